Source: an optimization exercise on an open RTL-to-GDS flow (aim: small area, a short achievable clock period and few clock cycles per item). Production flows keep margins and buffers that such runs may drop.
In this exercise RTL edits were held to simulation tests only and were not proved equivalent to the original.
The runs stand in the order in which they began. Some may have run side by side, so a run need not build on the results above it, and the first need not be the original design.
Not every run is shown, and edits may drop behaviour that the tests do not exercise.

<file path="design/flow/run.sh">
#!/bin/bash
# synth_recipe.tcl (not shown) runs the flow's synth.tcl, then flattens the netlist and writes it again
# the make line also repeats each setting of config.mk as NAME=value (left out here)
make -C /OpenROAD-flow-scripts/flow DESIGN_CONFIG=/design/flow/config.mk WORK_HOME=/design/flow/orfs CLKGATE_MAP_FILE= SYNTH_SCRIPT=/design/flow/synth_recipe.tcl finish
</file>
<file path="design/flow/config.mk">
export PLATFORM = sky130hd
export DESIGN_NAME = admm_check_node
export DESIGN_NICKNAME = admm_check_node
export VERILOG_FILES = /design/flow/design.v
export SDC_FILE = /design/flow/constraint.sdc
export NUM_CORES = 4
export LEC_CHECK = 0
export CAP_MARGIN = 20
export CORE_MARGIN = 2
export CORE_UTILIZATION = 40
export SLEW_MARGIN = 20
</file>
<file path="design/flow/constraint.sdc">
create_clock -name core_clock -period 10.0 [get_ports {clk}]
set_input_delay 2.0000 -clock core_clock [delete_from_list [all_inputs] [get_ports {clk}]]
set_output_delay 2.0000 -clock core_clock [all_outputs]
set_load 0.01 [all_outputs]
</file>
<file path="design/flow/design.v">
module PipelineTrain #  
(
	parameter TAG_WIDTH = 32,
	parameter NUM_REGISTERS	= 10  
) 
(
	input clk,
	input reset,
	input valid_in,
	input ready_in,
	input [TAG_WIDTH-1:0] tag_in,
	output valid_out,
	output ready_out,
	output busy,
	output enable,
	output [TAG_WIDTH-1:0] tag_out
);
reg [0:NUM_REGISTERS-1] validReg;
assign ready_out = ready_in | ~validReg[NUM_REGISTERS-1];
assign enable = ready_out & (busy | valid_in); 
assign valid_out = validReg[NUM_REGISTERS-1] & enable;
wire [0:NUM_REGISTERS-1] nextValidReg;
generate
	if(NUM_REGISTERS > 1) begin
		assign nextValidReg = {valid_in,validReg[0:NUM_REGISTERS-2]};
	end else begin
		assign nextValidReg = valid_in;  
	end
endgenerate
always @(posedge clk, posedge reset) begin
	if (1'b1 == reset) begin
		validReg <= 0;
	end else if (1'b1 == enable) begin
		validReg <= nextValidReg;
	end
end
assign busy = | validReg;  
reg [TAG_WIDTH-1:0] tagReg [0:NUM_REGISTERS-1];
integer i;
always @(posedge clk, posedge reset) begin
	if (1'b1 == reset) begin
		for(i = 0; i<NUM_REGISTERS; i=i+1 ) begin
			tagReg[i] <= 0;
		end
	end else if(1'b1 == enable) begin
		for(i = 1; i<NUM_REGISTERS; i=i+1 ) begin
			tagReg[i] <= tagReg[i-1];
		end
		tagReg[0] <= tag_in;
	end
end
assign tag_out = tagReg[NUM_REGISTERS-1];
endmodule
module PipelineSummer #
(
	parameter TAG_WIDTH = 32,
	parameter BLOCKLENGTH = 5, 
	parameter DATA_WIDTH = 8
) 
(
	input clk,
	input reset,
	input ready_in,
	input valid_in,
	input [TAG_WIDTH-1:0] tag_in,
	input [DATA_WIDTH*BLOCKLENGTH-1:0] data_in,
	output busy,
	output ready_out,
	output valid_out,
	output [TAG_WIDTH-1:0] tag_out,
	output signed [DATA_WIDTH-1:0] sum	
);
localparam NUM_REGISTERS = log2(BLOCKLENGTH) + 1;  
wire enable;
PipelineTrain #(.TAG_WIDTH(TAG_WIDTH),
				.NUM_REGISTERS(NUM_REGISTERS)) chooChoo(	clk, reset, valid_in, ready_in, tag_in,
															valid_out, ready_out, busy, enable, tag_out);
reg [DATA_WIDTH*BLOCKLENGTH-1:0] data_in_reg;
always @(posedge clk, posedge reset) begin
	if (1'b1 == reset) begin
		data_in_reg <= 0;
	end else if (1'b1 == enable) begin
		data_in_reg <= data_in;
	end
end	
Summer #(.BLOCKLENGTH(BLOCKLENGTH), 
		.DATA_WIDTH(DATA_WIDTH)) sumMod(clk, reset, enable, data_in_reg, sum);
function integer log2;
	input integer value;
	begin
		value = value-1;
		for (log2=0; value>0; log2=log2+1) begin
			value = value>>1;
		end
	end
endfunction
endmodule
module Summer # 
(
	parameter BLOCKLENGTH = 5, 
	parameter DATA_WIDTH = 8
) 
(
	input clk,
	input reset,
	input enable,
	input [DATA_WIDTH*BLOCKLENGTH-1:0] data_in,
	output signed [DATA_WIDTH-1:0] sum	
);
localparam LEVELS = log2(BLOCKLENGTH);
wire [DATA_WIDTH*BLOCKLENGTH-1:0] lvl [0:LEVELS];
assign lvl[0] = data_in;
genvar k;
genvar j;
generate
	for(k = 0; k < LEVELS; k = k+1) begin : levelLoop
		localparam integer N = levelCount(BLOCKLENGTH, k);  
		localparam integer M = (N+1)/2;  
		for(j = 0; j < M; j = j+1) begin : nodeLoop
			wire signed [DATA_WIDTH-1:0] a;
			wire signed [DATA_WIDTH-1:0] b;
			assign a = lvl[k][DATA_WIDTH*(2*j) +: DATA_WIDTH];
			if(2*j+1 < N) begin : pairAdd
				assign b = lvl[k][DATA_WIDTH*(2*j+1) +: DATA_WIDTH];
			end else begin : oddPass
				assign b = {(DATA_WIDTH){1'b0}};
			end
			reg signed [DATA_WIDTH-1:0] r;
			always @(posedge clk, posedge reset) begin
				if (1'b1 == reset) begin
					r <= 0;
				end else if (1'b1 == enable) begin
					r <= a + b;
				end
			end
			assign lvl[k+1][DATA_WIDTH*j +: DATA_WIDTH] = r;
		end
		if(M < BLOCKLENGTH) begin : padLoop
			assign lvl[k+1][DATA_WIDTH*BLOCKLENGTH-1:DATA_WIDTH*M] = 0;
		end
	end
endgenerate
assign sum = lvl[LEVELS][DATA_WIDTH-1:0];
function integer levelCount;
	input integer n;
	input integer lv;
	integer c;
	begin
		levelCount = n;
		for (c=0; c<lv; c=c+1) begin
			levelCount = (levelCount+1)/2;
		end
	end
endfunction
function integer log2;
	input integer value;
	begin
		value = value-1;
		for (log2=0; value>0; log2=log2+1) begin
			value = value>>1;
		end
	end
endfunction
endmodule
module VectorSummer #
(
	parameter TAG_WIDTH = 32,
	parameter BLOCKLENGTH = 5, 
	parameter DATA_WIDTH = 8
) 
(
	input clk,
	input reset,
	input ready_in,
	input valid_in,
	input [TAG_WIDTH-1:0] tag_in,
	input [DATA_WIDTH*BLOCKLENGTH-1:0] data_in1,
	input [DATA_WIDTH*BLOCKLENGTH-1:0] data_in2,
	output busy,
	output ready_out,
	output valid_out,
	output [TAG_WIDTH-1:0] tag_out,
	output [DATA_WIDTH*BLOCKLENGTH-1:0] data_out	
);
localparam NUM_REGISTERS = 2;
wire enable;
PipelineTrain #(.TAG_WIDTH(TAG_WIDTH),
				.NUM_REGISTERS(NUM_REGISTERS)) chooChoo(	clk, reset, valid_in, ready_in, tag_in,
															valid_out, ready_out, busy, enable, tag_out);
wire signed [DATA_WIDTH-1:0] in1 [0:BLOCKLENGTH-1];
genvar unpackIndex1; 
generate 
	for (unpackIndex1=0; unpackIndex1<(BLOCKLENGTH); unpackIndex1=unpackIndex1+1) begin : unpackLoop1 
		assign in1[unpackIndex1][((DATA_WIDTH)-1):0] = data_in1[((DATA_WIDTH)*unpackIndex1+(DATA_WIDTH-1)):((DATA_WIDTH)*unpackIndex1)]; 
	end 
endgenerate 
wire signed [DATA_WIDTH-1:0] in2 [0:BLOCKLENGTH-1];
genvar unpackIndex2; 
generate 
	for (unpackIndex2=0; unpackIndex2<(BLOCKLENGTH); unpackIndex2=unpackIndex2+1) begin : unpackLoop2 
		assign in2[unpackIndex2][((DATA_WIDTH)-1):0] = data_in2[((DATA_WIDTH)*unpackIndex2+(DATA_WIDTH-1)):((DATA_WIDTH)*unpackIndex2)]; 
	end 
endgenerate 
reg signed [DATA_WIDTH-1:0] reg1 [0:BLOCKLENGTH-1];
reg signed [DATA_WIDTH-1:0] reg2 [0:BLOCKLENGTH-1];
integer i;
always @(posedge clk, posedge reset) begin
	if (1'b1 == reset) begin
		for(i = 0; i<BLOCKLENGTH; i=i+1 ) begin
			reg1[i] <= 0;
			reg2[i] <= 0;
		end
	end else if (1'b1 == enable) begin
		for(i = 0; i<BLOCKLENGTH; i=i+1 ) begin
			reg1[i] <= in1[i];
			reg2[i] <= in2[i];
		end
	end
end
reg signed [DATA_WIDTH-1:0] outReg [0:BLOCKLENGTH-1];
always @(posedge clk, posedge reset) begin
	if (1'b1 == reset) begin
		for(i = 0; i<BLOCKLENGTH; i=i+1 ) begin
			outReg[i] <= 0;
		end
	end else if (1'b1 == enable) begin
		for(i = 0; i<BLOCKLENGTH; i=i+1 ) begin
			outReg[i] <= reg1[i] + reg2[i];
		end
	end
end
genvar pk_idx; 
generate 
	for (pk_idx=0; pk_idx<(BLOCKLENGTH); pk_idx=pk_idx+1) begin : packLoop 
		assign data_out[((DATA_WIDTH)*pk_idx+((DATA_WIDTH)-1)):((DATA_WIDTH)*pk_idx)] = outReg[pk_idx][((DATA_WIDTH)-1):0]; 
	end 
endgenerate 
endmodule
module VectorTrim # 
(
	parameter TAG_WIDTH = 32,
	parameter BLOCKLENGTH = 5, 
	parameter IN_DATA_WIDTH = 8,
	parameter IN_FRACTION_WIDTH = 6,
	parameter OUT_DATA_WIDTH = 8,
	parameter OUT_FRACTION_WIDTH = 6
) 
(
	input clk,
	input reset,
	input ready_in,
	input valid_in,
	input [TAG_WIDTH-1:0] tag_in,
	input [IN_DATA_WIDTH*BLOCKLENGTH-1:0] data_in,
	output busy,
	output ready_out,
	output valid_out,
	output [TAG_WIDTH-1:0] tag_out,
	output [OUT_DATA_WIDTH*BLOCKLENGTH-1:0] data_out
);
localparam IN_INTEGER_WIDTH = IN_DATA_WIDTH - IN_FRACTION_WIDTH - 1;
localparam OUT_INTEGER_WIDTH = OUT_DATA_WIDTH - OUT_FRACTION_WIDTH - 1;
localparam NUM_REGISTERS = 2;
wire enable;
PipelineTrain #(.TAG_WIDTH(TAG_WIDTH),
				.NUM_REGISTERS(NUM_REGISTERS)) chooChoo(	clk, reset, valid_in, ready_in, tag_in,
															valid_out, ready_out, busy, enable, tag_out);
wire signed [OUT_DATA_WIDTH-1:0] OUT_MAX;
wire signed [OUT_DATA_WIDTH-1:0] OUT_MIN;
assign OUT_MAX = {1'b0,{(OUT_DATA_WIDTH-1){1'b1}}};
assign OUT_MIN = -OUT_MAX; 
wire signed [IN_DATA_WIDTH-1:0] IN_MAX;
wire signed [IN_DATA_WIDTH-1:0] IN_MIN;
generate 
	if(OUT_FRACTION_WIDTH >= IN_FRACTION_WIDTH) begin
		assign IN_MAX = {{(IN_INTEGER_WIDTH-OUT_INTEGER_WIDTH){OUT_MAX[OUT_DATA_WIDTH-1]}}, OUT_MAX[OUT_DATA_WIDTH-1:OUT_FRACTION_WIDTH], OUT_MAX[OUT_FRACTION_WIDTH-1:OUT_FRACTION_WIDTH-IN_FRACTION_WIDTH]};
		assign IN_MIN = -IN_MAX; 
	end else begin
		assign IN_MAX = {{(IN_INTEGER_WIDTH-OUT_INTEGER_WIDTH){OUT_MAX[OUT_DATA_WIDTH-1]}}, OUT_MAX[OUT_DATA_WIDTH-1:0], {(IN_FRACTION_WIDTH-OUT_FRACTION_WIDTH){1'b0}}};
		assign IN_MIN = -IN_MAX; 
	end
endgenerate
wire signed [IN_DATA_WIDTH-1:0] in [0:BLOCKLENGTH-1];
genvar unpackIndex1; 
generate 
	for (unpackIndex1=0; unpackIndex1<(BLOCKLENGTH); unpackIndex1=unpackIndex1+1) begin : unpackLoop1 
		assign in[unpackIndex1][((IN_DATA_WIDTH)-1):0] = data_in[((IN_DATA_WIDTH)*unpackIndex1+(IN_DATA_WIDTH-1)):((IN_DATA_WIDTH)*unpackIndex1)]; 
	end 
endgenerate 
reg signed [IN_DATA_WIDTH-1:0] reg1 [0:BLOCKLENGTH-1];
integer i;
always @(posedge clk, posedge reset) begin
	if (1'b1 == reset) begin
		for(i = 0; i<BLOCKLENGTH; i=i+1 ) begin
			reg1[i] <= 0;
		end
	end else if (1'b1 == enable) begin
		for(i = 0; i<BLOCKLENGTH; i=i+1 ) begin
			reg1[i] <= in[i];
		end
	end
end
wire [0:BLOCKLENGTH-1] tooLow;
wire [0:BLOCKLENGTH-1] tooHigh;
wire signed [OUT_DATA_WIDTH-1:0] selection [0:BLOCKLENGTH-1];
genvar j;
generate
	for(j=0; j<BLOCKLENGTH; j=j+1) begin : satLoop
		assign tooLow[j] = (reg1[j] <= IN_MIN);
		assign tooHigh[j] = (reg1[j] >= IN_MAX);
		if(OUT_FRACTION_WIDTH > IN_FRACTION_WIDTH) begin
			assign selection[j] = {reg1[j][IN_FRACTION_WIDTH+OUT_INTEGER_WIDTH:0],{(OUT_FRACTION_WIDTH-IN_FRACTION_WIDTH){1'b0}}};
		end else if(OUT_FRACTION_WIDTH < IN_FRACTION_WIDTH) begin
			assign selection[j] = reg1[j][IN_FRACTION_WIDTH+OUT_INTEGER_WIDTH:IN_FRACTION_WIDTH-OUT_FRACTION_WIDTH] + {{(OUT_DATA_WIDTH-1){1'b0}}, reg1[j][IN_FRACTION_WIDTH-OUT_FRACTION_WIDTH-1]};
		end else begin
			assign selection[j] = reg1[j][IN_FRACTION_WIDTH+OUT_INTEGER_WIDTH:0];
		end
	end
endgenerate
reg signed [OUT_DATA_WIDTH-1:0] reg2 [0:BLOCKLENGTH-1];
always @(posedge clk, posedge reset) begin
	if (1'b1 == reset) begin
		for(i = 0; i<BLOCKLENGTH; i=i+1 ) begin
			reg2[i] <= 0;
		end
	end else if (1'b1 == enable) begin
		for(i = 0; i<BLOCKLENGTH; i=i+1 ) begin
			reg2[i] <= tooLow[i] ? OUT_MIN :
						tooHigh[i] ? OUT_MAX :
						selection[i];
		end
	end
end
genvar pk_idx; 
generate 
	for (pk_idx=0; pk_idx<(BLOCKLENGTH); pk_idx=pk_idx+1) begin : packLoop 
		assign data_out[((OUT_DATA_WIDTH)*pk_idx+((OUT_DATA_WIDTH)-1)):((OUT_DATA_WIDTH)*pk_idx)] = reg2[pk_idx][((OUT_DATA_WIDTH)-1):0]; 
	end 
endgenerate 
endmodule
module CenteredProjectBox # 
(
	parameter TAG_WIDTH = 32,
	parameter BLOCKLENGTH = 5, 
	parameter DATA_WIDTH = 8,
	parameter IN_FRACTION_WIDTH = 6
) 
(
	input clk,
	input reset,
	input ready_in,
	input valid_in,
	input [TAG_WIDTH-1:0] tag_in,
	input [DATA_WIDTH*BLOCKLENGTH-1:0] data_in,
	output busy,
	output ready_out,
	output valid_out,
	output [TAG_WIDTH-1:0] tag_out,
	output [DATA_WIDTH*BLOCKLENGTH-1:0] data_out	
);
localparam OUT_FRACTION_WIDTH = DATA_WIDTH-1;
localparam NUM_REGISTERS = 2;
wire enable;
PipelineTrain #(	.TAG_WIDTH(TAG_WIDTH),
						.NUM_REGISTERS(NUM_REGISTERS)) chooChoo(	clk, reset, valid_in, ready_in, tag_in,
																				valid_out, ready_out, busy, enable, tag_out);
localparam IN_INTEGER_WIDTH = DATA_WIDTH - IN_FRACTION_WIDTH -1;
localparam OUT_INTEGER_WIDTH = DATA_WIDTH - OUT_FRACTION_WIDTH -1;  
wire signed [DATA_WIDTH-1:0] IN_HALF;
wire signed [DATA_WIDTH-1:0] OUT_HALF;
assign OUT_HALF = {1'b0,1'b1,{(OUT_FRACTION_WIDTH-1){1'b0}}};
assign IN_HALF = {{(IN_INTEGER_WIDTH+1){1'b0}},1'b1,{(IN_FRACTION_WIDTH-1){1'b0}}};
wire signed [DATA_WIDTH-1:0] in [0:BLOCKLENGTH-1];
genvar unpk_idx; 
generate 
	for (unpk_idx=0; unpk_idx<(BLOCKLENGTH); unpk_idx=unpk_idx+1) begin : unpackLoop 
		assign in[unpk_idx][((DATA_WIDTH)-1):0] = data_in[((DATA_WIDTH)*unpk_idx+(DATA_WIDTH-1)):((DATA_WIDTH)*unpk_idx)]; 
	end 
endgenerate 
reg signed [DATA_WIDTH-1:0] reg0 [0:BLOCKLENGTH-1];
integer i;
always @(posedge clk, posedge reset) begin
	if (1'b1 == reset) begin
		for(i = 0; i<BLOCKLENGTH; i=i+1 ) begin
			reg0[i] <= 0;
		end
	end else if (1'b1 == enable) begin
		for(i = 0; i<BLOCKLENGTH; i=i+1 ) begin
			reg0[i] <= in[i];
		end
	end
end
wire signed [DATA_WIDTH-1:0] outFractions [0:BLOCKLENGTH-1];
wire [0:BLOCKLENGTH-1] belowNegHalf;
wire [0:BLOCKLENGTH-1] aboveHalf;
genvar j;
generate
	for(j = 0; j < BLOCKLENGTH; j=j+1) begin : CAP_LOOP
		assign belowNegHalf[j] = reg0[j] <= -IN_HALF; 
		assign aboveHalf[j] = reg0[j] >= IN_HALF;  
		if(OUT_FRACTION_WIDTH > IN_FRACTION_WIDTH) begin
			assign outFractions[j] = {reg0[j][DATA_WIDTH-1], reg0[j][IN_FRACTION_WIDTH-1:0],{(OUT_FRACTION_WIDTH-IN_FRACTION_WIDTH){1'b0}}};
		end else begin
			assign outFractions[j] = {reg0[j][DATA_WIDTH-1], reg0[j][IN_FRACTION_WIDTH-1:0]};
		end		
	end
endgenerate
reg signed [DATA_WIDTH-1:0] reg1 [0:BLOCKLENGTH-1];
always @(posedge clk, posedge reset) begin
	if (1'b1 == reset) begin
		for(i = 0; i<BLOCKLENGTH; i=i+1 ) begin
			reg1[i] <= 0;
		end
	end else if (1'b1 == enable) begin
		for(i = 0; i<BLOCKLENGTH; i=i+1 ) begin
			reg1[i] <= 	belowNegHalf[i] ? -OUT_HALF :
						aboveHalf[i] ?  OUT_HALF :
						outFractions[i];
		end
	end
end
genvar pk_idx; 
generate 
	for (pk_idx=0; pk_idx<(BLOCKLENGTH); pk_idx=pk_idx+1) begin : packLoop 
		assign data_out[((DATA_WIDTH)*pk_idx+((DATA_WIDTH)-1)):((DATA_WIDTH)*pk_idx)] = reg1[pk_idx][((DATA_WIDTH)-1):0]; 
	end 
endgenerate 
endmodule
module ArgMin # 
(
	parameter BLOCKLENGTH = 5, 
	parameter DATA_WIDTH = 8
) 
(
	input clk,
	input reset,
	input enable,
	input [DATA_WIDTH*BLOCKLENGTH-1:0] data_in,
	output [0:BLOCKLENGTH-1] arg	
);
generate
	if( 1 == BLOCKLENGTH ) begin
		assign arg[0] = 1'b1;
	end else if( 2 == BLOCKLENGTH) begin
		am2 #(	.BLOCKLENGTH(BLOCKLENGTH),
					.DATA_WIDTH(DATA_WIDTH)) amin(clk, reset, enable, data_in, arg);
	end else if( 3 == BLOCKLENGTH) begin
		am3 #(	.BLOCKLENGTH(BLOCKLENGTH),
					.DATA_WIDTH(DATA_WIDTH)) amin(clk, reset, enable, data_in, arg);
	end else if( 4 == BLOCKLENGTH) begin
		am4 #(	.BLOCKLENGTH(BLOCKLENGTH),
					.DATA_WIDTH(DATA_WIDTH)) amin(clk, reset, enable, data_in, arg);
	end else if( 5 == BLOCKLENGTH) begin
		am5 #(	.BLOCKLENGTH(BLOCKLENGTH),
					.DATA_WIDTH(DATA_WIDTH)) amin(clk, reset, enable, data_in, arg);
	end else if( 6 == BLOCKLENGTH) begin
		am6 #(	.BLOCKLENGTH(BLOCKLENGTH),
					.DATA_WIDTH(DATA_WIDTH)) amin(clk, reset, enable, data_in, arg);
	end else if( 7 == BLOCKLENGTH) begin
		am7 #(	.BLOCKLENGTH(BLOCKLENGTH),
					.DATA_WIDTH(DATA_WIDTH)) amin(clk, reset, enable, data_in, arg);
	end else if( 8 == BLOCKLENGTH) begin
		am8 #(	.BLOCKLENGTH(BLOCKLENGTH),
					.DATA_WIDTH(DATA_WIDTH)) amin(clk, reset, enable, data_in, arg);
	end else if( 14 == BLOCKLENGTH) begin
		am14 #(	.BLOCKLENGTH(BLOCKLENGTH),
					.DATA_WIDTH(DATA_WIDTH)) amin(clk, reset, enable, data_in, arg);
	end else if( 15 == BLOCKLENGTH) begin
		am15 #(	.BLOCKLENGTH(BLOCKLENGTH),
					.DATA_WIDTH(DATA_WIDTH)) amin(clk, reset, enable, data_in, arg);
	end else if( 16 == BLOCKLENGTH) begin
		am16 #(	.BLOCKLENGTH(BLOCKLENGTH),
					.DATA_WIDTH(DATA_WIDTH)) amin(clk, reset, enable, data_in, arg);
	end
endgenerate
endmodule
module am2 # 
(
	parameter BLOCKLENGTH = 2, 
	parameter DATA_WIDTH = 8
) 
(
	input clk,
	input reset,
	input enable,
	input [DATA_WIDTH*BLOCKLENGTH-1:0] data_in,
	output [0:BLOCKLENGTH-1] arg	
);
wire [DATA_WIDTH-1:0] in [0:BLOCKLENGTH-1];
genvar unpk_idx; 
generate 
	for (unpk_idx=0; unpk_idx<(BLOCKLENGTH); unpk_idx=unpk_idx+1) begin : unpackLoop 
		assign in[unpk_idx][((DATA_WIDTH)-1):0] = data_in[((DATA_WIDTH)*unpk_idx+(DATA_WIDTH-1)):((DATA_WIDTH)*unpk_idx)]; 
	end 
endgenerate 
reg [0:BLOCKLENGTH-1] out;
wire leq;
assign leq = in[0] <= in[1];
always @(posedge clk, posedge reset) begin
	if (1'b1 == reset) begin
		out <= 0;
	end else if (1'b1 == enable) begin
		out[0] <= leq;
		out[1] <= ~leq;
	end
end
assign arg = out;
endmodule
module am3 # 
(
	parameter BLOCKLENGTH = 3, 
	parameter DATA_WIDTH = 8
) 
(
	input clk,
	input reset,
	input enable,
	input [DATA_WIDTH*BLOCKLENGTH-1:0] data_in,
	output [0:BLOCKLENGTH-1] arg	
);
wire [DATA_WIDTH-1:0] in [0:BLOCKLENGTH-1];
genvar unpk_idx; 
generate 
	for (unpk_idx=0; unpk_idx<(BLOCKLENGTH); unpk_idx=unpk_idx+1) begin : unpackLoop 
		assign in[unpk_idx][((DATA_WIDTH)-1):0] = data_in[((DATA_WIDTH)*unpk_idx+(DATA_WIDTH-1)):((DATA_WIDTH)*unpk_idx)]; 
	end 
endgenerate 
reg [0:BLOCKLENGTH-1] arg1;
reg [DATA_WIDTH-1:0] min1 [0:1];
wire leq1;
assign leq1 = in[0] <= in[1];
always @(posedge clk, posedge reset) begin
	if (1'b1 == reset) begin
		min1[0] <= 0;
		min1[1] <= 0;
		arg1 <= 0;
	end else if (1'b1 == enable) begin
		arg1[0] <= leq1;
		arg1[1] <= ~leq1;
		arg1[2] <= 1'b1;
		min1[0] <= leq1 ? in[0] : in[1];
		min1[1] <= in[2];
	end
end
reg [0:BLOCKLENGTH-1] arg2;
wire leq2;
assign leq2 = min1[0] <= min1[1];
always @(posedge clk, posedge reset) begin
	if (1'b1 == reset) begin
		arg2 <= 0;
	end else if (1'b1 == enable) begin
		arg2[0] <= arg1[0] & leq2;
		arg2[1] <= arg1[1] & leq2;
		arg2[2] <= arg1[2] & ~leq2;
	end
end
assign arg = arg2;
endmodule
module am4 # 
(
	parameter BLOCKLENGTH = 4, 
	parameter DATA_WIDTH = 8
) 
(
	input clk,
	input reset,
	input enable,
	input [DATA_WIDTH*BLOCKLENGTH-1:0] data_in,
	output [0:BLOCKLENGTH-1] arg	
);
wire [DATA_WIDTH-1:0] in [0:BLOCKLENGTH-1];
genvar unpk_idx; 
generate 
	for (unpk_idx=0; unpk_idx<(BLOCKLENGTH); unpk_idx=unpk_idx+1) begin : unpackLoop 
		assign in[unpk_idx][((DATA_WIDTH)-1):0] = data_in[((DATA_WIDTH)*unpk_idx+(DATA_WIDTH-1)):((DATA_WIDTH)*unpk_idx)]; 
	end 
endgenerate 
reg [0:BLOCKLENGTH-1] arg1;
reg [DATA_WIDTH-1:0] min1 [0:1];
wire [0:1] leq1;
assign leq1[0] = in[0] <= in[1];
assign leq1[1] = in[2] <= in[3];
always @(posedge clk, posedge reset) begin
	if (1'b1 == reset) begin
		min1[0] <= 0;
		min1[1] <= 0;
		arg1 <= 0;
	end else if (1'b1 == enable) begin
		arg1[0] <= leq1[0];
		arg1[1] <= ~leq1[0];
		arg1[2] <= leq1[1];
		arg1[3] <= ~leq1[1];
		min1[0] <= leq1[0] ? in[0] : in[1];
		min1[1] <= leq1[1] ? in[2] : in[3];
	end
end
reg [0:BLOCKLENGTH-1] arg2;
wire leq2;
assign leq2 = min1[0] <= min1[1];
always @(posedge clk, posedge reset) begin
	if (1'b1 == reset) begin
		arg2 <= 0;
	end else if (1'b1 == enable) begin
		arg2[0] <= arg1[0] & leq2;
		arg2[1] <= arg1[1] & leq2;
		arg2[2] <= arg1[2] & ~leq2;
		arg2[3] <= arg1[3] & ~leq2;
	end
end
assign arg = arg2;
endmodule
module am5 # 
(
	parameter BLOCKLENGTH = 5, 
	parameter DATA_WIDTH = 8
) 
(
	input clk,
	input reset,
	input enable,
	input [DATA_WIDTH*BLOCKLENGTH-1:0] data_in,
	output [0:BLOCKLENGTH-1] arg	
);
wire [DATA_WIDTH-1:0] in [0:BLOCKLENGTH-1];
genvar unpk_idx; 
generate 
	for (unpk_idx=0; unpk_idx<(BLOCKLENGTH); unpk_idx=unpk_idx+1) begin : unpackLoop 
		assign in[unpk_idx][((DATA_WIDTH)-1):0] = data_in[((DATA_WIDTH)*unpk_idx+(DATA_WIDTH-1)):((DATA_WIDTH)*unpk_idx)]; 
	end 
endgenerate 
reg [0:BLOCKLENGTH-1] arg1;
reg [DATA_WIDTH-1:0] min1 [0:2];
wire [0:1] leq1;
assign leq1[0] = in[0] <= in[1];
assign leq1[1] = in[2] <= in[3];
always @(posedge clk, posedge reset) begin
	if (1'b1 == reset) begin
		min1[0] <= 0;
		min1[1] <= 0;
		min1[2] <= 0;
		arg1 <= 0;
	end else if (1'b1 == enable) begin
		arg1[0] <= leq1[0];
		arg1[1] <= ~leq1[0];
		arg1[2] <= leq1[1];
		arg1[3] <= ~leq1[1];
		arg1[4] <= 1'b1;
		min1[0] <= leq1[0] ? in[0] : in[1];
		min1[1] <= leq1[1] ? in[2] : in[3];
		min1[2] <= in[4];
	end
end
reg [DATA_WIDTH-1:0] min2 [0:1];
reg [0:BLOCKLENGTH-1] arg2;
wire leq2;
assign leq2 = min1[0] <= min1[1];
always @(posedge clk, posedge reset) begin
	if (1'b1 == reset) begin
		min2[0] <= 0;
		min2[1] <= 0;
		arg2 <= 0;
	end else if (1'b1 == enable) begin
		arg2[0] <= arg1[0] & leq2;
		arg2[1] <= arg1[1] & leq2;
		arg2[2] <= arg1[2] & ~leq2;
		arg2[3] <= arg1[3] & ~leq2;
		arg2[4] <= arg1[4];
		min2[0] <= leq2 ? min1[0] : min1[1];
		min2[1] <= min1[2]; 
	end
end
reg [0:BLOCKLENGTH-1] arg3;
wire leq3;
assign leq3 = min2[0] <= min2[1];
always @(posedge clk, posedge reset) begin
	if (1'b1 == reset) begin
		arg3 <= 0;
	end else if (1'b1 == enable) begin
		arg3[0] <= arg2[0] & leq3;
		arg3[1] <= arg2[1] & leq3;
		arg3[2] <= arg2[2] & leq3;
		arg3[3] <= arg2[3] & leq3;
		arg3[4] <= arg2[4] & ~leq3;
	end
end
assign arg = arg3;
endmodule
module am6 # 
(
	parameter BLOCKLENGTH = 6, 
	parameter DATA_WIDTH = 8
) 
(
	input clk,
	input reset,
	input enable,
	input [DATA_WIDTH*BLOCKLENGTH-1:0] data_in,
	output [0:BLOCKLENGTH-1] arg	
);
wire [DATA_WIDTH-1:0] in [0:BLOCKLENGTH-1];
genvar unpk_idx; 
generate 
	for (unpk_idx=0; unpk_idx<(BLOCKLENGTH); unpk_idx=unpk_idx+1) begin : unpackLoop 
		assign in[unpk_idx][((DATA_WIDTH)-1):0] = data_in[((DATA_WIDTH)*unpk_idx+(DATA_WIDTH-1)):((DATA_WIDTH)*unpk_idx)]; 
	end 
endgenerate 
reg [0:BLOCKLENGTH-1] arg1;
reg [DATA_WIDTH-1:0] min1 [0:2];
wire [0:2] leq1;
assign leq1[0] = in[0] <= in[1];
assign leq1[1] = in[2] <= in[3];
assign leq1[2] = in[4] <= in[5];
always @(posedge clk, posedge reset) begin
	if (1'b1 == reset) begin
		min1[0] <= 0;
		min1[1] <= 0;
		min1[2] <= 0;
		arg1 <= 0;
	end else if (1'b1 == enable) begin
		arg1[0] <= leq1[0];
		arg1[1] <= ~leq1[0];
		arg1[2] <= leq1[1];
		arg1[3] <= ~leq1[1];
		arg1[4] <= leq1[2];
		arg1[5] <= ~leq1[2];
		min1[0] <= leq1[0] ? in[0] : in[1];
		min1[1] <= leq1[1] ? in[2] : in[3];
		min1[2] <= leq1[2] ? in[4] : in[5];	
	end
end
reg [DATA_WIDTH-1:0] min2 [0:1];
reg [0:BLOCKLENGTH-1] arg2;
wire leq2;
assign leq2 = min1[0] <= min1[1];
always @(posedge clk, posedge reset) begin
	if (1'b1 == reset) begin
		min2[0] <= 0;
		min2[1] <= 0;
		arg2 <= 0;
	end else if (1'b1 == enable) begin
		arg2[0] <= arg1[0] & leq2;
		arg2[1] <= arg1[1] & leq2;
		arg2[2] <= arg1[2] & ~leq2;
		arg2[3] <= arg1[3] & ~leq2;
		arg2[4] <= arg1[4];
		arg2[5] <= arg1[5];
		min2[0] <= leq2 ? min1[0] : min1[1];
		min2[1] <= min1[2]; 
	end
end
reg [0:BLOCKLENGTH-1] arg3;
wire leq3;
assign leq3 = min2[0] <= min2[1];
always @(posedge clk, posedge reset) begin
	if (1'b1 == reset) begin
		arg3 <= 0;
	end else if (1'b1 == enable) begin
		arg3[0] <= arg2[0] & leq3;
		arg3[1] <= arg2[1] & leq3;
		arg3[2] <= arg2[2] & leq3;
		arg3[3] <= arg2[3] & leq3;
		arg3[4] <= arg2[4] & ~leq3;
		arg3[5] <= arg2[5] & ~leq3;
	end
end
assign arg = arg3;
endmodule
module am7 # 
(
	parameter BLOCKLENGTH = 7, 
	parameter DATA_WIDTH = 8
) 
(
	input clk,
	input reset,
	input enable,
	input [DATA_WIDTH*BLOCKLENGTH-1:0] data_in,
	output [0:BLOCKLENGTH-1] arg	
);
wire [DATA_WIDTH-1:0] in [0:BLOCKLENGTH-1];
genvar unpk_idx; 
generate 
	for (unpk_idx=0; unpk_idx<(BLOCKLENGTH); unpk_idx=unpk_idx+1) begin : unpackLoop 
		assign in[unpk_idx][((DATA_WIDTH)-1):0] = data_in[((DATA_WIDTH)*unpk_idx+(DATA_WIDTH-1)):((DATA_WIDTH)*unpk_idx)]; 
	end 
endgenerate 
reg [0:BLOCKLENGTH-1] arg1;
reg [DATA_WIDTH-1:0] min1 [0:3];
wire [0:2] leq1;
assign leq1[0] = in[0] <= in[1];
assign leq1[1] = in[2] <= in[3];
assign leq1[2] = in[4] <= in[5];
always @(posedge clk, posedge reset) begin
	if (1'b1 == reset) begin
		min1[0] <= 0;
		min1[1] <= 0;
		min1[2] <= 0;
		min1[3] <= 0;
		arg1 <= 0;
	end else if (1'b1 == enable) begin
		arg1[0] <= leq1[0];
		arg1[1] <= ~leq1[0];
		arg1[2] <= leq1[1];
		arg1[3] <= ~leq1[1];
		arg1[4] <= leq1[2];
		arg1[5] <= ~leq1[2];
		arg1[6] <= 1'b1;
		min1[0] <= leq1[0] ? in[0] : in[1];
		min1[1] <= leq1[1] ? in[2] : in[3];
		min1[2] <= leq1[2] ? in[4] : in[5];	
		min1[3] <= in[6];
	end
end
reg [DATA_WIDTH-1:0] min2 [0:1];
reg [0:BLOCKLENGTH-1] arg2;
wire [0:1] leq2;
assign leq2[0] = min1[0] <= min1[1];
assign leq2[1] = min1[2] <= min1[3];
always @(posedge clk, posedge reset) begin
	if (1'b1 == reset) begin
		min2[0] <= 0;
		min2[1] <= 0;
		arg2 <= 0;
	end else if (1'b1 == enable) begin
		arg2[0] <= arg1[0] & leq2[0];
		arg2[1] <= arg1[1] & leq2[0];
		arg2[2] <= arg1[2] & ~leq2[0];
		arg2[3] <= arg1[3] & ~leq2[0];
		arg2[4] <= arg1[4] & leq2[1];
		arg2[5] <= arg1[5] & leq2[1];
		arg2[6] <= arg1[6] & ~leq2[1];
		min2[0] <= leq2[0] ? min1[0] : min1[1];
		min2[1] <= leq2[1] ? min1[2] : min1[3]; 
	end
end
reg [0:BLOCKLENGTH-1] arg3;
wire leq3;
assign leq3 = min2[0] <= min2[1];
always @(posedge clk, posedge reset) begin
	if (1'b1 == reset) begin
		arg3 <= 0;
	end else if (1'b1 == enable) begin
		arg3[0] <= arg2[0] & leq3;
		arg3[1] <= arg2[1] & leq3;
		arg3[2] <= arg2[2] & leq3;
		arg3[3] <= arg2[3] & leq3;
		arg3[4] <= arg2[4] & ~leq3;
		arg3[5] <= arg2[5] & ~leq3;
		arg3[6] <= arg2[6] & ~leq3;
	end
end
assign arg = arg3;
endmodule
module am8 # 
(
	parameter BLOCKLENGTH = 8, 
	parameter DATA_WIDTH = 8
) 
(
	input clk,
	input reset,
	input enable,
	input [DATA_WIDTH*BLOCKLENGTH-1:0] data_in,
	output [0:BLOCKLENGTH-1] arg	
);
wire [DATA_WIDTH-1:0] in [0:BLOCKLENGTH-1];
genvar unpk_idx; 
generate 
	for (unpk_idx=0; unpk_idx<(BLOCKLENGTH); unpk_idx=unpk_idx+1) begin : unpackLoop 
		assign in[unpk_idx][((DATA_WIDTH)-1):0] = data_in[((DATA_WIDTH)*unpk_idx+(DATA_WIDTH-1)):((DATA_WIDTH)*unpk_idx)]; 
	end 
endgenerate 
reg [0:BLOCKLENGTH-1] arg1;
reg [DATA_WIDTH-1:0] min1 [0:3];
wire [0:3] leq1;
assign leq1[0] = in[0] <= in[1];
assign leq1[1] = in[2] <= in[3];
assign leq1[2] = in[4] <= in[5];
assign leq1[3] = in[6] <= in[7];
always @(posedge clk, posedge reset) begin
	if (1'b1 == reset) begin
		min1[0] <= 0;
		min1[1] <= 0;
		min1[2] <= 0;
		min1[3] <= 0;
		arg1 <= 0;
	end else if (1'b1 == enable) begin
		arg1[0] <= leq1[0];
		arg1[1] <= ~leq1[0];
		arg1[2] <= leq1[1];
		arg1[3] <= ~leq1[1];
		arg1[4] <= leq1[2];
		arg1[5] <= ~leq1[2];
		arg1[6] <= leq1[3];
		arg1[7] <= ~leq1[3];
		min1[0] <= leq1[0] ? in[0] : in[1];
		min1[1] <= leq1[1] ? in[2] : in[3];
		min1[2] <= leq1[2] ? in[4] : in[5];	
		min1[3] <= leq1[3] ? in[6] : in[7];	
	end
end
reg [DATA_WIDTH-1:0] min2 [0:1];
reg [0:BLOCKLENGTH-1] arg2;
wire [0:1] leq2;
assign leq2[0] = min1[0] <= min1[1];
assign leq2[1] = min1[2] <= min1[3];
always @(posedge clk, posedge reset) begin
	if (1'b1 == reset) begin
		min2[0] <= 0;
		min2[1] <= 0;
		arg2 <= 0;
	end else if (1'b1 == enable) begin
		arg2[0] <= arg1[0] & leq2[0];
		arg2[1] <= arg1[1] & leq2[0];
		arg2[2] <= arg1[2] & ~leq2[0];
		arg2[3] <= arg1[3] & ~leq2[0];
		arg2[4] <= arg1[4] & leq2[1];
		arg2[5] <= arg1[5] & leq2[1];
		arg2[6] <= arg1[6] & ~leq2[1];
		arg2[7] <= arg1[7] & ~leq2[1];
		min2[0] <= leq2[0] ? min1[0] : min1[1];
		min2[1] <= leq2[1] ? min1[2] : min1[3]; 
	end
end
reg [0:BLOCKLENGTH-1] arg3;
wire leq3;
assign leq3 = min2[0] <= min2[1];
always @(posedge clk, posedge reset) begin
	if (1'b1 == reset) begin
		arg3 <= 0;
	end else if (1'b1 == enable) begin
		arg3[0] <= arg2[0] & leq3;
		arg3[1] <= arg2[1] & leq3;
		arg3[2] <= arg2[2] & leq3;
		arg3[3] <= arg2[3] & leq3;
		arg3[4] <= arg2[4] & ~leq3;
		arg3[5] <= arg2[5] & ~leq3;
		arg3[6] <= arg2[6] & ~leq3;
		arg3[7] <= arg2[7] & ~leq3;
	end
end
assign arg = arg3;
endmodule
module am14 # 
(
	parameter BLOCKLENGTH = 14, 
	parameter DATA_WIDTH = 8
) 
(
	input clk,
	input reset,
	input enable,
	input [DATA_WIDTH*BLOCKLENGTH-1:0] data_in,
	output [0:BLOCKLENGTH-1] arg	
);
wire [DATA_WIDTH-1:0] in [0:BLOCKLENGTH-1];
genvar unpk_idx; 
generate 
	for (unpk_idx=0; unpk_idx<(BLOCKLENGTH); unpk_idx=unpk_idx+1) begin : unpackLoop 
		assign in[unpk_idx][((DATA_WIDTH)-1):0] = data_in[((DATA_WIDTH)*unpk_idx+(DATA_WIDTH-1)):((DATA_WIDTH)*unpk_idx)]; 
	end 
endgenerate 
reg [0:BLOCKLENGTH-1] arg1;
reg [DATA_WIDTH-1:0] min1 [0:6];
wire [0:6] leq1;
assign leq1[0] = in[0] <= in[1];
assign leq1[1] = in[2] <= in[3];
assign leq1[2] = in[4] <= in[5];
assign leq1[3] = in[6] <= in[7];
assign leq1[4] = in[8] <= in[9];
assign leq1[5] = in[10] <= in[11];
assign leq1[6] = in[12] <= in[13];
always @(posedge clk, posedge reset) begin
	if (1'b1 == reset) begin
		min1[0] <= 0;
		min1[1] <= 0;
		min1[2] <= 0;
		min1[3] <= 0;
		min1[4] <= 0;
		min1[5] <= 0;
		min1[6] <= 0;
		arg1 <= 0;
	end else if (1'b1 == enable) begin
		arg1[0] <= leq1[0];
		arg1[1] <= ~leq1[0];
		arg1[2] <= leq1[1];
		arg1[3] <= ~leq1[1];
		arg1[4] <= leq1[2];
		arg1[5] <= ~leq1[2];
		arg1[6] <= leq1[3];
		arg1[7] <= ~leq1[3];
		arg1[8] <= leq1[4];
		arg1[9] <= ~leq1[4];
		arg1[10] <= leq1[5];
		arg1[11] <= ~leq1[5];
		arg1[12] <= leq1[6];
		arg1[13] <= ~leq1[6];
		min1[0] <= leq1[0] ? in[0] : in[1];
		min1[1] <= leq1[1] ? in[2] : in[3];
		min1[2] <= leq1[2] ? in[4] : in[5];	
		min1[3] <= leq1[3] ? in[6] : in[7];
		min1[4] <= leq1[4] ? in[8] : in[9];
		min1[5] <= leq1[5] ? in[10] : in[11];
		min1[6] <= leq1[6] ? in[12] : in[13];		
	end
end
reg [DATA_WIDTH-1:0] min2 [0:3];
reg [0:BLOCKLENGTH-1] arg2;
wire [0:2] leq2;
assign leq2[0] = min1[0] <= min1[1];
assign leq2[1] = min1[2] <= min1[3];
assign leq2[2] = min1[4] <= min1[5];
always @(posedge clk, posedge reset) begin
	if (1'b1 == reset) begin
		min2[0] <= 0;
		min2[1] <= 0;
		min2[2] <= 0;
		min2[3] <= 0;
		arg2 <= 0;
	end else if (1'b1 == enable) begin
		arg2[0] <= arg1[0] & leq2[0];
		arg2[1] <= arg1[1] & leq2[0];
		arg2[2] <= arg1[2] & ~leq2[0];
		arg2[3] <= arg1[3] & ~leq2[0];
		arg2[4] <= arg1[4] & leq2[1];
		arg2[5] <= arg1[5] & leq2[1];
		arg2[6] <= arg1[6] & ~leq2[1];
		arg2[7] <= arg1[7] & ~leq2[1];
		arg2[8] <= arg1[8] & leq2[2];
		arg2[9] <= arg1[9] & leq2[2];
		arg2[10] <= arg1[10] & ~leq2[2];
		arg2[11] <= arg1[11] & ~leq2[2];
		arg2[12] <= arg1[12] & 1'b1;
		arg2[13] <= arg1[13] & 1'b1;
		min2[0] <= leq2[0] ? min1[0] : min1[1];
		min2[1] <= leq2[1] ? min1[2] : min1[3];
		min2[2] <= leq2[2] ? min1[4] : min1[5];
		min2[3] <= min1[6]; 		
	end
end
reg [DATA_WIDTH-1:0] min3 [0:1];
reg [0:BLOCKLENGTH-1] arg3;
wire [0:1] leq3;
assign leq3[0] = min2[0] <= min2[1];
assign leq3[1] = min2[2] <= min2[3];
always @(posedge clk, posedge reset) begin
	if (1'b1 == reset) begin
		arg3 <= 0;
		min3[0] <= 0;
		min3[1] <= 0;
	end else if (1'b1 == enable) begin
		arg3[0] <= arg2[0] & leq3[0];
		arg3[1] <= arg2[1] & leq3[0];
		arg3[2] <= arg2[2] & leq3[0];
		arg3[3] <= arg2[3] & leq3[0];
		arg3[4] <= arg2[4] & ~leq3[0];
		arg3[5] <= arg2[5] & ~leq3[0];
		arg3[6] <= arg2[6] & ~leq3[0];
		arg3[7] <= arg2[7] & ~leq3[0];
		arg3[8] <= arg2[8] & leq3[1];
		arg3[9] <= arg2[9] & leq3[1];
		arg3[10] <= arg2[10] & leq3[1];
		arg3[11] <= arg2[11] & leq3[1];
		arg3[12] <= arg2[12] & ~leq3[1];
		arg3[13] <= arg2[13] & ~leq3[1];	
		min3[0] <= leq3[0] ? min2[0] : min2[1];
		min3[1] <= leq3[1] ? min2[2] : min2[3];
	end
end
reg [0:BLOCKLENGTH-1] arg4;
wire leq4;
assign leq4 = min3[0] <= min3[1];
always @(posedge clk, posedge reset) begin
	if (1'b1 == reset) begin
		arg4 <= 0;
	end else if (1'b1 == enable) begin
		arg4[0] <= arg3[0] & leq4;
		arg4[1] <= arg3[1] & leq4;
		arg4[2] <= arg3[2] & leq4;
		arg4[3] <= arg3[3] & leq4;
		arg4[4] <= arg3[4] & leq4;
		arg4[5] <= arg3[5] & leq4;
		arg4[6] <= arg3[6] & leq4;
		arg4[7] <= arg3[7] & leq4;
		arg4[8] <= arg3[8] & ~leq4;
		arg4[9] <= arg3[9] & ~leq4;
		arg4[10] <= arg3[10] & ~leq4;
		arg4[11] <= arg3[11] & ~leq4;
		arg4[12] <= arg3[12] & ~leq4;
		arg4[13] <= arg3[13] & ~leq4;
	end
end
assign arg = arg4;
endmodule
module am15 # 
(
	parameter BLOCKLENGTH = 15, 
	parameter DATA_WIDTH = 8
) 
(
	input clk,
	input reset,
	input enable,
	input [DATA_WIDTH*BLOCKLENGTH-1:0] data_in,
	output [0:BLOCKLENGTH-1] arg	
);
wire [DATA_WIDTH-1:0] in [0:BLOCKLENGTH-1];
genvar unpk_idx; 
generate 
	for (unpk_idx=0; unpk_idx<(BLOCKLENGTH); unpk_idx=unpk_idx+1) begin : unpackLoop 
		assign in[unpk_idx][((DATA_WIDTH)-1):0] = data_in[((DATA_WIDTH)*unpk_idx+(DATA_WIDTH-1)):((DATA_WIDTH)*unpk_idx)]; 
	end 
endgenerate 
reg [0:BLOCKLENGTH-1] arg1;
reg [DATA_WIDTH-1:0] min1 [0:7];
wire [0:6] leq1;
assign leq1[0] = in[0] <= in[1];
assign leq1[1] = in[2] <= in[3];
assign leq1[2] = in[4] <= in[5];
assign leq1[3] = in[6] <= in[7];
assign leq1[4] = in[8] <= in[9];
assign leq1[5] = in[10] <= in[11];
assign leq1[6] = in[12] <= in[13];
always @(posedge clk, posedge reset) begin
	if (1'b1 == reset) begin
		min1[0] <= 0;
		min1[1] <= 0;
		min1[2] <= 0;
		min1[3] <= 0;
		min1[4] <= 0;
		min1[5] <= 0;
		min1[6] <= 0;
		min1[7] <= 0;
		arg1 <= 0;
	end else if (1'b1 == enable) begin
		arg1[0] <= leq1[0];
		arg1[1] <= ~leq1[0];
		arg1[2] <= leq1[1];
		arg1[3] <= ~leq1[1];
		arg1[4] <= leq1[2];
		arg1[5] <= ~leq1[2];
		arg1[6] <= leq1[3];
		arg1[7] <= ~leq1[3];
		arg1[8] <= leq1[4];
		arg1[9] <= ~leq1[4];
		arg1[10] <= leq1[5];
		arg1[11] <= ~leq1[5];
		arg1[12] <= leq1[6];
		arg1[13] <= ~leq1[6];
		arg1[14] <= 1'b1;
		min1[0] <= leq1[0] ? in[0] : in[1];
		min1[1] <= leq1[1] ? in[2] : in[3];
		min1[2] <= leq1[2] ? in[4] : in[5];	
		min1[3] <= leq1[3] ? in[6] : in[7];
		min1[4] <= leq1[4] ? in[8] : in[9];
		min1[5] <= leq1[5] ? in[10] : in[11];
		min1[6] <= leq1[6] ? in[12] : in[13];	
		min1[7] <= in[14];	
	end
end
reg [DATA_WIDTH-1:0] min2 [0:3];
reg [0:BLOCKLENGTH-1] arg2;
wire [0:3] leq2;
assign leq2[0] = min1[0] <= min1[1];
assign leq2[1] = min1[2] <= min1[3];
assign leq2[2] = min1[4] <= min1[5];
assign leq2[3] = min1[6] <= min1[7];
always @(posedge clk, posedge reset) begin
	if (1'b1 == reset) begin
		min2[0] <= 0;
		min2[1] <= 0;
		min2[2] <= 0;
		min2[3] <= 0;
		arg2 <= 0;
	end else if (1'b1 == enable) begin
		arg2[0] <= arg1[0] & leq2[0];
		arg2[1] <= arg1[1] & leq2[0];
		arg2[2] <= arg1[2] & ~leq2[0];
		arg2[3] <= arg1[3] & ~leq2[0];
		arg2[4] <= arg1[4] & leq2[1];
		arg2[5] <= arg1[5] & leq2[1];
		arg2[6] <= arg1[6] & ~leq2[1];
		arg2[7] <= arg1[7] & ~leq2[1];
		arg2[8] <= arg1[8] & leq2[2];
		arg2[9] <= arg1[9] & leq2[2];
		arg2[10] <= arg1[10] & ~leq2[2];
		arg2[11] <= arg1[11] & ~leq2[2];
		arg2[12] <= arg1[12] & leq2[3];
		arg2[13] <= arg1[13] & leq2[3];
		arg2[14] <= arg1[14] & ~leq2[3];
		min2[0] <= leq2[0] ? min1[0] : min1[1];
		min2[1] <= leq2[1] ? min1[2] : min1[3];
		min2[2] <= leq2[2] ? min1[4] : min1[5];
		min2[3] <= leq2[3] ? min1[6] : min1[7]; 		
	end
end
reg [DATA_WIDTH-1:0] min3 [0:1];
reg [0:BLOCKLENGTH-1] arg3;
wire [0:1] leq3;
assign leq3[0] = min2[0] <= min2[1];
assign leq3[1] = min2[2] <= min2[3];
always @(posedge clk, posedge reset) begin
	if (1'b1 == reset) begin
		arg3 <= 0;
		min3[0] <= 0;
		min3[1] <= 0;
	end else if (1'b1 == enable) begin
		arg3[0] <= arg2[0] & leq3[0];
		arg3[1] <= arg2[1] & leq3[0];
		arg3[2] <= arg2[2] & leq3[0];
		arg3[3] <= arg2[3] & leq3[0];
		arg3[4] <= arg2[4] & ~leq3[0];
		arg3[5] <= arg2[5] & ~leq3[0];
		arg3[6] <= arg2[6] & ~leq3[0];
		arg3[7] <= arg2[7] & ~leq3[0];
		arg3[8] <= arg2[8] & leq3[1];
		arg3[9] <= arg2[9] & leq3[1];
		arg3[10] <= arg2[10] & leq3[1];
		arg3[11] <= arg2[11] & leq3[1];
		arg3[12] <= arg2[12] & ~leq3[1];
		arg3[13] <= arg2[13] & ~leq3[1];
		arg3[14] <= arg2[14] & ~leq3[1];		
		min3[0] <= leq3[0] ? min2[0] : min2[1];
		min3[1] <= leq3[1] ? min2[2] : min2[3];
	end
end
reg [0:BLOCKLENGTH-1] arg4;
wire leq4;
assign leq4 = min3[0] <= min3[1];
always @(posedge clk, posedge reset) begin
	if (1'b1 == reset) begin
		arg4 <= 0;
	end else if (1'b1 == enable) begin
		arg4[0] <= arg3[0] & leq4;
		arg4[1] <= arg3[1] & leq4;
		arg4[2] <= arg3[2] & leq4;
		arg4[3] <= arg3[3] & leq4;
		arg4[4] <= arg3[4] & leq4;
		arg4[5] <= arg3[5] & leq4;
		arg4[6] <= arg3[6] & leq4;
		arg4[7] <= arg3[7] & leq4;
		arg4[8] <= arg3[8] & ~leq4;
		arg4[9] <= arg3[9] & ~leq4;
		arg4[10] <= arg3[10] & ~leq4;
		arg4[11] <= arg3[11] & ~leq4;
		arg4[12] <= arg3[12] & ~leq4;
		arg4[13] <= arg3[13] & ~leq4;
		arg4[14] <= arg3[14] & ~leq4;	
	end
end
assign arg = arg4;
endmodule
module am16 # 
(
	parameter BLOCKLENGTH = 16, 
	parameter DATA_WIDTH = 8
) 
(
	input clk,
	input reset,
	input enable,
	input [DATA_WIDTH*BLOCKLENGTH-1:0] data_in,
	output [0:BLOCKLENGTH-1] arg	
);
wire [DATA_WIDTH-1:0] in [0:BLOCKLENGTH-1];
genvar unpk_idx; 
generate 
	for (unpk_idx=0; unpk_idx<(BLOCKLENGTH); unpk_idx=unpk_idx+1) begin : unpackLoop 
		assign in[unpk_idx][((DATA_WIDTH)-1):0] = data_in[((DATA_WIDTH)*unpk_idx+(DATA_WIDTH-1)):((DATA_WIDTH)*unpk_idx)]; 
	end 
endgenerate 
reg [0:BLOCKLENGTH-1] arg1;
reg [DATA_WIDTH-1:0] min1 [0:7];
wire [0:7] leq1;
assign leq1[0] = in[0] <= in[1];
assign leq1[1] = in[2] <= in[3];
assign leq1[2] = in[4] <= in[5];
assign leq1[3] = in[6] <= in[7];
assign leq1[4] = in[8] <= in[9];
assign leq1[5] = in[10] <= in[11];
assign leq1[6] = in[12] <= in[13];
assign leq1[7] = in[14] <= in[15];
always @(posedge clk, posedge reset) begin
	if (1'b1 == reset) begin
		min1[0] <= 0;
		min1[1] <= 0;
		min1[2] <= 0;
		min1[3] <= 0;
		min1[4] <= 0;
		min1[5] <= 0;
		min1[6] <= 0;
		min1[7] <= 0;
		arg1 <= 0;
	end else if (1'b1 == enable) begin
		arg1[0] <= leq1[0];
		arg1[1] <= ~leq1[0];
		arg1[2] <= leq1[1];
		arg1[3] <= ~leq1[1];
		arg1[4] <= leq1[2];
		arg1[5] <= ~leq1[2];
		arg1[6] <= leq1[3];
		arg1[7] <= ~leq1[3];
		arg1[8] <= leq1[4];
		arg1[9] <= ~leq1[4];
		arg1[10] <= leq1[5];
		arg1[11] <= ~leq1[5];
		arg1[12] <= leq1[6];
		arg1[13] <= ~leq1[6];
		arg1[14] <= leq1[7];
		arg1[15] <= ~leq1[7];
		min1[0] <= leq1[0] ? in[0] : in[1];
		min1[1] <= leq1[1] ? in[2] : in[3];
		min1[2] <= leq1[2] ? in[4] : in[5];	
		min1[3] <= leq1[3] ? in[6] : in[7];
		min1[4] <= leq1[4] ? in[8] : in[9];
		min1[5] <= leq1[5] ? in[10] : in[11];
		min1[6] <= leq1[6] ? in[12] : in[13];	
		min1[7] <= leq1[7] ? in[14] : in[15];	
	end
end
reg [DATA_WIDTH-1:0] min2 [0:3];
reg [0:BLOCKLENGTH-1] arg2;
wire [0:3] leq2;
assign leq2[0] = min1[0] <= min1[1];
assign leq2[1] = min1[2] <= min1[3];
assign leq2[2] = min1[4] <= min1[5];
assign leq2[3] = min1[6] <= min1[7];
always @(posedge clk, posedge reset) begin
	if (1'b1 == reset) begin
		min2[0] <= 0;
		min2[1] <= 0;
		min2[2] <= 0;
		min2[3] <= 0;
		arg2 <= 0;
	end else if (1'b1 == enable) begin
		arg2[0] <= arg1[0] & leq2[0];
		arg2[1] <= arg1[1] & leq2[0];
		arg2[2] <= arg1[2] & ~leq2[0];
		arg2[3] <= arg1[3] & ~leq2[0];
		arg2[4] <= arg1[4] & leq2[1];
		arg2[5] <= arg1[5] & leq2[1];
		arg2[6] <= arg1[6] & ~leq2[1];
		arg2[7] <= arg1[7] & ~leq2[1];
		arg2[8] <= arg1[8] & leq2[2];
		arg2[9] <= arg1[9] & leq2[2];
		arg2[10] <= arg1[10] & ~leq2[2];
		arg2[11] <= arg1[11] & ~leq2[2];
		arg2[12] <= arg1[12] & leq2[3];
		arg2[13] <= arg1[13] & leq2[3];
		arg2[14] <= arg1[14] & ~leq2[3];
		arg2[15] <= arg1[15] & ~leq2[3];
		min2[0] <= leq2[0] ? min1[0] : min1[1];
		min2[1] <= leq2[1] ? min1[2] : min1[3];
		min2[2] <= leq2[2] ? min1[4] : min1[5];
		min2[3] <= leq2[3] ? min1[6] : min1[7]; 		
	end
end
reg [DATA_WIDTH-1:0] min3 [0:1];
reg [0:BLOCKLENGTH-1] arg3;
wire [0:1] leq3;
assign leq3[0] = min2[0] <= min2[1];
assign leq3[1] = min2[2] <= min2[3];
always @(posedge clk, posedge reset) begin
	if (1'b1 == reset) begin
		arg3 <= 0;
		min3[0] <= 0;
		min3[1] <= 0;
	end else if (1'b1 == enable) begin
		arg3[0] <= arg2[0] & leq3[0];
		arg3[1] <= arg2[1] & leq3[0];
		arg3[2] <= arg2[2] & leq3[0];
		arg3[3] <= arg2[3] & leq3[0];
		arg3[4] <= arg2[4] & ~leq3[0];
		arg3[5] <= arg2[5] & ~leq3[0];
		arg3[6] <= arg2[6] & ~leq3[0];
		arg3[7] <= arg2[7] & ~leq3[0];
		arg3[8] <= arg2[8] & leq3[1];
		arg3[9] <= arg2[9] & leq3[1];
		arg3[10] <= arg2[10] & leq3[1];
		arg3[11] <= arg2[11] & leq3[1];
		arg3[12] <= arg2[12] & ~leq3[1];
		arg3[13] <= arg2[13] & ~leq3[1];
		arg3[14] <= arg2[14] & ~leq3[1];
		arg3[15] <= arg2[15] & ~leq3[1];		
		min3[0] <= leq3[0] ? min2[0] : min2[1];
		min3[1] <= leq3[1] ? min2[2] : min2[3];
	end
end
reg [0:BLOCKLENGTH-1] arg4;
wire leq4;
assign leq4 = min3[0] <= min3[1];
always @(posedge clk, posedge reset) begin
	if (1'b1 == reset) begin
		arg4 <= 0;
	end else if (1'b1 == enable) begin
		arg4[0] <= arg3[0] & leq4;
		arg4[1] <= arg3[1] & leq4;
		arg4[2] <= arg3[2] & leq4;
		arg4[3] <= arg3[3] & leq4;
		arg4[4] <= arg3[4] & leq4;
		arg4[5] <= arg3[5] & leq4;
		arg4[6] <= arg3[6] & leq4;
		arg4[7] <= arg3[7] & leq4;
		arg4[8] <= arg3[8] & ~leq4;
		arg4[9] <= arg3[9] & ~leq4;
		arg4[10] <= arg3[10] & ~leq4;
		arg4[11] <= arg3[11] & ~leq4;
		arg4[12] <= arg3[12] & ~leq4;
		arg4[13] <= arg3[13] & ~leq4;
		arg4[14] <= arg3[14] & ~leq4;
		arg4[15] <= arg3[15] & ~leq4;		
	end
end
assign arg = arg4;
endmodule
module CenteredCutSearch # 
(
	parameter TAG_WIDTH = 32,
	parameter BLOCKLENGTH = 5, 
	parameter DATA_WIDTH = 8,
	parameter IN_FRACTION_WIDTH = 6
) 
(
	input clk,
	input reset,
	input ready_in,
	input valid_in,
	input [TAG_WIDTH-1:0] tag_in,
	input [DATA_WIDTH*BLOCKLENGTH-1:0] data_in,
	output busy,
	output ready_out,
	output valid_out,
	output [TAG_WIDTH-1:0] tag_out,
	output [0:BLOCKLENGTH-1] data_out	
);
localparam NUM_MIN_REGISTERS = log2(BLOCKLENGTH);
localparam NUM_REGISTERS = 3 + NUM_MIN_REGISTERS;
wire enable;
PipelineTrain #(	.TAG_WIDTH(TAG_WIDTH),
						.NUM_REGISTERS(NUM_REGISTERS)) chooChoo(	clk, reset, valid_in, ready_in, tag_in,
																				valid_out, ready_out, busy, enable, tag_out);
wire signed [DATA_WIDTH-1:0] in [0:BLOCKLENGTH-1];
genvar unpk_idx; 
generate 
	for (unpk_idx=0; unpk_idx<(BLOCKLENGTH); unpk_idx=unpk_idx+1) begin : unpackLoop 
		assign in[unpk_idx][((DATA_WIDTH)-1):0] = data_in[((DATA_WIDTH)*unpk_idx+(DATA_WIDTH-1)):((DATA_WIDTH)*unpk_idx)]; 
	end 
endgenerate 
reg signed [DATA_WIDTH-1:0] reg0 [0:BLOCKLENGTH-1];
integer i;
always @(posedge clk, posedge reset) begin
	if (1'b1 == reset) begin
		for(i = 0; i<BLOCKLENGTH; i=i+1 ) begin
			reg0[i] <= 0;
		end
	end else if (1'b1 == enable) begin
		for(i = 0; i<BLOCKLENGTH; i=i+1 ) begin
			reg0[i] <= in[i];
		end
	end
end
localparam IN_INTEGER_WIDTH = DATA_WIDTH - IN_FRACTION_WIDTH - 1;
localparam SUB_FRACTION_WIDTH = IN_FRACTION_WIDTH;
localparam SUB_INTEGER_WIDTH = IN_INTEGER_WIDTH+1;  
localparam SUB_DATA_WIDTH = SUB_INTEGER_WIDTH + SUB_FRACTION_WIDTH + 1;
wire signed [SUB_DATA_WIDTH-1:0] in_ext [0:BLOCKLENGTH-1];
genvar j;
generate
	for(j=0;j<BLOCKLENGTH;j=j+1) begin : extend_loop
		assign in_ext[j] = { reg0[j][DATA_WIDTH-1], reg0[j] };
	end
endgenerate
wire signed [SUB_DATA_WIDTH-1:0] neg [0:BLOCKLENGTH-1];
generate
	for(j=0;j<BLOCKLENGTH;j=j+1) begin : neg_loop
		assign neg[j] = in_ext[j][SUB_DATA_WIDTH-1] ? -in_ext[j] : in_ext[j];  
	end
endgenerate
reg [SUB_DATA_WIDTH-2:0] reg2 [0:BLOCKLENGTH-1];
reg [0:BLOCKLENGTH-1] f0;
always @(posedge clk, posedge reset) begin
	if (1'b1 == reset) begin
		for(i = 0; i<BLOCKLENGTH; i=i+1 ) begin
			f0[i] <= 0;
			reg2[i] <= 0;
		end
	end else if (1'b1 == enable) begin
		for(i = 0; i<BLOCKLENGTH; i=i+1 ) begin
			f0[i] <= in_ext[i]>0;  
			reg2[i] <=  neg[i][SUB_DATA_WIDTH-2:0];  
		end
	end
end
reg [0:NUM_MIN_REGISTERS-1] fbits;
always @(posedge clk, posedge reset) begin
	if (1'b1 == reset) begin
		fbits <= 0;
	end else if (1'b1 == enable) begin
		fbits <= {~(^f0),fbits[0:NUM_MIN_REGISTERS-2]};
	end
end
reg [0:BLOCKLENGTH-1] effs [0:NUM_MIN_REGISTERS-1];
always @(posedge clk, posedge reset) begin
	if (1'b1 == reset) begin
		for(i=1;i<NUM_MIN_REGISTERS;i=i+1) begin
			effs[i] <= 0;
		end
		effs[0] <= 0;
	end else if (1'b1 == enable) begin
		for(i=1;i<NUM_MIN_REGISTERS;i=i+1) begin
			effs[i] <= effs[i-1];
		end
		effs[0] <= f0;
	end
end
wire [(SUB_DATA_WIDTH-1)*BLOCKLENGTH-1:0] minIn;
genvar pk_idx; 
generate 
	for (pk_idx=0; pk_idx<(BLOCKLENGTH); pk_idx=pk_idx+1) begin : packLoop 
		assign minIn[((SUB_DATA_WIDTH-1)*pk_idx+((SUB_DATA_WIDTH-1)-1)):((SUB_DATA_WIDTH-1)*pk_idx)] = reg2[pk_idx][((SUB_DATA_WIDTH-1)-1):0]; 
	end 
endgenerate 
wire [0:BLOCKLENGTH-1] flipper;
ArgMin #(.BLOCKLENGTH(BLOCKLENGTH),
			.DATA_WIDTH(SUB_DATA_WIDTH-1)) amin(clk, reset, enable, minIn, flipper);
reg [0:BLOCKLENGTH-1] fOut;
always @(posedge clk, posedge reset) begin
	if (1'b1 == reset) begin
		fOut <= 0;
	end else if (1'b1 == enable) begin
		fOut <= effs[NUM_MIN_REGISTERS-1] ^ ({(BLOCKLENGTH){fbits[NUM_MIN_REGISTERS-1]}} & flipper);  
	end
end
assign data_out = fOut;
function integer log2;
	input integer value;
	begin
		value = value-1;
		for (log2=0; value>0; log2=log2+1) begin
			value = value>>1;
		end
	end
endfunction
endmodule
module CenteredSimilarityTransform # 
(
	parameter TAG_WIDTH = 32,
	parameter BLOCKLENGTH = 5, 
	parameter DATA_WIDTH = 8
) 
(
	input clk,
	input reset,
	input ready_in,
	input valid_in,
	input [TAG_WIDTH-1:0] tag_in,
	input [DATA_WIDTH*BLOCKLENGTH-1:0] data_in,
	input [0:BLOCKLENGTH-1] f,
	output busy,
	output ready_out,
	output valid_out,
	output [TAG_WIDTH-1:0] tag_out,
	output [DATA_WIDTH*BLOCKLENGTH-1:0] data_out	
);
localparam NUM_REGISTERS = 2;
wire enable;
PipelineTrain #(	.TAG_WIDTH(TAG_WIDTH),
						.NUM_REGISTERS(NUM_REGISTERS)) chooChoo(	clk, reset, valid_in, ready_in, tag_in,
																				valid_out, ready_out, busy, enable, tag_out);
wire signed [DATA_WIDTH-1:0] in [0:BLOCKLENGTH-1];
genvar unpk_idx; 
generate 
	for (unpk_idx=0; unpk_idx<(BLOCKLENGTH); unpk_idx=unpk_idx+1) begin : unpackLoop 
		assign in[unpk_idx][((DATA_WIDTH)-1):0] = data_in[((DATA_WIDTH)*unpk_idx+(DATA_WIDTH-1)):((DATA_WIDTH)*unpk_idx)]; 
	end 
endgenerate 
reg signed [DATA_WIDTH-1:0] reg0 [0:BLOCKLENGTH-1];
reg [0:BLOCKLENGTH-1] fReg0;
integer i;
always @(posedge clk, posedge reset) begin
	if (1'b1 == reset) begin
		for(i = 0; i<BLOCKLENGTH; i=i+1 ) begin
			reg0[i] <= 0;
		end
	end else if (1'b1 == enable) begin
		for(i = 0; i<BLOCKLENGTH; i=i+1 ) begin
			reg0[i] <= in[i];
		end
	end
end
always @(posedge clk, posedge reset) begin
	if (1'b1 == reset) begin
		fReg0 <= 0;
	end else if (1'b1 == enable) begin
		fReg0 <= f;
	end
end
reg signed [DATA_WIDTH-1:0] transform [0:BLOCKLENGTH-1];
always @(posedge clk, posedge reset) begin
	if (1'b1 == reset) begin
		for(i = 0; i<BLOCKLENGTH; i=i+1 ) begin
			transform[i] <= 0;
		end
	end else if (1'b1 == enable) begin
		for(i = 0; i<BLOCKLENGTH; i=i+1 ) begin
			transform[i] <= fReg0[i] ? -reg0[i] : reg0[i];
		end
	end
end
genvar pk_idx; 
generate 
	for (pk_idx=0; pk_idx<(BLOCKLENGTH); pk_idx=pk_idx+1) begin : packLoop 
		assign data_out[((DATA_WIDTH)*pk_idx+((DATA_WIDTH)-1)):((DATA_WIDTH)*pk_idx)] = transform[pk_idx][((DATA_WIDTH)-1):0]; 
	end 
endgenerate 
endmodule
module SortNetwork #  
(
	parameter TAG_WIDTH = 32,
	parameter BLOCKLENGTH	= 16, 
	parameter DATA_WIDTH = 8
) 
(
	input clk,
	input reset,
	input ready_in,
	input valid_in,
	input [TAG_WIDTH-1:0] tag_in,
	input [DATA_WIDTH*BLOCKLENGTH-1:0] unsortedData,
	output busy,
	output ready_out,
	output valid_out,
	output [TAG_WIDTH-1:0] tag_out,
	output [DATA_WIDTH*BLOCKLENGTH-1:0] sortedData 	
);
generate
	if (1 == BLOCKLENGTH) begin
		s1 #(	.TAG_WIDTH(TAG_WIDTH),
				.BLOCKLENGTH(BLOCKLENGTH),
				.DATA_WIDTH(DATA_WIDTH)) sorter(	clk, reset, ready_in, valid_in, tag_in, unsortedData,
															busy, ready_out, valid_out, tag_out, sortedData);
	end else if(2 == BLOCKLENGTH) begin
		s2 #( .TAG_WIDTH(TAG_WIDTH),
				.BLOCKLENGTH(BLOCKLENGTH),
				.DATA_WIDTH(DATA_WIDTH)) sorter(	clk, reset, ready_in, valid_in, tag_in, unsortedData,
															busy, ready_out, valid_out, tag_out, sortedData);
	end else if(3 == BLOCKLENGTH) begin
		s3 #( .TAG_WIDTH(TAG_WIDTH),
				.BLOCKLENGTH(BLOCKLENGTH),
				.DATA_WIDTH(DATA_WIDTH)) sorter(	clk, reset, ready_in, valid_in, tag_in, unsortedData,
															busy, ready_out, valid_out, tag_out, sortedData);
	end else if(4 == BLOCKLENGTH) begin
		s4 #( .TAG_WIDTH(TAG_WIDTH),
				.BLOCKLENGTH(BLOCKLENGTH),
				.DATA_WIDTH(DATA_WIDTH)) sorter(	clk, reset, ready_in, valid_in, tag_in, unsortedData,
															busy, ready_out, valid_out, tag_out, sortedData);
	end else if(5 == BLOCKLENGTH) begin
		s5 #( .TAG_WIDTH(TAG_WIDTH),
				.BLOCKLENGTH(BLOCKLENGTH),
				.DATA_WIDTH(DATA_WIDTH)) sorter(	clk, reset, ready_in, valid_in, tag_in, unsortedData,
															busy, ready_out, valid_out, tag_out, sortedData);
	end else if(6 == BLOCKLENGTH) begin
		s6 #( .TAG_WIDTH(TAG_WIDTH),
				.BLOCKLENGTH(BLOCKLENGTH),
				.DATA_WIDTH(DATA_WIDTH)) sorter(	clk, reset, ready_in, valid_in, tag_in, unsortedData,
															busy, ready_out, valid_out, tag_out, sortedData);
	end else if(7 == BLOCKLENGTH) begin
		s7 #( .TAG_WIDTH(TAG_WIDTH),
				.BLOCKLENGTH(BLOCKLENGTH),
				.DATA_WIDTH(DATA_WIDTH)) sorter(	clk, reset, ready_in, valid_in, tag_in, unsortedData,
															busy, ready_out, valid_out, tag_out, sortedData);
	end else if(8 == BLOCKLENGTH) begin
		s8 #( .TAG_WIDTH(TAG_WIDTH),
				.BLOCKLENGTH(BLOCKLENGTH),
				.DATA_WIDTH(DATA_WIDTH)) sorter(	clk, reset, ready_in, valid_in, tag_in, unsortedData,
															busy, ready_out, valid_out, tag_out, sortedData);
	end else if(14 == BLOCKLENGTH) begin
		s14 #( .TAG_WIDTH(TAG_WIDTH),
				.BLOCKLENGTH(BLOCKLENGTH),
				.DATA_WIDTH(DATA_WIDTH)) sorter(	clk, reset, ready_in, valid_in, tag_in, unsortedData,
															busy, ready_out, valid_out, tag_out, sortedData);
	end else if(15 == BLOCKLENGTH) begin
		s15 #( .TAG_WIDTH(TAG_WIDTH),
				.BLOCKLENGTH(BLOCKLENGTH),
				.DATA_WIDTH(DATA_WIDTH)) sorter(	clk, reset, ready_in, valid_in, tag_in, unsortedData,
															busy, ready_out, valid_out, tag_out, sortedData);
	end else if(16 == BLOCKLENGTH) begin
		s16 #( .TAG_WIDTH(TAG_WIDTH),
				.BLOCKLENGTH(BLOCKLENGTH),
				.DATA_WIDTH(DATA_WIDTH)) sorter(	clk, reset, ready_in, valid_in, tag_in, unsortedData,
															busy, ready_out, valid_out, tag_out, sortedData);
	end
endgenerate
endmodule
module s1 #
(
	parameter TAG_WIDTH = 32,
	parameter BLOCKLENGTH = 1,
	parameter DATA_WIDTH = 8
) 
(
	input clk,
	input reset,
	input ready_in,
	input valid_in,
	input [TAG_WIDTH-1:0] tag_in,
	input [DATA_WIDTH*BLOCKLENGTH-1:0] unsortedData,
	output busy,
	output ready_out,
	output valid_out,
	output [TAG_WIDTH-1:0] tag_out,
	output [DATA_WIDTH*BLOCKLENGTH-1:0] sortedData 
);
assign sortedData = unsortedData;
assign valid_out = valid_in;
assign ready_out = ready_in;
assign busy = 1'b0;
assign tag_out = tag_in;
endmodule
module s2 #
(
	parameter TAG_WIDTH = 32,
	parameter BLOCKLENGTH = 2,
	parameter DATA_WIDTH = 8
) 
(
	input clk,
	input reset,
	input ready_in,
	input valid_in,
	input [TAG_WIDTH-1:0] tag_in,
	input [DATA_WIDTH*BLOCKLENGTH-1:0] unsortedData_flat,
	output busy,
	output ready_out,
	output valid_out,
	output [TAG_WIDTH-1:0] tag_out,
	output [DATA_WIDTH*BLOCKLENGTH-1:0] sortedData_flat 
);
localparam NUM_REGISTERS = 2;
wire enable;
PipelineTrain #(	.TAG_WIDTH(TAG_WIDTH),
						.NUM_REGISTERS(NUM_REGISTERS)) chooChoo(	clk, reset, valid_in, ready_in, tag_in,
																				valid_out, ready_out, busy, enable, tag_out);
wire signed [DATA_WIDTH-1:0] unsorted [0:BLOCKLENGTH-1];
genvar unpk_idx; 
generate 
	for (unpk_idx=0; unpk_idx<(BLOCKLENGTH); unpk_idx=unpk_idx+1) begin : unpackLoop 
		assign unsorted[unpk_idx][((DATA_WIDTH)-1):0] = unsortedData_flat[((DATA_WIDTH)*unpk_idx+(DATA_WIDTH-1)):((DATA_WIDTH)*unpk_idx)]; 
	end 
endgenerate 
reg signed [DATA_WIDTH-1:0] reg0 [0:BLOCKLENGTH-1];
reg signed [DATA_WIDTH-1:0] reg1 [0:BLOCKLENGTH-1];
integer i;
always @(posedge clk, posedge reset) begin
	if (1'b1 == reset) begin
		for(i = 0; i<BLOCKLENGTH; i=i+1 ) begin
			reg0[i] <= 0;
		end
	end else if (1'b1 == enable) begin
		for(i = 0; i<BLOCKLENGTH; i=i+1 ) begin
			reg0[i] <= unsorted[i];
		end
	end
end
wire swapIndicator;
assign swapIndicator = reg0[0] < reg0[1];
always @(posedge clk, posedge reset) begin
	if (1'b1 == reset) begin
		reg1[0] <= 0;
		reg1[1] <= 0;
	end else if (1'b1 == enable) begin
		reg1[0] <= swapIndicator ? reg0[1] : reg0[0];
		reg1[1] <= swapIndicator ? reg0[0] : reg0[1];
	end
end
genvar pk_idx; 
generate 
	for (pk_idx=0; pk_idx<(BLOCKLENGTH); pk_idx=pk_idx+1) begin : packLoop 
		assign sortedData_flat[((DATA_WIDTH)*pk_idx+((DATA_WIDTH)-1)):((DATA_WIDTH)*pk_idx)] = reg1[pk_idx][((DATA_WIDTH)-1):0]; 
	end 
endgenerate 
endmodule
module s3 #
(
	parameter TAG_WIDTH = 32,
	parameter BLOCKLENGTH = 3,
	parameter DATA_WIDTH = 8
) 
(
	input clk,
	input reset,
	input ready_in,
	input valid_in,
	input [TAG_WIDTH-1:0] tag_in,
	input [DATA_WIDTH*BLOCKLENGTH-1:0] unsortedData_flat,
	output busy,
	output ready_out,
	output valid_out,
	output [TAG_WIDTH-1:0] tag_out,
	output [DATA_WIDTH*BLOCKLENGTH-1:0] sortedData_flat 
);
localparam NUM_REGISTERS = 4;
wire enable;
PipelineTrain #(	.TAG_WIDTH(TAG_WIDTH),
						.NUM_REGISTERS(NUM_REGISTERS)) chooChoo(	clk, reset, valid_in, ready_in, tag_in,
																				valid_out, ready_out, busy, enable, tag_out);
wire signed [DATA_WIDTH-1:0] unsorted [0:BLOCKLENGTH-1];
genvar unpk_idx; 
generate 
	for (unpk_idx=0; unpk_idx<(BLOCKLENGTH); unpk_idx=unpk_idx+1) begin : unpackLoop 
		assign unsorted[unpk_idx][((DATA_WIDTH)-1):0] = unsortedData_flat[((DATA_WIDTH)*unpk_idx+(DATA_WIDTH-1)):((DATA_WIDTH)*unpk_idx)]; 
	end 
endgenerate 
reg signed [DATA_WIDTH-1:0] reg0 [0:BLOCKLENGTH-1];
reg signed [DATA_WIDTH-1:0] reg1 [0:BLOCKLENGTH-1];
reg signed [DATA_WIDTH-1:0] reg2 [0:BLOCKLENGTH-1];
reg signed [DATA_WIDTH-1:0] reg3 [0:BLOCKLENGTH-1];
integer i;
always @(posedge clk, posedge reset) begin
	if (1'b1 == reset) begin
		for(i = 0; i<BLOCKLENGTH; i=i+1 ) begin
			reg0[i] <= 0;
		end
	end else if (1'b1 == enable) begin
		for(i = 0; i<BLOCKLENGTH; i=i+1 ) begin
			reg0[i] <= unsorted[i];
		end
	end
end
wire swapIndicator1;
assign swapIndicator1 = reg0[0] < reg0[1];
wire swapIndicator2;
assign swapIndicator2 = reg1[0] < reg1[2];
wire swapIndicator3;
assign swapIndicator3 = reg2[1] < reg2[2];
always @(posedge clk, posedge reset) begin
	if (1'b1 == reset) begin
		for(i = 0; i<BLOCKLENGTH; i=i+1 ) begin
			reg1[i] <= 0;
			reg2[i] <= 0;
			reg3[i] <= 0;
		end
	end else if (1'b1 == enable) begin
		reg1[0] <= swapIndicator1 ? reg0[1] : reg0[0];
		reg1[1] <= swapIndicator1 ? reg0[0] : reg0[1];
		reg1[2] <= reg0[2];
		reg2[0] <= swapIndicator2 ? reg1[2] : reg1[0];
		reg2[2] <= swapIndicator2 ? reg1[0] : reg1[2];
		reg2[1] <= reg1[1];
		reg3[1] <= swapIndicator3 ? reg2[2] : reg2[1];
		reg3[2] <= swapIndicator3 ? reg2[1] : reg2[2];
		reg3[0] <= reg2[0];
	end
end
genvar pk_idx; 
generate 
	for (pk_idx=0; pk_idx<(BLOCKLENGTH); pk_idx=pk_idx+1) begin : packLoop 
		assign sortedData_flat[((DATA_WIDTH)*pk_idx+((DATA_WIDTH)-1)):((DATA_WIDTH)*pk_idx)] = reg3[pk_idx][((DATA_WIDTH)-1):0]; 
	end 
endgenerate 
endmodule
module s4 #
(
	parameter TAG_WIDTH = 32,
	parameter BLOCKLENGTH = 4,
	parameter DATA_WIDTH = 8
) 
(
	input clk,
	input reset,
	input ready_in,
	input valid_in,
	input [TAG_WIDTH-1:0] tag_in,
	input [DATA_WIDTH*BLOCKLENGTH-1:0] unsortedData_flat,
	output busy,
	output ready_out,
	output valid_out,
	output [TAG_WIDTH-1:0] tag_out,
	output [DATA_WIDTH*BLOCKLENGTH-1:0] sortedData_flat 
);
localparam NUM_REGISTERS = 4;
wire enable;
PipelineTrain #(	.TAG_WIDTH(TAG_WIDTH),
						.NUM_REGISTERS(NUM_REGISTERS)) chooChoo(	clk, reset, valid_in, ready_in, tag_in,
																				valid_out, ready_out, busy, enable, tag_out);
wire signed [DATA_WIDTH-1:0] unsorted [0:BLOCKLENGTH-1];
genvar unpk_idx; 
generate 
	for (unpk_idx=0; unpk_idx<(BLOCKLENGTH); unpk_idx=unpk_idx+1) begin : unpackLoop 
		assign unsorted[unpk_idx][((DATA_WIDTH)-1):0] = unsortedData_flat[((DATA_WIDTH)*unpk_idx+(DATA_WIDTH-1)):((DATA_WIDTH)*unpk_idx)]; 
	end 
endgenerate 
reg signed [DATA_WIDTH-1:0] reg0 [0:BLOCKLENGTH-1];
reg signed [DATA_WIDTH-1:0] reg1 [0:BLOCKLENGTH-1];
reg signed [DATA_WIDTH-1:0] reg2 [0:BLOCKLENGTH-1];
reg signed [DATA_WIDTH-1:0] reg3 [0:BLOCKLENGTH-1];
integer i;
always @(posedge clk, posedge reset) begin
	if (1'b1 == reset) begin
		for(i = 0; i<BLOCKLENGTH; i=i+1 ) begin
			reg0[i] <= 0;
		end
	end else if (1'b1 == enable) begin
		for(i = 0; i<BLOCKLENGTH; i=i+1 ) begin
			reg0[i] <= unsorted[i];
		end
	end
end
wire [0:1] swapIndicator1;
assign swapIndicator1[0] = reg0[0] < reg0[1];
assign swapIndicator1[1] = reg0[2] < reg0[3];
wire [0:1] swapIndicator2;
assign swapIndicator2[0] = reg1[0] < reg1[2];
assign swapIndicator2[1] = reg1[1] < reg1[3];
wire swapIndicator3;
assign swapIndicator3 = reg2[1] < reg2[2];
always @(posedge clk, posedge reset) begin
	if (1'b1 == reset) begin
		for(i = 0; i<BLOCKLENGTH; i=i+1 ) begin
			reg1[i] <= 0;
			reg2[i] <= 0;
			reg3[i] <= 0;
		end
	end else if (1'b1 == enable) begin
		reg1[0] <= swapIndicator1[0] ? reg0[1] : reg0[0];
		reg1[1] <= swapIndicator1[0] ? reg0[0] : reg0[1];
		reg1[2] <= swapIndicator1[1] ? reg0[3] : reg0[2];
		reg1[3] <= swapIndicator1[1] ? reg0[2] : reg0[3];
		reg2[0] <= swapIndicator2[0] ? reg1[2] : reg1[0];
		reg2[2] <= swapIndicator2[0] ? reg1[0] : reg1[2];
		reg2[1] <= swapIndicator2[1] ? reg1[3] : reg1[1];
		reg2[3] <= swapIndicator2[1] ? reg1[1] : reg1[3];
		reg3[1] <= swapIndicator3 ? reg2[2] : reg2[1];
		reg3[2] <= swapIndicator3 ? reg2[1] : reg2[2];
		reg3[0] <= reg2[0];
		reg3[3] <= reg2[3];
	end
end
genvar pk_idx; 
generate 
	for (pk_idx=0; pk_idx<(BLOCKLENGTH); pk_idx=pk_idx+1) begin : packLoop 
		assign sortedData_flat[((DATA_WIDTH)*pk_idx+((DATA_WIDTH)-1)):((DATA_WIDTH)*pk_idx)] = reg3[pk_idx][((DATA_WIDTH)-1):0]; 
	end 
endgenerate 
endmodule
module s5 #
(
	parameter TAG_WIDTH = 32,
	parameter BLOCKLENGTH = 5,
	parameter DATA_WIDTH = 8
) 
(
	input clk,
	input reset,
	input ready_in,
	input valid_in,
	input [TAG_WIDTH-1:0] tag_in,
	input [DATA_WIDTH*BLOCKLENGTH-1:0] unsortedData_flat,
	output busy,
	output ready_out,
	output valid_out,
	output [TAG_WIDTH-1:0] tag_out,
	output [DATA_WIDTH*BLOCKLENGTH-1:0] sortedData_flat 
);
localparam NUM_REGISTERS = 6;
wire enable;
PipelineTrain #(	.TAG_WIDTH(TAG_WIDTH),
						.NUM_REGISTERS(NUM_REGISTERS)) chooChoo(	clk, reset, valid_in, ready_in, tag_in,
																				valid_out, ready_out, busy, enable, tag_out);
wire signed [DATA_WIDTH-1:0] unsorted [0:BLOCKLENGTH-1];
genvar unpk_idx; 
generate 
	for (unpk_idx=0; unpk_idx<(BLOCKLENGTH); unpk_idx=unpk_idx+1) begin : unpackLoop 
		assign unsorted[unpk_idx][((DATA_WIDTH)-1):0] = unsortedData_flat[((DATA_WIDTH)*unpk_idx+(DATA_WIDTH-1)):((DATA_WIDTH)*unpk_idx)]; 
	end 
endgenerate 
reg signed [DATA_WIDTH-1:0] reg0 [0:BLOCKLENGTH-1];
reg signed [DATA_WIDTH-1:0] reg1 [0:BLOCKLENGTH-1];
reg signed [DATA_WIDTH-1:0] reg2 [0:BLOCKLENGTH-1];
reg signed [DATA_WIDTH-1:0] reg3 [0:BLOCKLENGTH-1];
reg signed [DATA_WIDTH-1:0] reg4 [0:BLOCKLENGTH-1];
reg signed [DATA_WIDTH-1:0] reg5 [0:BLOCKLENGTH-1];
integer i;
always @(posedge clk, posedge reset) begin
	if (1'b1 == reset) begin
		for(i = 0; i<BLOCKLENGTH; i=i+1 ) begin
			reg0[i] <= 0;
		end
	end else if (1'b1 == enable) begin
		for(i = 0; i<BLOCKLENGTH; i=i+1 ) begin
			reg0[i] <= unsorted[i];
		end
	end
end
wire swapIndicator1 [0:1];
assign swapIndicator1[0] = reg0[0] < reg0[1];
assign swapIndicator1[1] = reg0[2] < reg0[3];
wire swapIndicator2 [0:1];
assign swapIndicator2[0] = reg1[0] < reg1[2];
assign swapIndicator2[1] = reg1[1] < reg1[4];
wire swapIndicator3 [0:1];
assign swapIndicator3[0] = reg2[0] < reg2[1];
assign swapIndicator3[1] = reg2[2] < reg2[3];
wire swapIndicator4 [0:1];
assign swapIndicator4[0] = reg3[1] < reg3[2];
assign swapIndicator4[1] = reg3[3] < reg3[4];
wire swapIndicator5;
assign swapIndicator5 = reg4[2] < reg4[3];
always @(posedge clk, posedge reset) begin
	if (1'b1 == reset) begin
		for(i = 0; i<BLOCKLENGTH; i=i+1 ) begin
			reg1[i] <= 0;
			reg2[i] <= 0;
			reg3[i] <= 0;
			reg4[i] <= 0;
			reg5[i] <= 0;
		end
	end else if (1'b1 == enable) begin
		reg1[0] <= swapIndicator1[0] ? reg0[1] : reg0[0];
		reg1[1] <= swapIndicator1[0] ? reg0[0] : reg0[1];
		reg1[2] <= swapIndicator1[1] ? reg0[3] : reg0[2];
		reg1[3] <= swapIndicator1[1] ? reg0[2] : reg0[3];
		reg1[4] <= reg0[4];
		reg2[0] <= swapIndicator2[0] ? reg1[2] : reg1[0];
		reg2[2] <= swapIndicator2[0] ? reg1[0] : reg1[2];
		reg2[1] <= swapIndicator2[1] ? reg1[4] : reg1[1];
		reg2[4] <= swapIndicator2[1] ? reg1[1] : reg1[4];
		reg2[3] <= reg1[3];
		reg3[0] <= swapIndicator3[0] ? reg2[1] : reg2[0];
		reg3[1] <= swapIndicator3[0] ? reg2[0] : reg2[1];
		reg3[2] <= swapIndicator3[1] ? reg2[3] : reg2[2];
		reg3[3] <= swapIndicator3[1] ? reg2[2] : reg2[3];
		reg3[4] <= reg2[4];
		reg4[1] <= swapIndicator4[0] ? reg3[2] : reg3[1];
		reg4[2] <= swapIndicator4[0] ? reg3[1] : reg3[2];
		reg4[3] <= swapIndicator4[1] ? reg3[4] : reg3[3];
		reg4[4] <= swapIndicator4[1] ? reg3[3] : reg3[4];
		reg4[0] <= reg3[0];
		reg5[2] <= swapIndicator5 ? reg4[3] : reg4[2];
		reg5[3] <= swapIndicator5 ? reg4[2] : reg4[3];
		reg5[0] <= reg4[0];
		reg5[1] <= reg4[1];
		reg5[4] <= reg4[4];
	end
end
genvar pk_idx; 
generate 
	for (pk_idx=0; pk_idx<(BLOCKLENGTH); pk_idx=pk_idx+1) begin : packLoop 
		assign sortedData_flat[((DATA_WIDTH)*pk_idx+((DATA_WIDTH)-1)):((DATA_WIDTH)*pk_idx)] = reg5[pk_idx][((DATA_WIDTH)-1):0]; 
	end 
endgenerate 
endmodule
module s6 #
(
	parameter TAG_WIDTH = 32,
	parameter BLOCKLENGTH = 6,
	parameter DATA_WIDTH = 8
) 
(
	input clk,
	input reset,
	input ready_in,
	input valid_in,
	input [TAG_WIDTH-1:0] tag_in,
	input [DATA_WIDTH*BLOCKLENGTH-1:0] unsortedData_flat,
	output busy,
	output ready_out,
	output valid_out,
	output [TAG_WIDTH-1:0] tag_out,
	output [DATA_WIDTH*BLOCKLENGTH-1:0] sortedData_flat 
);
localparam NUM_REGISTERS = 6;
wire enable;
PipelineTrain #(	.TAG_WIDTH(TAG_WIDTH),
						.NUM_REGISTERS(NUM_REGISTERS)) chooChoo(	clk, reset, valid_in, ready_in, tag_in,
																				valid_out, ready_out, busy, enable, tag_out);
wire signed [DATA_WIDTH-1:0] unsorted [0:BLOCKLENGTH-1];
genvar unpk_idx; 
generate 
	for (unpk_idx=0; unpk_idx<(BLOCKLENGTH); unpk_idx=unpk_idx+1) begin : unpackLoop 
		assign unsorted[unpk_idx][((DATA_WIDTH)-1):0] = unsortedData_flat[((DATA_WIDTH)*unpk_idx+(DATA_WIDTH-1)):((DATA_WIDTH)*unpk_idx)]; 
	end 
endgenerate 
reg signed [DATA_WIDTH-1:0] reg0 [0:BLOCKLENGTH-1];
reg signed [DATA_WIDTH-1:0] reg1 [0:BLOCKLENGTH-1];
reg signed [DATA_WIDTH-1:0] reg2 [0:BLOCKLENGTH-1];
reg signed [DATA_WIDTH-1:0] reg3 [0:BLOCKLENGTH-1];
reg signed [DATA_WIDTH-1:0] reg4 [0:BLOCKLENGTH-1];
reg signed [DATA_WIDTH-1:0] reg5 [0:BLOCKLENGTH-1];
integer i;
always @(posedge clk, posedge reset) begin
	if (1'b1 == reset) begin
		for(i = 0; i<BLOCKLENGTH; i=i+1 ) begin
			reg0[i] <= 0;
		end
	end else if (1'b1 == enable) begin
		for(i = 0; i<BLOCKLENGTH; i=i+1 ) begin
			reg0[i] <= unsorted[i];
		end
	end
end
wire swapIndicator1 [0:2];
assign swapIndicator1[0] = reg0[0] < reg0[1];
assign swapIndicator1[1] = reg0[2] < reg0[3];
assign swapIndicator1[2] = reg0[4] < reg0[5];
wire swapIndicator2 [0:2];
assign swapIndicator2[0] = reg1[0] < reg1[2];
assign swapIndicator2[1] = reg1[3] < reg1[5];
assign swapIndicator2[2] = reg1[1] < reg1[4];
wire swapIndicator3 [0:2];
assign swapIndicator3[0] = reg2[0] < reg2[1];
assign swapIndicator3[1] = reg2[2] < reg2[3];
assign swapIndicator3[2] = reg2[4] < reg2[5];
wire swapIndicator4 [0:1];
assign swapIndicator4[0] = reg3[1] < reg3[2];
assign swapIndicator4[1] = reg3[3] < reg3[4];
wire swapIndicator5;
assign swapIndicator5 = reg4[2] < reg4[3];
always @(posedge clk, posedge reset) begin
	if (1'b1 == reset) begin
		for(i = 0; i<BLOCKLENGTH; i=i+1 ) begin
			reg1[i] <= 0;
			reg2[i] <= 0;
			reg3[i] <= 0;
			reg4[i] <= 0;
			reg5[i] <= 0;
		end
	end else if (1'b1 == enable) begin
		reg1[0] <= swapIndicator1[0] ? reg0[1] : reg0[0];
		reg1[1] <= swapIndicator1[0] ? reg0[0] : reg0[1];
		reg1[2] <= swapIndicator1[1] ? reg0[3] : reg0[2];
		reg1[3] <= swapIndicator1[1] ? reg0[2] : reg0[3];
		reg1[4] <= swapIndicator1[2] ? reg0[5] : reg0[4];
		reg1[5] <= swapIndicator1[2] ? reg0[4] : reg0[5];
		reg2[0] <= swapIndicator2[0] ? reg1[2] : reg1[0];
		reg2[2] <= swapIndicator2[0] ? reg1[0] : reg1[2];
		reg2[3] <= swapIndicator2[1] ? reg1[5] : reg1[3];
		reg2[5] <= swapIndicator2[1] ? reg1[3] : reg1[5];
		reg2[1] <= swapIndicator2[2] ? reg1[4] : reg1[1];
		reg2[4] <= swapIndicator2[2] ? reg1[1] : reg1[4];
		reg3[0] <= swapIndicator3[0] ? reg2[1] : reg2[0];
		reg3[1] <= swapIndicator3[0] ? reg2[0] : reg2[1];
		reg3[2] <= swapIndicator3[1] ? reg2[3] : reg2[2];
		reg3[3] <= swapIndicator3[1] ? reg2[2] : reg2[3];
		reg3[4] <= swapIndicator3[2] ? reg2[5] : reg2[4];
		reg3[5] <= swapIndicator3[2] ? reg2[4] : reg2[5];
		reg4[1] <= swapIndicator4[0] ? reg3[2] : reg3[1];
		reg4[2] <= swapIndicator4[0] ? reg3[1] : reg3[2];
		reg4[3] <= swapIndicator4[1] ? reg3[4] : reg3[3];
		reg4[4] <= swapIndicator4[1] ? reg3[3] : reg3[4];
		reg4[0] <= reg3[0];
		reg4[5] <= reg3[5];
		reg5[2] <= swapIndicator5 ? reg4[3] : reg4[2];
		reg5[3] <= swapIndicator5 ? reg4[2] : reg4[3];
		reg5[0] <= reg4[0];
		reg5[1] <= reg4[1];
		reg5[4] <= reg4[4];
		reg5[5] <= reg4[5];
	end
end
genvar pk_idx; 
generate 
	for (pk_idx=0; pk_idx<(BLOCKLENGTH); pk_idx=pk_idx+1) begin : packLoop 
		assign sortedData_flat[((DATA_WIDTH)*pk_idx+((DATA_WIDTH)-1)):((DATA_WIDTH)*pk_idx)] = reg5[pk_idx][((DATA_WIDTH)-1):0]; 
	end 
endgenerate 
endmodule
module s7 #
(
	parameter TAG_WIDTH = 32,
	parameter BLOCKLENGTH = 7,
	parameter DATA_WIDTH = 8
) 
(
	input clk,
	input reset,
	input ready_in,
	input valid_in,
	input [TAG_WIDTH-1:0] tag_in,
	input [DATA_WIDTH*BLOCKLENGTH-1:0] unsortedData_flat,
	output busy,
	output ready_out,
	output valid_out,
	output [TAG_WIDTH-1:0] tag_out,
	output [DATA_WIDTH*BLOCKLENGTH-1:0] sortedData_flat 
);
localparam NUM_REGISTERS = 7;
wire enable;
PipelineTrain #(	.TAG_WIDTH(TAG_WIDTH),
						.NUM_REGISTERS(NUM_REGISTERS)) chooChoo(	clk, reset, valid_in, ready_in, tag_in,
																				valid_out, ready_out, busy, enable, tag_out);
wire signed [DATA_WIDTH-1:0] unsorted [0:BLOCKLENGTH-1];
genvar unpk_idx; 
generate 
	for (unpk_idx=0; unpk_idx<(BLOCKLENGTH); unpk_idx=unpk_idx+1) begin : unpackLoop 
		assign unsorted[unpk_idx][((DATA_WIDTH)-1):0] = unsortedData_flat[((DATA_WIDTH)*unpk_idx+(DATA_WIDTH-1)):((DATA_WIDTH)*unpk_idx)]; 
	end 
endgenerate 
reg signed [DATA_WIDTH-1:0] reg0 [0:BLOCKLENGTH-1];
reg signed [DATA_WIDTH-1:0] reg1 [0:BLOCKLENGTH-1];
reg signed [DATA_WIDTH-1:0] reg2 [0:BLOCKLENGTH-1];
reg signed [DATA_WIDTH-1:0] reg3 [0:BLOCKLENGTH-1];
reg signed [DATA_WIDTH-1:0] reg4 [0:BLOCKLENGTH-1];
reg signed [DATA_WIDTH-1:0] reg5 [0:BLOCKLENGTH-1];
reg signed [DATA_WIDTH-1:0] reg6 [0:BLOCKLENGTH-1];
integer i;
always @(posedge clk, posedge reset) begin
	if (1'b1 == reset) begin
		for(i = 0; i<BLOCKLENGTH; i=i+1 ) begin
			reg0[i] <= 0;
		end
	end else if (1'b1 == enable) begin
		for(i = 0; i<BLOCKLENGTH; i=i+1 ) begin
			reg0[i] <= unsorted[i];
		end
	end
end
wire swapIndicator1 [0:2];
assign swapIndicator1[0] = reg0[0] < reg0[1];
assign swapIndicator1[1] = reg0[2] < reg0[3];
assign swapIndicator1[2] = reg0[4] < reg0[5];
wire swapIndicator2 [0:2];
assign swapIndicator2[0] = reg1[0] < reg1[2];
assign swapIndicator2[1] = reg1[4] < reg1[6];
assign swapIndicator2[2] = reg1[1] < reg1[3];
wire swapIndicator3 [0:2];
assign swapIndicator3[0] = reg2[0] < reg2[4];
assign swapIndicator3[1] = reg2[1] < reg2[5];
assign swapIndicator3[2] = reg2[2] < reg2[6];
wire swapIndicator4 [0:1];
assign swapIndicator4[0] = reg3[1] < reg3[2];
assign swapIndicator4[1] = reg3[5] < reg3[6];
wire swapIndicator5 [0:1];
assign swapIndicator5[0] = reg4[2] < reg4[4];
assign swapIndicator5[1] = reg4[3] < reg4[5];
wire swapIndicator6 [0:2];
assign swapIndicator6[0] = reg5[1] < reg5[2];
assign swapIndicator6[1] = reg5[3] < reg5[4];
assign swapIndicator6[2] = reg5[5] < reg5[6];
always @(posedge clk, posedge reset) begin
	if (1'b1 == reset) begin
		for(i = 0; i<BLOCKLENGTH; i=i+1 ) begin
			reg1[i] <= 0;
			reg2[i] <= 0;
			reg3[i] <= 0;
			reg4[i] <= 0;
			reg5[i] <= 0;
			reg6[i] <= 0;
		end
	end else if (1'b1 == enable) begin
		reg1[0] <= swapIndicator1[0] ? reg0[1] : reg0[0];
		reg1[1] <= swapIndicator1[0] ? reg0[0] : reg0[1];
		reg1[2] <= swapIndicator1[1] ? reg0[3] : reg0[2];
		reg1[3] <= swapIndicator1[1] ? reg0[2] : reg0[3];
		reg1[4] <= swapIndicator1[2] ? reg0[5] : reg0[4];
		reg1[5] <= swapIndicator1[2] ? reg0[4] : reg0[5];
		reg1[6] <= reg0[6];
		reg2[0] <= swapIndicator2[0] ? reg1[2] : reg1[0];
		reg2[2] <= swapIndicator2[0] ? reg1[0] : reg1[2];
		reg2[4] <= swapIndicator2[1] ? reg1[6] : reg1[4];
		reg2[6] <= swapIndicator2[1] ? reg1[4] : reg1[6];
		reg2[1] <= swapIndicator2[2] ? reg1[3] : reg1[1];
		reg2[3] <= swapIndicator2[2] ? reg1[1] : reg1[3];
		reg2[5] <= reg1[5];
		reg3[0] <= swapIndicator3[0] ? reg2[4] : reg2[0];
		reg3[4] <= swapIndicator3[0] ? reg2[0] : reg2[4];
		reg3[1] <= swapIndicator3[1] ? reg2[5] : reg2[1];
		reg3[5] <= swapIndicator3[1] ? reg2[1] : reg2[5];
		reg3[2] <= swapIndicator3[2] ? reg2[6] : reg2[2];
		reg3[6] <= swapIndicator3[2] ? reg2[2] : reg2[6];
		reg3[3] <= reg2[3];
		reg4[1] <= swapIndicator4[0] ? reg3[2] : reg3[1];
		reg4[2] <= swapIndicator4[0] ? reg3[1] : reg3[2];
		reg4[5] <= swapIndicator4[1] ? reg3[6] : reg3[5];
		reg4[6] <= swapIndicator4[1] ? reg3[5] : reg3[6];
		reg4[0] <= reg3[0];
		reg4[3] <= reg3[3];
		reg4[4] <= reg3[4];
		reg5[2] <= swapIndicator5[0] ? reg4[4] : reg4[2];
		reg5[4] <= swapIndicator5[0] ? reg4[2] : reg4[4];
		reg5[3] <= swapIndicator5[1] ? reg4[5] : reg4[3];
		reg5[5] <= swapIndicator5[1] ? reg4[3] : reg4[5];
		reg5[0] <= reg4[0];
		reg5[1] <= reg4[1];
		reg5[6] <= reg4[6];
		reg6[1] <= swapIndicator6[0] ? reg5[2] : reg5[1];
		reg6[2] <= swapIndicator6[0] ? reg5[1] : reg5[2];
		reg6[3] <= swapIndicator6[1] ? reg5[4] : reg5[3];
		reg6[4] <= swapIndicator6[1] ? reg5[3] : reg5[4];
		reg6[5] <= swapIndicator6[2] ? reg5[6] : reg5[5];
		reg6[6] <= swapIndicator6[2] ? reg5[5] : reg5[6];
		reg6[0] <= reg5[0];
	end
end
genvar pk_idx; 
generate 
	for (pk_idx=0; pk_idx<(BLOCKLENGTH); pk_idx=pk_idx+1) begin : packLoop 
		assign sortedData_flat[((DATA_WIDTH)*pk_idx+((DATA_WIDTH)-1)):((DATA_WIDTH)*pk_idx)] = reg6[pk_idx][((DATA_WIDTH)-1):0]; 
	end 
endgenerate 
endmodule
module s8 #
(
	parameter TAG_WIDTH = 32,
	parameter BLOCKLENGTH = 8,
	parameter DATA_WIDTH = 8
) 
(
	input clk,
	input reset,
	input ready_in,
	input valid_in,
	input [TAG_WIDTH-1:0] tag_in,
	input [DATA_WIDTH*BLOCKLENGTH-1:0] unsortedData_flat,
	output busy,
	output ready_out,
	output valid_out,
	output [TAG_WIDTH-1:0] tag_out,
	output [DATA_WIDTH*BLOCKLENGTH-1:0] sortedData_flat 
);
localparam NUM_REGISTERS = 7;
wire enable;
PipelineTrain #(	.TAG_WIDTH(TAG_WIDTH),
						.NUM_REGISTERS(NUM_REGISTERS)) chooChoo(	clk, reset, valid_in, ready_in, tag_in,
																				valid_out, ready_out, busy, enable, tag_out);
wire signed [DATA_WIDTH-1:0] unsorted [0:BLOCKLENGTH-1];
genvar unpk_idx; 
generate 
	for (unpk_idx=0; unpk_idx<(BLOCKLENGTH); unpk_idx=unpk_idx+1) begin : unpackLoop 
		assign unsorted[unpk_idx][((DATA_WIDTH)-1):0] = unsortedData_flat[((DATA_WIDTH)*unpk_idx+(DATA_WIDTH-1)):((DATA_WIDTH)*unpk_idx)]; 
	end 
endgenerate 
reg signed [DATA_WIDTH-1:0] reg0 [0:BLOCKLENGTH-1];
reg signed [DATA_WIDTH-1:0] reg1 [0:BLOCKLENGTH-1];
reg signed [DATA_WIDTH-1:0] reg2 [0:BLOCKLENGTH-1];
reg signed [DATA_WIDTH-1:0] reg3 [0:BLOCKLENGTH-1];
reg signed [DATA_WIDTH-1:0] reg4 [0:BLOCKLENGTH-1];
reg signed [DATA_WIDTH-1:0] reg5 [0:BLOCKLENGTH-1];
reg signed [DATA_WIDTH-1:0] reg6 [0:BLOCKLENGTH-1];
integer i;
always @(posedge clk, posedge reset) begin
	if (1'b1 == reset) begin
		for(i = 0; i<BLOCKLENGTH; i=i+1 ) begin
			reg0[i] <= 0;
		end
	end else if (1'b1 == enable) begin
		for(i = 0; i<BLOCKLENGTH; i=i+1 ) begin
			reg0[i] <= unsorted[i];
		end
	end
end
wire swapIndicator1 [0:3];
assign swapIndicator1[0] = reg0[0] < reg0[1];
assign swapIndicator1[1] = reg0[2] < reg0[3];
assign swapIndicator1[2] = reg0[4] < reg0[5];
assign swapIndicator1[3] = reg0[6] < reg0[7];
wire swapIndicator2 [0:3];
assign swapIndicator2[0] = reg1[0] < reg1[2];
assign swapIndicator2[1] = reg1[4] < reg1[6];
assign swapIndicator2[2] = reg1[1] < reg1[3];
assign swapIndicator2[3] = reg1[5] < reg1[7];
wire swapIndicator3 [0:3];
assign swapIndicator3[0] = reg2[0] < reg2[4];
assign swapIndicator3[1] = reg2[1] < reg2[5];
assign swapIndicator3[2] = reg2[2] < reg2[6];
assign swapIndicator3[3] = reg2[3] < reg2[7];
wire swapIndicator4 [0:1];
assign swapIndicator4[0] = reg3[1] < reg3[2];
assign swapIndicator4[1] = reg3[5] < reg3[6];
wire swapIndicator5 [0:1];
assign swapIndicator5[0] = reg4[2] < reg4[4];
assign swapIndicator5[1] = reg4[3] < reg4[5];
wire swapIndicator6 [0:2];
assign swapIndicator6[0] = reg5[1] < reg5[2];
assign swapIndicator6[1] = reg5[3] < reg5[4];
assign swapIndicator6[2] = reg5[5] < reg5[6];
always @(posedge clk, posedge reset) begin
	if (1'b1 == reset) begin
		for(i = 0; i<BLOCKLENGTH; i=i+1 ) begin
			reg1[i] <= 0;
			reg2[i] <= 0;
			reg3[i] <= 0;
			reg4[i] <= 0;
			reg5[i] <= 0;
			reg6[i] <= 0;
		end
	end else if (1'b1 == enable) begin
		reg1[0] <= swapIndicator1[0] ? reg0[1] : reg0[0];
		reg1[1] <= swapIndicator1[0] ? reg0[0] : reg0[1];
		reg1[2] <= swapIndicator1[1] ? reg0[3] : reg0[2];
		reg1[3] <= swapIndicator1[1] ? reg0[2] : reg0[3];
		reg1[4] <= swapIndicator1[2] ? reg0[5] : reg0[4];
		reg1[5] <= swapIndicator1[2] ? reg0[4] : reg0[5];
		reg1[6] <= swapIndicator1[3] ? reg0[7] : reg0[6];
		reg1[7] <= swapIndicator1[3] ? reg0[6] : reg0[7];
		reg2[0] <= swapIndicator2[0] ? reg1[2] : reg1[0];
		reg2[2] <= swapIndicator2[0] ? reg1[0] : reg1[2];
		reg2[4] <= swapIndicator2[1] ? reg1[6] : reg1[4];
		reg2[6] <= swapIndicator2[1] ? reg1[4] : reg1[6];
		reg2[1] <= swapIndicator2[2] ? reg1[3] : reg1[1];
		reg2[3] <= swapIndicator2[2] ? reg1[1] : reg1[3];
		reg2[5] <= swapIndicator2[3] ? reg1[7] : reg1[5];
		reg2[7] <= swapIndicator2[3] ? reg1[5] : reg1[7];
		reg3[0] <= swapIndicator3[0] ? reg2[4] : reg2[0];
		reg3[4] <= swapIndicator3[0] ? reg2[0] : reg2[4];
		reg3[1] <= swapIndicator3[1] ? reg2[5] : reg2[1];
		reg3[5] <= swapIndicator3[1] ? reg2[1] : reg2[5];
		reg3[2] <= swapIndicator3[2] ? reg2[6] : reg2[2];
		reg3[6] <= swapIndicator3[2] ? reg2[2] : reg2[6];
		reg3[3] <= swapIndicator3[3] ? reg2[7] : reg2[3];
		reg3[7] <= swapIndicator3[3] ? reg2[3] : reg2[7];		
		reg4[1] <= swapIndicator4[0] ? reg3[2] : reg3[1];
		reg4[2] <= swapIndicator4[0] ? reg3[1] : reg3[2];
		reg4[5] <= swapIndicator4[1] ? reg3[6] : reg3[5];
		reg4[6] <= swapIndicator4[1] ? reg3[5] : reg3[6];
		reg4[0] <= reg3[0];
		reg4[3] <= reg3[3];
		reg4[4] <= reg3[4];
		reg4[7] <= reg3[7];
		reg5[2] <= swapIndicator5[0] ? reg4[4] : reg4[2];
		reg5[4] <= swapIndicator5[0] ? reg4[2] : reg4[4];
		reg5[3] <= swapIndicator5[1] ? reg4[5] : reg4[3];
		reg5[5] <= swapIndicator5[1] ? reg4[3] : reg4[5];
		reg5[0] <= reg4[0];
		reg5[1] <= reg4[1];
		reg5[6] <= reg4[6];
		reg5[7] <= reg4[7];
		reg6[1] <= swapIndicator6[0] ? reg5[2] : reg5[1];
		reg6[2] <= swapIndicator6[0] ? reg5[1] : reg5[2];
		reg6[3] <= swapIndicator6[1] ? reg5[4] : reg5[3];
		reg6[4] <= swapIndicator6[1] ? reg5[3] : reg5[4];
		reg6[5] <= swapIndicator6[2] ? reg5[6] : reg5[5];
		reg6[6] <= swapIndicator6[2] ? reg5[5] : reg5[6];
		reg6[0] <= reg5[0];
		reg6[7] <= reg5[7];
	end
end
genvar pk_idx; 
generate 
	for (pk_idx=0; pk_idx<(BLOCKLENGTH); pk_idx=pk_idx+1) begin : packLoop 
		assign sortedData_flat[((DATA_WIDTH)*pk_idx+((DATA_WIDTH)-1)):((DATA_WIDTH)*pk_idx)] = reg6[pk_idx][((DATA_WIDTH)-1):0]; 
	end 
endgenerate 
endmodule
module s14 #
(
	parameter TAG_WIDTH = 32,
	parameter BLOCKLENGTH = 14,
	parameter DATA_WIDTH = 8
) 
(
	input clk,
	input reset,
	input ready_in,
	input valid_in,
	input [TAG_WIDTH-1:0] tag_in,
	input [DATA_WIDTH*BLOCKLENGTH-1:0] unsortedData_flat,
	output busy,
	output ready_out,
	output valid_out,
	output [TAG_WIDTH-1:0] tag_out,
	output [DATA_WIDTH*BLOCKLENGTH-1:0] sortedData_flat 
);
localparam NUM_REGISTERS = 10;
wire enable;
PipelineTrain #(	.TAG_WIDTH(TAG_WIDTH),
						.NUM_REGISTERS(NUM_REGISTERS)) chooChoo(	clk, reset, valid_in, ready_in, tag_in,
																				valid_out, ready_out, busy, enable, tag_out);
wire signed [DATA_WIDTH-1:0] unsorted [0:BLOCKLENGTH-1];
genvar unpk_idx; 
generate 
	for (unpk_idx=0; unpk_idx<(BLOCKLENGTH); unpk_idx=unpk_idx+1) begin : unpackLoop 
		assign unsorted[unpk_idx][((DATA_WIDTH)-1):0] = unsortedData_flat[((DATA_WIDTH)*unpk_idx+(DATA_WIDTH-1)):((DATA_WIDTH)*unpk_idx)]; 
	end 
endgenerate 
reg signed [DATA_WIDTH-1:0] reg0 [0:BLOCKLENGTH-1];
integer i;
always @(posedge clk, posedge reset) begin
	if (1'b1 == reset) begin
		for(i = 0; i<BLOCKLENGTH; i=i+1 ) begin
			reg0[i] <= 0;
		end
	end else if (1'b1 == enable) begin
		for(i = 0; i<BLOCKLENGTH; i=i+1 ) begin
			reg0[i] <= unsorted[i];
		end
	end
end
wire swapIndicator1 [0:7];
wire signed [DATA_WIDTH-1:0] postLayer1 [0:BLOCKLENGTH-1];
genvar i1;
generate
	for (i1=0; i1<7; i1=i1+1) begin : layer1  
		assign swapIndicator1[i1] = reg0[2*i1] < reg0[2*i1+1];
		assign postLayer1[2*i1] = swapIndicator1[i1] ? reg0[2*i1+1] : reg0[2*i1];
		assign postLayer1[2*i1+1] = swapIndicator1[i1] ? reg0[2*i1] : reg0[2*i1+1];	
	end
endgenerate
reg signed [DATA_WIDTH-1:0] reg1 [0:BLOCKLENGTH-1];
always @(posedge clk, posedge reset) begin
	if (1'b1 == reset) begin
		for(i = 0; i<BLOCKLENGTH; i=i+1 ) begin
			reg1[i] <= 0;
		end
	end else if (1'b1 == enable) begin
		for(i = 0; i<BLOCKLENGTH; i=i+1 ) begin
			reg1[i] <= postLayer1[i];
		end
	end
end
wire swapIndicator2 [0:5];
wire signed [DATA_WIDTH-1:0] postLayer2 [0:BLOCKLENGTH-1];
genvar i2;
generate
	for (i2=0; i2<3; i2=i2+1) begin : layer2  
		assign swapIndicator2[i2*2] = reg1[i2*4] < reg1[i2*4+2];
		assign postLayer2[i2*4] = swapIndicator2[i2*2] ? reg1[i2*4+2] : reg1[i2*4];
		assign postLayer2[i2*4+2] = swapIndicator2[i2*2] ? reg1[i2*4] : reg1[i2*4+2];
		assign swapIndicator2[i2*2+1] = reg1[i2*4+1] < reg1[i2*4+3];
		assign postLayer2[i2*4+1] = swapIndicator2[i2*2+1] ? reg1[i2*4+3] : reg1[i2*4+1];
		assign postLayer2[i2*4+3] = swapIndicator2[i2*2+1] ? reg1[i2*4+1] : reg1[i2*4+3];
	end
endgenerate
assign postLayer2[13] = reg1[13];
assign postLayer2[12] = reg1[12];
reg signed [DATA_WIDTH-1:0] reg2 [0:BLOCKLENGTH-1];
always @(posedge clk, posedge reset) begin
	if (1'b1 == reset) begin
		for(i = 0; i<BLOCKLENGTH; i=i+1 ) begin
			reg2[i] <= 0;
		end
	end else if (1'b1 == enable) begin
		for(i = 0; i<BLOCKLENGTH; i=i+1 ) begin
			reg2[i] <= postLayer2[i];
		end
	end
end
wire swapIndicator3 [0:5];
wire signed [DATA_WIDTH-1:0] postLayer3 [0:BLOCKLENGTH-1];
genvar i3;
generate
	for (i3=0; i3<4; i3=i3+1) begin : layer3  
		assign swapIndicator3[i3] = reg2[i3] < reg2[i3+4];
		assign postLayer3[i3] = swapIndicator3[i3] ? reg2[i3+4] : reg2[i3];
		assign postLayer3[i3+4] = swapIndicator3[i3] ? reg2[i3] : reg2[i3+4];
	end
endgenerate
assign postLayer3[10] = reg2[10];
assign postLayer3[11] = reg2[11];
assign swapIndicator3[4] = reg2[8] < reg2[12];
assign postLayer3[8] = swapIndicator3[4] ? reg2[12] : reg2[8];
assign postLayer3[12] = swapIndicator3[4] ? reg2[8] : reg2[12];
assign swapIndicator3[5] = reg2[9] < reg2[13];
assign postLayer3[9] = swapIndicator3[5] ? reg2[13] : reg2[9];
assign postLayer3[13] = swapIndicator3[5] ? reg2[9] : reg2[13];
reg signed [DATA_WIDTH-1:0] reg3 [0:BLOCKLENGTH-1];
always @(posedge clk, posedge reset) begin
	if (1'b1 == reset) begin
		for(i = 0; i<BLOCKLENGTH; i=i+1 ) begin
			reg3[i] <= 0;
		end
	end else if (1'b1 == enable) begin
		for(i = 0; i<BLOCKLENGTH; i=i+1 ) begin
			reg3[i] <= postLayer3[i];
		end
	end
end
wire swapIndicator4 [0:5];
wire signed [DATA_WIDTH-1:0] postLayer4 [0:BLOCKLENGTH-1];
assign postLayer4[7] = reg3[7];
assign postLayer4[6] = reg3[6];
genvar i4;
generate
	for (i4=0; i4<6; i4=i4+1) begin : layer4  
		assign swapIndicator4[i4] = reg3[i4] < reg3[i4+8];
		assign postLayer4[i4] = swapIndicator4[i4] ? reg3[i4+8] : reg3[i4];
		assign postLayer4[i4+8] = swapIndicator4[i4] ? reg3[i4] : reg3[i4+8];	
	end
endgenerate
reg signed [DATA_WIDTH-1:0] reg4 [0:BLOCKLENGTH-1];
always @(posedge clk, posedge reset) begin
	if (1'b1 == reset) begin
		for(i = 0; i<BLOCKLENGTH; i=i+1 ) begin
			reg4[i] <= 0;
		end
	end else if (1'b1 == enable) begin
		for(i = 0; i<BLOCKLENGTH; i=i+1 ) begin
			reg4[i] <= postLayer4[i];
		end
	end
end
wire swapIndicator5 [0:5];
wire signed [DATA_WIDTH-1:0] postLayer5 [0:BLOCKLENGTH-1];
assign postLayer5[0] = reg4[0];
assign postLayer5[13] = reg4[13];
assign swapIndicator5[0] = reg4[1] < reg4[2];
assign postLayer5[1] = swapIndicator5[0] ? reg4[2] : reg4[1];
assign postLayer5[2] = swapIndicator5[0] ? reg4[1] : reg4[2];
assign swapIndicator5[1] = reg4[3] < reg4[12];
assign postLayer5[3] = swapIndicator5[1] ? reg4[12] : reg4[3];
assign postLayer5[12] = swapIndicator5[1] ? reg4[3] : reg4[12];
assign swapIndicator5[2] = reg4[4] < reg4[8];
assign postLayer5[4] = swapIndicator5[2] ? reg4[8] : reg4[4];
assign postLayer5[8] = swapIndicator5[2] ? reg4[4] : reg4[8];
assign swapIndicator5[3] = reg4[5] < reg4[10];
assign postLayer5[5] = swapIndicator5[3] ? reg4[10] : reg4[5];
assign postLayer5[10] = swapIndicator5[3] ? reg4[5] : reg4[10];
assign swapIndicator5[4] = reg4[6] < reg4[9];
assign postLayer5[6] = swapIndicator5[4] ? reg4[9] : reg4[6];
assign postLayer5[9] = swapIndicator5[4] ? reg4[6] : reg4[9];
assign swapIndicator5[5] = reg4[7] < reg4[11];
assign postLayer5[7] = swapIndicator5[5] ? reg4[11] : reg4[7];
assign postLayer5[11] = swapIndicator5[5] ? reg4[7] : reg4[11];
reg signed [DATA_WIDTH-1:0] reg5 [0:BLOCKLENGTH-1];
always @(posedge clk, posedge reset) begin
	if (1'b1 == reset) begin
		for(i = 0; i<BLOCKLENGTH; i=i+1 ) begin
			reg5[i] <= 0;
		end
	end else if (1'b1 == enable) begin
		for(i = 0; i<BLOCKLENGTH; i=i+1 ) begin
			reg5[i] <= postLayer5[i];
		end
	end
end
wire swapIndicator6 [0:5];
wire signed [DATA_WIDTH-1:0] postLayer6 [0:BLOCKLENGTH-1];
assign postLayer6[0] = reg5[0];
assign postLayer6[11] = reg5[11];
assign swapIndicator6[0] = reg5[1] < reg5[4];
assign postLayer6[1] = swapIndicator6[0] ? reg5[4] : reg5[1];
assign postLayer6[4] = swapIndicator6[0] ? reg5[1] : reg5[4];
assign swapIndicator6[1] = reg5[2] < reg5[8];
assign postLayer6[2] = swapIndicator6[1] ? reg5[8] : reg5[2];
assign postLayer6[8] = swapIndicator6[1] ? reg5[2] : reg5[8];
assign swapIndicator6[2] = reg5[3] < reg5[10];
assign postLayer6[3] = swapIndicator6[2] ? reg5[10] : reg5[3];
assign postLayer6[10] = swapIndicator6[2] ? reg5[3] : reg5[10];
assign swapIndicator6[3] = reg5[5] < reg5[9];
assign postLayer6[5] = swapIndicator6[3] ? reg5[9] : reg5[5];
assign postLayer6[9] = swapIndicator6[3] ? reg5[5] : reg5[9];
assign swapIndicator6[4] = reg5[6] < reg5[12];
assign postLayer6[6] = swapIndicator6[4] ? reg5[12] : reg5[6];
assign postLayer6[12] = swapIndicator6[4] ? reg5[6] : reg5[12];
assign swapIndicator6[5] = reg5[7] < reg5[13];
assign postLayer6[7] = swapIndicator6[5] ? reg5[13] : reg5[7];
assign postLayer6[13] = swapIndicator6[5] ? reg5[7] : reg5[13];
reg signed [DATA_WIDTH-1:0] reg6 [0:BLOCKLENGTH-1];
always @(posedge clk, posedge reset) begin
	if (1'b1 == reset) begin
		for(i = 0; i<BLOCKLENGTH; i=i+1 ) begin
			reg6[i] <= 0;
		end
	end else if (1'b1 == enable) begin
		for(i = 0; i<BLOCKLENGTH; i=i+1 ) begin
			reg6[i] <= postLayer6[i];
		end
	end
end
wire swapIndicator7 [0:5];
wire signed [DATA_WIDTH-1:0] postLayer7 [0:BLOCKLENGTH-1];
assign postLayer7[0] = reg6[0];
assign postLayer7[1] = reg6[1];
genvar i7;
generate
	for (i7=0; i7<3; i7=i7+1) begin : layer7  
		assign swapIndicator7[i7] = reg6[4*i7+2] < reg6[4*i7+4];
		assign postLayer7[4*i7+2] = swapIndicator7[i7] ? reg6[4*i7+4] : reg6[4*i7+2];
		assign postLayer7[4*i7+4] = swapIndicator7[i7] ? reg6[4*i7+2] : reg6[4*i7+4];
		assign swapIndicator7[i7+3] = reg6[4*i7+3] < reg6[4*i7+5];
		assign postLayer7[4*i7+3] = swapIndicator7[i7+3] ? reg6[4*i7+5] : reg6[4*i7+3];
		assign postLayer7[4*i7+5] = swapIndicator7[i7+3] ? reg6[4*i7+3] : reg6[4*i7+5];
	end
endgenerate
reg signed [DATA_WIDTH-1:0] reg7 [0:BLOCKLENGTH-1];
always @(posedge clk, posedge reset) begin
	if (1'b1 == reset) begin
		for(i = 0; i<BLOCKLENGTH; i=i+1 ) begin
			reg7[i] <= 0;
		end
	end else if (1'b1 == enable) begin
		for(i = 0; i<BLOCKLENGTH; i=i+1 ) begin
			reg7[i] <= postLayer7[i];
		end
	end
end
wire swapIndicator8 [0:3];
wire signed [DATA_WIDTH-1:0] postLayer8 [0:BLOCKLENGTH-1];
assign postLayer8[0] = reg7[0];
assign postLayer8[1] = reg7[1];
assign postLayer8[2] = reg7[2];
assign postLayer8[4] = reg7[4];
assign postLayer8[11] = reg7[11];
assign postLayer8[13] = reg7[13];
genvar i8;
generate
	for (i8=0; i8<4; i8=i8+1) begin : layer8  
		assign swapIndicator8[i8] = reg7[2*i8+3] < reg7[2*i8+6];
		assign postLayer8[2*i8+3] = swapIndicator8[i8] ? reg7[2*i8+6] : reg7[2*i8+3];
		assign postLayer8[2*i8+6] = swapIndicator8[i8] ? reg7[2*i8+3] : reg7[2*i8+6];
	end
endgenerate
reg signed [DATA_WIDTH-1:0] reg8 [0:BLOCKLENGTH-1];
always @(posedge clk, posedge reset) begin
	if (1'b1 == reset) begin
		for(i = 0; i<BLOCKLENGTH; i=i+1 ) begin
			reg8[i] <= 0;
		end
	end else if (1'b1 == enable) begin
		for(i = 0; i<BLOCKLENGTH; i=i+1 ) begin
			reg8[i] <= postLayer8[i];
		end
	end
end
wire swapIndicator9 [0:4];
wire signed [DATA_WIDTH-1:0] postLayer9 [0:BLOCKLENGTH-1];
assign postLayer9[0] = reg8[0];
assign postLayer9[1] = reg8[1];
assign postLayer9[2] = reg8[2];
assign postLayer9[13] = reg8[13];
genvar i9;
generate
	for (i9=0; i9<5; i9=i9+1) begin : layer9  
		assign swapIndicator9[i9] = reg8[2*i9+3] < reg8[2*i9+4];
		assign postLayer9[2*i9+3] = swapIndicator9[i9] ? reg8[2*i9+4] : reg8[2*i9+3];
		assign postLayer9[2*i9+4] = swapIndicator9[i9] ? reg8[2*i9+3] : reg8[2*i9+4];
	end
endgenerate
reg signed [DATA_WIDTH-1:0] reg9 [0:BLOCKLENGTH-1];
always @(posedge clk, posedge reset) begin
	if (1'b1 == reset) begin
		for(i = 0; i<BLOCKLENGTH; i=i+1 ) begin
			reg9[i] <= 0;
		end
	end else if (1'b1 == enable) begin
		for(i = 0; i<BLOCKLENGTH; i=i+1 ) begin
			reg9[i] <= postLayer9[i];
		end
	end
end
genvar pk_idx; 
generate 
	for (pk_idx=0; pk_idx<(BLOCKLENGTH); pk_idx=pk_idx+1) begin : packLoop 
		assign sortedData_flat[((DATA_WIDTH)*pk_idx+((DATA_WIDTH)-1)):((DATA_WIDTH)*pk_idx)] = reg9[pk_idx][((DATA_WIDTH)-1):0]; 
	end 
endgenerate 
endmodule
module s15 #
(
	parameter TAG_WIDTH = 32,
	parameter BLOCKLENGTH = 15,
	parameter DATA_WIDTH = 8
) 
(
	input clk,
	input reset,
	input ready_in,
	input valid_in,
	input [TAG_WIDTH-1:0] tag_in,
	input [DATA_WIDTH*BLOCKLENGTH-1:0] unsortedData_flat,
	output busy,
	output ready_out,
	output valid_out,
	output [TAG_WIDTH-1:0] tag_out,
	output [DATA_WIDTH*BLOCKLENGTH-1:0] sortedData_flat 
);
localparam NUM_REGISTERS = 10;
wire enable;
PipelineTrain #(	.TAG_WIDTH(TAG_WIDTH),
						.NUM_REGISTERS(NUM_REGISTERS)) chooChoo(	clk, reset, valid_in, ready_in, tag_in,
																				valid_out, ready_out, busy, enable, tag_out);
wire signed [DATA_WIDTH-1:0] unsorted [0:BLOCKLENGTH-1];
genvar unpk_idx; 
generate 
	for (unpk_idx=0; unpk_idx<(BLOCKLENGTH); unpk_idx=unpk_idx+1) begin : unpackLoop 
		assign unsorted[unpk_idx][((DATA_WIDTH)-1):0] = unsortedData_flat[((DATA_WIDTH)*unpk_idx+(DATA_WIDTH-1)):((DATA_WIDTH)*unpk_idx)]; 
	end 
endgenerate 
reg signed [DATA_WIDTH-1:0] reg0 [0:BLOCKLENGTH-1];
integer i;
always @(posedge clk, posedge reset) begin
	if (1'b1 == reset) begin
		for(i = 0; i<BLOCKLENGTH; i=i+1 ) begin
			reg0[i] <= 0;
		end
	end else if (1'b1 == enable) begin
		for(i = 0; i<BLOCKLENGTH; i=i+1 ) begin
			reg0[i] <= unsorted[i];
		end
	end
end
wire swapIndicator1 [0:7];
wire signed [DATA_WIDTH-1:0] postLayer1 [0:BLOCKLENGTH-1];
genvar i1;
generate
	for (i1=0; i1<7; i1=i1+1) begin : layer1  
		assign swapIndicator1[i1] = reg0[2*i1] < reg0[2*i1+1];
		assign postLayer1[2*i1] = swapIndicator1[i1] ? reg0[2*i1+1] : reg0[2*i1];
		assign postLayer1[2*i1+1] = swapIndicator1[i1] ? reg0[2*i1] : reg0[2*i1+1];	
	end
endgenerate
assign postLayer1[14] = reg0[14];
reg signed [DATA_WIDTH-1:0] reg1 [0:BLOCKLENGTH-1];
always @(posedge clk, posedge reset) begin
	if (1'b1 == reset) begin
		for(i = 0; i<BLOCKLENGTH; i=i+1 ) begin
			reg1[i] <= 0;
		end
	end else if (1'b1 == enable) begin
		for(i = 0; i<BLOCKLENGTH; i=i+1 ) begin
			reg1[i] <= postLayer1[i];
		end
	end
end
wire swapIndicator2 [0:6];
wire signed [DATA_WIDTH-1:0] postLayer2 [0:BLOCKLENGTH-1];
genvar i2;
generate
	for (i2=0; i2<3; i2=i2+1) begin : layer2  
		assign swapIndicator2[i2*2] = reg1[i2*4] < reg1[i2*4+2];
		assign postLayer2[i2*4] = swapIndicator2[i2*2] ? reg1[i2*4+2] : reg1[i2*4];
		assign postLayer2[i2*4+2] = swapIndicator2[i2*2] ? reg1[i2*4] : reg1[i2*4+2];
		assign swapIndicator2[i2*2+1] = reg1[i2*4+1] < reg1[i2*4+3];
		assign postLayer2[i2*4+1] = swapIndicator2[i2*2+1] ? reg1[i2*4+3] : reg1[i2*4+1];
		assign postLayer2[i2*4+3] = swapIndicator2[i2*2+1] ? reg1[i2*4+1] : reg1[i2*4+3];
	end
endgenerate
assign postLayer2[13] = reg1[13];
assign swapIndicator2[6] = reg1[12] < reg1[14];
assign postLayer2[12] = swapIndicator2[6] ? reg1[14] : reg1[12];
assign postLayer2[14] = swapIndicator2[6] ? reg1[12] : reg1[14];
reg signed [DATA_WIDTH-1:0] reg2 [0:BLOCKLENGTH-1];
always @(posedge clk, posedge reset) begin
	if (1'b1 == reset) begin
		for(i = 0; i<BLOCKLENGTH; i=i+1 ) begin
			reg2[i] <= 0;
		end
	end else if (1'b1 == enable) begin
		for(i = 0; i<BLOCKLENGTH; i=i+1 ) begin
			reg2[i] <= postLayer2[i];
		end
	end
end
wire swapIndicator3 [0:6];
wire signed [DATA_WIDTH-1:0] postLayer3 [0:BLOCKLENGTH-1];
genvar i3;
generate
	for (i3=0; i3<3; i3=i3+1) begin : layer3  
		assign swapIndicator3[i3] = reg2[i3] < reg2[i3+4];
		assign postLayer3[i3] = swapIndicator3[i3] ? reg2[i3+4] : reg2[i3];
		assign postLayer3[i3+4] = swapIndicator3[i3] ? reg2[i3] : reg2[i3+4];
		assign swapIndicator3[i3+4] = reg2[i3+8] < reg2[i3+12];
		assign postLayer3[i3+8] = swapIndicator3[i3+4] ? reg2[i3+12] : reg2[i3+8];
		assign postLayer3[i3+12] = swapIndicator3[i3+4] ? reg2[i3+8] : reg2[i3+12];
	end
endgenerate
assign postLayer3[11] = reg2[11];
assign swapIndicator3[3] = reg2[3] < reg2[7];
assign postLayer3[3] = swapIndicator3[3] ? reg2[7] : reg2[3];
assign postLayer3[7] = swapIndicator3[3] ? reg2[3] : reg2[7];
reg signed [DATA_WIDTH-1:0] reg3 [0:BLOCKLENGTH-1];
always @(posedge clk, posedge reset) begin
	if (1'b1 == reset) begin
		for(i = 0; i<BLOCKLENGTH; i=i+1 ) begin
			reg3[i] <= 0;
		end
	end else if (1'b1 == enable) begin
		for(i = 0; i<BLOCKLENGTH; i=i+1 ) begin
			reg3[i] <= postLayer3[i];
		end
	end
end
wire swapIndicator4 [0:6];
wire signed [DATA_WIDTH-1:0] postLayer4 [0:BLOCKLENGTH-1];
assign postLayer4[7] = reg3[7];
genvar i4;
generate
	for (i4=0; i4<7; i4=i4+1) begin : layer4  
		assign swapIndicator4[i4] = reg3[i4] < reg3[i4+8];
		assign postLayer4[i4] = swapIndicator4[i4] ? reg3[i4+8] : reg3[i4];
		assign postLayer4[i4+8] = swapIndicator4[i4] ? reg3[i4] : reg3[i4+8];	
	end
endgenerate
reg signed [DATA_WIDTH-1:0] reg4 [0:BLOCKLENGTH-1];
always @(posedge clk, posedge reset) begin
	if (1'b1 == reset) begin
		for(i = 0; i<BLOCKLENGTH; i=i+1 ) begin
			reg4[i] <= 0;
		end
	end else if (1'b1 == enable) begin
		for(i = 0; i<BLOCKLENGTH; i=i+1 ) begin
			reg4[i] <= postLayer4[i];
		end
	end
end
wire swapIndicator5 [0:6];
wire signed [DATA_WIDTH-1:0] postLayer5 [0:BLOCKLENGTH-1];
assign postLayer5[0] = reg4[0];
assign swapIndicator5[0] = reg4[1] < reg4[2];
assign postLayer5[1] = swapIndicator5[0] ? reg4[2] : reg4[1];
assign postLayer5[2] = swapIndicator5[0] ? reg4[1] : reg4[2];
assign swapIndicator5[1] = reg4[3] < reg4[12];
assign postLayer5[3] = swapIndicator5[1] ? reg4[12] : reg4[3];
assign postLayer5[12] = swapIndicator5[1] ? reg4[3] : reg4[12];
assign swapIndicator5[2] = reg4[4] < reg4[8];
assign postLayer5[4] = swapIndicator5[2] ? reg4[8] : reg4[4];
assign postLayer5[8] = swapIndicator5[2] ? reg4[4] : reg4[8];
assign swapIndicator5[3] = reg4[5] < reg4[10];
assign postLayer5[5] = swapIndicator5[3] ? reg4[10] : reg4[5];
assign postLayer5[10] = swapIndicator5[3] ? reg4[5] : reg4[10];
assign swapIndicator5[4] = reg4[6] < reg4[9];
assign postLayer5[6] = swapIndicator5[4] ? reg4[9] : reg4[6];
assign postLayer5[9] = swapIndicator5[4] ? reg4[6] : reg4[9];
assign swapIndicator5[5] = reg4[7] < reg4[11];
assign postLayer5[7] = swapIndicator5[5] ? reg4[11] : reg4[7];
assign postLayer5[11] = swapIndicator5[5] ? reg4[7] : reg4[11];
assign swapIndicator5[6] = reg4[13] < reg4[14];
assign postLayer5[13] = swapIndicator5[6] ? reg4[14] : reg4[13];
assign postLayer5[14] = swapIndicator5[6] ? reg4[13] : reg4[14];
reg signed [DATA_WIDTH-1:0] reg5 [0:BLOCKLENGTH-1];
always @(posedge clk, posedge reset) begin
	if (1'b1 == reset) begin
		for(i = 0; i<BLOCKLENGTH; i=i+1 ) begin
			reg5[i] <= 0;
		end
	end else if (1'b1 == enable) begin
		for(i = 0; i<BLOCKLENGTH; i=i+1 ) begin
			reg5[i] <= postLayer5[i];
		end
	end
end
wire swapIndicator6 [0:6];
wire signed [DATA_WIDTH-1:0] postLayer6 [0:BLOCKLENGTH-1];
assign postLayer6[0] = reg5[0];
assign swapIndicator6[0] = reg5[1] < reg5[4];
assign postLayer6[1] = swapIndicator6[0] ? reg5[4] : reg5[1];
assign postLayer6[4] = swapIndicator6[0] ? reg5[1] : reg5[4];
assign swapIndicator6[1] = reg5[2] < reg5[8];
assign postLayer6[2] = swapIndicator6[1] ? reg5[8] : reg5[2];
assign postLayer6[8] = swapIndicator6[1] ? reg5[2] : reg5[8];
assign swapIndicator6[2] = reg5[3] < reg5[10];
assign postLayer6[3] = swapIndicator6[2] ? reg5[10] : reg5[3];
assign postLayer6[10] = swapIndicator6[2] ? reg5[3] : reg5[10];
assign swapIndicator6[3] = reg5[5] < reg5[9];
assign postLayer6[5] = swapIndicator6[3] ? reg5[9] : reg5[5];
assign postLayer6[9] = swapIndicator6[3] ? reg5[5] : reg5[9];
assign swapIndicator6[4] = reg5[6] < reg5[12];
assign postLayer6[6] = swapIndicator6[4] ? reg5[12] : reg5[6];
assign postLayer6[12] = swapIndicator6[4] ? reg5[6] : reg5[12];
assign swapIndicator6[5] = reg5[7] < reg5[13];
assign postLayer6[7] = swapIndicator6[5] ? reg5[13] : reg5[7];
assign postLayer6[13] = swapIndicator6[5] ? reg5[7] : reg5[13];
assign swapIndicator6[6] = reg5[11] < reg5[14];
assign postLayer6[11] = swapIndicator6[6] ? reg5[14] : reg5[11];
assign postLayer6[14] = swapIndicator6[6] ? reg5[11] : reg5[14];
reg signed [DATA_WIDTH-1:0] reg6 [0:BLOCKLENGTH-1];
always @(posedge clk, posedge reset) begin
	if (1'b1 == reset) begin
		for(i = 0; i<BLOCKLENGTH; i=i+1 ) begin
			reg6[i] <= 0;
		end
	end else if (1'b1 == enable) begin
		for(i = 0; i<BLOCKLENGTH; i=i+1 ) begin
			reg6[i] <= postLayer6[i];
		end
	end
end
wire swapIndicator7 [0:5];
wire signed [DATA_WIDTH-1:0] postLayer7 [0:BLOCKLENGTH-1];
assign postLayer7[0] = reg6[0];
assign postLayer7[1] = reg6[1];
assign postLayer7[14] = reg6[14];
genvar i7;
generate
	for (i7=0; i7<3; i7=i7+1) begin : layer7  
		assign swapIndicator7[i7] = reg6[4*i7+2] < reg6[4*i7+4];
		assign postLayer7[4*i7+2] = swapIndicator7[i7] ? reg6[4*i7+4] : reg6[4*i7+2];
		assign postLayer7[4*i7+4] = swapIndicator7[i7] ? reg6[4*i7+2] : reg6[4*i7+4];
		assign swapIndicator7[i7+3] = reg6[4*i7+3] < reg6[4*i7+5];
		assign postLayer7[4*i7+3] = swapIndicator7[i7+3] ? reg6[4*i7+5] : reg6[4*i7+3];
		assign postLayer7[4*i7+5] = swapIndicator7[i7+3] ? reg6[4*i7+3] : reg6[4*i7+5];
	end
endgenerate
reg signed [DATA_WIDTH-1:0] reg7 [0:BLOCKLENGTH-1];
always @(posedge clk, posedge reset) begin
	if (1'b1 == reset) begin
		for(i = 0; i<BLOCKLENGTH; i=i+1 ) begin
			reg7[i] <= 0;
		end
	end else if (1'b1 == enable) begin
		for(i = 0; i<BLOCKLENGTH; i=i+1 ) begin
			reg7[i] <= postLayer7[i];
		end
	end
end
wire swapIndicator8 [0:3];
wire signed [DATA_WIDTH-1:0] postLayer8 [0:BLOCKLENGTH-1];
assign postLayer8[0] = reg7[0];
assign postLayer8[1] = reg7[1];
assign postLayer8[2] = reg7[2];
assign postLayer8[4] = reg7[4];
assign postLayer8[11] = reg7[11];
assign postLayer8[13] = reg7[13];
assign postLayer8[14] = reg7[14];
genvar i8;
generate
	for (i8=0; i8<4; i8=i8+1) begin : layer8  
		assign swapIndicator8[i8] = reg7[2*i8+3] < reg7[2*i8+6];
		assign postLayer8[2*i8+3] = swapIndicator8[i8] ? reg7[2*i8+6] : reg7[2*i8+3];
		assign postLayer8[2*i8+6] = swapIndicator8[i8] ? reg7[2*i8+3] : reg7[2*i8+6];
	end
endgenerate
reg signed [DATA_WIDTH-1:0] reg8 [0:BLOCKLENGTH-1];
always @(posedge clk, posedge reset) begin
	if (1'b1 == reset) begin
		for(i = 0; i<BLOCKLENGTH; i=i+1 ) begin
			reg8[i] <= 0;
		end
	end else if (1'b1 == enable) begin
		for(i = 0; i<BLOCKLENGTH; i=i+1 ) begin
			reg8[i] <= postLayer8[i];
		end
	end
end
wire swapIndicator9 [0:4];
wire signed [DATA_WIDTH-1:0] postLayer9 [0:BLOCKLENGTH-1];
assign postLayer9[0] = reg8[0];
assign postLayer9[1] = reg8[1];
assign postLayer9[2] = reg8[2];
assign postLayer9[13] = reg8[13];
assign postLayer9[14] = reg8[14];
genvar i9;
generate
	for (i9=0; i9<5; i9=i9+1) begin : layer9  
		assign swapIndicator9[i9] = reg8[2*i9+3] < reg8[2*i9+4];
		assign postLayer9[2*i9+3] = swapIndicator9[i9] ? reg8[2*i9+4] : reg8[2*i9+3];
		assign postLayer9[2*i9+4] = swapIndicator9[i9] ? reg8[2*i9+3] : reg8[2*i9+4];
	end
endgenerate
reg signed [DATA_WIDTH-1:0] reg9 [0:BLOCKLENGTH-1];
always @(posedge clk, posedge reset) begin
	if (1'b1 == reset) begin
		for(i = 0; i<BLOCKLENGTH; i=i+1 ) begin
			reg9[i] <= 0;
		end
	end else if (1'b1 == enable) begin
		for(i = 0; i<BLOCKLENGTH; i=i+1 ) begin
			reg9[i] <= postLayer9[i];
		end
	end
end
genvar pk_idx; 
generate 
	for (pk_idx=0; pk_idx<(BLOCKLENGTH); pk_idx=pk_idx+1) begin : packLoop 
		assign sortedData_flat[((DATA_WIDTH)*pk_idx+((DATA_WIDTH)-1)):((DATA_WIDTH)*pk_idx)] = reg9[pk_idx][((DATA_WIDTH)-1):0]; 
	end 
endgenerate 
endmodule
module s16 #
(
	parameter TAG_WIDTH = 32,
	parameter BLOCKLENGTH = 16,
	parameter DATA_WIDTH = 8
) 
(
	input clk,
	input reset,
	input ready_in,
	input valid_in,
	input [TAG_WIDTH-1:0] tag_in,
	input [DATA_WIDTH*BLOCKLENGTH-1:0] unsortedData_flat,
	output busy,
	output ready_out,
	output valid_out,
	output [TAG_WIDTH-1:0] tag_out,
	output [DATA_WIDTH*BLOCKLENGTH-1:0] sortedData_flat 
);
localparam NUM_REGISTERS = 10;
wire enable;
PipelineTrain #(	.TAG_WIDTH(TAG_WIDTH),
						.NUM_REGISTERS(NUM_REGISTERS)) chooChoo(	clk, reset, valid_in, ready_in, tag_in,
																				valid_out, ready_out, busy, enable, tag_out);
wire signed [DATA_WIDTH-1:0] unsorted [0:BLOCKLENGTH-1];
genvar unpk_idx; 
generate 
	for (unpk_idx=0; unpk_idx<(BLOCKLENGTH); unpk_idx=unpk_idx+1) begin : unpackLoop 
		assign unsorted[unpk_idx][((DATA_WIDTH)-1):0] = unsortedData_flat[((DATA_WIDTH)*unpk_idx+(DATA_WIDTH-1)):((DATA_WIDTH)*unpk_idx)]; 
	end 
endgenerate 
reg signed [DATA_WIDTH-1:0] reg0 [0:BLOCKLENGTH-1];
integer i;
always @(posedge clk, posedge reset) begin
	if (1'b1 == reset) begin
		for(i = 0; i<BLOCKLENGTH; i=i+1 ) begin
			reg0[i] <= 0;
		end
	end else if (1'b1 == enable) begin
		for(i = 0; i<BLOCKLENGTH; i=i+1 ) begin
			reg0[i] <= unsorted[i];
		end
	end
end
wire swapIndicator1 [0:7];
wire signed [DATA_WIDTH-1:0] postLayer1 [0:BLOCKLENGTH-1];
genvar i1;
generate
	for (i1=0; i1<8; i1=i1+1) begin : layer1  
		assign swapIndicator1[i1] = reg0[2*i1] < reg0[2*i1+1];
		assign postLayer1[2*i1] = swapIndicator1[i1] ? reg0[2*i1+1] : reg0[2*i1];
		assign postLayer1[2*i1+1] = swapIndicator1[i1] ? reg0[2*i1] : reg0[2*i1+1];	
	end
endgenerate
reg signed [DATA_WIDTH-1:0] reg1 [0:BLOCKLENGTH-1];
always @(posedge clk, posedge reset) begin
	if (1'b1 == reset) begin
		for(i = 0; i<BLOCKLENGTH; i=i+1 ) begin
			reg1[i] <= 0;
		end
	end else if (1'b1 == enable) begin
		for(i = 0; i<BLOCKLENGTH; i=i+1 ) begin
			reg1[i] <= postLayer1[i];
		end
	end
end
wire swapIndicator2 [0:7];
wire signed [DATA_WIDTH-1:0] postLayer2 [0:BLOCKLENGTH-1];
genvar i2;
generate
	for (i2=0; i2<4; i2=i2+1) begin : layer2  
		assign swapIndicator2[i2*2] = reg1[i2*4] < reg1[i2*4+2];
		assign postLayer2[i2*4] = swapIndicator2[i2*2] ? reg1[i2*4+2] : reg1[i2*4];
		assign postLayer2[i2*4+2] = swapIndicator2[i2*2] ? reg1[i2*4] : reg1[i2*4+2];
		assign swapIndicator2[i2*2+1] = reg1[i2*4+1] < reg1[i2*4+3];
		assign postLayer2[i2*4+1] = swapIndicator2[i2*2+1] ? reg1[i2*4+3] : reg1[i2*4+1];
		assign postLayer2[i2*4+3] = swapIndicator2[i2*2+1] ? reg1[i2*4+1] : reg1[i2*4+3];
	end
endgenerate
reg signed [DATA_WIDTH-1:0] reg2 [0:BLOCKLENGTH-1];
always @(posedge clk, posedge reset) begin
	if (1'b1 == reset) begin
		for(i = 0; i<BLOCKLENGTH; i=i+1 ) begin
			reg2[i] <= 0;
		end
	end else if (1'b1 == enable) begin
		for(i = 0; i<BLOCKLENGTH; i=i+1 ) begin
			reg2[i] <= postLayer2[i];
		end
	end
end
wire swapIndicator3 [0:7];
wire signed [DATA_WIDTH-1:0] postLayer3 [0:BLOCKLENGTH-1];
genvar i3;
generate
	for (i3=0; i3<4; i3=i3+1) begin : layer3  
		assign swapIndicator3[i3] = reg2[i3] < reg2[i3+4];
		assign postLayer3[i3] = swapIndicator3[i3] ? reg2[i3+4] : reg2[i3];
		assign postLayer3[i3+4] = swapIndicator3[i3] ? reg2[i3] : reg2[i3+4];
		assign swapIndicator3[i3+4] = reg2[i3+8] < reg2[i3+12];
		assign postLayer3[i3+8] = swapIndicator3[i3+4] ? reg2[i3+12] : reg2[i3+8];
		assign postLayer3[i3+12] = swapIndicator3[i3+4] ? reg2[i3+8] : reg2[i3+12];
	end
endgenerate
reg signed [DATA_WIDTH-1:0] reg3 [0:BLOCKLENGTH-1];
always @(posedge clk, posedge reset) begin
	if (1'b1 == reset) begin
		for(i = 0; i<BLOCKLENGTH; i=i+1 ) begin
			reg3[i] <= 0;
		end
	end else if (1'b1 == enable) begin
		for(i = 0; i<BLOCKLENGTH; i=i+1 ) begin
			reg3[i] <= postLayer3[i];
		end
	end
end
wire swapIndicator4 [0:7];
wire signed [DATA_WIDTH-1:0] postLayer4 [0:BLOCKLENGTH-1];
genvar i4;
generate
	for (i4=0; i4<8; i4=i4+1) begin : layer4  
		assign swapIndicator4[i4] = reg3[i4] < reg3[i4+8];
		assign postLayer4[i4] = swapIndicator4[i4] ? reg3[i4+8] : reg3[i4];
		assign postLayer4[i4+8] = swapIndicator4[i4] ? reg3[i4] : reg3[i4+8];	
	end
endgenerate
reg signed [DATA_WIDTH-1:0] reg4 [0:BLOCKLENGTH-1];
always @(posedge clk, posedge reset) begin
	if (1'b1 == reset) begin
		for(i = 0; i<BLOCKLENGTH; i=i+1 ) begin
			reg4[i] <= 0;
		end
	end else if (1'b1 == enable) begin
		for(i = 0; i<BLOCKLENGTH; i=i+1 ) begin
			reg4[i] <= postLayer4[i];
		end
	end
end
wire swapIndicator5 [0:6];
wire signed [DATA_WIDTH-1:0] postLayer5 [0:BLOCKLENGTH-1];
assign postLayer5[0] = reg4[0];
assign postLayer5[15] = reg4[15];
assign swapIndicator5[0] = reg4[1] < reg4[2];
assign postLayer5[1] = swapIndicator5[0] ? reg4[2] : reg4[1];
assign postLayer5[2] = swapIndicator5[0] ? reg4[1] : reg4[2];
assign swapIndicator5[1] = reg4[3] < reg4[12];
assign postLayer5[3] = swapIndicator5[1] ? reg4[12] : reg4[3];
assign postLayer5[12] = swapIndicator5[1] ? reg4[3] : reg4[12];
assign swapIndicator5[2] = reg4[4] < reg4[8];
assign postLayer5[4] = swapIndicator5[2] ? reg4[8] : reg4[4];
assign postLayer5[8] = swapIndicator5[2] ? reg4[4] : reg4[8];
assign swapIndicator5[3] = reg4[5] < reg4[10];
assign postLayer5[5] = swapIndicator5[3] ? reg4[10] : reg4[5];
assign postLayer5[10] = swapIndicator5[3] ? reg4[5] : reg4[10];
assign swapIndicator5[4] = reg4[6] < reg4[9];
assign postLayer5[6] = swapIndicator5[4] ? reg4[9] : reg4[6];
assign postLayer5[9] = swapIndicator5[4] ? reg4[6] : reg4[9];
assign swapIndicator5[5] = reg4[7] < reg4[11];
assign postLayer5[7] = swapIndicator5[5] ? reg4[11] : reg4[7];
assign postLayer5[11] = swapIndicator5[5] ? reg4[7] : reg4[11];
assign swapIndicator5[6] = reg4[13] < reg4[14];
assign postLayer5[13] = swapIndicator5[6] ? reg4[14] : reg4[13];
assign postLayer5[14] = swapIndicator5[6] ? reg4[13] : reg4[14];
reg signed [DATA_WIDTH-1:0] reg5 [0:BLOCKLENGTH-1];
always @(posedge clk, posedge reset) begin
	if (1'b1 == reset) begin
		for(i = 0; i<BLOCKLENGTH; i=i+1 ) begin
			reg5[i] <= 0;
		end
	end else if (1'b1 == enable) begin
		for(i = 0; i<BLOCKLENGTH; i=i+1 ) begin
			reg5[i] <= postLayer5[i];
		end
	end
end
wire swapIndicator6 [0:6];
wire signed [DATA_WIDTH-1:0] postLayer6 [0:BLOCKLENGTH-1];
assign postLayer6[0] = reg5[0];
assign postLayer6[15] = reg5[15];
assign swapIndicator6[0] = reg5[1] < reg5[4];
assign postLayer6[1] = swapIndicator6[0] ? reg5[4] : reg5[1];
assign postLayer6[4] = swapIndicator6[0] ? reg5[1] : reg5[4];
assign swapIndicator6[1] = reg5[2] < reg5[8];
assign postLayer6[2] = swapIndicator6[1] ? reg5[8] : reg5[2];
assign postLayer6[8] = swapIndicator6[1] ? reg5[2] : reg5[8];
assign swapIndicator6[2] = reg5[3] < reg5[10];
assign postLayer6[3] = swapIndicator6[2] ? reg5[10] : reg5[3];
assign postLayer6[10] = swapIndicator6[2] ? reg5[3] : reg5[10];
assign swapIndicator6[3] = reg5[5] < reg5[9];
assign postLayer6[5] = swapIndicator6[3] ? reg5[9] : reg5[5];
assign postLayer6[9] = swapIndicator6[3] ? reg5[5] : reg5[9];
assign swapIndicator6[4] = reg5[6] < reg5[12];
assign postLayer6[6] = swapIndicator6[4] ? reg5[12] : reg5[6];
assign postLayer6[12] = swapIndicator6[4] ? reg5[6] : reg5[12];
assign swapIndicator6[5] = reg5[7] < reg5[13];
assign postLayer6[7] = swapIndicator6[5] ? reg5[13] : reg5[7];
assign postLayer6[13] = swapIndicator6[5] ? reg5[7] : reg5[13];
assign swapIndicator6[6] = reg5[11] < reg5[14];
assign postLayer6[11] = swapIndicator6[6] ? reg5[14] : reg5[11];
assign postLayer6[14] = swapIndicator6[6] ? reg5[11] : reg5[14];
reg signed [DATA_WIDTH-1:0] reg6 [0:BLOCKLENGTH-1];
always @(posedge clk, posedge reset) begin
	if (1'b1 == reset) begin
		for(i = 0; i<BLOCKLENGTH; i=i+1 ) begin
			reg6[i] <= 0;
		end
	end else if (1'b1 == enable) begin
		for(i = 0; i<BLOCKLENGTH; i=i+1 ) begin
			reg6[i] <= postLayer6[i];
		end
	end
end
wire swapIndicator7 [0:5];
wire signed [DATA_WIDTH-1:0] postLayer7 [0:BLOCKLENGTH-1];
assign postLayer7[0] = reg6[0];
assign postLayer7[1] = reg6[1];
assign postLayer7[14] = reg6[14];
assign postLayer7[15] = reg6[15];
genvar i7;
generate
	for (i7=0; i7<3; i7=i7+1) begin : layer7  
		assign swapIndicator7[i7] = reg6[4*i7+2] < reg6[4*i7+4];
		assign postLayer7[4*i7+2] = swapIndicator7[i7] ? reg6[4*i7+4] : reg6[4*i7+2];
		assign postLayer7[4*i7+4] = swapIndicator7[i7] ? reg6[4*i7+2] : reg6[4*i7+4];
		assign swapIndicator7[i7+3] = reg6[4*i7+3] < reg6[4*i7+5];
		assign postLayer7[4*i7+3] = swapIndicator7[i7+3] ? reg6[4*i7+5] : reg6[4*i7+3];
		assign postLayer7[4*i7+5] = swapIndicator7[i7+3] ? reg6[4*i7+3] : reg6[4*i7+5];
	end
endgenerate
reg signed [DATA_WIDTH-1:0] reg7 [0:BLOCKLENGTH-1];
always @(posedge clk, posedge reset) begin
	if (1'b1 == reset) begin
		for(i = 0; i<BLOCKLENGTH; i=i+1 ) begin
			reg7[i] <= 0;
		end
	end else if (1'b1 == enable) begin
		for(i = 0; i<BLOCKLENGTH; i=i+1 ) begin
			reg7[i] <= postLayer7[i];
		end
	end
end
wire swapIndicator8 [0:3];
wire signed [DATA_WIDTH-1:0] postLayer8 [0:BLOCKLENGTH-1];
assign postLayer8[0] = reg7[0];
assign postLayer8[1] = reg7[1];
assign postLayer8[2] = reg7[2];
assign postLayer8[4] = reg7[4];
assign postLayer8[11] = reg7[11];
assign postLayer8[13] = reg7[13];
assign postLayer8[14] = reg7[14];
assign postLayer8[15] = reg7[15];
genvar i8;
generate
	for (i8=0; i8<4; i8=i8+1) begin : layer8  
		assign swapIndicator8[i8] = reg7[2*i8+3] < reg7[2*i8+6];
		assign postLayer8[2*i8+3] = swapIndicator8[i8] ? reg7[2*i8+6] : reg7[2*i8+3];
		assign postLayer8[2*i8+6] = swapIndicator8[i8] ? reg7[2*i8+3] : reg7[2*i8+6];
	end
endgenerate
reg signed [DATA_WIDTH-1:0] reg8 [0:BLOCKLENGTH-1];
always @(posedge clk, posedge reset) begin
	if (1'b1 == reset) begin
		for(i = 0; i<BLOCKLENGTH; i=i+1 ) begin
			reg8[i] <= 0;
		end
	end else if (1'b1 == enable) begin
		for(i = 0; i<BLOCKLENGTH; i=i+1 ) begin
			reg8[i] <= postLayer8[i];
		end
	end
end
wire swapIndicator9 [0:4];
wire signed [DATA_WIDTH-1:0] postLayer9 [0:BLOCKLENGTH-1];
assign postLayer9[0] = reg8[0];
assign postLayer9[1] = reg8[1];
assign postLayer9[2] = reg8[2];
assign postLayer9[13] = reg8[13];
assign postLayer9[14] = reg8[14];
assign postLayer9[15] = reg8[15];
genvar i9;
generate
	for (i9=0; i9<5; i9=i9+1) begin : layer9  
		assign swapIndicator9[i9] = reg8[2*i9+3] < reg8[2*i9+4];
		assign postLayer9[2*i9+3] = swapIndicator9[i9] ? reg8[2*i9+4] : reg8[2*i9+3];
		assign postLayer9[2*i9+4] = swapIndicator9[i9] ? reg8[2*i9+3] : reg8[2*i9+4];
	end
endgenerate
reg signed [DATA_WIDTH-1:0] reg9 [0:BLOCKLENGTH-1];
always @(posedge clk, posedge reset) begin
	if (1'b1 == reset) begin
		for(i = 0; i<BLOCKLENGTH; i=i+1 ) begin
			reg9[i] <= 0;
		end
	end else if (1'b1 == enable) begin
		for(i = 0; i<BLOCKLENGTH; i=i+1 ) begin
			reg9[i] <= postLayer9[i];
		end
	end
end
genvar pk_idx; 
generate 
	for (pk_idx=0; pk_idx<(BLOCKLENGTH); pk_idx=pk_idx+1) begin : packLoop 
		assign sortedData_flat[((DATA_WIDTH)*pk_idx+((DATA_WIDTH)-1)):((DATA_WIDTH)*pk_idx)] = reg9[pk_idx][((DATA_WIDTH)-1):0]; 
	end 
endgenerate 
endmodule
module PrefixAdder #  
(
	parameter TAG_WIDTH = 32,
	parameter BLOCKLENGTH	= 5, 
	parameter DATA_WIDTH = 8
) 
(
	input clk,
	input reset,
	input ready_in,
	input valid_in,
	input [TAG_WIDTH-1:0] tag_in,
	input [DATA_WIDTH*BLOCKLENGTH-1:0] data_in,
	output busy,
	output ready_out,
	output valid_out,
	output [TAG_WIDTH-1:0] tag_out,
	output [DATA_WIDTH*BLOCKLENGTH-1:0] data_out 	
);
generate
	if (1 == BLOCKLENGTH) begin
		a1 #(	.TAG_WIDTH(TAG_WIDTH),
				.BLOCKLENGTH(BLOCKLENGTH),
				.DATA_WIDTH(DATA_WIDTH)) adder(	clk, reset, ready_in, valid_in, tag_in, data_in,
															busy, ready_out, valid_out, tag_out, data_out);
	end else if(2 == BLOCKLENGTH) begin
		a2 #( .TAG_WIDTH(TAG_WIDTH),
				.BLOCKLENGTH(BLOCKLENGTH),
				.DATA_WIDTH(DATA_WIDTH)) adder(	clk, reset, ready_in, valid_in, tag_in, data_in,
															busy, ready_out, valid_out, tag_out, data_out);
	end else if(3 == BLOCKLENGTH) begin
		a3 #( .TAG_WIDTH(TAG_WIDTH),
				.BLOCKLENGTH(BLOCKLENGTH),
				.DATA_WIDTH(DATA_WIDTH)) adder(	clk, reset, ready_in, valid_in, tag_in, data_in,
															busy, ready_out, valid_out, tag_out, data_out);
	end else if(4 == BLOCKLENGTH) begin
		a4 #( .TAG_WIDTH(TAG_WIDTH),
				.BLOCKLENGTH(BLOCKLENGTH),
				.DATA_WIDTH(DATA_WIDTH)) adder(	clk, reset, ready_in, valid_in, tag_in, data_in,
															busy, ready_out, valid_out, tag_out, data_out);
	end else if(5 == BLOCKLENGTH) begin
		a5 #( .TAG_WIDTH(TAG_WIDTH),
				.BLOCKLENGTH(BLOCKLENGTH),
				.DATA_WIDTH(DATA_WIDTH)) adder(	clk, reset, ready_in, valid_in, tag_in, data_in,
															busy, ready_out, valid_out, tag_out, data_out);
	end else if(6 == BLOCKLENGTH) begin
		a6 #( .TAG_WIDTH(TAG_WIDTH),
				.BLOCKLENGTH(BLOCKLENGTH),
				.DATA_WIDTH(DATA_WIDTH)) adder(	clk, reset, ready_in, valid_in, tag_in, data_in,
															busy, ready_out, valid_out, tag_out, data_out);
	end else if(7 == BLOCKLENGTH) begin
		a7 #( .TAG_WIDTH(TAG_WIDTH),
				.BLOCKLENGTH(BLOCKLENGTH),
				.DATA_WIDTH(DATA_WIDTH)) adder(	clk, reset, ready_in, valid_in, tag_in, data_in,
															busy, ready_out, valid_out, tag_out, data_out);
	end else if(8 == BLOCKLENGTH) begin
		a8 #( .TAG_WIDTH(TAG_WIDTH),
				.BLOCKLENGTH(BLOCKLENGTH),
				.DATA_WIDTH(DATA_WIDTH)) adder(	clk, reset, ready_in, valid_in, tag_in, data_in,
															busy, ready_out, valid_out, tag_out, data_out);
	end else if(9 == BLOCKLENGTH) begin
		a9 #( .TAG_WIDTH(TAG_WIDTH),
				.BLOCKLENGTH(BLOCKLENGTH),
				.DATA_WIDTH(DATA_WIDTH)) adder(	clk, reset, ready_in, valid_in, tag_in, data_in,
															busy, ready_out, valid_out, tag_out, data_out);
	end else if(15 == BLOCKLENGTH) begin
		a15 #( .TAG_WIDTH(TAG_WIDTH),
				.BLOCKLENGTH(BLOCKLENGTH),
				.DATA_WIDTH(DATA_WIDTH)) adder(	clk, reset, ready_in, valid_in, tag_in, data_in,
															busy, ready_out, valid_out, tag_out, data_out);													
	end else if(16 == BLOCKLENGTH) begin
		a16 #( .TAG_WIDTH(TAG_WIDTH),
				.BLOCKLENGTH(BLOCKLENGTH),
				.DATA_WIDTH(DATA_WIDTH)) adder(	clk, reset, ready_in, valid_in, tag_in, data_in,
															busy, ready_out, valid_out, tag_out, data_out);
	end else if(17 == BLOCKLENGTH) begin
		a17 #( .TAG_WIDTH(TAG_WIDTH),
				.BLOCKLENGTH(BLOCKLENGTH),
				.DATA_WIDTH(DATA_WIDTH)) adder(	clk, reset, ready_in, valid_in, tag_in, data_in,
															busy, ready_out, valid_out, tag_out, data_out);
	end
endgenerate
endmodule
module a1 #
(
	parameter TAG_WIDTH = 32,
	parameter BLOCKLENGTH	= 1, 
	parameter DATA_WIDTH = 8
) 
(
	input clk,
	input reset,
	input ready_in,
	input valid_in,
	input [TAG_WIDTH-1:0] tag_in,
	input [DATA_WIDTH*BLOCKLENGTH-1:0] data_in,
	output busy,
	output ready_out,
	output valid_out,
	output [TAG_WIDTH-1:0] tag_out,
	output [DATA_WIDTH*BLOCKLENGTH-1:0] data_out	
);
assign data_out = data_in;
assign valid_out = valid_in;
assign ready_out = ready_in;
assign busy = 1'b0;
assign tag_out = tag_in;
endmodule
module a2 #
(
	parameter TAG_WIDTH = 32,
	parameter BLOCKLENGTH	= 2, 
	parameter DATA_WIDTH = 8
) 
(
	input clk,
	input reset,
	input ready_in,
	input valid_in,
	input [TAG_WIDTH-1:0] tag_in,
	input [DATA_WIDTH*BLOCKLENGTH-1:0] data_in,
	output busy,
	output ready_out,
	output valid_out,
	output [TAG_WIDTH-1:0] tag_out,
	output [DATA_WIDTH*BLOCKLENGTH-1:0] data_out
);
localparam NUM_REGISTERS = 2;
wire enable;
PipelineTrain #(	.TAG_WIDTH(TAG_WIDTH),
						.NUM_REGISTERS(NUM_REGISTERS)) chooChoo(	clk, reset, valid_in, ready_in, tag_in,
																				valid_out, ready_out, busy, enable, tag_out);
wire signed [DATA_WIDTH-1:0] in [0:BLOCKLENGTH-1];
genvar unpk_idx; 
generate 
	for (unpk_idx=0; unpk_idx<(BLOCKLENGTH); unpk_idx=unpk_idx+1) begin : unpackLoop 
		assign in[unpk_idx][((DATA_WIDTH)-1):0] = data_in[((DATA_WIDTH)*unpk_idx+(DATA_WIDTH-1)):((DATA_WIDTH)*unpk_idx)]; 
	end 
endgenerate 
reg signed [DATA_WIDTH-1:0] reg0 [0:BLOCKLENGTH-1];
reg signed [DATA_WIDTH-1:0] reg1 [0:BLOCKLENGTH-1];
integer i;
always @(posedge clk, posedge reset) begin
	if (1'b1 == reset) begin
		for(i = 0; i<BLOCKLENGTH; i=i+1 ) begin
			reg0[i] <= 0;
		end
	end else if (1'b1 == enable) begin
		for(i = 0; i<BLOCKLENGTH; i=i+1 ) begin
			reg0[i] <= in[i];
		end
	end
end
always @(posedge clk, posedge reset) begin
	if (1'b1 == reset) begin
		reg1[0] <= 0;
		reg1[1] <= 0;
	end else if (1'b1 == enable) begin
		reg1[0] <= reg0[0];
		reg1[1] <= reg0[0] + reg0[1];
	end
end
genvar pk_idx; 
generate 
	for (pk_idx=0; pk_idx<(BLOCKLENGTH); pk_idx=pk_idx+1) begin : packLoop 
		assign data_out[((DATA_WIDTH)*pk_idx+((DATA_WIDTH)-1)):((DATA_WIDTH)*pk_idx)] = reg1[pk_idx][((DATA_WIDTH)-1):0]; 
	end 
endgenerate 
endmodule
module a3 #
(
	parameter TAG_WIDTH = 32,
	parameter BLOCKLENGTH	= 3, 
	parameter DATA_WIDTH = 8
) 
(
	input clk,
	input reset,
	input ready_in,
	input valid_in,
	input [TAG_WIDTH-1:0] tag_in,
	input [DATA_WIDTH*BLOCKLENGTH-1:0] data_in,
	output busy,
	output ready_out,
	output valid_out,
	output [TAG_WIDTH-1:0] tag_out,
	output [DATA_WIDTH*BLOCKLENGTH-1:0] data_out
);
localparam NUM_REGISTERS = 3;
wire enable;
PipelineTrain #(	.TAG_WIDTH(TAG_WIDTH),
						.NUM_REGISTERS(NUM_REGISTERS)) chooChoo(	clk, reset, valid_in, ready_in, tag_in,
																				valid_out, ready_out, busy, enable, tag_out);
wire signed [DATA_WIDTH-1:0] in [0:BLOCKLENGTH-1];
genvar unpk_idx; 
generate 
	for (unpk_idx=0; unpk_idx<(BLOCKLENGTH); unpk_idx=unpk_idx+1) begin : unpackLoop 
		assign in[unpk_idx][((DATA_WIDTH)-1):0] = data_in[((DATA_WIDTH)*unpk_idx+(DATA_WIDTH-1)):((DATA_WIDTH)*unpk_idx)]; 
	end 
endgenerate 
reg signed [DATA_WIDTH-1:0] reg0 [0:BLOCKLENGTH-1];
reg signed [DATA_WIDTH-1:0] reg1 [0:BLOCKLENGTH-1];
reg signed [DATA_WIDTH-1:0] reg2 [0:BLOCKLENGTH-1];
integer i;
always @(posedge clk, posedge reset) begin
	if (1'b1 == reset) begin
		for(i = 0; i<BLOCKLENGTH; i=i+1 ) begin
			reg0[i] <= 0;
		end
	end else if (1'b1 == enable) begin
		for(i = 0; i<BLOCKLENGTH; i=i+1 ) begin
			reg0[i] <= in[i];
		end
	end
end
always @(posedge clk, posedge reset) begin
	if (1'b1 == reset) begin
		for(i = 0; i<BLOCKLENGTH; i=i+1 ) begin
			reg1[i] <= 0;
			reg2[i] <= 0;
		end
	end else if (1'b1 == enable) begin
		reg1[0] <= reg0[0];
		reg1[1] <= reg0[0] + reg0[1];
		reg1[2] <= reg0[2];
		reg2[0] <= reg1[0];
		reg2[1] <= reg1[1];
		reg2[2] <= reg1[1] + reg1[2];
	end
end
genvar pk_idx; 
generate 
	for (pk_idx=0; pk_idx<(BLOCKLENGTH); pk_idx=pk_idx+1) begin : packLoop 
		assign data_out[((DATA_WIDTH)*pk_idx+((DATA_WIDTH)-1)):((DATA_WIDTH)*pk_idx)] = reg2[pk_idx][((DATA_WIDTH)-1):0]; 
	end 
endgenerate 
endmodule
module a4 #
(
	parameter TAG_WIDTH = 32,
	parameter BLOCKLENGTH	= 4, 
	parameter DATA_WIDTH = 8
) 
(
	input clk,
	input reset,
	input ready_in,
	input valid_in,
	input [TAG_WIDTH-1:0] tag_in,
	input [DATA_WIDTH*BLOCKLENGTH-1:0] data_in,
	output busy,
	output ready_out,
	output valid_out,
	output [TAG_WIDTH-1:0] tag_out,
	output [DATA_WIDTH*BLOCKLENGTH-1:0] data_out
);
localparam NUM_REGISTERS = 3;
wire enable;
PipelineTrain #(	.TAG_WIDTH(TAG_WIDTH),
						.NUM_REGISTERS(NUM_REGISTERS)) chooChoo(	clk, reset, valid_in, ready_in, tag_in,
																				valid_out, ready_out, busy, enable, tag_out);
wire signed [DATA_WIDTH-1:0] in [0:BLOCKLENGTH-1];
genvar unpk_idx; 
generate 
	for (unpk_idx=0; unpk_idx<(BLOCKLENGTH); unpk_idx=unpk_idx+1) begin : unpackLoop 
		assign in[unpk_idx][((DATA_WIDTH)-1):0] = data_in[((DATA_WIDTH)*unpk_idx+(DATA_WIDTH-1)):((DATA_WIDTH)*unpk_idx)]; 
	end 
endgenerate 
reg signed [DATA_WIDTH-1:0] reg0 [0:BLOCKLENGTH-1];
reg signed [DATA_WIDTH-1:0] reg1 [0:BLOCKLENGTH-1];
reg signed [DATA_WIDTH-1:0] reg2 [0:BLOCKLENGTH-1];
integer i;
always @(posedge clk, posedge reset) begin
	if (1'b1 == reset) begin
		for(i = 0; i<BLOCKLENGTH; i=i+1 ) begin
			reg0[i] <= 0;
		end
	end else if (1'b1 == enable) begin
		for(i = 0; i<BLOCKLENGTH; i=i+1 ) begin
			reg0[i] <= in[i];
		end
	end
end
always @(posedge clk, posedge reset) begin
	if (1'b1 == reset) begin
		for(i = 0; i<BLOCKLENGTH; i=i+1 ) begin
			reg1[i] <= 0;
			reg2[i] <= 0;
		end
	end else if (1'b1 == enable) begin
		reg1[0] <= reg0[0];
		reg1[1] <= reg0[0] + reg0[1];
		reg1[2] <= reg0[2];
		reg1[3] <= reg0[2] + reg0[3];
		reg2[0] <= reg1[0];
		reg2[1] <= reg1[1];
		reg2[2] <= reg1[1] + reg1[2];
		reg2[3] <= reg1[1] + reg1[3];
	end
end
genvar pk_idx; 
generate 
	for (pk_idx=0; pk_idx<(BLOCKLENGTH); pk_idx=pk_idx+1) begin : packLoop 
		assign data_out[((DATA_WIDTH)*pk_idx+((DATA_WIDTH)-1)):((DATA_WIDTH)*pk_idx)] = reg2[pk_idx][((DATA_WIDTH)-1):0]; 
	end 
endgenerate 
endmodule
module a5 #
(
	parameter TAG_WIDTH = 32,
	parameter BLOCKLENGTH	= 5, 
	parameter DATA_WIDTH = 8
) 
(
	input clk,
	input reset,
	input ready_in,
	input valid_in,
	input [TAG_WIDTH-1:0] tag_in,
	input [DATA_WIDTH*BLOCKLENGTH-1:0] data_in,
	output busy,
	output ready_out,
	output valid_out,
	output [TAG_WIDTH-1:0] tag_out,
	output [DATA_WIDTH*BLOCKLENGTH-1:0] data_out
);
localparam NUM_REGISTERS = 4;
wire enable;
PipelineTrain #(	.TAG_WIDTH(TAG_WIDTH),
						.NUM_REGISTERS(NUM_REGISTERS)) chooChoo(	clk, reset, valid_in, ready_in, tag_in,
																				valid_out, ready_out, busy, enable, tag_out);
wire signed [DATA_WIDTH-1:0] in [0:BLOCKLENGTH-1];
genvar unpk_idx; 
generate 
	for (unpk_idx=0; unpk_idx<(BLOCKLENGTH); unpk_idx=unpk_idx+1) begin : unpackLoop 
		assign in[unpk_idx][((DATA_WIDTH)-1):0] = data_in[((DATA_WIDTH)*unpk_idx+(DATA_WIDTH-1)):((DATA_WIDTH)*unpk_idx)]; 
	end 
endgenerate 
reg signed [DATA_WIDTH-1:0] reg0 [0:BLOCKLENGTH-1];
reg signed [DATA_WIDTH-1:0] reg1 [0:BLOCKLENGTH-1];
reg signed [DATA_WIDTH-1:0] reg2 [0:BLOCKLENGTH-1];
reg signed [DATA_WIDTH-1:0] reg3 [0:BLOCKLENGTH-1];
integer i;
always @(posedge clk, posedge reset) begin
	if (1'b1 == reset) begin
		for(i = 0; i<BLOCKLENGTH; i=i+1 ) begin
			reg0[i] <= 0;
		end
	end else if (1'b1 == enable) begin
		for(i = 0; i<BLOCKLENGTH; i=i+1 ) begin
			reg0[i] <= in[i];
		end
	end
end
always @(posedge clk, posedge reset) begin
	if (1'b1 == reset) begin
		for(i = 0; i<BLOCKLENGTH; i=i+1 ) begin
			reg1[i] <= 0;
			reg2[i] <= 0;
			reg3[i] <= 0;
		end
	end else if (1'b1 == enable) begin
		reg1[0] <= reg0[0];
		reg1[1] <= reg0[0] + reg0[1];
		reg1[2] <= reg0[2];
		reg1[3] <= reg0[3];
		reg1[4] <= reg0[3] + reg0[4];
		reg2[0] <= reg1[0];
		reg2[1] <= reg1[1];
		reg2[2] <= reg1[1] + reg1[2];
		reg2[3] <= reg1[3];
		reg2[4] <= reg1[4];
		reg3[0] <= reg2[0];
		reg3[1] <= reg2[1];
		reg3[2] <= reg2[2];
		reg3[3] <= reg2[2] + reg2[3];
		reg3[4] <= reg2[2] + reg2[4];
	end
end
genvar pk_idx; 
generate 
	for (pk_idx=0; pk_idx<(BLOCKLENGTH); pk_idx=pk_idx+1) begin : packLoop 
		assign data_out[((DATA_WIDTH)*pk_idx+((DATA_WIDTH)-1)):((DATA_WIDTH)*pk_idx)] = reg3[pk_idx][((DATA_WIDTH)-1):0]; 
	end 
endgenerate 
endmodule
module a6 #
(
	parameter TAG_WIDTH = 32,
	parameter BLOCKLENGTH	= 6, 
	parameter DATA_WIDTH = 8
) 
(
	input clk,
	input reset,
	input ready_in,
	input valid_in,
	input [TAG_WIDTH-1:0] tag_in,
	input [DATA_WIDTH*BLOCKLENGTH-1:0] data_in,
	output busy,
	output ready_out,
	output valid_out,
	output [TAG_WIDTH-1:0] tag_out,
	output [DATA_WIDTH*BLOCKLENGTH-1:0] data_out
);
localparam NUM_REGISTERS = 4;
wire enable;
PipelineTrain #(	.TAG_WIDTH(TAG_WIDTH),
						.NUM_REGISTERS(NUM_REGISTERS)) chooChoo(	clk, reset, valid_in, ready_in, tag_in,
																				valid_out, ready_out, busy, enable, tag_out);
wire signed [DATA_WIDTH-1:0] in [0:BLOCKLENGTH-1];
genvar unpk_idx; 
generate 
	for (unpk_idx=0; unpk_idx<(BLOCKLENGTH); unpk_idx=unpk_idx+1) begin : unpackLoop 
		assign in[unpk_idx][((DATA_WIDTH)-1):0] = data_in[((DATA_WIDTH)*unpk_idx+(DATA_WIDTH-1)):((DATA_WIDTH)*unpk_idx)]; 
	end 
endgenerate 
reg signed [DATA_WIDTH-1:0] reg0 [0:BLOCKLENGTH-1];
reg signed [DATA_WIDTH-1:0] reg1 [0:BLOCKLENGTH-1];
reg signed [DATA_WIDTH-1:0] reg2 [0:BLOCKLENGTH-1];
reg signed [DATA_WIDTH-1:0] reg3 [0:BLOCKLENGTH-1];
integer i;
always @(posedge clk, posedge reset) begin
	if (1'b1 == reset) begin
		for(i = 0; i<BLOCKLENGTH; i=i+1 ) begin
			reg0[i] <= 0;
		end
	end else if (1'b1 == enable) begin
		for(i = 0; i<BLOCKLENGTH; i=i+1 ) begin
			reg0[i] <= in[i];
		end
	end
end
always @(posedge clk, posedge reset) begin
	if (1'b1 == reset) begin
		for(i = 0; i<BLOCKLENGTH; i=i+1 ) begin
			reg1[i] <= 0;
			reg2[i] <= 0;
			reg3[i] <= 0;
		end
	end else if (1'b1 == enable) begin
		reg1[0] <= reg0[0];
		reg1[1] <= reg0[0] + reg0[1];
		reg1[2] <= reg0[2];
		reg1[3] <= reg0[3];
		reg1[4] <= reg0[3] + reg0[4];
		reg1[5] <= reg0[5];
		reg2[0] <= reg1[0];
		reg2[1] <= reg1[1];
		reg2[2] <= reg1[1] + reg1[2];
		reg2[3] <= reg1[3];
		reg2[4] <= reg1[4];
		reg2[5] <= reg1[4] + reg1[5];
		reg3[0] <= reg2[0];
		reg3[1] <= reg2[1];
		reg3[2] <= reg2[2];
		reg3[3] <= reg2[2] + reg2[3];
		reg3[4] <= reg2[2] + reg2[4];
		reg3[5] <= reg2[2] + reg2[5];
	end
end
genvar pk_idx; 
generate 
	for (pk_idx=0; pk_idx<(BLOCKLENGTH); pk_idx=pk_idx+1) begin : packLoop 
		assign data_out[((DATA_WIDTH)*pk_idx+((DATA_WIDTH)-1)):((DATA_WIDTH)*pk_idx)] = reg3[pk_idx][((DATA_WIDTH)-1):0]; 
	end 
endgenerate 
endmodule
module a7 #
(
	parameter TAG_WIDTH = 32,
	parameter BLOCKLENGTH	= 7, 
	parameter DATA_WIDTH = 8
) 
(
	input clk,
	input reset,
	input ready_in,
	input valid_in,
	input [TAG_WIDTH-1:0] tag_in,
	input [DATA_WIDTH*BLOCKLENGTH-1:0] data_in,
	output busy,
	output ready_out,
	output valid_out,
	output [TAG_WIDTH-1:0] tag_out,
	output [DATA_WIDTH*BLOCKLENGTH-1:0] data_out
);
localparam NUM_REGISTERS = 4;
wire enable;
PipelineTrain #(	.TAG_WIDTH(TAG_WIDTH),
						.NUM_REGISTERS(NUM_REGISTERS)) chooChoo(	clk, reset, valid_in, ready_in, tag_in,
																				valid_out, ready_out, busy, enable, tag_out);
wire signed [DATA_WIDTH-1:0] in [0:BLOCKLENGTH-1];
genvar unpk_idx; 
generate 
	for (unpk_idx=0; unpk_idx<(BLOCKLENGTH); unpk_idx=unpk_idx+1) begin : unpackLoop 
		assign in[unpk_idx][((DATA_WIDTH)-1):0] = data_in[((DATA_WIDTH)*unpk_idx+(DATA_WIDTH-1)):((DATA_WIDTH)*unpk_idx)]; 
	end 
endgenerate 
reg signed [DATA_WIDTH-1:0] reg0 [0:BLOCKLENGTH-1];
reg signed [DATA_WIDTH-1:0] reg1 [0:BLOCKLENGTH-1];
reg signed [DATA_WIDTH-1:0] reg2 [0:BLOCKLENGTH-1];
reg signed [DATA_WIDTH-1:0] reg3 [0:BLOCKLENGTH-1];
integer i;
always @(posedge clk, posedge reset) begin
	if (1'b1 == reset) begin
		for(i = 0; i<BLOCKLENGTH; i=i+1 ) begin
			reg0[i] <= 0;
		end
	end else if (1'b1 == enable) begin
		for(i = 0; i<BLOCKLENGTH; i=i+1 ) begin
			reg0[i] <= in[i];
		end
	end
end
always @(posedge clk, posedge reset) begin
	if (1'b1 == reset) begin
		for(i = 0; i<BLOCKLENGTH; i=i+1 ) begin
			reg1[i] <= 0;
			reg2[i] <= 0;
			reg3[i] <= 0;
		end
	end else if (1'b1 == enable) begin
		reg1[0] <= reg0[0];
		reg1[1] <= reg0[0] + reg0[1];
		reg1[2] <= reg0[2];
		reg1[3] <= reg0[2] + reg0[3];
		reg1[4] <= reg0[4];
		reg1[5] <= reg0[4] + reg0[5];
		reg1[6] <= reg0[6];
		reg2[0] <= reg1[0];
		reg2[1] <= reg1[1];
		reg2[2] <= reg1[1] + reg1[2];
		reg2[3] <= reg1[1] + reg1[3];
		reg2[4] <= reg1[4];
		reg2[5] <= reg1[5];
		reg2[6] <= reg1[5] + reg1[6];
		reg3[0] <= reg2[0];
		reg3[1] <= reg2[1];
		reg3[2] <= reg2[2];
		reg3[3] <= reg2[3];
		reg3[4] <= reg2[3] + reg2[4];
		reg3[5] <= reg2[3] + reg2[5];
		reg3[6] <= reg2[3] + reg2[6];
	end
end
genvar pk_idx; 
generate 
	for (pk_idx=0; pk_idx<(BLOCKLENGTH); pk_idx=pk_idx+1) begin : packLoop 
		assign data_out[((DATA_WIDTH)*pk_idx+((DATA_WIDTH)-1)):((DATA_WIDTH)*pk_idx)] = reg3[pk_idx][((DATA_WIDTH)-1):0]; 
	end 
endgenerate 
endmodule
module a8 #
(
	parameter TAG_WIDTH = 32,
	parameter BLOCKLENGTH	= 8, 
	parameter DATA_WIDTH = 8
) 
(
	input clk,
	input reset,
	input ready_in,
	input valid_in,
	input [TAG_WIDTH-1:0] tag_in,
	input [DATA_WIDTH*BLOCKLENGTH-1:0] data_in,
	output busy,
	output ready_out,
	output valid_out,
	output [TAG_WIDTH-1:0] tag_out,
	output [DATA_WIDTH*BLOCKLENGTH-1:0] data_out
);
localparam NUM_REGISTERS = 4;
wire enable;
PipelineTrain #(	.TAG_WIDTH(TAG_WIDTH),
						.NUM_REGISTERS(NUM_REGISTERS)) chooChoo(	clk, reset, valid_in, ready_in, tag_in,
																				valid_out, ready_out, busy, enable, tag_out);
wire signed [DATA_WIDTH-1:0] in [0:BLOCKLENGTH-1];
genvar unpk_idx; 
generate 
	for (unpk_idx=0; unpk_idx<(BLOCKLENGTH); unpk_idx=unpk_idx+1) begin : unpackLoop 
		assign in[unpk_idx][((DATA_WIDTH)-1):0] = data_in[((DATA_WIDTH)*unpk_idx+(DATA_WIDTH-1)):((DATA_WIDTH)*unpk_idx)]; 
	end 
endgenerate 
reg signed [DATA_WIDTH-1:0] reg0 [0:BLOCKLENGTH-1];
reg signed [DATA_WIDTH-1:0] reg1 [0:BLOCKLENGTH-1];
reg signed [DATA_WIDTH-1:0] reg2 [0:BLOCKLENGTH-1];
reg signed [DATA_WIDTH-1:0] reg3 [0:BLOCKLENGTH-1];
integer i;
always @(posedge clk, posedge reset) begin
	if (1'b1 == reset) begin
		for(i = 0; i<BLOCKLENGTH; i=i+1 ) begin
			reg0[i] <= 0;
		end
	end else if (1'b1 == enable) begin
		for(i = 0; i<BLOCKLENGTH; i=i+1 ) begin
			reg0[i] <= in[i];
		end
	end
end
always @(posedge clk, posedge reset) begin
	if (1'b1 == reset) begin
		for(i = 0; i<BLOCKLENGTH; i=i+1 ) begin
			reg1[i] <= 0;
			reg2[i] <= 0;
			reg3[i] <= 0;
		end
	end else if (1'b1 == enable) begin
		reg1[0] <= reg0[0];
		reg1[1] <= reg0[0] + reg0[1];
		reg1[2] <= reg0[2];
		reg1[3] <= reg0[2] + reg0[3];
		reg1[4] <= reg0[4];
		reg1[5] <= reg0[4] + reg0[5];
		reg1[6] <= reg0[6];
		reg1[7] <= reg0[6] + reg0[7];
		reg2[0] <= reg1[0];
		reg2[1] <= reg1[1];
		reg2[2] <= reg1[1] + reg1[2];
		reg2[3] <= reg1[1] + reg1[3];
		reg2[4] <= reg1[4];
		reg2[5] <= reg1[5];
		reg2[6] <= reg1[5] + reg1[6];
		reg2[7] <= reg1[5] + reg1[7];
		reg3[0] <= reg2[0];
		reg3[1] <= reg2[1];
		reg3[2] <= reg2[2];
		reg3[3] <= reg2[3];
		reg3[4] <= reg2[3] + reg2[4];
		reg3[5] <= reg2[3] + reg2[5];
		reg3[6] <= reg2[3] + reg2[6];
		reg3[7] <= reg2[3] + reg2[7];
	end
end
genvar pk_idx; 
generate 
	for (pk_idx=0; pk_idx<(BLOCKLENGTH); pk_idx=pk_idx+1) begin : packLoop 
		assign data_out[((DATA_WIDTH)*pk_idx+((DATA_WIDTH)-1)):((DATA_WIDTH)*pk_idx)] = reg3[pk_idx][((DATA_WIDTH)-1):0]; 
	end 
endgenerate 
endmodule
module a9 #
(
	parameter TAG_WIDTH = 32,
	parameter BLOCKLENGTH	= 9, 
	parameter DATA_WIDTH = 8
) 
(
	input clk,
	input reset,
	input ready_in,
	input valid_in,
	input [TAG_WIDTH-1:0] tag_in,
	input [DATA_WIDTH*BLOCKLENGTH-1:0] data_in,
	output busy,
	output ready_out,
	output valid_out,
	output [TAG_WIDTH-1:0] tag_out,
	output [DATA_WIDTH*BLOCKLENGTH-1:0] data_out
);
localparam NUM_REGISTERS = 5;
wire enable;
PipelineTrain #(	.TAG_WIDTH(TAG_WIDTH),
						.NUM_REGISTERS(NUM_REGISTERS)) chooChoo(	clk, reset, valid_in, ready_in, tag_in,
																				valid_out, ready_out, busy, enable, tag_out);
wire signed [DATA_WIDTH-1:0] in [0:BLOCKLENGTH-1];
genvar unpk_idx; 
generate 
	for (unpk_idx=0; unpk_idx<(BLOCKLENGTH); unpk_idx=unpk_idx+1) begin : unpackLoop 
		assign in[unpk_idx][((DATA_WIDTH)-1):0] = data_in[((DATA_WIDTH)*unpk_idx+(DATA_WIDTH-1)):((DATA_WIDTH)*unpk_idx)]; 
	end 
endgenerate 
reg signed [DATA_WIDTH-1:0] reg0 [0:BLOCKLENGTH-1];
reg signed [DATA_WIDTH-1:0] reg1 [0:BLOCKLENGTH-1];
reg signed [DATA_WIDTH-1:0] reg2 [0:BLOCKLENGTH-1];
reg signed [DATA_WIDTH-1:0] reg3 [0:BLOCKLENGTH-1];
reg signed [DATA_WIDTH-1:0] reg4 [0:BLOCKLENGTH-1];
integer i;
always @(posedge clk, posedge reset) begin
	if (1'b1 == reset) begin
		for(i = 0; i<BLOCKLENGTH; i=i+1 ) begin
			reg0[i] <= 0;
		end
	end else if (1'b1 == enable) begin
		for(i = 0; i<BLOCKLENGTH; i=i+1 ) begin
			reg0[i] <= in[i];
		end
	end
end
always @(posedge clk, posedge reset) begin
	if (1'b1 == reset) begin
		for(i = 0; i<BLOCKLENGTH; i=i+1 ) begin
			reg1[i] <= 0;
			reg2[i] <= 0;
			reg3[i] <= 0;
			reg4[i] <= 0;
		end
	end else if (1'b1 == enable) begin
		reg1[0] <= reg0[0];
		reg1[1] <= reg0[0] + reg0[1];
		reg1[2] <= reg0[2];
		reg1[3] <= reg0[3];
		reg1[4] <= reg0[3] + reg0[4];
		reg1[5] <= reg0[5];
		reg1[6] <= reg0[5] + reg0[6];
		reg1[7] <= reg0[7];
		reg1[8] <= reg0[7] + reg0[8];
		reg2[0] <= reg1[0];
		reg2[1] <= reg1[1];
		reg2[2] <= reg1[1] + reg1[2];
		reg2[3] <= reg1[3];
		reg2[4] <= reg1[4];
		reg2[5] <= reg1[5];
		reg2[6] <= reg1[6];
		reg2[7] <= reg1[6] + reg1[7];
		reg2[8] <= reg1[6] + reg1[8];
		reg3[0] <= reg2[0];
		reg3[1] <= reg2[1];
		reg3[2] <= reg2[2];
		reg3[3] <= reg2[2] + reg2[3];
		reg3[4] <= reg2[2] + reg2[4];
		reg3[5] <= reg2[5];
		reg3[6] <= reg2[6];
		reg3[7] <= reg2[7];
		reg3[8] <= reg2[8];
		reg4[0] <= reg3[0];
		reg4[1] <= reg3[1];
		reg4[2] <= reg3[2];
		reg4[3] <= reg3[3];
		reg4[4] <= reg3[4];
		reg4[5] <= reg3[4] + reg3[5];
		reg4[6] <= reg3[4] + reg3[6];
		reg4[7] <= reg3[4] + reg3[7];
		reg4[8] <= reg3[4] + reg3[8];		
	end
end
genvar pk_idx; 
generate 
	for (pk_idx=0; pk_idx<(BLOCKLENGTH); pk_idx=pk_idx+1) begin : packLoop 
		assign data_out[((DATA_WIDTH)*pk_idx+((DATA_WIDTH)-1)):((DATA_WIDTH)*pk_idx)] = reg4[pk_idx][((DATA_WIDTH)-1):0]; 
	end 
endgenerate 
endmodule
module a15 #
(
	parameter TAG_WIDTH = 32,
	parameter BLOCKLENGTH = 15, 
	parameter DATA_WIDTH = 8
) 
(
	input clk,
	input reset,
	input ready_in,
	input valid_in,
	input [TAG_WIDTH-1:0] tag_in,
	input [DATA_WIDTH*BLOCKLENGTH-1:0] data_in,
	output busy,
	output ready_out,
	output valid_out,
	output [TAG_WIDTH-1:0] tag_out,
	output [DATA_WIDTH*BLOCKLENGTH-1:0] data_out
);
localparam NUM_REGISTERS = 5;
wire enable;
PipelineTrain #(	.TAG_WIDTH(TAG_WIDTH),
						.NUM_REGISTERS(NUM_REGISTERS)) chooChoo(	clk, reset, valid_in, ready_in, tag_in,
																				valid_out, ready_out, busy, enable, tag_out);
wire signed [DATA_WIDTH-1:0] in [0:BLOCKLENGTH-1];
genvar unpk_idx; 
generate 
	for (unpk_idx=0; unpk_idx<(BLOCKLENGTH); unpk_idx=unpk_idx+1) begin : unpackLoop 
		assign in[unpk_idx][((DATA_WIDTH)-1):0] = data_in[((DATA_WIDTH)*unpk_idx+(DATA_WIDTH-1)):((DATA_WIDTH)*unpk_idx)]; 
	end 
endgenerate 
reg signed [DATA_WIDTH-1:0] reg0 [0:BLOCKLENGTH-1];
reg signed [DATA_WIDTH-1:0] reg1 [0:BLOCKLENGTH-1];
reg signed [DATA_WIDTH-1:0] reg2 [0:BLOCKLENGTH-1];
reg signed [DATA_WIDTH-1:0] reg3 [0:BLOCKLENGTH-1];
reg signed [DATA_WIDTH-1:0] reg4 [0:BLOCKLENGTH-1];
integer i;
always @(posedge clk, posedge reset) begin
	if (1'b1 == reset) begin
		for(i = 0; i<BLOCKLENGTH; i=i+1 ) begin
			reg0[i] <= 0;
		end
	end else if (1'b1 == enable) begin
		for(i = 0; i<BLOCKLENGTH; i=i+1 ) begin
			reg0[i] <= in[i];
		end
	end
end
always @(posedge clk, posedge reset) begin
	if (1'b1 == reset) begin
		for(i = 0; i<BLOCKLENGTH; i=i+1 ) begin
			reg1[i] <= 0;
			reg2[i] <= 0;
			reg3[i] <= 0;
			reg4[i] <= 0;
		end
	end else if (1'b1 == enable) begin
		reg1[0] <= reg0[0];
		reg1[1] <= reg0[0] + reg0[1];
		reg1[2] <= reg0[2];
		reg1[3] <= reg0[2] + reg0[3];
		reg1[4] <= reg0[4];
		reg1[5] <= reg0[4] + reg0[5];
		reg1[6] <= reg0[6];
		reg1[7] <= reg0[6] + reg0[7];
		reg1[8] <= reg0[8];
		reg1[9] <= reg0[8] + reg0[9];
		reg1[10] <= reg0[10];
		reg1[11] <= reg0[10] + reg0[11];
		reg1[12] <= reg0[12];
		reg1[13] <= reg0[12] + reg0[13];
		reg1[14] <= reg0[14];
		reg2[0] <= reg1[0];
		reg2[1] <= reg1[1];
		reg2[2] <= reg1[1] + reg1[2];
		reg2[3] <= reg1[1] + reg1[3];
		reg2[4] <= reg1[4];
		reg2[5] <= reg1[5];
		reg2[6] <= reg1[6];
		reg2[7] <= reg1[5] + reg1[7];
		reg2[8] <= reg1[8];
		reg2[9] <= reg1[9];
		reg2[10] <= reg1[9] + reg1[10];
		reg2[11] <= reg1[9] + reg1[11];
		reg2[12] <= reg1[12];
		reg2[13] <= reg1[13];
		reg2[14] <= reg1[13] + reg1[14];
		reg3[0] <= reg2[0];
		reg3[1] <= reg2[1];
		reg3[2] <= reg2[2];
		reg3[3] <= reg2[3];
		reg3[4] <= reg2[3] + reg2[4];
		reg3[5] <= reg2[3] + reg2[5];
		reg3[6] <= reg2[6];
		reg3[7] <= reg2[3] + reg2[7];
		reg3[8] <= reg2[8];
		reg3[9] <= reg2[9];
		reg3[10] <= reg2[10];
		reg3[11] <= reg2[11];
		reg3[12] <= reg2[11] + reg2[12];
		reg3[13] <= reg2[11] + reg2[13];
		reg3[14] <= reg2[11] + reg2[14];
		reg4[0] <= reg3[0];
		reg4[1] <= reg3[1];
		reg4[2] <= reg3[2];
		reg4[3] <= reg3[3];
		reg4[4] <= reg3[4];
		reg4[5] <= reg3[5];
		reg4[6] <= reg3[5] + reg3[6];
		reg4[7] <= reg3[7];
		reg4[8] <= reg3[7] + reg3[8];
		reg4[9] <= reg3[7] + reg3[9];
		reg4[10] <= reg3[7] + reg3[10];
		reg4[11] <= reg3[7] + reg3[11];
		reg4[12] <= reg3[7] + reg3[12];
		reg4[13] <= reg3[7] + reg3[13];
		reg4[14] <= reg3[7] + reg3[14];
	end
end
genvar pk_idx; 
generate 
	for (pk_idx=0; pk_idx<(BLOCKLENGTH); pk_idx=pk_idx+1) begin : packLoop 
		assign data_out[((DATA_WIDTH)*pk_idx+((DATA_WIDTH)-1)):((DATA_WIDTH)*pk_idx)] = reg4[pk_idx][((DATA_WIDTH)-1):0]; 
	end 
endgenerate 
endmodule
module a16 #
(
	parameter TAG_WIDTH = 32,
	parameter BLOCKLENGTH = 16, 
	parameter DATA_WIDTH = 8
) 
(
	input clk,
	input reset,
	input ready_in,
	input valid_in,
	input [TAG_WIDTH-1:0] tag_in,
	input [DATA_WIDTH*BLOCKLENGTH-1:0] data_in,
	output busy,
	output ready_out,
	output valid_out,
	output [TAG_WIDTH-1:0] tag_out,
	output [DATA_WIDTH*BLOCKLENGTH-1:0] data_out
);
localparam NUM_REGISTERS = 5;
wire enable;
PipelineTrain #(	.TAG_WIDTH(TAG_WIDTH),
						.NUM_REGISTERS(NUM_REGISTERS)) chooChoo(	clk, reset, valid_in, ready_in, tag_in,
																				valid_out, ready_out, busy, enable, tag_out);
wire signed [DATA_WIDTH-1:0] in [0:BLOCKLENGTH-1];
genvar unpk_idx; 
generate 
	for (unpk_idx=0; unpk_idx<(BLOCKLENGTH); unpk_idx=unpk_idx+1) begin : unpackLoop 
		assign in[unpk_idx][((DATA_WIDTH)-1):0] = data_in[((DATA_WIDTH)*unpk_idx+(DATA_WIDTH-1)):((DATA_WIDTH)*unpk_idx)]; 
	end 
endgenerate 
reg signed [DATA_WIDTH-1:0] reg0 [0:BLOCKLENGTH-1];
reg signed [DATA_WIDTH-1:0] reg1 [0:BLOCKLENGTH-1];
reg signed [DATA_WIDTH-1:0] reg2 [0:BLOCKLENGTH-1];
reg signed [DATA_WIDTH-1:0] reg3 [0:BLOCKLENGTH-1];
reg signed [DATA_WIDTH-1:0] reg4 [0:BLOCKLENGTH-1];
integer i;
always @(posedge clk, posedge reset) begin
	if (1'b1 == reset) begin
		for(i = 0; i<BLOCKLENGTH; i=i+1 ) begin
			reg0[i] <= 0;
		end
	end else if (1'b1 == enable) begin
		for(i = 0; i<BLOCKLENGTH; i=i+1 ) begin
			reg0[i] <= in[i];
		end
	end
end
always @(posedge clk, posedge reset) begin
	if (1'b1 == reset) begin
		for(i = 0; i<BLOCKLENGTH; i=i+1 ) begin
			reg1[i] <= 0;
			reg2[i] <= 0;
			reg3[i] <= 0;
			reg4[i] <= 0;
		end
	end else if (1'b1 == enable) begin
		reg1[0] <= reg0[0];
		reg1[1] <= reg0[0] + reg0[1];
		reg1[2] <= reg0[2];
		reg1[3] <= reg0[2] + reg0[3];
		reg1[4] <= reg0[4];
		reg1[5] <= reg0[4] + reg0[5];
		reg1[6] <= reg0[6];
		reg1[7] <= reg0[6] + reg0[7];
		reg1[8] <= reg0[8];
		reg1[9] <= reg0[8] + reg0[9];
		reg1[10] <= reg0[10];
		reg1[11] <= reg0[10] + reg0[11];
		reg1[12] <= reg0[12];
		reg1[13] <= reg0[12] + reg0[13];
		reg1[14] <= reg0[14];
		reg1[15] <= reg0[14] + reg0[15];
		reg2[0] <= reg1[0];
		reg2[1] <= reg1[1];
		reg2[2] <= reg1[1] + reg1[2];
		reg2[3] <= reg1[1] + reg1[3];
		reg2[4] <= reg1[4];
		reg2[5] <= reg1[5];
		reg2[6] <= reg1[6];
		reg2[7] <= reg1[5] + reg1[7];
		reg2[8] <= reg1[8];
		reg2[9] <= reg1[9];
		reg2[10] <= reg1[9] + reg1[10];
		reg2[11] <= reg1[9] + reg1[11];
		reg2[12] <= reg1[12];
		reg2[13] <= reg1[13];
		reg2[14] <= reg1[13] + reg1[14];
		reg2[15] <= reg1[13] + reg1[15];
		reg3[0] <= reg2[0];
		reg3[1] <= reg2[1];
		reg3[2] <= reg2[2];
		reg3[3] <= reg2[3];
		reg3[4] <= reg2[3] + reg2[4];
		reg3[5] <= reg2[3] + reg2[5];
		reg3[6] <= reg2[6];
		reg3[7] <= reg2[3] + reg2[7];
		reg3[8] <= reg2[8];
		reg3[9] <= reg2[9];
		reg3[10] <= reg2[10];
		reg3[11] <= reg2[11];
		reg3[12] <= reg2[11] + reg2[12];
		reg3[13] <= reg2[11] + reg2[13];
		reg3[14] <= reg2[11] + reg2[14];
		reg3[15] <= reg2[11] + reg2[15];
		reg4[0] <= reg3[0];
		reg4[1] <= reg3[1];
		reg4[2] <= reg3[2];
		reg4[3] <= reg3[3];
		reg4[4] <= reg3[4];
		reg4[5] <= reg3[5];
		reg4[6] <= reg3[5] + reg3[6];
		reg4[7] <= reg3[7];
		reg4[8] <= reg3[7] + reg3[8];
		reg4[9] <= reg3[7] + reg3[9];
		reg4[10] <= reg3[7] + reg3[10];
		reg4[11] <= reg3[7] + reg3[11];
		reg4[12] <= reg3[7] + reg3[12];
		reg4[13] <= reg3[7] + reg3[13];
		reg4[14] <= reg3[7] + reg3[14];
		reg4[15] <= reg3[7] + reg3[15];
	end
end
genvar pk_idx; 
generate 
	for (pk_idx=0; pk_idx<(BLOCKLENGTH); pk_idx=pk_idx+1) begin : packLoop 
		assign data_out[((DATA_WIDTH)*pk_idx+((DATA_WIDTH)-1)):((DATA_WIDTH)*pk_idx)] = reg4[pk_idx][((DATA_WIDTH)-1):0]; 
	end 
endgenerate 
endmodule
module a17 #
(
	parameter TAG_WIDTH = 32,
	parameter BLOCKLENGTH = 17, 
	parameter DATA_WIDTH = 8
) 
(
	input clk,
	input reset,
	input ready_in,
	input valid_in,
	input [TAG_WIDTH-1:0] tag_in,
	input [DATA_WIDTH*BLOCKLENGTH-1:0] data_in,
	output busy,
	output ready_out,
	output valid_out,
	output [TAG_WIDTH-1:0] tag_out,
	output [DATA_WIDTH*BLOCKLENGTH-1:0] data_out
);
localparam NUM_REGISTERS = 6;
wire enable;
PipelineTrain #(	.TAG_WIDTH(TAG_WIDTH),
						.NUM_REGISTERS(NUM_REGISTERS)) chooChoo(	clk, reset, valid_in, ready_in, tag_in,
																				valid_out, ready_out, busy, enable, tag_out);
wire signed [DATA_WIDTH-1:0] in [0:BLOCKLENGTH-1];
genvar unpk_idx; 
generate 
	for (unpk_idx=0; unpk_idx<(BLOCKLENGTH); unpk_idx=unpk_idx+1) begin : unpackLoop 
		assign in[unpk_idx][((DATA_WIDTH)-1):0] = data_in[((DATA_WIDTH)*unpk_idx+(DATA_WIDTH-1)):((DATA_WIDTH)*unpk_idx)]; 
	end 
endgenerate 
reg signed [DATA_WIDTH-1:0] reg0 [0:BLOCKLENGTH-1];
reg signed [DATA_WIDTH-1:0] reg1 [0:BLOCKLENGTH-1];
reg signed [DATA_WIDTH-1:0] reg2 [0:BLOCKLENGTH-1];
reg signed [DATA_WIDTH-1:0] reg3 [0:BLOCKLENGTH-1];
reg signed [DATA_WIDTH-1:0] reg4 [0:BLOCKLENGTH-1];
reg signed [DATA_WIDTH-1:0] reg5 [0:BLOCKLENGTH-1];
integer i;
always @(posedge clk, posedge reset) begin
	if (1'b1 == reset) begin
		for(i = 0; i<BLOCKLENGTH; i=i+1 ) begin
			reg0[i] <= 0;
		end
	end else if (1'b1 == enable) begin
		for(i = 0; i<BLOCKLENGTH; i=i+1 ) begin
			reg0[i] <= in[i];
		end
	end
end
always @(posedge clk, posedge reset) begin
	if (1'b1 == reset) begin
		for(i = 0; i<BLOCKLENGTH; i=i+1 ) begin
			reg1[i] <= 0;
			reg2[i] <= 0;
			reg3[i] <= 0;
			reg4[i] <= 0;
			reg5[i] <= 0;
		end
	end else if (1'b1 == enable) begin
		reg1[0] <= reg0[0];
		reg1[1] <= reg0[0] + reg0[1];
		reg1[2] <= reg0[2];
		reg1[3] <= reg0[2] + reg0[3];
		reg1[4] <= reg0[4];
		reg1[5] <= reg0[4] + reg0[5];
		reg1[6] <= reg0[6];
		reg1[7] <= reg0[6] + reg0[7];
		reg1[8] <= reg0[8];
		reg1[9] <= reg0[9];
		reg1[10] <= reg0[9] + reg0[10];
		reg1[11] <= reg0[11];
		reg1[12] <= reg0[11] + reg0[12];
		reg1[13] <= reg0[13];
		reg1[14] <= reg0[13] + reg0[14];
		reg1[15] <= reg0[15];
		reg1[16] <= reg0[15] + reg0[16];
		reg2[0] <= reg1[0];
		reg2[1] <= reg1[1];
		reg2[2] <= reg1[1] + reg1[2];
		reg2[3] <= reg1[1] + reg1[3];
		reg2[4] <= reg1[4];
		reg2[5] <= reg1[5];
		reg2[6] <= reg1[6];
		reg2[7] <= reg1[7];
		reg2[8] <= reg1[7] + reg1[8];
		reg2[9] <= reg1[9];
		reg2[10] <= reg1[10];
		reg2[11] <= reg1[10] + reg1[11];
		reg2[12] <= reg1[10] + reg1[12];
		reg2[13] <= reg1[13];
		reg2[14] <= reg1[14];
		reg2[15] <= reg1[14] + reg1[15];
		reg2[16] <= reg1[14] + reg1[16];
		reg3[0] <= reg2[0];
		reg3[1] <= reg2[1];
		reg3[2] <= reg2[2];
		reg3[3] <= reg2[3];
		reg3[4] <= reg2[3] + reg2[4];
		reg3[5] <= reg2[3] + reg2[5];
		reg3[6] <= reg2[6];
		reg3[7] <= reg2[7];
		reg3[8] <= reg2[8];
		reg3[9] <= reg2[9];
		reg3[10] <= reg2[10];
		reg3[11] <= reg2[11];
		reg3[12] <= reg2[12];
		reg3[13] <= reg2[12] + reg2[13];
		reg3[14] <= reg2[12] + reg2[14];
		reg3[15] <= reg2[12] + reg2[15];
		reg3[16] <= reg2[12] + reg2[16];
		reg4[0] <= reg3[0];
		reg4[1] <= reg3[1];
		reg4[2] <= reg3[2];
		reg4[3] <= reg3[3];
		reg4[4] <= reg3[4];
		reg4[5] <= reg3[5];
		reg4[6] <= reg3[5] + reg3[6];
		reg4[7] <= reg3[5] + reg3[7];
		reg4[8] <= reg3[5] + reg3[8];
		reg4[9] <= reg3[9];
		reg4[10] <= reg3[10];
		reg4[11] <= reg3[11];
		reg4[12] <= reg3[12];
		reg4[13] <= reg3[13];
		reg4[14] <= reg3[14];
		reg4[15] <= reg3[15];
		reg4[16] <= reg3[16];
		reg5[0] <= reg4[0];
		reg5[1] <= reg4[1];
		reg5[2] <= reg4[2];
		reg5[3] <= reg4[3];
		reg5[4] <= reg4[4];
		reg5[5] <= reg4[5];
		reg5[6] <= reg4[6];
		reg5[7] <= reg4[7];
		reg5[8] <= reg4[8];
		reg5[9] <= reg4[8] + reg4[9];
		reg5[10] <= reg4[8] + reg4[10];
		reg5[11] <= reg4[8] + reg4[11];
		reg5[12] <= reg4[8] + reg4[12];
		reg5[13] <= reg4[8] + reg4[13];
		reg5[14] <= reg4[8] + reg4[14];
		reg5[15] <= reg4[8] + reg4[15];
		reg5[16] <= reg4[8] + reg4[16];
	end
end
genvar pk_idx; 
generate 
	for (pk_idx=0; pk_idx<(BLOCKLENGTH); pk_idx=pk_idx+1) begin : packLoop 
		assign data_out[((DATA_WIDTH)*pk_idx+((DATA_WIDTH)-1)):((DATA_WIDTH)*pk_idx)] = reg5[pk_idx][((DATA_WIDTH)-1):0]; 
	end 
endgenerate 
endmodule
module Normalize # 
(
	parameter TAG_WIDTH = 32,
	parameter BLOCKLENGTH = 5, 
	parameter IN_DATA_WIDTH = 8,
	parameter IN_FRACTION_WIDTH = 4,
	parameter OUT_DATA_WIDTH = 8,
	parameter OUT_FRACTION_WIDTH = 4
) 
(
	input clk,
	input reset,
	input ready_in,
	input valid_in,
	input [TAG_WIDTH-1:0] tag_in,
	input [IN_DATA_WIDTH*BLOCKLENGTH-1:0] data_in,
	output busy,
	output ready_out,
	output valid_out,
	output [TAG_WIDTH-1:0] tag_out,
	output [OUT_DATA_WIDTH*BLOCKLENGTH-1:0] data_out	
);
localparam RECIP_DATA_WIDTH = 25;  
localparam RECIP_INTEGER_WIDTH = 0;
localparam RECIP_FRACTION_WIDTH = RECIP_DATA_WIDTH - RECIP_INTEGER_WIDTH - 1;
localparam OUT_INTEGER_WIDTH = OUT_DATA_WIDTH - OUT_FRACTION_WIDTH - 1;
localparam NUM_REGISTERS = 2;
wire enable;
PipelineTrain #(	.TAG_WIDTH(TAG_WIDTH),
						.NUM_REGISTERS(NUM_REGISTERS)) chooChoo(	clk, reset, valid_in, ready_in, tag_in,
																				valid_out, ready_out, busy, enable, tag_out);
wire signed [IN_DATA_WIDTH-1:0] in [0:BLOCKLENGTH-1];
genvar unpackIndex1; 
generate 
	for (unpackIndex1=0; unpackIndex1<(BLOCKLENGTH); unpackIndex1=unpackIndex1+1) begin : unpackLoop1 
		assign in[unpackIndex1][((IN_DATA_WIDTH)-1):0] = data_in[((IN_DATA_WIDTH)*unpackIndex1+(IN_DATA_WIDTH-1)):((IN_DATA_WIDTH)*unpackIndex1)]; 
	end 
endgenerate 
reg signed [IN_DATA_WIDTH-1:0] reg0 [0:BLOCKLENGTH-1];
integer i;
always @(posedge clk, posedge reset) begin
	if (1'b1 == reset) begin
		for(i = 0; i<BLOCKLENGTH; i=i+1 ) begin
			reg0[i] <= 0;
		end
	end else if (1'b1 == enable) begin
		for(i = 0; i<BLOCKLENGTH; i=i+1 ) begin
			reg0[i] <= in[i];
		end
	end
end
localparam MULT_DATA_WIDTH = IN_DATA_WIDTH + RECIP_DATA_WIDTH;
localparam MULT_FRACTION_WIDTH = IN_FRACTION_WIDTH + RECIP_FRACTION_WIDTH;  
localparam MULT_HALF_POSITION = MULT_FRACTION_WIDTH - 1;
wire signed [MULT_DATA_WIDTH-1:0] mult [0:BLOCKLENGTH-1];
genvar i2;
generate
	for(i2 = 1; i2 < BLOCKLENGTH; i2 = i2 + 1) begin : MULT_LOOP
		assign mult[i2] = reg0[i2] * reciprocal(i2+1);
	end
endgenerate
assign mult[0] = {reg0[0][IN_DATA_WIDTH-1],reg0[0],{(RECIP_FRACTION_WIDTH){1'b0}}};  
reg signed [OUT_DATA_WIDTH-1:0] reg1 [0:BLOCKLENGTH-1];
always @(posedge clk, posedge reset) begin
	if (1'b1 == reset) begin
		for(i = 0; i<BLOCKLENGTH; i=i+1 ) begin
			reg1[i] <= 0;
		end
	end else if (1'b1 == enable) begin
		for(i = 0; i<BLOCKLENGTH; i=i+1 ) begin
			reg1[i] <= mult[i][MULT_HALF_POSITION + OUT_INTEGER_WIDTH + 1:MULT_HALF_POSITION - OUT_FRACTION_WIDTH + 1] + {{(OUT_DATA_WIDTH-1){1'b0}}, mult[i][MULT_HALF_POSITION - OUT_FRACTION_WIDTH]};
		end
	end
end
genvar pk_idx; 
generate 
	for (pk_idx=0; pk_idx<(BLOCKLENGTH); pk_idx=pk_idx+1) begin : packLoop 
		assign data_out[((OUT_DATA_WIDTH)*pk_idx+((OUT_DATA_WIDTH)-1)):((OUT_DATA_WIDTH)*pk_idx)] = reg1[pk_idx][((OUT_DATA_WIDTH)-1):0]; 
	end 
endgenerate 
function signed [RECIP_DATA_WIDTH-1:0] reciprocal;
	input integer x;
	reg signed [2*RECIP_DATA_WIDTH-1:0] preRound;
	begin
		if(1 == x) begin
			reciprocal[RECIP_DATA_WIDTH-1] = 1'b0;
			reciprocal[RECIP_DATA_WIDTH-2:0] = {(RECIP_DATA_WIDTH-1){1'b1}};
		end else begin
			preRound = (2**RECIP_DATA_WIDTH)/x; 
			reciprocal = preRound[RECIP_DATA_WIDTH:1] + {{(RECIP_DATA_WIDTH-1){1'b0}}, preRound[0]};
		end
	end
endfunction
endmodule
module SingleNormalize # 
(
	parameter TAG_WIDTH = 32,
	parameter BLOCKLENGTH = 5, 
	parameter DATA_WIDTH = 8
) 
(
	input clk,
	input reset,
	input ready_in,
	input valid_in,
	input [TAG_WIDTH-1:0] tag_in,
	input signed [DATA_WIDTH-1:0] data_in,
	output busy,
	output ready_out,
	output valid_out,
	output [TAG_WIDTH-1:0] tag_out,
	output signed [2*DATA_WIDTH-1:0] data_out	
);
localparam RECIP_DATA_WIDTH = 25;  
localparam RECIP_INTEGER_WIDTH = 0;
localparam RECIP_FRACTION_WIDTH = RECIP_DATA_WIDTH - RECIP_INTEGER_WIDTH - 1;
parameter OUT_DATA_WIDTH = DATA_WIDTH*2;
localparam NUM_REGISTERS = 2;
wire enable;
PipelineTrain #(.TAG_WIDTH(TAG_WIDTH),
				.NUM_REGISTERS(NUM_REGISTERS)) chooChoo(	clk, reset, valid_in, ready_in, tag_in,
															valid_out, ready_out, busy, enable, tag_out);
reg signed [DATA_WIDTH-1:0] reg0;
always @(posedge clk, posedge reset) begin
	if (1'b1 == reset) begin
		reg0 <= 0;
	end else if (1'b1 == enable) begin
		reg0 <= data_in;
	end
end
localparam MULT_DATA_WIDTH = DATA_WIDTH + RECIP_DATA_WIDTH;
wire signed [MULT_DATA_WIDTH-1:0] carefulMult;
generate
	if(1 == BLOCKLENGTH) begin
		assign carefulMult = {reg0[DATA_WIDTH-1],reg0,{(RECIP_FRACTION_WIDTH){1'b0}}};
	end else begin
		assign carefulMult = reg0 * reciprocal(BLOCKLENGTH);
	end
endgenerate
reg signed [2*DATA_WIDTH-1:0] reg1;
always @(posedge clk, posedge reset) begin
	if (1'b1 == reset) begin
		reg1 <= 0;
	end else if (1'b1 == enable) begin
		reg1 <= carefulMult[MULT_DATA_WIDTH-1:MULT_DATA_WIDTH-OUT_DATA_WIDTH] + {{(OUT_DATA_WIDTH-1){1'b0}}, carefulMult[MULT_DATA_WIDTH-OUT_DATA_WIDTH-1]};
	end
end
assign data_out = reg1;
function signed [RECIP_DATA_WIDTH-1:0] reciprocal;
	input integer x;
	reg signed [2*RECIP_DATA_WIDTH-1:0] preRound;
	begin
		if(1 == x) begin
			reciprocal[RECIP_DATA_WIDTH-1] = 1'b0;
			reciprocal[RECIP_DATA_WIDTH-2:0] = {(RECIP_DATA_WIDTH-1){1'b1}};
		end else begin
			preRound = (2**RECIP_DATA_WIDTH)/x; 
			reciprocal = preRound[RECIP_DATA_WIDTH:1] + {{(RECIP_DATA_WIDTH-1){1'b0}}, preRound[0]};
		end
	end
endfunction
endmodule
module MaxIndex # 
(
	parameter TAG_WIDTH = 32,
	parameter BLOCKLENGTH = 5, 
	parameter DATA_WIDTH = 8
) 
(
	input clk,
	input reset,
	input ready_in,
	input valid_in,
	input [TAG_WIDTH-1:0] tag_in,
	input [DATA_WIDTH*BLOCKLENGTH-1:0] data_in1,
	input [DATA_WIDTH*BLOCKLENGTH-1:0] data_in2,
	output busy,
	output ready_out,
	output valid_out,
	output [TAG_WIDTH-1:0] tag_out,
	output signed [DATA_WIDTH-1:0] selection_out	
);
localparam NUM_REGISTERS = 4;
wire enable;
PipelineTrain #(	.TAG_WIDTH(TAG_WIDTH),
						.NUM_REGISTERS(NUM_REGISTERS)) chooChoo(	clk, reset, valid_in, ready_in, tag_in,
																				valid_out, ready_out, busy, enable, tag_out);
wire signed [DATA_WIDTH-1:0] in1 [0:BLOCKLENGTH-1];
genvar unpackIndex1; 
generate 
	for (unpackIndex1=0; unpackIndex1<(BLOCKLENGTH); unpackIndex1=unpackIndex1+1) begin : unpackLoop1 
		assign in1[unpackIndex1][((DATA_WIDTH)-1):0] = data_in1[((DATA_WIDTH)*unpackIndex1+(DATA_WIDTH-1)):((DATA_WIDTH)*unpackIndex1)]; 
	end 
endgenerate 
wire signed [DATA_WIDTH-1:0] in2 [0:BLOCKLENGTH-1];
genvar unpackIndex2; 
generate 
	for (unpackIndex2=0; unpackIndex2<(BLOCKLENGTH); unpackIndex2=unpackIndex2+1) begin : unpackLoop2 
		assign in2[unpackIndex2][((DATA_WIDTH)-1):0] = data_in2[((DATA_WIDTH)*unpackIndex2+(DATA_WIDTH-1)):((DATA_WIDTH)*unpackIndex2)]; 
	end 
endgenerate 
reg signed [DATA_WIDTH-1:0] inReg1 [0:BLOCKLENGTH-1];
reg signed [DATA_WIDTH-1:0] inReg2 [0:BLOCKLENGTH-1];
integer i;
always @(posedge clk, posedge reset) begin
	if (1'b1 == reset) begin
		for(i = 0; i<BLOCKLENGTH; i=i+1 ) begin
			inReg1[i] <= 0;
			inReg2[i] <= 0;
		end
	end else if (1'b1 == enable) begin
		for(i = 0; i<BLOCKLENGTH; i=i+1 ) begin
			inReg1[i] <= in1[i];
			inReg2[i] <= in2[i];
		end
	end
end
reg [0:BLOCKLENGTH-1] gtIndicator; 
always @(posedge clk, posedge reset) begin
	if (1'b1 == reset) begin
		gtIndicator <= 0;
	end else if (1'b1 == enable) begin
		for(i = 0; i<BLOCKLENGTH; i=i+1 ) begin
			gtIndicator[i] <= inReg1[i] > inReg2[i];			
		end
	end
end
reg signed [DATA_WIDTH-1:0] in2_keeper1 [0:BLOCKLENGTH-1];
always @(posedge clk, posedge reset) begin
	if (1'b1 == reset) begin
		for(i = 0; i<BLOCKLENGTH; i=i+1 ) begin
			in2_keeper1[i] <= 0;
		end
	end else if (1'b1 == enable) begin
		for(i = 0; i<BLOCKLENGTH; i=i+1 ) begin
			in2_keeper1[i] <= inReg2[i];
		end
	end
end
genvar j;
wire [0:BLOCKLENGTH-2] tempSignals ;
generate
	for(j = 0; j < BLOCKLENGTH-1; j = j+1) begin : VAR_LOOP
		assign tempSignals[j] = |gtIndicator[j+1:BLOCKLENGTH-1];
	end
endgenerate
reg [0:BLOCKLENGTH-1] oneHotSelector;
always @(posedge clk, posedge reset) begin
	if (1'b1 == reset) begin
		oneHotSelector <= 0;
	end else if (1'b1 == enable) begin
		oneHotSelector[BLOCKLENGTH-1] <= gtIndicator[BLOCKLENGTH-1];
		for(i = 0; i<BLOCKLENGTH-1; i=i+1 ) begin
			oneHotSelector[i] <= gtIndicator[i] & (~tempSignals[i]);	
		end
	end
end
reg signed [DATA_WIDTH-1:0] in2_keeper2 [0:BLOCKLENGTH-1];
always @(posedge clk, posedge reset) begin
	if (1'b1 == reset) begin
		for(i = 0; i<BLOCKLENGTH; i=i+1 ) begin
			in2_keeper2[i] <= 0;
		end
	end else if (1'b1 == enable) begin
		for(i = 0; i<BLOCKLENGTH; i=i+1 ) begin
			in2_keeper2[i] <= in2_keeper1[i];
		end
	end
end
wire signed [DATA_WIDTH-1:0] selection;
wire [DATA_WIDTH-1:0] selectTerms [0:BLOCKLENGTH];
assign selectTerms[0] = {(DATA_WIDTH){1'b0}};
genvar i2;
generate
	for(i2 = 0; i2 < BLOCKLENGTH; i2 = i2+1) begin : SELECT_LOOP
		assign selectTerms[i2+1] = selectTerms[i2] | ({(DATA_WIDTH){oneHotSelector[i2]}} & in2_keeper2[i2]);
	end
endgenerate
assign selection = selectTerms[BLOCKLENGTH];
reg signed [DATA_WIDTH-1:0] selectionReg;
always @(posedge clk, posedge reset) begin
	if (1'b1 == reset) begin
		selectionReg <= 0;
	end else if (1'b1 == enable) begin
		selectionReg <= selection;		
	end
end
assign selection_out = selectionReg;
endmodule
module CenteredOutSubtract # 
(
	parameter TAG_WIDTH = 32,
	parameter BLOCKLENGTH = 5, 
	parameter IN_DATA_WIDTH = 8,
	parameter OUT_DATA_WIDTH = 8
) 
(
	input clk,
	input reset,
	input ready_in,
	input valid_in,
	input [TAG_WIDTH-1:0] tag_in,
	input [IN_DATA_WIDTH*BLOCKLENGTH-1:0] data_in,
	input signed [IN_DATA_WIDTH-1:0] subtract_in,
	output busy,
	output ready_out,
	output valid_out,
	output [TAG_WIDTH-1:0] tag_out,
	output [OUT_DATA_WIDTH*BLOCKLENGTH-1:0] data_out	
);
parameter FRACTION_WIDTH = OUT_DATA_WIDTH - 1;
localparam IN_INTEGER_WIDTH = IN_DATA_WIDTH - FRACTION_WIDTH - 1;
localparam OUT_INTEGER_WIDTH = OUT_DATA_WIDTH - FRACTION_WIDTH - 1;
localparam NUM_REGISTERS = 4;
wire enable;
PipelineTrain #(	.TAG_WIDTH(TAG_WIDTH),
						.NUM_REGISTERS(NUM_REGISTERS)) chooChoo(	clk, reset, valid_in, ready_in, tag_in,
																				valid_out, ready_out, busy, enable, tag_out);
wire signed [IN_DATA_WIDTH-1:0] in [0:BLOCKLENGTH-1];
genvar unpackIndex1; 
generate 
	for (unpackIndex1=0; unpackIndex1<(BLOCKLENGTH); unpackIndex1=unpackIndex1+1) begin : unpackLoop1 
		assign in[unpackIndex1][((IN_DATA_WIDTH)-1):0] = data_in[((IN_DATA_WIDTH)*unpackIndex1+(IN_DATA_WIDTH-1)):((IN_DATA_WIDTH)*unpackIndex1)]; 
	end 
endgenerate 
reg signed [IN_DATA_WIDTH-1:0] reg0 [0:BLOCKLENGTH-1];
reg signed [IN_DATA_WIDTH-1:0] subReg; 
integer i;
always @(posedge clk, posedge reset) begin
	if (1'b1 == reset) begin
		subReg <= 0;
		for(i = 0; i<BLOCKLENGTH; i=i+1 ) begin
			reg0[i] <= 0;
		end
	end else if (1'b1 == enable) begin
		subReg <= subtract_in;
		for(i = 0; i<BLOCKLENGTH; i=i+1 ) begin
			reg0[i] <= in[i];
		end
	end
end
localparam SUM_INTEGER_WIDTH = IN_INTEGER_WIDTH + 2;
localparam SUM_FRACTION_WIDTH = FRACTION_WIDTH;
localparam SUM_DATA_WIDTH = SUM_INTEGER_WIDTH + SUM_FRACTION_WIDTH + 1;
wire signed [SUM_DATA_WIDTH-1:0] IN_HALF = {{(SUM_INTEGER_WIDTH+1){1'b0}},1'b1,{(SUM_FRACTION_WIDTH-1){1'b0}}};
wire signed [SUM_DATA_WIDTH-1:0] reg0_ext [0:BLOCKLENGTH-1];
wire signed [SUM_DATA_WIDTH-1:0] subReg_ext;
assign subReg_ext = {subReg[IN_DATA_WIDTH-1],subReg[IN_DATA_WIDTH-1],subReg};
genvar j;
generate
	for(j = 0; j<BLOCKLENGTH; j=j+1 ) begin :ext
		assign reg0_ext[j] = {reg0[j][IN_DATA_WIDTH-1],reg0[j][IN_DATA_WIDTH-1],reg0[j]};
	end
endgenerate
reg signed [SUM_DATA_WIDTH-1:0] intermediateResultReg [0:BLOCKLENGTH-1];
always @(posedge clk, posedge reset) begin
	if (1'b1 == reset) begin
		for(i = 0; i<BLOCKLENGTH; i=i+1 ) begin
			intermediateResultReg[i] <= 0;
		end
	end else if (1'b1 == enable) begin
		for(i = 0; i<BLOCKLENGTH; i=i+1 ) begin
			intermediateResultReg[i] <= reg0_ext[i] - subReg_ext;  
		end
	end
end
reg clipIndicator [0:BLOCKLENGTH-1];
reg signed [SUM_DATA_WIDTH-1:0] resultReg [0:BLOCKLENGTH-1];
always @(posedge clk, posedge reset) begin
	if (1'b1 == reset) begin
		for(i = 0; i<BLOCKLENGTH; i=i+1 ) begin
			clipIndicator[i] <= 0;
			resultReg[i] <= 0;
		end
	end else if (1'b1 == enable) begin
		for(i = 0; i<BLOCKLENGTH; i=i+1 ) begin
			clipIndicator[i] <= intermediateResultReg[i][SUM_DATA_WIDTH-1];  
			resultReg[i] <= intermediateResultReg[i] - IN_HALF;
		end
	end
end
wire signed [OUT_DATA_WIDTH-1:0] OUT_HALF;
assign OUT_HALF = {1'b0,1'b1,{(FRACTION_WIDTH-1){1'b0}}};
wire signed [OUT_DATA_WIDTH-1:0] outFractions [0:BLOCKLENGTH-1];
generate
	for(j = 0; j < BLOCKLENGTH; j=j+1) begin : CAP_LOOP
		assign outFractions[j] = {resultReg[j][SUM_DATA_WIDTH-1], resultReg[j][FRACTION_WIDTH-1:0]};		
	end
endgenerate
reg signed [OUT_DATA_WIDTH-1:0] out [0:BLOCKLENGTH-1];
always @(posedge clk, posedge reset) begin
	if (1'b1 == reset) begin
		for(i = 0; i<BLOCKLENGTH; i=i+1 ) begin
			out[i] <= 0;
		end
	end else if (1'b1 == enable) begin
		for(i = 0; i<BLOCKLENGTH; i=i+1 ) begin
			out[i] <= 	clipIndicator[i] ? -OUT_HALF : outFractions[i];
		end
	end
end
genvar pk_idx; 
generate 
	for (pk_idx=0; pk_idx<(BLOCKLENGTH); pk_idx=pk_idx+1) begin : packLoop 
		assign data_out[((OUT_DATA_WIDTH)*pk_idx+((OUT_DATA_WIDTH)-1)):((OUT_DATA_WIDTH)*pk_idx)] = out[pk_idx][((OUT_DATA_WIDTH)-1):0]; 
	end 
endgenerate 
endmodule
module CenteredProjectSimplex # 
(
	parameter TAG_WIDTH = 32,
	parameter BLOCKLENGTH = 5, 
	parameter DATA_WIDTH = 8,
	parameter IN_FRACTION_WIDTH = 6
) 
(
	input clk,
	input reset,
	input ready_in,
	input valid_in,
	input [TAG_WIDTH-1:0] tag_in,
	input [DATA_WIDTH*BLOCKLENGTH-1:0] data_in,
	output busy,
	output ready_out,
	output valid_out,
	output [TAG_WIDTH-1:0] tag_out,
	output [DATA_WIDTH*BLOCKLENGTH-1:0] data_out	
);
localparam OUT_FRACTION_WIDTH = DATA_WIDTH - 1;
localparam IN_INTEGER_WIDTH = DATA_WIDTH - IN_FRACTION_WIDTH - 1;
wire addReady;
wire sortReady;
wire normReady;
wire maxReady;
wire subCapReady;
localparam SORT_TAG_WIDTH = TAG_WIDTH + BLOCKLENGTH*DATA_WIDTH;  
wire sortBusy;
wire sortValid;
wire [SORT_TAG_WIDTH-1:0] sortTag_out;
wire [SORT_TAG_WIDTH-1:0] sortTag_in;
wire [DATA_WIDTH*BLOCKLENGTH-1:0] sortData_out;
assign sortTag_in = {tag_in, data_in};
SortNetwork #( 
	.TAG_WIDTH(SORT_TAG_WIDTH),
	.BLOCKLENGTH(BLOCKLENGTH),
	.DATA_WIDTH(DATA_WIDTH)) sorter(clk, reset, addReady, valid_in, sortTag_in, data_in,
													sortBusy, sortReady, sortValid, sortTag_out, sortData_out);
localparam ADD_BLOCKLENGTH = BLOCKLENGTH + 1;
localparam ADD_TAG_WIDTH = SORT_TAG_WIDTH + BLOCKLENGTH*DATA_WIDTH;  
localparam ADD_DATA_WIDTH = DATA_WIDTH + log2(ADD_BLOCKLENGTH);  
localparam ADD_FRACTION_WIDTH = IN_FRACTION_WIDTH;
localparam ADD_INTEGER_WIDTH = ADD_DATA_WIDTH - ADD_FRACTION_WIDTH - 1;
wire addBusy;
wire addValid;
wire [ADD_TAG_WIDTH-1:0] addTag_out;
wire [ADD_TAG_WIDTH-1:0] addTag_in;
wire [ADD_DATA_WIDTH*ADD_BLOCKLENGTH-1:0] addData_out;
wire [ADD_DATA_WIDTH*ADD_BLOCKLENGTH-1:0] addData_in;
assign addTag_in = {sortTag_out, sortData_out};
wire signed [DATA_WIDTH-1:0] sortData [0:BLOCKLENGTH-1];
genvar unpackIndex1; 
generate 
	for (unpackIndex1=0; unpackIndex1<(BLOCKLENGTH); unpackIndex1=unpackIndex1+1) begin : unpackLoop1 
		assign sortData[unpackIndex1][((DATA_WIDTH)-1):0] = sortData_out[((DATA_WIDTH)*unpackIndex1+(DATA_WIDTH-1)):((DATA_WIDTH)*unpackIndex1)]; 
	end 
endgenerate 
wire signed [ADD_DATA_WIDTH-1:0] addData [0:ADD_BLOCKLENGTH-1];
genvar i;
generate
	for(i=1; i<ADD_BLOCKLENGTH; i=i+1) begin : ADD_EXTEND_LOOP
		assign addData[i] = {{(ADD_DATA_WIDTH - DATA_WIDTH){sortData[i-1][DATA_WIDTH-1]}},sortData[i-1]};
	end
endgenerate
wire signed [ADD_DATA_WIDTH-1:0] ADD_ONE;
assign ADD_ONE = {{(ADD_INTEGER_WIDTH){1'b0}},1'b1,{(ADD_FRACTION_WIDTH){1'b0}}};
assign addData[0] = -ADD_ONE;  
genvar packIndex1; 
generate 
	for (packIndex1=0; packIndex1<(ADD_BLOCKLENGTH); packIndex1=packIndex1+1) begin : packLoop1 
		assign addData_in[((ADD_DATA_WIDTH)*packIndex1+((ADD_DATA_WIDTH)-1)):((ADD_DATA_WIDTH)*packIndex1)] = addData[packIndex1][((ADD_DATA_WIDTH)-1):0]; 
	end 
endgenerate 
PrefixAdder #( 
	.TAG_WIDTH(ADD_TAG_WIDTH),
	.BLOCKLENGTH(ADD_BLOCKLENGTH),
	.DATA_WIDTH(ADD_DATA_WIDTH)) adder(clk, reset, normReady, sortValid, addTag_in, addData_in,
													addBusy, addReady, addValid, addTag_out, addData_out);
localparam NORM_INTEGER_WIDTH = IN_INTEGER_WIDTH+1;  
localparam NORM_FRACTION_WIDTH = OUT_FRACTION_WIDTH;  
localparam NORM_DATA_WIDTH = NORM_FRACTION_WIDTH + NORM_INTEGER_WIDTH + 1;
wire normBusy;
wire normValid;
wire [ADD_TAG_WIDTH-1:0] normTag_out;
wire [NORM_DATA_WIDTH*BLOCKLENGTH-1:0] normData_out;
wire [ADD_DATA_WIDTH*BLOCKLENGTH-1:0] normData_in;
wire signed [ADD_DATA_WIDTH-1:0] aData [0:ADD_BLOCKLENGTH-1];
genvar unpackIndex2; 
generate 
	for (unpackIndex2=0; unpackIndex2<(ADD_BLOCKLENGTH); unpackIndex2=unpackIndex2+1) begin : unpackLoop2 
		assign aData[unpackIndex2][((ADD_DATA_WIDTH)-1):0] = addData_out[((ADD_DATA_WIDTH)*unpackIndex2+(ADD_DATA_WIDTH-1)):((ADD_DATA_WIDTH)*unpackIndex2)]; 
	end 
endgenerate 
wire signed [ADD_DATA_WIDTH-1:0] normData [0:BLOCKLENGTH-1];
generate
	for(i=0; i<BLOCKLENGTH; i=i+1) begin : PRE_NORM_LOOP
		assign normData[i] = aData[i+1];
	end
endgenerate
genvar packIndex2; 
generate 
	for (packIndex2=0; packIndex2<(BLOCKLENGTH); packIndex2=packIndex2+1) begin : packLoop2 
		assign normData_in[((ADD_DATA_WIDTH)*packIndex2+((ADD_DATA_WIDTH)-1)):((ADD_DATA_WIDTH)*packIndex2)] = normData[packIndex2][((ADD_DATA_WIDTH)-1):0]; 
	end 
endgenerate 
Normalize #( 
	.TAG_WIDTH(ADD_TAG_WIDTH),
	.BLOCKLENGTH(BLOCKLENGTH),
	.IN_DATA_WIDTH(ADD_DATA_WIDTH),
	.IN_FRACTION_WIDTH(ADD_FRACTION_WIDTH),
	.OUT_DATA_WIDTH(NORM_DATA_WIDTH),
	.OUT_FRACTION_WIDTH(NORM_FRACTION_WIDTH)) normalizer(clk, reset, maxReady, addValid, addTag_out, normData_in,
																	normBusy, normReady, normValid, normTag_out, normData_out);
localparam MAX_TAG_WIDTH = SORT_TAG_WIDTH;
wire maxBusy;
wire maxValid;
wire [MAX_TAG_WIDTH-1:0] maxTag_in;
wire [MAX_TAG_WIDTH-1:0] maxTag_out;
wire signed [NORM_DATA_WIDTH-1:0] maxData_out;  
wire [DATA_WIDTH*BLOCKLENGTH-1:0] sortedFromNomalize_flat;
wire signed [DATA_WIDTH-1:0] sortedFromNomalize [0:BLOCKLENGTH-1];
genvar unpackIndex3; 
generate 
	for (unpackIndex3=0; unpackIndex3<(BLOCKLENGTH); unpackIndex3=unpackIndex3+1) begin : unpackLoop3 
		assign sortedFromNomalize[unpackIndex3][((DATA_WIDTH)-1):0] = sortedFromNomalize_flat[((DATA_WIDTH)*unpackIndex3+(DATA_WIDTH-1)):((DATA_WIDTH)*unpackIndex3)]; 
	end 
endgenerate 
wire signed [NORM_DATA_WIDTH-1:0] sortedFromNomalizeExtended [0:BLOCKLENGTH-1];
wire [NORM_DATA_WIDTH*BLOCKLENGTH-1:0] sortedFromNomalizeExtended_flat;
genvar packIndex3; 
generate 
	for (packIndex3=0; packIndex3<(BLOCKLENGTH); packIndex3=packIndex3+1) begin : packLoop3 
		assign sortedFromNomalizeExtended_flat[((NORM_DATA_WIDTH)*packIndex3+((NORM_DATA_WIDTH)-1)):((NORM_DATA_WIDTH)*packIndex3)] = sortedFromNomalizeExtended[packIndex3][((NORM_DATA_WIDTH)-1):0]; 
	end 
endgenerate 
generate
	for(i=0; i<BLOCKLENGTH; i=i+1) begin : SORTED_EXTEND_LOOP
		if(NORM_FRACTION_WIDTH > IN_FRACTION_WIDTH) begin
			assign sortedFromNomalizeExtended[i] = {sortedFromNomalize[i][DATA_WIDTH-1],sortedFromNomalize[i],{(NORM_FRACTION_WIDTH - IN_FRACTION_WIDTH){1'b0}}};  
		end else begin
			assign sortedFromNomalizeExtended[i] = {sortedFromNomalize[i][DATA_WIDTH-1],sortedFromNomalize[i]};
		end
	end
endgenerate
assign sortedFromNomalize_flat = normTag_out[DATA_WIDTH*BLOCKLENGTH-1:0];
assign maxTag_in = normTag_out[ADD_TAG_WIDTH-1:DATA_WIDTH*BLOCKLENGTH];
 MaxIndex #( 
	.TAG_WIDTH(MAX_TAG_WIDTH),
	.BLOCKLENGTH(BLOCKLENGTH),
	.DATA_WIDTH(NORM_DATA_WIDTH)) maxer(clk, reset, subCapReady, normValid, maxTag_in, sortedFromNomalizeExtended_flat, normData_out, 
													maxBusy, maxReady, maxValid, maxTag_out, maxData_out);
localparam SUB_CAP_TAG_WIDTH = TAG_WIDTH;
wire subCapBusy;
wire subCapValid;
wire [SUB_CAP_TAG_WIDTH-1:0] subCapTag_in;
wire [SUB_CAP_TAG_WIDTH-1:0] subCapTag_out;
wire [DATA_WIDTH*BLOCKLENGTH-1:0] inputFromMax_flat;
wire signed [DATA_WIDTH-1:0] inputFromMax [0:BLOCKLENGTH-1];
genvar unpackIndex4; 
generate 
	for (unpackIndex4=0; unpackIndex4<(BLOCKLENGTH); unpackIndex4=unpackIndex4+1) begin : unpackLoop4 
		assign inputFromMax[unpackIndex4][((DATA_WIDTH)-1):0] = inputFromMax_flat[((DATA_WIDTH)*unpackIndex4+(DATA_WIDTH-1)):((DATA_WIDTH)*unpackIndex4)]; 
	end 
endgenerate 
wire signed [NORM_DATA_WIDTH-1:0] inputFromMaxExtended [0:BLOCKLENGTH-1];
wire [NORM_DATA_WIDTH*BLOCKLENGTH-1:0] inputFromMaxExtended_flat;
genvar packIndex4; 
generate 
	for (packIndex4=0; packIndex4<(BLOCKLENGTH); packIndex4=packIndex4+1) begin : packLoop4 
		assign inputFromMaxExtended_flat[((NORM_DATA_WIDTH)*packIndex4+((NORM_DATA_WIDTH)-1)):((NORM_DATA_WIDTH)*packIndex4)] = inputFromMaxExtended[packIndex4][((NORM_DATA_WIDTH)-1):0]; 
	end 
endgenerate 
generate
	for(i=0; i<BLOCKLENGTH; i=i+1) begin : INPUT_EXTEND_LOOP
		if(NORM_FRACTION_WIDTH > IN_FRACTION_WIDTH) begin
			assign inputFromMaxExtended[i] = {inputFromMax[i][DATA_WIDTH-1],inputFromMax[i],{(NORM_FRACTION_WIDTH - IN_FRACTION_WIDTH){1'b0}}};  
		end else begin
			assign inputFromMaxExtended[i] = {inputFromMax[i][DATA_WIDTH-1],inputFromMax[i]};
		end
	end
endgenerate
assign inputFromMax_flat = maxTag_out[DATA_WIDTH*BLOCKLENGTH-1:0];
assign subCapTag_in = maxTag_out[MAX_TAG_WIDTH-1:DATA_WIDTH*BLOCKLENGTH];
 CenteredOutSubtract #( 
	.TAG_WIDTH(SUB_CAP_TAG_WIDTH),
	.BLOCKLENGTH(BLOCKLENGTH),
	.IN_DATA_WIDTH(NORM_DATA_WIDTH),
	.OUT_DATA_WIDTH(DATA_WIDTH)) subCap(clk, reset, ready_in, maxValid, subCapTag_in, inputFromMaxExtended_flat, maxData_out,
													subCapBusy, subCapReady, subCapValid, subCapTag_out, data_out);
assign ready_out = sortReady;
assign valid_out = subCapValid;
assign tag_out = subCapTag_out;
assign busy = sortBusy | addBusy | normBusy | maxBusy | subCapBusy;
function integer log2;
	input integer value;
	begin
		value = value-1;
		for (log2=0; value>0; log2=log2+1) begin
			value = value>>1;
		end
	end
endfunction
endmodule
module CenteredSelectionTest # 
(
	parameter TAG_WIDTH = 32,
	parameter BLOCKLENGTH = 5, 
	parameter DATA_WIDTH = 8,
	parameter FRACTION_WIDTH = 6
) 
(
	input clk,
	input reset,
	input ready_in,
	input valid_in,
	input [TAG_WIDTH-1:0] tag_in,
	input [DATA_WIDTH*BLOCKLENGTH-1:0] data_in,
	output busy,
	output ready_out,
	output valid_out,
	output [TAG_WIDTH-1:0] tag_out,
	output indicator	
);
localparam INTEGER_WIDTH = DATA_WIDTH - FRACTION_WIDTH -1;
localparam NUM_REGISTERS = 2 + log2(BLOCKLENGTH);
wire enable;
PipelineTrain #(	.TAG_WIDTH(TAG_WIDTH),
						.NUM_REGISTERS(NUM_REGISTERS)) chooChoo(	clk, reset, valid_in, ready_in, tag_in,
																				valid_out, ready_out, busy, enable, tag_out);
reg signed [DATA_WIDTH*BLOCKLENGTH-1:0] reg0;
always @(posedge clk, posedge reset) begin
	if (1'b1 == reset) begin
		reg0 <= 0;
	end else if (1'b1 == enable) begin
		reg0 <= data_in;
	end
end
wire signed [DATA_WIDTH-1:0] sumOut;
Summer #(.BLOCKLENGTH(BLOCKLENGTH), 
			.DATA_WIDTH(DATA_WIDTH)) sum(clk, reset, enable, reg0, sumOut);
wire signed [DATA_WIDTH-1:0] ONE_MINUS_D_OVER_2;
wire signed [DATA_WIDTH-1:0] ONE;
wire signed [DATA_WIDTH-1:0] D;
wire signed [DATA_WIDTH-1:0] D_OVER_2;
assign ONE = {{(INTEGER_WIDTH){1'b0}},1'b1,{(FRACTION_WIDTH){1'b0}}};
assign D = BLOCKLENGTH;
assign D_OVER_2 = {D[DATA_WIDTH-(FRACTION_WIDTH-1)-1:0],{(FRACTION_WIDTH-1){1'b0}}};
assign ONE_MINUS_D_OVER_2 = ONE - D_OVER_2;
reg out;
always @(posedge clk, posedge reset) begin
	if (1'b1 == reset) begin
		out <= 0;
	end else if (1'b1 == enable) begin
		out <= sumOut >= ONE_MINUS_D_OVER_2;
	end
end
assign indicator = out;
function integer log2;
	input integer value;
	begin
		value = value-1;
		for (log2=0; value>0; log2=log2+1) begin
			value = value>>1;
		end
	end
endfunction
endmodule
module OutSelect # 
(
	parameter TAG_WIDTH = 32,
	parameter BLOCKLENGTH = 5, 
	parameter DATA_WIDTH = 8
) 
(
	input clk,
	input reset,
	input ready_in,
	input valid_in,
	input [TAG_WIDTH-1:0] tag_in,
	input [DATA_WIDTH*BLOCKLENGTH-1:0] data_in1,
	input [DATA_WIDTH*BLOCKLENGTH-1:0] data_in2,
	input selector,
	output busy,
	output ready_out,
	output valid_out,
	output [TAG_WIDTH-1:0] tag_out,
	output [DATA_WIDTH*BLOCKLENGTH-1:0] data_out
);
localparam NUM_REGISTERS = 2;
wire enable;
PipelineTrain #(	.TAG_WIDTH(TAG_WIDTH),
						.NUM_REGISTERS(NUM_REGISTERS)) chooChoo(	clk, reset, valid_in, ready_in, tag_in,
																				valid_out, ready_out, busy, enable, tag_out);	
reg [DATA_WIDTH*BLOCKLENGTH-1:0] in1;
reg [DATA_WIDTH*BLOCKLENGTH-1:0] in2;
reg selreg;
always @(posedge clk, posedge reset) begin
	if (1'b1 == reset) begin
		in1 <= 0;
		in2 <= 0;
		selreg <= 0;
	end else if (1'b1 == enable) begin
		in1 <= data_in1;
		in2 <= data_in2;
		selreg <= selector;
	end
end
reg [DATA_WIDTH*BLOCKLENGTH-1:0] out;
always @(posedge clk, posedge reset) begin
	if (1'b1 == reset) begin
		out <= 0;
	end else if (1'b1 == enable) begin
		out <= selreg ? in1 : in2;
	end
end
assign data_out = out;
endmodule
module CenteredProjectParityPolytope # 
(
	parameter TAG_WIDTH = 32,
	parameter BLOCKLENGTH = 5, 
	parameter DATA_WIDTH = 8,
	parameter IN_FRACTION_WIDTH = 6
) 
(
	input clk,
	input reset,
	input ready_in,
	input valid_in,
	input [TAG_WIDTH-1:0] tag_in,
	input [DATA_WIDTH*BLOCKLENGTH-1:0] data_in,
	output busy,
	output ready_out,
	output valid_out,
	output [TAG_WIDTH-1:0] tag_out,
	output [DATA_WIDTH*BLOCKLENGTH-1:0] data_out	
);
localparam OUT_FRACTION_WIDTH = DATA_WIDTH - 1;
wire inBoxProjReady;
wire cutSearchReady;
wire simTranOneReady;
wire simpProjReady;
wire simTranTwoReady;
wire boxProjTwoReady;
wire selectTestReady;
wire outSelectReady;
localparam IN_BOX_PROJ_TAG_WIDTH = TAG_WIDTH + BLOCKLENGTH*DATA_WIDTH;  
wire inBoxProjBusy;
wire inBoxProjValid;
wire [IN_BOX_PROJ_TAG_WIDTH-1:0] inBoxProjTag_out;
wire [IN_BOX_PROJ_TAG_WIDTH-1:0] inBoxProjTag_in;
wire [DATA_WIDTH*BLOCKLENGTH-1:0] inBoxProjData_out;
assign inBoxProjTag_in = {tag_in, data_in};  
CenteredProjectBox #( 
	.TAG_WIDTH(IN_BOX_PROJ_TAG_WIDTH),
	.BLOCKLENGTH(BLOCKLENGTH),
	.DATA_WIDTH(DATA_WIDTH),
	.IN_FRACTION_WIDTH(IN_FRACTION_WIDTH)) boxProj(clk, reset, cutSearchReady, valid_in, inBoxProjTag_in, data_in,
													inBoxProjBusy, inBoxProjReady, inBoxProjValid, inBoxProjTag_out, inBoxProjData_out);
localparam CUT_SEARCH_TAG_WIDTH = IN_BOX_PROJ_TAG_WIDTH + BLOCKLENGTH*DATA_WIDTH;
wire cutSearchBusy;
wire cutSearchValid;
wire [CUT_SEARCH_TAG_WIDTH-1:0] cutSearchTag_out;
wire [CUT_SEARCH_TAG_WIDTH-1:0] cutSearchTag_in;
wire [0:BLOCKLENGTH-1] cutSearchData_out;
assign cutSearchTag_in = {inBoxProjTag_out, inBoxProjData_out};  
CenteredCutSearch #( 
	.TAG_WIDTH(CUT_SEARCH_TAG_WIDTH),
	.BLOCKLENGTH(BLOCKLENGTH),
	.DATA_WIDTH(DATA_WIDTH),
	.IN_FRACTION_WIDTH(OUT_FRACTION_WIDTH)) cutSearch(clk, reset, simTranOneReady, inBoxProjValid, cutSearchTag_in, inBoxProjData_out,
																	cutSearchBusy, cutSearchReady, cutSearchValid, cutSearchTag_out, cutSearchData_out);
localparam SIM_TRAN_ONE_TAG_WIDTH = CUT_SEARCH_TAG_WIDTH - BLOCKLENGTH*DATA_WIDTH + BLOCKLENGTH;  
localparam SIM_TRAN_ONE_DATA_WIDTH = DATA_WIDTH+1;
wire [DATA_WIDTH*BLOCKLENGTH-1:0] inForSimTranOne_flat;
assign inForSimTranOne_flat = cutSearchTag_out[CUT_SEARCH_TAG_WIDTH-TAG_WIDTH-1 : CUT_SEARCH_TAG_WIDTH-TAG_WIDTH-BLOCKLENGTH*DATA_WIDTH];
wire [DATA_WIDTH-1:0] inForSimTranOne [0:BLOCKLENGTH-1];
genvar unpackIndex1; 
generate 
	for (unpackIndex1=0; unpackIndex1<(BLOCKLENGTH); unpackIndex1=unpackIndex1+1) begin : unpackLoop1 
		assign inForSimTranOne[unpackIndex1][((DATA_WIDTH)-1):0] = inForSimTranOne_flat[((DATA_WIDTH)*unpackIndex1+(DATA_WIDTH-1)):((DATA_WIDTH)*unpackIndex1)]; 
	end 
endgenerate 
wire [SIM_TRAN_ONE_DATA_WIDTH-1:0] inForSimTranOne_ext [0:BLOCKLENGTH-1];
genvar j;
generate
	for(j=0;j<BLOCKLENGTH;j=j+1) begin : tranOneExtend_loop
		assign inForSimTranOne_ext[j] = {inForSimTranOne[j][DATA_WIDTH-1],inForSimTranOne[j]};
	end
endgenerate
wire [SIM_TRAN_ONE_DATA_WIDTH*BLOCKLENGTH-1:0] inForSimTranOne_ext_flat;
genvar packIndex1; 
generate 
	for (packIndex1=0; packIndex1<(BLOCKLENGTH); packIndex1=packIndex1+1) begin : packLoop1 
		assign inForSimTranOne_ext_flat[((SIM_TRAN_ONE_DATA_WIDTH)*packIndex1+((SIM_TRAN_ONE_DATA_WIDTH)-1)):((SIM_TRAN_ONE_DATA_WIDTH)*packIndex1)] = inForSimTranOne_ext[packIndex1][((SIM_TRAN_ONE_DATA_WIDTH)-1):0]; 
	end 
endgenerate 
wire simTranOneBusy;
wire simTranOneValid;
wire [SIM_TRAN_ONE_TAG_WIDTH-1:0] simTranOneTag_in;
wire [SIM_TRAN_ONE_TAG_WIDTH-1:0] simTranOneTag_out;
assign simTranOneTag_in = {cutSearchTag_out[CUT_SEARCH_TAG_WIDTH-1 : CUT_SEARCH_TAG_WIDTH-TAG_WIDTH], cutSearchTag_out[CUT_SEARCH_TAG_WIDTH-TAG_WIDTH-BLOCKLENGTH*DATA_WIDTH - 1 : 0], cutSearchData_out };
wire [SIM_TRAN_ONE_DATA_WIDTH*BLOCKLENGTH-1:0] simTranOneData_out;
CenteredSimilarityTransform #( 
	.TAG_WIDTH(SIM_TRAN_ONE_TAG_WIDTH),
	.BLOCKLENGTH(BLOCKLENGTH),
	.DATA_WIDTH(SIM_TRAN_ONE_DATA_WIDTH)) simTranOne(clk, reset, simpProjReady, cutSearchValid, simTranOneTag_in, inForSimTranOne_ext_flat, cutSearchData_out,
																	simTranOneBusy, simTranOneReady, simTranOneValid, simTranOneTag_out, simTranOneData_out);
localparam SIMP_PROJ_TAG_WIDTH = SIM_TRAN_ONE_TAG_WIDTH + SIM_TRAN_ONE_DATA_WIDTH*BLOCKLENGTH;  
wire simpProjBusy;
wire simpProjValid;
wire [SIMP_PROJ_TAG_WIDTH-1:0] simpProjTag_in;
wire [SIMP_PROJ_TAG_WIDTH-1:0] simpProjTag_out;
assign simpProjTag_in = {simTranOneTag_out, simTranOneData_out};  
wire [SIM_TRAN_ONE_DATA_WIDTH*BLOCKLENGTH-1:0] simProjData_out;
CenteredProjectSimplex #( 
	.TAG_WIDTH(SIMP_PROJ_TAG_WIDTH),
	.BLOCKLENGTH(BLOCKLENGTH),
	.DATA_WIDTH(SIM_TRAN_ONE_DATA_WIDTH),
	.IN_FRACTION_WIDTH(IN_FRACTION_WIDTH)) simpProj(clk, reset, simTranTwoReady, simTranOneValid, simpProjTag_in, simTranOneData_out,
																	simpProjBusy, simpProjReady, simpProjValid, simpProjTag_out, simProjData_out);
localparam SIM_TRAN_TWO_TAG_WIDTH = SIMP_PROJ_TAG_WIDTH - BLOCKLENGTH;  
localparam SIM_TRAN_TWO_DATA_WIDTH = SIM_TRAN_ONE_DATA_WIDTH;  
wire simTranTwoBusy;
wire simTranTwoValid;
wire [SIM_TRAN_TWO_TAG_WIDTH-1:0] simTranTwoTag_in;
wire [SIM_TRAN_TWO_TAG_WIDTH-1:0] simTranTwoTag_out;
wire [SIM_TRAN_TWO_DATA_WIDTH*BLOCKLENGTH-1:0] simTranTwoData_out;
wire [0:BLOCKLENGTH-1] transformVector;
assign transformVector = simpProjTag_out[SIM_TRAN_ONE_DATA_WIDTH*BLOCKLENGTH+BLOCKLENGTH-1:SIM_TRAN_ONE_DATA_WIDTH*BLOCKLENGTH];
assign simTranTwoTag_in = {simpProjTag_out[SIMP_PROJ_TAG_WIDTH-1:SIM_TRAN_ONE_DATA_WIDTH*BLOCKLENGTH+BLOCKLENGTH],simpProjTag_out[SIM_TRAN_ONE_DATA_WIDTH*BLOCKLENGTH-1:0]};
CenteredSimilarityTransform #( 
	.TAG_WIDTH(SIM_TRAN_TWO_TAG_WIDTH),
	.BLOCKLENGTH(BLOCKLENGTH),
	.DATA_WIDTH(SIM_TRAN_TWO_DATA_WIDTH)) simTranTwo(clk, reset, boxProjTwoReady, simpProjValid, simTranTwoTag_in, simProjData_out, transformVector,
													simTranTwoBusy, simTranTwoReady, simTranTwoValid, simTranTwoTag_out, simTranTwoData_out);
wire signed [SIM_TRAN_TWO_DATA_WIDTH-1:0] simplexRouteOutput_ext [0:BLOCKLENGTH-1];
genvar unpackIndex2; 
generate 
	for (unpackIndex2=0; unpackIndex2<(BLOCKLENGTH); unpackIndex2=unpackIndex2+1) begin : unpackLoop2 
		assign simplexRouteOutput_ext[unpackIndex2][((SIM_TRAN_TWO_DATA_WIDTH)-1):0] = simTranTwoData_out[((SIM_TRAN_TWO_DATA_WIDTH)*unpackIndex2+(SIM_TRAN_TWO_DATA_WIDTH-1)):((SIM_TRAN_TWO_DATA_WIDTH)*unpackIndex2)]; 
	end 
endgenerate 
wire signed [DATA_WIDTH-1:0] simplexRouteOutput [0:BLOCKLENGTH-1];
generate
	for(j=0;j<BLOCKLENGTH;j=j+1) begin : simplexRouteFormat_loop
		assign simplexRouteOutput[j] = simplexRouteOutput_ext[j][SIM_TRAN_TWO_DATA_WIDTH-1:1] + {{(SIM_TRAN_TWO_DATA_WIDTH-2){1'b0}},simplexRouteOutput_ext[j][0]};  
	end
endgenerate
wire [DATA_WIDTH*BLOCKLENGTH-1:0] simplexRouteOutput_flat;
genvar packIndex2; 
generate 
	for (packIndex2=0; packIndex2<(BLOCKLENGTH); packIndex2=packIndex2+1) begin : packLoop2 
		assign simplexRouteOutput_flat[((DATA_WIDTH)*packIndex2+((DATA_WIDTH)-1)):((DATA_WIDTH)*packIndex2)] = simplexRouteOutput[packIndex2][((DATA_WIDTH)-1):0]; 
	end 
endgenerate 
localparam BOX_PROJ_TWO_TAG_WIDTH = SIM_TRAN_TWO_TAG_WIDTH - SIM_TRAN_ONE_DATA_WIDTH*BLOCKLENGTH + DATA_WIDTH*BLOCKLENGTH;  
wire [BOX_PROJ_TWO_TAG_WIDTH-1:0] boxProjTwoTag_in;
wire [BOX_PROJ_TWO_TAG_WIDTH-1:0] boxProjTwoTag_out;
assign boxProjTwoTag_in = {simTranTwoTag_out[SIM_TRAN_TWO_TAG_WIDTH-1:SIM_TRAN_ONE_DATA_WIDTH*BLOCKLENGTH],simplexRouteOutput_flat};
wire [SIM_TRAN_ONE_DATA_WIDTH*BLOCKLENGTH-1:0] boxProjTwoData_in;
wire [SIM_TRAN_ONE_DATA_WIDTH*BLOCKLENGTH-1:0] boxProjTwoData_out;
assign boxProjTwoData_in = simTranTwoTag_out[SIM_TRAN_ONE_DATA_WIDTH*BLOCKLENGTH-1:0];
wire boxProjTwoBusy;
wire boxProjTwoValid;
CenteredProjectBox #( 
	.TAG_WIDTH(BOX_PROJ_TWO_TAG_WIDTH),
	.BLOCKLENGTH(BLOCKLENGTH),
	.DATA_WIDTH(SIM_TRAN_ONE_DATA_WIDTH),
	.IN_FRACTION_WIDTH(IN_FRACTION_WIDTH)) boxProjTwo(clk, reset, selectTestReady, simTranTwoValid, boxProjTwoTag_in, boxProjTwoData_in,
																	boxProjTwoBusy, boxProjTwoReady, boxProjTwoValid, boxProjTwoTag_out, boxProjTwoData_out);
localparam SELECT_TEST_DATA_WIDTH = SIM_TRAN_ONE_DATA_WIDTH + log2(BLOCKLENGTH);  
wire signed [SIM_TRAN_ONE_DATA_WIDTH-1:0] box2DataOut [0:BLOCKLENGTH-1];
genvar unpackIndex3; 
generate 
	for (unpackIndex3=0; unpackIndex3<(BLOCKLENGTH); unpackIndex3=unpackIndex3+1) begin : unpackLoop3 
		assign box2DataOut[unpackIndex3][((SIM_TRAN_ONE_DATA_WIDTH)-1):0] = boxProjTwoData_out[((SIM_TRAN_ONE_DATA_WIDTH)*unpackIndex3+(SIM_TRAN_ONE_DATA_WIDTH-1)):((SIM_TRAN_ONE_DATA_WIDTH)*unpackIndex3)]; 
	end 
endgenerate 
wire signed [SELECT_TEST_DATA_WIDTH-1:0] box2DataOut_ext [0:BLOCKLENGTH-1];
generate
	for(j=0;j<BLOCKLENGTH;j=j+1) begin : selectTestExtend_loop
		if(log2(BLOCKLENGTH) > 0) begin
			assign box2DataOut_ext[j] = {{(log2(BLOCKLENGTH)){box2DataOut[j][SIM_TRAN_ONE_DATA_WIDTH-1]}},box2DataOut[j]};
		end else begin
			assign box2DataOut_ext[j] = box2DataOut[j];
		end
	end
endgenerate
wire [SELECT_TEST_DATA_WIDTH*BLOCKLENGTH-1:0] selectTestData_in;
genvar packIndex3; 
generate 
	for (packIndex3=0; packIndex3<(BLOCKLENGTH); packIndex3=packIndex3+1) begin : packLoop3 
		assign selectTestData_in[((SELECT_TEST_DATA_WIDTH)*packIndex3+((SELECT_TEST_DATA_WIDTH)-1)):((SELECT_TEST_DATA_WIDTH)*packIndex3)] = box2DataOut_ext[packIndex3][((SELECT_TEST_DATA_WIDTH)-1):0]; 
	end 
endgenerate 
wire selectTestBusy;
wire selectTestValid;
wire [BOX_PROJ_TWO_TAG_WIDTH-1:0] selectTestTag_in;
wire [BOX_PROJ_TWO_TAG_WIDTH-1:0] selectTestTag_out;
assign selectTestTag_in = boxProjTwoTag_out;
wire selectTestData_out;
CenteredSelectionTest #(.TAG_WIDTH(BOX_PROJ_TWO_TAG_WIDTH),
						.BLOCKLENGTH(BLOCKLENGTH),
						.DATA_WIDTH(SELECT_TEST_DATA_WIDTH),
						.FRACTION_WIDTH(SIM_TRAN_ONE_DATA_WIDTH-1)) selectTest(clk, reset, outSelectReady, boxProjTwoValid, selectTestTag_in, selectTestData_in,
																								selectTestBusy, selectTestReady, selectTestValid, selectTestTag_out, selectTestData_out);
wire [TAG_WIDTH-1:0] outSelectTag_in;
wire [DATA_WIDTH*BLOCKLENGTH-1:0] inBoxProj;
wire [DATA_WIDTH*BLOCKLENGTH-1:0] transformedSimplexProj;
assign outSelectTag_in = selectTestTag_out[BOX_PROJ_TWO_TAG_WIDTH-1:BOX_PROJ_TWO_TAG_WIDTH-TAG_WIDTH];
assign inBoxProj = selectTestTag_out[BOX_PROJ_TWO_TAG_WIDTH-TAG_WIDTH-1:BOX_PROJ_TWO_TAG_WIDTH-TAG_WIDTH-DATA_WIDTH*BLOCKLENGTH];
assign transformedSimplexProj = selectTestTag_out[BOX_PROJ_TWO_TAG_WIDTH-TAG_WIDTH-DATA_WIDTH*BLOCKLENGTH-1:0];
wire outSelectBusy;
wire outSelectValid;
OutSelect #(.TAG_WIDTH(TAG_WIDTH),
				.BLOCKLENGTH(BLOCKLENGTH),
				.DATA_WIDTH(DATA_WIDTH)) outSelect(clk, reset, ready_in, selectTestValid, outSelectTag_in, inBoxProj, transformedSimplexProj, selectTestData_out,
																outSelectBusy, outSelectReady, outSelectValid, tag_out, data_out);
assign busy = inBoxProjBusy | cutSearchBusy | simTranOneBusy | simpProjBusy | simTranTwoBusy | boxProjTwoBusy | selectTestBusy | outSelectBusy;
assign ready_out = inBoxProjReady;
assign valid_out = outSelectValid;
function integer log2;
	input integer value;
	begin
		value = value-1;
		for (log2=0; value>0; log2=log2+1) begin
			value = value>>1;
		end
	end
endfunction
endmodule
module CenteredCheckNodeADMM # 
(
	parameter TAG_WIDTH = 32,
	parameter BLOCKLENGTH = 5, 
	parameter DATA_WIDTH = 8,
	parameter OTHER_FRACTION_WIDTH = 6 
) 
(
	input clk,
	input reset,
	input ready_in,
	input valid_in,
	input [TAG_WIDTH-1:0] tag_in,
	input [DATA_WIDTH*BLOCKLENGTH-1:0] messages_in,
	input [DATA_WIDTH*BLOCKLENGTH-1:0] duals_in,
	output busy,
	output ready_out,
	output valid_out,
	output [TAG_WIDTH-1:0] tag_out,
	output checkNotSatisfied, 
	output [DATA_WIDTH*BLOCKLENGTH-1:0] messages_out,
	output [DATA_WIDTH*BLOCKLENGTH-1:0] duals_out
);
localparam MI_FRACTION_WIDTH = DATA_WIDTH-1;
localparam MI_INTEGER_WIDTH = DATA_WIDTH - MI_FRACTION_WIDTH - 1;
localparam OTHER_INTEGER_WIDTH = DATA_WIDTH - OTHER_FRACTION_WIDTH - 1;
wire inSumReady;
wire ppProjectReady;
wire dualUpdateReady;
wire messageOutReady;
wire dualTrimReady;
wire messageTrimReady;
localparam IN_SUM_INTEGER_WIDTH = OTHER_INTEGER_WIDTH + 1; 
localparam IN_SUM_FRACTION_WIDTH = MI_FRACTION_WIDTH; 
localparam IN_SUM_DATA_WIDTH = IN_SUM_INTEGER_WIDTH + IN_SUM_FRACTION_WIDTH + 1;
wire signed [DATA_WIDTH-1:0] messageIn [0:BLOCKLENGTH-1];
wire signed [DATA_WIDTH-1:0] dualIn [0:BLOCKLENGTH-1];
genvar unpackIndex1; 
generate 
	for (unpackIndex1=0; unpackIndex1<(BLOCKLENGTH); unpackIndex1=unpackIndex1+1) begin : unpackLoop1 
		assign messageIn[unpackIndex1][((DATA_WIDTH)-1):0] = messages_in[((DATA_WIDTH)*unpackIndex1+(DATA_WIDTH-1)):((DATA_WIDTH)*unpackIndex1)]; 
	end 
endgenerate 
genvar unpackIndex2; 
generate 
	for (unpackIndex2=0; unpackIndex2<(BLOCKLENGTH); unpackIndex2=unpackIndex2+1) begin : unpackLoop2 
		assign dualIn[unpackIndex2][((DATA_WIDTH)-1):0] = duals_in[((DATA_WIDTH)*unpackIndex2+(DATA_WIDTH-1)):((DATA_WIDTH)*unpackIndex2)]; 
	end 
endgenerate 
wire signed [IN_SUM_DATA_WIDTH-1:0] messageInExt [0:BLOCKLENGTH-1];
wire signed [IN_SUM_DATA_WIDTH-1:0] dualInExt [0:BLOCKLENGTH-1];
genvar j;
generate
	for(j=0;j<BLOCKLENGTH;j=j+1) begin : sumExtend_loop
		assign messageInExt[j] = {{(IN_SUM_INTEGER_WIDTH - MI_INTEGER_WIDTH){messageIn[j][DATA_WIDTH-1]}}, messageIn[j]};
		if(IN_SUM_FRACTION_WIDTH > OTHER_FRACTION_WIDTH) begin
			assign dualInExt[j] = {{(IN_SUM_INTEGER_WIDTH - OTHER_INTEGER_WIDTH){dualIn[j][DATA_WIDTH-1]}}, dualIn[j], {(IN_SUM_FRACTION_WIDTH-OTHER_FRACTION_WIDTH){1'b0}}};
		end else begin
			assign dualInExt[j] = {{(IN_SUM_INTEGER_WIDTH - OTHER_INTEGER_WIDTH){dualIn[j][DATA_WIDTH-1]}}, dualIn[j]};
		end
	end
endgenerate
wire [IN_SUM_DATA_WIDTH*BLOCKLENGTH-1:0] messageInExt_flat;
wire [IN_SUM_DATA_WIDTH*BLOCKLENGTH-1:0] dualInExt_flat;
genvar packIndex1; 
generate 
	for (packIndex1=0; packIndex1<(BLOCKLENGTH); packIndex1=packIndex1+1) begin : packLoop1 
		assign messageInExt_flat[((IN_SUM_DATA_WIDTH)*packIndex1+((IN_SUM_DATA_WIDTH)-1)):((IN_SUM_DATA_WIDTH)*packIndex1)] = messageInExt[packIndex1][((IN_SUM_DATA_WIDTH)-1):0]; 
	end 
endgenerate 
genvar packIndex2; 
generate 
	for (packIndex2=0; packIndex2<(BLOCKLENGTH); packIndex2=packIndex2+1) begin : packLoop2 
		assign dualInExt_flat[((IN_SUM_DATA_WIDTH)*packIndex2+((IN_SUM_DATA_WIDTH)-1)):((IN_SUM_DATA_WIDTH)*packIndex2)] = dualInExt[packIndex2][((IN_SUM_DATA_WIDTH)-1):0]; 
	end 
endgenerate 
wire [0:BLOCKLENGTH-1] bitValues;
generate
	for(j=0;j<BLOCKLENGTH;j=j+1) begin : createBits_loop
		assign bitValues[j] = ~messageIn[j][DATA_WIDTH-1];  
	end
endgenerate
wire immediateCheckNotSatisfied;
assign immediateCheckNotSatisfied = ^bitValues;  
localparam IN_SUM_TAG_WIDTH = TAG_WIDTH+1;  
wire inSumBusy;
wire inSumValid;
wire [IN_SUM_DATA_WIDTH*BLOCKLENGTH-1:0] inSumDataOut_flat;
wire [IN_SUM_TAG_WIDTH-1:0] inSumTag_in;
wire [IN_SUM_TAG_WIDTH-1:0] inSumTag_out;
assign inSumTag_in = {tag_in,immediateCheckNotSatisfied};
VectorSummer #( 
	.TAG_WIDTH(IN_SUM_TAG_WIDTH), 
	.BLOCKLENGTH(BLOCKLENGTH),
	.DATA_WIDTH(IN_SUM_DATA_WIDTH)) inSum(clk, reset, ppProjectReady, valid_in, inSumTag_in, messageInExt_flat, dualInExt_flat,
												inSumBusy, inSumReady, inSumValid, inSumTag_out, inSumDataOut_flat);
localparam PP_PROJECT_TAG_WIDTH = IN_SUM_TAG_WIDTH + IN_SUM_DATA_WIDTH*BLOCKLENGTH;  
wire ppProjectBusy;
wire ppProjectValid;
wire [PP_PROJECT_TAG_WIDTH-1:0] ppProjectTag_in;
wire [PP_PROJECT_TAG_WIDTH-1:0] ppProjectTag_out;
assign ppProjectTag_in = {inSumTag_out, inSumDataOut_flat};
wire [IN_SUM_DATA_WIDTH*BLOCKLENGTH-1:0] ppProjectDataOut_flat;
CenteredProjectParityPolytope #( 
	.TAG_WIDTH(PP_PROJECT_TAG_WIDTH), 
	.BLOCKLENGTH(BLOCKLENGTH),
	.DATA_WIDTH(IN_SUM_DATA_WIDTH),
	.IN_FRACTION_WIDTH(IN_SUM_FRACTION_WIDTH)) ppProject(clk, reset, (messageOutReady & dualUpdateReady), inSumValid, ppProjectTag_in, inSumDataOut_flat,
														ppProjectBusy, ppProjectReady, ppProjectValid, ppProjectTag_out, ppProjectDataOut_flat);
wire [IN_SUM_DATA_WIDTH*BLOCKLENGTH-1:0] storedInSum_flat;
assign storedInSum_flat = ppProjectTag_out[IN_SUM_DATA_WIDTH*BLOCKLENGTH-1:0];
wire [IN_SUM_TAG_WIDTH-1:0] outSumTag_in;
assign outSumTag_in = ppProjectTag_out[PP_PROJECT_TAG_WIDTH-1:IN_SUM_DATA_WIDTH*BLOCKLENGTH];
wire [IN_SUM_TAG_WIDTH-1:0] outSumTag_out;
wire signed [IN_SUM_DATA_WIDTH-1:0] storedInSum [0:BLOCKLENGTH-1];
wire signed [IN_SUM_DATA_WIDTH-1:0] projection [0:BLOCKLENGTH-1];
genvar unpackIndex3; 
generate 
	for (unpackIndex3=0; unpackIndex3<(BLOCKLENGTH); unpackIndex3=unpackIndex3+1) begin : unpackLoop3 
		assign storedInSum[unpackIndex3][((IN_SUM_DATA_WIDTH)-1):0] = storedInSum_flat[((IN_SUM_DATA_WIDTH)*unpackIndex3+(IN_SUM_DATA_WIDTH-1)):((IN_SUM_DATA_WIDTH)*unpackIndex3)]; 
	end 
endgenerate 
genvar unpackIndex4; 
generate 
	for (unpackIndex4=0; unpackIndex4<(BLOCKLENGTH); unpackIndex4=unpackIndex4+1) begin : unpackLoop4 
		assign projection[unpackIndex4][((IN_SUM_DATA_WIDTH)-1):0] = ppProjectDataOut_flat[((IN_SUM_DATA_WIDTH)*unpackIndex4+(IN_SUM_DATA_WIDTH-1)):((IN_SUM_DATA_WIDTH)*unpackIndex4)]; 
	end 
endgenerate 
localparam DUAL_UPDATE_FRACTION_WIDTH = IN_SUM_DATA_WIDTH - 1;  
localparam DUAL_UPDATE_INTEGER_WIDTH = IN_SUM_INTEGER_WIDTH + 1;  
localparam DUAL_UPDATE_DATA_WIDTH = DUAL_UPDATE_FRACTION_WIDTH + DUAL_UPDATE_INTEGER_WIDTH + 1;
wire signed [DUAL_UPDATE_DATA_WIDTH-1:0] storedInSum_dualExt [0:BLOCKLENGTH-1];
wire signed [DUAL_UPDATE_DATA_WIDTH-1:0] projection_dualExt [0:BLOCKLENGTH-1];
generate
	for(j=0;j<BLOCKLENGTH;j=j+1) begin : dualUpdateExtend_loop
		assign projection_dualExt[j] = -{{(DUAL_UPDATE_INTEGER_WIDTH ){projection[j][IN_SUM_DATA_WIDTH-1]}}, projection[j]};
		if(DUAL_UPDATE_FRACTION_WIDTH > IN_SUM_FRACTION_WIDTH) begin
			assign storedInSum_dualExt[j] = {{(DUAL_UPDATE_INTEGER_WIDTH - IN_SUM_INTEGER_WIDTH){storedInSum[j][IN_SUM_DATA_WIDTH-1]}}, storedInSum[j], {(DUAL_UPDATE_FRACTION_WIDTH-IN_SUM_FRACTION_WIDTH){1'b0}}};
		end else begin
			assign storedInSum_dualExt[j] = {{(DUAL_UPDATE_INTEGER_WIDTH - IN_SUM_INTEGER_WIDTH){storedInSum[j][IN_SUM_DATA_WIDTH-1]}}, storedInSum[j]};
		end
	end
endgenerate
wire [DUAL_UPDATE_DATA_WIDTH*BLOCKLENGTH-1:0] storedInSum_dualExt_flat;
wire [DUAL_UPDATE_DATA_WIDTH*BLOCKLENGTH-1:0] projection_dualExt_flat;
genvar packIndex3; 
generate 
	for (packIndex3=0; packIndex3<(BLOCKLENGTH); packIndex3=packIndex3+1) begin : packLoop3 
		assign storedInSum_dualExt_flat[((DUAL_UPDATE_DATA_WIDTH)*packIndex3+((DUAL_UPDATE_DATA_WIDTH)-1)):((DUAL_UPDATE_DATA_WIDTH)*packIndex3)] = storedInSum_dualExt[packIndex3][((DUAL_UPDATE_DATA_WIDTH)-1):0]; 
	end 
endgenerate 
genvar packIndex4; 
generate 
	for (packIndex4=0; packIndex4<(BLOCKLENGTH); packIndex4=packIndex4+1) begin : packLoop4 
		assign projection_dualExt_flat[((DUAL_UPDATE_DATA_WIDTH)*packIndex4+((DUAL_UPDATE_DATA_WIDTH)-1)):((DUAL_UPDATE_DATA_WIDTH)*packIndex4)] = projection_dualExt[packIndex4][((DUAL_UPDATE_DATA_WIDTH)-1):0]; 
	end 
endgenerate 
wire dualUpdateBusy;
wire dualUpdateValid;
wire [DUAL_UPDATE_DATA_WIDTH*BLOCKLENGTH-1:0] dualUpdate_out;
VectorSummer #( 
	.TAG_WIDTH(IN_SUM_TAG_WIDTH), 
	.BLOCKLENGTH(BLOCKLENGTH),
	.DATA_WIDTH(DUAL_UPDATE_DATA_WIDTH)) dualUpdate(clk, reset, (messageTrimReady & dualTrimReady), ppProjectValid, outSumTag_in, storedInSum_dualExt_flat, projection_dualExt_flat,
												dualUpdateBusy, dualUpdateReady, dualUpdateValid, outSumTag_out, dualUpdate_out);
localparam TWICE_PROJECTION_INTEGER_WIDTH = 1;  
localparam TWICE_PROJECTION_FRACTION_WIDTH = IN_SUM_DATA_WIDTH - TWICE_PROJECTION_INTEGER_WIDTH - 1;
localparam MESSAGE_OUT_FRACTION_WIDTH = (TWICE_PROJECTION_FRACTION_WIDTH > IN_SUM_FRACTION_WIDTH) ? TWICE_PROJECTION_FRACTION_WIDTH : IN_SUM_FRACTION_WIDTH;
localparam MESSAGE_OUT_INTEGER_WIDTH = (TWICE_PROJECTION_INTEGER_WIDTH > IN_SUM_INTEGER_WIDTH) ? TWICE_PROJECTION_INTEGER_WIDTH + 1 : IN_SUM_INTEGER_WIDTH + 1;  
localparam MESSAGE_OUT_DATA_WIDTH = MESSAGE_OUT_FRACTION_WIDTH + MESSAGE_OUT_INTEGER_WIDTH + 1;
wire signed [DUAL_UPDATE_DATA_WIDTH-1:0] storedInSum_messageExt [0:BLOCKLENGTH-1];
wire signed [DUAL_UPDATE_DATA_WIDTH-1:0] projection_messageExt [0:BLOCKLENGTH-1];
generate
	for(j=0;j<BLOCKLENGTH;j=j+1) begin : messageOutExtend_loop
		if(MESSAGE_OUT_FRACTION_WIDTH > TWICE_PROJECTION_FRACTION_WIDTH) begin
			assign projection_messageExt[j] = {{(MESSAGE_OUT_INTEGER_WIDTH - TWICE_PROJECTION_INTEGER_WIDTH){projection[j][IN_SUM_DATA_WIDTH-1]}}, projection[j], {(MESSAGE_OUT_FRACTION_WIDTH-TWICE_PROJECTION_FRACTION_WIDTH){1'b0}}};
		end else begin
			assign projection_messageExt[j] = {{(MESSAGE_OUT_INTEGER_WIDTH - TWICE_PROJECTION_INTEGER_WIDTH){projection[j][IN_SUM_DATA_WIDTH-1]}}, projection[j]};
		end
		if(MESSAGE_OUT_FRACTION_WIDTH > IN_SUM_FRACTION_WIDTH) begin
			assign storedInSum_messageExt[j] = -{{(MESSAGE_OUT_INTEGER_WIDTH - IN_SUM_INTEGER_WIDTH){storedInSum[j][IN_SUM_DATA_WIDTH-1]}}, storedInSum[j], {(MESSAGE_OUT_FRACTION_WIDTH-IN_SUM_FRACTION_WIDTH){1'b0}}};
		end else begin
			assign storedInSum_messageExt[j] = -{{(MESSAGE_OUT_INTEGER_WIDTH - IN_SUM_INTEGER_WIDTH){storedInSum[j][IN_SUM_DATA_WIDTH-1]}}, storedInSum[j]};
		end
	end
endgenerate
wire [MESSAGE_OUT_DATA_WIDTH*BLOCKLENGTH-1:0] storedInSum_messageExt_flat;
wire [MESSAGE_OUT_DATA_WIDTH*BLOCKLENGTH-1:0] projection_messageExt_flat;
genvar packIndex5; 
generate 
	for (packIndex5=0; packIndex5<(BLOCKLENGTH); packIndex5=packIndex5+1) begin : packLoop5 
		assign storedInSum_messageExt_flat[((MESSAGE_OUT_DATA_WIDTH)*packIndex5+((MESSAGE_OUT_DATA_WIDTH)-1)):((MESSAGE_OUT_DATA_WIDTH)*packIndex5)] = storedInSum_messageExt[packIndex5][((MESSAGE_OUT_DATA_WIDTH)-1):0]; 
	end 
endgenerate 
genvar packIndex6; 
generate 
	for (packIndex6=0; packIndex6<(BLOCKLENGTH); packIndex6=packIndex6+1) begin : packLoop6 
		assign projection_messageExt_flat[((MESSAGE_OUT_DATA_WIDTH)*packIndex6+((MESSAGE_OUT_DATA_WIDTH)-1)):((MESSAGE_OUT_DATA_WIDTH)*packIndex6)] = projection_messageExt[packIndex6][((MESSAGE_OUT_DATA_WIDTH)-1):0]; 
	end 
endgenerate 
wire messageOutBusy;
wire messageOutValid;
wire messageOutTagOut_dummy;
wire [MESSAGE_OUT_DATA_WIDTH*BLOCKLENGTH-1:0] messageOut_out;
VectorSummer #( 
	.TAG_WIDTH(1), 
	.BLOCKLENGTH(BLOCKLENGTH),
	.DATA_WIDTH(MESSAGE_OUT_DATA_WIDTH)) messageOut(clk, reset, (messageTrimReady & dualTrimReady), ppProjectValid, 1'b0, storedInSum_messageExt_flat, projection_messageExt_flat,
												messageOutBusy, messageOutReady, messageOutValid, messageOutTagOut_dummy, messageOut_out);
wire dualTrimBusy;
wire dualTrimValid;
wire [IN_SUM_TAG_WIDTH-1:0] trimTag_out;
VectorTrim #(
		.TAG_WIDTH(IN_SUM_TAG_WIDTH),
		.BLOCKLENGTH(BLOCKLENGTH),
		.IN_DATA_WIDTH(DUAL_UPDATE_DATA_WIDTH),
		.IN_FRACTION_WIDTH(DUAL_UPDATE_FRACTION_WIDTH),
		.OUT_DATA_WIDTH(DATA_WIDTH),
		.OUT_FRACTION_WIDTH(OTHER_FRACTION_WIDTH)) dualOutTrim(clk, reset, ready_in, (dualUpdateValid & messageOutValid), outSumTag_out, dualUpdate_out,
														dualTrimBusy, dualTrimReady, dualTrimValid, trimTag_out, duals_out);
assign tag_out = trimTag_out[IN_SUM_TAG_WIDTH-1:1];
assign checkNotSatisfied = trimTag_out[0];
wire messageTrimBusy;
wire messageTrimValid;
wire messageTrimTagOut_dummy;
VectorTrim #(
		.TAG_WIDTH(1),
		.BLOCKLENGTH(BLOCKLENGTH),
		.IN_DATA_WIDTH(MESSAGE_OUT_DATA_WIDTH),
		.IN_FRACTION_WIDTH(MESSAGE_OUT_FRACTION_WIDTH),
		.OUT_DATA_WIDTH(DATA_WIDTH),
		.OUT_FRACTION_WIDTH(OTHER_FRACTION_WIDTH)) messageOutTrim(clk, reset, ready_in, (dualUpdateValid & messageOutValid), messageOutTagOut_dummy, messageOut_out,
														messageTrimBusy, messageTrimReady, messageTrimValid, messageTrimTagOut_dummy, messages_out);
assign valid_out = messageTrimValid & dualTrimValid;
assign busy = inSumBusy | ppProjectBusy | dualUpdateBusy | messageOutBusy | dualTrimBusy | messageTrimBusy;
assign ready_out = inSumReady;
endmodule
module admm_check_node (
	input clk,
	input reset,
	input ready_in,
	input valid_in,
	input [7:0] tag_in,
	input [54:0] messages_in,
	input [54:0] duals_in,
	output busy,
	output ready_out,
	output valid_out,
	output [7:0] tag_out,
	output checkNotSatisfied,
	output [54:0] messages_out,
	output [54:0] duals_out
);
CenteredCheckNodeADMM #(
	.TAG_WIDTH(8),
	.BLOCKLENGTH(5),
	.DATA_WIDTH(11),
	.OTHER_FRACTION_WIDTH(6)) check(clk, reset, ready_in, valid_in, tag_in, messages_in, duals_in,
	                                busy, ready_out, valid_out, tag_out, checkNotSatisfied, messages_out, duals_out);
endmodule
</file>
==> results of run 1 <==
-- cell families (layout without fill, tap and decap cells) --
group | count (synthesis) | after routing
AO/OA/AOI/OAI | 3537 | 3537
XOR/XNOR | 916 | 916
adder cells (fa/ha/maj) | 1340 | 1340
buffers and inverters | 3436 | 3965
flip-flops | 12200 | 12200
multiplexers | 3668 | 3668
other | 0 | 9
AND/OR/NAND/NOR | 24400 | 24400
-- Yosys cell counts, drive strengths merged, types with 13 or more instances --
master / n / area (um^2)
a31oi: 99 / 634
a21o: 267 / 2000
or2: 38 / 238
a21boi: 37 / 278
nand4: 97 / 607
and2: 21 / 133
nand2b: 213 / 1330
o21bai: 71 / 533
a22o: 107 / 937
inv: 980 / 3680
o21ai: 1632 / 8170
nor4: 118 / 772
fa: 222 / 4440
mux2i: 347 / 3470
nand3: 337 / 1700
or4: 46 / 353
nand3b: 13 / 97.6
o41ai: 20 / 228
a211oi: 58 / 445
o21a: 28 / 210
a211o: 17 / 149
or3: 132 / 831
a22oi: 23 / 173
and3: 116 / 727
mux2: 3321 / 37400
nand2: 22200 / 83200
a21oi: 837 / 4220
buf: 507 / 2490
xor2: 493 / 4320
o211ai: 19 / 153
nor2b: 100 / 626
ha: 1116 / 14000
nor3b: 21 / 163
xnor2: 423 / 3700
nor3: 147 / 752
o31ai: 134 / 1010
a222oi: 19 / 190
dfrtp: 12200 / 306000
clkbuf: 1949 / 7320
nor2: 842 / 3170
o221ai: 67 / 587
-- worst min-delay path: cells and delay by family, from the launching register on --
kind | cells | cell delay, ns
and+or+nand+nor | 2 | 0.10
DFF | 1 | 0.34
-- metrics by stage --
stage	cells	setup WS [ns]
2_1_floorplan	49500	-162.66
3_3_place_gp	64500	1.57
3_5_place_dp	64500	1.52
4_1_cts	66800	1.52
5_1_grt	66800	1.16
6_report	66800	1.36
-- layout make-up --
type,count,area [um^2],share of cell area
antenna,9,22.5,0.0000399
clock inverter,298,3310,0.00586
tap,16700,20900,0.0371
sequential,12200,306000,0.541
clock buffer,1982,39400,0.0699
inverter,980,3680,0.00652
multi-input combinational,33900,184000,0.325
timing repair buffer,705,7920,0.0140
-- metal layers --
metal / wire length, um / share of wire / track usage / vias to the layer above
met3: 37900 / 0.033 / 0.0209 / 1683
met5: 0 / 0 / 0 / -
met1: 574000 / 0.50 / 0.277 / 157000
met2: 512000 / 0.44 / 0.278 / 4179
met4: 36200 / 0.031 / 0.0522 / 0
li1: - / - / - / 159000
-- worst max path at each step --
stage / slack (ns) / depth (start not counted) / from / endpoint
after CTS: 1.52 / 11 / ready_in / ready_out
after global placement: 1.57 / 11 / ready_in / ready_out
after floorplan: -162.66 / 1 / reset / check.dualOutTrim.chooChoo.tagReg[0][0]
after detailed placement: 1.52 / 11 / ready_in / ready_out
after global routing: 1.16 / 11 / ready_in / ready_out
final: 1.36 / 11 / ready_in / ready_out
==> summary.md, run 1 <==
| Metric | Value |
|---|---|
| Run status | finished clean |
| Crit Reg-Reg Endpoint | check.ppProject.simpProj.normalizer.reg1[2][19] |
| Yosys reg bits | roughly 12,000 |
| Final nets | slightly above 50,000 |
| Fillcell total | 119,000 |
| Grt total ovfl | 0 |
| Worst path max stage delay | 0.80 ns |
| Post-CTS Hold Buffers | 0 |
| Initial Util | 0.401 |
| Setup bufs post-CTS | 0 |
| Slowest CP cell | nor2_2 |
| Post-synthesis mux area share | 0.0814 |
| Slew margin rel. | 0.114 |
| Vias in the first global route | around 320k |
| XOR/XNOR share of the synthesized area | 0.0160 |
| H-tree depth | 7 |
| DP Area | 0.522 mm^2 |
| CP bufs+invs | 2 |
| Post-DP HPWL | just under 800,000 um |
| Area growth, synth to finish | 12.4% |
| Crit path max-delay family | simple AND/OR/NAND/NOR gates |
| Port Buf Inserts | 243 |
| Post-Syn Area per Cell | 10.1 um^2 |
| Unrepaired setup endpoints after global routing | false |
| Skew-Pair Late Insertion Delay | approximately 1.3 ns |
| Slew @ Worst Pin | 1.33 ns |
| R2R depth | 27 |
| Initial antenna violation count | 15 |
| Largest family of logic cells by synthesized area | simple AND/OR/NAND/NOR gates |
| CP arrival | between 6 and 7 ns |
| Finish-stage setup viols | 0 |
| Clock Sinks | about 12,000 |
| Commonest cells after routing, fill and taps aside | nand2_1, dfrtp_1, mux2_2 |
| Reg-to-reg slack, setup | 2.19 ns |
| Commonest non-fill, non-tap cell in the layout | nand2_1 |
| Async SR Flop Fraction | 1.00 |
| Fraction of final layout cells with drive strength greater than 1 | 0.117 |
| Critical-path cell list | clkdlybuf4s50_1 -> nor2_1 -> o21ai_1 -> nor2_1 -> nand3_2 -> nor2_2 -> nand2_2 -> nor2_2 -> and3_1 -> nand3_1 -> clkdlybuf4s50_1 |
| Setup CP Type | in -> out |
| Mapped Cells | slightly below 50,000 |
| Final non-filler cell area | 0.565 mm^2 |
| Worst min path class | reg -> reg |
| Via count | 321,000 |
| Adder-Cell Fraction of Synth Area | 0.0367 |
| Worst hold endpoint | check.dualOutTrim.reg1[2][3] |
| Post-synth EDFFs | 0 |
| Period utilisation layout | 0.864 |
| Site Rows | 411 |
| Fmax | between 100 and 150 MHz |
| Worst clock skew | roughly 0.13 ns |
| GRT Util Overall | 0.183 |
| Yosys cell types | around 100 |
| Crit path time final | 8.64 ns |
| Max-slew violations | 0 |
| First-pass GRT wire length | between 1,500,000 and 2,000,000 um |
| Avg WL per Cell | 17.4 um |
| Vias per cell | between 4 and 5 |
| Die area | 1.26 mm^2 |
| Clk root buf | clkbuf_16 |
| Final Util | 0.451 |
| Hold Fails Final Rpt | 0 |
| Largest net degree at the start of global routing | around 260 |
| Syn_nets | slightly above 50,000 |
| Register area share after synthesis | 0.608 |
| Placer congestion estimate | slightly above 0.8 |
| Fin Setup TNS | 0 ns |
| Final Hold Slack | between 0.3 and 0.4 ns |
| WL final | about 1,200,000 um |
| Dominant synthesized flop cell | dfrtp_1 |
| FF-to-FF Start | check.ppProject.simpProj.normalizer.reg0[2][7] |
| TritonCTS Buffers | 1,337 |
| Synth warn | 97 |
| Die height | roughly 1100 um |
| Drt initial violations | approximately 26,000 |
| Core ar. | 1.25 mm^2 |
| Post-route ant nets | 0 |
| Drt first pass iters | 7 |
| CTS clk-pin slew, worst paths | 0.06 ns |
| DRC errors left | 0 |
| Endpoint class of the critical path | primary output |
| Worst-case clock buffer depth | 6 |
| Die W | approximately 1100 um |
| Complex-gate fraction of the synthesized area | 0.0417 |
| Cts repair resizes | 0 |
| Netlist area before placement | around 0.5 mm^2 |
| Worst-path maximum fanout | 7 |
| Number of cells on the worst hold path | 2 |
| Max capacitance violation total | 0 |
| Worst hold start | check.dualUpdate.outReg[2][3] |
| Startpoint Class | primary input |
| Post-synthesis simple-gate area fraction | 0.189 |
| I/O pins | ~240 |
| CTS tree | built |
| CP required | about 8.0 ns |
Testbench counts, summed over its fixed seeds: cycles 5,176, items 4,800.
Power of run 1 is not shown: default switching activity piles up to over one toggle a cycle in this logic, so the estimate is an artifact.
==> run 2, diff against run 1 <==
==> design/flow/design.v (replaced) <==
module acn_reg #(parameter W = 1, parameter ON = 1) (
	input clk,
	input en,
	input [W-1:0] d,
	output [W-1:0] q
);
generate
	if (ON) begin : r
		reg [W-1:0] q_r;
		always @(posedge clk)
			if (en) q_r <= d;
		assign q = q_r;
	end else begin : w
		assign q = d;
	end
endgenerate
endmodule
module acn_divc #(parameter D = 3, parameter N = 20) (
	input [N-1:0] x,
	output [N-1:0] q,
	output [2:0] r
);
localparam L = clog2f(N);
wire [2:0] pv [0:L][0:N-1];
genvar l, k;
generate
	for (k = 0; k < N; k = k + 1) begin : init
		assign pv[0][k] = {2'b00, x[N-1-k]};
	end
	for (l = 0; l < L; l = l + 1) begin : lev
		for (k = 0; k < N; k = k + 1) begin : node
			if ((k >> l) & 1) begin : comb
				localparam integer J = ((k >> l) << l) - 1;
				localparam integer M = pow2mod(k - J);
				assign pv[l+1][k] = addmod(mulmod(pv[l][J], M), pv[l][k]);
			end else begin : pass
				assign pv[l+1][k] = pv[l][k];
			end
		end
	end
	for (k = 0; k < N; k = k + 1) begin : qbits
		if (k == 0) begin : first
			assign q[N-1] = (x[N-1] >= D);
		end else begin : rest
			wire [3:0] tw = {pv[L][k-1], 1'b0} + x[N-1-k];
			assign q[N-1-k] = (tw >= D);
		end
	end
endgenerate
assign r = pv[L][N-1];
function [2:0] addmod;
	input [2:0] a;
	input [2:0] b;
	integer i;
	begin
		addmod = 3'd0;
		for (i = 0; i < D * D; i = i + 1)
			if (a == i / D && b == i % D) addmod = (i / D + i % D) % D;
	end
endfunction
function [2:0] mulmod;
	input [2:0] a;
	input integer m;
	integer i;
	begin
		mulmod = 3'd0;
		for (i = 0; i < D; i = i + 1)
			if (a == i) mulmod = (i * m) % D;
	end
endfunction
function integer pow2mod;
	input integer e;
	integer i;
	begin
		pow2mod = 1;
		for (i = 0; i < e; i = i + 1)
			pow2mod = (pow2mod * 2) % D;
	end
endfunction
function integer clog2f;
	input integer v;
	integer t;
	begin
		t = v - 1;
		for (clog2f = 0; t > 0; clog2f = clog2f + 1)
			t = t >> 1;
	end
endfunction
endmodule
module admm_check_node (
	input clk,
	input reset,
	input ready_in,
	input valid_in,
	input [7:0] tag_in,
	input [54:0] messages_in,
	input [54:0] duals_in,
	output busy,
	output ready_out,
	output valid_out,
	output [7:0] tag_out,
	output checkNotSatisfied,
	output [54:0] messages_out,
	output [54:0] duals_out
);
localparam C1 = 1;  
localparam C2 = 1;  
localparam C3 = 1;  
localparam C4 = 1;  
localparam C5 = 1;  
localparam C6 = 1;  
localparam C7 = 1;  
localparam NS = C1 + C2 + C3 + C4 + C5 + C6 + C7;
wire en = ready_in;
assign ready_out = ready_in;
reg [NS-1:0] vld;
always @(posedge clk or posedge reset)
	if (reset) vld <= {NS{1'b0}};
	else if (en) vld <= {vld[NS-2:0], valid_in};
assign valid_out = vld[NS-1] & ready_in;
assign busy = |vld;
genvar g, h;
wire [79:0] v0_flat;
wire [4:0] xs;
generate
	for (g = 0; g < 5; g = g + 1) begin : s1
		wire [10:0] x = messages_in[11*g +: 11];
		wire [10:0] l = duals_in[11*g +: 11];
		assign v0_flat[16*g +: 16] = {{5{x[10]}}, x} + {l[10], l, 4'b0000};
		assign xs[g] = x[10];
	end
endgenerate
wire cns0 = ^(~xs);
wire [79:0] v1_flat;
wire [8:0] tg1;
acn_reg #(80, C1) r1v (clk, en, v0_flat, v1_flat);
acn_reg #(9, C1) r1t (clk, en, {tag_in, cns0}, tg1);
wire [9:0] a1 [0:4];
wire [4:0] f0;
generate
	for (g = 0; g < 5; g = g + 1) begin : s2
		wire signed [15:0] v = v1_flat[16*g +: 16];
		wire big = (v >= 16'sd512) | (v <= -16'sd512);
		wire [9:0] nv = -v[9:0];
		assign a1[g] = big ? 10'd512 : (v[15] ? nv : v[9:0]);
		assign f0[g] = ~v[15] & (|v);
	end
endgenerate
wire [4:0] amin;
assign amin[0] = (a1[0] <= a1[1]) & (a1[0] <= a1[2]) & (a1[0] <= a1[3]) & (a1[0] <= a1[4]);
assign amin[1] = (a1[1] <  a1[0]) & (a1[1] <= a1[2]) & (a1[1] <= a1[3]) & (a1[1] <= a1[4]);
assign amin[2] = (a1[2] <  a1[0]) & (a1[2] <  a1[1]) & (a1[2] <= a1[3]) & (a1[2] <= a1[4]);
assign amin[3] = (a1[3] <  a1[0]) & (a1[3] <  a1[1]) & (a1[3] <  a1[2]) & (a1[3] <= a1[4]);
assign amin[4] = (a1[4] <  a1[0]) & (a1[4] <  a1[1]) & (a1[4] <  a1[2]) & (a1[4] <  a1[3]);
wire flip = ~(^f0);
wire [4:0] f1 = f0 ^ ({5{flip}} & amin);
wire [79:0] t1_flat;
generate
	for (g = 0; g < 5; g = g + 1) begin : s2t
		wire [15:0] v = v1_flat[16*g +: 16];
		assign t1_flat[16*g +: 16] = f1[g] ? -v : v;
	end
endgenerate
wire [79:0] t2_flat;
wire [4:0] f2;
wire [8:0] tg2;
acn_reg #(80, C2) r2v (clk, en, t1_flat, t2_flat);
acn_reg #(5, C2) r2f (clk, en, f1, f2);
acn_reg #(9, C2) r2t (clk, en, tg1, tg2);
wire [9:0] ge2;
generate
	for (g = 0; g < 5; g = g + 1) begin : s3
		for (h = g + 1; h < 5; h = h + 1) begin : c
			wire signed [15:0] ti = t2_flat[16*g +: 16];
			wire signed [15:0] tj = t2_flat[16*h +: 16];
			assign ge2[pidx(g, h)] = ti >= tj;
		end
	end
endgenerate
wire [79:0] t3_flat;
wire [4:0] f3;
wire [8:0] tg3;
wire [9:0] ge3;
acn_reg #(80, C3) r3v (clk, en, t2_flat, t3_flat);
acn_reg #(5, C3) r3f (clk, en, f2, f3);
acn_reg #(9, C3) r3t (clk, en, tg2, tg3);
acn_reg #(10, C3) r3g (clk, en, ge2, ge3);
wire [2:0] rk [0:4];
generate
	for (g = 0; g < 5; g = g + 1) begin : s4r
		wire [4:0] bef;
		for (h = 0; h < 5; h = h + 1) begin : b
			if (h < g) begin : lo
				assign bef[h] = ge3[pidx(h, g)];
			end else if (h > g) begin : hi
				assign bef[h] = ~ge3[pidx(g, h)];
			end else begin : eq
				assign bef[h] = 1'b0;
			end
		end
		assign rk[g] = bef[0] + bef[1] + bef[2] + bef[3] + bef[4];
	end
endgenerate
wire signed [15:0] s [0:4];
generate
	for (g = 0; g < 5; g = g + 1) begin : s4s
		wire [15:0] m0 = {16{rk[0] == g}} & t3_flat[0 +: 16];
		wire [15:0] m1 = {16{rk[1] == g}} & t3_flat[16 +: 16];
		wire [15:0] m2 = {16{rk[2] == g}} & t3_flat[32 +: 16];
		wire [15:0] m3 = {16{rk[3] == g}} & t3_flat[48 +: 16];
		wire [15:0] m4 = {16{rk[4] == g}} & t3_flat[64 +: 16];
		assign s[g] = m0 | m1 | m2 | m3 | m4;
	end
endgenerate
wire signed [18:0] S1 = s[0] + s[1];
wire signed [18:0] S2 = s[0] + s[1] + s[2];
wire signed [18:0] S3 = s[0] + s[1] + s[2] + s[3];
wire signed [18:0] S4 = s[0] + s[1] + s[2] + s[3] + s[4];
wire signed [19:0] u1 = s[0] - s[1];
wire signed [19:0] u2 = s[0] + s[1] - 2 * s[2];
wire signed [19:0] u3 = s[0] + s[1] + s[2] - 3 * s[3];
wire signed [19:0] u4 = s[0] + s[1] + s[2] + s[3] - 4 * s[4];
wire [4:1] gt = {u4 < 20'sd1024, u3 < 20'sd1024, u2 < 20'sd1024, u1 < 20'sd1024};
wire [4:0] kh = {gt[4], gt[3] & ~gt[4], gt[2] & ~gt[3], gt[1] & ~gt[2], ~gt[1]};  
wire signed [18:0] S0 = s[0];
wire signed [18:0] SK = ({19{kh[0]}} & S0) | ({19{kh[1]}} & S1) | ({19{kh[2]}} & S2) |
                        ({19{kh[3]}} & S3) | ({19{kh[4]}} & S4);
wire [18:0] Pn = 19'sd1024 - SK;  
wire signed [10:0] ct [0:4];
generate
	for (g = 0; g < 5; g = g + 1) begin : s4c
		wire signed [15:0] t = t3_flat[16*g +: 16];
		assign ct[g] = (t <= -16'sd512) ? -11'sd512 : (t >= 16'sd512) ? 11'sd512 : t[10:0];
	end
endgenerate
wire signed [13:0] csum = ct[0] + ct[1] + ct[2] + ct[3] + ct[4];
wire sel4 = csum >= -14'sd1536;
wire [79:0] t4_flat;
wire [4:0] f4;
wire [8:0] tg4;
wire [18:0] Pn4;
wire [4:0] kh4;
wire sel5;
acn_reg #(80, C4) r4v (clk, en, t3_flat, t4_flat);
acn_reg #(5, C4) r4f (clk, en, f3, f4);
acn_reg #(9, C4) r4t (clk, en, tg3, tg4);
acn_reg #(19, C4) r4p (clk, en, Pn, Pn4);
acn_reg #(5, C4) r4k (clk, en, kh, kh4);
acn_reg #(1, C4) r4s (clk, en, sel4, sel5);
wire [19:0] q3;
wire [2:0] m3;
wire [20:0] q5;
wire [2:0] m5;
acn_divc #(3, 20) dv3 ({1'b1, ~Pn4[18], Pn4[17:0]}, q3, m3);
acn_divc #(5, 21) dv5 ({2'b10, ~Pn4[18], Pn4[17:0]}, q5, m5);
wire [18:0] fl3 = {~q3[18], q3[17:0]};
wire [18:0] fl5 = {~q5[18], q5[17:0]};
wire [18:0] Dv = ({19{kh4[0]}} & Pn4) | ({19{kh4[1]}} & {Pn4[18], Pn4[18:1]}) | ({19{kh4[2]}} & fl3) |
                 ({19{kh4[3]}} & {{2{Pn4[18]}}, Pn4[18:2]}) | ({19{kh4[4]}} & fl5);
reg [5:0] ntl;  
always @* begin
	ntl = 6'd0;
	if (kh4[1]) ntl = {Pn4[0], 5'd0};
	if (kh4[3]) ntl = {Pn4[1:0], 4'd0};
	if (kh4[2]) case (m3[1:0]) 2'd1: ntl = 6'd21; 2'd2: ntl = 6'd43; default: ntl = 6'd0; endcase
	if (kh4[4]) case (m5) 3'd1: ntl = 6'd13; 3'd2: ntl = 6'd26; 3'd3: ntl = 6'd38; 3'd4: ntl = 6'd51; default: ntl = 6'd0; endcase
end
wire [79:0] t5_flat;
wire [4:0] f5;
wire [8:0] tg5;
wire [18:0] Dv5;
wire [5:0] ntl5;
wire sel6;
acn_reg #(80, C5) r5v (clk, en, t4_flat, t5_flat);
acn_reg #(5, C5) r5f (clk, en, f4, f5);
acn_reg #(9, C5) r5t (clk, en, tg4, tg5);
acn_reg #(19, C5) r5d (clk, en, Dv, Dv5);
acn_reg #(6, C5) r5n (clk, en, ntl, ntl5);
acn_reg #(1, C5) r5s (clk, en, sel5, sel6);
wire [59:0] jb6;
wire [79:0] v6_flat;
generate
	for (g = 0; g < 5; g = g + 1) begin : s6
		wire signed [15:0] t = t5_flat[16*g +: 16];
		wire signed [18:0] dv = Dv5;
		wire signed [18:0] J = t + dv;
		wire clip = J[18];
		wire y16 = J < 19'sd512;
		assign jb6[12*g +: 12] = {clip, y16, J[9:0]};
		assign v6_flat[16*g +: 16] = f5[g] ? -t : t;
	end
endgenerate
wire [59:0] jb7;
wire [79:0] v7_flat;
wire [4:0] f7;
wire [8:0] tg7;
wire [5:0] ntl7;
wire sel7;
acn_reg #(60, C6) r6j (clk, en, jb6, jb7);
acn_reg #(80, C6) r6v (clk, en, v6_flat, v7_flat);
acn_reg #(5, C6) r6f (clk, en, f5, f7);
acn_reg #(9, C6) r6t (clk, en, tg5, tg7);
acn_reg #(6, C6) r6n (clk, en, ntl5, ntl7);
acn_reg #(1, C6) r6s (clk, en, sel6, sel7);
wire [4:0] lo = ntl7[5:1];
wire [4:0] lo_p = lo + ntl7[0];
wire c_p = ntl7[0] & (&lo);
wire [4:0] lo_n = -lo;
wire c_n = ~(|lo);
wire [54:0] dual7, msg7;
generate
	for (g = 0; g < 5; g = g + 1) begin : s7
		wire [11:0] jb = jb7[12*g +: 12];
		wire f = f7[g];
		wire [10:0] U = {jb[10], ~jb[9], jb[8:0]} ^ {11{f}};
		wire [10:0] Ui = U + (f ? c_n : c_p);
		wire [15:0] sr = jb[11] ? {~f, 15'h4000} : {Ui, f ? lo_n : lo_p};
		wire signed [15:0] v = v7_flat[16*g +: 16];
		wire signed [10:0] c = (v <= -16'sd512) ? -11'sd512 : (v >= 16'sd512) ? 11'sd512 : v[10:0];
		wire [15:0] z = sel7 ? {c, 5'b00000} : sr;
		wire signed [10:0] zh = z[15:5];
		wire nz = |z[4:0];
		wire signed [11:0] zh4 = z[15:4];
		wire zz4 = ~(|z[3:0]);
		wire signed [1:0] nzs = {1'b0, nz};
		wire signed [16:0] N = v - zh + 17'sd8 - nzs;
		wire signed [16:0] G = zh4 - v + 17'sd8;
		assign dual7[11*g +: 11] = (N >= 17'sd16376) ? 11'h3ff :
		                           ((N <= -17'sd16361) | ((N == -17'sd16360) & ~nz)) ? 11'h401 : N[14:4];
		assign msg7[11*g +: 11] = (G >= 17'sd16376) ? 11'h3ff :
		                          ((G <= -17'sd16361) | ((G == -17'sd16360) & zz4)) ? 11'h401 : G[14:4];
	end
endgenerate
acn_reg #(55, C7) r7d (clk, en, dual7, duals_out);
acn_reg #(55, C7) r7m (clk, en, msg7, messages_out);
acn_reg #(9, C7) r7t (clk, en, tg7, {tag_out, checkNotSatisfied});
function integer pidx;
	input integer i;
	input integer j;
	begin
		pidx = i * 4 - (i * (i - 1)) / 2 + (j - i - 1);
	end
endfunction
endmodule
==> run 2 against run 1 <==
Still clean. Clock-buffer cell count shrank 1877. Via count fell by 82%. Core utilization is 0.35 points higher. Global-route usage rose by 4.5 points. Routed wire length decreased by 81%. Die area is 85% lower. Synthesized area decreased by 86%. Fmax shrank 10%. Register-to-register slack got worse by 1.8 ns. Sequential cell count shrank 11402. Synthesized cell count fell by 85%. Critical path type is now reg -> reg. Critical endpoint is now r4p.r.q_r[18].
==> summary.md, run 2 <==
| Metric | Value |
|---|---|
| Run status | finished clean |
| WL final | 215,000 um (-81%) |
| Area share of the largest cell type after synthesis | 0.336 (-0.273) |
| Wire length on met2 | 99,400 um (-81%) |
| CTS tree | built |
| Post-DP HPWL | 167,000 um (-78%) |
| Commonest non-fill, non-tap cell in the layout | ha_1 |
| Async SR Flop Fraction | 0.00861 (-0.991) |
| GRT Util Overall | 0.228 (+0.0448) |
| H-tree depth | 3 (-4) |
| Slew margin rel. | 0.240 (+0.126) |
| Count leader, synth | ha_1 |
| Reg area | 0.0244 mm^2 (-92%) |
| Routed length on met1 | 94,200 um (-84%) |
| Netlist area before placement | 0.0721 mm^2 (-86%) |
| Vias per cell | 5.72 (+19%) |
| Met3 wire len | 13,000 um (-66%) |
| Grt total ovfl | 0 (unchanged) |
| Startpoint Class | flop |
| Register area share after synthesis | 0.338 (-0.271) |
| Endpoint class of the critical path | flop |
| Placer congestion estimate | 0.966 (+16%) |
| Via count | 59,400 (-82%) |
| Area growth, synth to finish | 12.6% |
| Initial Util | 0.403 (+0.00226) |
| Finished Layout Cells | 10,400 (-84%) |
| Yosys cell types | 99 (-2.9%) |
| Final Hold Slack | 0.381 ns (-0.0152 ns) |
| CP bufs+invs | 8 (+6) |
| I/O pins | 244 (unchanged) |
| CP required | 10.49 ns (+2.49 ns) |
| Fraction of final layout cells with drive strength greater than 1 | 0.0551 (-0.0624) |
| Slowest CP cell | fa_1 |
| TritonCTS Buffers | 95 (-93%) |
| Post-route ant nets | 0 (unchanged) |
| Crit path time final | 9.65 ns (+1.00 ns) |
| Avg WL per Cell | 20.7 um (+19%) |
| Skew-Pair Late Insertion Delay | 0.79 ns (-0.50 ns) |
| Die height | 429 um (-62%) |
| Core ar. | 0.179 mm^2 (-86%) |
| Drt initial violations | 5,507 (-79%) |
| Max-slew violations | 0 (unchanged) |
| Worst clock skew | 0.0444 ns (-0.0871 ns) |
| Post-synth EDFFs | 806 (+806) |
| Die W | 429 um (-62%) |
| Initial antenna violation count | 4 (-11) |
| DRC errors left | 0 (unchanged) |
| Worst min path class | reg -> reg |
| Worst-case clock buffer depth | 3 (-3) |
| Clock Sinks | 813 (-93%) |
| Max layer used | met5 |
| Vias in the first global route | 57,000 (-82%) |
| Worst-path maximum fanout | 9 (+2) |
| Post-CTS Hold Buffers | 0 (unchanged) |
| Dominant synthesized flop cell | edfxtp_1 |
| Fillcell total | 16,900 (-86%) |
| Slew @ Worst Pin | 1.14 ns (-0.189 ns) |
| Synth warn | 12 (-88%) |
| Worst path max stage delay | 0.58 ns (-0.22 ns) |
| Cell taking the most area after synthesis | edfxtp_1 |
| Syn_nets | 8,895 (-83%) |
| Max capacitance violation total | 0 (unchanged) |
| Period utilisation layout | 0.965 (+0.100) |
| Synth top area cells | edfxtp_1, ha_1, xnor2_1 |
| Synth cell count leaders | ha_1, inv_1, edfxtp_1 |
| First-pass GRT wire length | 330,000 um (-82%) |
| Largest net degree at the start of global routing | 165 (-35%) |
| Setup WS post-layout | 0.355 ns (-1.00 ns) |
| Setup slack at placement | 0.119 ns (-1.40 ns) |
| Mapped Cells | 7,669 (-85%) |
| Post-Syn Area per Cell | 9.41 um^2 (-7.2%) |
| Commonest cells after routing, fill and taps aside | ha_1, inv_1, edfxtp_1 |
| Die area | 0.184 mm^2 (-85%) |
| CP arrival | 10.13 ns (+3.49 ns) |
| Setup CP Type | reg -> reg |
| Hold Fails Final Rpt | 0 (unchanged) |
| Yosys reg bits | 813 (-93%) |
| Drt first pass iters | 9 (+2) |
| Placed Instances | 10,200 (-84%) |
| Clk root buf | clkbuf_16 |
| Site Rows | 155 (-62%) |
| Final nets | 9,158 (-82%) |
| Port Buf Inserts | 243 (unchanged) |
| Area of the multi-input gates | 0.0439 mm^2 (-76%) |
| CTS clk-pin slew, worst paths | 0.06 ns (about the same) |
| Crit path max-delay family | adder cells |
| Fmax | 104 MHz (-10%) |
| Finish-stage setup viols | 0 (unchanged) |
==> run 2: cell types whose count changed after synthesis, moves of 198 or more <==
| cell | previous run | this run |
|---|---|---|
| o21ai_0 | 1593 | 432 |
| edfxtp_1 | 0 | 806 |
| nand2_1 | 22162 | 629 |
| dfrtp_1 | 12215 | 7 |
| nand3_1 | 334 | 136 |
| xor2_1 | 493 | 163 |
| nor2_1 | 840 | 387 |
| mux2i_1 | 347 | 32 |
| a21oi_1 | 831 | 499 |
| buf_2 | 425 | 8 |
| clkbuf_1 | 1949 | 187 |
| mux2_2 | 3321 | 17 |
==> run 2: metrics by stage <==
| stage | TNS (ns) | utilization | instance area, um^2 |
|---|---|---|---|
| global placement | 0 | 0.434 | 77700 |
| detailed placement | 0 | 0.434 | 77700 |
| global route | -0.173 | 0.454 | 81200 |
| floorplan | 0 | - | 72100 |
| finish | 0 | 0.454 | 81200 |
| CTS | 0 | 0.453 | 80900 |
==> run 2: worst paths after layout <==
path,slack [ns],cells after the start,from,end
worst min-delay path,0.38,0,r4v.r.q_r[46],r5v.r.q_r[46]
max in group asynchronous,8.31,2,reset,vld[5]
worst max-delay path,0.35,43,r3g.r.q_r[3],r4p.r.q_r[18]
worst max register to register,0.35,43,r3g.r.q_r[3],r4p.r.q_r[18]
worst min register to register,0.38,0,r4v.r.q_r[46],r5v.r.q_r[46]
min in group asynchronous,1.48,2,reset,vld[6]
==> run 2: worst register-to-register path, delay by kind of cell, from the launching register on <==
kind | cells | cell delay [ns]
buffers and inverters | 8 | 1.13
AO/OA/AOI/OAI | 14 | 2.56
adder cells (fa/ha/maj) | 8 | 2.68
AND/OR/NAND/NOR | 10 | 2.16
flip-flops | 1 | 0.41
XOR/XNOR | 3 | 0.40
==> run 2: layout make-up <==
cell class	count	share of cell area
multi-input combinational	5789	0.540
sequential	813	0.300
timing repair buffer	391	0.0444
inverter	842	0.0389
tap	2355	0.0363
clock buffer	105	0.0300
clock inverter	70	0.00979
antenna	4	0.000123
==> run 2: repair_timing <==
item	in CTS	in global routing
setup buffers	0	13
setup endpoints to repair	0	16
resized for setup	0	49
==> run 2: per-layer routing <==
metal / up-vias / GRT usage
met1: 28300 / 0.300
met5: - / 0
met4: 4 / 0.0902
met3: 442 / 0.0320
li1: 28600 / -
met2: 2034 / 0.376
==> run 2: cell families after synthesis <==
family | after synthesis | share of synthesized area
AO/OA/AOI/OAI | 2045 | 0.188
buffers and inverters | 1067 | 0.0560
adder cells (fa/ha/maj) | 1104 | 0.203
multiplexers | 50 | 0.00725
flip-flops | 813 | 0.338
XOR/XNOR | 598 | 0.0726
AND/OR/NAND/NOR | 1992 | 0.135
Testbench counts for the RTL of run 2, summed over its fixed seeds: cycles 4,856, items 4,800.
Power of run 2 is left out for the same reason.
==> run 3, diff against run 2 <==
--- a/design/flow/design.v
+++ b/design/flow/design.v
@@ -168,5 +168,5 @@
 acn_reg #(5, C2) r2f (clk, en, f1, f2);
 acn_reg #(9, C2) r2t (clk, en, tg1, tg2);
-wire [9:0] ge2;
+wire [9:0] ge;
 generate
 	for (g = 0; g < 5; g = g + 1) begin : s3
@@ -174,25 +174,17 @@
 			wire signed [15:0] ti = t2_flat[16*g +: 16];
 			wire signed [15:0] tj = t2_flat[16*h +: 16];
-			assign ge2[pidx(g, h)] = ti >= tj;
+			assign ge[pidx(g, h)] = ti >= tj;
 		end
 	end
 endgenerate
-wire [79:0] t3_flat;
-wire [4:0] f3;
-wire [8:0] tg3;
-wire [9:0] ge3;
-acn_reg #(80, C3) r3v (clk, en, t2_flat, t3_flat);
-acn_reg #(5, C3) r3f (clk, en, f2, f3);
-acn_reg #(9, C3) r3t (clk, en, tg2, tg3);
-acn_reg #(10, C3) r3g (clk, en, ge2, ge3);
 wire [2:0] rk [0:4];
 generate
-	for (g = 0; g < 5; g = g + 1) begin : s4r
+	for (g = 0; g < 5; g = g + 1) begin : s3r
 		wire [4:0] bef;
 		for (h = 0; h < 5; h = h + 1) begin : b
 			if (h < g) begin : lo
-				assign bef[h] = ge3[pidx(h, g)];
+				assign bef[h] = ge[pidx(h, g)];
 			end else if (h > g) begin : hi
-				assign bef[h] = ~ge3[pidx(g, h)];
+				assign bef[h] = ~ge[pidx(g, h)];
 			end else begin : eq
 				assign bef[h] = 1'b0;
@@ -202,19 +194,34 @@
 	end
 endgenerate
+wire [79:0] s2_flat;
+generate
+	for (g = 0; g < 5; g = g + 1) begin : s3s
+		wire [15:0] m0 = {16{rk[0] == g}} & t2_flat[0 +: 16];
+		wire [15:0] m1 = {16{rk[1] == g}} & t2_flat[16 +: 16];
+		wire [15:0] m2 = {16{rk[2] == g}} & t2_flat[32 +: 16];
+		wire [15:0] m3 = {16{rk[3] == g}} & t2_flat[48 +: 16];
+		wire [15:0] m4 = {16{rk[4] == g}} & t2_flat[64 +: 16];
+		assign s2_flat[16*g +: 16] = m0 | m1 | m2 | m3 | m4;
+	end
+endgenerate
+wire [79:0] t3_flat;
+wire [79:0] s3_flat;
+wire [4:0] f3;
+wire [8:0] tg3;
+acn_reg #(80, C3) r3v (clk, en, t2_flat, t3_flat);
+acn_reg #(80, C3) r3s (clk, en, s2_flat, s3_flat);
+acn_reg #(5, C3) r3f (clk, en, f2, f3);
+acn_reg #(9, C3) r3t (clk, en, tg2, tg3);
 wire signed [15:0] s [0:4];
 generate
 	for (g = 0; g < 5; g = g + 1) begin : s4s
-		wire [15:0] m0 = {16{rk[0] == g}} & t3_flat[0 +: 16];
-		wire [15:0] m1 = {16{rk[1] == g}} & t3_flat[16 +: 16];
-		wire [15:0] m2 = {16{rk[2] == g}} & t3_flat[32 +: 16];
-		wire [15:0] m3 = {16{rk[3] == g}} & t3_flat[48 +: 16];
-		wire [15:0] m4 = {16{rk[4] == g}} & t3_flat[64 +: 16];
-		assign s[g] = m0 | m1 | m2 | m3 | m4;
+		assign s[g] = s3_flat[16*g +: 16];
 	end
 endgenerate
-wire signed [18:0] S1 = s[0] + s[1];
-wire signed [18:0] S2 = s[0] + s[1] + s[2];
-wire signed [18:0] S3 = s[0] + s[1] + s[2] + s[3];
-wire signed [18:0] S4 = s[0] + s[1] + s[2] + s[3] + s[4];
+wire signed [18:0] N0 = 19'sd1024 - s[0];
+wire signed [18:0] N1 = 19'sd1024 - s[0] - s[1];
+wire signed [18:0] N2 = 19'sd1024 - s[0] - s[1] - s[2];
+wire signed [18:0] N3 = 19'sd1024 - s[0] - s[1] - s[2] - s[3];
+wire signed [18:0] N4 = 19'sd1024 - s[0] - s[1] - s[2] - s[3] - s[4];
 wire signed [19:0] u1 = s[0] - s[1];
 wire signed [19:0] u2 = s[0] + s[1] - 2 * s[2];
@@ -223,8 +230,6 @@
 wire [4:1] gt = {u4 < 20'sd1024, u3 < 20'sd1024, u2 < 20'sd1024, u1 < 20'sd1024};
 wire [4:0] kh = {gt[4], gt[3] & ~gt[4], gt[2] & ~gt[3], gt[1] & ~gt[2], ~gt[1]};  
-wire signed [18:0] S0 = s[0];
-wire signed [18:0] SK = ({19{kh[0]}} & S0) | ({19{kh[1]}} & S1) | ({19{kh[2]}} & S2) |
-                        ({19{kh[3]}} & S3) | ({19{kh[4]}} & S4);
-wire [18:0] Pn = 19'sd1024 - SK;  
+wire [18:0] Pn = ({19{kh[0]}} & N0) | ({19{kh[1]}} & N1) | ({19{kh[2]}} & N2) |
+                 ({19{kh[3]}} & N3) | ({19{kh[4]}} & N4);  
 wire signed [10:0] ct [0:4];
 generate
@@ -278,5 +283,11 @@
 acn_reg #(6, C5) r5n (clk, en, ntl, ntl5);
 acn_reg #(1, C5) r5s (clk, en, sel5, sel6);
-wire [59:0] jb6;
+wire [4:0] lo = ntl5[5:1];
+wire [4:0] lo_p = lo + ntl5[0];
+wire c_p = ntl5[0] & (&lo);
+wire [4:0] lo_n = -lo;
+wire c_n = ~(|lo);
+wire [54:0] ui6;
+wire [4:0] clip6;
 wire [79:0] v6_flat;
 generate
@@ -285,35 +296,31 @@
 		wire signed [18:0] dv = Dv5;
 		wire signed [18:0] J = t + dv;
-		wire clip = J[18];
 		wire y16 = J < 19'sd512;
-		assign jb6[12*g +: 12] = {clip, y16, J[9:0]};
-		assign v6_flat[16*g +: 16] = f5[g] ? -t : t;
+		wire f = f5[g];
+		wire [10:0] U = {y16, ~J[9], J[8:0]} ^ {11{f}};
+		assign ui6[11*g +: 11] = U + (f ? c_n : c_p);
+		assign clip6[g] = J[18];
+		assign v6_flat[16*g +: 16] = f ? -t : t;
 	end
 endgenerate
-wire [59:0] jb7;
+wire [54:0] ui7;
+wire [4:0] clip7;
 wire [79:0] v7_flat;
 wire [4:0] f7;
 wire [8:0] tg7;
-wire [5:0] ntl7;
+wire [4:0] lop7, lon7;
 wire sel7;
-acn_reg #(60, C6) r6j (clk, en, jb6, jb7);
+acn_reg #(55, C6) r6u (clk, en, ui6, ui7);
+acn_reg #(5, C6) r6c (clk, en, clip6, clip7);
 acn_reg #(80, C6) r6v (clk, en, v6_flat, v7_flat);
 acn_reg #(5, C6) r6f (clk, en, f5, f7);
 acn_reg #(9, C6) r6t (clk, en, tg5, tg7);
-acn_reg #(6, C6) r6n (clk, en, ntl5, ntl7);
+acn_reg #(10, C6) r6l (clk, en, {lo_p, lo_n}, {lop7, lon7});
 acn_reg #(1, C6) r6s (clk, en, sel6, sel7);
-wire [4:0] lo = ntl7[5:1];
-wire [4:0] lo_p = lo + ntl7[0];
-wire c_p = ntl7[0] & (&lo);
-wire [4:0] lo_n = -lo;
-wire c_n = ~(|lo);
 wire [54:0] dual7, msg7;
 generate
 	for (g = 0; g < 5; g = g + 1) begin : s7
-		wire [11:0] jb = jb7[12*g +: 12];
 		wire f = f7[g];
-		wire [10:0] U = {jb[10], ~jb[9], jb[8:0]} ^ {11{f}};
-		wire [10:0] Ui = U + (f ? c_n : c_p);
-		wire [15:0] sr = jb[11] ? {~f, 15'h4000} : {Ui, f ? lo_n : lo_p};
+		wire [15:0] sr = clip7[g] ? {~f, 15'h4000} : {ui7[11*g +: 11], f ? lon7 : lop7};
 		wire signed [15:0] v = v7_flat[16*g +: 16];
 		wire signed [10:0] c = (v <= -16'sd512) ? -11'sd512 : (v >= 16'sd512) ? 11'sd512 : v[10:0];
@@ -321,7 +328,7 @@
 		wire signed [10:0] zh = z[15:5];
 		wire nz = |z[4:0];
+		wire signed [1:0] nzs = {1'b0, nz};
 		wire signed [11:0] zh4 = z[15:4];
 		wire zz4 = ~(|z[3:0]);
-		wire signed [1:0] nzs = {1'b0, nz};
 		wire signed [16:0] N = v - zh + 17'sd8 - nzs;
 		wire signed [16:0] G = zh4 - v + 17'sd8;
==> run 3 against run 2 <==
Non-clock buffer count shrank 62. Final cell count grew 3.9%. Synthesized area increased by 6.8%. Die area grew 6.7%. Worst hold slack improved by 0.026 ns. Core utilization fell by 0.75 points.
==> summary.md, run 3 <==
| Metric | Value |
|---|---|
| Yosys reg bits | 887 (+9.1%) |
| Post-Syn Area per Cell | 9.68 um^2 (+2.9%) |
| Placed Instances | 10,600 (+4.1%) |
| Clk root buf | clkbuf_16 |
| First-pass GRT wire length | 337,000 um (+2.1%) |
| Worst min path class | reg -> reg |
| WL final | 217,000 um (+1.1%) |
| Post-CTS Hold Buffers | 0 (unchanged) |
| TritonCTS Buffers | 102 (+7.4%) |
| Yosys cell types | 125 (+26%) |
| Avg WL per Cell | 20.2 um (-2.8%) |
| Setup bufs post-CTS | 0 (unchanged) |
| Clock Sinks | 887 (+9.1%) |
| Endpoint class of the critical path | flop |
| Finished Layout Cells | 10,800 (+3.9%) |
| Fraction of final layout cells with drive strength greater than 1 | 0.0452 (-0.00985) |
| Max capacitance violation total | 0 (unchanged) |
| R2R depth | 29 (-33%) |
| Die W | 443 um (+3.3%) |
| Post-synth EDFFs | 880 (+9.2%) |
| Reg-to-reg slack, setup | 1.42 ns (+1.06 ns) |
| Finish-stage setup viols | 0 (unchanged) |
| Via count | 62,000 (+4.5%) |
| Syn_nets | 9,225 (+3.7%) |
| Cts repair resizes | 0 (unchanged) |
| Unrepaired setup endpoints after global routing | false |
| Drt initial violations | 6,224 (+13%) |
| Core ar. | 0.192 mm^2 (+7.4%) |
| CP required | 10.48 ns (about the same) |
| Worst clock skew | 0.0522 ns (+0.00776 ns) |
| Fin Setup TNS | 0 ns (unchanged) |
| Worst hold endpoint | r5v.r.q_r[63] |
| Worst path max stage delay | 0.66 ns (+0.08 ns) |
| CTS tree | built |
| Placer congestion estimate | 0.919 (-4.9%) |
| Hold Fails Final Rpt | 0 (unchanged) |
| Vias in the first global route | 59,000 (+3.5%) |
| Area growth, synth to finish | 11.4% |
| Slew margin rel. | 0.213 (-0.0268) |
| Run status | finished clean |
| Count leader, synth | ha_1 |
| Initial antenna violation count | 4 (unchanged) |
| Largest net degree at the start of global routing | 179 (+8.5%) |
| Startpoint Class | flop |
| Netlist area before placement | 0.0770 mm^2 (+6.8%) |
| Commonest cells after routing, fill and taps aside | ha_1, edfxtp_1, inv_1 |
| Initial Util | 0.401 (-0.00215) |
| Slew @ Worst Pin | 1.17 ns (+0.0254 ns) |
| Area share of the largest cell type after synthesis | 0.343 (+0.00751) |
| Slowest CP cell | o31ai_1 |
| FF-to-FF Start | r3s.r.q_r[0] |
| Final nets | 9,434 (+3.0%) |
| Register area share after synthesis | 0.345 (+0.00735) |
| Fillcell total | 18,200 (+7.6%) |
| Worst-path maximum fanout | 18 (+9) |
| Site Rows | 161 (+3.9%) |
| Worst-case clock buffer depth | 3 (unchanged) |
| Synth top area cells | edfxtp_1, ha_1, xnor2_1 |
| I/O pins | 244 (unchanged) |
| DRC errors left | 0 (unchanged) |
| Vias per cell | 5.76 (+0.56%) |
| Synth cell count leaders | ha_1, edfxtp_1, inv_1 |
| GRT Util Overall | 0.215 (-0.0126) |
| H-tree depth | 3 (unchanged) |
| Dominant synthesized flop cell | edfxtp_1 |
| Skew-Pair Late Insertion Delay | 0.76 ns (-0.03 ns) |
| Setup CP Type | reg -> reg |
| Die height | 443 um (+3.3%) |
| Crit path time final | 8.58 ns (-1.06 ns) |
| Die area | 0.196 mm^2 (+6.7%) |
| Grt total ovfl | 0 (unchanged) |
| Cell taking the most area after synthesis | edfxtp_1 |
| Post-DP HPWL | 166,000 um (-0.53%) |
| CP arrival | 9.07 ns (-1.06 ns) |
| Synth warn | 11 (-1) |
| Period utilisation layout | 0.858 (-0.106) |
| Worst hold start | r4v.r.q_r[63] |
| Number of cells on the worst hold path | 0 (unchanged) |
| CTS clk-pin slew, worst paths | 0.06 ns (about the same) |
| Port Buf Inserts | 243 (unchanged) |
| Final Hold Slack | 0.406 ns (+0.0256 ns) |
| Crit Reg-Reg Endpoint | r4p.r.q_r[17] |
| Post-route ant nets | 0 (unchanged) |
| Mapped Cells | 7,962 (+3.8%) |
| Max-slew violations | 0 (unchanged) |
| Fmax | 116 MHz (+12%) |
| Commonest non-fill, non-tap cell in the layout | ha_1 |
| Drt first pass iters | 11 (+2) |
| Async SR Flop Fraction | 0.00789 (-0.000718) |
run 3: cell types whose count changed in the layout (fill, tap and decap cells not counted), moves of 38 or more:
| cell | previous run | this run |
|---|---|---|
| edfxtp_1 | 806 | 880 |
| buf_4 | 141 | 84 |
| nand2_1 | 628 | 573 |
| a221o_1 | 58 | 16 |
| nand2b_1 | 125 | 84 |
| ha_1 | 991 | 1031 |
| mux2i_1 | 32 | 70 |
run 3: per-stage QoR:
| step | setup slack, ns | area [um^2] | utilization |
|---|---|---|---|
| final | 1.42 | 85800 | 0.447 |
| after global routing | 0.815 | 85800 | 0.447 |
| after CTS | 1.56 | 85800 | 0.447 |
| after detailed placement | 1.62 | 82400 | 0.429 |
| after global placement | 1.65 | 82400 | 0.429 |
| after floorplan | 3.27 | 77000 | - |
run 3: final cells by class:
class	count	area (um^2)	area share
multi-input cells	6003	46300	0.540
flip-flops and latches	887	26600	0.310
inverters	848	3180	0.0371
well taps	2526	3160	0.0368
repair buffers	329	3110	0.0362
clock buffers	121	2620	0.0306
clock inverters	63	772	0.00900
diodes	1	2.50	0.0000292
run 3: worst max path at each step:
stage / start / end / slack, ns / cells after the start
2_1_floorplan: r3s.r.q_r[0] / r4p.r.q_r[17] / 3.27 / 28
5_1_grt: r3s.r.q_r[0] / r4p.r.q_r[17] / 0.81 / 29
4_1_cts: r3s.r.q_r[0] / r4p.r.q_r[17] / 1.56 / 29
3_5_place_dp: r3s.r.q_r[0] / r4p.r.q_r[17] / 1.62 / 29
6_report: r3s.r.q_r[0] / r4p.r.q_r[17] / 1.42 / 29
3_3_place_gp: r3s.r.q_r[0] / r4p.r.q_r[17] / 1.65 / 29
run 3: routing by layer:
layer  global-route usage  share of wire  up-vias  wire length [um]
li1                     -              -    30000                 -
met1                0.294           0.45    29500             97100
met2                0.347           0.45     2143             98800
met3               0.0333          0.065      425             14100
met4               0.0683          0.034        2              7310
met5                    0       0.000060        -                13
run 3: kinds of logic (layout without fill, tap and decap cells):
kind of cell / after synthesis / in the layout / synth area share
multiplexers: 96 / 96 / 0.0130
buffers and inverters: 1072 / 1361 / 0.0534
AO/OA/AOI/OAI: 2137 / 2137 / 0.190
XOR/XNOR: 624 / 624 / 0.0715
adder cells (fa/ha/maj): 1142 / 1142 / 0.196
AND/OR/NAND/NOR: 2004 / 2004 / 0.131
other: 0 / 1 / 0
flip-flops: 887 / 887 / 0.345
run 3: worst max-delay path, delay by kind of cell, from the launching register on:
family | cells | cell delay, ns
DFF | 1 | 0.48
and+or+nand+nor | 5 | 1.04
AOI/OAI and AO/OA | 15 | 3.87
xor gates and xnor gates | 1 | 0.24
adders and majority gates | 5 | 1.80
buffers and inverters | 2 | 0.58
muxes | 1 | 0.26
Testbench counts for the RTL of run 3, summed over its fixed seeds: cycles 4,856, items 4,800.
Power of run 3 is left out for the same reason.
==> run 4, diff against run 3 <==
==> design/flow/design.v (replaced) <==
module acn_reg #(parameter W = 1, parameter ON = 1) (
	input clk,
	input en,
	input [W-1:0] d,
	output [W-1:0] q
);
generate
	if (ON) begin : r
		reg [W-1:0] q_r;
		always @(posedge clk)
			if (en) q_r <= d;
		assign q = q_r;
	end else begin : w
		assign q = d;
	end
endgenerate
endmodule
module acn_csa #(parameter W = 8) (
	input [W-1:0] a,
	input [W-1:0] b,
	input [W-1:0] c,
	output [W-1:0] s,
	output [W-1:0] cy
);
wire [W-1:0] m = (a & b) | (c & (a ^ b));
assign s = a ^ b ^ c;
assign cy = {m[W-2:0], 1'b0};
endmodule
module acn_divc #(parameter D = 3, parameter N = 20) (
	input [N-1:0] x,
	output [N-1:0] q,
	output [2:0] r
);
localparam L = clog2f(N);
wire [2:0] pv [0:L][0:N-1];
genvar l, k;
generate
	for (k = 0; k < N; k = k + 1) begin : init
		assign pv[0][k] = {2'b00, x[N-1-k]};
	end
	for (l = 0; l < L; l = l + 1) begin : lev
		for (k = 0; k < N; k = k + 1) begin : node
			if ((k >> l) & 1) begin : comb
				localparam integer J = ((k >> l) << l) - 1;
				localparam integer M = pow2mod(k - J);
				assign pv[l+1][k] = addmod(mulmod(pv[l][J], M), pv[l][k]);
			end else begin : pass
				assign pv[l+1][k] = pv[l][k];
			end
		end
	end
	for (k = 0; k < N; k = k + 1) begin : qbits
		if (k == 0) begin : first
			assign q[N-1] = (x[N-1] >= D);
		end else begin : rest
			wire [3:0] tw = {pv[L][k-1], 1'b0} + x[N-1-k];
			assign q[N-1-k] = (tw >= D);
		end
	end
endgenerate
assign r = pv[L][N-1];
function [2:0] addmod;
	input [2:0] a;
	input [2:0] b;
	integer i;
	begin
		addmod = 3'd0;
		for (i = 0; i < D * D; i = i + 1)
			if (a == i / D && b == i % D) addmod = (i / D + i % D) % D;
	end
endfunction
function [2:0] mulmod;
	input [2:0] a;
	input integer m;
	integer i;
	begin
		mulmod = 3'd0;
		for (i = 0; i < D; i = i + 1)
			if (a == i) mulmod = (i * m) % D;
	end
endfunction
function integer pow2mod;
	input integer e;
	integer i;
	begin
		pow2mod = 1;
		for (i = 0; i < e; i = i + 1)
			pow2mod = (pow2mod * 2) % D;
	end
endfunction
function integer clog2f;
	input integer v;
	integer t;
	begin
		t = v - 1;
		for (clog2f = 0; t > 0; clog2f = clog2f + 1)
			t = t >> 1;
	end
endfunction
endmodule
module admm_check_node (
	input clk,
	input reset,
	input ready_in,
	input valid_in,
	input [7:0] tag_in,
	input [54:0] messages_in,
	input [54:0] duals_in,
	output busy,
	output ready_out,
	output valid_out,
	output [7:0] tag_out,
	output checkNotSatisfied,
	output [54:0] messages_out,
	output [54:0] duals_out
);
localparam C1 = 1;  
localparam C2 = 1;  
localparam C3 = 1;  
localparam C4 = 1;  
localparam C5 = 1;  
localparam C6 = 1;  
localparam NS = C1 + C2 + C3 + C4 + C5 + C6;
wire en = ready_in;
assign ready_out = ready_in;
reg [NS-1:0] vld;
always @(posedge clk or posedge reset)
	if (reset) vld <= {NS{1'b0}};
	else if (en) vld <= {vld[NS-2:0], valid_in};
assign valid_out = vld[NS-1] & ready_in;
assign busy = |vld;
genvar g, h;
wire [74:0] w0_flat;
wire [4:0] sv0;
wire [4:0] xs;
generate
	for (g = 0; g < 5; g = g + 1) begin : s1
		wire signed [10:0] x = messages_in[11*g +: 11];
		wire signed [10:0] l = duals_in[11*g +: 11];
		wire signed [15:0] xe = x;
		wire signed [15:0] le = {l[10], l, 4'b0000};
		wire signed [15:0] v = xe + le;
		wire signed [15:0] nv = -xe - le;
		assign sv0[g] = v[15];
		assign w0_flat[15*g +: 15] = v[15] ? nv[14:0] : v[14:0];
		assign xs[g] = x[10];
	end
endgenerate
wire cns0 = ^(~xs);
wire [74:0] w1_flat;
wire [4:0] sv1;
wire [8:0] tg1;
acn_reg #(75, C1) r1w (clk, en, w0_flat, w1_flat);
acn_reg #(5, C1) r1s (clk, en, sv0, sv1);
acn_reg #(9, C1) r1t (clk, en, {tag_in, cns0}, tg1);
wire [14:0] w [0:4];
wire [4:0] big, f0;
generate
	for (g = 0; g < 5; g = g + 1) begin : s2w
		assign w[g] = w1_flat[15*g +: 15];
		assign big[g] = |w[g][14:9];
		assign f0[g] = ~sv1[g] & (|w[g]);
	end
endgenerate
wire [9:0] le;
generate
	for (g = 0; g < 5; g = g + 1) begin : s2c
		for (h = g + 1; h < 5; h = h + 1) begin : c
			assign le[pidx(g, h)] = w[g] <= w[h];
		end
	end
endgenerate
wire [4:0] bef [0:4];
wire [4:0] amin;
generate
	for (g = 0; g < 5; g = g + 1) begin : s2b
		wire [4:0] am;
		for (h = 0; h < 5; h = h + 1) begin : b
			if (h < g) begin : lo
				assign bef[g][h] = le[pidx(h, g)];
				assign am[h] = ~(le[pidx(h, g)] | big[g]);
			end else if (h > g) begin : hi
				assign bef[g][h] = ~le[pidx(g, h)];
				assign am[h] = le[pidx(g, h)] | big[h];
			end else begin : eq
				assign bef[g][h] = 1'b0;
				assign am[h] = 1'b1;
			end
		end
		assign amin[g] = &am;
	end
endgenerate
wire flip = ~(^f0);
wire [4:0] f2 = f0 ^ ({5{flip}} & amin);
wire [4:0] ts2 = f2 ^ sv1;  
wire [2:0] rk [0:4];
generate
	for (g = 0; g < 5; g = g + 1) begin : s2r
		wire [2:0] wr = bef[g][0] + bef[g][1] + bef[g][2] + bef[g][3] + bef[g][4];
		wire mb = |(amin & bef[g]);
		assign rk[g] = ~flip ? wr : amin[g] ? 3'd0 : wr + {2'b00, ~mb};
	end
endgenerate
wire [79:0] s2_flat;
generate
	for (g = 0; g < 5; g = g + 1) begin : s2s
		wire [15:0] t [0:4];
		wire [15:0] m [0:4];
		for (h = 0; h < 5; h = h + 1) begin : mm
			assign t[h] = ts2[h] ? -{1'b0, w[h]} : {1'b0, w[h]};
			assign m[h] = {16{rk[h] == g}} & t[h];
		end
		assign s2_flat[16*g +: 16] = m[0] | m[1] | m[2] | m[3] | m[4];
	end
endgenerate
wire [79:0] s3_flat;
wire [74:0] w3_flat;
wire [4:0] sv3, ts3;
wire [8:0] tg3;
acn_reg #(80, C2) r2s (clk, en, s2_flat, s3_flat);
acn_reg #(75, C2) r2w (clk, en, w1_flat, w3_flat);
acn_reg #(5, C2) r2v (clk, en, sv1, sv3);
acn_reg #(5, C2) r2f (clk, en, ts2, ts3);
acn_reg #(9, C2) r2t (clk, en, tg1, tg3);
wire signed [15:0] s [0:4];
generate
	for (g = 0; g < 5; g = g + 1) begin : s3s
		assign s[g] = s3_flat[16*g +: 16];
	end
endgenerate
wire [18:0] ns [0:4];
generate
	for (g = 0; g < 5; g = g + 1) begin : s3n
		assign ns[g] = ~{{3{s[g][15]}}, s[g]};
	end
endgenerate
wire [18:0] a012s, a012c, a3s, a3c, k4s, k4c, a4s, a4c, a4t, a4u, k2s, k2c;
acn_csa #(19) cs0 (ns[0], ns[1], ns[2], a012s, a012c);
acn_csa #(19) cs1 (a012s, a012c, 19'd1027, k2s, k2c);
acn_csa #(19) cs2 (a012s, a012c, ns[3], a3s, a3c);
acn_csa #(19) cs3 (ns[3], ns[4], 19'd1029, k4s, k4c);
acn_csa #(19) cs4 (a012s, a012c, k4s, a4s, a4c);
acn_csa #(19) cs5 (a4s, a4c, k4c, a4t, a4u);
wire [18:0] a3t, a3u;
acn_csa #(19) cs6 (a3s, a3c, 19'd1028, a3t, a3u);
wire signed [18:0] N0 = ns[0] + 19'd1025;
wire signed [18:0] N1 = ns[0] + ns[1] + 19'd1026;
wire signed [18:0] N2 = k2s + k2c;
wire signed [18:0] N3 = a3t + a3u;
wire signed [18:0] N4 = a4t + a4u;
wire [16:0] d1 = s[0] - s[1];
wire [16:0] d2 = s[1] - s[2];
wire [16:0] d3 = s[2] - s[3];
wire [16:0] d4 = s[3] - s[4];
wire b1 = |d1[16:10];
wire b2 = |d2[16:10];
wire b3 = |d3[16:10];
wire b4 = |d4[16:10];
wire [12:0] u2 = d1[9:0] + {d2[9:0], 1'b0};
wire [13:0] e1 = {4'd0, d1[9:0]};
wire [13:0] e2 = {3'd0, d2[9:0], 1'b0};
wire [13:0] e3 = {3'd0, d3[9:0], 1'b0};
wire [13:0] e3b = {4'd0, d3[9:0]};
wire [13:0] e4 = {2'd0, d4[9:0], 2'b00};
wire [13:0] p3s, p3c, p3t, p3u, p4s, p4c, p4t, p4u;
acn_csa #(14) cu0 (e1, e2, e3, p3s, p3c);
acn_csa #(14) cu1 (p3s, p3c, e3b, p3t, p3u);
acn_csa #(14) cu2 (p3t, p3u, e4, p4t, p4u);
wire [13:0] u3 = p3t + p3u;
wire [13:0] u4 = p4t + p4u;
wire [4:1] gt;
assign gt[1] = ~b1;
assign gt[2] = ~b1 & ~b2 & (u2 < 13'd1024);
assign gt[3] = ~b1 & ~b2 & ~b3 & (u3 < 14'd1024);
assign gt[4] = ~b1 & ~b2 & ~b3 & ~b4 & (u4 < 14'd1024);
wire [74:0] w4_flat;
wire [4:0] sv4, ts4;
wire [8:0] tg4;
wire [94:0] N4_flat;
wire [4:1] gt4;
acn_reg #(75, C3) r3w (clk, en, w3_flat, w4_flat);
acn_reg #(5, C3) r3v (clk, en, sv3, sv4);
acn_reg #(5, C3) r3f (clk, en, ts3, ts4);
acn_reg #(9, C3) r3t (clk, en, tg3, tg4);
acn_reg #(95, C3) r3p (clk, en, {N4, N3, N2, N1, N0}, N4_flat);
acn_reg #(4, C3) r3k (clk, en, gt, gt4);
wire [4:0] kh4 = {gt4[4], gt4[3] & ~gt4[4], gt4[2] & ~gt4[3], gt4[1] & ~gt4[2], ~gt4[1]};  
wire [18:0] M0 = N4_flat[0 +: 19];
wire [18:0] M1 = N4_flat[19 +: 19];
wire [18:0] M2 = N4_flat[38 +: 19];
wire [18:0] M3 = N4_flat[57 +: 19];
wire [18:0] M4 = N4_flat[76 +: 19];
wire [19:0] q3;
wire [2:0] m3;
wire [20:0] q5;
wire [2:0] m5;
acn_divc #(3, 20) dv3 ({1'b1, ~M2[18], M2[17:0]}, q3, m3);
acn_divc #(5, 21) dv5 ({2'b10, ~M4[18], M4[17:0]}, q5, m5);
wire [18:0] fl3 = {~q3[18], q3[17:0]};
wire [18:0] fl5 = {~q5[18], q5[17:0]};
wire [18:0] Dv = ({19{kh4[0]}} & M0) | ({19{kh4[1]}} & {M1[18], M1[18:1]}) | ({19{kh4[2]}} & fl3) |
                 ({19{kh4[3]}} & {{2{M3[18]}}, M3[18:2]}) | ({19{kh4[4]}} & fl5);
wire signed [10:0] ct [0:4];
generate
	for (g = 0; g < 5; g = g + 1) begin : s4c
		wire [14:0] wv = w4_flat[15*g +: 15];
		wire [9:0] cm = (|wv[14:9]) ? 10'd512 : wv[9:0];
		assign ct[g] = ts4[g] ? -{1'b0, cm} : {1'b0, cm};
	end
endgenerate
wire [13:0] ce [0:4];
generate
	for (g = 0; g < 5; g = g + 1) begin : s4ce
		assign ce[g] = {{3{ct[g][10]}}, ct[g]};
	end
endgenerate
wire [13:0] cs_a, cs_b, cs_c, cs_d, cs_e, cs_f;
acn_csa #(14) cc0 (ce[0], ce[1], ce[2], cs_a, cs_b);
acn_csa #(14) cc1 (cs_a, cs_b, ce[3], cs_c, cs_d);
acn_csa #(14) cc2 (cs_c, cs_d, ce[4], cs_e, cs_f);
wire signed [13:0] csum = cs_e + cs_f;
wire sel4 = csum >= -14'sd1536;
reg [5:0] ntl;  
always @* begin
	ntl = 6'd0;
	if (kh4[1]) ntl = {M1[0], 5'd0};
	if (kh4[3]) ntl = {M3[1:0], 4'd0};
	if (kh4[2]) case (m3[1:0]) 2'd1: ntl = 6'd21; 2'd2: ntl = 6'd43; default: ntl = 6'd0; endcase
	if (kh4[4]) case (m5) 3'd1: ntl = 6'd13; 3'd2: ntl = 6'd26; 3'd3: ntl = 6'd38; 3'd4: ntl = 6'd51; default: ntl = 6'd0; endcase
end
wire [74:0] w5_flat;
wire [4:0] sv5, ts5;
wire [8:0] tg5;
wire [18:0] Dv5;
wire [5:0] ntl5;
wire sel5;
acn_reg #(75, C4) r4w (clk, en, w4_flat, w5_flat);
acn_reg #(5, C4) r4v (clk, en, sv4, sv5);
acn_reg #(5, C4) r4f (clk, en, ts4, ts5);
acn_reg #(9, C4) r4t (clk, en, tg4, tg5);
acn_reg #(19, C4) r4d (clk, en, Dv, Dv5);
acn_reg #(6, C4) r4n (clk, en, ntl, ntl5);
acn_reg #(1, C4) r4s (clk, en, sel4, sel5);
wire [4:0] lo = ntl5[5:1];
wire [4:0] lo_p = lo + ntl5[0];
wire c_p = ntl5[0] & (&lo);
wire [4:0] lo_n = -lo;
wire c_n = ~(|lo);
wire [79:0] z5_flat;
generate
	for (g = 0; g < 5; g = g + 1) begin : s5
		wire [14:0] wv = w5_flat[15*g +: 15];
		wire signed [18:0] tx = {4'b0000, wv} ^ {19{ts5[g]}};
		wire signed [1:0] tc = {1'b0, ts5[g]};
		wire signed [18:0] dv = Dv5;
		wire [19:0] Jx = {dv, 1'b1} + {tx, ts5[g]};
		wire signed [18:0] J = Jx[19:1];
		wire y16 = J < 19'sd512;
		wire sv = sv5[g];
		wire f = ts5[g] ^ sv;
		wire [10:0] U = {y16, ~J[9], J[8:0]} ^ {11{f}};
		wire [10:0] Ui = U + (f ? c_n : c_p);
		wire [15:0] sr = J[18] ? {~f, 15'h4000} : {Ui, f ? lo_n : lo_p};
		wire [9:0] cm = (|wv[14:9]) ? 10'd512 : wv[9:0];
		wire [10:0] c = sv ? -{1'b0, cm} : {1'b0, cm};
		assign z5_flat[16*g +: 16] = sel5 ? {c, 5'b00000} : sr;
	end
endgenerate
wire [79:0] z6_flat;
wire [74:0] w6_flat;
wire [4:0] sv6;
wire [8:0] tg6;
acn_reg #(80, C5) r5z (clk, en, z5_flat, z6_flat);
acn_reg #(75, C5) r5w (clk, en, w5_flat, w6_flat);
acn_reg #(5, C5) r5v (clk, en, sv5, sv6);
acn_reg #(9, C5) r5t (clk, en, tg5, tg6);
wire [54:0] dual6, msg6;
generate
	for (g = 0; g < 5; g = g + 1) begin : s6
		wire sv = sv6[g];
		wire [14:0] wv = w6_flat[15*g +: 15];
		wire [15:0] z = z6_flat[16*g +: 16];
		wire signed [10:0] zh = z[15:5];
		wire nz = |z[4:0];
		wire signed [1:0] nzs = {1'b0, nz};
		wire signed [11:0] zh4 = z[15:4];
		wire zz4 = ~(|z[3:0]);
		wire signed [16:0] vx = {2'b00, wv} ^ {17{sv}};    
		wire signed [16:0] nvx = {2'b00, wv} ^ {17{~sv}};  
		wire signed [1:0] svs = {1'b0, sv};
		wire signed [1:0] nsvs = {1'b0, ~sv};
		wire [16:0] nzh = ~{{6{zh[10]}}, zh};
		wire [16:0] kn = {13'd0, 4'd8 + {3'd0, sv} + {3'd0, ~nz}};
		wire [16:0] ns_, nc_;
		acn_csa #(17) cn (vx, nzh, kn, ns_, nc_);
		wire signed [16:0] N = ns_ + nc_;
		wire [16:0] zh4e = {{5{zh4[11]}}, zh4};
		wire [16:0] kg = {13'd0, 4'd8 + {3'd0, ~sv}};
		wire [16:0] gs_, gc_;
		acn_csa #(17) cg (zh4e, nvx, kg, gs_, gc_);
		wire signed [16:0] G = gs_ + gc_;
		assign dual6[11*g +: 11] = (N >= 17'sd16376) ? 11'h3ff :
		                           ((N <= -17'sd16361) | ((N == -17'sd16360) & ~nz)) ? 11'h401 : N[14:4];
		assign msg6[11*g +: 11] = (G >= 17'sd16376) ? 11'h3ff :
		                          ((G <= -17'sd16361) | ((G == -17'sd16360) & zz4)) ? 11'h401 : G[14:4];
	end
endgenerate
acn_reg #(55, C6) r6d (clk, en, dual6, duals_out);
acn_reg #(55, C6) r6m (clk, en, msg6, messages_out);
acn_reg #(9, C6) r6t (clk, en, tg6, {tag_out, checkNotSatisfied});
function integer pidx;
	input integer i;
	input integer j;
	begin
		pidx = i * 4 - (i * (i - 1)) / 2 + (j - i - 1);
	end
endfunction
endmodule
--- a/design/flow/config.mk
+++ b/design/flow/config.mk
@@ -6,6 +6,8 @@
 export NUM_CORES = 4
 export LEC_CHECK = 0
+export ABC_AREA = 1
 export CAP_MARGIN = 20
 export CORE_MARGIN = 2
 export CORE_UTILIZATION = 40
+export SETUP_SLACK_MARGIN = 5.0
 export SLEW_MARGIN = 20
==> run 4 against run 3 <==
Still clean on timing, DRC and antenna. Global-route usage increased by 1.5 points. Design area is 6.8% higher. Synthesized cell count up 12%.
==> summary.md, run 4 <==
| Metric | Value |
|---|---|
| Netlist area before placement | 0.0773 mm^2 (+0.37%) |
| Post-Syn Area per Cell | 8.66 um^2 (-10%) |
| Startpoint Class | flop |
| Drt first pass iters | 6 (-5) |
| Setup CP Type | reg -> reg |
| CTS clk-pin slew, worst paths | 0.06 ns (about the same) |
| Post-DP HPWL | 181,000 um (+9.0%) |
| CP required | 10.61 ns (+0.13 ns) |
| Die W | 444 um (+0.19%) |
| Met3 GRT Util | 0.0317 (-0.00157) |
| Initial antenna violation count | 9 (+5) |
| Post-synth EDFFs | 864 (-1.8%) |
| Post-CTS Hold Buffers | 0 (unchanged) |
| Drt initial violations | 5,175 (-17%) |
| Area growth, synth to finish | 18.5% |
| Area share of the largest cell type after synthesis | 0.336 (-0.00749) |
| Initial Util | 0.402 (+0.000655) |
| Port Buf Inserts | 243 (unchanged) |
| Async SR Flop Fraction | 0.00690 (-0.000995) |
| Worst path max stage delay | 0.57 ns (-0.09 ns) |
| Run status | finished clean |
| Worst-case clock buffer depth | 3 (unchanged) |
| Worst clock skew | 0.0887 ns (+0.0366 ns) |
| Grt total ovfl | 0 (unchanged) |
| DRC errors left | 0 (unchanged) |
| Final non-filler cell area | 0.0916 mm^2 (+6.8%) |
| Fraction of final layout cells with drive strength greater than 1 | 0.114 (+0.0687) |
| Crit Reg-Reg Endpoint | r3k.r.q_r[3] |
| Post-route ant nets | 0 (unchanged) |
| Final Util | 0.476 (+0.0294) |
| Synth top area cells | edfxtp_1, ha_1, inv_1 |
| Yosys reg bits | 870 (-1.9%) |
| WL final | 235,000 um (+8.1%) |
| Grt peak-use layer | met2 |
| Crit path time final | 5.80 ns (-2.79 ns) |
| CP arrival | 6.41 ns (-2.66 ns) |
| CP bufs+invs | 5 (+3) |
| Unrepaired setup endpoints after global routing | true |
| Finish-stage setup viols | 0 (unchanged) |
| Crit path capture | r3k.r.q_r[3] |
| Reg-to-reg slack, setup | 4.20 ns (+2.79 ns) |
| DP Area | 0.0829 mm^2 (+0.56%) |
| Die area | 0.197 mm^2 (+0.37%) |
| TritonCTS Buffers | 100 (-2.0%) |
| Clock Sinks | 870 (-1.9%) |
| Placer congestion estimate | 0.985 (+7.2%) |
| Met1 Track Usage GR | 0.310 (+0.0151) |
| Synth warn | 13 (+2) |
| Skew-Pair Late Insertion Delay | 0.79 ns (+0.03 ns) |
| Crit path max-delay family | adder cells |
| Top reg by flops | r3p.r.q_r |
| Fmax | 172 MHz (+48%) |
| Slowest CP cell | fa_1 |
| Commonest non-fill, non-tap cell in the layout | inv_1 |
| Slew margin rel. | 0.256 (+0.0433) |
| Clk root buf | clkbuf_16 |
| Worst min path class | reg -> reg |
| Top Registers | r3p.r.q_r x95, r2s.r.q_r x80, r5z.r.q_r x80 |
| Via count | 65,000 (+4.7%) |
| FF-to-FF Start | r2s.r.q_r[1] |
| Count leader, synth | inv_1 |
| Slew @ Worst Pin | 1.10 ns (-0.0619 ns) |
| Register area share after synthesis | 0.337 (-0.00782) |
| Site Rows | 161 (unchanged) |
| Die height | 444 um (+0.19%) |
| Vias per cell | 5.34 (-7.3%) |
| Max reg flops | 95 |
| Synth cell count leaders | inv_1, nand2_1, ha_1 |
| Cell taking the most area after synthesis | edfxtp_1 |
| Commonest cells after routing, fill and taps aside | inv_1, nand2_1, ha_1 |
| Fin Setup TNS | 0 ns (unchanged) |
| Core ar. | 0.192 mm^2 (+0.21%) |
| Yosys cell types | 85 (-32%) |
| GRT met2 Usage | 0.370 (+0.0226) |
| Worst-path maximum fanout | 4 (-14) |
| Final Hold Slack | 0.405 ns (-0.00134 ns) |
| Hold Fails Final Rpt | 0 (unchanged) |
| Critical Path Source | r2s.r.q_r[1] |
| CTS tree | built |
| Endpoint class of the critical path | flop |
| GRT Util Overall | 0.229 (+0.0145) |
| Final nets | 10,900 (+15%) |
| Dominant synthesized flop cell | edfxtp_1 |
| Max capacitance violation total | 0 (unchanged) |
| R2R depth | 27 (-6.9%) |
| WP depth | 27 (-6.9%) |
| I/O pins | 244 (unchanged) |
| Avg WL per Cell | 19.3 um (-4.2%) |
| Vias in the first global route | 61,600 (+4.5%) |
| Period utilisation layout | 0.580 (-0.279) |
| Mapped Cells | 8,924 (+12%) |
| Largest net degree at the start of global routing | 164 (-8.4%) |
| First-pass GRT wire length | 354,000 um (+4.9%) |
| H-tree depth | 3 (unchanged) |
| Syn_nets | 10,300 (+11%) |
| Max-slew violations | 0 (unchanged) |
==> run 4: changes by cell type in the layout (fill, tap and decap cells not counted), sizes merged, moves of 210 or more <==
cell and change:
buf +302, inv +658, nand2 +805, nand3 +210, nor2 +248, xnor2 -230, xor2 +381
==> run 4: kinds of logic after synthesis <==
family | after synthesis | share of synthesized area
xor gates and xnor gates | 774 | 0.0877
DFF | 870 | 0.337
and+or+nand+nor | 2712 | 0.151
buffers and inverters | 1641 | 0.0806
muxes | 1 | 0.000129
adders and majority gates | 1216 | 0.213
AOI/OAI and AO/OA | 1710 | 0.130
==> run 4: layer usage <==
| metal | part of all wire | vias to the layer above | wire length [um] |
|---|---|---|---|
| li1 | - | 31500 | - |
| met1 | 0.44 | 30700 | 103000 |
| met2 | 0.45 | 2189 | 106000 |
| met3 | 0.067 | 495 | 15700 |
| met4 | 0.045 | 8 | 10700 |
| met5 | 0.00022 | - | 52 |
==> run 4: timing repair <==
action,4_1_cts,5_1_grt
endpoints found under the hold margin,0,0
gates cloned,1,5
setup endpoints to repair,138,235
pin swaps,85,140
gates resized for setup,199,408
setup buffers,206,151
==> run 4: cell type report <==
| cell class | count | area, um^2 |
|---|---|---|
| Fill cell | 18000 | 101000 |
| Multi-Input combinational cell | 6415 | 47200 |
| Sequential cell | 870 | 26100 |
| Inverter | 1535 | 5900 |
| Timing Repair Buffer | 633 | 5820 |
| Tap cell | 2526 | 3160 |
| Clock buffer | 114 | 2550 |
| Clock inverter | 67 | 836 |
| Timing Repair inverter | 3 | 20.0 |
| Antenna cell | 5 | 12.5 |
==> run 4: through the flow <==
| step | setup WS (ns) | instances |
|---|---|---|
| after floorplan | 4.85 | 8924 |
| after global placement | 3.78 | 11600 |
| after detailed placement | 3.80 | 11600 |
| after CTS | 4.38 | 12000 |
| after global routing | 3.85 | 12200 |
| final | 4.20 | 12200 |
==> run 4: worst min path at each step <==
stage,start,to,slack [ns],depth (start not counted)
after detailed placement,r1t.r.q_r[3],r2t.r.q_r[3],0.40,0
final,r2w.r.q_r[24],r3w.r.q_r[24],0.40,0
after CTS,r2f.r.q_r[0],r3f.r.q_r[0],0.41,0
after global routing,r3t.r.q_r[5],r4t.r.q_r[5],0.42,0
after global placement,r2t.r.q_r[5],r3t.r.q_r[5],0.40,0
after floorplan,r1t.r.q_r[0],r2t.r.q_r[0],0.40,0
Testbench counts for the RTL of run 4, summed over its fixed seeds: cycles 4,848, items 4,800.
Power of run 4 is left out for the same reason.
==> run 5, diff against run 4 <==
--- a/design/flow/design.v
+++ b/design/flow/design.v
@@ -249,29 +249,28 @@
 wire signed [18:0] N3 = a3t + a3u;
 wire signed [18:0] N4 = a4t + a4u;
-wire [16:0] d1 = s[0] - s[1];
-wire [16:0] d2 = s[1] - s[2];
-wire [16:0] d3 = s[2] - s[3];
-wire [16:0] d4 = s[3] - s[4];
-wire b1 = |d1[16:10];
-wire b2 = |d2[16:10];
-wire b3 = |d3[16:10];
-wire b4 = |d4[16:10];
-wire [12:0] u2 = d1[9:0] + {d2[9:0], 1'b0};
-wire [13:0] e1 = {4'd0, d1[9:0]};
-wire [13:0] e2 = {3'd0, d2[9:0], 1'b0};
-wire [13:0] e3 = {3'd0, d3[9:0], 1'b0};
-wire [13:0] e3b = {4'd0, d3[9:0]};
-wire [13:0] e4 = {2'd0, d4[9:0], 2'b00};
-wire [13:0] p3s, p3c, p3t, p3u, p4s, p4c, p4t, p4u;
-acn_csa #(14) cu0 (e1, e2, e3, p3s, p3c);
-acn_csa #(14) cu1 (p3s, p3c, e3b, p3t, p3u);
-acn_csa #(14) cu2 (p3t, p3u, e4, p4t, p4u);
-wire [13:0] u3 = p3t + p3u;
-wire [13:0] u4 = p4t + p4u;
-wire [4:1] gt;
-assign gt[1] = ~b1;
-assign gt[2] = ~b1 & ~b2 & (u2 < 13'd1024);
-assign gt[3] = ~b1 & ~b2 & ~b3 & (u3 < 14'd1024);
-assign gt[4] = ~b1 & ~b2 & ~b3 & ~b4 & (u4 < 14'd1024);
+wire [18:0] ps [0:4];
+generate
+	for (g = 0; g < 5; g = g + 1) begin : s3p
+		assign ps[g] = {{3{s[g][15]}}, s[g]};
+	end
+endgenerate
+wire [18:0] g1s, g1c;
+acn_csa #(19) cg1 (ns[0], ps[1], 19'd1024, g1s, g1c);
+wire [18:0] g1v = g1s + g1c;
+wire [18:0] g2s, g2c, g2t, g2u;
+acn_csa #(19) cg2a (ns[0], ns[1], {ps[2][17:0], 1'b0}, g2s, g2c);
+acn_csa #(19) cg2b (g2s, g2c, 19'd1025, g2t, g2u);
+wire [18:0] g2v = g2t + g2u;
+wire [18:0] g3m, g3n, g3s, g3c, g3t, g3u;
+acn_csa #(19) cg3a (ps[3], {ps[3][17:0], 1'b0}, 19'd1026, g3m, g3n);
+acn_csa #(19) cg3b (a012s, a012c, g3m, g3s, g3c);
+acn_csa #(19) cg3c (g3s, g3c, g3n, g3t, g3u);
+wire [18:0] g3v = g3t + g3u;
+wire [18:0] g4m, g4n, g4s, g4c, g4t, g4u;
+acn_csa #(19) cg4a (ns[3], {ps[4][16:0], 2'b00}, 19'd1027, g4m, g4n);
+acn_csa #(19) cg4b (a012s, a012c, g4m, g4s, g4c);
+acn_csa #(19) cg4c (g4s, g4c, g4n, g4t, g4u);
+wire [18:0] g4v = g4t + g4u;
+wire [4:1] gt = {~g4v[18], ~g3v[18], ~g2v[18], ~g1v[18]};
 wire [74:0] w4_flat;
 wire [4:0] sv4, ts4;
@@ -301,24 +300,21 @@
 wire [18:0] Dv = ({19{kh4[0]}} & M0) | ({19{kh4[1]}} & {M1[18], M1[18:1]}) | ({19{kh4[2]}} & fl3) |
                  ({19{kh4[3]}} & {{2{M3[18]}}, M3[18:2]}) | ({19{kh4[4]}} & fl5);
-wire signed [10:0] ct [0:4];
+wire [13:0] ce [0:4];
 generate
 	for (g = 0; g < 5; g = g + 1) begin : s4c
 		wire [14:0] wv = w4_flat[15*g +: 15];
 		wire [9:0] cm = (|wv[14:9]) ? 10'd512 : wv[9:0];
-		assign ct[g] = ts4[g] ? -{1'b0, cm} : {1'b0, cm};
-	end
-endgenerate
-wire [13:0] ce [0:4];
-generate
-	for (g = 0; g < 5; g = g + 1) begin : s4ce
-		assign ce[g] = {{3{ct[g][10]}}, ct[g]};
+		assign ce[g] = {4'd0, cm} ^ {14{ts4[g]}};
 	end
 endgenerate
-wire [13:0] cs_a, cs_b, cs_c, cs_d, cs_e, cs_f;
+wire [2:0] tpc = ts4[0] + ts4[1] + ts4[2] + ts4[3] + ts4[4];
+wire [13:0] kc = {3'd0, 2'b11, 6'd0, tpc};
+wire [13:0] cs_a, cs_b, cs_c, cs_d, cs_e, cs_f, cs_g, cs_h;
 acn_csa #(14) cc0 (ce[0], ce[1], ce[2], cs_a, cs_b);
-acn_csa #(14) cc1 (cs_a, cs_b, ce[3], cs_c, cs_d);
-acn_csa #(14) cc2 (cs_c, cs_d, ce[4], cs_e, cs_f);
-wire signed [13:0] csum = cs_e + cs_f;
-wire sel4 = csum >= -14'sd1536;
+acn_csa #(14) cc1 (ce[3], ce[4], kc, cs_c, cs_d);
+acn_csa #(14) cc2 (cs_a, cs_b, cs_c, cs_e, cs_f);
+acn_csa #(14) cc3 (cs_e, cs_f, cs_d, cs_g, cs_h);
+wire [13:0] csum = cs_g + cs_h;
+wire sel4 = ~csum[13];
 reg [5:0] ntl;  
 always @* begin
--- a/design/flow/config.mk
+++ b/design/flow/config.mk
@@ -9,5 +9,5 @@
 export CAP_MARGIN = 20
 export CORE_MARGIN = 2
-export CORE_UTILIZATION = 40
+export CORE_UTILIZATION = 60
 export SETUP_SLACK_MARGIN = 5.0
 export SLEW_MARGIN = 20
==> run 5 against run 4 <==
Via count shrank 0.14%. Clock skew shrank 0.053 ns. Largest cell class unchanged. Critical endpoint is now r2s.r.q_r[13]. Fmax grew 11%. Still clean on timing, DRC and antenna. Setup slack gained 0.58 ns.
==> summary.md, run 5 <==
| Metric | Value |
|---|---|
| Number of cells on the worst hold path | 0 (unchanged) |
| Placed Instances | 10,600 (-8.9%) |
| Fraction of final layout cells with drive strength greater than 1 | 0.115 (+0.00134) |
| Die height | 363 um (-18%) |
| Final non-filler cell area | 0.0906 mm^2 (-1.2%) |
| Clk root buf | clkbuf_16 |
| Port Buf Inserts | 243 (unchanged) |
| TritonCTS Buffers | 97 (-3.0%) |
| Async SR Flop Fraction | 0.00690 (unchanged) |
| Post-DP HPWL | 171,000 um (-5.5%) |
| Post-CTS Hold Buffers | 0 (unchanged) |
| Unrepaired setup endpoints after global routing | true |
| CTS clk-pin slew, worst paths | 0.06 ns (about the same) |
| Placer congestion estimate | 1.00 (+2.1%) |
| Grt total ovfl | 0 (unchanged) |
| Count leader, synth | inv_1 |
| Worst-path maximum fanout | 12 (+8) |
| Vias in the first global route | 60,300 (-2.1%) |
| Synth top area cells | edfxtp_1, ha_1, inv_1 |
| Worst clock skew | 0.0358 ns (-0.0529 ns) |
| Worst hold start | r2w.r.q_r[45] |
| Reg-to-reg slack, setup | 4.78 ns (+0.58 ns) |
| Cell taking the most area after synthesis | edfxtp_1 |
| Fin Setup TNS | 0 ns (unchanged) |
| FF-to-FF Start | r1w.r.q_r[1] |
| CP dominant cell by count | inv_2 |
| Via count | 64,900 (-0.14%) |
| H-tree depth | 3 (unchanged) |
| Area growth, synth to finish | 17.2% |
| Skew-Pair Late Insertion Delay | 0.74 ns (-0.05 ns) |
| Post-route ant nets | 0 (unchanged) |
| DRC errors left | 0 (unchanged) |
| Drt initial violations | 6,166 (+19%) |
| First-pass GRT wire length | 337,000 um (-4.8%) |
| Crit Reg-Reg Endpoint | r2s.r.q_r[13] |
| Finished Layout Cells | 11,100 (-8.5%) |
| Commonest non-fill, non-tap cell in the layout | inv_1 |
| Syn_nets | 10,200 (-0.77%) |
| CP arrival | 5.74 ns (-0.67 ns) |
| R2R depth | 28 (+3.7%) |
| Commonest cells after routing, fill and taps aside | inv_1, nand2_1, ha_1 |
| Top reg by flops | r3p.r.q_r |
| Drt first pass iters | 8 (+2) |
| CP required | 10.52 ns (-0.09 ns) |
| Synth warn | 13 (unchanged) |
| Avg WL per Cell | 20.2 um (+4.8%) |
| Max reg flops | 95 (unchanged) |
| Worst-case clock buffer depth | 3 (unchanged) |
| WL final | 225,000 um (-4.2%) |
| Period utilisation layout | 0.522 (-0.0579) |
| CTS tree | built |
| Largest net degree at the start of global routing | 142 (-13%) |
| Worst path max stage delay | 0.49 ns (-0.08 ns) |
| Final nets | 10,800 (-0.80%) |
| Synth cell count leaders | inv_1, nand2_1, ha_1 |
| DP Area | 0.0816 mm^2 (-1.5%) |
| Post-Syn Area per Cell | 8.82 um^2 (+1.8%) |
| Yosys cell types | 79 (-7.1%) |
| Setup CP Type | reg -> reg |
| Fmax | 192 MHz (+11%) |
| Top Registers | r3p.r.q_r x95, r2s.r.q_r x80, r5z.r.q_r x80 |
| Register area share after synthesis | 0.338 (+0.000383) |
| Finish-stage setup viols | 0 (unchanged) |
| Initial antenna violation count | 8 (-1) |
| Slew margin rel. | 0.165 (-0.0914) |
| Initial Util | 0.605 (+0.203) |
| I/O pins | 244 (unchanged) |
| Site Rows | 131 (-19%) |
| Area share of the largest cell type after synthesis | 0.336 (+0.000380) |
| Critical Path Source | r1w.r.q_r[1] |
| Core ar. | 0.128 mm^2 (-34%) |
| Max capacitance violation total | 0 (unchanged) |
| Vias per cell | 5.83 (+9.2%) |
| Run status | finished clean |
| Dominant synthesized flop cell | edfxtp_1 |
| GRT Util Overall | 0.327 (+0.0979) |
| Slew @ Worst Pin | 1.24 ns (+0.136 ns) |
| Worst min path class | reg -> reg |
| Clock Sinks | 870 (unchanged) |
| Endpoint class of the critical path | flop |
| Netlist area before placement | 0.0772 mm^2 (-0.11%) |
| Startpoint Class | flop |
| Worst hold endpoint | r3w.r.q_r[45] |
| Hold Fails Final Rpt | 0 (unchanged) |
| Mapped Cells | 8,760 (-1.8%) |
| Slowest CP cell | edfxtp_1 |
| Die W | 363 um (-18%) |
| Crit path time final | 5.22 ns (-0.579 ns) |
| Post-synth EDFFs | 864 (unchanged) |
| Max-slew violations | 0 (unchanged) |
| Yosys reg bits | 870 (unchanged) |
| Die area | 0.132 mm^2 (-33%) |
-- run 5: changes by cell type after synthesis, moves of 18 or more --
cell,previous run,this run
fa_1,171,221
a21oi_1,661,630
o21bai_1,109,83
a22oi_1,12,33
nand3_1,358,318
ha_1,1045,1080
nor3_1,127,100
xor2_1,563,490
nor2_1,603,585
nand2_1,1354,1311
-- run 5: layout make-up --
type	count	area, um^2
repair buffers	635	6000
diodes	2	5.00
well taps	1662	2080
clock inverters	61	743
inverters	1517	5820
repair inverters	5	32.5
clock buffers	116	2500
multi-input cells	6260	47300
fillers	9790	37100
flip-flops and latches	870	26100
-- run 5: logic make-up after synthesis --
kind of cell,Yosys count,synth area share
mux,2,0.000259
compound gates,1684,0.128
simple gates,2563,0.142
flops,870,0.338
fa+ha+maj,1301,0.232
buf+inv,1637,0.0807
xor+xnor,703,0.0797
-- run 5: how the worst max path moves through the flow --
stage	cells past startpoint	slack (ns)	end
after floorplan	25	5.18	r6d.r.q_r[23]
after detailed placement	28	3.90	r2s.r.q_r[0]
after CTS	25	4.92	r2s.r.q_r[45]
after global placement	29	3.98	r2s.r.q_r[0]
final	28	4.78	r2s.r.q_r[13]
after global routing	28	4.75	r2s.r.q_r[79]
-- run 5: routing by layer --
metal / vias to the layer above / track usage / share of wire
li1: 31000 / - / -
met1: 30600 / 0.442 / 0.41
met2: 2637 / 0.534 / 0.46
met3: 583 / 0.0455 / 0.081
met4: 6 / 0.126 / 0.046
met5: - / 0 / 0.00018
-- run 5: worst max-delay path: cells and delay by family (launching register included) --
| family | cells | cell delay [ns] |
|---|---|---|
| flip-flops | 1 | 0.49 |
| buffers and inverters | 10 | 1.18 |
| adder cells (fa/ha/maj) | 3 | 0.99 |
| AND/OR/NAND/NOR | 7 | 0.82 |
| AO/OA/AOI/OAI | 8 | 1.50 |
-- run 5: timing repair --
action	4_1_cts	5_1_grt
hold endpoints to repair	0	0
gates resized for setup	160	531
pin swaps	36	229
endpoints found under the setup margin	337	291
cloned	3	14
setup buffers	117	225
-- run 5: per-stage QoR --
stage | hold slack (ns) | setup slack (ns) | util
2_1_floorplan | 0.400 | 5.18 | -
3_3_place_gp | 0.401 | 3.98 | 0.639
3_5_place_dp | 0.405 | 3.90 | 0.639
4_1_cts | 0.408 | 4.92 | 0.678
5_1_grt | 0.410 | 4.75 | 0.709
6_report | 0.404 | 4.78 | 0.709
Testbench counts for the RTL of run 5, summed over its fixed seeds: cycles 4,848, items 4,800.
Power of run 5 is left out for the same reason.
==> run 6, diff against run 5 <==
--- a/design/flow/design.v
+++ b/design/flow/design.v
@@ -99,4 +99,61 @@
 endfunction
 endmodule
+module acn_kp (
+	input [74:0] ws_flat,
+	input flip,
+	output [18:0] N0,
+	output [18:0] N1,
+	output [18:0] N2,
+	output [18:0] N3,
+	output [18:0] N4,
+	output [4:1] gt
+);
+genvar g;
+wire [18:0] ws [0:4];    
+wire [18:0] nws [0:4];   
+generate
+	for (g = 0; g < 5; g = g + 1) begin : s3s
+		assign ws[g] = {4'd0, ws_flat[15*g +: 15]};
+		assign nws[g] = ~ws[g];
+	end
+endgenerate
+wire [18:0] y0 = ws[0] ^ {19{flip}};
+wire [18:0] K0 = {8'd0, 1'b1, 9'd0, flip};                  
+wire [18:0] K1 = {8'd0, 1'b1, 8'd0, flip, ~flip};          
+wire [18:0] K2 = {8'd0, 1'b1, 8'd0, 1'b1, flip};           
+wire [18:0] K3 = {8'd0, 1'b1, 7'd0, flip, ~flip, ~flip};  
+wire [18:0] a_s, a_c, n1s, n1c, n2s, n2c, b_s, b_c, n3s, n3c, c_s, c_c, d_s, d_c, n4s, n4c;
+acn_csa #(19) cs0 (y0, ws[1], ws[2], a_s, a_c);
+acn_csa #(19) cs1 (y0, ws[1], K0, n1s, n1c);
+acn_csa #(19) cs2 (a_s, a_c, K0, n2s, n2c);
+acn_csa #(19) cs3 (a_s, a_c, ws[3], b_s, b_c);
+acn_csa #(19) cs4 (b_s, b_c, K0, n3s, n3c);
+acn_csa #(19) cs5 (ws[3], ws[4], K0, c_s, c_c);
+acn_csa #(19) cs6 (a_s, a_c, c_s, d_s, d_c);
+acn_csa #(19) cs7 (d_s, d_c, c_c, n4s, n4c);
+assign N0 = y0 + K0;
+assign N1 = n1s + n1c;
+assign N2 = n2s + n2c;
+assign N3 = n3s + n3c;
+assign N4 = n4s + n4c;
+wire [18:0] g1s, g1c;
+acn_csa #(19) cg1 (y0, K0, nws[1], g1s, g1c);
+wire [18:0] g1v = g1s + g1c;
+wire [18:0] g2s, g2c, g2t, g2u;
+acn_csa #(19) cg2a (y0, ws[1], {nws[2][17:0], 1'b0}, g2s, g2c);
+acn_csa #(19) cg2b (g2s, g2c, K1, g2t, g2u);
+wire [18:0] g2v = g2t + g2u;
+wire [18:0] g3m, g3n, g3s, g3c, g3t, g3u;
+acn_csa #(19) cg3a (nws[3], {nws[3][17:0], 1'b0}, K2, g3m, g3n);
+acn_csa #(19) cg3b (a_s, a_c, g3m, g3s, g3c);
+acn_csa #(19) cg3c (g3s, g3c, g3n, g3t, g3u);
+wire [18:0] g3v = g3t + g3u;
+wire [18:0] g4m, g4n, g4s, g4c, g4t, g4u;
+acn_csa #(19) cg4a (ws[3], {nws[4][16:0], 2'b00}, K3, g4m, g4n);
+acn_csa #(19) cg4b (a_s, a_c, g4m, g4s, g4c);
+acn_csa #(19) cg4c (g4s, g4c, g4n, g4t, g4u);
+wire [18:0] g4v = g4t + g4u;
+assign gt = {~g4v[18], ~g3v[18], ~g2v[18], ~g1v[18]};
+endmodule
 module admm_check_node (
 	input clk,
@@ -141,7 +198,6 @@
 		wire signed [15:0] le = {l[10], l, 4'b0000};
 		wire signed [15:0] v = xe + le;
-		wire signed [15:0] nv = -xe - le;
 		assign sv0[g] = v[15];
-		assign w0_flat[15*g +: 15] = v[15] ? nv[14:0] : v[14:0];
+		assign w0_flat[15*g +: 15] = (v[14:0] ^ {15{v[15]}}) + v[15];
 		assign xs[g] = x[10];
 	end
@@ -202,75 +258,28 @@
 	end
 endgenerate
-wire [79:0] s2_flat;
+wire [74:0] s2_flat;
 generate
 	for (g = 0; g < 5; g = g + 1) begin : s2s
-		wire [15:0] t [0:4];
-		wire [15:0] m [0:4];
+		wire [14:0] m [0:4];
 		for (h = 0; h < 5; h = h + 1) begin : mm
-			assign t[h] = ts2[h] ? -{1'b0, w[h]} : {1'b0, w[h]};
-			assign m[h] = {16{rk[h] == g}} & t[h];
+			assign m[h] = {15{rk[h] == g}} & w[h];
 		end
-		assign s2_flat[16*g +: 16] = m[0] | m[1] | m[2] | m[3] | m[4];
+		assign s2_flat[15*g +: 15] = m[0] | m[1] | m[2] | m[3] | m[4];
 	end
 endgenerate
-wire [79:0] s3_flat;
+wire [74:0] s3_flat;
+wire flip3;
 wire [74:0] w3_flat;
 wire [4:0] sv3, ts3;
 wire [8:0] tg3;
-acn_reg #(80, C2) r2s (clk, en, s2_flat, s3_flat);
+acn_reg #(75, C2) r2s (clk, en, s2_flat, s3_flat);
+acn_reg #(1, C2) r2p (clk, en, flip, flip3);
 acn_reg #(75, C2) r2w (clk, en, w1_flat, w3_flat);
 acn_reg #(5, C2) r2v (clk, en, sv1, sv3);
 acn_reg #(5, C2) r2f (clk, en, ts2, ts3);
 acn_reg #(9, C2) r2t (clk, en, tg1, tg3);
-wire signed [15:0] s [0:4];
-generate
-	for (g = 0; g < 5; g = g + 1) begin : s3s
-		assign s[g] = s3_flat[16*g +: 16];
-	end
-endgenerate
-wire [18:0] ns [0:4];
-generate
-	for (g = 0; g < 5; g = g + 1) begin : s3n
-		assign ns[g] = ~{{3{s[g][15]}}, s[g]};
-	end
-endgenerate
-wire [18:0] a012s, a012c, a3s, a3c, k4s, k4c, a4s, a4c, a4t, a4u, k2s, k2c;
-acn_csa #(19) cs0 (ns[0], ns[1], ns[2], a012s, a012c);
-acn_csa #(19) cs1 (a012s, a012c, 19'd1027, k2s, k2c);
-acn_csa #(19) cs2 (a012s, a012c, ns[3], a3s, a3c);
-acn_csa #(19) cs3 (ns[3], ns[4], 19'd1029, k4s, k4c);
-acn_csa #(19) cs4 (a012s, a012c, k4s, a4s, a4c);
-acn_csa #(19) cs5 (a4s, a4c, k4c, a4t, a4u);
-wire [18:0] a3t, a3u;
-acn_csa #(19) cs6 (a3s, a3c, 19'd1028, a3t, a3u);
-wire signed [18:0] N0 = ns[0] + 19'd1025;
-wire signed [18:0] N1 = ns[0] + ns[1] + 19'd1026;
-wire signed [18:0] N2 = k2s + k2c;
-wire signed [18:0] N3 = a3t + a3u;
-wire signed [18:0] N4 = a4t + a4u;
-wire [18:0] ps [0:4];
-generate
-	for (g = 0; g < 5; g = g + 1) begin : s3p
-		assign ps[g] = {{3{s[g][15]}}, s[g]};
-	end
-endgenerate
-wire [18:0] g1s, g1c;
-acn_csa #(19) cg1 (ns[0], ps[1], 19'd1024, g1s, g1c);
-wire [18:0] g1v = g1s + g1c;
-wire [18:0] g2s, g2c, g2t, g2u;
-acn_csa #(19) cg2a (ns[0], ns[1], {ps[2][17:0], 1'b0}, g2s, g2c);
-acn_csa #(19) cg2b (g2s, g2c, 19'd1025, g2t, g2u);
-wire [18:0] g2v = g2t + g2u;
-wire [18:0] g3m, g3n, g3s, g3c, g3t, g3u;
-acn_csa #(19) cg3a (ps[3], {ps[3][17:0], 1'b0}, 19'd1026, g3m, g3n);
-acn_csa #(19) cg3b (a012s, a012c, g3m, g3s, g3c);
-acn_csa #(19) cg3c (g3s, g3c, g3n, g3t, g3u);
-wire [18:0] g3v = g3t + g3u;
-wire [18:0] g4m, g4n, g4s, g4c, g4t, g4u;
-acn_csa #(19) cg4a (ns[3], {ps[4][16:0], 2'b00}, 19'd1027, g4m, g4n);
-acn_csa #(19) cg4b (a012s, a012c, g4m, g4s, g4c);
-acn_csa #(19) cg4c (g4s, g4c, g4n, g4t, g4u);
-wire [18:0] g4v = g4t + g4u;
-wire [4:1] gt = {~g4v[18], ~g3v[18], ~g2v[18], ~g1v[18]};
+wire [18:0] N0, N1, N2, N3, N4;
+wire [4:1] gt;
+acn_kp kp (s3_flat, flip3, N0, N1, N2, N3, N4, gt);
 wire [74:0] w4_flat;
 wire [4:0] sv4, ts4;
==> run 6 against run 5 <==
Sequential cell count shrank 4. Worst hold slack better by 0.012 ns. Sequential share of layout area increased by 0.95 points. Design area shrank 3.6%. Largest cell class unchanged.
==> summary.md, run 6 <==
| Metric | Value |
|---|---|
| Slew margin rel. | 0.252 (+0.0867) |
| Period utilisation layout | 0.528 (+0.00637) |
| Netlist area before placement | 0.0733 mm^2 (-5.1%) |
| Die area | 0.125 mm^2 (-5.0%) |
| Worst min path class | reg -> reg |
| Largest net degree at the start of global routing | 188 (+32%) |
| Post-route ant nets | 0 (unchanged) |
| Avg WL per Cell | 20.6 um (+1.6%) |
| Crit path max-delay family | adder cells |
| Fillcell total | 9,130 (-6.7%) |
| Area of the multi-input gates | 0.0448 mm^2 (-5.3%) |
| Max-slew violations | 0 (unchanged) |
| CTS clk-pin slew, worst paths | 0.06 ns (about the same) |
| Drt first pass iters | 7 (-1) |
| Fmax | 189 MHz (-1.2%) |
| Crit path time final | 5.28 ns (+0.0637 ns) |
| Area growth, synth to finish | 19.0% |
| Drt initial violations | 6,153 (-0.21%) |
| Slew @ Worst Pin | 1.12 ns (-0.117 ns) |
| H-tree depth | 3 (unchanged) |
| Initial antenna violation count | 5 (-3) |
| Critical-path cell list | clkinvlp_4 -> buf_4 -> ha_1 -> nand2_1 -> nor3_1 -> inv_1 -> o221ai_2 -> nand2_2 -> fa_1 -> inv_2 -> ha_4 -> ha_4 -> inv_2 -> fa_1 -> inv_2 -> a31oi_4 -> buf_6 -> nand2_8 -> buf_4 -> nor2_4 -> buf_12 -> nand2_1 -> o211ai_1 |
| Slowest CP cell | edfxtp_1 |
| GRT met2 Usage | 0.518 (-0.0156) |
| Post-synth EDFFs | 860 (-0.46%) |
| Top reg by flops | r3p.r.q_r |
| Core ar. | 0.122 mm^2 (-4.8%) |
| Async SR Flop Fraction | 0.00693 (+0.0000319) |
| Max reg flops | 95 (unchanged) |
| Endpoint class of the critical path | flop |
| Worst path max stage delay | 0.64 ns (+0.15 ns) |
| Count leader, synth | inv_1 |
| Met3 GRT Util | 0.0574 (+0.0120) |
| Reg area | 0.0260 mm^2 (-0.46%) |
| Dominant synthesized flop cell | edfxtp_1 |
| CTS tree | built |
| Finish-stage setup viols | 0 (unchanged) |
| Site Rows | 128 (-2.3%) |
| Port Buf Inserts | 243 (unchanged) |
| Final nets | 9,943 (-8.0%) |
| Cell taking the most area after synthesis | edfxtp_1 |
| GRT Util Overall | 0.321 (-0.00589) |
| Synth cell count leaders | inv_1, nand2_1, ha_1 |
| Register area share after synthesis | 0.354 (+0.0165) |
| Synth warn | 14 (+1) |
| I/O pins | 244 (unchanged) |
| Run status | finished clean |
| Clock Sinks | 866 (-0.46%) |
| First-pass GRT wire length | 313,000 um (-7.1%) |
| Fraction of final layout cells with drive strength greater than 1 | 0.139 (+0.0234) |
| Area share of the largest cell type after synthesis | 0.352 (+0.0164) |
| Die W | 354 um (-2.5%) |
| Vias in the first global route | 56,200 (-6.9%) |
| Worst clock skew | 0.0440 ns (+0.00812 ns) |
| Die height | 354 um (-2.5%) |
| Commonest cells after routing, fill and taps aside | inv_1, nand2_1, ha_1 |
| Met1 Track Usage GR | 0.423 (-0.0195) |
| CP dominant cell by count | inv_2 |
| Top Registers | r3p.r.q_r x95, r5z.r.q_r x80 |
| Worst-case clock buffer depth | 3 (unchanged) |
| Placer congestion estimate | 0.987 (-1.8%) |
| Via count | 60,500 (-6.8%) |
| Worst-path maximum fanout | 11 (-1) |
| Startpoint Class | flop |
| Yosys reg bits | 866 (-0.46%) |
| WL final | 213,000 um (-5.4%) |
| Setup CP Type | reg -> reg |
| Clk root buf | clkbuf_16 |
| Max capacitance violation total | 0 (unchanged) |
| TritonCTS Buffers | 96 (-1.0%) |
| Initial Util | 0.603 (-0.00181) |
| Post-Syn Area per Cell | 9.14 um^2 (+3.7%) |
| Grt peak-use layer | met2 |
| Syn_nets | 9,307 (-8.6%) |
| Unrepaired setup endpoints after global routing | true |
| Synth top area cells | edfxtp_1, ha_1, inv_1 |
| CP required | 10.47 ns (-0.05 ns) |
| DRC errors left | 0 (unchanged) |
| CP arrival | 5.76 ns (+0.02 ns) |
| Mapped Cells | 8,019 (-8.5%) |
| Vias per cell | 5.83 (about the same) |
| Post-DP HPWL | 153,000 um (-10%) |
| Hold Fails Final Rpt | 0 (unchanged) |
| CP bufs+invs | 9 (-1) |
| Yosys cell types | 84 (+6.3%) |
| Fin Setup TNS | 0 ns (unchanged) |
| Skew-Pair Late Insertion Delay | 0.71 ns (-0.03 ns) |
| Grt total ovfl | 0 (unchanged) |
| Commonest non-fill, non-tap cell in the layout | inv_1 |
==> run 6: worst reg2reg max path: stages, from the launching register on <==
cell and delay [ns]:
edfxtp_1 0.64, clkinvlp_4 0.41, buf_4 0.24, ha_1 0.26
nand2_1 0.06, nor3_1 0.28, inv_1 0.10, o221ai_2 0.22
nand2_2 0.11, fa_1 0.53, inv_2 0.05, ha_4 0.27
ha_4 0.13, inv_2 0.04, fa_1 0.52, inv_2 0.05
a31oi_4 0.27, buf_6 0.17, nand2_8 0.05, buf_4 0.16
nor2_4 0.14, buf_12 0.16, nand2_1 0.07, o211ai_1 0.15
==> run 6: cells by family after synthesis <==
logic type / share of synthesized area
fa+ha+maj: 0.221
simple gates: 0.141
flops: 0.354
compound gates: 0.119
xor+xnor: 0.0907
mux: 0.000410
buf+inv: 0.0738
==> run 6: final timing paths <==
check                              start             to  slack, ns  cells after the start
max reg2reg                r1w.r.q_r[69]  r2s.r.q_r[60]       4.72                     23
max                        r1w.r.q_r[69]  r2s.r.q_r[60]       4.72                     23
min                         r4t.r.q_r[1]   r5t.r.q_r[1]       0.42                      0
min in group asynchronous          reset         vld[0]       1.52                      2
max in group asynchronous          reset         vld[3]       8.28                      2
min reg2reg                 r4t.r.q_r[1]   r5t.r.q_r[1]       0.42                      0
==> run 6: final cells by class <==
cell class | instances | area share
Timing Repair Buffer | 660 | 0.0719
Clock buffer | 108 | 0.0290
Antenna cell | 3 | 0.0000860
Inverter | 1285 | 0.0562
Clock inverter | 69 | 0.00869
Tap cell | 1625 | 0.0233
Sequential cell | 866 | 0.298
Multi-Input combinational cell | 5746 | 0.513
==> run 6: per-stage QoR <==
stage	setup slack [ns]	utilization	std cells	hold WS (ns)	instance area [um^2]
after floorplan	4.97	-	8019	0.400	73300
after global placement	3.90	0.638	9806	0.401	77600
after detailed placement	3.81	0.638	9806	0.405	77600
after CTS	5.00	0.682	10100	0.409	82900
after global routing	4.69	0.718	10400	0.420	87200
final	4.72	0.718	10400	0.416	87300
==> run 6: layer usage <==
| metal | vias to the layer above | wire length (um) | share of wire |
|---|---|---|---|
| met4 | 4 | 13100 | 0.061 |
| met2 | 2690 | 95300 | 0.45 |
| met1 | 28200 | 85000 | 0.40 |
| met5 | - | 30 | 0.00014 |
| met3 | 767 | 19500 | 0.092 |
| li1 | 28800 | - | - |
==> run 6: what timing repair did <==
action / 4_1_cts / 5_1_grt
buffers inserted: 154 / 206
endpoints found under the setup margin: 206 / 236
hold endpoints to repair: 0 / 0
hold buffers: 0 / 0
gates cloned: 3 / 12
resized for setup: 142 / 655
pin swaps: 34 / 213
Testbench counts for the RTL of run 6, summed over its fixed seeds: cycles 4,848, items 4,800.
Power of run 6 is left out for the same reason.
==> run 7, diff against run 6 <==
--- a/design/flow/design.v
+++ b/design/flow/design.v
@@ -250,10 +250,11 @@
 wire [4:0] f2 = f0 ^ ({5{flip}} & amin);
 wire [4:0] ts2 = f2 ^ sv1;  
-wire [2:0] rk [0:4];
+wire [4:0] oh [0:4];
 generate
 	for (g = 0; g < 5; g = g + 1) begin : s2r
-		wire [2:0] wr = bef[g][0] + bef[g][1] + bef[g][2] + bef[g][3] + bef[g][4];
-		wire mb = |(amin & bef[g]);
-		assign rk[g] = ~flip ? wr : amin[g] ? 3'd0 : wr + {2'b00, ~mb};
+		wire [4:0] ow = cnt1h(bef[g]);             
+		wire mb = |(amin & bef[g]);                
+		wire [4:0] ofl = amin[g] ? 5'b00001 : (mb ? ow : {ow[3:0], 1'b0});
+		assign oh[g] = flip ? ofl : ow;
 	end
 endgenerate
@@ -263,5 +264,5 @@
 		wire [14:0] m [0:4];
 		for (h = 0; h < 5; h = h + 1) begin : mm
-			assign m[h] = {15{rk[h] == g}} & w[h];
+			assign m[h] = {15{oh[h][g]}} & w[h];
 		end
 		assign s2_flat[15*g +: 15] = m[0] | m[1] | m[2] | m[3] | m[4];
@@ -414,4 +415,18 @@
 acn_reg #(55, C6) r6m (clk, en, msg6, messages_out);
 acn_reg #(9, C6) r6t (clk, en, tg6, {tag_out, checkNotSatisfied});
+function [4:0] cnt1h;
+	input [4:0] b;
+	integer i, j, c;
+	begin
+		cnt1h = 5'b00001;
+		for (i = 0; i < 32; i = i + 1) begin
+			c = 0;
+			for (j = 0; j < 5; j = j + 1)
+				c = c + ((i >> j) & 1);
+			if (b == i)
+				cnt1h = 5'b00001 << c;
+		end
+	end
+endfunction
 function integer pidx;
 	input integer i;
--- a/design/flow/config.mk
+++ b/design/flow/config.mk
@@ -10,4 +10,4 @@
 export CORE_MARGIN = 2
 export CORE_UTILIZATION = 60
-export SETUP_SLACK_MARGIN = 5.0
+export SETUP_SLACK_MARGIN = 4.7
 export SLEW_MARGIN = 20
==> run 7 against run 6 <==
Still clean. Register-to-register slack improved by 0.09 ns. Critical path depth did not move. Fmax rose by 1.8%. Via count fell by 2.9%. Clock-buffer cell count rose by 1. Setup slack improved by 0.092 ns. Sequential share of layout area rose by 1.9 points.
==> summary.md, run 7 <==
| Metric | Value |
|---|---|
| Dominant synthesized flop cell | edfxtp_1 |
| Mapped Cells | 8,117 (+1.2%) |
| Period utilisation layout | 0.519 (-0.00915) |
| Post-Syn Area per Cell | 9.02 um^2 (-1.4%) |
| Via count | 58,700 (-2.9%) |
| Clock Sinks | 866 (unchanged) |
| Initial Util | 0.603 (about the same) |
| TritonCTS Buffers | 93 (-3.1%) |
| Top reg by flops | r3p.r.q_r |
| Post-route ant nets | 0 (unchanged) |
| Die height | 353 um (about the same) |
| Slew margin rel. | 0.253 (+0.000971) |
| Setup CP Type | reg -> reg |
| Worst min path class | reg -> reg |
| Max capacitance violation total | 0 (unchanged) |
| Worst clock skew | 0.0393 ns (-0.00467 ns) |
| Fmax | 193 MHz (+1.8%) |
| Commonest cells after routing, fill and taps aside | nand2_1, inv_1, ha_1 |
| Synth cell count leaders | nand2_1, inv_1, ha_1 |
| Unrepaired setup endpoints after global routing | true |
| Skew-Pair Late Insertion Delay | 0.73 ns (+0.02 ns) |
| Largest net degree at the start of global routing | 179 (-4.8%) |
| Max-slew violations | 0 (unchanged) |
| Top Registers | r3p.r.q_r x95, r5z.r.q_r x80 |
| Drt initial violations | 5,479 (-11%) |
| H-tree depth | 3 (unchanged) |
| First-pass GRT wire length | 306,000 um (-2.2%) |
| Port Buf Inserts | 243 (unchanged) |
| CP arrival | 5.62 ns (-0.14 ns) |
| Run status | finished clean |
| Slew @ Worst Pin | 1.12 ns (-0.00146 ns) |
| CP required | 10.43 ns (-0.04 ns) |
| Max reg flops | 95 (unchanged) |
| Area share of the largest cell type after synthesis | 0.353 (+0.000548) |
| Fillcell total | 9,886 (+8.3%) |
| Worst-path maximum fanout | 13 (+2) |
| Final nets | 9,697 (-2.5%) |
| Yosys cell types | 81 (-3.6%) |
| Crit path time final | 5.19 ns (-0.0915 ns) |
| GRT Util Overall | 0.310 (-0.0111) |
| Core ar. | 0.121 mm^2 (-0.13%) |
| Finish-stage setup viols | 0 (unchanged) |
| Endpoint class of the critical path | flop |
| Reg-to-reg slack, setup | 4.81 ns (+0.09 ns) |
| Commonest non-fill, non-tap cell in the layout | nand2_1 |
| Async SR Flop Fraction | 0.00693 (unchanged) |
| Register area share after synthesis | 0.355 (+0.000551) |
| Hold Fails Final Rpt | 0 (unchanged) |
| Post-DP HPWL | 153,000 um (about the same) |
| Drt first pass iters | 10 (+3) |
| Placer congestion estimate | 1.05 (+6.8%) |
| Grt total ovfl | 0 (unchanged) |
| Post-synth EDFFs | 860 (unchanged) |
| DRC errors left | 0 (unchanged) |
| Clk root buf | clkbuf_16 |
| Final Hold Slack | 0.407 ns (-0.00971 ns) |
| Vias in the first global route | 56,200 (+0.012%) |
| Die area | 0.125 mm^2 (-0.15%) |
| Startpoint Class | flop |
| Synth top area cells | edfxtp_1, ha_1, nand2_1 |
| Final Util | 0.675 (-0.0430) |
| Syn_nets | 9,378 (+0.76%) |
| CTS clk-pin slew, worst paths | 0.06 ns (about the same) |
| Area of the multi-input gates | 0.0426 mm^2 (-4.9%) |
| Area growth, synth to finish | 11.9% |
| Site Rows | 128 (unchanged) |
| Initial antenna violation count | 7 (+2) |
| DP Area | 0.0775 mm^2 (-0.12%) |
| Netlist area before placement | 0.0732 mm^2 (-0.16%) |
| Avg WL per Cell | 19.5 um (-5.1%) |
| I/O pins | 244 (unchanged) |
| Count leader, synth | nand2_1 |
| WL final | 198,000 um (-7.1%) |
| Fraction of final layout cells with drive strength greater than 1 | 0.0577 (-0.0810) |
| Vias per cell | 5.79 (-0.74%) |
| Reg area | 0.0260 mm^2 (unchanged) |
| Final non-filler cell area | 0.0819 mm^2 (-6.1%) |
| Fin Setup TNS | 0 ns (unchanged) |
| Die W | 353 um (about the same) |
| Cell taking the most area after synthesis | edfxtp_1 |
| Synth warn | 14 (unchanged) |
| CTS tree | built |
| Yosys reg bits | 866 (unchanged) |
| Worst-case clock buffer depth | 3 (unchanged) |
==> run 7: cell types whose count changed after synthesis, moves of 12 or more <==
cell	delta
o21bai_1	+13
a211oi_1	-19
o21ai_0	-15
o22ai_1	+31
o22a_1	+15
ha_1	-17
nand3_1	-39
nand4_1	+30
nor2_1	+68
xnor2_1	-16
nand2_1	+90
a32oi_1	-12
==> run 7: logic make-up (layout without fill, tap and decap cells) <==
logic type | after synthesis | after routing | share of synthesized area
AO/OA/AOI/OAI | 1479 | 1480 | 0.119
XOR/XNOR | 750 | 750 | 0.0897
adder cells (fa/ha/maj) | 1139 | 1139 | 0.215
buffers and inverters | 1414 | 1809 | 0.0734
flip-flops | 866 | 866 | 0.355
multiplexers | 3 | 3 | 0.000410
other | 0 | 3 | 0
AND/OR/NAND/NOR | 2466 | 2466 | 0.147
==> run 7: timing repair <==
item / CTS / global route
gates resized for setup: 34 / 131
setup buffers: 2 / 57
hold buffers: 0 / 0
endpoints found under the setup margin: 42 / 183
pin swaps: 2 / 25
cloned: 0 / 2
==> run 7: metrics by stage <==
stage,cells,setup slack [ns]
final,10100,4.81
after detailed placement,9905,3.54
after global routing,10100,4.61
after floorplan,8117,4.72
after global placement,9905,3.66
after CTS,10100,4.61
==> run 7: worst paths after layout <==
check / depth (start not counted) / to / from
hold / removal: 0 / r3w.r.q_r[51] / r2w.r.q_r[51]
setup reg to reg: 23 / r3p.r.q_r[94] / r2p.r.q_r
setup / recovery: 23 / r3p.r.q_r[94] / r2p.r.q_r
hold reg to reg: 0 / r3w.r.q_r[51] / r2w.r.q_r[51]
min in group asynchronous: 2 / vld[0] / reset
max in group asynchronous: 2 / vld[2] / reset
==> run 7: critical path: stages, from the launching register on <==
cell      delay [ns]
edfxtp_1        0.43
buf_12          0.18
or2_2           0.30
nand2_2         0.11
fa_2            0.49
inv_4           0.10
fa_1            0.41
fa_1            0.55
ha_1            0.17
inv_1           0.07
fa_2            0.36
nor2_2          0.14
a211oi_2        0.07
o21ai_2         0.19
nand3_1         0.10
nand2_1         0.13
nand3_1         0.09
nand2_1         0.12
a21oi_2         0.08
o21bai_1        0.22
a21oi_2         0.09
o21bai_1        0.22
a211oi_2        0.11
xor2_1          0.15
==> run 7: per-layer routing <==
layer	vias up	wire length [um]	track usage
li1	28400	-	-
met1	27400	84200	0.423
met2	2396	88700	0.493
met3	538	16100	0.0524
met4	4	8890	0.128
met5	-	23	0
==> run 7: area by class of cell <==
cell class                 instances  share of cell area
antenna                            3           0.0000916
clock buffer                     109              0.0291
clock inverter                    63             0.00945
inverter                        1297              0.0596
multi-input combinational       5838               0.520
sequential                       866               0.317
tap                             1625              0.0248
timing repair buffer             340              0.0399
Testbench counts for the RTL of run 7, summed over its fixed seeds: cycles 4,848, items 4,800.
Power of run 7 is left out for the same reason.
==> run 8, diff against run 7 <==
--- a/design/flow/design.v
+++ b/design/flow/design.v
@@ -250,4 +250,28 @@
 wire [4:0] f2 = f0 ^ ({5{flip}} & amin);
 wire [4:0] ts2 = f2 ^ sv1;  
+wire [11:0] cmw [0:4];
+generate
+	for (g = 0; g < 5; g = g + 1) begin : s2m
+		assign cmw[g] = {2'b00, big[g] ? 10'd512 : w[g][9:0]};
+	end
+endgenerate
+wire [11:0] cms = ({12{amin[0]}} & cmw[0]) | ({12{amin[1]}} & cmw[1]) | ({12{amin[2]}} & cmw[2]) |
+                  ({12{amin[3]}} & cmw[3]) | ({12{amin[4]}} & cmw[4]);
+wire [13:0] c2m = {2'b00, cms[10:0], 1'b0} & {14{flip}};
+wire [13:0] ce [0:4];
+generate
+	for (g = 0; g < 5; g = g + 1) begin : s2ce
+		assign ce[g] = {2'b00, cmw[g]};
+	end
+endgenerate
+wire [13:0] cq_a, cq_b, cq_c, cq_d, cq_e, cq_f, cq_g, cq_h;
+acn_csa #(14) cq0 (ce[0], ce[1], ce[2], cq_a, cq_b);
+acn_csa #(14) cq1 (ce[3], ce[4], 14'h3a00, cq_c, cq_d);  
+acn_csa #(14) cq2 (cq_a, cq_b, cq_c, cq_e, cq_f);
+acn_csa #(14) cq3 (cq_e, cq_f, cq_d, cq_g, cq_h);
+wire [13:0] cq_i, cq_j;
+acn_csa #(14) cq4 (cq_g, cq_h, ~c2m, cq_i, cq_j);
+wire [13:0] cqv = cq_i + cq_j;
+wire sel2 = cqv[13];
 wire [4:0] oh [0:4];
 generate
@@ -271,4 +295,5 @@
 wire [74:0] s3_flat;
 wire flip3;
+wire sel3;
 wire [74:0] w3_flat;
 wire [4:0] sv3, ts3;
@@ -276,4 +301,5 @@
 acn_reg #(75, C2) r2s (clk, en, s2_flat, s3_flat);
 acn_reg #(1, C2) r2p (clk, en, flip, flip3);
+acn_reg #(1, C2) r2e (clk, en, sel2, sel3);
 acn_reg #(75, C2) r2w (clk, en, w1_flat, w3_flat);
 acn_reg #(5, C2) r2v (clk, en, sv1, sv3);
@@ -288,4 +314,5 @@
 wire [94:0] N4_flat;
 wire [4:1] gt4;
+wire sel4;
 acn_reg #(75, C3) r3w (clk, en, w3_flat, w4_flat);
 acn_reg #(5, C3) r3v (clk, en, sv3, sv4);
@@ -294,4 +321,5 @@
 acn_reg #(95, C3) r3p (clk, en, {N4, N3, N2, N1, N0}, N4_flat);
 acn_reg #(4, C3) r3k (clk, en, gt, gt4);
+acn_reg #(1, C3) r3e (clk, en, sel3, sel4);
 wire [4:0] kh4 = {gt4[4], gt4[3] & ~gt4[4], gt4[2] & ~gt4[3], gt4[1] & ~gt4[2], ~gt4[1]};  
 wire [18:0] M0 = N4_flat[0 +: 19];
@@ -310,21 +338,4 @@
 wire [18:0] Dv = ({19{kh4[0]}} & M0) | ({19{kh4[1]}} & {M1[18], M1[18:1]}) | ({19{kh4[2]}} & fl3) |
                  ({19{kh4[3]}} & {{2{M3[18]}}, M3[18:2]}) | ({19{kh4[4]}} & fl5);
-wire [13:0] ce [0:4];
-generate
-	for (g = 0; g < 5; g = g + 1) begin : s4c
-		wire [14:0] wv = w4_flat[15*g +: 15];
-		wire [9:0] cm = (|wv[14:9]) ? 10'd512 : wv[9:0];
-		assign ce[g] = {4'd0, cm} ^ {14{ts4[g]}};
-	end
-endgenerate
-wire [2:0] tpc = ts4[0] + ts4[1] + ts4[2] + ts4[3] + ts4[4];
-wire [13:0] kc = {3'd0, 2'b11, 6'd0, tpc};
-wire [13:0] cs_a, cs_b, cs_c, cs_d, cs_e, cs_f, cs_g, cs_h;
-acn_csa #(14) cc0 (ce[0], ce[1], ce[2], cs_a, cs_b);
-acn_csa #(14) cc1 (ce[3], ce[4], kc, cs_c, cs_d);
-acn_csa #(14) cc2 (cs_a, cs_b, cs_c, cs_e, cs_f);
-acn_csa #(14) cc3 (cs_e, cs_f, cs_d, cs_g, cs_h);
-wire [13:0] csum = cs_g + cs_h;
-wire sel4 = ~csum[13];
 reg [5:0] ntl;  
 always @* begin
--- a/design/flow/config.mk
+++ b/design/flow/config.mk
@@ -10,4 +10,4 @@
 export CORE_MARGIN = 2
 export CORE_UTILIZATION = 60
-export SETUP_SLACK_MARGIN = 4.7
+export SETUP_SLACK_MARGIN = 5.0
 export SLEW_MARGIN = 20
==> run 8 against run 7 <==
Still clean on timing, DRC and antenna. Sequential share of layout area is 0.78 points lower. Design area rose by 2.8%. Final cell count is 0.29% higher. Critical endpoint is now r2e.r.q_r. Highest routed layer unchanged.
==> summary.md, run 8 <==
| Metric | Value |
|---|---|
| Run status | finished clean |
| Clk root buf | clkbuf_16 |
| Netlist area before placement | 0.0727 mm^2 (-0.74%) |
| Fin Setup TNS | 0 ns (unchanged) |
| Area share of the largest cell type after synthesis | 0.356 (+0.00345) |
| Dominant synthesized flop cell | edfxtp_1 |
| DRC errors left | 0 (unchanged) |
| Skew-Pair Late Insertion Delay | 0.72 ns (about the same) |
| Top reg by flops | r3p.r.q_r |
| Reg area | 0.0260 mm^2 (+0.23%) |
| Area of the multi-input gates | 0.0431 mm^2 (+1.3%) |
| Worst path max stage delay | 0.68 ns (+0.13 ns) |
| Die W | 352 um (-0.37%) |
| Register area share after synthesis | 0.358 (+0.00347) |
| Worst-case clock buffer depth | 3 (unchanged) |
| Post-Syn Area per Cell | 9.16 um^2 (+1.6%) |
| Fmax | 188 MHz (-2.2%) |
| WL final | 212,000 um (+7.1%) |
| Initial Util | 0.606 (+0.00266) |
| Final Util | 0.702 (+0.0269) |
| Crit path time final | 5.31 ns (+0.116 ns) |
| H-tree depth | 3 (unchanged) |
| Reg-to-reg slack, setup | 4.69 ns (-0.12 ns) |
| Startpoint Class | flop |
| Clock Sinks | 868 (+0.23%) |
| CP required | 10.54 ns (+0.11 ns) |
| Async SR Flop Fraction | 0.00691 (-0.0000160) |
| Worst clock skew | 0.0373 ns (-0.00201 ns) |
| Count leader, synth | inv_1 |
| CTS clk-pin slew, worst paths | 0.07 ns (about the same) |
| Fraction of final layout cells with drive strength greater than 1 | 0.106 (+0.0485) |
| Worst-path maximum fanout | 7 (-6) |
| Top Registers | r3p.r.q_r x95, r5z.r.q_r x80 |
| I/O pins | 244 (unchanged) |
| Worst min path class | reg -> reg |
| Finish-stage setup viols | 0 (unchanged) |
| Yosys cell types | 79 (-2.5%) |
| Final nets | 9,734 (+0.38%) |
| Post-DP HPWL | 156,000 um (+1.9%) |
| Die area | 0.124 mm^2 (-0.73%) |
| GRT Util Overall | 0.330 (+0.0194) |
| Commonest cells after routing, fill and taps aside | inv_1, nand2_1, ha_1 |
| Via count | 60,000 (+2.1%) |
| Synth top area cells | edfxtp_1, ha_1, inv_1 |
| Post-route ant nets | 0 (unchanged) |
| Commonest non-fill, non-tap cell in the layout | inv_1 |
| Slew @ Worst Pin | 1.12 ns (-0.00241 ns) |
| Hold Fails Final Rpt | 0 (unchanged) |
| Setup CP Type | reg -> reg |
| CP dominant cell by count | a21oi_1 |
| Slew margin rel. | 0.253 (+0.000784) |
| Mapped Cells | 7,928 (-2.3%) |
| Max-slew violations | 0 (unchanged) |
| TritonCTS Buffers | 94 (+1.1%) |
| Site Rows | 127 (-0.78%) |
| Crit path max-delay family | compound AO/OA/AOI/OAI gates |
| CP arrival | 5.85 ns (+0.23 ns) |
| Max reg flops | 95 (unchanged) |
| Core ar. | 0.120 mm^2 (-1.2%) |
| Post-synth EDFFs | 862 (+0.23%) |
| Vias in the first global route | 56,800 (+1.0%) |
| Cell taking the most area after synthesis | edfxtp_1 |
| CTS tree | built |
| Synth cell count leaders | inv_1, nand2_1, ha_1 |
| Slowest CP cell | edfxtp_1 |
| Drt initial violations | 5,875 (+7.2%) |
| Yosys reg bits | 868 (+0.23%) |
| Placer congestion estimate | 1.05 (unchanged) |
| Die height | 352 um (-0.37%) |
| Initial antenna violation count | 10 (+3) |
| First-pass GRT wire length | 318,000 um (+4.0%) |
| Syn_nets | 9,188 (-2.0%) |
| Grt total ovfl | 0 (unchanged) |
| Area growth, synth to finish | 15.9% |
| Period utilisation layout | 0.531 (+0.0116) |
| Drt first pass iters | 9 (-1) |
| Max capacitance violation total | 0 (unchanged) |
| Vias per cell | 5.90 (+1.8%) |
| Critical-path cell list | clkinvlp_4 -> buf_4 -> ha_1 -> a21oi_1 -> o21a_1 -> o21bai_1 -> a21oi_1 -> o21ai_1 -> o21ai_2 -> or2_2 -> nand4_1 -> o22ai_1 -> o41ai_2 -> fa_1 -> ha_1 -> a31o_2 -> nand3_1 -> nand2_1 -> a21o_1 -> a21oi_2 -> o21bai_1 -> a21oi_1 -> o21ai_0 -> a21oi_1 |
| Port Buf Inserts | 243 (unchanged) |
| Avg WL per Cell | 20.8 um (+6.8%) |
| Unrepaired setup endpoints after global routing | true |
| Largest net degree at the start of global routing | 168 (-6.1%) |
| Endpoint class of the critical path | flop |
| Synth warn | 14 (unchanged) |
| CP bufs+invs | 2 (-1) |
| Fillcell total | 9,249 (-6.4%) |
[run 8: changes by cell type after synthesis, sizes merged, moves of 21 or more]
cell,change
nand2,-128
inv,-36
o21ai,-28
nand3,-41
nor2,-39
nand4,-38
o221ai,+21
a22oi,+32
o22ai,+28
[run 8: repair_timing]
item,4_1_cts,5_1_grt
hold buffers,0,0
pin swaps,20,113
endpoints found under the setup margin,200,253
resized for setup,100,301
setup buffers,100,160
cloned,3,4
[run 8: metal layers]
| metal | vias to the layer above | global-route usage | share of wire |
|---|---|---|---|
| met4 | 8 | 0.156 | 0.055 |
| met3 | 650 | 0.0844 | 0.10 |
| met1 | 28100 | 0.435 | 0.41 |
| li1 | 28400 | - | - |
| met5 | - | 0.00500 | 0.00060 |
| met2 | 2744 | 0.508 | 0.44 |
[run 8: area by class of cell]
class	count	share of cell area
Multi-Input combinational cell	5678	0.512
Sequential cell	868	0.309
Timing Repair Buffer	563	0.0601
Inverter	1269	0.0582
Clock buffer	106	0.0287
Tap cell	1612	0.0240
Clock inverter	69	0.00725
Antenna cell	5	0.000149
[run 8: path summary, 6_finish.rpt]
kind / from / depth (start not counted) / endpoint
worst max-delay path: r1w.r.q_r[63] / 24 / r2e.r.q_r
worst min-delay path: r2w.r.q_r[52] / 0 / r3w.r.q_r[52]
worst max register to register: r1w.r.q_r[63] / 24 / r2e.r.q_r
worst min register to register: r2w.r.q_r[52] / 0 / r3w.r.q_r[52]
max in group asynchronous: reset / 2 / vld[0]
min in group asynchronous: reset / 2 / vld[4]
[run 8: per-stage QoR]
step / cell area (um^2) / std cells / setup WS [ns] / hold WS (ns)
final: 84200 / 10200 / 4.69 / 0.386
after global routing: 84200 / 10200 / 4.54 / 0.408
after CTS: 81600 / 10000 / 4.73 / 0.385
after detailed placement: 77300 / 9722 / 3.71 / 0.405
after global placement: 77300 / 9722 / 3.83 / 0.401
after floorplan: 72900 / 7928 / 4.99 / 0.400
[run 8: cells by family (layout without fill, tap and decap cells)]
logic type | Yosys count | count (layout) | synth area share
simple gates | 2245 | 2247 | 0.134
fa+ha+maj | 1138 | 1138 | 0.217
mux | 4 | 4 | 0.000568
flops | 868 | 868 | 0.358
xor+xnor | 753 | 753 | 0.0908
compound gates | 1534 | 1536 | 0.128
other cells | 0 | 5 | 0
buf+inv | 1386 | 2007 | 0.0723
Testbench counts for the RTL of run 8, summed over its fixed seeds: cycles 4,848, items 4,800.
Power of run 8 is left out for the same reason.
==> run 9, diff against run 8 <==
--- a/design/flow/config.mk
+++ b/design/flow/config.mk
@@ -10,4 +10,4 @@
 export CORE_MARGIN = 2
 export CORE_UTILIZATION = 60
-export SETUP_SLACK_MARGIN = 5.0
+export SETUP_SLACK_MARGIN = 4.5
 export SLEW_MARGIN = 20
==> run 9 against run 8 <==
Critical endpoint is now r2s.r.q_r[43]. Still clean on timing, DRC and antenna. Highest routed layer is now met4. Non-clock buffer count decreased by 192. Worst hold slack improved by 0.024 ns. Synthesized area unchanged. Largest cell class unchanged. Sequential share of layout area increased by 1.1 points. First-iteration DRC count decreased by 5.6%. Clock-buffer cell count unchanged. Final cell count decreased by 2.0%. Via count decreased by 2.5%.
==> summary.md, run 9 <==
| Metric | Value |
|---|---|
| Worst hold start | r2w.r.q_r[17] |
| Final nets | 9,536 (-2.0%) |
| Drt initial violations | 5,546 (-5.6%) |
| I/O pins | 244 (unchanged) |
| Initial antenna violation count | 7 (-3) |
| Fin Setup TNS | 0 ns (unchanged) |
| Area growth, synth to finish | 11.8% |
| Top reg by flops | r3p.r.q_r |
| Slowest CP cell | edfxtp_1 |
| Placer congestion estimate | 1.06 (+1.0%) |
| Fillcell total | 9,621 (+4.0%) |
| DRC errors left | 0 (unchanged) |
| Setup CP Type | reg -> reg |
| Startpoint Class | flop |
| Post-CTS Hold Buffers | 0 (unchanged) |
| Max reg flops | 95 (unchanged) |
| Die area | 0.124 mm^2 (unchanged) |
| Port Buf Inserts | 243 (unchanged) |
| Met1 Track Usage GR | 0.430 (-0.00525) |
| Async SR Flop Fraction | 0.00691 (unchanged) |
| Drt first pass iters | 8 (-1) |
| Largest net degree at the start of global routing | 186 (+11%) |
| Avg WL per Cell | 20.0 um (-3.9%) |
| Worst-case clock buffer depth | 3 (unchanged) |
| Vias per cell | 5.87 (-0.48%) |
| Final non-filler cell area | 0.0812 mm^2 (-3.6%) |
| Critical-path cell list | nor2_1 -> nand3_1 -> clkinv_1 -> nand4_1 -> nand2_1 -> xnor2_1 -> xor2_1 -> nand2_1 -> nand2_2 -> inv_2 -> nor2_1 -> inv_1 -> nand3_1 -> inv_1 -> a21oi_1 -> o2111ai_1 |
| Die height | 352 um (unchanged) |
| Worst path max stage delay | 0.84 ns (+0.16 ns) |
| FF-to-FF Start | r1w.r.q_r[27] |
| Via count | 58,500 (-2.5%) |
| Synth cell count leaders | inv_1, nand2_1, ha_1 |
| Grt peak-use layer | met2 |
| Post-synth EDFFs | 862 (unchanged) |
| First-pass GRT wire length | 306,000 um (-3.9%) |
| CP arrival | 5.93 ns (+0.08 ns) |
| Count leader, synth | inv_1 |
| Worst min path class | reg -> reg |
| Area share of the largest cell type after synthesis | 0.356 (unchanged) |
| Commonest non-fill, non-tap cell in the layout | inv_1 |
| Critical Path Source | r1w.r.q_r[27] |
| Site Rows | 127 (unchanged) |
| Max-slew violations | 0 (unchanged) |
| Netlist area before placement | 0.0727 mm^2 (unchanged) |
| CP required | 10.37 ns (-0.17 ns) |
| Core ar. | 0.120 mm^2 (unchanged) |
| Commonest cells after routing, fill and taps aside | inv_1, nand2_1, ha_1 |
| Register area share after synthesis | 0.358 (unchanged) |
| Initial Util | 0.606 (unchanged) |
| Mapped Cells | 7,928 (unchanged) |
| WL final | 200,000 um (-5.8%) |
| Post-DP HPWL | 154,000 um (-1.5%) |
| Slew margin rel. | 0.267 (+0.0140) |
| Hold Fails Final Rpt | 0 (unchanged) |
| Skew-Pair Late Insertion Delay | 0.70 ns (-0.02 ns) |
| Yosys cell types | 79 (unchanged) |
| Crit path time final | 5.57 ns (+0.261 ns) |
| H-tree depth | 3 (unchanged) |
| Slew @ Worst Pin | 1.10 ns (-0.0197 ns) |
| Post-Syn Area per Cell | 9.16 um^2 (unchanged) |
| Endpoint class of the critical path | flop |
| Top Registers | r3p.r.q_r x95, r5z.r.q_r x80 |
| TritonCTS Buffers | 91 (-3.2%) |
| Cell taking the most area after synthesis | edfxtp_1 |
| CTS clk-pin slew, worst paths | 0.06 ns (about the same) |
| Syn_nets | 9,188 (unchanged) |
| Post-route ant nets | 0 (unchanged) |
| Final Util | 0.677 (-0.0249) |
| Grt total ovfl | 0 (unchanged) |
| Vias in the first global route | 54,900 (-3.2%) |
| Fraction of final layout cells with drive strength greater than 1 | 0.0563 (-0.0499) |
| Unrepaired setup endpoints after global routing | true |
| Max capacitance violation total | 0 (unchanged) |
| Synth top area cells | edfxtp_1, ha_1, inv_1 |
| GRT Util Overall | 0.314 (-0.0159) |
| Met3 GRT Util | 0.0553 (-0.0291) |
| GRT met2 Usage | 0.490 (-0.0179) |
| Dominant synthesized flop cell | edfxtp_1 |
| Finish-stage setup viols | 0 (unchanged) |
| DP Area | 0.0771 mm^2 (-0.30%) |
| Synth warn | 14 (unchanged) |
| Fmax | 180 MHz (-4.7%) |
| Clk root buf | clkbuf_16 |
| Worst clock skew | 0.0290 ns (-0.00830 ns) |
| Worst-path maximum fanout | 20 (+13) |
| Period utilisation layout | 0.557 (+0.0261) |
| Clock Sinks | 868 (unchanged) |
| Die W | 352 um (unchanged) |
| Run status | finished clean |
| CTS tree | built |
| Yosys reg bits | 868 (unchanged) |
[run 9: changes by cell type in the layout (fill, tap and decap cells not counted), moves of 26 or more]
| cell | change |
|---|---|
| buf_4 | -179 |
| inv_1 | +26 |
| o21ai_0 | +37 |
| a21oi_1 | +30 |
| a21oi_2 | -27 |
| o21ai_1 | -30 |
| ha_4 | -39 |
| ha_1 | +48 |
[run 9: cell families after synthesis]
group,Yosys count,share of synthesized area
compound gates,1534,0.128
mux,4,0.000568
fa+ha+maj,1138,0.217
simple gates,2245,0.134
flops,868,0.358
buf+inv,1386,0.0723
xor+xnor,753,0.0908
[run 9: repair_timing]
item | in CTS | in global routing
endpoints found under the setup margin | 92 | 162
gates resized for setup | 26 | 73
buffers inserted | 4 | 70
gates cloned | 0 | 2
pin swaps | 2 | 8
[run 9: cell type report]
| type | count | area, um^2 | area share |
|---|---|---|---|
| timing repair buffer | 371 | 3520 | 0.0433 |
| inverter | 1269 | 4810 | 0.0592 |
| clock inverter | 64 | 742 | 0.00914 |
| clock buffer | 106 | 2330 | 0.0287 |
| tap | 1612 | 2020 | 0.0248 |
| multi-input combinational | 5675 | 41700 | 0.514 |
| antenna | 2 | 5.00 | 0.0000616 |
| sequential | 868 | 26000 | 0.321 |
[run 9: stage by stage]
step | worst slack, ns | hold WS, ns | instances
3_5_place_dp | 3.42 | 0.405 | 9719
4_1_cts | 4.21 | 0.406 | 9893
6_report | 4.43 | 0.410 | 9967
5_1_grt | 4.28 | 0.411 | 9965
2_1_floorplan | 4.51 | 0.400 | 7928
3_3_place_gp | 3.56 | 0.401 | 9719
[run 9: final timing paths]
kind	end	slack (ns)	depth (start not counted)
hold reg to reg	r3w.r.q_r[17]	0.41	0
min in group asynchronous	vld[2]	1.53	2
setup reg to reg	r2s.r.q_r[43]	4.43	16
setup / recovery	r2s.r.q_r[43]	4.43	16
max in group asynchronous	vld[1]	8.28	2
hold / removal	r3w.r.q_r[17]	0.41	0
[run 9: per-layer routing]
layer / share of wire / up-vias
li1: - / 28100
met1: 0.42 / 27400
met2: 0.44 / 2474
met3: 0.088 / 558
met4: 0.049 / 0
met5: 0 / -
[run 9: worst max-delay path, delay by kind of cell, from the launching register on]
| family | cells | cell delay [ns] |
|---|---|---|
| buffers and inverters | 4 | 1.08 |
| and+or+nand+nor | 8 | 2.10 |
| DFF | 1 | 0.84 |
| AOI/OAI and AO/OA | 2 | 0.49 |
| xor gates and xnor gates | 2 | 0.70 |
Power of run 9 is left out for the same reason.
==> run 10, diff against run 9 <==
==> design/flow/design.v: back to that of run 7 <==
--- a/design/flow/config.mk
+++ b/design/flow/config.mk
@@ -10,4 +10,5 @@
 export CORE_MARGIN = 2
 export CORE_UTILIZATION = 60
-export SETUP_SLACK_MARGIN = 4.5
+export SETUP_SLACK_MARGIN = 5.0
 export SLEW_MARGIN = 20
+export TNS_END_PERCENT = 20
==> run 10 against run 9 <==
Setup slack improved by 0.42 ns. Clock skew increased by 0.010 ns. Non-clock buffer count increased by 34. Synthesized area increased by 0.74%. Synthesized cell count increased by 2.4%. Worst hold slack got worse by 0.021 ns. Global-route usage increased by 1.1 points. Critical path depth unchanged. Highest routed layer is now met5. Final cell count increased by 2.6%. Clock-buffer cell count increased by 8. Critical path type unchanged. Design area increased by 2.1%. Still clean. Sequential cell count decreased by 2.
==> summary.md, run 10 <==
| Metric | Value |
|---|---|
| Mapped Cells | 8,117 (+2.4%) |
| Clock Sinks | 866 (-0.23%) |
| Synth top area cells | edfxtp_1, ha_1, nand2_1 |
| Vias in the first global route | 56,800 (+3.4%) |
| Area share of the largest cell type after synthesis | 0.353 (-0.00345) |
| CTS clk-pin slew, worst paths | 0.06 ns (about the same) |
| Initial antenna violation count | 2 (-5) |
| Worst hold endpoint | r3w.r.q_r[52] |
| First-pass GRT wire length | 318,000 um (+3.9%) |
| Via count | 59,400 (+1.6%) |
| Synth cell count leaders | nand2_1, inv_1, ha_1 |
| Initial Util | 0.603 (-0.00266) |
| Fmax | 194 MHz (+8.2%) |
| Area growth, synth to finish | 13.3% |
| Syn_nets | 9,378 (+2.1%) |
| Fin Setup TNS | 0 ns (unchanged) |
| Finish-stage setup viols | 0 (unchanged) |
| Async SR Flop Fraction | 0.00693 (+0.0000160) |
| Placer congestion estimate | 1.02 (-3.8%) |
| Setup slack at placement | 3.67 ns (+0.251 ns) |
| Fillcell total | 9,593 (-0.29%) |
| Crit Reg-Reg Endpoint | r2s.r.q_r[12] |
| Max reg flops | 95 (unchanged) |
| Clk root buf | clkbuf_16 |
| Die height | 353 um (+0.37%) |
| Yosys reg bits | 866 (-0.23%) |
| Post-route ant nets | 0 (unchanged) |
| Drt first pass iters | 8 (unchanged) |
| Post-Syn Area per Cell | 9.02 um^2 (-1.6%) |
| Port Buf Inserts | 243 (unchanged) |
| Setup CP Type | reg -> reg |
| Final nets | 9,771 (+2.5%) |
| CTS tree | built |
| Endpoint class of the critical path | flop |
| Worst-path maximum fanout | 14 (-30%) |
| H-tree depth | 3 (unchanged) |
| Worst hold start | r2w.r.q_r[52] |
| Grt total ovfl | 0 (unchanged) |
| Die W | 353 um (+0.37%) |
| Commonest non-fill, non-tap cell in the layout | nand2_1 |
| TritonCTS Buffers | 97 (+6.6%) |
| Yosys cell types | 81 (+2.5%) |
| Reg-to-reg slack, setup | 4.86 ns (+0.42 ns) |
| Worst clock skew | 0.0391 ns (+0.0101 ns) |
| Core ar. | 0.121 mm^2 (+1.2%) |
| CP arrival | 5.51 ns (-0.42 ns) |
| Crit path time final | 5.14 ns (-0.424 ns) |
| Period utilisation layout | 0.514 (-0.0424) |
| Hold Fails Final Rpt | 0 (unchanged) |
| Netlist area before placement | 0.0732 mm^2 (+0.74%) |
| Register area share after synthesis | 0.355 (-0.00347) |
| Commonest cells after routing, fill and taps aside | nand2_1, inv_1, ha_1 |
| Number of cells on the worst hold path | 0 (unchanged) |
| Top reg by flops | r3p.r.q_r |
| Post-synth EDFFs | 860 (-0.23%) |
| Count leader, synth | nand2_1 |
| Unrepaired setup endpoints after global routing | true |
| Post-DP HPWL | 160,000 um (+3.8%) |
| Worst min path class | reg -> reg |
| Cell taking the most area after synthesis | edfxtp_1 |
| Worst-case clock buffer depth | 3 (unchanged) |
| Setup WS post-layout | 4.86 ns (+0.424 ns) |
| Largest net degree at the start of global routing | 85 (-54%) |
| Slew @ Worst Pin | 1.04 ns (-0.0571 ns) |
| Post-CTS Hold Buffers | 0 (unchanged) |
| CP required | 10.37 ns (about the same) |
| GRT Util Overall | 0.325 (+0.0111) |
| WL final | 208,000 um (+4.1%) |
| Fraction of final layout cells with drive strength greater than 1 | 0.0724 (+0.0161) |
| R2R depth | 16 (unchanged) |
| Vias per cell | 5.82 (-0.92%) |
| Die area | 0.125 mm^2 (+0.74%) |
| Top Registers | r3p.r.q_r x95, r5z.r.q_r x80 |
| FF-to-FF Start | r1w.r.q_r[0] |
| Run status | finished clean |
| Startpoint Class | flop |
| Slew margin rel. | 0.305 (+0.0380) |
| Avg WL per Cell | 20.3 um (+1.5%) |
| Max-slew violations | 0 (unchanged) |
| Synth warn | 14 (unchanged) |
| Drt initial violations | 5,799 (+4.6%) |
| Site Rows | 128 (+0.79%) |
| DRC errors left | 0 (unchanged) |
| Skew-Pair Late Insertion Delay | 0.72 ns (+0.02 ns) |
| Max capacitance violation total | 0 (unchanged) |
| I/O pins | 244 (unchanged) |
| Dominant synthesized flop cell | edfxtp_1 |
[run 10: cell count changes in the layout (fill, tap and decap cells not counted), sizes merged, moves of 28 or more]
cell / delta
a22oi: -32
nor2: +39
nand2: +129
buf: +34
o21ai: +28
nand4: +38
nand3: +41
inv: +37
o22ai: -28
[run 10: metrics by stage]
stage / cells / util / cell area (um^2) / hold slack, ns
after floorplan: 8117 / - / 73400 / 0.400
after global placement: 9917 / 0.640 / 77700 / 0.400
after detailed placement: 9918 / 0.640 / 77700 / 0.405
after CTS: 10100 / 0.672 / 81600 / 0.388
after global routing: 10200 / 0.683 / 82900 / 0.402
final: 10200 / 0.683 / 82900 / 0.388
[run 10: how the worst max path moves through the flow]
stage                                from             to  slack (ns)  depth (start not counted)
final                        r1w.r.q_r[0]  r2s.r.q_r[12]        4.86                         16
after detailed placement  messages_in[43]  r1w.r.q_r[59]        3.67                         21
after global routing        r5z.r.q_r[18]  r6d.r.q_r[18]        4.63                         22
after global placement    messages_in[43]  r1w.r.q_r[59]        3.87                         21
after floorplan                 r2p.r.q_r  r3p.r.q_r[94]        4.94                         23
after CTS                   r1w.r.q_r[15]  r2s.r.q_r[66]        4.82                         22
[run 10: logic make-up after synthesis]
group           count (synthesis)  share of synthesized area
compound gates               1479                      0.119
flops                         866                      0.355
mux                             3                   0.000410
simple gates                 2466                      0.147
xor+xnor                      750                     0.0897
fa+ha+maj                    1139                      0.215
buf+inv                      1414                     0.0734
[run 10: critical path, cell delays in order (launching register included)]
cell and delay (ns):
edfxtp_1 0.64, inv_1 0.31, ha_1 0.37, nand4_1 0.07
nor3_1 0.75, nand2_1 0.10, and2_1 0.23, nand2_1 0.12
nor2_1 0.08, nand2_1 0.22, nand2_1 0.17, inv_1 0.11
nand3_1 0.25, a21oi_1 0.40, inv_1 0.45, a21oi_1 0.27
o221ai_1 0.24
[run 10: area by class of cell]
type | instances | area [um^2] | area share
Sequential cell | 866 | 26000 | 0.313
Tap cell | 1625 | 2030 | 0.0245
Multi-Input combinational cell | 5842 | 43000 | 0.518
Inverter | 1297 | 4900 | 0.0591
Timing Repair inverter | 1 | 7.51 | 0.0000905
Clock inverter | 70 | 777 | 0.00937
Clock buffer | 114 | 2510 | 0.0303
Antenna cell | 2 | 5.00 | 0.0000604
Timing Repair Buffer | 405 | 3740 | 0.0451
[run 10: routing by layer]
| metal | global-route usage | up-vias | routed length [um] |
|---|---|---|---|
| met4 | 0.135 | 2 | 9850 |
| li1 | - | 28600 | - |
| met3 | 0.0459 | 518 | 16200 |
| met5 | 0 | - | 13 |
| met1 | 0.442 | 27900 | 87100 |
| met2 | 0.523 | 2459 | 94500 |
[run 10: what timing repair did]
item	in CTS	in global routing
gates cloned	1	6
pin swaps	8	36
setup endpoints to repair	191	235
setup buffers	15	96
gates resized for setup	85	131
Testbench counts for the RTL of run 10, summed over its fixed seeds: cycles 4,848, items 4,800.
Power of run 10 is left out for the same reason.
==> run 11, diff against run 10 <==
--- a/design/flow/config.mk
+++ b/design/flow/config.mk
@@ -9,6 +9,5 @@
 export CAP_MARGIN = 20
 export CORE_MARGIN = 2
-export CORE_UTILIZATION = 60
-export SETUP_SLACK_MARGIN = 5.0
+export CORE_UTILIZATION = 70
+export SETUP_SLACK_MARGIN = 4.7
 export SLEW_MARGIN = 20
-export TNS_END_PERCENT = 20
==> run 11 against run 10 <==
Synthesized area unchanged. Synthesized cell count unchanged. Global-route usage up 5.7 points. Core utilization rose by 11 points. Critical endpoint is now r2s.r.q_r[5]. Fmax shrank 3.4%.
==> summary.md, run 11 <==
| Metric | Value |
|---|---|
| Mapped Cells | 8,117 (unchanged) |
| Startpoint Class | flop |
| Die area | 0.107 mm^2 (-14%) |
| Cell taking the most area after synthesis | edfxtp_1 |
| CTS clk-pin slew, worst paths | 0.07 ns (about the same) |
| Post-route ant nets | 0 (unchanged) |
| Area share of the largest cell type after synthesis | 0.353 (unchanged) |
| Post-synthesis simple-gate area fraction | 0.147 (unchanged) |
| Worst-path maximum fanout | 14 (unchanged) |
| Slowest CP cell | edfxtp_1 |
| Core ar. | 0.104 mm^2 (-15%) |
| Critical-path cell list | inv_1 -> ha_1 -> a21oi_1 -> o21ai_1 -> a21oi_1 -> o21ai_1 -> o21a_1 -> o21a_1 -> nor2_1 -> o21ai_1 -> nand2_1 -> nor2_1 -> inv_1 -> nor2_1 -> nand2_1 -> nand2_1 -> inv_1 -> nand3_1 -> a21oi_1 -> inv_1 -> a21oi_1 -> o221ai_1 |
| Adder-Cell Fraction of Synth Area | 0.215 (unchanged) |
| Via count | 61,800 (+4.0%) |
| Top Registers | r3p.r.q_r x95, r5z.r.q_r x80 |
| TritonCTS Buffers | 91 (-6.2%) |
| CP required | 10.38 ns (about the same) |
| Skew-Pair Late Insertion Delay | 0.70 ns (-0.02 ns) |
| Die W | 327 um (-7.3%) |
| Post-synthesis mux area share | 0.000410 (unchanged) |
| Clk root buf | clkbuf_16 |
| Yosys reg bits | 866 (unchanged) |
| Post-synth EDFFs | 860 (unchanged) |
| Post-Syn Area per Cell | 9.02 um^2 (unchanged) |
| Worst-case clock buffer depth | 3 (unchanged) |
| Synth warn | 14 (unchanged) |
| Crit path time final | 5.32 ns (+0.179 ns) |
| Post-DP HPWL | 158,000 um (-1.3%) |
| Avg WL per Cell | 21.6 um (+6.5%) |
| Drt initial violations | 6,683 (+15%) |
| Initial Util | 0.706 (+0.103) |
| Vias in the first global route | 59,000 (+3.9%) |
| Reg-to-reg slack, setup | 4.68 ns (-0.18 ns) |
| Fmax | 188 MHz (-3.4%) |
| Max-slew violations | 0 (unchanged) |
| Period utilisation layout | 0.532 (+0.0179) |
| Top reg by flops | r3p.r.q_r |
| Initial antenna violation count | 7 (+5) |
| Synth top area cells | edfxtp_1, ha_1, nand2_1 |
| Worst min path class | reg -> reg |
| Endpoint class of the critical path | flop |
| Port Buf Inserts | 243 (unchanged) |
| Setup CP Type | reg -> reg |
| XOR/XNOR share of the synthesized area | 0.0897 (unchanged) |
| Unrepaired setup endpoints after global routing | true |
| Grt total ovfl | 0 (unchanged) |
| Count leader, synth | nand2_1 |
| Finish-stage setup viols | 0 (unchanged) |
| First-pass GRT wire length | 320,000 um (+0.60%) |
| GRT Util Overall | 0.382 (+0.0569) |
| Syn_nets | 9,378 (unchanged) |
| Die height | 327 um (-7.3%) |
| Final Util | 0.790 (+0.107) |
| Placer congestion estimate | 1.06 (+3.5%) |
| Slew @ Worst Pin | 1.14 ns (+0.0955 ns) |
| Drt first pass iters | 14 (+6) |
| Vias per cell | 6.24 (+7.3%) |
| Post-CTS Hold Buffers | 0 (unchanged) |
| Commonest cells after routing, fill and taps aside | nand2_1, inv_1, ha_1 |
| H-tree depth | 3 (unchanged) |
| Worst clock skew | 0.0250 ns (-0.0141 ns) |
| Complex-gate fraction of the synthesized area | 0.119 (unchanged) |
| Worst path max stage delay | 0.70 ns (-0.05 ns) |
| Clock Sinks | 866 (unchanged) |
| Max reg flops | 95 (unchanged) |
| Commonest non-fill, non-tap cell in the layout | nand2_1 |
| Dominant synthesized flop cell | edfxtp_1 |
| Largest net degree at the start of global routing | 180 (+110%) |
| Async SR Flop Fraction | 0.00693 (unchanged) |
| Final nets | 9,702 (-0.71%) |
| WL final | 214,000 um (+3.2%) |
| I/O pins | 244 (unchanged) |
| Fraction of final layout cells with drive strength greater than 1 | 0.0616 (-0.0107) |
| Yosys cell types | 81 (unchanged) |
| Area growth, synth to finish | 11.9% |
| Largest family of logic cells by synthesized area | adder cells |
| Register area share after synthesis | 0.355 (unchanged) |
| Max capacitance violation total | 0 (unchanged) |
| CP arrival | 5.70 ns (+0.19 ns) |
| CTS tree | built |
| Synth cell count leaders | nand2_1, inv_1, ha_1 |
| DRC errors left | 0 (unchanged) |
| Slew margin rel. | 0.241 (-0.0645) |
| Run status | finished clean |
| Hold Fails Final Rpt | 0 (unchanged) |
| Fin Setup TNS | 0 ns (unchanged) |
| Site Rows | 118 (-7.8%) |
| Netlist area before placement | 0.0732 mm^2 (unchanged) |
[run 11: cell counts after synthesis]
Identical to the previous run, type by type.
[run 11: cell families after synthesis]
kind of cell	Yosys count
DFF	866
buffers and inverters	1414
and+or+nand+nor	2466
xor gates and xnor gates	750
muxes	3
AOI/OAI and AO/OA	1479
adders and majority gates	1139
[run 11: timing repair]
item                       CTS  global route
resized for setup           29           179
cloned                       1             5
setup buffers                3            56
setup endpoints to repair   63           211
pin swaps                    1            42
[run 11: final cells by class]
class / count / area [um^2]
flip-flops and latches: 866 / 26000
repair buffers: 344 / 3320
inverters: 1297 / 4880
fillers: 6593 / 21700
clock inverters: 67 / 861
multi-input cells: 5841 / 42800
well taps: 1380 / 1730
clock buffers: 102 / 2320
diodes: 5 / 12.5
[run 11: worst max-delay path: cells and delay by family (launching register included)]
family,cells,cell delay (ns)
DFF,1,0.70
buffers and inverters,4,0.93
and+or+nand+nor,7,1.14
adders and majority gates,1,0.41
AOI/OAI and AO/OA,10,1.77
[run 11: path summary, 6_finish.rpt]
check,depth (start not counted),endpoint,start
hold reg to reg,0,r4t.r.q_r[6],r3t.r.q_r[6]
hold / removal,0,r4t.r.q_r[6],r3t.r.q_r[6]
max in group asynchronous,2,vld[1],reset
setup / recovery,22,r2s.r.q_r[5],r1w.r.q_r[62]
setup reg to reg,22,r2s.r.q_r[5],r1w.r.q_r[62]
min in group asynchronous,2,vld[4],reset
[run 11: stage by stage]
step                cell area (um^2)  setup WS, ns  hold WS, ns  std cells
floorplan                      73200          4.72        0.400       8117
global placement               77200          3.72        0.400       9662
detailed placement             77200          3.43        0.405       9662
CTS                            80500          4.49        0.409       9835
global route                   81900          4.50        0.418       9898
finish                         81900          4.68        0.417       9902
[run 11: routing by layer]
metal	up-vias	global-route usage	wire [um]
met3	895	0.0767	22100
li1	28400	-	-
met5	-	0	23
met4	4	0.193	13400
met2	3505	0.619	98600
met1	29000	0.488	80200
Power of run 11 is left out for the same reason.
==> run 12, diff against run 11 <==
--- a/design/flow/config.mk
+++ b/design/flow/config.mk
@@ -6,8 +6,7 @@
 export NUM_CORES = 4
 export LEC_CHECK = 0
-export ABC_AREA = 1
 export CAP_MARGIN = 20
 export CORE_MARGIN = 2
-export CORE_UTILIZATION = 70
+export CORE_UTILIZATION = 60
 export SETUP_SLACK_MARGIN = 4.7
 export SLEW_MARGIN = 20
==> run 12 against run 11 <==
Via count grew 1.2%. Critical path type unchanged. Highest routed layer unchanged. Clock skew grew 0.033 ns. Die area grew 21%. Non-clock buffer count grew 229. Critical path depth grew 2. Design area grew 6.2%. Core utilization shrank 9.8 points. Still clean. Synthesized area grew 4.1%. Worst hold slack lost 0.0074 ns. Synthesized cell count shrank 3.7%. Sequential share of layout area shrank 1.9 points.
==> summary.md, run 12 <==
| Metric | Value |
|---|---|
| Vias per cell | 6.29 (+0.78%) |
| Yosys cell types | 122 (+51%) |
| Endpoint class of the critical path | flop |
| Period utilisation layout | 0.531 (-0.00108) |
| Fillcell total | 9,684 (+47%) |
| Initial Util | 0.606 (-0.100) |
| Area share of the largest cell type after synthesis | 0.339 (-0.0138) |
| Area of the multi-input gates | 0.0479 mm^2 (+12%) |
| Site Rows | 130 (+10%) |
| Core ar. | 0.126 mm^2 (+21%) |
| Setup CP Type | reg -> reg |
| Placer congestion estimate | 0.992 (-6.4%) |
| TritonCTS Buffers | 93 (+2.2%) |
| Startpoint Class | flop |
| Final nets | 9,476 (-2.3%) |
| Max reg flops | 95 (unchanged) |
| Worst clock skew | 0.0581 ns (+0.0331 ns) |
| Die height | 360 um (+10%) |
| Reg area | 0.0260 mm^2 (unchanged) |
| Finish-stage setup viols | 0 (unchanged) |
| Avg WL per Cell | 21.9 um (+1.1%) |
| Synth top area cells | edfxtp_1, ha_1, xnor2_1 |
| DRC errors left | 0 (unchanged) |
| GRT Util Overall | 0.322 (-0.0597) |
| Critical Path Source | r2p.r.q_r |
| Initial antenna violation count | 8 (+1) |
| Post-DP HPWL | 159,000 um (+1.0%) |
| Synth warn | 14 (unchanged) |
| Slew @ Worst Pin | 1.06 ns (-0.0779 ns) |
| Yosys reg bits | 866 (unchanged) |
| Fin Setup TNS | 0 ns (unchanged) |
| Commonest cells after routing, fill and taps aside | ha_1, edfxtp_1, inv_1 |
| Crit path time final | 5.31 ns (-0.0108 ns) |
| Max capacitance violation total | 0 (unchanged) |
| WL final | 218,000 um (+1.5%) |
| Slew margin rel. | 0.294 (+0.0528) |
| Port Buf Inserts | 243 (unchanged) |
| Syn_nets | 9,074 (-3.2%) |
| Largest net degree at the start of global routing | 160 (-11%) |
| Max-slew violations | 0 (unchanged) |
| Drt first pass iters | 14 (unchanged) |
| FF-to-FF Start | r2p.r.q_r |
| Count leader, synth | ha_1 |
| Grt total ovfl | 0 (unchanged) |
| R2R depth | 24 (+9.1%) |
| Worst-case clock buffer depth | 3 (unchanged) |
| CTS tree | built |
| Post-Syn Area per Cell | 9.75 um^2 (+8.1%) |
| Die area | 0.130 mm^2 (+21%) |
| Unrepaired setup endpoints after global routing | true |
| Reg-to-reg slack, setup | 4.69 ns (about the same) |
| Drt initial violations | 6,341 (-5.1%) |
| Top Registers | r3p.r.q_r x95, r5z.r.q_r x80 |
| CP arrival | 5.75 ns (+0.05 ns) |
| I/O pins | 244 (unchanged) |
| CTS clk-pin slew, worst paths | 0.07 ns (about the same) |
| Synth cell count leaders | ha_1, edfxtp_1, inv_1 |
| Fmax | 188 MHz (+0.20%) |
| Top reg by flops | r3p.r.q_r |
| Fraction of final layout cells with drive strength greater than 1 | 0.105 (+0.0437) |
| Commonest non-fill, non-tap cell in the layout | ha_1 |
| Async SR Flop Fraction | 0.00693 (unchanged) |
| Netlist area before placement | 0.0762 mm^2 (+4.1%) |
| Clock Sinks | 866 (unchanged) |
| Mapped Cells | 7,813 (-3.7%) |
| Dominant synthesized flop cell | edfxtp_1 |
| Post-route ant nets | 0 (unchanged) |
| Worst-path maximum fanout | 4 (-10) |
| Via count | 62,500 (+1.2%) |
| Cell taking the most area after synthesis | edfxtp_1 |
| Run status | finished clean |
| Area growth, synth to finish | 14.2% |
| Vias in the first global route | 58,900 (-0.16%) |
| Post-synth EDFFs | 860 (unchanged) |
| Clk root buf | clkbuf_16 |
| Crit path capture | r3p.r.q_r[94] |
| Register area share after synthesis | 0.341 (-0.0139) |
| Hold Fails Final Rpt | 0 (unchanged) |
| H-tree depth | 3 (unchanged) |
| Skew-Pair Late Insertion Delay | 0.74 ns (+0.04 ns) |
| Die W | 360 um (+10%) |
| Worst min path class | reg -> reg |
| Crit Reg-Reg Endpoint | r3p.r.q_r[94] |
| First-pass GRT wire length | 331,000 um (+3.4%) |
| CP required | 10.43 ns (+0.05 ns) |
==> run 12: kinds of logic (layout without fill, tap and decap cells) <==
logic type / after synthesis / after routing / synth area share
AND/OR/NAND/NOR: 1950 / 1950 / 0.125
other: 0 / 4 / 0
buffers and inverters: 1031 / 1500 / 0.0525
XOR/XNOR: 800 / 800 / 0.0927
flip-flops: 866 / 866 / 0.341
adder cells (fa/ha/maj): 1141 / 1141 / 0.207
AO/OA/AOI/OAI: 1955 / 1961 / 0.172
multiplexers: 70 / 70 / 0.00956
==> run 12: worst min-delay path by stage <==
stage | start | endpoint | slack (ns) | cells past startpoint
finish | r5t.r.q_r[2] | r6t.r.q_r[2] | 0.41 | 0
global route | r5t.r.q_r[2] | r6t.r.q_r[2] | 0.42 | 0
CTS | r2w.r.q_r[39] | r3w.r.q_r[39] | 0.41 | 0
detailed placement | r2w.r.q_r[15] | r3w.r.q_r[15] | 0.40 | 0
global placement | r3t.r.q_r[7] | r4t.r.q_r[7] | 0.40 | 0
floorplan | r1t.r.q_r[0] | r2t.r.q_r[0] | 0.40 | 0
==> run 12: area by class of cell <==
| cell class | instances | share of cell area |
|---|---|---|
| Multi-Input combinational cell | 5922 | 0.551 |
| Timing Repair inverter | 2 | 0.000115 |
| Timing Repair Buffer | 573 | 0.0594 |
| Inverter | 757 | 0.0328 |
| Tap cell | 1650 | 0.0237 |
| Clock buffer | 110 | 0.0275 |
| Antenna cell | 4 | 0.000115 |
| Sequential cell | 866 | 0.298 |
| Clock inverter | 58 | 0.00720 |
==> run 12: through the flow <==
stage,setup slack [ns],instance area [um^2],utilization,hold slack (ns),instances
2_1_floorplan,4.47,76600,-,0.400,7813
3_3_place_gp,3.18,80500,0.640,0.401,9512
3_5_place_dp,3.12,80500,0.640,0.405,9512
4_1_cts,4.50,84600,0.673,0.412,9757
5_1_grt,4.47,87000,0.692,0.418,9939
6_report,4.69,87000,0.692,0.409,9942
==> run 12: critical path, cell delays in order, from the launching register on <==
cell and delay, ns:
edfxtp_1 0.46, buf_6 0.17, buf_16 0.13, xor2_4 0.19, inv_2 0.07, fa_2 0.58
inv_2 0.07, fa_1 0.46, fa_1 0.56, inv_2 0.05, fa_2 0.37, nor2b_2 0.13
o21ai_2 0.09, a21boi_2 0.18, o21ai_2 0.10, a21boi_2 0.20, o21ai_2 0.09, a21boi_2 0.20
o21ai_2 0.09, a21boi_2 0.18, o21ai_2 0.07, nand2b_1 0.12, a21o_1 0.20, nand4_1 0.11
o211a_1 0.15
==> run 12: repair_timing <==
action,CTS,global route
setup buffers,69,176
endpoints found under the setup margin,193,225
hold buffers,0,0
resized for setup,107,246
pin swaps,42,133
endpoints found under the hold margin,0,0
gates cloned,8,3
==> run 12: layer usage <==
layer	share of wire	vias up	track usage	wire length [um]
li1	-	29300	-	-
met1	0.41	29700	0.434	89400
met2	0.45	2829	0.516	98900
met3	0.088	607	0.0542	19100
met4	0.047	6	0.135	10300
met5	0.00017	-	0	37
Power of run 12 is left out for the same reason.
==> run 13, diff against run 12 <==
--- a/design/flow/config.mk
+++ b/design/flow/config.mk
@@ -6,7 +6,9 @@
 export NUM_CORES = 4
 export LEC_CHECK = 0
+export ABC_AREA = 1
 export CAP_MARGIN = 20
 export CORE_MARGIN = 2
 export CORE_UTILIZATION = 60
+export CTS_BUF_LIST = sky130_fd_sc_hd__clkbuf_4 sky130_fd_sc_hd__clkbuf_8
 export SETUP_SLACK_MARGIN = 4.7
 export SLEW_MARGIN = 20
==> run 13 against run 12 <==
Final cell count rose by 2.8%. Die area is 3.9% lower. Routed wire length shrank 8.9%. Highest routed layer unchanged. Fmax rose by 1.4%. Setup slack gained 0.071 ns. Critical endpoint unchanged. Still clean. Core utilization down 2.0 points. First-iteration DRC count is 14% lower. Sequential cell count unchanged. Clock-buffer cell count rose by 79. Synthesized area down 3.9%. Worst hold slack got worse by 0.0091 ns. Sequential share of layout area increased by 2.0 points.
==> summary.md, run 13 <==
| Metric | Value |
|---|---|
| Number of cells on the worst hold path | 0 (unchanged) |
| Area share of the largest cell type after synthesis | 0.353 (+0.0138) |
| Reg area | 0.0260 mm^2 (unchanged) |
| Unrepaired setup endpoints after global routing | true |
| Syn_nets | 9,378 (+3.4%) |
| Via count | 59,000 (-5.7%) |
| Worst min path class | reg -> reg |
| WL final | 198,000 um (-8.9%) |
| Run status | finished clean |
| Post-Syn Area per Cell | 9.02 um^2 (-7.5%) |
| Placed Instances | 9,905 (+4.1%) |
| Final nets | 9,747 (+2.9%) |
| Fraction of final layout cells with drive strength greater than 1 | 0.0644 (-0.0410) |
| TritonCTS Buffers | 151 (+62%) |
| Fin Setup TNS | 0 ns (unchanged) |
| Placer congestion estimate | 1.05 (+6.3%) |
| Initial antenna violation count | 6 (-2) |
| Area growth, synth to finish | 11.4% |
| Period utilisation layout | 0.524 (-0.00712) |
| Area of the multi-input gates | 0.0425 mm^2 (-11%) |
| Post-synthesis mux area share | 0.000410 (-0.00915) |
| CTS clk-pin slew, worst paths | 0.06 ns (about the same) |
| Adder-Cell Fraction of Synth Area | 0.215 (+0.00817) |
| DP Area | 0.0775 mm^2 (-3.7%) |
| Mapped Cells | 8,117 (+3.9%) |
| FF-to-FF Start | r2p.r.q_r |
| H-tree depth | 4 (+1) |
| Top Registers | r3p.r.q_r x95, r5z.r.q_r x80 |
| Top reg by flops | r3p.r.q_r |
| Max-slew violations | 0 (unchanged) |
| Initial Util | 0.603 (-0.00293) |
| I/O pins | 244 (unchanged) |
| Vias per cell | 5.77 (-8.3%) |
| Post-synth EDFFs | 860 (unchanged) |
| Vias in the first global route | 56,600 (-3.9%) |
| Hold Fails Final Rpt | 0 (unchanged) |
| Worst hold start | r2w.r.q_r[5] |
| Slew @ Worst Pin | 1.11 ns (+0.0539 ns) |
| Crit Reg-Reg Endpoint | r3p.r.q_r[94] |
| Slew margin rel. | 0.258 (-0.0359) |
| Synth cell count leaders | nand2_1, inv_1, ha_1 |
| Worst hold endpoint | r3w.r.q_r[5] |
| Core ar. | 0.121 mm^2 (-3.4%) |
| Worst clock skew | 0.0519 ns (-0.00619 ns) |
| Die W | 353 um (-2.0%) |
| Site Rows | 128 (-1.5%) |
| Startpoint Class | flop |
| Yosys reg bits | 866 (unchanged) |
| Netlist area before placement | 0.0732 mm^2 (-3.9%) |
| Post-DP HPWL | 153,000 um (-3.8%) |
| CTS tree | built |
| Die area | 0.125 mm^2 (-3.9%) |
| Final Util | 0.672 (-0.0201) |
| Async SR Flop Fraction | 0.00693 (unchanged) |
| Post-synthesis simple-gate area fraction | 0.147 (+0.0216) |
| Drt initial violations | 5,473 (-14%) |
| Fillcell total | 9,931 (+2.6%) |
| Commonest non-fill, non-tap cell in the layout | nand2_1 |
| Complex-gate fraction of the synthesized area | 0.119 (-0.0525) |
| Largest net degree at the start of global routing | 179 (+12%) |
| Fmax | 191 MHz (+1.4%) |
| Cell taking the most area after synthesis | edfxtp_1 |
| Post-CTS Hold Buffers | 0 (unchanged) |
| Skew-Pair Late Insertion Delay | 0.89 ns (+0.15 ns) |
| Avg WL per Cell | 19.4 um (-11%) |
| Grt total ovfl | 0 (unchanged) |
| GRT Util Overall | 0.312 (-0.0101) |
| CP arrival | 5.84 ns (+0.09 ns) |
| Die height | 353 um (-2.0%) |
| Setup CP Type | reg -> reg |
| Clock Sinks | 866 (unchanged) |
| Drt first pass iters | 8 (-6) |
| Max reg flops | 95 (unchanged) |
| Worst-case clock buffer depth | 3 (unchanged) |
| DRC errors left | 0 (unchanged) |
| XOR/XNOR share of the synthesized area | 0.0897 (-0.00292) |
| Yosys cell types | 81 (-34%) |
| Clk root buf | clkbuf_8 |
| Commonest cells after routing, fill and taps aside | nand2_1, inv_1, ha_1 |
| Largest family of logic cells by synthesized area | adder cells |
| Max capacitance violation total | 0 (unchanged) |
| Count leader, synth | nand2_1 |
| R2R depth | 23 (-4.2%) |
| CP required | 10.60 ns (+0.17 ns) |
| Synth top area cells | edfxtp_1, ha_1, nand2_1 |
| Reg-to-reg slack, setup | 4.76 ns (+0.07 ns) |
| Register area share after synthesis | 0.355 (+0.0139) |
| Finished Layout Cells | 10,200 (+2.8%) |
| Dominant synthesized flop cell | edfxtp_1 |
| Post-route ant nets | 0 (unchanged) |
| First-pass GRT wire length | 307,000 um (-7.2%) |
| Endpoint class of the critical path | flop |
| Synth warn | 14 (unchanged) |
| Port Buf Inserts | 243 (unchanged) |
| Final non-filler cell area | 0.0816 mm^2 (-6.3%) |
| Finish-stage setup viols | 0 (unchanged) |
| Worst-path maximum fanout | 15 (+11) |
| Crit path time final | 5.24 ns (-0.0712 ns) |
run 13: cell families (layout without fill, tap and decap cells):
family                   after synthesis  count (layout)
XOR/XNOR                             750             750
buffers and inverters               1414            1888
AND/OR/NAND/NOR                     2466            2467
flip-flops                           866             866
adder cells (fa/ha/maj)             1139            1139
other                                  0               4
AO/OA/AOI/OAI                       1479            1479
multiplexers                           3               3
run 13: critical path: stages (launching register included):
cell	delay, ns
edfxtp_1	0.43
buf_12	0.18
or2_2	0.30
nand2_2	0.11
fa_2	0.48
inv_2	0.12
fa_1	0.42
fa_1	0.55
ha_1	0.17
inv_1	0.07
fa_2	0.36
nor2_2	0.14
a211oi_2	0.06
o21ai_2	0.20
nand3_1	0.10
nand2_1	0.14
nand3_1	0.09
nand2_1	0.10
a21oi_1	0.10
o21bai_1	0.23
a21oi_1	0.13
o21bai_1	0.21
a211oi_1	0.11
xor2_1	0.15
run 13: stage by stage:
| stage | worst slack [ns] | hold WS, ns |
|---|---|---|
| 6_report | 4.76 | 0.400 |
| 5_1_grt | 4.55 | 0.406 |
| 4_1_cts | 4.59 | 0.402 |
| 3_5_place_dp | 3.54 | 0.405 |
| 3_3_place_gp | 3.66 | 0.400 |
| 2_1_floorplan | 4.72 | 0.400 |
run 13: worst max-delay path by stage:
stage               slack, ns       endpoint       startpoint
floorplan                4.72  r3p.r.q_r[94]        r2p.r.q_r
global placement         3.66  r1w.r.q_r[14]  messages_in[10]
detailed placement       3.54  r1w.r.q_r[14]  messages_in[10]
CTS                      4.59  r3p.r.q_r[94]        r2p.r.q_r
global route             4.55  r3p.r.q_r[94]        r2p.r.q_r
finish                   4.76  r3p.r.q_r[94]        r2p.r.q_r
run 13: routing by layer:
layer	routed length, um	vias to the layer above	global-route usage
li1	-	28500	-
met1	84100	27600	0.423
met2	88900	2321	0.494
met3	16400	532	0.0547
met4	8850	6	0.133
met5	44	-	0
run 13: final cells by class:
type	count	share of cell area
repair buffers	332	0.0393
clock buffers	189	0.0294
flip-flops and latches	866	0.318
multi-input cells	5838	0.521
well taps	1625	0.0249
inverters	1297	0.0598
diodes	4	0.000123
clock inverters	70	0.00741
run 13: timing repair:
action / 4_1_cts / 5_1_grt
pin swaps: 1 / 18
endpoints found under the setup margin: 39 / 170
resized for setup: 21 / 118
buffers inserted: 2 / 49
gates cloned: 0 / 2
Power of run 13 is left out for the same reason.
==> run 14, diff against run 13 <==
--- a/design/flow/config.mk
+++ b/design/flow/config.mk
@@ -11,4 +11,5 @@
 export CORE_UTILIZATION = 60
 export CTS_BUF_LIST = sky130_fd_sc_hd__clkbuf_4 sky130_fd_sc_hd__clkbuf_8
-export SETUP_SLACK_MARGIN = 4.7
+export SETUP_SLACK_MARGIN = 4.85
 export SLEW_MARGIN = 20
+export TNS_END_PERCENT = 20
==> run 14 against run 13 <==
Still clean. Setup slack worse by 0.047 ns. Register-to-register slack improved by 0.12 ns. Fmax decreased by 0.89%. Worst hold slack better by 0.0053 ns. Sequential share of layout area down 0.15 points. First-iteration DRC count up 8.3%. Synthesized cell count unchanged. Clock-buffer cell count is 7 lower. Die area unchanged. Critical endpoint is now valid_out. Largest cell class unchanged.
==> summary.md, run 14 <==
| Metric | Value |
|---|---|
| Run status | finished clean |
| H-tree depth | 4 (unchanged) |
| Fillcell total | 9,833 (-0.99%) |
| Initial antenna violation count | 4 (-2) |
| Final nets | 9,758 (+0.11%) |
| Top Registers | r3p.r.q_r x95, r5z.r.q_r x80 |
| Grt total ovfl | 0 (unchanged) |
| Max-slew violations | 0 (unchanged) |
| Post-Syn Area per Cell | 9.02 um^2 (unchanged) |
| CTS clk-pin slew, worst paths | 0.06 ns (about the same) |
| Clk root buf | clkbuf_8 |
| Netlist area before placement | 0.0732 mm^2 (unchanged) |
| Worst-path maximum fanout | 95 (+80) |
| TritonCTS Buffers | 152 (+0.66%) |
| Synth cell count leaders | nand2_1, inv_1, ha_1 |
| Max reg flops | 95 (unchanged) |
| Drt first pass iters | 9 (+1) |
| Endpoint class of the critical path | primary output |
| CP arrival | 3.29 ns (-2.55 ns) |
| Period utilisation layout | 0.529 (+0.00473) |
| Yosys reg bits | 866 (unchanged) |
| Startpoint Class | primary input |
| Avg WL per Cell | 19.5 um (+0.39%) |
| Crit path time final | 5.29 ns (+0.0473 ns) |
| Skew-Pair Late Insertion Delay | 0.87 ns (-0.02 ns) |
| Post-CTS Hold Buffers | 0 (unchanged) |
| Yosys cell types | 81 (unchanged) |
| Largest net degree at the start of global routing | 166 (-7.3%) |
| Commonest cells after routing, fill and taps aside | nand2_1, inv_1, ha_1 |
| CP required | 8.00 ns (-2.60 ns) |
| Finish-stage setup viols | 0 (unchanged) |
| Synth warn | 14 (unchanged) |
| Drt initial violations | 5,929 (+8.3%) |
| Fmax | 189 MHz (-0.89%) |
| Post-synth EDFFs | 860 (unchanged) |
| CTS tree | built |
| Core ar. | 0.121 mm^2 (unchanged) |
| Cell taking the most area after synthesis | edfxtp_1 |
| GRT met2 Usage | 0.501 (+0.00647) |
| Met1 Track Usage GR | 0.425 (+0.00177) |
| Slew @ Worst Pin | 1.12 ns (+0.00174 ns) |
| Initial Util | 0.603 (unchanged) |
| Top reg by flops | r3p.r.q_r |
| Port Buf Inserts | 243 (unchanged) |
| Clock Sinks | 866 (unchanged) |
| Mapped Cells | 8,117 (unchanged) |
| Setup CP Type | in -> out |
| Die area | 0.125 mm^2 (unchanged) |
| Area growth, synth to finish | 12.0% |
| DRC errors left | 0 (unchanged) |
| First-pass GRT wire length | 307,000 um (about the same) |
| Fraction of final layout cells with drive strength greater than 1 | 0.0692 (+0.00484) |
| Post-DP HPWL | 155,000 um (+0.75%) |
| Fin Setup TNS | 0 ns (unchanged) |
| Register area share after synthesis | 0.355 (unchanged) |
| Max capacitance violation total | 0 (unchanged) |
| WL final | 200,000 um (+0.65%) |
| Placer congestion estimate | 1.03 (-2.0%) |
| Async SR Flop Fraction | 0.00693 (unchanged) |
| Vias in the first global route | 55,900 (-1.2%) |
| Area share of the largest cell type after synthesis | 0.353 (unchanged) |
| Final Util | 0.675 (+0.00311) |
| Syn_nets | 9,378 (unchanged) |
| Commonest non-fill, non-tap cell in the layout | nand2_1 |
| Site Rows | 128 (unchanged) |
| Met3 GRT Util | 0.0537 (-0.000982) |
| Die W | 353 um (unchanged) |
| Post-route ant nets | 0 (unchanged) |
| I/O pins | 244 (unchanged) |
| Grt peak-use layer | met2 |
| Slew margin rel. | 0.256 (-0.00198) |
| Die height | 353 um (unchanged) |
| Synth top area cells | edfxtp_1, ha_1, nand2_1 |
| Worst min path class | reg -> reg |
| Worst-case clock buffer depth | 3 (unchanged) |
| Via count | 59,000 (+0.12%) |
| Vias per cell | 5.76 (-0.15%) |
| Unrepaired setup endpoints after global routing | true |
| GRT Util Overall | 0.313 (+0.000598) |
| Dominant synthesized flop cell | edfxtp_1 |
| Hold Fails Final Rpt | 0 (unchanged) |
| Worst clock skew | 0.0670 ns (+0.0151 ns) |
| Count leader, synth | nand2_1 |
-- run 14: timing repair --
item / 4_1_cts / 5_1_grt
cloned: 0 / 2
pin swaps: 1 / 27
setup buffers: 9 / 52
resized for setup: 35 / 128
setup endpoints to repair: 134 / 205
-- run 14: stage by stage --
| step | worst slack [ns] | area (um^2) | cells | hold WS [ns] |
|---|---|---|---|---|
| 6_report | 4.71 | 82000 | 10200 | 0.406 |
| 5_1_grt | 4.59 | 81900 | 10200 | 0.413 |
| 4_1_cts | 4.68 | 80900 | 10200 | 0.401 |
| 3_5_place_dp | 3.66 | 77500 | 9904 | 0.405 |
| 3_3_place_gp | 3.79 | 77500 | 9904 | 0.400 |
| 2_1_floorplan | 4.83 | 73300 | 8117 | 0.400 |
-- run 14: cell type report --
class	instances	area, um^2	area share
tap	1625	2030	0.0248
clock inverter	88	813	0.00992
sequential	866	26000	0.317
timing repair buffer	341	3290	0.0402
inverter	1297	4900	0.0598
antenna	10	25.0	0.000305
multi-input combinational	5839	42600	0.520
clock buffer	182	2320	0.0283
-- run 14: final timing paths --
path,start,to,slack [ns],depth (start not counted)
worst max-delay path,ready_in,valid_out,4.71,4
worst min-delay path,r2f.r.q_r[0],r3f.r.q_r[0],0.41,0
worst max register to register,r1w.r.q_r[73],r2s.r.q_r[0],4.88,20
worst min register to register,r2f.r.q_r[0],r3f.r.q_r[0],0.41,0
max in group asynchronous,reset,vld[2],8.44,2
min in group asynchronous,reset,vld[5],1.37,2
-- run 14: cell families (layout without fill, tap and decap cells) --
| logic type | Yosys count | in the layout | share of synthesized area |
|---|---|---|---|
| and+or+nand+nor | 2466 | 2468 | 0.147 |
| muxes | 3 | 3 | 0.000410 |
| DFF | 866 | 866 | 0.355 |
| buffers and inverters | 1414 | 1908 | 0.0734 |
| xor gates and xnor gates | 750 | 750 | 0.0897 |
| other | 0 | 10 | 0 |
| AOI/OAI and AO/OA | 1479 | 1479 | 0.119 |
| adders and majority gates | 1139 | 1139 | 0.215 |
-- run 14: critical path: stages --
cell             delay (ns)
buf_8                  0.47
nand2_1                0.10
inv_1                  0.08
clkdlybuf4s50_1        0.56
-- run 14: per-layer routing --
| layer | part of all wire | wire [um] |
|---|---|---|
| met3 | 0.080 | 15900 |
| met4 | 0.039 | 7870 |
| met2 | 0.46 | 90800 |
| met5 | 0.000040 | 8 |
| met1 | 0.43 | 85000 |
Power of run 14 is left out for the same reason.
==> run 15, diff against run 14 <==
==> design/flow/config.mk (replaced) <==
export PLATFORM = sky130hd
export DESIGN_NAME = admm_check_node
export DESIGN_NICKNAME = admm_check_node
export VERILOG_FILES = /design/flow/design.v
export SDC_FILE = /design/flow/constraint.sdc
export NUM_CORES = 4
export LEC_CHECK = 0
export ABC_AREA = 1
export CAP_MARGIN = 10
export CORE_MARGIN = 2
export CORE_UTILIZATION = 60
export SETUP_SLACK_MARGIN = 4.7
export SLEW_MARGIN = 10
==> run 15 against run 14 <==
Worst hold slack gained 0.00084 ns. Synthesized cell count is the same. Critical path type is now reg -> reg. Highest routed layer unchanged. Still clean on timing, DRC and antenna. Sequential cell count is the same.
==> summary.md, run 15 <==
| Metric | Value |
|---|---|
| Worst-case clock buffer depth | 3 (unchanged) |
| Endpoint class of the critical path | flop |
| Post-CTS Hold Buffers | 0 (unchanged) |
| Slew margin rel. | 0.253 (-0.00321) |
| Run status | finished clean |
| Placer congestion estimate | 1.05 (+2.1%) |
| Worst path max stage delay | 0.55 ns (about the same) |
| I/O pins | 244 (unchanged) |
| Drt initial violations | 5,479 (-7.6%) |
| Netlist area before placement | 0.0732 mm^2 (unchanged) |
| Setup CP Type | reg -> reg |
| Unrepaired setup endpoints after global routing | true |
| Setup WS post-layout | 4.81 ns (+0.0973 ns) |
| R2R depth | 23 (+15%) |
| Placed Instances | 9,905 (+0.010%) |
| Syn_nets | 9,378 (unchanged) |
| CP required | 10.43 ns (+2.43 ns) |
| Slowest CP cell | fa_1 |
| TritonCTS Buffers | 93 (-39%) |
| CTS clk-pin slew, worst paths | 0.06 ns (about the same) |
| Die height | 353 um (unchanged) |
| Yosys reg bits | 866 (unchanged) |
| Crit path time final | 5.19 ns (-0.0973 ns) |
| H-tree depth | 3 (-1) |
| Final Hold Slack | 0.407 ns (+0.000838 ns) |
| Yosys cell types | 81 (unchanged) |
| Dominant synthesized flop cell | edfxtp_1 |
| CP arrival | 5.62 ns (+2.33 ns) |
| Slew @ Worst Pin | 1.12 ns (+0.00604 ns) |
| Clock Sinks | 866 (unchanged) |
| Worst clock skew | 0.0393 ns (-0.0277 ns) |
| Async SR Flop Fraction | 0.00693 (unchanged) |
| Finish-stage setup viols | 0 (unchanged) |
| Crit Reg-Reg Endpoint | r3p.r.q_r[94] |
| Critical Path Source | r2p.r.q_r |
| Port Buf Inserts | 243 (unchanged) |
| Post-DP HPWL | 153,000 um (-0.75%) |
| Period utilisation layout | 0.519 (-0.00973) |
| Die W | 353 um (unchanged) |
| Crit path capture | r3p.r.q_r[94] |
| Vias per cell | 5.79 (+0.55%) |
| Max-slew violations | 0 (unchanged) |
| Startpoint Class | flop |
| Fraction of final layout cells with drive strength greater than 1 | 0.0577 (-0.0115) |
| Final nets | 9,697 (-0.63%) |
| Drt first pass iters | 10 (+1) |
| Synth cell count leaders | nand2_1, inv_1, ha_1 |
| Post-Syn Area per Cell | 9.02 um^2 (unchanged) |
| Area growth, synth to finish | 11.9% (about the same) |
| Finished Layout Cells | 10,100 (-1.0%) |
| Top reg by flops | r3p.r.q_r |
| Synth top area cells | edfxtp_1, ha_1, nand2_1 |
| Grt total ovfl | 0 (unchanged) |
| Vias in the first global route | 56,200 (+0.42%) |
| Cell taking the most area after synthesis | edfxtp_1 |
| Reg-to-reg slack, setup | 4.81 ns (-0.07 ns) |
| Fmax | 193 MHz (+1.9%) |
| Worst-path maximum fanout | 13 (-86%) |
| Area share of the largest cell type after synthesis | 0.353 (unchanged) |
| Largest net degree at the start of global routing | 179 (+7.8%) |
| Register area share after synthesis | 0.355 (unchanged) |
| Top Registers | r3p.r.q_r x95, r5z.r.q_r x80 |
| Avg WL per Cell | 19.5 um (+0.17%) |
| Core ar. | 0.121 mm^2 (unchanged) |
| Mapped Cells | 8,117 (unchanged) |
| Setup slack at placement | 3.54 ns (-0.119 ns) |
| Initial antenna violation count | 7 (+3) |
| CTS tree | built |
| Count leader, synth | nand2_1 |
| GRT Util Overall | 0.310 (-0.00233) |
| Clk root buf | clkbuf_16 |
| Commonest non-fill, non-tap cell in the layout | nand2_1 |
| First-pass GRT wire length | 306,000 um (-0.35%) |
| DRC errors left | 0 (unchanged) |
| Post-synth EDFFs | 860 (unchanged) |
| Synth warn | 14 (unchanged) |
| Fin Setup TNS | 0 ns (unchanged) |
| Worst hold start | r2w.r.q_r[51] |
| FF-to-FF Start | r2p.r.q_r |
| Critical-path cell list | buf_12 -> or2_2 -> nand2_2 -> fa_2 -> inv_4 -> fa_1 -> fa_1 -> ha_1 -> inv_1 -> fa_2 -> nor2_2 -> a211oi_2 -> o21ai_2 -> nand3_1 -> nand2_1 -> nand3_1 -> nand2_1 -> a21oi_2 -> o21bai_1 -> a21oi_2 -> o21bai_1 -> a211oi_2 -> xor2_1 |
| WL final | 198,000 um (-0.88%) |
| Hold Fails Final Rpt | 0 (unchanged) |
| Site Rows | 128 (unchanged) |
| Die area | 0.125 mm^2 (unchanged) |
| Commonest cells after routing, fill and taps aside | nand2_1, inv_1, ha_1 |
| Worst min path class | reg -> reg |
| Via count | 58,700 (-0.50%) |
| Initial Util | 0.603 (unchanged) |
| Post-route ant nets | 0 (unchanged) |
| Skew-Pair Late Insertion Delay | 0.73 ns (-0.14 ns) |
| Max reg flops | 95 (unchanged) |
| Max capacitance violation total | 0 (unchanged) |
-- run 15: cell types whose count changed in the layout (fill, tap and decap cells not counted), moves of 6 or more --
cell,delta
clkbuf_8,-152
clkbuf_16,+94
clkbuf_4,-30
clkinv_1,-22
clkbuf_1,+16
ha_2,-8
clkinv_2,-7
diode_2,-7
ha_1,+7
inv_1,+6
o21ai_0,-6
-- run 15: cells by family after synthesis --
logic type                 after synthesis  synth area share
and+or+nand+nor                       2466             0.147
AOI/OAI and AO/OA                     1479             0.119
buffers and inverters                 1414            0.0734
adders and majority gates             1139             0.215
DFF                                    866             0.355
xor gates and xnor gates               750            0.0897
muxes                                    3          0.000410
-- run 15: critical path, delay by kind of cell, from the launching register on --
family / cells / cell delay (ns)
compound gates: 7 / 0.98
buf+inv: 3 / 0.35
fa+ha+maj: 5 / 1.98
simple gates: 7 / 0.99
flops: 1 / 0.43
xor+xnor: 1 / 0.15
-- run 15: worst min path at each step --
stage	cells after the start	slack [ns]	endpoint
6_report	0	0.41	r3w.r.q_r[51]
5_1_grt	0	0.41	r3w.r.q_r[51]
4_1_cts	0	0.41	r3w.r.q_r[51]
3_5_place_dp	0	0.40	r3t.r.q_r[2]
3_3_place_gp	0	0.40	r3w.r.q_r[6]
2_1_floorplan	0	0.40	r2t.r.q_r[0]
-- run 15: area by class of cell --
cell class / instances / area, um^2
antenna: 3 / 7.51
clock buffer: 109 / 2390
clock inverter: 63 / 774
fill: 9886 / 39500
inverter: 1297 / 4880
multi-input combinational: 5838 / 42600
sequential: 866 / 26000
tap: 1625 / 2030
timing repair buffer: 340 / 3270
-- run 15: layer usage --
metal	wire length, um	up-vias	share of wire	global-route usage
met1	84200	27400	0.43	0.423
met5	23	-	0.00012	0
li1	-	28400	-	-
met4	8890	4	0.045	0.128
met2	88700	2396	0.45	0.493
met3	16100	538	0.081	0.0524
-- run 15: stage by stage --
step	area (um^2)	utilization
floorplan	73200	-
detailed placement	77500	0.639
CTS	80800	0.666
global placement	77500	0.639
global route	81900	0.675
finish	81900	0.675
-- run 15: timing repair --
item / 4_1_cts / 5_1_grt
gates cloned: 0 / 2
pin swaps: 2 / 25
setup endpoints to repair: 42 / 183
buffers inserted: 2 / 57
resized for setup: 34 / 131
Power of run 15 is left out for the same reason.
==> run 16, diff against run 15 <==
--- a/design/flow/design.v
+++ b/design/flow/design.v
@@ -27,5 +27,5 @@
 assign cy = {m[W-2:0], 1'b0};
 endmodule
-module acn_divc #(parameter D = 3, parameter N = 20) (
+module acn_divc #(parameter D = 3, parameter N = 20, parameter BK = 1) (
 	input [N-1:0] x,
 	output [N-1:0] q,
@@ -33,18 +33,45 @@
 );
 localparam L = clog2f(N);
-wire [2:0] pv [0:L][0:N-1];
+wire [2:0] pv [0:2*L][0:N-1];
 genvar l, k;
 generate
 	for (k = 0; k < N; k = k + 1) begin : init
-		assign pv[0][k] = {2'b00, x[N-1-k]};
+		assign pv[0][k] = x[N-1-k] ? pow2mod(N-1-k) : 3'd0;
 	end
-	for (l = 0; l < L; l = l + 1) begin : lev
-		for (k = 0; k < N; k = k + 1) begin : node
-			if ((k >> l) & 1) begin : comb
-				localparam integer J = ((k >> l) << l) - 1;
-				localparam integer M = pow2mod(k - J);
-				assign pv[l+1][k] = addmod(mulmod(pv[l][J], M), pv[l][k]);
-			end else begin : pass
-				assign pv[l+1][k] = pv[l][k];
+	if (BK) begin : bk
+		for (l = 1; l <= L; l = l + 1) begin : up
+			for (k = 0; k < N; k = k + 1) begin : node
+				if (k % (1 << l) == (1 << l) - 1) begin : c
+					assign pv[l][k] = addmod(pv[l-1][k - (1 << (l-1))], pv[l-1][k]);
+				end else begin : p
+					assign pv[l][k] = pv[l-1][k];
+				end
+			end
+		end
+		for (l = L - 1; l >= 1; l = l - 1) begin : dn
+			for (k = 0; k < N; k = k + 1) begin : node
+				if (k >= (1 << l) + (1 << (l-1)) - 1 && (k - ((1 << l) + (1 << (l-1)) - 1)) % (1 << l) == 0) begin : c
+					assign pv[2*L-l][k] = addmod(pv[2*L-l-1][k - (1 << (l-1))], pv[2*L-l-1][k]);
+				end else begin : p
+					assign pv[2*L-l][k] = pv[2*L-l-1][k];
+				end
+			end
+		end
+		for (k = 0; k < N; k = k + 1) begin : last
+			assign pv[2*L][k] = pv[2*L-1][k];
+		end
+	end else begin : sk
+		for (l = 0; l < L; l = l + 1) begin : lev
+			for (k = 0; k < N; k = k + 1) begin : node
+				if ((k >> l) & 1) begin : c
+					assign pv[l+1][k] = addmod(pv[l][((k >> l) << l) - 1], pv[l][k]);
+				end else begin : p
+					assign pv[l+1][k] = pv[l][k];
+				end
+			end
+		end
+		for (l = L + 1; l <= 2 * L; l = l + 1) begin : fill
+			for (k = 0; k < N; k = k + 1) begin : node
+				assign pv[l][k] = pv[l-1][k];
 			end
 		end
@@ -54,10 +81,11 @@
 			assign q[N-1] = (x[N-1] >= D);
 		end else begin : rest
-			wire [3:0] tw = {pv[L][k-1], 1'b0} + x[N-1-k];
+			wire [2:0] rr = mulmod(pv[2*L][k-1], inv2pow(N-k));
+			wire [3:0] tw = {rr, 1'b0} + x[N-1-k];
 			assign q[N-1-k] = (tw >= D);
 		end
 	end
 endgenerate
-assign r = pv[L][N-1];
+assign r = pv[2*L][N-1];
 function [2:0] addmod;
 	input [2:0] a;
@@ -89,4 +117,14 @@
 	end
 endfunction
+function integer inv2pow;
+	input integer e;
+	integer i, p;
+	begin
+		p = pow2mod(e);
+		inv2pow = 1;
+		for (i = 1; i < D; i = i + 1)
+			if ((p * i) % D == 1) inv2pow = i;
+	end
+endfunction
 function integer clog2f;
 	input integer v;
--- a/design/flow/config.mk
+++ b/design/flow/config.mk
@@ -7,7 +7,9 @@
 export LEC_CHECK = 0
 export ABC_AREA = 1
-export CAP_MARGIN = 10
+export CAP_MARGIN = 20
 export CORE_MARGIN = 2
 export CORE_UTILIZATION = 60
-export SETUP_SLACK_MARGIN = 4.7
-export SLEW_MARGIN = 10
+export CTS_BUF_LIST = sky130_fd_sc_hd__clkbuf_4 sky130_fd_sc_hd__clkbuf_8
+export SETUP_SLACK_MARGIN = 4.85
+export SLEW_MARGIN = 20
+export TNS_END_PERCENT = 20
==> run 16 against run 15 <==
Clock skew increased by 0.011 ns. Setup slack got worse by 0.14 ns. Sequential share of layout area increased by 0.40 points. Non-clock buffer count is 39 higher. Register-to-register slack barely moved. Routed wire length decreased by 0.24%. Fmax shrank 2.6%. Design area shrank 1.2%. Die area down 1.9%. First-iteration DRC count is 6.1% lower. Global-route usage is 0.88 points higher. Clock-buffer cell count grew 76. Highest routed layer unchanged.
==> summary.md, run 16 <==
| Metric | Value |
|---|---|
| Run status | finished clean |
| Initial Util | 0.606 (+0.00337) |
| Commonest non-fill, non-tap cell in the layout | inv_1 |
| Startpoint Class | primary input |
| Via count | 57,300 (-2.4%) |
| Die height | 350 um (-0.96%) |
| WL final | 197,000 um (-0.24%) |
| Register area share after synthesis | 0.362 (+0.00697) |
| CP required | 8.00 ns (-2.43 ns) |
| Critical-path cell list | buf_8 -> nand2_1 -> inv_1 -> clkdlybuf4s50_1 |
| Netlist area before placement | 0.0718 mm^2 (-1.9%) |
| Area share of the largest cell type after synthesis | 0.360 (+0.00693) |
| Core ar. | 0.118 mm^2 (-2.5%) |
| Worst min path class | reg -> reg |
| CTS clk-pin slew, worst paths | 0.06 ns (about the same) |
| Worst-case clock buffer depth | 3 (unchanged) |
| Endpoint class of the critical path | primary output |
| Unrepaired setup endpoints after global routing | true |
| DRC errors left | 0 (unchanged) |
| Synth cell count leaders | inv_1, nand2_1, ha_1 |
| I/O pins | 244 (unchanged) |
| Period utilisation layout | 0.533 (+0.0138) |
| Yosys reg bits | 866 (unchanged) |
| CTS tree | built |
| CP arrival | 3.33 ns (-2.29 ns) |
| Post-route ant nets | 0 (unchanged) |
| Max-slew violations | 0 (unchanged) |
| Syn_nets | 9,046 (-3.5%) |
| Dominant synthesized flop cell | edfxtp_1 |
| Post-Syn Area per Cell | 9.22 um^2 (+2.2%) |
| Drt first pass iters | 8 (-2) |
| Count leader, synth | inv_1 |
| Cell taking the most area after synthesis | edfxtp_1 |
| Placer congestion estimate | 1.02 (-3.3%) |
| Clk root buf | clkbuf_8 |
| Skew-Pair Late Insertion Delay | 0.92 ns (+0.19 ns) |
| Die W | 350 um (-0.96%) |
| Hold Fails Final Rpt | 0 (unchanged) |
| Max capacitance violation total | 0 (unchanged) |
| Crit path time final | 5.33 ns (+0.138 ns) |
| GRT Util Overall | 0.319 (+0.00881) |
| Yosys cell types | 78 (-3.7%) |
| Placed Instances | 9,570 (-3.4%) |
| Largest net degree at the start of global routing | 172 (-3.9%) |
| H-tree depth | 4 (+1) |
| Slew margin rel. | 0.225 (-0.0276) |
| Mapped Cells | 7,789 (-4.0%) |
| Synth top area cells | edfxtp_1, ha_1, xor2_1 |
| Avg WL per Cell | 19.9 um (+1.8%) |
| Initial antenna violation count | 9 (+2) |
| Grt total ovfl | 0 (unchanged) |
| Worst-path maximum fanout | 97 (+84) |
| Drt initial violations | 5,143 (-6.1%) |
| Top reg by flops | r3p.r.q_r |
| Top Registers | r3p.r.q_r x95, r5z.r.q_r x80 |
| Setup WS post-layout | 4.67 ns (-0.138 ns) |
| Die area | 0.122 mm^2 (-1.9%) |
| Slowest CP cell | clkdlybuf4s50_1 |
| Clock Sinks | 866 (unchanged) |
| Reg area | 0.0260 mm^2 (unchanged) |
| Post-DP HPWL | 152,000 um (-1.0%) |
| Worst clock skew | 0.0508 ns (+0.0115 ns) |
| Post-synth EDFFs | 860 (unchanged) |
| Fillcell total | 9,417 (-4.7%) |
| Port Buf Inserts | 243 (unchanged) |
| Area growth, synth to finish | 12.7% |
| Fraction of final layout cells with drive strength greater than 1 | 0.0702 (+0.0125) |
| Slew @ Worst Pin | 1.16 ns (+0.0413 ns) |
| Site Rows | 126 (-1.6%) |
| Area of the multi-input gates | 0.0414 mm^2 (-2.9%) |
| Vias in the first global route | 54,300 (-3.3%) |
| Setup CP Type | in -> out |
| Worst path max stage delay | 0.52 ns (-0.03 ns) |
| Vias per cell | 5.76 (-0.49%) |
| Commonest cells after routing, fill and taps aside | inv_1, nand2_1, ha_1 |
| Synth warn | 14 (unchanged) |
| Setup slack at placement | 3.52 ns (-0.0212 ns) |
| Finish-stage setup viols | 0 (unchanged) |
| First-pass GRT wire length | 301,000 um (-1.5%) |
| Final nets | 9,480 (-2.2%) |
| Fmax | 188 MHz (-2.6%) |
| Max reg flops | 95 (unchanged) |
| Fin Setup TNS | 0 ns (unchanged) |
| Async SR Flop Fraction | 0.00693 (unchanged) |
| Finished Layout Cells | 9,942 (-2.0%) |
| Post-CTS Hold Buffers | 0 (unchanged) |
| TritonCTS Buffers | 153 (+65%) |
## run 16: cell types whose count changed in the layout (fill, tap and decap cells not counted), sizes merged, moves of 18 or more
| cell | previous run | this run |
|---|---|---|
| o221ai | 33 | 82 |
| inv | 1297 | 1233 |
| clkbuf | 110 | 186 |
| nand3 | 322 | 294 |
| clkinv | 39 | 67 |
| o2111ai | 32 | 14 |
| buf | 97 | 136 |
| nand4 | 134 | 98 |
| a21oi | 576 | 615 |
| nor2 | 505 | 461 |
| o21ai | 431 | 374 |
| nand2 | 1280 | 1133 |
## run 16: cell type report
type / instances / area share
repair buffers: 379 / 0.0447
well taps: 1600 / 0.0247
diodes: 4 / 0.000124
inverters: 1243 / 0.0579
multi-input cells: 5580 / 0.511
clock inverters: 85 / 0.0112
flip-flops and latches: 866 / 0.321
clock buffers: 185 / 0.0290
## run 16: per-layer routing
metal / share of wire / track usage
met1: 0.42 / 0.423
met2: 0.45 / 0.510
met3: 0.078 / 0.0577
met4: 0.050 / 0.146
met5: 0.00020 / 0
## run 16: worst max-delay path, delay by kind of cell
family | cells | cell delay, ns
buf+inv | 3 | 1.06
simple gates | 1 | 0.12
## run 16: timing repair
| item | in CTS | in global routing |
|---|---|---|
| pin swaps | 4 | 20 |
| setup buffers | 22 | 75 |
| endpoints found under the setup margin | 126 | 202 |
| gates resized for setup | 36 | 86 |
## run 16: kinds of logic after synthesis
kind of cell | Yosys count | share of synthesized area
xor+xnor | 766 | 0.0935
simple gates | 2225 | 0.136
mux | 3 | 0.000436
buf+inv | 1343 | 0.0705
flops | 866 | 0.362
fa+ha+maj | 1135 | 0.219
compound gates | 1451 | 0.119
## run 16: worst paths after layout
path	start	end	slack, ns	cells after the start
worst max-delay path	ready_in	valid_out	4.67	4
worst min-delay path	r3v.r.q_r[4]	r4v.r.q_r[4]	0.41	0
worst max register to register	r2p.r.q_r	r3p.r.q_r[94]	4.81	25
worst min register to register	r3v.r.q_r[4]	r4v.r.q_r[4]	0.41	0
max in group asynchronous	reset	vld[2]	8.49	2
min in group asynchronous	reset	vld[3]	1.32	2
## run 16: through the flow
step,hold slack (ns),utilization,area [um^2]
final,0.408,0.683,80900
after global placement,0.401,0.644,76200
after floorplan,0.400,-,71800
after CTS,0.410,0.674,79800
after global routing,0.415,0.683,80900
after detailed placement,0.405,0.644,76200
Testbench counts for the RTL of run 16, summed over its fixed seeds: cycles 4,848, items 4,800.
Power of run 16 is left out for the same reason.
==> run 17, diff against run 16 <==
--- a/design/flow/design.v
+++ b/design/flow/design.v
@@ -407,6 +407,6 @@
 		wire [15:0] sr = J[18] ? {~f, 15'h4000} : {Ui, f ? lo_n : lo_p};
 		wire [9:0] cm = (|wv[14:9]) ? 10'd512 : wv[9:0];
-		wire [10:0] c = sv ? -{1'b0, cm} : {1'b0, cm};
-		assign z5_flat[16*g +: 16] = sel5 ? {c, 5'b00000} : sr;
+		wire [10:0] cx = {1'b0, cm} ^ {11{sv}};
+		assign z5_flat[16*g +: 16] = sel5 ? {cx, 5'b00000} : sr;
 	end
 endgenerate
@@ -419,4 +419,6 @@
 acn_reg #(5, C5) r5v (clk, en, sv5, sv6);
 acn_reg #(9, C5) r5t (clk, en, tg5, tg6);
+wire sel6;
+acn_reg #(1, C5) r5s (clk, en, sel5, sel6);
 wire [54:0] dual6, msg6;
 generate
@@ -435,10 +437,11 @@
 		wire signed [1:0] nsvs = {1'b0, ~sv};
 		wire [16:0] nzh = ~{{6{zh[10]}}, zh};
-		wire [16:0] kn = {13'd0, 4'd8 + {3'd0, sv} + {3'd0, ~nz}};
+		wire bsv = sel6 & sv;  
+		wire [16:0] kn = {13'd0, 4'd8 + {3'd0, sv & ~sel6} + {3'd0, ~nz}};
 		wire [16:0] ns_, nc_;
 		acn_csa #(17) cn (vx, nzh, kn, ns_, nc_);
 		wire signed [16:0] N = ns_ + nc_;
 		wire [16:0] zh4e = {{5{zh4[11]}}, zh4};
-		wire [16:0] kg = {13'd0, 4'd8 + {3'd0, ~sv}};
+		wire [16:0] kg = {13'd0, 4'd8 + {3'd0, ~sv} + {2'd0, bsv, 1'b0}};
 		wire [16:0] gs_, gc_;
 		acn_csa #(17) cg (zh4e, nvx, kg, gs_, gc_);
==> run 17 against run 16 <==
Register-to-register slack got worse by 0.09 ns. Clock-buffer cell count fell by 6. Critical endpoint unchanged. Routed wire length fell by 2.1%. Still clean on timing, DRC and antenna. Synthesized area is 0.35% lower. Highest routed layer unchanged. Critical path depth did not move. Design area is 0.90% lower. Clock skew shrank 0.0011 ns. Final cell count decreased by 2.3%.
==> summary.md, run 17 <==
| Metric | Value |
|---|---|
| WP depth | 4 (unchanged) |
| Worst-case clock buffer depth | 3 (unchanged) |
| Run status | finished clean |
| Top Registers | r3p.r.q_r x95, r5z.r.q_r x80 |
| Worst path max stage delay | 0.53 ns (about the same) |
| Dominant synthesized flop cell | edfxtp_1 |
| Max reg flops | 95 (unchanged) |
| Commonest non-fill, non-tap cell in the layout | inv_1 |
| Startpoint Class | primary input |
| Avg WL per Cell | 19.9 um (+0.15%) |
| Fillcell total | 9,528 (+1.2%) |
| CTS tree | built |
| Finish-stage setup viols | 0 (unchanged) |
| H-tree depth | 4 (unchanged) |
| Synth warn | 14 (unchanged) |
| Netlist area before placement | 0.0715 mm^2 (-0.35%) |
| Drt first pass iters | 6 (-2) |
| Fraction of final layout cells with drive strength greater than 1 | 0.0747 (+0.00456) |
| Reg area | 0.0260 mm^2 (+0.12%) |
| Site Rows | 126 (unchanged) |
| Synth top area cells | edfxtp_1, ha_1, xor2_1 |
| Unrepaired setup endpoints after global routing | true |
| Die height | 349 um (-0.17%) |
| Count leader, synth | inv_1 |
| Syn_nets | 8,917 (-1.4%) |
| Post-synth EDFFs | 861 (+0.12%) |
| Max-slew violations | 0 (unchanged) |
| Yosys cell types | 84 (+7.7%) |
| Die W | 349 um (-0.17%) |
| Post-DP HPWL | 149,000 um (-1.8%) |
| Routed length on met1 | 84,100 um (+1.3%) |
| Reg-to-reg slack, setup | 4.72 ns (-0.09 ns) |
| Crit Reg-Reg Endpoint | r2s.r.q_r[62] |
| Vias per cell | 5.79 (+0.45%) |
| Max capacitance violation total | 0 (unchanged) |
| Hold Fails Final Rpt | 0 (unchanged) |
| Synth cell count leaders | inv_1, nand2_1, ha_1 |
| Post-route ant nets | 0 (unchanged) |
| Clk root buf | clkbuf_8 |
| Crit path time final | 5.31 ns (-0.0188 ns) |
| I/O pins | 244 (unchanged) |
| Initial antenna violation count | 10 (+1) |
| Setup CP Type | in -> out |
| TritonCTS Buffers | 148 (-3.3%) |
| Slew @ Worst Pin | 1.17 ns (+0.0110 ns) |
| Skew-Pair Late Insertion Delay | 0.89 ns (-0.03 ns) |
| Port Buf Inserts | 243 (unchanged) |
| Clock Sinks | 867 (+0.12%) |
| Vias in the first global route | 53,400 (-1.7%) |
| Grt total ovfl | 0 (unchanged) |
| Slew margin rel. | 0.218 (-0.00735) |
| First-pass GRT wire length | 293,000 um (-2.7%) |
| Area growth, synth to finish | 12.1% |
| R2R depth | 22 (-12%) |
| Largest net degree at the start of global routing | 197 (+15%) |
| Crit path capture | valid_out |
| DRC errors left | 0 (unchanged) |
| Drt initial violations | 4,790 (-6.9%) |
| Post-Syn Area per Cell | 9.34 um^2 (+1.3%) |
| Critical-path cell list | buf_8 -> nand2_1 -> inv_1 -> clkdlybuf4s50_1 |
| Async SR Flop Fraction | 0.00692 (-0.00000799) |
| Worst clock skew | 0.0497 ns (-0.00108 ns) |
| Slowest CP cell | clkdlybuf4s50_1 |
| Fmax | 188 MHz (+0.36%) |
| Core ar. | 0.118 mm^2 (-0.13%) |
| Worst min path class | reg -> reg |
| Area share of the largest cell type after synthesis | 0.361 (+0.00167) |
| WL final | 193,000 um (-2.1%) |
| Crit path max-delay family | buffers and inverters |
| Met3 wire len | 14,800 um (-3.9%) |
| Placer congestion estimate | 1.02 (about the same) |
| Initial Util | 0.605 (-0.00130) |
| CTS clk-pin slew, worst paths | 0.06 ns (about the same) |
| CP bufs+invs | 3 (unchanged) |
| Yosys reg bits | 867 (+0.12%) |
| Mapped Cells | 7,660 (-1.7%) |
| Die area | 0.122 mm^2 (-0.34%) |
| Period utilisation layout | 0.531 (-0.00188) |
| FF-to-FF Start | r1w.r.q_r[62] |
| Wire length on met2 | 86,500 um (-2.8%) |
| CP arrival | 3.31 ns (-0.02 ns) |
| Endpoint class of the critical path | primary output |
| Register area share after synthesis | 0.364 (+0.00168) |
| GRT Util Overall | 0.310 (-0.00889) |
| Worst-path maximum fanout | 104 (+7.2%) |
| Top reg by flops | r3p.r.q_r |
| Fin Setup TNS | 0 ns (unchanged) |
| CP required | 8.00 ns (about the same) |
| Final nets | 9,314 (-1.8%) |
| Via count | 56,300 (-1.8%) |
| Commonest cells after routing, fill and taps aside | inv_1, nand2_1, ha_1 |
| Cell taking the most area after synthesis | edfxtp_1 |
| Max layer used | met5 |
| Area of the multi-input gates | 0.0413 mm^2 (-0.11%) |
| Critical Path Source | ready_in |
-- run 17: worst min-delay path by stage --
stage / from / end / slack [ns] / depth (start not counted)
after floorplan: r1t.r.q_r[0] / r2t.r.q_r[0] / 0.40 / 0
after global placement: r2w.r.q_r[36] / r3w.r.q_r[36] / 0.40 / 0
after detailed placement: r2f.r.q_r[3] / r3f.r.q_r[3] / 0.40 / 0
after CTS: r2w.r.q_r[19] / r3w.r.q_r[19] / 0.39 / 0
after global routing: r2w.r.q_r[19] / r3w.r.q_r[19] / 0.39 / 0
final: r2w.r.q_r[19] / r3w.r.q_r[19] / 0.40 / 0
-- run 17: metal layers --
layer	GRT usage	vias up
li1	-	27200
met5	0	-
met1	0.427	26300
met4	0.123	12
met3	0.0528	496
met2	0.490	2174
-- run 17: through the flow --
stage | utilization | instance area [um^2] | std cells | hold slack, ns | setup slack [ns]
2_1_floorplan | - | 71500 | 7660 | 0.400 | 4.81
3_5_place_dp | 0.640 | 75700 | 9367 | 0.405 | 3.62
6_report | 0.678 | 80200 | 9717 | 0.396 | 4.69
5_1_grt | 0.678 | 80200 | 9716 | 0.393 | 4.50
4_1_cts | 0.668 | 79000 | 9646 | 0.388 | 4.62
3_3_place_gp | 0.640 | 75700 | 9366 | 0.401 | 3.67
-- run 17: repair_timing --
item,in CTS,in global routing
hold buffers,0,0
setup buffers,8,61
endpoints found under the setup margin,135,243
cloned,1,6
pin swaps,5,56
gates resized for setup,32,142
-- run 17: worst register-to-register path: stages (launching register included) --
cell and delay (ns):
edfxtp_1 0.61, inv_1 0.32, ha_1 0.38, nand2_1 0.07, o21ai_0 0.17, a21oi_1 0.09
o21a_1 0.17, o21bai_1 0.13, a21oi_1 0.08, o41ai_1 0.23, nand2_1 0.29, inv_1 0.16
nand2_1 0.06, o2111ai_1 0.20, inv_1 0.14, nand2_1 0.08, nand4_1 0.18, inv_1 0.19
nand2_1 0.07, nand2_1 0.46, clkinvlp_4 0.45, a21oi_1 0.23, o221ai_1 0.18
-- run 17: layout make-up --
cell class	count	share of cell area
diodes	4	0.000125
clock buffers	179	0.0285
inverters	1194	0.0564
clock inverters	91	0.00975
flip-flops and latches	867	0.324
well taps	1536	0.0240
repair inverters	1	0.0000624
multi-input cells	5502	0.515
repair buffers	343	0.0415
-- run 17: cell families after synthesis --
logic type / synth area share
adder cells (fa/ha/maj): 0.220
buffers and inverters: 0.0690
AO/OA/AOI/OAI: 0.118
multiplexers: 0.000140
flip-flops: 0.364
XOR/XNOR: 0.0962
AND/OR/NAND/NOR: 0.133
Testbench counts for the RTL of run 17, summed over its fixed seeds: cycles 4,848, items 4,800.
Power of run 17 is left out for the same reason.
==> run 18, diff against run 17 <==
--- a/design/flow/config.mk
+++ b/design/flow/config.mk
@@ -10,6 +10,4 @@
 export CORE_MARGIN = 2
 export CORE_UTILIZATION = 60
-export CTS_BUF_LIST = sky130_fd_sc_hd__clkbuf_4 sky130_fd_sc_hd__clkbuf_8
-export SETUP_SLACK_MARGIN = 4.85
+export SETUP_SLACK_MARGIN = 4.7
 export SLEW_MARGIN = 20
-export TNS_END_PERCENT = 20
==> run 18 against run 17 <==
Still clean on timing, DRC and antenna. First-iteration DRC count increased by 2.9%. Core utilization decreased by 0.061 points. Fmax increased by 2.2%. Worst hold slack improved by 0.012 ns. Sequential cell count unchanged. Via count decreased by 0.99%. Synthesized cell count unchanged.
==> summary.md, run 18 <==
| Metric | Value |
|---|---|
| DP Area | 0.0758 mm^2 (about the same) |
| Site Rows | 126 (unchanged) |
| Final non-filler cell area | 0.0801 mm^2 (about the same) |
| Netlist area before placement | 0.0715 mm^2 (unchanged) |
| Worst hold start | r2w.r.q_r[43] |
| Post-DP HPWL | 149,000 um (-0.18%) |
| Core ar. | 0.118 mm^2 (unchanged) |
| Endpoint class of the critical path | flop |
| Cell taking the most area after synthesis | edfxtp_1 |
| Worst-case clock buffer depth | 3 (unchanged) |
| WL final | 191,000 um (-1.4%) |
| Largest net degree at the start of global routing | 89 (-55%) |
| Initial antenna violation count | 4 (-6) |
| Crit path time final | 5.20 ns (-0.113 ns) |
| Syn_nets | 8,917 (unchanged) |
| Async SR Flop Fraction | 0.00692 (unchanged) |
| Post-CTS Hold Buffers | 0 (unchanged) |
| Fmax | 192 MHz (+2.2%) |
| Avg WL per Cell | 19.8 um (-0.34%) |
| Max reg flops | 95 (unchanged) |
| Grt total ovfl | 0 (unchanged) |
| Critical Path Source | r1w.r.q_r[57] |
| First-pass GRT wire length | 291,000 um (-0.71%) |
| CTS clk-pin slew, worst paths | 0.06 ns (about the same) |
| CP arrival | 5.67 ns (+2.36 ns) |
| Worst path max stage delay | 0.66 ns (+0.13 ns) |
| Unrepaired setup endpoints after global routing | true |
| Setup CP Type | reg -> reg |
| FF-to-FF Start | r1w.r.q_r[57] |
| Period utilisation layout | 0.520 (-0.0113) |
| CP dominant cell by count | inv_1 |
| Yosys cell types | 84 (unchanged) |
| Worst min path class | reg -> reg |
| Slowest CP cell | a2111oi_1 |
| Dominant synthesized flop cell | edfxtp_1 |
| Slew @ Worst Pin | 1.11 ns (-0.0669 ns) |
| GRT Util Overall | 0.308 (-0.00245) |
| Vias per cell | 5.79 (about the same) |
| Synth warn | 14 (unchanged) |
| Final nets | 9,256 (-0.62%) |
| Initial Util | 0.605 (unchanged) |
| Final Hold Slack | 0.408 ns (+0.0121 ns) |
| Run status | finished clean |
| Hold Fails Final Rpt | 0 (unchanged) |
| Die W | 349 um (unchanged) |
| TritonCTS Buffers | 96 (-35%) |
| DRC errors left | 0 (unchanged) |
| Drt first pass iters | 9 (+3) |
| Port Buf Inserts | 243 (unchanged) |
| I/O pins | 244 (unchanged) |
| Top Registers | r3p.r.q_r x95, r5z.r.q_r x80 |
| Synth top area cells | edfxtp_1, ha_1, xor2_1 |
| Skew-Pair Late Insertion Delay | 0.71 ns (-0.18 ns) |
| Placer congestion estimate | 1.02 (-0.30%) |
| Commonest non-fill, non-tap cell in the layout | inv_1 |
| Startpoint Class | flop |
| Critical-path cell list | inv_1 -> ha_1 -> a21oi_1 -> nor2_1 -> a2111oi_1 -> o21ai_0 -> o21ai_2 -> nor2_1 -> inv_1 -> o2111ai_1 -> inv_1 -> nand2_1 -> nand3_1 -> inv_1 -> nand2_1 -> nand3_1 -> o221ai_1 |
| Vias in the first global route | 52,300 (-2.0%) |
| Top reg by flops | r3p.r.q_r |
| Max capacitance violation total | 0 (unchanged) |
| Area share of the largest cell type after synthesis | 0.361 (unchanged) |
| CTS tree | built |
| CP required | 10.47 ns (+2.47 ns) |
| Clk root buf | clkbuf_16 |
| Commonest cells after routing, fill and taps aside | inv_1, nand2_1, ha_1 |
| Mapped Cells | 7,660 (unchanged) |
| Fin Setup TNS | 0 ns (unchanged) |
| Fraction of final layout cells with drive strength greater than 1 | 0.0588 (-0.0159) |
| Post-synth EDFFs | 861 (unchanged) |
| Die height | 349 um (unchanged) |
| Area growth, synth to finish | 12.0% (about the same) |
| Drt initial violations | 4,929 (+2.9%) |
| Die area | 0.122 mm^2 (unchanged) |
| Count leader, synth | inv_1 |
| Post-Syn Area per Cell | 9.34 um^2 (unchanged) |
| Worst clock skew | 0.0418 ns (-0.00791 ns) |
| Clock Sinks | 867 (unchanged) |
| Worst-path maximum fanout | 15 (-86%) |
| Synth cell count leaders | inv_1, nand2_1, ha_1 |
| Yosys reg bits | 867 (unchanged) |
| Finish-stage setup viols | 0 (unchanged) |
| Slew margin rel. | 0.257 (+0.0390) |
| Register area share after synthesis | 0.364 (unchanged) |
| Via count | 55,700 (-0.99%) |
| H-tree depth | 3 (-1) |
| Max-slew violations | 0 (unchanged) |
| Post-route ant nets | 0 (unchanged) |
-- run 18: cell counts after synthesis --
Identical to the previous run, type by type.
-- run 18: kinds of logic (layout without fill, tap and decap cells) --
kind of cell	count (synthesis)	in the layout	share of synthesized area
muxes	1	1	0.000140
AOI/OAI and AO/OA	1419	1420	0.118
xor gates and xnor gates	786	786	0.0962
DFF	867	867	0.364
and+or+nand+nor	2157	2158	0.133
buffers and inverters	1295	1710	0.0690
other	0	5	0
adders and majority gates	1135	1135	0.220
-- run 18: repair_timing --
item                       CTS  global route
gates cloned                 0             2
pin swaps                    1             9
resized for setup           14           111
buffers inserted             9            49
setup endpoints to repair   75           162
-- run 18: final cells by class --
| type | count | area, um^2 |
|---|---|---|
| Multi-Input combinational cell | 5500 | 41100 |
| Fill cell | 9389 | 38100 |
| Sequential cell | 867 | 26000 |
| Inverter | 1194 | 4520 |
| Timing Repair Buffer | 340 | 3250 |
| Clock buffer | 107 | 2440 |
| Tap cell | 1536 | 1920 |
| Clock inverter | 69 | 863 |
| Antenna cell | 5 | 12.5 |
-- run 18: per-stage QoR --
stage / utilization / std cells / setup WS (ns)
finish: 0.677 / 9618 / 4.80
global route: 0.677 / 9613 / 4.65
CTS: 0.670 / 9560 / 4.69
detailed placement: 0.641 / 9375 / 3.71
global placement: 0.641 / 9375 / 3.73
floorplan: - / 7660 / 4.71
-- run 18: worst max-delay path: cells and delay by family, from the launching register on --
kind,cells,cell delay (ns)
AO/OA/AOI/OAI,6,2.20
adder cells (fa/ha/maj),1,0.34
buffers and inverters,4,0.80
flip-flops,1,0.52
AND/OR/NAND/NOR,6,1.11
-- run 18: path summary, 6_finish.rpt --
| path | slack, ns | to | depth (start not counted) |
|---|---|---|---|
| min in group asynchronous | 1.53 | vld[5] | 2 |
| min reg2reg | 0.41 | r3w.r.q_r[43] | 0 |
| max | 4.80 | r2s.r.q_r[29] | 17 |
| max reg2reg | 4.80 | r2s.r.q_r[29] | 17 |
| min | 0.41 | r3w.r.q_r[43] | 0 |
| max in group asynchronous | 8.27 | vld[0] | 2 |
-- run 18: layer usage --
| layer | part of all wire | vias up | global-route usage |
|---|---|---|---|
| li1 | - | 27100 | - |
| met1 | 0.43 | 26100 | 0.425 |
| met2 | 0.45 | 2108 | 0.492 |
| met3 | 0.076 | 465 | 0.0519 |
| met4 | 0.039 | 4 | 0.106 |
| met5 | 0.00016 | - | 0 |
Power of run 18 is left out for the same reason.

-- port drivers added, routing unchanged --
In the flow no input, the clock included, has a driving cell. The finished layouts below were timed again as built, in two steps.
Step 1, drivers: a clkbuf_16 drives clk and a buf_2 each remaining input, both assumed.
Step 2 times the ports against the registers' clock, not the clock port: input delays grow and output delays shrink by t, the midpoint of the rising clock arrivals with the driver on.
Three values: no drivers, after step 1, after step 2; two values: the first two.
run | shift t [ns] | setup WS [ns] | worst setup path at the end | worst register clock-pin slew, ns | pins driven straight from the clock port
run 1 | 1.383 | 1.359 / 1.204 / 1.204 | input to output | 0.08 / 0.08 | 1
run 2 | 0.845 | 0.355 / 0.355 / 0.355 | register to register | 0.07 / 0.07 | 1
run 3 | 0.806 | 1.416 / 1.416 / 1.416 | register to register | 0.07 / 0.07 | 1
run 4 | 0.826 | 4.203 / 4.203 / 4.203 | register to register | 0.08 / 0.08 | 1
run 5 | 0.801 | 4.781 / 4.781 / 4.434 | input to register | 0.07 / 0.07 | 1
run 6 | 0.773 | 4.718 / 4.718 / 4.470 | input to register | 0.07 / 0.07 | 1
run 7 | 0.791 | 4.809 / 4.809 / 4.186 | input to register | 0.07 / 0.07 | 1
run 8 | 0.781 | 4.694 / 4.694 / 4.434 | input to register | 0.07 / 0.07 | 1
run 9 | 0.763 | 4.433 / 4.433 / 4.038 | input to register | 0.07 / 0.07 | 1
run 10 | 0.778 | 4.857 / 4.857 / 4.235 | input to register | 0.07 / 0.07 | 1
run 11 | 0.764 | 4.677 / 4.677 / 4.113 | input to register | 0.07 / 0.07 | 1
run 12 | 0.788 | 4.688 / 4.688 / 4.098 | input to register | 0.07 / 0.07 | 1
run 13 | 0.941 | 4.759 / 4.759 / 4.029 | input to register | 0.07 / 0.07 | 1
run 14 | 0.919 | 4.712 / 4.665 / 4.063 | input to register | 0.09 / 0.09 | 1
run 15 | 0.791 | 4.809 / 4.809 / 4.186 | input to register | 0.07 / 0.07 | 1
run 16 | 0.974 | 4.671 / 4.612 / 4.072 | input to register | 0.08 / 0.08 | 1
run 17 | 0.944 | 4.690 / 4.632 / 4.270 | input to register | 0.08 / 0.08 | 1
run 18 | 0.770 | 4.803 / 4.803 / 4.304 | input to register | 0.07 / 0.07 | 1
After both steps every run listed still meets setup and hold. The setup slack of run 13, which loses most, moves by 0.000 ns with the drivers and by -0.730 ns with both steps.
